Source: an optimization exercise on an open RTL-to-GDS flow (aim: small area, a short achievable clock period and few clock cycles). Production flows keep margins and buffers that such runs may drop. Function was checked by simulation only, so behaviour that the tests miss may differ from the original. The runs stand in the order in which they began. Some may have run side by side, so a run need not build on the results above it, and the first need not be the original design. Not every run is shown, and edits may drop behaviour that the tests do not exercise.

File: flow/run.sh
#!/bin/bash
# synth_recipe.tcl (not shown) runs the flow's synth.tcl, then flattens the netlist and writes it again
# the make line also repeats each setting of config.mk as NAME=value (left out here)
make -C /OpenROAD-flow-scripts/flow DESIGN_CONFIG=/design/flow/config.mk WORK_HOME=/design/flow/orfs CLKGATE_MAP_FILE= SYNTH_SCRIPT=/design/flow/synth_recipe.tcl finish
File: flow/config.mk
export PLATFORM = sky130hd
export DESIGN_NAME = frigate_cpu
export DESIGN_NICKNAME = frigate_cpu
export VERILOG_FILES = /design/flow/design.v
export SDC_FILE = /design/flow/constraint.sdc
export NUM_CORES = 8
export LEC_CHECK = 0
export CAP_MARGIN = 20
export CORE_MARGIN = 2
export CORE_UTILIZATION = 25
export SLEW_MARGIN = 20
File: flow/constraint.sdc
create_clock -name core_clock -period 20.0 [get_ports {clk}]
set_input_delay 4.0000 -clock core_clock [delete_from_list [all_inputs] [get_ports {clk}]]
set_output_delay 4.0000 -clock core_clock [all_outputs]
set_load 0.01 [all_outputs]
File: flow/design.v
`default_nettype none
module frigate_cpu (
	input  wire        clk,
	input  wire        rst_n,
	output wire [31:0] i_haddr,
	output wire [1:0]  i_htrans,
	output wire [2:0]  i_hsize,
	output wire [3:0]  i_hprot,
	input  wire        i_hready,
	input  wire [31:0] i_hrdata,
	output wire [31:0] d_haddr,
	output wire        d_hwrite,
	output wire [1:0]  d_htrans,
	output wire [2:0]  d_hsize,
	output wire [3:0]  d_hprot,
	output wire        d_hexcl,
	input  wire        d_hready,
	input  wire        d_hexokay,
	output wire [31:0] d_hwdata,
	input  wire [31:0] d_hrdata
);
wire pwrup_req;
wire unblock_out;
wire [2:0]  i_hburst_unused;
wire        i_hmastlock_unused;
wire [7:0]  i_hmaster_unused;
wire        i_hwrite_unused;
wire [31:0] i_hwdata_unused;
wire [2:0]  d_hburst_unused;
wire        d_hmastlock_unused;
wire [7:0]  d_hmaster_unused;
hazard3_cpu_2port #(
	.RESET_VECTOR    (32'h0000_0040),
	.MTVEC_INIT      (32'h0000_0000),
	.CSR_M_MANDATORY (1),
	.CSR_M_TRAP      (1),
	.DEBUG_SUPPORT   (1),
	.NUM_IRQS        (64),
	.RESET_REGFILE   (1)
) cpu (
	.clk                        (clk),
	.clk_always_on              (clk),
	.rst_n                      (rst_n),
	.pwrup_req                  (pwrup_req),
	.pwrup_ack                  (pwrup_req),
	.clk_en                     (),
	.unblock_out                (unblock_out),
	.unblock_in                 (unblock_out),
	.i_haddr                    (i_haddr),
	.i_hwrite                   (i_hwrite_unused),
	.i_htrans                   (i_htrans),
	.i_hsize                    (i_hsize),
	.i_hburst                   (i_hburst_unused),
	.i_hprot                    (i_hprot),
	.i_hmastlock                (i_hmastlock_unused),
	.i_hmaster                  (i_hmaster_unused),
	.i_hready                   (i_hready),
	.i_hresp                    (1'b0),
	.i_hwdata                   (i_hwdata_unused),
	.i_hrdata                   (i_hrdata),
	.d_haddr                    (d_haddr),
	.d_hwrite                   (d_hwrite),
	.d_htrans                   (d_htrans),
	.d_hsize                    (d_hsize),
	.d_hburst                   (d_hburst_unused),
	.d_hprot                    (d_hprot),
	.d_hmastlock                (d_hmastlock_unused),
	.d_hmaster                  (d_hmaster_unused),
	.d_hexcl                    (d_hexcl),
	.d_hready                   (d_hready),
	.d_hresp                    (1'b0),
	.d_hexokay                  (d_hexokay),
	.d_hwdata                   (d_hwdata),
	.d_hrdata                   (d_hrdata),
	.dbg_req_halt               (1'b0),
	.dbg_req_halt_on_reset      (1'b0),
	.dbg_req_resume             (1'b0),
	.dbg_halted                 (),
	.dbg_running                (),
	.dbg_data0_rdata            (32'h0),
	.dbg_data0_wdata            (),
	.dbg_data0_wen              (),
	.dbg_instr_data             (32'h0),
	.dbg_instr_data_vld         (1'b0),
	.dbg_instr_data_rdy         (),
	.dbg_instr_caught_exception (),
	.dbg_instr_caught_ebreak    (),
	.dbg_sbus_addr              (32'h0),
	.dbg_sbus_write             (1'b0),
	.dbg_sbus_size              (2'h0),
	.dbg_sbus_vld               (1'b0),
	.dbg_sbus_rdy               (),
	.dbg_sbus_err               (),
	.dbg_sbus_wdata             (32'h0),
	.dbg_sbus_rdata             (),
	.irq                        (64'h0),
	.soft_irq                   (1'b0),
	.timer_irq                  (1'b0)
);
endmodule
`default_nettype wire
`default_nettype none
module hazard3_alu #(
parameter RESET_VECTOR        = 32'h00000040,
parameter MTVEC_INIT          = 32'h00000000,
parameter EXTENSION_A         = 1,
parameter EXTENSION_C         = 1,
parameter EXTENSION_M         = 1,
parameter EXTENSION_ZBA       = 0,
parameter EXTENSION_ZBB       = 0,
parameter EXTENSION_ZBC       = 0,
parameter EXTENSION_ZBS       = 0,
parameter EXTENSION_ZBKB      = 0,
parameter EXTENSION_ZCB       = 0,
parameter EXTENSION_ZCMP      = 0,
parameter EXTENSION_ZIFENCEI  = 0,
parameter EXTENSION_XH3BEXTM  = 0,
parameter EXTENSION_XH3IRQ    = 1,
parameter EXTENSION_XH3PMPM   = 0,
parameter EXTENSION_XH3POWER  = 1,
parameter CSR_M_MANDATORY     = 1,
parameter CSR_M_TRAP          = 1,
parameter CSR_COUNTER         = 0,
parameter U_MODE              = 0,
parameter PMP_REGIONS         = 0,
parameter PMP_REGIONS_TEMP    = PMP_REGIONS ? PMP_REGIONS:1, 
parameter PMP_GRAIN           = 0,
parameter PMP_HARDWIRED       = PMP_REGIONS > 0 ? {PMP_REGIONS_TEMP{1'b0}} : 1'b0,
parameter PMP_HARDWIRED_ADDR  = PMP_REGIONS > 0 ? {PMP_REGIONS_TEMP{32'h0}} : 1'b0,
parameter PMP_HARDWIRED_CFG   = PMP_REGIONS > 0 ? {PMP_REGIONS_TEMP{8'h00}} : 1'b0,
parameter DEBUG_SUPPORT       = 1,
parameter BREAKPOINT_TRIGGERS = 0,
parameter NUM_IRQS            = 64,
parameter IRQ_PRIORITY_BITS   = 0,
parameter IRQ_INPUT_BYPASS    = {NUM_IRQS{1'b0}},
parameter MVENDORID_VAL       = 32'h0,
parameter MIMPID_VAL          = 32'h0,
parameter MHARTID_VAL         = 32'h0,
parameter MCONFIGPTR_VAL      = 32'h0,
parameter REDUCED_BYPASS      = 0,
parameter MULDIV_UNROLL       = 1,
parameter MUL_FAST            = 0,
parameter MUL_FASTER          = 0,
parameter MULH_FAST           = 0,
parameter FAST_BRANCHCMP      = 1,
parameter RESET_REGFILE       = 1,
parameter BRANCH_PREDICTOR    = 0,
parameter MTVEC_WMASK         = 32'hfffffffd,
parameter W_ADDR              = 32,    
parameter W_DATA              = 32     
,
parameter W_REGADDR = 5,
parameter W_ALUOP   = 6,
parameter W_ALUSRC  = 1,
parameter W_MEMOP   = 5,
parameter W_BCOND   = 2,
parameter W_SHAMT   = 5,
parameter W_EXCEPT  = 4,
parameter W_MULOP   = 3
) (
	input  wire [W_ALUOP-1:0] aluop,
	input  wire [6:0]         funct7_32b,
	input  wire [2:0]         funct3_32b,
	input  wire [W_DATA-1:0]  op_a,
	input  wire [W_DATA-1:0]  op_b,
	output reg  [W_DATA-1:0]  result,
	output wire               cmp
);
localparam ALUOP_ADD     = 6'h00; 
localparam ALUOP_SUB     = 6'h01; 
localparam ALUOP_LT      = 6'h02;
localparam ALUOP_LTU     = 6'h04;
localparam ALUOP_AND     = 6'h06;
localparam ALUOP_OR      = 6'h07;
localparam ALUOP_XOR     = 6'h08;
localparam ALUOP_SRL     = 6'h09;
localparam ALUOP_SRA     = 6'h0a;
localparam ALUOP_SLL     = 6'h0b;
localparam ALUOP_MULDIV  = 6'h0c;
localparam ALUOP_RS2     = 6'h0d;  
localparam ALUOP_SHXADD  = 6'h20;
localparam ALUOP_CLZ     = 6'h23;
localparam ALUOP_CPOP    = 6'h24;
localparam ALUOP_CTZ     = 6'h25;
localparam ALUOP_ANDN    = 6'h26;  
localparam ALUOP_ORN     = 6'h27;  
localparam ALUOP_XNOR    = 6'h28;  
localparam ALUOP_MAX     = 6'h29;
localparam ALUOP_MAXU    = 6'h2a;
localparam ALUOP_MIN     = 6'h2b;
localparam ALUOP_MINU    = 6'h2c;
localparam ALUOP_ORC_B   = 6'h2d;
localparam ALUOP_REV8    = 6'h2e;
localparam ALUOP_ROL     = 6'h2f;
localparam ALUOP_ROR     = 6'h30;
localparam ALUOP_SEXT_B  = 6'h31;
localparam ALUOP_SEXT_H  = 6'h32;
localparam ALUOP_ZEXT_H  = 6'h33;
localparam ALUOP_CLMUL   = 6'h34;
localparam ALUOP_BCLR    = 6'h35;
localparam ALUOP_BEXT    = 6'h36;
localparam ALUOP_BINV    = 6'h37;
localparam ALUOP_BSET    = 6'h38;
localparam ALUOP_PACK    = 6'h39;
localparam ALUOP_PACKH   = 6'h3a;
localparam ALUOP_BREV8   = 6'h3b;
localparam ALUOP_ZIP     = 6'h3c;
localparam ALUOP_UNZIP   = 6'h3d;
localparam ALUOP_BEXTM   = 6'h3e;
localparam ALUSRCA_RS1 = 1'h0;
localparam ALUSRCA_PC  = 1'h1;
localparam ALUSRCB_RS2 = 1'h0;
localparam ALUSRCB_IMM = 1'h1;
localparam MEMOP_LW   = 5'h00;
localparam MEMOP_LH   = 5'h01;
localparam MEMOP_LB   = 5'h02;
localparam MEMOP_LHU  = 5'h03;
localparam MEMOP_LBU  = 5'h04;
localparam MEMOP_SW   = 5'h05;
localparam MEMOP_SH   = 5'h06;
localparam MEMOP_SB   = 5'h07;
localparam MEMOP_LR_W = 5'h08;
localparam MEMOP_SC_W = 5'h09;
localparam MEMOP_AMO  = 5'h0a;
localparam MEMOP_NONE = 5'h10;
localparam BCOND_NEVER  = 2'h0;
localparam BCOND_ALWAYS = 2'h1;
localparam BCOND_ZERO   = 2'h2;
localparam BCOND_NZERO  = 2'h3;
localparam CSR_WTYPE_W    = 2'h0;
localparam CSR_WTYPE_S    = 2'h1;
localparam CSR_WTYPE_C    = 2'h2;
localparam EXCEPT_NONE           = 4'hf;
localparam EXCEPT_INSTR_MISALIGN = 4'h0;
localparam EXCEPT_INSTR_FAULT    = 4'h1;
localparam EXCEPT_INSTR_ILLEGAL  = 4'h2;
localparam EXCEPT_EBREAK         = 4'h3;
localparam EXCEPT_LOAD_ALIGN     = 4'h4;
localparam EXCEPT_LOAD_FAULT     = 4'h5;
localparam EXCEPT_STORE_ALIGN    = 4'h6;
localparam EXCEPT_STORE_FAULT    = 4'h7;
localparam EXCEPT_ECALL_U        = 4'h8;
localparam EXCEPT_MRET           = 4'ha;  
localparam EXCEPT_ECALL_M        = 4'hb;
localparam M_OP_MUL    = 3'h0;
localparam M_OP_MULH   = 3'h1;
localparam M_OP_MULHSU = 3'h2;
localparam M_OP_MULHU  = 3'h3;
localparam M_OP_DIV    = 3'h4;
localparam M_OP_DIVU   = 3'h5;
localparam M_OP_REM    = 3'h6;
localparam M_OP_REMU   = 3'h7;
wire sub = !(aluop == ALUOP_ADD || (|EXTENSION_ZBA && aluop == ALUOP_SHXADD));
wire inv_op_b = sub && !(
	aluop == ALUOP_AND || aluop == ALUOP_OR || aluop == ALUOP_XOR || aluop == ALUOP_RS2
);
wire [W_DATA-1:0] op_a_shifted =
	|EXTENSION_ZBA && aluop == ALUOP_SHXADD ? (
		!funct3_32b[2] ? op_a << 1 :
		!funct3_32b[1] ? op_a << 2 : op_a << 3
	) : op_a;
wire [W_DATA-1:0] op_b_inv = op_b ^ {W_DATA{inv_op_b}};
wire [W_DATA-1:0] sum  = op_a_shifted + op_b_inv + sub;
wire [W_DATA-1:0] op_xor = op_a ^ op_b;
wire cmp_is_unsigned = aluop == ALUOP_LTU ||
	|EXTENSION_ZBB && aluop == ALUOP_MAXU ||
	|EXTENSION_ZBB && aluop == ALUOP_MINU;
wire lt = op_a[W_DATA-1] == op_b[W_DATA-1] ? sum[W_DATA-1]  :
          cmp_is_unsigned                  ? op_b[W_DATA-1] : op_a[W_DATA-1] ;
assign cmp = aluop == ALUOP_SUB ? |op_xor : lt;
wire [W_DATA-1:0] shift_dout;
wire shift_right_nleft = aluop == ALUOP_SRL || aluop == ALUOP_SRA ||
	|EXTENSION_ZBB      && aluop == ALUOP_ROR  ||
	|EXTENSION_ZBS      && aluop == ALUOP_BEXT ||
	|EXTENSION_XH3BEXTM && aluop == ALUOP_BEXTM;
wire shift_arith = aluop == ALUOP_SRA;
wire shift_rotate = |EXTENSION_ZBB & (aluop == ALUOP_ROR || aluop == ALUOP_ROL);
hazard3_shift_barrel #(
.RESET_VECTOR        (RESET_VECTOR),
.MTVEC_INIT          (MTVEC_INIT),
.EXTENSION_A         (EXTENSION_A),
.EXTENSION_C         (EXTENSION_C),
.EXTENSION_M         (EXTENSION_M),
.EXTENSION_ZBA       (EXTENSION_ZBA),
.EXTENSION_ZBB       (EXTENSION_ZBB),
.EXTENSION_ZBC       (EXTENSION_ZBC),
.EXTENSION_ZBS       (EXTENSION_ZBS),
.EXTENSION_ZBKB      (EXTENSION_ZBKB),
.EXTENSION_ZCB       (EXTENSION_ZCB),
.EXTENSION_ZCMP      (EXTENSION_ZCMP),
.EXTENSION_ZIFENCEI  (EXTENSION_ZIFENCEI),
.EXTENSION_XH3BEXTM  (EXTENSION_XH3BEXTM),
.EXTENSION_XH3IRQ    (EXTENSION_XH3IRQ),
.EXTENSION_XH3PMPM   (EXTENSION_XH3PMPM),
.EXTENSION_XH3POWER  (EXTENSION_XH3POWER),
.CSR_M_MANDATORY     (CSR_M_MANDATORY),
.CSR_M_TRAP          (CSR_M_TRAP),
.CSR_COUNTER         (CSR_COUNTER),
.U_MODE              (U_MODE),
.PMP_REGIONS         (PMP_REGIONS),
.PMP_GRAIN           (PMP_GRAIN),
.PMP_HARDWIRED       (PMP_HARDWIRED),
.PMP_HARDWIRED_ADDR  (PMP_HARDWIRED_ADDR),
.PMP_HARDWIRED_CFG   (PMP_HARDWIRED_CFG),
.DEBUG_SUPPORT       (DEBUG_SUPPORT),
.BREAKPOINT_TRIGGERS (BREAKPOINT_TRIGGERS),
.NUM_IRQS            (NUM_IRQS),
.IRQ_PRIORITY_BITS   (IRQ_PRIORITY_BITS),
.IRQ_INPUT_BYPASS    (IRQ_INPUT_BYPASS),
.MVENDORID_VAL       (MVENDORID_VAL),
.MIMPID_VAL          (MIMPID_VAL),
.MHARTID_VAL         (MHARTID_VAL),
.MCONFIGPTR_VAL      (MCONFIGPTR_VAL),
.REDUCED_BYPASS      (REDUCED_BYPASS),
.MULDIV_UNROLL       (MULDIV_UNROLL),
.MUL_FAST            (MUL_FAST),
.MUL_FASTER          (MUL_FASTER),
.MULH_FAST           (MULH_FAST),
.FAST_BRANCHCMP      (FAST_BRANCHCMP),
.BRANCH_PREDICTOR    (BRANCH_PREDICTOR),
.MTVEC_WMASK         (MTVEC_WMASK),
.RESET_REGFILE       (RESET_REGFILE),
.W_ADDR              (W_ADDR),
.W_DATA              (W_DATA)
) shifter (
	.din         (op_a),
	.shamt       (op_b[4:0]),
	.right_nleft (shift_right_nleft),
	.rotate      (shift_rotate),
	.arith       (shift_arith),
	.dout        (shift_dout)
);
reg [W_DATA-1:0] op_a_rev;
always @ (*) begin: rev_op_a
	integer i;
	for (i = 0; i < W_DATA; i = i + 1) begin
		op_a_rev[i] = op_a[W_DATA - 1 - i];
	end
end
wire [W_DATA-1:0] ctz_search_mask = aluop == ALUOP_CLZ ? op_a_rev : op_a;
wire [W_SHAMT:0]  ctz_clz;
hazard3_priority_encode #(
	.W_REQ        (W_DATA),
	.HIGHEST_WINS (0)
) ctz_priority_encode (
	.req (ctz_search_mask),
	.gnt (ctz_clz[W_SHAMT-1:0])
);
assign ctz_clz[W_SHAMT] = ~|op_a;
reg [W_SHAMT:0] cpop;
always @ (*) begin: cpop_count
	integer i;
	cpop = {W_SHAMT+1{1'b0}};
	for (i = 0; i < W_DATA; i = i + 1) begin
		cpop = cpop + {{W_SHAMT{1'b0}}, op_a[i]};
	end
end
reg [2*W_DATA-1:0] clmul64;
always @ (*) begin: clmul_mul
	integer i;
	clmul64 = {2*W_DATA{1'b0}};
	for (i = 0; i < W_DATA; i = i + 1) begin
		clmul64 = clmul64 ^ (({{W_DATA{1'b0}}, op_a} << i) & {2*W_DATA{op_b[i]}});
	end
end
wire [W_DATA-1:0] clmul =
	!funct3_32b[1] ? clmul64[31: 0] :
	!funct3_32b[0] ? clmul64[62:31] : clmul64[63:32];
reg [W_DATA-1:0] zip;
reg [W_DATA-1:0] unzip;
always @ (*) begin: do_zip_unzip
	integer i;
	for (i = 0; i < W_DATA; i = i + 1) begin
		zip[i]   = op_a[{i[0], i[4:1]}];  
		unzip[i] = op_a[{i[3:0], i[4]}];  
	end
end
reg [W_DATA-1:0] bitwise;
always @ (*) begin: bitwise_ops
	case (aluop[1:0])
		ALUOP_AND[1:0]: bitwise = op_a & op_b_inv;
		ALUOP_OR [1:0]: bitwise = op_a | op_b_inv;
		ALUOP_XOR[1:0]: bitwise = op_a ^ op_b_inv;
		ALUOP_RS2[1:0]: bitwise =        op_b_inv;
	endcase
end
wire [W_DATA-1:0] zbs_mask = {{W_DATA-1{1'b0}}, 1'b1} << op_b[W_SHAMT-1:0];
always @ (*) begin
	casez ({|EXTENSION_A, |EXTENSION_ZBA, |EXTENSION_ZBB, |EXTENSION_ZBC,
	        |EXTENSION_ZBS, |EXTENSION_ZBKB, |EXTENSION_XH3BEXTM, aluop})
		{7'bzzzzzzz, ALUOP_ADD    }: result = sum;
		{7'bzzzzzzz, ALUOP_SUB    }: result = sum;
		{7'bzzzzzzz, ALUOP_LT     }: result = {{W_DATA-1{1'b0}}, lt};
		{7'bzzzzzzz, ALUOP_LTU    }: result = {{W_DATA-1{1'b0}}, lt};
		{7'bzzzzzzz, ALUOP_SRL    }: result = shift_dout;
		{7'bzzzzzzz, ALUOP_SRA    }: result = shift_dout;
		{7'bzzzzzzz, ALUOP_SLL    }: result = shift_dout;
		{7'b1zzzzzz, ALUOP_MAX    }: result = lt ? op_b : op_a;
		{7'b1zzzzzz, ALUOP_MAXU   }: result = lt ? op_b : op_a;
		{7'b1zzzzzz, ALUOP_MIN    }: result = lt ? op_a : op_b;
		{7'b1zzzzzz, ALUOP_MINU   }: result = lt ? op_a : op_b;
		{7'bz1zzzzz, ALUOP_SHXADD }: result = sum;
		{7'bzz1zzzz, ALUOP_ANDN   }: result = bitwise;
		{7'bzz1zzzz, ALUOP_ORN    }: result = bitwise;
		{7'bzz1zzzz, ALUOP_XNOR   }: result = bitwise;
		{7'bzz1zzzz, ALUOP_CLZ    }: result = {{W_DATA-W_SHAMT-1{1'b0}}, ctz_clz};
		{7'bzz1zzzz, ALUOP_CTZ    }: result = {{W_DATA-W_SHAMT-1{1'b0}}, ctz_clz};
		{7'bzz1zzzz, ALUOP_CPOP   }: result = {{W_DATA-W_SHAMT-1{1'b0}}, cpop};
		{7'bzz1zzzz, ALUOP_MAX    }: result = lt ? op_b : op_a;
		{7'bzz1zzzz, ALUOP_MAXU   }: result = lt ? op_b : op_a;
		{7'bzz1zzzz, ALUOP_MIN    }: result = lt ? op_a : op_b;
		{7'bzz1zzzz, ALUOP_MINU   }: result = lt ? op_a : op_b;
		{7'bzz1zzzz, ALUOP_SEXT_B }: result = {{W_DATA-8{op_a[7]}}, op_a[7:0]};
		{7'bzz1zzzz, ALUOP_SEXT_H }: result = {{W_DATA-16{op_a[15]}}, op_a[15:0]};
		{7'bzz1zzzz, ALUOP_ZEXT_H }: result = {{W_DATA-16{1'b0}}, op_a[15:0]};
		{7'bzz1zzzz, ALUOP_ORC_B  }: result = {{8{|op_a[31:24]}}, {8{|op_a[23:16]}}, {8{|op_a[15:8]}}, {8{|op_a[7:0]}}};
		{7'bzz1zzzz, ALUOP_REV8   }: result = {op_a[7:0], op_a[15:8], op_a[23:16], op_a[31:24]};
		{7'bzz1zzzz, ALUOP_ROL    }: result = shift_dout;
		{7'bzz1zzzz, ALUOP_ROR    }: result = shift_dout;
		{7'bzzz1zzz, ALUOP_CLMUL  }: result = clmul;
		{7'bzzzz1zz, ALUOP_BCLR   }: result = op_a & ~zbs_mask;
		{7'bzzzz1zz, ALUOP_BSET   }: result = op_a |  zbs_mask;
		{7'bzzzz1zz, ALUOP_BINV   }: result = op_a ^  zbs_mask;
		{7'bzzzz1zz, ALUOP_BEXT   }: result = {{W_DATA-1{1'b0}}, shift_dout[0]};
		{7'bzzzzz1z, ALUOP_PACK   }: result = {op_b[15:0], op_a[15:0]};
		{7'bzzzzz1z, ALUOP_PACKH  }: result = {{W_DATA-16{1'b0}}, op_b[7:0], op_a[7:0]};
		{7'bzzzzz1z, ALUOP_BREV8  }: result = {op_a_rev[7:0], op_a_rev[15:8], op_a_rev[23:16], op_a_rev[31:24]};
		{7'bzzzzz1z, ALUOP_UNZIP  }: result = unzip;
		{7'bzzzzz1z, ALUOP_ZIP    }: result = zip;
		{7'bzzzzzz1, ALUOP_BEXTM  }: result = shift_dout & {24'h0, {~(8'hfe << funct7_32b[3:1])}};
		default:                    result = bitwise;
	endcase
end
endmodule
`default_nettype wire
`default_nettype none
module hazard3_branchcmp #(
parameter RESET_VECTOR        = 32'h00000040,
parameter MTVEC_INIT          = 32'h00000000,
parameter EXTENSION_A         = 1,
parameter EXTENSION_C         = 1,
parameter EXTENSION_M         = 1,
parameter EXTENSION_ZBA       = 0,
parameter EXTENSION_ZBB       = 0,
parameter EXTENSION_ZBC       = 0,
parameter EXTENSION_ZBS       = 0,
parameter EXTENSION_ZBKB      = 0,
parameter EXTENSION_ZCB       = 0,
parameter EXTENSION_ZCMP      = 0,
parameter EXTENSION_ZIFENCEI  = 0,
parameter EXTENSION_XH3BEXTM  = 0,
parameter EXTENSION_XH3IRQ    = 1,
parameter EXTENSION_XH3PMPM   = 0,
parameter EXTENSION_XH3POWER  = 1,
parameter CSR_M_MANDATORY     = 1,
parameter CSR_M_TRAP          = 1,
parameter CSR_COUNTER         = 0,
parameter U_MODE              = 0,
parameter PMP_REGIONS         = 0,
parameter PMP_REGIONS_TEMP    = PMP_REGIONS ? PMP_REGIONS:1, 
parameter PMP_GRAIN           = 0,
parameter PMP_HARDWIRED       = PMP_REGIONS > 0 ? {PMP_REGIONS_TEMP{1'b0}} : 1'b0,
parameter PMP_HARDWIRED_ADDR  = PMP_REGIONS > 0 ? {PMP_REGIONS_TEMP{32'h0}} : 1'b0,
parameter PMP_HARDWIRED_CFG   = PMP_REGIONS > 0 ? {PMP_REGIONS_TEMP{8'h00}} : 1'b0,
parameter DEBUG_SUPPORT       = 1,
parameter BREAKPOINT_TRIGGERS = 0,
parameter NUM_IRQS            = 64,
parameter IRQ_PRIORITY_BITS   = 0,
parameter IRQ_INPUT_BYPASS    = {NUM_IRQS{1'b0}},
parameter MVENDORID_VAL       = 32'h0,
parameter MIMPID_VAL          = 32'h0,
parameter MHARTID_VAL         = 32'h0,
parameter MCONFIGPTR_VAL      = 32'h0,
parameter REDUCED_BYPASS      = 0,
parameter MULDIV_UNROLL       = 1,
parameter MUL_FAST            = 0,
parameter MUL_FASTER          = 0,
parameter MULH_FAST           = 0,
parameter FAST_BRANCHCMP      = 1,
parameter RESET_REGFILE       = 1,
parameter BRANCH_PREDICTOR    = 0,
parameter MTVEC_WMASK         = 32'hfffffffd,
parameter W_ADDR              = 32,    
parameter W_DATA              = 32     
,
parameter W_REGADDR = 5,
parameter W_ALUOP   = 6,
parameter W_ALUSRC  = 1,
parameter W_MEMOP   = 5,
parameter W_BCOND   = 2,
parameter W_SHAMT   = 5,
parameter W_EXCEPT  = 4,
parameter W_MULOP   = 3
) (
	input  wire [W_ALUOP-1:0] aluop,
	input  wire [W_DATA-1:0]  op_a,
	input  wire [W_DATA-1:0]  op_b,
	output wire               cmp
);
localparam ALUOP_ADD     = 6'h00; 
localparam ALUOP_SUB     = 6'h01; 
localparam ALUOP_LT      = 6'h02;
localparam ALUOP_LTU     = 6'h04;
localparam ALUOP_AND     = 6'h06;
localparam ALUOP_OR      = 6'h07;
localparam ALUOP_XOR     = 6'h08;
localparam ALUOP_SRL     = 6'h09;
localparam ALUOP_SRA     = 6'h0a;
localparam ALUOP_SLL     = 6'h0b;
localparam ALUOP_MULDIV  = 6'h0c;
localparam ALUOP_RS2     = 6'h0d;  
localparam ALUOP_SHXADD  = 6'h20;
localparam ALUOP_CLZ     = 6'h23;
localparam ALUOP_CPOP    = 6'h24;
localparam ALUOP_CTZ     = 6'h25;
localparam ALUOP_ANDN    = 6'h26;  
localparam ALUOP_ORN     = 6'h27;  
localparam ALUOP_XNOR    = 6'h28;  
localparam ALUOP_MAX     = 6'h29;
localparam ALUOP_MAXU    = 6'h2a;
localparam ALUOP_MIN     = 6'h2b;
localparam ALUOP_MINU    = 6'h2c;
localparam ALUOP_ORC_B   = 6'h2d;
localparam ALUOP_REV8    = 6'h2e;
localparam ALUOP_ROL     = 6'h2f;
localparam ALUOP_ROR     = 6'h30;
localparam ALUOP_SEXT_B  = 6'h31;
localparam ALUOP_SEXT_H  = 6'h32;
localparam ALUOP_ZEXT_H  = 6'h33;
localparam ALUOP_CLMUL   = 6'h34;
localparam ALUOP_BCLR    = 6'h35;
localparam ALUOP_BEXT    = 6'h36;
localparam ALUOP_BINV    = 6'h37;
localparam ALUOP_BSET    = 6'h38;
localparam ALUOP_PACK    = 6'h39;
localparam ALUOP_PACKH   = 6'h3a;
localparam ALUOP_BREV8   = 6'h3b;
localparam ALUOP_ZIP     = 6'h3c;
localparam ALUOP_UNZIP   = 6'h3d;
localparam ALUOP_BEXTM   = 6'h3e;
localparam ALUSRCA_RS1 = 1'h0;
localparam ALUSRCA_PC  = 1'h1;
localparam ALUSRCB_RS2 = 1'h0;
localparam ALUSRCB_IMM = 1'h1;
localparam MEMOP_LW   = 5'h00;
localparam MEMOP_LH   = 5'h01;
localparam MEMOP_LB   = 5'h02;
localparam MEMOP_LHU  = 5'h03;
localparam MEMOP_LBU  = 5'h04;
localparam MEMOP_SW   = 5'h05;
localparam MEMOP_SH   = 5'h06;
localparam MEMOP_SB   = 5'h07;
localparam MEMOP_LR_W = 5'h08;
localparam MEMOP_SC_W = 5'h09;
localparam MEMOP_AMO  = 5'h0a;
localparam MEMOP_NONE = 5'h10;
localparam BCOND_NEVER  = 2'h0;
localparam BCOND_ALWAYS = 2'h1;
localparam BCOND_ZERO   = 2'h2;
localparam BCOND_NZERO  = 2'h3;
localparam CSR_WTYPE_W    = 2'h0;
localparam CSR_WTYPE_S    = 2'h1;
localparam CSR_WTYPE_C    = 2'h2;
localparam EXCEPT_NONE           = 4'hf;
localparam EXCEPT_INSTR_MISALIGN = 4'h0;
localparam EXCEPT_INSTR_FAULT    = 4'h1;
localparam EXCEPT_INSTR_ILLEGAL  = 4'h2;
localparam EXCEPT_EBREAK         = 4'h3;
localparam EXCEPT_LOAD_ALIGN     = 4'h4;
localparam EXCEPT_LOAD_FAULT     = 4'h5;
localparam EXCEPT_STORE_ALIGN    = 4'h6;
localparam EXCEPT_STORE_FAULT    = 4'h7;
localparam EXCEPT_ECALL_U        = 4'h8;
localparam EXCEPT_MRET           = 4'ha;  
localparam EXCEPT_ECALL_M        = 4'hb;
localparam M_OP_MUL    = 3'h0;
localparam M_OP_MULH   = 3'h1;
localparam M_OP_MULHSU = 3'h2;
localparam M_OP_MULHU  = 3'h3;
localparam M_OP_DIV    = 3'h4;
localparam M_OP_DIVU   = 3'h5;
localparam M_OP_REM    = 3'h6;
localparam M_OP_REMU   = 3'h7;
wire [W_DATA-1:0] diff = op_a - op_b;
wire cmp_is_unsigned = aluop[2];  
wire lt = op_a[W_DATA-1] == op_b[W_DATA-1] ? diff[W_DATA-1] :
          cmp_is_unsigned                  ? op_b[W_DATA-1] :
                                             op_a[W_DATA-1] ;
assign cmp = aluop[0] ? op_a != op_b : lt;
endmodule
`default_nettype wire
`default_nettype none
module hazard3_core #(
parameter RESET_VECTOR        = 32'h00000040,
parameter MTVEC_INIT          = 32'h00000000,
parameter EXTENSION_A         = 1,
parameter EXTENSION_C         = 1,
parameter EXTENSION_M         = 1,
parameter EXTENSION_ZBA       = 0,
parameter EXTENSION_ZBB       = 0,
parameter EXTENSION_ZBC       = 0,
parameter EXTENSION_ZBS       = 0,
parameter EXTENSION_ZBKB      = 0,
parameter EXTENSION_ZCB       = 0,
parameter EXTENSION_ZCMP      = 0,
parameter EXTENSION_ZIFENCEI  = 0,
parameter EXTENSION_XH3BEXTM  = 0,
parameter EXTENSION_XH3IRQ    = 1,
parameter EXTENSION_XH3PMPM   = 0,
parameter EXTENSION_XH3POWER  = 1,
parameter CSR_M_MANDATORY     = 1,
parameter CSR_M_TRAP          = 1,
parameter CSR_COUNTER         = 0,
parameter U_MODE              = 0,
parameter PMP_REGIONS         = 0,
parameter PMP_REGIONS_TEMP    = PMP_REGIONS ? PMP_REGIONS:1, 
parameter PMP_GRAIN           = 0,
parameter PMP_HARDWIRED       = PMP_REGIONS > 0 ? {PMP_REGIONS_TEMP{1'b0}} : 1'b0,
parameter PMP_HARDWIRED_ADDR  = PMP_REGIONS > 0 ? {PMP_REGIONS_TEMP{32'h0}} : 1'b0,
parameter PMP_HARDWIRED_CFG   = PMP_REGIONS > 0 ? {PMP_REGIONS_TEMP{8'h00}} : 1'b0,
parameter DEBUG_SUPPORT       = 1,
parameter BREAKPOINT_TRIGGERS = 0,
parameter NUM_IRQS            = 64,
parameter IRQ_PRIORITY_BITS   = 0,
parameter IRQ_INPUT_BYPASS    = {NUM_IRQS{1'b0}},
parameter MVENDORID_VAL       = 32'h0,
parameter MIMPID_VAL          = 32'h0,
parameter MHARTID_VAL         = 32'h0,
parameter MCONFIGPTR_VAL      = 32'h0,
parameter REDUCED_BYPASS      = 0,
parameter MULDIV_UNROLL       = 1,
parameter MUL_FAST            = 0,
parameter MUL_FASTER          = 0,
parameter MULH_FAST           = 0,
parameter FAST_BRANCHCMP      = 1,
parameter RESET_REGFILE       = 1,
parameter BRANCH_PREDICTOR    = 0,
parameter MTVEC_WMASK         = 32'hfffffffd,
parameter W_ADDR              = 32,    
parameter W_DATA              = 32     
,
parameter W_REGADDR = 5,
parameter W_ALUOP   = 6,
parameter W_ALUSRC  = 1,
parameter W_MEMOP   = 5,
parameter W_BCOND   = 2,
parameter W_SHAMT   = 5,
parameter W_EXCEPT  = 4,
parameter W_MULOP   = 3
) (
	input wire                 clk,
	input wire                 clk_always_on,
	input wire                 rst_n,
	output wire                pwrup_req,
	input  wire                pwrup_ack,
	output wire                clk_en,
	output reg                 unblock_out,
	input  wire                unblock_in,
	output wire                bus_aph_req_i,
	output wire                bus_aph_panic_i,  
	input  wire                bus_aph_ready_i,
	input  wire                bus_dph_ready_i,
	input  wire                bus_dph_err_i,
	output wire [W_ADDR-1:0]   bus_haddr_i,
	output wire [2:0]          bus_hsize_i,
	output wire                bus_priv_i,
	input  wire [W_DATA-1:0]   bus_rdata_i,
	output reg                 bus_aph_req_d,
	output wire                bus_aph_excl_d,
	input  wire                bus_aph_ready_d,
	input  wire                bus_dph_ready_d,
	input  wire                bus_dph_err_d,
	input  wire                bus_dph_exokay_d,
	output reg  [W_ADDR-1:0]   bus_haddr_d,
	output reg  [2:0]          bus_hsize_d,
	output reg                 bus_priv_d,
	output reg                 bus_hwrite_d,
	output reg  [W_DATA-1:0]   bus_wdata_d,
	input  wire [W_DATA-1:0]   bus_rdata_d,
	input  wire                dbg_req_halt,
	input  wire                dbg_req_halt_on_reset,
	input  wire                dbg_req_resume,
	output wire                dbg_halted,
	output wire                dbg_running,
	input  wire [W_DATA-1:0]   dbg_data0_rdata,
	output wire [W_DATA-1:0]   dbg_data0_wdata,
	output wire                dbg_data0_wen,
	input  wire [W_DATA-1:0]   dbg_instr_data,
	input  wire                dbg_instr_data_vld,
	output wire                dbg_instr_data_rdy,
	output wire                dbg_instr_caught_exception,
	output wire                dbg_instr_caught_ebreak,
	input  wire [NUM_IRQS-1:0] irq,        
	input  wire                soft_irq,   
	input  wire                timer_irq   
);
localparam ALUOP_ADD     = 6'h00; 
localparam ALUOP_SUB     = 6'h01; 
localparam ALUOP_LT      = 6'h02;
localparam ALUOP_LTU     = 6'h04;
localparam ALUOP_AND     = 6'h06;
localparam ALUOP_OR      = 6'h07;
localparam ALUOP_XOR     = 6'h08;
localparam ALUOP_SRL     = 6'h09;
localparam ALUOP_SRA     = 6'h0a;
localparam ALUOP_SLL     = 6'h0b;
localparam ALUOP_MULDIV  = 6'h0c;
localparam ALUOP_RS2     = 6'h0d;  
localparam ALUOP_SHXADD  = 6'h20;
localparam ALUOP_CLZ     = 6'h23;
localparam ALUOP_CPOP    = 6'h24;
localparam ALUOP_CTZ     = 6'h25;
localparam ALUOP_ANDN    = 6'h26;  
localparam ALUOP_ORN     = 6'h27;  
localparam ALUOP_XNOR    = 6'h28;  
localparam ALUOP_MAX     = 6'h29;
localparam ALUOP_MAXU    = 6'h2a;
localparam ALUOP_MIN     = 6'h2b;
localparam ALUOP_MINU    = 6'h2c;
localparam ALUOP_ORC_B   = 6'h2d;
localparam ALUOP_REV8    = 6'h2e;
localparam ALUOP_ROL     = 6'h2f;
localparam ALUOP_ROR     = 6'h30;
localparam ALUOP_SEXT_B  = 6'h31;
localparam ALUOP_SEXT_H  = 6'h32;
localparam ALUOP_ZEXT_H  = 6'h33;
localparam ALUOP_CLMUL   = 6'h34;
localparam ALUOP_BCLR    = 6'h35;
localparam ALUOP_BEXT    = 6'h36;
localparam ALUOP_BINV    = 6'h37;
localparam ALUOP_BSET    = 6'h38;
localparam ALUOP_PACK    = 6'h39;
localparam ALUOP_PACKH   = 6'h3a;
localparam ALUOP_BREV8   = 6'h3b;
localparam ALUOP_ZIP     = 6'h3c;
localparam ALUOP_UNZIP   = 6'h3d;
localparam ALUOP_BEXTM   = 6'h3e;
localparam ALUSRCA_RS1 = 1'h0;
localparam ALUSRCA_PC  = 1'h1;
localparam ALUSRCB_RS2 = 1'h0;
localparam ALUSRCB_IMM = 1'h1;
localparam MEMOP_LW   = 5'h00;
localparam MEMOP_LH   = 5'h01;
localparam MEMOP_LB   = 5'h02;
localparam MEMOP_LHU  = 5'h03;
localparam MEMOP_LBU  = 5'h04;
localparam MEMOP_SW   = 5'h05;
localparam MEMOP_SH   = 5'h06;
localparam MEMOP_SB   = 5'h07;
localparam MEMOP_LR_W = 5'h08;
localparam MEMOP_SC_W = 5'h09;
localparam MEMOP_AMO  = 5'h0a;
localparam MEMOP_NONE = 5'h10;
localparam BCOND_NEVER  = 2'h0;
localparam BCOND_ALWAYS = 2'h1;
localparam BCOND_ZERO   = 2'h2;
localparam BCOND_NZERO  = 2'h3;
localparam CSR_WTYPE_W    = 2'h0;
localparam CSR_WTYPE_S    = 2'h1;
localparam CSR_WTYPE_C    = 2'h2;
localparam EXCEPT_NONE           = 4'hf;
localparam EXCEPT_INSTR_MISALIGN = 4'h0;
localparam EXCEPT_INSTR_FAULT    = 4'h1;
localparam EXCEPT_INSTR_ILLEGAL  = 4'h2;
localparam EXCEPT_EBREAK         = 4'h3;
localparam EXCEPT_LOAD_ALIGN     = 4'h4;
localparam EXCEPT_LOAD_FAULT     = 4'h5;
localparam EXCEPT_STORE_ALIGN    = 4'h6;
localparam EXCEPT_STORE_FAULT    = 4'h7;
localparam EXCEPT_ECALL_U        = 4'h8;
localparam EXCEPT_MRET           = 4'ha;  
localparam EXCEPT_ECALL_M        = 4'hb;
localparam M_OP_MUL    = 3'h0;
localparam M_OP_MULH   = 3'h1;
localparam M_OP_MULHSU = 3'h2;
localparam M_OP_MULHU  = 3'h3;
localparam M_OP_DIV    = 3'h4;
localparam M_OP_DIVU   = 3'h5;
localparam M_OP_REM    = 3'h6;
localparam M_OP_REMU   = 3'h7;
wire x_stall;
wire m_stall;
localparam HSIZE_WORD  = 3'd2;
localparam HSIZE_HWORD = 3'd1;
localparam HSIZE_BYTE  = 3'd0;
wire debug_mode;
assign dbg_halted = DEBUG_SUPPORT && debug_mode;
assign dbg_running = DEBUG_SUPPORT && !debug_mode;
wire                 f_jump_req;
wire [W_ADDR-1:0]    f_jump_target;
wire                 f_jump_priv;
wire                 f_jump_rdy;
wire                 f_jump_now = f_jump_req && f_jump_rdy;
wire                 f_frontend_pwrdown_ok;
wire [W_REGADDR-1:0] f_rs1_coarse;
wire [W_REGADDR-1:0] f_rs2_coarse;
wire [W_REGADDR-1:0] f_rs1_fine;
wire [W_REGADDR-1:0] f_rs2_fine;
wire [31:0]          fd_cir;
wire [1:0]           fd_cir_err;
wire [1:0]           fd_cir_predbranch;
wire [1:0]           fd_cir_vld;
wire [1:0]           df_cir_use;
wire                 df_cir_flush_behind;
wire [3:0]           df_uop_step_next;
wire                 x_btb_set;
wire [W_ADDR-1:0]    x_btb_set_src_addr;
wire                 x_btb_set_src_size;
wire [W_ADDR-1:0]    x_btb_set_target_addr;
wire                 x_btb_clear;
wire [W_ADDR-1:0]    d_btb_target_addr;
assign bus_aph_panic_i = 1'b0;
wire f_mem_size;
assign bus_hsize_i = f_mem_size ? HSIZE_WORD : HSIZE_HWORD;
hazard3_frontend #(
.RESET_VECTOR        (RESET_VECTOR),
.MTVEC_INIT          (MTVEC_INIT),
.EXTENSION_A         (EXTENSION_A),
.EXTENSION_C         (EXTENSION_C),
.EXTENSION_M         (EXTENSION_M),
.EXTENSION_ZBA       (EXTENSION_ZBA),
.EXTENSION_ZBB       (EXTENSION_ZBB),
.EXTENSION_ZBC       (EXTENSION_ZBC),
.EXTENSION_ZBS       (EXTENSION_ZBS),
.EXTENSION_ZBKB      (EXTENSION_ZBKB),
.EXTENSION_ZCB       (EXTENSION_ZCB),
.EXTENSION_ZCMP      (EXTENSION_ZCMP),
.EXTENSION_ZIFENCEI  (EXTENSION_ZIFENCEI),
.EXTENSION_XH3BEXTM  (EXTENSION_XH3BEXTM),
.EXTENSION_XH3IRQ    (EXTENSION_XH3IRQ),
.EXTENSION_XH3PMPM   (EXTENSION_XH3PMPM),
.EXTENSION_XH3POWER  (EXTENSION_XH3POWER),
.CSR_M_MANDATORY     (CSR_M_MANDATORY),
.CSR_M_TRAP          (CSR_M_TRAP),
.CSR_COUNTER         (CSR_COUNTER),
.U_MODE              (U_MODE),
.PMP_REGIONS         (PMP_REGIONS),
.PMP_GRAIN           (PMP_GRAIN),
.PMP_HARDWIRED       (PMP_HARDWIRED),
.PMP_HARDWIRED_ADDR  (PMP_HARDWIRED_ADDR),
.PMP_HARDWIRED_CFG   (PMP_HARDWIRED_CFG),
.DEBUG_SUPPORT       (DEBUG_SUPPORT),
.BREAKPOINT_TRIGGERS (BREAKPOINT_TRIGGERS),
.NUM_IRQS            (NUM_IRQS),
.IRQ_PRIORITY_BITS   (IRQ_PRIORITY_BITS),
.IRQ_INPUT_BYPASS    (IRQ_INPUT_BYPASS),
.MVENDORID_VAL       (MVENDORID_VAL),
.MIMPID_VAL          (MIMPID_VAL),
.MHARTID_VAL         (MHARTID_VAL),
.MCONFIGPTR_VAL      (MCONFIGPTR_VAL),
.REDUCED_BYPASS      (REDUCED_BYPASS),
.MULDIV_UNROLL       (MULDIV_UNROLL),
.MUL_FAST            (MUL_FAST),
.MUL_FASTER          (MUL_FASTER),
.MULH_FAST           (MULH_FAST),
.FAST_BRANCHCMP      (FAST_BRANCHCMP),
.BRANCH_PREDICTOR    (BRANCH_PREDICTOR),
.MTVEC_WMASK         (MTVEC_WMASK),
.RESET_REGFILE       (RESET_REGFILE),
.W_ADDR              (W_ADDR),
.W_DATA              (W_DATA)
) frontend (
	.clk                  (clk),
	.rst_n                (rst_n),
	.mem_size             (f_mem_size),
	.mem_addr             (bus_haddr_i),
	.mem_priv             (bus_priv_i),
	.mem_addr_vld         (bus_aph_req_i),
	.mem_addr_rdy         (bus_aph_ready_i),
	.mem_data             (bus_rdata_i),
	.mem_data_err         (bus_dph_err_i),
	.mem_data_vld         (bus_dph_ready_i),
	.jump_target          (f_jump_target),
	.jump_priv            (f_jump_priv),
	.jump_target_vld      (f_jump_req),
	.jump_target_rdy      (f_jump_rdy),
	.btb_set              (x_btb_set),
	.btb_set_src_addr     (x_btb_set_src_addr),
	.btb_set_src_size     (x_btb_set_src_size),
	.btb_set_target_addr  (x_btb_set_target_addr),
	.btb_clear            (x_btb_clear),
	.btb_target_addr_out  (d_btb_target_addr),
	.cir                  (fd_cir),
	.cir_err              (fd_cir_err),
	.cir_predbranch       (fd_cir_predbranch),
	.cir_vld              (fd_cir_vld),
	.cir_use              (df_cir_use),
	.cir_flush_behind     (df_cir_flush_behind),
	.df_uop_step_next     (df_uop_step_next),
	.pwrdown_ok           (f_frontend_pwrdown_ok),
	.delay_first_fetch    (!pwrup_ack),
	.predecode_rs1_coarse (f_rs1_coarse),
	.predecode_rs2_coarse (f_rs2_coarse),
	.predecode_rs1_fine   (f_rs1_fine),
	.predecode_rs2_fine   (f_rs2_fine),
	.debug_mode           (debug_mode),
	.dbg_instr_data       (dbg_instr_data),
	.dbg_instr_data_vld   (dbg_instr_data_vld),
	.dbg_instr_data_rdy   (dbg_instr_data_rdy)
);
wire                 d_starved;
wire [W_DATA-1:0]    d_imm;
wire [W_REGADDR-1:0] d_rs1;
wire [W_REGADDR-1:0] d_rs2;
wire [W_REGADDR-1:0] d_rd;
wire [2:0]           d_funct3_32b;
wire [6:0]           d_funct7_32b;
wire [W_ALUSRC-1:0]  d_alusrc_a;
wire [W_ALUSRC-1:0]  d_alusrc_b;
wire [W_ALUOP-1:0]   d_aluop;
wire [W_MEMOP-1:0]   d_memop;
wire [W_MULOP-1:0]   d_mulop;
wire [W_BCOND-1:0]   d_branchcond;
wire [W_ADDR-1:0]    d_addr_offs;
wire                 d_addr_is_regoffs;
wire [W_ADDR-1:0]    d_pc;
wire [W_EXCEPT-1:0]  d_except;
wire                 d_sleep_wfi;
wire                 d_sleep_block;
wire                 d_sleep_unblock;
wire                 d_no_pc_increment;
wire                 d_uninterruptible;
wire                 d_fence_i;
wire                 d_csr_ren;
wire                 d_csr_wen;
wire [1:0]           d_csr_wtype;
wire                 d_csr_w_imm;
wire                 x_jump_not_except;
wire                 x_mmode_execution;
wire                 x_trap_wfi;
wire [W_ADDR-1:0]    debug_dpc_wdata;
wire                 debug_dpc_wen;
wire [W_ADDR-1:0]    debug_dpc_rdata;
hazard3_decode #(
.RESET_VECTOR        (RESET_VECTOR),
.MTVEC_INIT          (MTVEC_INIT),
.EXTENSION_A         (EXTENSION_A),
.EXTENSION_C         (EXTENSION_C),
.EXTENSION_M         (EXTENSION_M),
.EXTENSION_ZBA       (EXTENSION_ZBA),
.EXTENSION_ZBB       (EXTENSION_ZBB),
.EXTENSION_ZBC       (EXTENSION_ZBC),
.EXTENSION_ZBS       (EXTENSION_ZBS),
.EXTENSION_ZBKB      (EXTENSION_ZBKB),
.EXTENSION_ZCB       (EXTENSION_ZCB),
.EXTENSION_ZCMP      (EXTENSION_ZCMP),
.EXTENSION_ZIFENCEI  (EXTENSION_ZIFENCEI),
.EXTENSION_XH3BEXTM  (EXTENSION_XH3BEXTM),
.EXTENSION_XH3IRQ    (EXTENSION_XH3IRQ),
.EXTENSION_XH3PMPM   (EXTENSION_XH3PMPM),
.EXTENSION_XH3POWER  (EXTENSION_XH3POWER),
.CSR_M_MANDATORY     (CSR_M_MANDATORY),
.CSR_M_TRAP          (CSR_M_TRAP),
.CSR_COUNTER         (CSR_COUNTER),
.U_MODE              (U_MODE),
.PMP_REGIONS         (PMP_REGIONS),
.PMP_GRAIN           (PMP_GRAIN),
.PMP_HARDWIRED       (PMP_HARDWIRED),
.PMP_HARDWIRED_ADDR  (PMP_HARDWIRED_ADDR),
.PMP_HARDWIRED_CFG   (PMP_HARDWIRED_CFG),
.DEBUG_SUPPORT       (DEBUG_SUPPORT),
.BREAKPOINT_TRIGGERS (BREAKPOINT_TRIGGERS),
.NUM_IRQS            (NUM_IRQS),
.IRQ_PRIORITY_BITS   (IRQ_PRIORITY_BITS),
.IRQ_INPUT_BYPASS    (IRQ_INPUT_BYPASS),
.MVENDORID_VAL       (MVENDORID_VAL),
.MIMPID_VAL          (MIMPID_VAL),
.MHARTID_VAL         (MHARTID_VAL),
.MCONFIGPTR_VAL      (MCONFIGPTR_VAL),
.REDUCED_BYPASS      (REDUCED_BYPASS),
.MULDIV_UNROLL       (MULDIV_UNROLL),
.MUL_FAST            (MUL_FAST),
.MUL_FASTER          (MUL_FASTER),
.MULH_FAST           (MULH_FAST),
.FAST_BRANCHCMP      (FAST_BRANCHCMP),
.BRANCH_PREDICTOR    (BRANCH_PREDICTOR),
.MTVEC_WMASK         (MTVEC_WMASK),
.RESET_REGFILE       (RESET_REGFILE),
.W_ADDR              (W_ADDR),
.W_DATA              (W_DATA)
) decode_u (
	.clk                  (clk),
	.rst_n                (rst_n),
	.fd_cir               (fd_cir),
	.fd_cir_err           (fd_cir_err),
	.fd_cir_predbranch    (fd_cir_predbranch),
	.fd_cir_vld           (fd_cir_vld),
	.df_cir_use           (df_cir_use),
	.df_cir_flush_behind  (df_cir_flush_behind),
	.df_uop_step_next     (df_uop_step_next),
	.d_pc                 (d_pc),
	.x_jump_not_except    (x_jump_not_except),
	.debug_mode           (debug_mode),
	.m_mode               (x_mmode_execution),
	.trap_wfi             (x_trap_wfi),
	.debug_dpc_wdata      (debug_dpc_wdata),
	.debug_dpc_wen        (debug_dpc_wen),
	.debug_dpc_rdata      (debug_dpc_rdata),
	.d_starved            (d_starved),
	.x_stall              (x_stall),
	.f_jump_now           (f_jump_now),
	.f_jump_target        (f_jump_target),
	.d_btb_target_addr    (d_btb_target_addr),
	.d_imm                (d_imm),
	.d_rs1                (d_rs1),
	.d_rs2                (d_rs2),
	.d_rd                 (d_rd),
	.d_funct3_32b         (d_funct3_32b),
	.d_funct7_32b         (d_funct7_32b),
	.d_alusrc_a           (d_alusrc_a),
	.d_alusrc_b           (d_alusrc_b),
	.d_aluop              (d_aluop),
	.d_memop              (d_memop),
	.d_mulop              (d_mulop),
	.d_csr_ren            (d_csr_ren),
	.d_csr_wen            (d_csr_wen),
	.d_csr_wtype          (d_csr_wtype),
	.d_csr_w_imm          (d_csr_w_imm),
	.d_branchcond         (d_branchcond),
	.d_addr_offs          (d_addr_offs),
	.d_addr_is_regoffs    (d_addr_is_regoffs),
	.d_except             (d_except),
	.d_sleep_wfi          (d_sleep_wfi),
	.d_sleep_block        (d_sleep_block),
	.d_sleep_unblock      (d_sleep_unblock),
	.d_no_pc_increment    (d_no_pc_increment),
	.d_uninterruptible    (d_uninterruptible),
	.d_fence_i            (d_fence_i)
);
reg  [W_REGADDR-1:0] mw_rd;
reg  [W_DATA-1:0]    mw_result;
wire [W_DATA-1:0]    x_rdata1;
wire [W_DATA-1:0]    x_rdata2;
reg   [W_DATA-1:0]   x_rs1_bypass;
reg   [W_DATA-1:0]   x_rs2_bypass;
reg   [W_DATA-1:0]   x_op_a;
reg   [W_DATA-1:0]   x_op_b;
wire  [W_DATA-1:0]   x_alu_result;
wire                 x_alu_cmp;
wire [W_DATA-1:0]    m_trap_addr;
wire                 m_trap_is_irq;
wire                 m_trap_is_debug_entry;
wire                 m_trap_enter_vld;
wire                 m_trap_enter_soon;
wire                 m_trap_enter_rdy = f_jump_rdy;
wire                 x_mmode_loadstore;
wire                 m_mmode_trap_entry;
reg  [W_REGADDR-1:0] xm_rs1;
reg  [W_REGADDR-1:0] xm_rs2;
reg  [W_REGADDR-1:0] xm_rd;
reg  [W_DATA-1:0]    xm_result;
reg  [1:0]           xm_addr_align;
reg  [W_MEMOP-1:0]   xm_memop;
reg  [W_EXCEPT-1:0]  xm_except;
reg                  xm_except_to_d_mode;
reg                  xm_no_pc_increment;
reg                  xm_sleep_wfi;
reg                  xm_sleep_block;
reg                  xm_delay_irq_entry_on_ls_stagex;
wire x_stall_on_trap = m_trap_enter_vld && !m_trap_enter_rdy ||
	m_trap_enter_soon && !m_trap_enter_vld;
wire d_memop_is_amo = |EXTENSION_A && d_memop == MEMOP_AMO;
wire x_stall_on_exclusive_overlap = |EXTENSION_A && (
	(d_memop_is_amo || d_memop == MEMOP_SC_W || d_memop == MEMOP_LR_W) &&
	(xm_memop == MEMOP_SC_W || xm_memop	== MEMOP_LR_W)
);
reg [2:0] x_amo_phase;
wire x_stall_on_amo = |EXTENSION_A && d_memop_is_amo && !m_trap_enter_soon && (
	x_amo_phase < 3'h3 || (x_amo_phase == 3'h3 && (!bus_dph_ready_d || !bus_dph_exokay_d || bus_dph_err_d))
);
wire m_fast_mul_result_vld;
wire m_generating_result =
	xm_memop < MEMOP_SW ||
	|EXTENSION_A && xm_memop == MEMOP_LR_W ||
	|EXTENSION_A && xm_memop == MEMOP_SC_W ||  
	|EXTENSION_M && m_fast_mul_result_vld;
reg x_stall_on_raw;
always @ (*) begin
	x_stall_on_raw = 1'b0;
	if (REDUCED_BYPASS) begin
		x_stall_on_raw =
			|xm_rd && (xm_rd == d_rs1 || xm_rd == d_rs2) ||
			|mw_rd && (mw_rd == d_rs1 || mw_rd == d_rs2);
	end else if (m_generating_result) begin
		if (|xm_rd && xm_rd == d_rs1) begin
			x_stall_on_raw = 1'b1;
		end else if (|xm_rd && xm_rd == d_rs2) begin
			x_stall_on_raw = !(d_memop == MEMOP_SW || d_memop == MEMOP_SH || d_memop == MEMOP_SB);
		end
	end
end
wire x_stall_muldiv;
wire x_jump_req;
assign x_stall =
	m_stall ||
	x_stall_on_trap ||
	x_stall_on_exclusive_overlap ||
	x_stall_on_amo ||
	x_stall_on_raw ||
	x_stall_muldiv ||
	bus_aph_req_d && !bus_aph_ready_d ||
	x_jump_req && !f_jump_rdy;
wire m_sleep_stall_release;
wire x_loadstore_pmp_fail;
wire x_exec_pmp_fail;
wire x_trig_break;
wire x_trig_break_d_mode;
reg [W_REGADDR-1:0] d_rs1_predecoded;
reg [W_REGADDR-1:0] d_rs2_predecoded;
always @ (posedge clk or negedge rst_n) begin
	if (!rst_n) begin
		d_rs1_predecoded <= {W_REGADDR{1'b0}};
		d_rs2_predecoded <= {W_REGADDR{1'b0}};
	end else if (d_starved || !x_stall) begin
		d_rs1_predecoded <= f_rs1_fine;
		d_rs2_predecoded <= f_rs2_fine;
	end
end
always @ (*) begin
	if (~|d_rs1_predecoded) begin
		x_rs1_bypass = {W_DATA{1'b0}};
	end else if (xm_rd == d_rs1_predecoded) begin
		x_rs1_bypass = xm_result;
	end else if (mw_rd == d_rs1_predecoded && !REDUCED_BYPASS) begin
		x_rs1_bypass = mw_result;
	end else begin
		x_rs1_bypass = x_rdata1;
	end
	if (~|d_rs2_predecoded) begin
		x_rs2_bypass = {W_DATA{1'b0}};
	end else if (xm_rd == d_rs2_predecoded) begin
		x_rs2_bypass = xm_result;
	end else if (mw_rd == d_rs2_predecoded && !REDUCED_BYPASS) begin
		x_rs2_bypass = mw_result;
	end else begin
		x_rs2_bypass = x_rdata2;
	end
	if (|EXTENSION_A && x_amo_phase == 3'h2)
		x_op_a = mw_result;
	else if (d_alusrc_a)
		x_op_a = d_pc;
	else
		x_op_a = x_rs1_bypass;
	if (d_alusrc_b)
		x_op_b = d_imm;
	else
		x_op_b = x_rs2_bypass;
end
hazard3_alu #(
.RESET_VECTOR        (RESET_VECTOR),
.MTVEC_INIT          (MTVEC_INIT),
.EXTENSION_A         (EXTENSION_A),
.EXTENSION_C         (EXTENSION_C),
.EXTENSION_M         (EXTENSION_M),
.EXTENSION_ZBA       (EXTENSION_ZBA),
.EXTENSION_ZBB       (EXTENSION_ZBB),
.EXTENSION_ZBC       (EXTENSION_ZBC),
.EXTENSION_ZBS       (EXTENSION_ZBS),
.EXTENSION_ZBKB      (EXTENSION_ZBKB),
.EXTENSION_ZCB       (EXTENSION_ZCB),
.EXTENSION_ZCMP      (EXTENSION_ZCMP),
.EXTENSION_ZIFENCEI  (EXTENSION_ZIFENCEI),
.EXTENSION_XH3BEXTM  (EXTENSION_XH3BEXTM),
.EXTENSION_XH3IRQ    (EXTENSION_XH3IRQ),
.EXTENSION_XH3PMPM   (EXTENSION_XH3PMPM),
.EXTENSION_XH3POWER  (EXTENSION_XH3POWER),
.CSR_M_MANDATORY     (CSR_M_MANDATORY),
.CSR_M_TRAP          (CSR_M_TRAP),
.CSR_COUNTER         (CSR_COUNTER),
.U_MODE              (U_MODE),
.PMP_REGIONS         (PMP_REGIONS),
.PMP_GRAIN           (PMP_GRAIN),
.PMP_HARDWIRED       (PMP_HARDWIRED),
.PMP_HARDWIRED_ADDR  (PMP_HARDWIRED_ADDR),
.PMP_HARDWIRED_CFG   (PMP_HARDWIRED_CFG),
.DEBUG_SUPPORT       (DEBUG_SUPPORT),
.BREAKPOINT_TRIGGERS (BREAKPOINT_TRIGGERS),
.NUM_IRQS            (NUM_IRQS),
.IRQ_PRIORITY_BITS   (IRQ_PRIORITY_BITS),
.IRQ_INPUT_BYPASS    (IRQ_INPUT_BYPASS),
.MVENDORID_VAL       (MVENDORID_VAL),
.MIMPID_VAL          (MIMPID_VAL),
.MHARTID_VAL         (MHARTID_VAL),
.MCONFIGPTR_VAL      (MCONFIGPTR_VAL),
.REDUCED_BYPASS      (REDUCED_BYPASS),
.MULDIV_UNROLL       (MULDIV_UNROLL),
.MUL_FAST            (MUL_FAST),
.MUL_FASTER          (MUL_FASTER),
.MULH_FAST           (MULH_FAST),
.FAST_BRANCHCMP      (FAST_BRANCHCMP),
.BRANCH_PREDICTOR    (BRANCH_PREDICTOR),
.MTVEC_WMASK         (MTVEC_WMASK),
.RESET_REGFILE       (RESET_REGFILE),
.W_ADDR              (W_ADDR),
.W_DATA              (W_DATA)
) alu (
	.aluop      (d_aluop),
	.funct3_32b (d_funct3_32b),
	.funct7_32b (d_funct7_32b),
	.op_a       (x_op_a),
	.op_b       (x_op_b),
	.result     (x_alu_result),
	.cmp        (x_alu_cmp)
);
wire x_unaligned_addr = d_memop != MEMOP_NONE && (
	bus_hsize_d == HSIZE_WORD && |bus_haddr_d[1:0] ||
	bus_hsize_d == HSIZE_HWORD && bus_haddr_d[0]
);
reg mw_local_exclusive_reserved;
wire x_memop_vld = d_memop != MEMOP_NONE && !(
	|EXTENSION_A && d_memop == MEMOP_SC_W && !mw_local_exclusive_reserved ||
	|EXTENSION_A && d_memop_is_amo && x_amo_phase != 3'h0 && x_amo_phase != 3'h2
);
wire x_memop_write =
	d_memop == MEMOP_SW || d_memop == MEMOP_SH || d_memop == MEMOP_SB ||
	|EXTENSION_A && d_memop == MEMOP_SC_W ||
	|EXTENSION_A && d_memop_is_amo && x_amo_phase == 3'h2;
assign bus_aph_excl_d = |EXTENSION_A && (
	d_memop == MEMOP_LR_W ||
	d_memop == MEMOP_SC_W ||
	d_memop_is_amo
);
always @ (posedge clk or negedge rst_n) begin
	if (!rst_n) begin
		x_amo_phase <= 3'h0;
	end else if (|EXTENSION_A && d_memop_is_amo && (
		bus_aph_ready_d || bus_dph_ready_d ||
		m_trap_enter_vld || x_unaligned_addr ||
		x_amo_phase == 3'h4
	)) begin
		if (m_trap_enter_vld) begin
			x_amo_phase <= 3'h0;
		end else if (x_stall_on_raw || x_stall_on_exclusive_overlap || m_trap_enter_soon) begin
			x_amo_phase <= 3'h0;
		end else if (x_amo_phase == 3'h4) begin
			if (!x_stall)
				x_amo_phase <= 3'h0;
		end else if (x_unaligned_addr) begin
			x_amo_phase <= 3'h4;
		end else if (x_amo_phase == 3'h1 && !bus_dph_exokay_d) begin
			x_amo_phase <= 3'h4;
		end else if ((x_amo_phase == 3'h1 || x_amo_phase == 3'h3) && bus_dph_err_d) begin
			x_amo_phase <= 3'h4;
		end else if (x_amo_phase == 3'h3) begin
			x_amo_phase <= 3'h0;
		end else begin
			x_amo_phase <= x_amo_phase + 3'h1;
		end
	end
end
wire [W_ADDR-1:0] x_addr_sum = (d_addr_is_regoffs ? x_rs1_bypass : d_pc) + d_addr_offs;
always @ (*) begin
	bus_haddr_d = x_addr_sum;
	bus_hwrite_d = x_memop_write;
	bus_priv_d = x_mmode_loadstore;
	case (d_memop)
		MEMOP_LW:  bus_hsize_d = HSIZE_WORD;
		MEMOP_SW:  bus_hsize_d = HSIZE_WORD;
		MEMOP_LH:  bus_hsize_d = HSIZE_HWORD;
		MEMOP_LHU: bus_hsize_d = HSIZE_HWORD;
		MEMOP_SH:  bus_hsize_d = HSIZE_HWORD;
		MEMOP_LB:  bus_hsize_d = HSIZE_BYTE;
		MEMOP_LBU: bus_hsize_d = HSIZE_BYTE;
		MEMOP_SB:  bus_hsize_d = HSIZE_BYTE;
		default:   bus_hsize_d = HSIZE_WORD;
	endcase
	bus_aph_req_d = x_memop_vld && !(
		x_stall_on_raw ||
		x_stall_on_exclusive_overlap ||
		x_loadstore_pmp_fail ||
		x_exec_pmp_fail ||
		x_trig_break ||
		x_unaligned_addr ||
		m_trap_enter_soon ||
		((xm_sleep_wfi || xm_sleep_block) && !m_sleep_stall_release)
	);
end
wire [W_DATA-1:0] x_muldiv_result;
wire [W_DATA-1:0] m_fast_mul_result;
wire x_use_fast_mul = d_aluop == ALUOP_MULDIV && (
	MUL_FAST  && d_mulop == M_OP_MUL   ||
	MULH_FAST && d_mulop == M_OP_MULH  ||
	MULH_FAST && d_mulop == M_OP_MULHU ||
	MULH_FAST && d_mulop == M_OP_MULHSU
);
generate
if (EXTENSION_M) begin: has_muldiv
	wire              x_muldiv_op_vld;
	wire              x_muldiv_op_rdy;
	wire              x_muldiv_result_vld;
	wire [W_DATA-1:0] x_muldiv_result_h;
	wire [W_DATA-1:0] x_muldiv_result_l;
	reg x_muldiv_posted;
	always @ (posedge clk or negedge rst_n)
		if (!rst_n)
			x_muldiv_posted <= 1'b0;
		else
			x_muldiv_posted <= (x_muldiv_posted || (x_muldiv_op_vld && x_muldiv_op_rdy)) && x_stall;
	wire x_muldiv_kill = m_trap_enter_soon;
	assign x_muldiv_op_vld = (d_aluop == ALUOP_MULDIV && !x_use_fast_mul)
		&& !(x_muldiv_posted || x_stall_on_raw || x_muldiv_kill);
	hazard3_muldiv_seq #(
.RESET_VECTOR        (RESET_VECTOR),
.MTVEC_INIT          (MTVEC_INIT),
.EXTENSION_A         (EXTENSION_A),
.EXTENSION_C         (EXTENSION_C),
.EXTENSION_M         (EXTENSION_M),
.EXTENSION_ZBA       (EXTENSION_ZBA),
.EXTENSION_ZBB       (EXTENSION_ZBB),
.EXTENSION_ZBC       (EXTENSION_ZBC),
.EXTENSION_ZBS       (EXTENSION_ZBS),
.EXTENSION_ZBKB      (EXTENSION_ZBKB),
.EXTENSION_ZCB       (EXTENSION_ZCB),
.EXTENSION_ZCMP      (EXTENSION_ZCMP),
.EXTENSION_ZIFENCEI  (EXTENSION_ZIFENCEI),
.EXTENSION_XH3BEXTM  (EXTENSION_XH3BEXTM),
.EXTENSION_XH3IRQ    (EXTENSION_XH3IRQ),
.EXTENSION_XH3PMPM   (EXTENSION_XH3PMPM),
.EXTENSION_XH3POWER  (EXTENSION_XH3POWER),
.CSR_M_MANDATORY     (CSR_M_MANDATORY),
.CSR_M_TRAP          (CSR_M_TRAP),
.CSR_COUNTER         (CSR_COUNTER),
.U_MODE              (U_MODE),
.PMP_REGIONS         (PMP_REGIONS),
.PMP_GRAIN           (PMP_GRAIN),
.PMP_HARDWIRED       (PMP_HARDWIRED),
.PMP_HARDWIRED_ADDR  (PMP_HARDWIRED_ADDR),
.PMP_HARDWIRED_CFG   (PMP_HARDWIRED_CFG),
.DEBUG_SUPPORT       (DEBUG_SUPPORT),
.BREAKPOINT_TRIGGERS (BREAKPOINT_TRIGGERS),
.NUM_IRQS            (NUM_IRQS),
.IRQ_PRIORITY_BITS   (IRQ_PRIORITY_BITS),
.IRQ_INPUT_BYPASS    (IRQ_INPUT_BYPASS),
.MVENDORID_VAL       (MVENDORID_VAL),
.MIMPID_VAL          (MIMPID_VAL),
.MHARTID_VAL         (MHARTID_VAL),
.MCONFIGPTR_VAL      (MCONFIGPTR_VAL),
.REDUCED_BYPASS      (REDUCED_BYPASS),
.MULDIV_UNROLL       (MULDIV_UNROLL),
.MUL_FAST            (MUL_FAST),
.MUL_FASTER          (MUL_FASTER),
.MULH_FAST           (MULH_FAST),
.FAST_BRANCHCMP      (FAST_BRANCHCMP),
.BRANCH_PREDICTOR    (BRANCH_PREDICTOR),
.MTVEC_WMASK         (MTVEC_WMASK),
.RESET_REGFILE       (RESET_REGFILE),
.W_ADDR              (W_ADDR),
.W_DATA              (W_DATA)
	) muldiv (
		.clk        (clk),
		.rst_n      (rst_n),
		.op         (d_mulop),
		.op_vld     (x_muldiv_op_vld),
		.op_rdy     (x_muldiv_op_rdy),
		.op_kill    (x_muldiv_kill),
		.op_a       (x_rs1_bypass),
		.op_b       (x_rs2_bypass),
		.result_h   (x_muldiv_result_h),
		.result_l   (x_muldiv_result_l),
		.result_vld (x_muldiv_result_vld)
	);
	wire x_muldiv_result_is_high =
		d_mulop == M_OP_MULH ||
		d_mulop == M_OP_MULHSU ||
		d_mulop == M_OP_MULHU ||
		d_mulop == M_OP_REM ||
		d_mulop == M_OP_REMU;
	assign x_muldiv_result = x_muldiv_result_is_high ? x_muldiv_result_h : x_muldiv_result_l;
	assign x_stall_muldiv = x_muldiv_op_vld || !x_muldiv_result_vld;
	if (MUL_FAST) begin: has_fast_mul
		wire x_issue_fast_mul = x_use_fast_mul && |d_rd && !x_stall && !MUL_FASTER;
		hazard3_mul_fast #(
.RESET_VECTOR        (RESET_VECTOR),
.MTVEC_INIT          (MTVEC_INIT),
.EXTENSION_A         (EXTENSION_A),
.EXTENSION_C         (EXTENSION_C),
.EXTENSION_M         (EXTENSION_M),
.EXTENSION_ZBA       (EXTENSION_ZBA),
.EXTENSION_ZBB       (EXTENSION_ZBB),
.EXTENSION_ZBC       (EXTENSION_ZBC),
.EXTENSION_ZBS       (EXTENSION_ZBS),
.EXTENSION_ZBKB      (EXTENSION_ZBKB),
.EXTENSION_ZCB       (EXTENSION_ZCB),
.EXTENSION_ZCMP      (EXTENSION_ZCMP),
.EXTENSION_ZIFENCEI  (EXTENSION_ZIFENCEI),
.EXTENSION_XH3BEXTM  (EXTENSION_XH3BEXTM),
.EXTENSION_XH3IRQ    (EXTENSION_XH3IRQ),
.EXTENSION_XH3PMPM   (EXTENSION_XH3PMPM),
.EXTENSION_XH3POWER  (EXTENSION_XH3POWER),
.CSR_M_MANDATORY     (CSR_M_MANDATORY),
.CSR_M_TRAP          (CSR_M_TRAP),
.CSR_COUNTER         (CSR_COUNTER),
.U_MODE              (U_MODE),
.PMP_REGIONS         (PMP_REGIONS),
.PMP_GRAIN           (PMP_GRAIN),
.PMP_HARDWIRED       (PMP_HARDWIRED),
.PMP_HARDWIRED_ADDR  (PMP_HARDWIRED_ADDR),
.PMP_HARDWIRED_CFG   (PMP_HARDWIRED_CFG),
.DEBUG_SUPPORT       (DEBUG_SUPPORT),
.BREAKPOINT_TRIGGERS (BREAKPOINT_TRIGGERS),
.NUM_IRQS            (NUM_IRQS),
.IRQ_PRIORITY_BITS   (IRQ_PRIORITY_BITS),
.IRQ_INPUT_BYPASS    (IRQ_INPUT_BYPASS),
.MVENDORID_VAL       (MVENDORID_VAL),
.MIMPID_VAL          (MIMPID_VAL),
.MHARTID_VAL         (MHARTID_VAL),
.MCONFIGPTR_VAL      (MCONFIGPTR_VAL),
.REDUCED_BYPASS      (REDUCED_BYPASS),
.MULDIV_UNROLL       (MULDIV_UNROLL),
.MUL_FAST            (MUL_FAST),
.MUL_FASTER          (MUL_FASTER),
.MULH_FAST           (MULH_FAST),
.FAST_BRANCHCMP      (FAST_BRANCHCMP),
.BRANCH_PREDICTOR    (BRANCH_PREDICTOR),
.MTVEC_WMASK         (MTVEC_WMASK),
.RESET_REGFILE       (RESET_REGFILE),
.W_ADDR              (W_ADDR),
.W_DATA              (W_DATA)
		) mul_fast (
			.clk        (clk),
			.rst_n      (rst_n),
			.op_vld     (x_issue_fast_mul),
			.op         (d_mulop),
			.op_a       (x_rs1_bypass),
			.op_b       (x_rs2_bypass),
			.result     (m_fast_mul_result),
			.result_vld (m_fast_mul_result_vld)
		);
	end else begin: no_fast_mul
		assign m_fast_mul_result = {W_DATA{1'b0}};
		assign m_fast_mul_result_vld = 1'b0;
	end
end else begin: no_muldiv
	assign x_muldiv_result = {W_DATA{1'b0}};
	assign m_fast_mul_result = {W_DATA{1'b0}};
	assign m_fast_mul_result_vld = 1'b0;
	assign x_stall_muldiv = 1'b0;
end
endgenerate
wire [W_ADDR-1:0] x_jump_target = x_addr_sum & ~32'h1;
wire              x_jump_misaligned = ~|EXTENSION_C && x_addr_sum[1];
wire              x_branch_cmp_noinvert;
wire              x_branch_was_predicted = |BRANCH_PREDICTOR && fd_cir_predbranch[0];
wire              x_branch_cmp = x_branch_cmp_noinvert ^ x_branch_was_predicted;
generate
if (~|FAST_BRANCHCMP) begin: alu_branchcmp
	assign x_branch_cmp_noinvert = x_alu_cmp;
end else begin: fast_branchcmp
	hazard3_branchcmp #(
.RESET_VECTOR        (RESET_VECTOR),
.MTVEC_INIT          (MTVEC_INIT),
.EXTENSION_A         (EXTENSION_A),
.EXTENSION_C         (EXTENSION_C),
.EXTENSION_M         (EXTENSION_M),
.EXTENSION_ZBA       (EXTENSION_ZBA),
.EXTENSION_ZBB       (EXTENSION_ZBB),
.EXTENSION_ZBC       (EXTENSION_ZBC),
.EXTENSION_ZBS       (EXTENSION_ZBS),
.EXTENSION_ZBKB      (EXTENSION_ZBKB),
.EXTENSION_ZCB       (EXTENSION_ZCB),
.EXTENSION_ZCMP      (EXTENSION_ZCMP),
.EXTENSION_ZIFENCEI  (EXTENSION_ZIFENCEI),
.EXTENSION_XH3BEXTM  (EXTENSION_XH3BEXTM),
.EXTENSION_XH3IRQ    (EXTENSION_XH3IRQ),
.EXTENSION_XH3PMPM   (EXTENSION_XH3PMPM),
.EXTENSION_XH3POWER  (EXTENSION_XH3POWER),
.CSR_M_MANDATORY     (CSR_M_MANDATORY),
.CSR_M_TRAP          (CSR_M_TRAP),
.CSR_COUNTER         (CSR_COUNTER),
.U_MODE              (U_MODE),
.PMP_REGIONS         (PMP_REGIONS),
.PMP_GRAIN           (PMP_GRAIN),
.PMP_HARDWIRED       (PMP_HARDWIRED),
.PMP_HARDWIRED_ADDR  (PMP_HARDWIRED_ADDR),
.PMP_HARDWIRED_CFG   (PMP_HARDWIRED_CFG),
.DEBUG_SUPPORT       (DEBUG_SUPPORT),
.BREAKPOINT_TRIGGERS (BREAKPOINT_TRIGGERS),
.NUM_IRQS            (NUM_IRQS),
.IRQ_PRIORITY_BITS   (IRQ_PRIORITY_BITS),
.IRQ_INPUT_BYPASS    (IRQ_INPUT_BYPASS),
.MVENDORID_VAL       (MVENDORID_VAL),
.MIMPID_VAL          (MIMPID_VAL),
.MHARTID_VAL         (MHARTID_VAL),
.MCONFIGPTR_VAL      (MCONFIGPTR_VAL),
.REDUCED_BYPASS      (REDUCED_BYPASS),
.MULDIV_UNROLL       (MULDIV_UNROLL),
.MUL_FAST            (MUL_FAST),
.MUL_FASTER          (MUL_FASTER),
.MULH_FAST           (MULH_FAST),
.FAST_BRANCHCMP      (FAST_BRANCHCMP),
.BRANCH_PREDICTOR    (BRANCH_PREDICTOR),
.MTVEC_WMASK         (MTVEC_WMASK),
.RESET_REGFILE       (RESET_REGFILE),
.W_ADDR              (W_ADDR),
.W_DATA              (W_DATA)
	) branchcmp_u (
		.aluop (d_aluop),
		.op_a  (x_rs1_bypass),
		.op_b  (x_rs2_bypass),
		.cmp   (x_branch_cmp_noinvert)
	);
end
endgenerate
wire x_jump_req_unchecked = !x_stall_on_raw && (
	d_branchcond == BCOND_ALWAYS ||
	d_branchcond == BCOND_ZERO && !x_branch_cmp ||
	d_branchcond == BCOND_NZERO && x_branch_cmp
);
assign x_jump_req = x_jump_req_unchecked && !x_jump_misaligned && !x_exec_pmp_fail && !x_trig_break;
assign x_btb_set = |BRANCH_PREDICTOR && (
	x_jump_req_unchecked && d_addr_offs[W_ADDR - 1] && !x_branch_was_predicted &&
	(d_branchcond == BCOND_NZERO || d_branchcond == BCOND_ZERO)
);
assign x_btb_clear = d_fence_i || (m_trap_enter_vld && m_trap_enter_rdy) || (|BRANCH_PREDICTOR && (
	x_branch_was_predicted && x_jump_req_unchecked
));
assign x_btb_set_src_addr = d_pc;
assign x_btb_set_target_addr = x_jump_target;
assign x_btb_set_src_size = &fd_cir[1:0];
wire [11:0]       x_pmp_cfg_addr;
wire              x_pmp_cfg_wen;
wire [W_DATA-1:0] x_pmp_cfg_wdata;
wire [W_DATA-1:0] x_pmp_cfg_rdata;
generate
if (PMP_REGIONS > 0) begin: have_pmp
	wire x_loadstore_pmp_badperm;
	assign x_loadstore_pmp_fail = x_loadstore_pmp_badperm && x_memop_vld;
	hazard3_pmp #(
.RESET_VECTOR        (RESET_VECTOR),
.MTVEC_INIT          (MTVEC_INIT),
.EXTENSION_A         (EXTENSION_A),
.EXTENSION_C         (EXTENSION_C),
.EXTENSION_M         (EXTENSION_M),
.EXTENSION_ZBA       (EXTENSION_ZBA),
.EXTENSION_ZBB       (EXTENSION_ZBB),
.EXTENSION_ZBC       (EXTENSION_ZBC),
.EXTENSION_ZBS       (EXTENSION_ZBS),
.EXTENSION_ZBKB      (EXTENSION_ZBKB),
.EXTENSION_ZCB       (EXTENSION_ZCB),
.EXTENSION_ZCMP      (EXTENSION_ZCMP),
.EXTENSION_ZIFENCEI  (EXTENSION_ZIFENCEI),
.EXTENSION_XH3BEXTM  (EXTENSION_XH3BEXTM),
.EXTENSION_XH3IRQ    (EXTENSION_XH3IRQ),
.EXTENSION_XH3PMPM   (EXTENSION_XH3PMPM),
.EXTENSION_XH3POWER  (EXTENSION_XH3POWER),
.CSR_M_MANDATORY     (CSR_M_MANDATORY),
.CSR_M_TRAP          (CSR_M_TRAP),
.CSR_COUNTER         (CSR_COUNTER),
.U_MODE              (U_MODE),
.PMP_REGIONS         (PMP_REGIONS),
.PMP_GRAIN           (PMP_GRAIN),
.PMP_HARDWIRED       (PMP_HARDWIRED),
.PMP_HARDWIRED_ADDR  (PMP_HARDWIRED_ADDR),
.PMP_HARDWIRED_CFG   (PMP_HARDWIRED_CFG),
.DEBUG_SUPPORT       (DEBUG_SUPPORT),
.BREAKPOINT_TRIGGERS (BREAKPOINT_TRIGGERS),
.NUM_IRQS            (NUM_IRQS),
.IRQ_PRIORITY_BITS   (IRQ_PRIORITY_BITS),
.IRQ_INPUT_BYPASS    (IRQ_INPUT_BYPASS),
.MVENDORID_VAL       (MVENDORID_VAL),
.MIMPID_VAL          (MIMPID_VAL),
.MHARTID_VAL         (MHARTID_VAL),
.MCONFIGPTR_VAL      (MCONFIGPTR_VAL),
.REDUCED_BYPASS      (REDUCED_BYPASS),
.MULDIV_UNROLL       (MULDIV_UNROLL),
.MUL_FAST            (MUL_FAST),
.MUL_FASTER          (MUL_FASTER),
.MULH_FAST           (MULH_FAST),
.FAST_BRANCHCMP      (FAST_BRANCHCMP),
.BRANCH_PREDICTOR    (BRANCH_PREDICTOR),
.MTVEC_WMASK         (MTVEC_WMASK),
.RESET_REGFILE       (RESET_REGFILE),
.W_ADDR              (W_ADDR),
.W_DATA              (W_DATA)
	) pmp (
		.clk              (clk),
		.rst_n            (rst_n),
		.cfg_addr         (x_pmp_cfg_addr),
		.cfg_wen          (x_pmp_cfg_wen),
		.cfg_wdata        (x_pmp_cfg_wdata),
		.cfg_rdata        (x_pmp_cfg_rdata),
		.i_addr           (d_pc),
		.i_instr_is_32bit (&fd_cir[1:0]),
		.i_m_mode         (x_mmode_execution),
		.i_kill           (x_exec_pmp_fail),
		.d_addr           (bus_haddr_d),
		.d_m_mode         (x_mmode_loadstore),
		.d_write          (bus_hwrite_d),
		.d_kill           (x_loadstore_pmp_badperm)
	);
end else begin: no_pmp
	assign x_pmp_cfg_rdata = 1'b0;
	assign x_loadstore_pmp_fail = 1'b0;
	assign x_exec_pmp_fail = 1'b0;
end
endgenerate
wire [11:0]       x_trig_cfg_addr;
wire              x_trig_cfg_wen;
wire [W_DATA-1:0] x_trig_cfg_wdata;
wire [W_DATA-1:0] x_trig_cfg_rdata;
wire              x_trig_m_en;
generate
if (BREAKPOINT_TRIGGERS > 0) begin: have_triggers
	hazard3_triggers #(
.RESET_VECTOR        (RESET_VECTOR),
.MTVEC_INIT          (MTVEC_INIT),
.EXTENSION_A         (EXTENSION_A),
.EXTENSION_C         (EXTENSION_C),
.EXTENSION_M         (EXTENSION_M),
.EXTENSION_ZBA       (EXTENSION_ZBA),
.EXTENSION_ZBB       (EXTENSION_ZBB),
.EXTENSION_ZBC       (EXTENSION_ZBC),
.EXTENSION_ZBS       (EXTENSION_ZBS),
.EXTENSION_ZBKB      (EXTENSION_ZBKB),
.EXTENSION_ZCB       (EXTENSION_ZCB),
.EXTENSION_ZCMP      (EXTENSION_ZCMP),
.EXTENSION_ZIFENCEI  (EXTENSION_ZIFENCEI),
.EXTENSION_XH3BEXTM  (EXTENSION_XH3BEXTM),
.EXTENSION_XH3IRQ    (EXTENSION_XH3IRQ),
.EXTENSION_XH3PMPM   (EXTENSION_XH3PMPM),
.EXTENSION_XH3POWER  (EXTENSION_XH3POWER),
.CSR_M_MANDATORY     (CSR_M_MANDATORY),
.CSR_M_TRAP          (CSR_M_TRAP),
.CSR_COUNTER         (CSR_COUNTER),
.U_MODE              (U_MODE),
.PMP_REGIONS         (PMP_REGIONS),
.PMP_GRAIN           (PMP_GRAIN),
.PMP_HARDWIRED       (PMP_HARDWIRED),
.PMP_HARDWIRED_ADDR  (PMP_HARDWIRED_ADDR),
.PMP_HARDWIRED_CFG   (PMP_HARDWIRED_CFG),
.DEBUG_SUPPORT       (DEBUG_SUPPORT),
.BREAKPOINT_TRIGGERS (BREAKPOINT_TRIGGERS),
.NUM_IRQS            (NUM_IRQS),
.IRQ_PRIORITY_BITS   (IRQ_PRIORITY_BITS),
.IRQ_INPUT_BYPASS    (IRQ_INPUT_BYPASS),
.MVENDORID_VAL       (MVENDORID_VAL),
.MIMPID_VAL          (MIMPID_VAL),
.MHARTID_VAL         (MHARTID_VAL),
.MCONFIGPTR_VAL      (MCONFIGPTR_VAL),
.REDUCED_BYPASS      (REDUCED_BYPASS),
.MULDIV_UNROLL       (MULDIV_UNROLL),
.MUL_FAST            (MUL_FAST),
.MUL_FASTER          (MUL_FASTER),
.MULH_FAST           (MULH_FAST),
.FAST_BRANCHCMP      (FAST_BRANCHCMP),
.BRANCH_PREDICTOR    (BRANCH_PREDICTOR),
.MTVEC_WMASK         (MTVEC_WMASK),
.RESET_REGFILE       (RESET_REGFILE),
.W_ADDR              (W_ADDR),
.W_DATA              (W_DATA)
	) triggers (
		.clk              (clk),
		.rst_n            (rst_n),
		.cfg_addr         (x_trig_cfg_addr),
		.cfg_wen          (x_trig_cfg_wen),
		.cfg_wdata        (x_trig_cfg_wdata),
		.cfg_rdata        (x_trig_cfg_rdata),
		.trig_m_en        (x_trig_m_en),
		.pc               (d_pc),
		.m_mode           (x_mmode_execution),
		.d_mode           (debug_mode),
		.break_any        (x_trig_break),
		.break_d_mode     (x_trig_break_d_mode)
	);
end else begin: no_triggers
	assign x_trig_cfg_rdata = {W_DATA{1'b0}};
	assign x_trig_break = 1'b0;
	assign x_trig_break_d_mode = 1'b0;
end
endgenerate
wire [W_DATA-1:0] x_csr_wdata = d_csr_w_imm ?
	{{W_DATA-5{1'b0}}, d_rs1} : x_rs1_bypass;
wire [W_DATA-1:0] x_csr_rdata;
wire              x_csr_illegal_access;
reg prev_instr_was_32_bit;
always @ (posedge clk or negedge rst_n) begin
	if (!rst_n) begin
		xm_delay_irq_entry_on_ls_stagex <= 1'b0;
		prev_instr_was_32_bit <= 1'b0;
	end else begin
		xm_delay_irq_entry_on_ls_stagex <= bus_aph_req_d && !bus_aph_ready_d ||
			d_memop_is_amo && !(
				x_amo_phase == 3'h3 && bus_dph_ready_d && !bus_dph_err_d ||
				x_amo_phase == 3'h1 & bus_dph_ready_d && !bus_dph_err_d && bus_dph_exokay_d
			);
		if (!x_stall)
			prev_instr_was_32_bit <= df_cir_use == 2'd2;
	end
end
wire [W_ADDR-1:0] m_exception_return_addr;
wire [W_EXCEPT-1:0] x_except =
	x_trig_break                                             ? EXCEPT_EBREAK         :
	x_exec_pmp_fail                                          ? EXCEPT_INSTR_FAULT    :
	x_jump_req_unchecked && x_jump_misaligned                ? EXCEPT_INSTR_MISALIGN :
	x_csr_illegal_access                                     ? EXCEPT_INSTR_ILLEGAL  :
	|EXTENSION_A && x_unaligned_addr &&  d_memop_is_amo      ? EXCEPT_STORE_ALIGN    :
	|EXTENSION_A && x_amo_phase == 3'h4 && x_unaligned_addr  ? EXCEPT_STORE_ALIGN    :
	|EXTENSION_A && x_amo_phase == 3'h4                      ? EXCEPT_STORE_FAULT    :
	x_unaligned_addr &&  x_memop_write                       ? EXCEPT_STORE_ALIGN    :
	x_unaligned_addr && !x_memop_write                       ? EXCEPT_LOAD_ALIGN     :
	x_loadstore_pmp_fail && (d_memop_is_amo || bus_hwrite_d) ? EXCEPT_STORE_FAULT    :
	x_loadstore_pmp_fail                                     ? EXCEPT_LOAD_FAULT     : d_except;
wire x_except_counts_as_retire =
	x_except == EXCEPT_EBREAK  ||
	x_except == EXCEPT_MRET    ||
	x_except == EXCEPT_ECALL_M ||
	x_except == EXCEPT_ECALL_U;
wire x_instr_ret = |df_cir_use && (x_except == EXCEPT_NONE || x_except_counts_as_retire);
wire m_dphase_in_flight = xm_memop != MEMOP_NONE && xm_memop != MEMOP_AMO;
wire m_delay_irq_entry = xm_delay_irq_entry_on_ls_stagex ||
	((xm_sleep_wfi || xm_sleep_block) && !m_sleep_stall_release);
wire m_pwr_allow_clkgate;
wire m_pwr_allow_power_down;
wire m_pwr_allow_sleep_on_block;
wire m_wfi_wakeup_req;
hazard3_csr #(
	.XLEN            (W_DATA),
.RESET_VECTOR        (RESET_VECTOR),
.MTVEC_INIT          (MTVEC_INIT),
.EXTENSION_A         (EXTENSION_A),
.EXTENSION_C         (EXTENSION_C),
.EXTENSION_M         (EXTENSION_M),
.EXTENSION_ZBA       (EXTENSION_ZBA),
.EXTENSION_ZBB       (EXTENSION_ZBB),
.EXTENSION_ZBC       (EXTENSION_ZBC),
.EXTENSION_ZBS       (EXTENSION_ZBS),
.EXTENSION_ZBKB      (EXTENSION_ZBKB),
.EXTENSION_ZCB       (EXTENSION_ZCB),
.EXTENSION_ZCMP      (EXTENSION_ZCMP),
.EXTENSION_ZIFENCEI  (EXTENSION_ZIFENCEI),
.EXTENSION_XH3BEXTM  (EXTENSION_XH3BEXTM),
.EXTENSION_XH3IRQ    (EXTENSION_XH3IRQ),
.EXTENSION_XH3PMPM   (EXTENSION_XH3PMPM),
.EXTENSION_XH3POWER  (EXTENSION_XH3POWER),
.CSR_M_MANDATORY     (CSR_M_MANDATORY),
.CSR_M_TRAP          (CSR_M_TRAP),
.CSR_COUNTER         (CSR_COUNTER),
.U_MODE              (U_MODE),
.PMP_REGIONS         (PMP_REGIONS),
.PMP_GRAIN           (PMP_GRAIN),
.PMP_HARDWIRED       (PMP_HARDWIRED),
.PMP_HARDWIRED_ADDR  (PMP_HARDWIRED_ADDR),
.PMP_HARDWIRED_CFG   (PMP_HARDWIRED_CFG),
.DEBUG_SUPPORT       (DEBUG_SUPPORT),
.BREAKPOINT_TRIGGERS (BREAKPOINT_TRIGGERS),
.NUM_IRQS            (NUM_IRQS),
.IRQ_PRIORITY_BITS   (IRQ_PRIORITY_BITS),
.IRQ_INPUT_BYPASS    (IRQ_INPUT_BYPASS),
.MVENDORID_VAL       (MVENDORID_VAL),
.MIMPID_VAL          (MIMPID_VAL),
.MHARTID_VAL         (MHARTID_VAL),
.MCONFIGPTR_VAL      (MCONFIGPTR_VAL),
.REDUCED_BYPASS      (REDUCED_BYPASS),
.MULDIV_UNROLL       (MULDIV_UNROLL),
.MUL_FAST            (MUL_FAST),
.MUL_FASTER          (MUL_FASTER),
.MULH_FAST           (MULH_FAST),
.FAST_BRANCHCMP      (FAST_BRANCHCMP),
.BRANCH_PREDICTOR    (BRANCH_PREDICTOR),
.MTVEC_WMASK         (MTVEC_WMASK),
.RESET_REGFILE       (RESET_REGFILE),
.W_ADDR              (W_ADDR),
.W_DATA              (W_DATA)
) csr_u (
	.clk                        (clk),
	.clk_always_on              (clk_always_on),
	.rst_n                      (rst_n),
	.debug_mode                 (debug_mode),
	.dbg_req_halt               (dbg_req_halt),
	.dbg_req_halt_on_reset      (dbg_req_halt_on_reset),
	.dbg_req_resume             (dbg_req_resume),
	.dbg_instr_caught_exception (dbg_instr_caught_exception),
	.dbg_instr_caught_ebreak    (dbg_instr_caught_ebreak),
	.dbg_data0_rdata            (dbg_data0_rdata),
	.dbg_data0_wdata            (dbg_data0_wdata),
	.dbg_data0_wen              (dbg_data0_wen),
	.debug_dpc_wdata            (debug_dpc_wdata),
	.debug_dpc_wen              (debug_dpc_wen),
	.debug_dpc_rdata            (debug_dpc_rdata),
	.addr                       (fd_cir[31:20]),  
	.wdata                      (x_csr_wdata),
	.wen_raw                    (d_csr_wen),
	.wen_soon                   (d_csr_wen && !m_trap_enter_soon),
	.wen                        (d_csr_wen && !m_trap_enter_soon && !x_stall),
	.wtype                      (d_csr_wtype),
	.rdata                      (x_csr_rdata),
	.ren_soon                   (d_csr_ren && !m_trap_enter_soon),
	.ren                        (d_csr_ren && !m_trap_enter_soon && !x_stall),
	.illegal                    (x_csr_illegal_access),
	.trap_addr                  (m_trap_addr),
	.trap_is_irq                (m_trap_is_irq),
	.trap_is_debug_entry        (m_trap_is_debug_entry),
	.trap_enter_soon            (m_trap_enter_soon),
	.trap_enter_vld             (m_trap_enter_vld),
	.trap_enter_rdy             (m_trap_enter_rdy),
	.loadstore_dphase_pending   (m_dphase_in_flight),
	.delay_irq_entry            (m_delay_irq_entry || d_uninterruptible),
	.mepc_in                    (m_exception_return_addr),
	.pwr_allow_clkgate          (m_pwr_allow_clkgate),
	.pwr_allow_power_down       (m_pwr_allow_power_down),
	.pwr_allow_sleep_on_block   (m_pwr_allow_sleep_on_block),
	.pwr_wfi_wakeup_req         (m_wfi_wakeup_req),
	.m_mode_execution           (x_mmode_execution),
	.m_mode_loadstore           (x_mmode_loadstore),
	.m_mode_trap_entry          (m_mmode_trap_entry),
	.irq                        (irq),
	.irq_software               (soft_irq),
	.irq_timer                  (timer_irq),
	.except                     (xm_except),
	.except_to_d_mode           (xm_except_to_d_mode),
	.pmp_cfg_addr               (x_pmp_cfg_addr),
	.pmp_cfg_wen                (x_pmp_cfg_wen),
	.pmp_cfg_wdata              (x_pmp_cfg_wdata),
	.pmp_cfg_rdata              (x_pmp_cfg_rdata),
	.trig_cfg_addr              (x_trig_cfg_addr),
	.trig_cfg_wen               (x_trig_cfg_wen),
	.trig_cfg_wdata             (x_trig_cfg_wdata),
	.trig_cfg_rdata             (x_trig_cfg_rdata),
	.trig_m_en                  (x_trig_m_en),
	.trap_wfi                   (x_trap_wfi),
	.instr_ret                  (x_instr_ret)
);
always @ (posedge clk or negedge rst_n) begin
	if (!rst_n) begin
		xm_memop <= MEMOP_NONE;
		xm_except <= EXCEPT_NONE;
		xm_except_to_d_mode <= 1'b0;
		xm_sleep_wfi <= 1'b0;
		xm_sleep_block <= 1'b0;
		unblock_out <= 1'b0;
		xm_rs1 <= {W_REGADDR{1'b0}};
		xm_rs2 <= {W_REGADDR{1'b0}};
		xm_rd <= {W_REGADDR{1'b0}};
		xm_no_pc_increment <= 1'b0;
	end else begin
		unblock_out <= 1'b0;
		if (!m_stall) begin
			xm_rs1 <= d_rs1;
			xm_rs2 <= d_rs2;
			xm_rd <= d_rd;
			xm_no_pc_increment <= d_no_pc_increment && |EXTENSION_ZCMP;
			xm_memop            <= x_except != EXCEPT_NONE ? MEMOP_NONE : d_memop;
			xm_except           <= x_except;
			xm_except_to_d_mode <= x_trig_break_d_mode;
			xm_sleep_wfi        <= x_except == EXCEPT_NONE && d_sleep_wfi;
			xm_sleep_block      <= x_except == EXCEPT_NONE && d_sleep_block;
			unblock_out         <= x_except == EXCEPT_NONE && d_sleep_unblock;
			if (x_stall || d_starved || m_trap_enter_soon) begin
				xm_rd               <= {W_REGADDR{1'b0}};
				xm_memop            <= MEMOP_NONE;
				xm_except           <= EXCEPT_NONE;
				xm_except_to_d_mode <= 1'b0;
				xm_sleep_wfi        <= 1'b0;
				xm_sleep_block      <= 1'b0;
				unblock_out         <= 1'b0;
			end
		end else if (bus_dph_err_d) begin
			xm_except <=
				|EXTENSION_A && xm_memop == MEMOP_LR_W ? EXCEPT_LOAD_FAULT :
				                xm_memop <= MEMOP_LBU  ? EXCEPT_LOAD_FAULT : EXCEPT_STORE_FAULT;
		end
	end
end
always @ (posedge clk or negedge rst_n) begin
	if (!rst_n) begin
		xm_result <= {W_DATA{1'b0}};
		xm_addr_align <= 2'b00;
	end else if (!m_stall && !(|EXTENSION_A && x_amo_phase == 3'h3 && !bus_dph_ready_d)) begin
		xm_result <=
			d_csr_ren                               ? x_csr_rdata       :
			|EXTENSION_A && x_amo_phase == 3'h3     ? mw_result         :
			|MUL_FASTER  && x_use_fast_mul          ? m_fast_mul_result :
			|EXTENSION_M && d_aluop == ALUOP_MULDIV ? x_muldiv_result   :
			                                          x_alu_result;
		xm_addr_align <= x_addr_sum[1:0];
	end
end
reg [W_DATA-1:0] m_rdata_pick_sext;
reg [W_DATA-1:0] m_wdata;
reg [W_DATA-1:0] m_result;
assign f_jump_req = x_jump_req || m_trap_enter_vld;
assign f_jump_target = m_trap_enter_vld	? m_trap_addr : x_jump_target;
assign f_jump_priv = m_trap_enter_vld ? m_mmode_trap_entry : x_mmode_execution;
assign x_jump_not_except = !m_trap_enter_vld;
wire m_bus_stall = m_dphase_in_flight && !bus_dph_ready_d && xm_except == EXCEPT_NONE && !(
	|EXTENSION_A && xm_memop == MEMOP_SC_W && !mw_local_exclusive_reserved
);
assign m_stall = m_bus_stall ||
	(m_trap_enter_vld && !m_trap_enter_rdy && !m_trap_is_irq) ||
	((xm_sleep_wfi || xm_sleep_block) && !m_sleep_stall_release);
assign m_exception_return_addr = d_pc - (
	m_trap_is_irq         ? 32'h0 :
	xm_no_pc_increment    ? 32'h0 :
	prev_instr_was_32_bit ? 32'h4 : 32'h2
);
hazard3_power_ctrl power_ctrl (
	.clk_always_on          (clk_always_on),
	.rst_n                  (rst_n),
	.pwrup_req              (pwrup_req),
	.pwrup_ack              (pwrup_ack),
	.clk_en                 (clk_en),
	.allow_clkgate          (m_pwr_allow_clkgate),
	.allow_power_down       (m_pwr_allow_power_down),
	.allow_sleep_on_block   (m_pwr_allow_sleep_on_block),
	.frontend_pwrdown_ok    (f_frontend_pwrdown_ok),
	.sleeping_on_wfi        (xm_sleep_wfi),
	.wfi_wakeup_req         (m_wfi_wakeup_req),
	.sleeping_on_block      (xm_sleep_block),
	.block_wakeup_req_pulse (unblock_in),
	.stall_release          (m_sleep_stall_release)
);
always @ (*) begin
	if (|mw_rd && xm_rs2 == mw_rd && !REDUCED_BYPASS) begin
		m_wdata = mw_result;
	end else begin
		m_wdata = xm_result;
	end
	case (xm_memop)
		MEMOP_SH: bus_wdata_d = {2{m_wdata[15:0]}};
		MEMOP_SB: bus_wdata_d = {4{m_wdata[7:0]}};
		default:  bus_wdata_d = m_wdata;
	endcase
	casez ({xm_memop, xm_addr_align[1:0]})
		{MEMOP_LH  , 2'b0z}: m_rdata_pick_sext = {{16{bus_rdata_d[15]}}, bus_rdata_d[15: 0]};
		{MEMOP_LH  , 2'b1z}: m_rdata_pick_sext = {{16{bus_rdata_d[31]}}, bus_rdata_d[31:16]};
		{MEMOP_LHU , 2'b0z}: m_rdata_pick_sext = {{16{1'b0           }}, bus_rdata_d[15: 0]};
		{MEMOP_LHU , 2'b1z}: m_rdata_pick_sext = {{16{1'b0           }}, bus_rdata_d[31:16]};
		{MEMOP_LB  , 2'b00}: m_rdata_pick_sext = {{24{bus_rdata_d[ 7]}}, bus_rdata_d[ 7: 0]};
		{MEMOP_LB  , 2'b01}: m_rdata_pick_sext = {{24{bus_rdata_d[15]}}, bus_rdata_d[15: 8]};
		{MEMOP_LB  , 2'b10}: m_rdata_pick_sext = {{24{bus_rdata_d[23]}}, bus_rdata_d[23:16]};
		{MEMOP_LB  , 2'b11}: m_rdata_pick_sext = {{24{bus_rdata_d[31]}}, bus_rdata_d[31:24]};
		{MEMOP_LBU , 2'b00}: m_rdata_pick_sext = {{24{1'b0           }}, bus_rdata_d[ 7: 0]};
		{MEMOP_LBU , 2'b01}: m_rdata_pick_sext = {{24{1'b0           }}, bus_rdata_d[15: 8]};
		{MEMOP_LBU , 2'b10}: m_rdata_pick_sext = {{24{1'b0           }}, bus_rdata_d[23:16]};
		{MEMOP_LBU , 2'b11}: m_rdata_pick_sext = {{24{1'b0           }}, bus_rdata_d[31:24]};
		{MEMOP_LW  , 2'bzz}: m_rdata_pick_sext = bus_rdata_d;
		{MEMOP_LR_W, 2'bzz}: m_rdata_pick_sext = bus_rdata_d;
		default:             m_rdata_pick_sext = 32'hxxxx_xxxx;
	endcase
	if (|EXTENSION_A && x_amo_phase == 3'h1) begin
		m_result = bus_rdata_d;
	end else if (|EXTENSION_A && xm_memop == MEMOP_SC_W) begin
		m_result = {31'h0, !(mw_local_exclusive_reserved && bus_dph_exokay_d)};
	end else if (xm_memop != MEMOP_NONE && xm_memop != MEMOP_AMO) begin
		m_result = m_rdata_pick_sext;
	end else if (MUL_FAST && m_fast_mul_result_vld) begin
		m_result = m_fast_mul_result;
	end else begin
		m_result = xm_result;
	end
end
always @ (posedge clk or negedge rst_n) begin
	if (!rst_n) begin
		mw_local_exclusive_reserved <= 1'b0;
	end else begin
		if (|EXTENSION_A && (!m_stall || bus_dph_err_d)) begin
			if (d_memop_is_amo) begin
				mw_local_exclusive_reserved <= 1'b0;
			end else if (xm_memop == MEMOP_SC_W && (bus_dph_ready_d || bus_dph_err_d)) begin
				mw_local_exclusive_reserved <= 1'b0;
			end else if (xm_memop == MEMOP_LR_W && bus_dph_ready_d) begin
				mw_local_exclusive_reserved <= bus_dph_exokay_d && !bus_dph_err_d;
			end
		end
		if (m_trap_enter_vld && m_trap_enter_rdy && !(debug_mode || m_trap_is_debug_entry)) begin
			mw_local_exclusive_reserved <= 1'b0;
		end
	end
end
wire m_reg_wen_if_nonzero = !m_bus_stall && xm_except == EXCEPT_NONE;
wire m_reg_wen = |xm_rd && m_reg_wen_if_nonzero;
always @ (posedge clk or negedge rst_n) begin
	if (!rst_n) begin
		mw_result <= {W_DATA{1'b0}};
	end else if (m_reg_wen_if_nonzero && !(|EXTENSION_A && x_amo_phase[1])) begin
		mw_result <= m_result;
	end
end
always @ (posedge clk or negedge rst_n) begin
	if (!rst_n) begin
		mw_rd <= {W_REGADDR{1'b0}};
	end else begin
		if (m_reg_wen_if_nonzero)
			mw_rd <= xm_rd;
	end
end
hazard3_regfile_1w2r #(
	.RESET_REGS (RESET_REGFILE),
	.N_REGS     (32),
	.W_DATA     (W_DATA)
) regs (
	.clk    (clk),
	.rst_n  (rst_n),
	.raddr1 (x_stall && !d_starved ? d_rs1 : f_rs1_coarse),
	.rdata1 (x_rdata1),
	.raddr2 (x_stall && !d_starved ? d_rs2 : f_rs2_coarse),
	.rdata2 (x_rdata2),
	.waddr  (xm_rd),
	.wdata  (m_result),
	.wen    (m_reg_wen)
);
endmodule
`default_nettype wire
`default_nettype none
module hazard3_cpu_2port #(
parameter RESET_VECTOR        = 32'h00000040,
parameter MTVEC_INIT          = 32'h00000000,
parameter EXTENSION_A         = 1,
parameter EXTENSION_C         = 1,
parameter EXTENSION_M         = 1,
parameter EXTENSION_ZBA       = 0,
parameter EXTENSION_ZBB       = 0,
parameter EXTENSION_ZBC       = 0,
parameter EXTENSION_ZBS       = 0,
parameter EXTENSION_ZBKB      = 0,
parameter EXTENSION_ZCB       = 0,
parameter EXTENSION_ZCMP      = 0,
parameter EXTENSION_ZIFENCEI  = 0,
parameter EXTENSION_XH3BEXTM  = 0,
parameter EXTENSION_XH3IRQ    = 1,
parameter EXTENSION_XH3PMPM   = 0,
parameter EXTENSION_XH3POWER  = 1,
parameter CSR_M_MANDATORY     = 1,
parameter CSR_M_TRAP          = 1,
parameter CSR_COUNTER         = 0,
parameter U_MODE              = 0,
parameter PMP_REGIONS         = 0,
parameter PMP_REGIONS_TEMP    = PMP_REGIONS ? PMP_REGIONS:1, 
parameter PMP_GRAIN           = 0,
parameter PMP_HARDWIRED       = PMP_REGIONS > 0 ? {PMP_REGIONS_TEMP{1'b0}} : 1'b0,
parameter PMP_HARDWIRED_ADDR  = PMP_REGIONS > 0 ? {PMP_REGIONS_TEMP{32'h0}} : 1'b0,
parameter PMP_HARDWIRED_CFG   = PMP_REGIONS > 0 ? {PMP_REGIONS_TEMP{8'h00}} : 1'b0,
parameter DEBUG_SUPPORT       = 1,
parameter BREAKPOINT_TRIGGERS = 0,
parameter NUM_IRQS            = 64,
parameter IRQ_PRIORITY_BITS   = 0,
parameter IRQ_INPUT_BYPASS    = {NUM_IRQS{1'b0}},
parameter MVENDORID_VAL       = 32'h0,
parameter MIMPID_VAL          = 32'h0,
parameter MHARTID_VAL         = 32'h0,
parameter MCONFIGPTR_VAL      = 32'h0,
parameter REDUCED_BYPASS      = 0,
parameter MULDIV_UNROLL       = 1,
parameter MUL_FAST            = 0,
parameter MUL_FASTER          = 0,
parameter MULH_FAST           = 0,
parameter FAST_BRANCHCMP      = 1,
parameter RESET_REGFILE       = 1,
parameter BRANCH_PREDICTOR    = 0,
parameter MTVEC_WMASK         = 32'hfffffffd,
parameter W_ADDR              = 32,    
parameter W_DATA              = 32     
) (
	input wire                clk,
	input wire                clk_always_on,
	input wire                rst_n,
	output wire               pwrup_req,
	input  wire               pwrup_ack,
	output wire               clk_en,
	output wire               unblock_out,
	input  wire               unblock_in,
	output wire [W_ADDR-1:0]  i_haddr,
	output wire               i_hwrite,
	output wire [1:0]         i_htrans,
	output wire [2:0]         i_hsize,
	output wire [2:0]         i_hburst,
	output wire [3:0]         i_hprot,
	output wire               i_hmastlock,
	output wire [7:0]         i_hmaster,
	input  wire               i_hready,
	input  wire               i_hresp,
	output wire [W_DATA-1:0]  i_hwdata,
	input  wire [W_DATA-1:0]  i_hrdata,
	output wire [W_ADDR-1:0]  d_haddr,
	output wire               d_hwrite,
	output wire [1:0]         d_htrans,
	output wire [2:0]         d_hsize,
	output wire [2:0]         d_hburst,
	output wire [3:0]         d_hprot,
	output wire               d_hmastlock,
	output wire [7:0]         d_hmaster,
	output wire               d_hexcl,
	input  wire               d_hready,
	input  wire               d_hresp,
	input  wire               d_hexokay,
	output wire [W_DATA-1:0]  d_hwdata,
	input  wire [W_DATA-1:0]  d_hrdata,
	input  wire               dbg_req_halt,
	input  wire               dbg_req_halt_on_reset,
	input  wire               dbg_req_resume,
	output wire               dbg_halted,
	output wire               dbg_running,
	input  wire [W_DATA-1:0]  dbg_data0_rdata,
	output wire [W_DATA-1:0]  dbg_data0_wdata,
	output wire               dbg_data0_wen,
	input  wire [W_DATA-1:0]  dbg_instr_data,
	input  wire               dbg_instr_data_vld,
	output wire               dbg_instr_data_rdy,
	output wire               dbg_instr_caught_exception,
	output wire               dbg_instr_caught_ebreak,
	input  wire [W_ADDR-1:0]  dbg_sbus_addr,
	input  wire               dbg_sbus_write,
	input  wire [1:0]         dbg_sbus_size,
	input  wire               dbg_sbus_vld,
	output wire               dbg_sbus_rdy,
	output wire               dbg_sbus_err,
	input  wire [W_DATA-1:0]  dbg_sbus_wdata,
	output wire [W_DATA-1:0]  dbg_sbus_rdata,
	input wire [NUM_IRQS-1:0] irq,        
	input wire                soft_irq,   
	input wire                timer_irq   
);
wire              core_aph_req_i;
wire              core_aph_ready_i;
wire              core_dph_ready_i;
wire              core_dph_err_i;
wire [W_ADDR-1:0] core_haddr_i;
wire [2:0]        core_hsize_i;
wire              core_priv_i;
wire [W_DATA-1:0] core_rdata_i;
wire              core_aph_req_d;
wire              core_aph_excl_d;
wire              core_aph_ready_d;
wire              core_dph_ready_d;
wire              core_dph_err_d;
wire              core_dph_exokay_d;
wire [W_ADDR-1:0] core_haddr_d;
wire [2:0]        core_hsize_d;
wire              core_priv_d;
wire              core_hwrite_d;
wire [W_DATA-1:0] core_wdata_d;
wire [W_DATA-1:0] core_rdata_d;
hazard3_core #(
.RESET_VECTOR        (RESET_VECTOR),
.MTVEC_INIT          (MTVEC_INIT),
.EXTENSION_A         (EXTENSION_A),
.EXTENSION_C         (EXTENSION_C),
.EXTENSION_M         (EXTENSION_M),
.EXTENSION_ZBA       (EXTENSION_ZBA),
.EXTENSION_ZBB       (EXTENSION_ZBB),
.EXTENSION_ZBC       (EXTENSION_ZBC),
.EXTENSION_ZBS       (EXTENSION_ZBS),
.EXTENSION_ZBKB      (EXTENSION_ZBKB),
.EXTENSION_ZCB       (EXTENSION_ZCB),
.EXTENSION_ZCMP      (EXTENSION_ZCMP),
.EXTENSION_ZIFENCEI  (EXTENSION_ZIFENCEI),
.EXTENSION_XH3BEXTM  (EXTENSION_XH3BEXTM),
.EXTENSION_XH3IRQ    (EXTENSION_XH3IRQ),
.EXTENSION_XH3PMPM   (EXTENSION_XH3PMPM),
.EXTENSION_XH3POWER  (EXTENSION_XH3POWER),
.CSR_M_MANDATORY     (CSR_M_MANDATORY),
.CSR_M_TRAP          (CSR_M_TRAP),
.CSR_COUNTER         (CSR_COUNTER),
.U_MODE              (U_MODE),
.PMP_REGIONS         (PMP_REGIONS),
.PMP_GRAIN           (PMP_GRAIN),
.PMP_HARDWIRED       (PMP_HARDWIRED),
.PMP_HARDWIRED_ADDR  (PMP_HARDWIRED_ADDR),
.PMP_HARDWIRED_CFG   (PMP_HARDWIRED_CFG),
.DEBUG_SUPPORT       (DEBUG_SUPPORT),
.BREAKPOINT_TRIGGERS (BREAKPOINT_TRIGGERS),
.NUM_IRQS            (NUM_IRQS),
.IRQ_PRIORITY_BITS   (IRQ_PRIORITY_BITS),
.IRQ_INPUT_BYPASS    (IRQ_INPUT_BYPASS),
.MVENDORID_VAL       (MVENDORID_VAL),
.MIMPID_VAL          (MIMPID_VAL),
.MHARTID_VAL         (MHARTID_VAL),
.MCONFIGPTR_VAL      (MCONFIGPTR_VAL),
.REDUCED_BYPASS      (REDUCED_BYPASS),
.MULDIV_UNROLL       (MULDIV_UNROLL),
.MUL_FAST            (MUL_FAST),
.MUL_FASTER          (MUL_FASTER),
.MULH_FAST           (MULH_FAST),
.FAST_BRANCHCMP      (FAST_BRANCHCMP),
.BRANCH_PREDICTOR    (BRANCH_PREDICTOR),
.MTVEC_WMASK         (MTVEC_WMASK),
.RESET_REGFILE       (RESET_REGFILE),
.W_ADDR              (W_ADDR),
.W_DATA              (W_DATA)
) core (
	.clk                        (clk),
	.clk_always_on              (clk_always_on),
	.rst_n                      (rst_n),
	.pwrup_req                  (pwrup_req),
	.pwrup_ack                  (pwrup_ack),
	.clk_en                     (clk_en),
	.unblock_out                (unblock_out),
	.unblock_in                 (unblock_in),
	.bus_aph_req_i              (core_aph_req_i),
	.bus_aph_panic_i            ( ),
	.bus_aph_ready_i            (core_aph_ready_i),
	.bus_dph_ready_i            (core_dph_ready_i),
	.bus_dph_err_i              (core_dph_err_i),
	.bus_haddr_i                (core_haddr_i),
	.bus_hsize_i                (core_hsize_i),
	.bus_priv_i                 (core_priv_i),
	.bus_rdata_i                (core_rdata_i),
	.bus_aph_req_d              (core_aph_req_d),
	.bus_aph_excl_d             (core_aph_excl_d),
	.bus_aph_ready_d            (core_aph_ready_d),
	.bus_dph_ready_d            (core_dph_ready_d),
	.bus_dph_err_d              (core_dph_err_d),
	.bus_dph_exokay_d           (core_dph_exokay_d),
	.bus_haddr_d                (core_haddr_d),
	.bus_hsize_d                (core_hsize_d),
	.bus_priv_d                 (core_priv_d),
	.bus_hwrite_d               (core_hwrite_d),
	.bus_wdata_d                (core_wdata_d),
	.bus_rdata_d                (core_rdata_d),
	.dbg_req_halt               (dbg_req_halt),
	.dbg_req_halt_on_reset      (dbg_req_halt_on_reset),
	.dbg_req_resume             (dbg_req_resume),
	.dbg_halted                 (dbg_halted),
	.dbg_running                (dbg_running),
	.dbg_data0_rdata            (dbg_data0_rdata),
	.dbg_data0_wdata            (dbg_data0_wdata),
	.dbg_data0_wen              (dbg_data0_wen),
	.dbg_instr_data             (dbg_instr_data),
	.dbg_instr_data_vld         (dbg_instr_data_vld),
	.dbg_instr_data_rdy         (dbg_instr_data_rdy),
	.dbg_instr_caught_exception (dbg_instr_caught_exception),
	.dbg_instr_caught_ebreak    (dbg_instr_caught_ebreak),
	.irq                        (irq),
	.soft_irq                   (soft_irq),
	.timer_irq                  (timer_irq)
);
localparam HTRANS_IDLE = 2'b00;
localparam HTRANS_NSEQ = 2'b10;
assign i_haddr = core_haddr_i;
assign i_htrans = core_aph_req_i ? HTRANS_NSEQ : HTRANS_IDLE;
assign i_hsize = core_hsize_i;
reg dphase_active_i;
always @ (posedge clk or negedge rst_n)
	if (!rst_n)
		dphase_active_i <= 1'b0;
	else if (i_hready)
		dphase_active_i <= core_aph_req_i;
assign core_aph_ready_i = i_hready && core_aph_req_i;
assign core_dph_ready_i = i_hready && dphase_active_i;
assign core_dph_err_i   = i_hready && dphase_active_i && i_hresp;
assign core_rdata_i = i_hrdata;
assign i_hwrite = 1'b0;
assign i_hburst = 3'h0;
assign i_hmastlock = 1'b0;
assign i_hmaster = 8'h00;
assign i_hwdata = {W_DATA{1'b0}};
assign i_hprot = {
	2'b00,          
	core_priv_i,    
	1'b0            
};
wire      bus_gnt_d;
wire      bus_gnt_s;
reg       bus_hold_aph;
reg [1:0] bus_gnt_ds_prev;
reg       bus_active_dph_d;
reg       bus_active_dph_s;
always @ (posedge clk or negedge rst_n) begin
	if (!rst_n) begin
		bus_hold_aph <= 1'b0;
		bus_gnt_ds_prev <= 2'h0;
	end else begin
		bus_hold_aph <= d_htrans[1] && !d_hready && !d_hresp;
		bus_gnt_ds_prev <= {bus_gnt_d, bus_gnt_s};
	end
end
assign {bus_gnt_d, bus_gnt_s} =
	bus_hold_aph                      ? bus_gnt_ds_prev :
	core_aph_req_d                    ? 2'b10 :
	dbg_sbus_vld && !bus_active_dph_s ? 2'b01 :
	                                    2'b00 ;
always @ (posedge clk or negedge rst_n) begin
	if (!rst_n) begin
		bus_active_dph_d <= 1'b0;
		bus_active_dph_s <= 1'b0;
	end else if (d_hready) begin
		bus_active_dph_d <= bus_gnt_d;
		bus_active_dph_s <= bus_gnt_s;
	end
end
assign d_htrans = bus_gnt_d || bus_gnt_s ? HTRANS_NSEQ : HTRANS_IDLE;
assign d_haddr  = bus_gnt_s ? dbg_sbus_addr         : core_haddr_d;
assign d_hwrite = bus_gnt_s ? dbg_sbus_write        : core_hwrite_d;
assign d_hsize  = bus_gnt_s ? {1'b0, dbg_sbus_size} : core_hsize_d;
assign d_hexcl  = bus_gnt_s ? 1'b0                  : core_aph_excl_d;
assign d_hprot = {
	2'b00,                     
	bus_gnt_s || core_priv_d,  
	1'b1                       
};
assign d_hwdata = bus_active_dph_s ? dbg_sbus_wdata : core_wdata_d;
assign core_aph_ready_d  = d_hready && bus_gnt_d;
assign core_dph_ready_d  = bus_active_dph_d && d_hready;
assign core_dph_err_d    = bus_active_dph_d && d_hresp;
assign core_dph_exokay_d = bus_active_dph_d && d_hexokay;
assign core_rdata_d = d_hrdata;
assign dbg_sbus_err = bus_active_dph_s && d_hresp;
assign dbg_sbus_rdy = bus_active_dph_s && d_hready;
assign dbg_sbus_rdata = d_hrdata;
assign d_hburst = 3'h0;
assign d_hmastlock = 1'b0;
assign d_hmaster = bus_gnt_s ? 8'h01 : 8'h00;
endmodule
`default_nettype wire
`default_nettype none
module hazard3_csr #(
	parameter XLEN            = 32,    
parameter RESET_VECTOR        = 32'h00000040,
parameter MTVEC_INIT          = 32'h00000000,
parameter EXTENSION_A         = 1,
parameter EXTENSION_C         = 1,
parameter EXTENSION_M         = 1,
parameter EXTENSION_ZBA       = 0,
parameter EXTENSION_ZBB       = 0,
parameter EXTENSION_ZBC       = 0,
parameter EXTENSION_ZBS       = 0,
parameter EXTENSION_ZBKB      = 0,
parameter EXTENSION_ZCB       = 0,
parameter EXTENSION_ZCMP      = 0,
parameter EXTENSION_ZIFENCEI  = 0,
parameter EXTENSION_XH3BEXTM  = 0,
parameter EXTENSION_XH3IRQ    = 1,
parameter EXTENSION_XH3PMPM   = 0,
parameter EXTENSION_XH3POWER  = 1,
parameter CSR_M_MANDATORY     = 1,
parameter CSR_M_TRAP          = 1,
parameter CSR_COUNTER         = 0,
parameter U_MODE              = 0,
parameter PMP_REGIONS         = 0,
parameter PMP_REGIONS_TEMP    = PMP_REGIONS ? PMP_REGIONS:1, 
parameter PMP_GRAIN           = 0,
parameter PMP_HARDWIRED       = PMP_REGIONS > 0 ? {PMP_REGIONS_TEMP{1'b0}} : 1'b0,
parameter PMP_HARDWIRED_ADDR  = PMP_REGIONS > 0 ? {PMP_REGIONS_TEMP{32'h0}} : 1'b0,
parameter PMP_HARDWIRED_CFG   = PMP_REGIONS > 0 ? {PMP_REGIONS_TEMP{8'h00}} : 1'b0,
parameter DEBUG_SUPPORT       = 1,
parameter BREAKPOINT_TRIGGERS = 0,
parameter NUM_IRQS            = 64,
parameter IRQ_PRIORITY_BITS   = 0,
parameter IRQ_INPUT_BYPASS    = {NUM_IRQS{1'b0}},
parameter MVENDORID_VAL       = 32'h0,
parameter MIMPID_VAL          = 32'h0,
parameter MHARTID_VAL         = 32'h0,
parameter MCONFIGPTR_VAL      = 32'h0,
parameter REDUCED_BYPASS      = 0,
parameter MULDIV_UNROLL       = 1,
parameter MUL_FAST            = 0,
parameter MUL_FASTER          = 0,
parameter MULH_FAST           = 0,
parameter FAST_BRANCHCMP      = 1,
parameter RESET_REGFILE       = 1,
parameter BRANCH_PREDICTOR    = 0,
parameter MTVEC_WMASK         = 32'hfffffffd,
parameter W_ADDR              = 32,    
parameter W_DATA              = 32     
,
parameter W_REGADDR = 5,
parameter W_ALUOP   = 6,
parameter W_ALUSRC  = 1,
parameter W_MEMOP   = 5,
parameter W_BCOND   = 2,
parameter W_SHAMT   = 5,
parameter W_EXCEPT  = 4,
parameter W_MULOP   = 3
) (
	input  wire               clk,
	input  wire               clk_always_on,
	input  wire               rst_n,
	output reg                debug_mode,
	input  wire               dbg_req_halt,
	input  wire               dbg_req_halt_on_reset,
	input  wire               dbg_req_resume,
	output wire               dbg_instr_caught_exception,
	output wire               dbg_instr_caught_ebreak,
	input  wire [W_DATA-1:0]  dbg_data0_rdata,
	output wire [W_DATA-1:0]  dbg_data0_wdata,
	output wire               dbg_data0_wen,
	output wire [W_ADDR-1:0]  debug_dpc_wdata,
	output wire               debug_dpc_wen,
	input  wire [W_ADDR-1:0]  debug_dpc_rdata,
	input  wire [11:0]        addr,
	input  wire [XLEN-1:0]    wdata,
	input  wire               wen,
	input  wire               wen_soon,  
	input  wire               wen_raw,   
	input  wire [1:0]         wtype,
	output reg  [XLEN-1:0]    rdata,
	input  wire               ren,
	input  wire               ren_soon,  
	output wire               illegal,
	output wire [XLEN-1:0]     trap_addr,
	output wire                trap_is_irq,
	output wire                trap_is_debug_entry,
	output wire                trap_enter_vld,
	input  wire                trap_enter_rdy,
	output wire                trap_enter_soon,
	input  wire                loadstore_dphase_pending,
	input  wire                delay_irq_entry,
	input  wire [XLEN-1:0]     mepc_in,
	output wire                pwr_allow_clkgate,
	output wire                pwr_allow_power_down,
	output wire                pwr_allow_sleep_on_block,
	output wire                pwr_wfi_wakeup_req,
	output wire                m_mode_execution,
	output wire                m_mode_trap_entry,
	output wire                m_mode_loadstore,
	input  wire [W_EXCEPT-1:0] except,
	input  wire                except_to_d_mode,
	input  wire [NUM_IRQS-1:0] irq,
	input  wire                irq_software,
	input  wire                irq_timer,
	output wire [11:0]         pmp_cfg_addr,
	output reg                 pmp_cfg_wen,
	output wire [W_DATA-1:0]   pmp_cfg_wdata,
	input  wire [W_DATA-1:0]   pmp_cfg_rdata,
	output wire [11:0]         trig_cfg_addr,
	output reg                 trig_cfg_wen,
	output wire [W_DATA-1:0]   trig_cfg_wdata,
	input  wire [W_DATA-1:0]   trig_cfg_rdata,
	output wire                trig_m_en,
	output wire                trap_wfi,
	input  wire                instr_ret
);
localparam ALUOP_ADD     = 6'h00; 
localparam ALUOP_SUB     = 6'h01; 
localparam ALUOP_LT      = 6'h02;
localparam ALUOP_LTU     = 6'h04;
localparam ALUOP_AND     = 6'h06;
localparam ALUOP_OR      = 6'h07;
localparam ALUOP_XOR     = 6'h08;
localparam ALUOP_SRL     = 6'h09;
localparam ALUOP_SRA     = 6'h0a;
localparam ALUOP_SLL     = 6'h0b;
localparam ALUOP_MULDIV  = 6'h0c;
localparam ALUOP_RS2     = 6'h0d;  
localparam ALUOP_SHXADD  = 6'h20;
localparam ALUOP_CLZ     = 6'h23;
localparam ALUOP_CPOP    = 6'h24;
localparam ALUOP_CTZ     = 6'h25;
localparam ALUOP_ANDN    = 6'h26;  
localparam ALUOP_ORN     = 6'h27;  
localparam ALUOP_XNOR    = 6'h28;  
localparam ALUOP_MAX     = 6'h29;
localparam ALUOP_MAXU    = 6'h2a;
localparam ALUOP_MIN     = 6'h2b;
localparam ALUOP_MINU    = 6'h2c;
localparam ALUOP_ORC_B   = 6'h2d;
localparam ALUOP_REV8    = 6'h2e;
localparam ALUOP_ROL     = 6'h2f;
localparam ALUOP_ROR     = 6'h30;
localparam ALUOP_SEXT_B  = 6'h31;
localparam ALUOP_SEXT_H  = 6'h32;
localparam ALUOP_ZEXT_H  = 6'h33;
localparam ALUOP_CLMUL   = 6'h34;
localparam ALUOP_BCLR    = 6'h35;
localparam ALUOP_BEXT    = 6'h36;
localparam ALUOP_BINV    = 6'h37;
localparam ALUOP_BSET    = 6'h38;
localparam ALUOP_PACK    = 6'h39;
localparam ALUOP_PACKH   = 6'h3a;
localparam ALUOP_BREV8   = 6'h3b;
localparam ALUOP_ZIP     = 6'h3c;
localparam ALUOP_UNZIP   = 6'h3d;
localparam ALUOP_BEXTM   = 6'h3e;
localparam ALUSRCA_RS1 = 1'h0;
localparam ALUSRCA_PC  = 1'h1;
localparam ALUSRCB_RS2 = 1'h0;
localparam ALUSRCB_IMM = 1'h1;
localparam MEMOP_LW   = 5'h00;
localparam MEMOP_LH   = 5'h01;
localparam MEMOP_LB   = 5'h02;
localparam MEMOP_LHU  = 5'h03;
localparam MEMOP_LBU  = 5'h04;
localparam MEMOP_SW   = 5'h05;
localparam MEMOP_SH   = 5'h06;
localparam MEMOP_SB   = 5'h07;
localparam MEMOP_LR_W = 5'h08;
localparam MEMOP_SC_W = 5'h09;
localparam MEMOP_AMO  = 5'h0a;
localparam MEMOP_NONE = 5'h10;
localparam BCOND_NEVER  = 2'h0;
localparam BCOND_ALWAYS = 2'h1;
localparam BCOND_ZERO   = 2'h2;
localparam BCOND_NZERO  = 2'h3;
localparam CSR_WTYPE_W    = 2'h0;
localparam CSR_WTYPE_S    = 2'h1;
localparam CSR_WTYPE_C    = 2'h2;
localparam EXCEPT_NONE           = 4'hf;
localparam EXCEPT_INSTR_MISALIGN = 4'h0;
localparam EXCEPT_INSTR_FAULT    = 4'h1;
localparam EXCEPT_INSTR_ILLEGAL  = 4'h2;
localparam EXCEPT_EBREAK         = 4'h3;
localparam EXCEPT_LOAD_ALIGN     = 4'h4;
localparam EXCEPT_LOAD_FAULT     = 4'h5;
localparam EXCEPT_STORE_ALIGN    = 4'h6;
localparam EXCEPT_STORE_FAULT    = 4'h7;
localparam EXCEPT_ECALL_U        = 4'h8;
localparam EXCEPT_MRET           = 4'ha;  
localparam EXCEPT_ECALL_M        = 4'hb;
localparam M_OP_MUL    = 3'h0;
localparam M_OP_MULH   = 3'h1;
localparam M_OP_MULHSU = 3'h2;
localparam M_OP_MULHU  = 3'h3;
localparam M_OP_DIV    = 3'h4;
localparam M_OP_DIVU   = 3'h5;
localparam M_OP_REM    = 3'h6;
localparam M_OP_REMU   = 3'h7;
localparam MVENDORID      = 12'hf11;  
localparam MARCHID        = 12'hf12;  
localparam MIMPID         = 12'hf13;  
localparam MHARTID        = 12'hf14;  
localparam MCONFIGPTR     = 12'hf15;  
localparam MSTATUS        = 12'h300;  
localparam MSTATUSH       = 12'h310;  
localparam MISA           = 12'h301;  
localparam MEDELEG        = 12'h302;  
localparam MIDELEG        = 12'h303;  
localparam MIE            = 12'h304;  
localparam MTVEC          = 12'h305;  
localparam MCOUNTEREN     = 12'h306;  
localparam MSCRATCH       = 12'h340;  
localparam MEPC           = 12'h341;  
localparam MCAUSE         = 12'h342;  
localparam MTVAL          = 12'h343;  
localparam MIP            = 12'h344;  
localparam PMPCFG0        = 12'h3a0;  
localparam PMPCFG1        = 12'h3a1;  
localparam PMPCFG2        = 12'h3a2;  
localparam PMPCFG3        = 12'h3a3;  
localparam PMPADDR0       = 12'h3b0;  
localparam PMPADDR1       = 12'h3b1;  
localparam PMPADDR2       = 12'h3b2;
localparam PMPADDR3       = 12'h3b3;
localparam PMPADDR4       = 12'h3b4;
localparam PMPADDR5       = 12'h3b5;
localparam PMPADDR6       = 12'h3b6;
localparam PMPADDR7       = 12'h3b7;
localparam PMPADDR8       = 12'h3b8;
localparam PMPADDR9       = 12'h3b9;
localparam PMPADDR10      = 12'h3ba;
localparam PMPADDR11      = 12'h3bb;
localparam PMPADDR12      = 12'h3bc;
localparam PMPADDR13      = 12'h3bd;
localparam PMPADDR14      = 12'h3be;
localparam PMPADDR15      = 12'h3bf;
localparam MSECCFG        = 12'h747;
localparam MSECCFGH       = 12'h757;
localparam MCYCLE         = 12'hb00;  
localparam MINSTRET       = 12'hb02;  
localparam MHPMCOUNTER3   = 12'hb03;  
localparam MHPMCOUNTER4   = 12'hb04;  
localparam MHPMCOUNTER5   = 12'hb05;  
localparam MHPMCOUNTER6   = 12'hb06;  
localparam MHPMCOUNTER7   = 12'hb07;  
localparam MHPMCOUNTER8   = 12'hb08;  
localparam MHPMCOUNTER9   = 12'hb09;  
localparam MHPMCOUNTER10  = 12'hb0a;  
localparam MHPMCOUNTER11  = 12'hb0b;  
localparam MHPMCOUNTER12  = 12'hb0c;  
localparam MHPMCOUNTER13  = 12'hb0d;  
localparam MHPMCOUNTER14  = 12'hb0e;  
localparam MHPMCOUNTER15  = 12'hb0f;  
localparam MHPMCOUNTER16  = 12'hb10;  
localparam MHPMCOUNTER17  = 12'hb11;  
localparam MHPMCOUNTER18  = 12'hb12;  
localparam MHPMCOUNTER19  = 12'hb13;  
localparam MHPMCOUNTER20  = 12'hb14;  
localparam MHPMCOUNTER21  = 12'hb15;  
localparam MHPMCOUNTER22  = 12'hb16;  
localparam MHPMCOUNTER23  = 12'hb17;  
localparam MHPMCOUNTER24  = 12'hb18;  
localparam MHPMCOUNTER25  = 12'hb19;  
localparam MHPMCOUNTER26  = 12'hb1a;  
localparam MHPMCOUNTER27  = 12'hb1b;  
localparam MHPMCOUNTER28  = 12'hb1c;  
localparam MHPMCOUNTER29  = 12'hb1d;  
localparam MHPMCOUNTER30  = 12'hb1e;  
localparam MHPMCOUNTER31  = 12'hb1f;  
localparam MCYCLEH        = 12'hb80;  
localparam MINSTRETH      = 12'hb82;
localparam MHPMCOUNTER3H  = 12'hb83;
localparam MHPMCOUNTER4H  = 12'hb84;
localparam MHPMCOUNTER5H  = 12'hb85;
localparam MHPMCOUNTER6H  = 12'hb86;
localparam MHPMCOUNTER7H  = 12'hb87;
localparam MHPMCOUNTER8H  = 12'hb88;
localparam MHPMCOUNTER9H  = 12'hb89;
localparam MHPMCOUNTER10H = 12'hb8a;
localparam MHPMCOUNTER11H = 12'hb8b;
localparam MHPMCOUNTER12H = 12'hb8c;
localparam MHPMCOUNTER13H = 12'hb8d;
localparam MHPMCOUNTER14H = 12'hb8e;
localparam MHPMCOUNTER15H = 12'hb8f;
localparam MHPMCOUNTER16H = 12'hb90;
localparam MHPMCOUNTER17H = 12'hb91;
localparam MHPMCOUNTER18H = 12'hb92;
localparam MHPMCOUNTER19H = 12'hb93;
localparam MHPMCOUNTER20H = 12'hb94;
localparam MHPMCOUNTER21H = 12'hb95;
localparam MHPMCOUNTER22H = 12'hb96;
localparam MHPMCOUNTER23H = 12'hb97;
localparam MHPMCOUNTER24H = 12'hb98;
localparam MHPMCOUNTER25H = 12'hb99;
localparam MHPMCOUNTER26H = 12'hb9a;
localparam MHPMCOUNTER27H = 12'hb9b;
localparam MHPMCOUNTER28H = 12'hb9c;
localparam MHPMCOUNTER29H = 12'hb9d;
localparam MHPMCOUNTER30H = 12'hb9e;
localparam MHPMCOUNTER31H = 12'hb9f;
localparam MCOUNTINHIBIT  = 12'h320;  
localparam MHPMEVENT3     = 12'h323;  
localparam MHPMEVENT4     = 12'h324;  
localparam MHPMEVENT5     = 12'h325;  
localparam MHPMEVENT6     = 12'h326;  
localparam MHPMEVENT7     = 12'h327;  
localparam MHPMEVENT8     = 12'h328;  
localparam MHPMEVENT9     = 12'h329;  
localparam MHPMEVENT10    = 12'h32a;  
localparam MHPMEVENT11    = 12'h32b;  
localparam MHPMEVENT12    = 12'h32c;  
localparam MHPMEVENT13    = 12'h32d;  
localparam MHPMEVENT14    = 12'h32e;  
localparam MHPMEVENT15    = 12'h32f;  
localparam MHPMEVENT16    = 12'h330;  
localparam MHPMEVENT17    = 12'h331;  
localparam MHPMEVENT18    = 12'h332;  
localparam MHPMEVENT19    = 12'h333;  
localparam MHPMEVENT20    = 12'h334;  
localparam MHPMEVENT21    = 12'h335;  
localparam MHPMEVENT22    = 12'h336;  
localparam MHPMEVENT23    = 12'h337;  
localparam MHPMEVENT24    = 12'h338;  
localparam MHPMEVENT25    = 12'h339;  
localparam MHPMEVENT26    = 12'h33a;  
localparam MHPMEVENT27    = 12'h33b;  
localparam MHPMEVENT28    = 12'h33c;  
localparam MHPMEVENT29    = 12'h33d;  
localparam MHPMEVENT30    = 12'h33e;  
localparam MHPMEVENT31    = 12'h33f;  
localparam MENVCFG        = 12'h30a;
localparam MENVCFGH       = 12'h31a;
localparam PMPCFGM0       = 12'hbd0;  
localparam MEIEA          = 12'hbe0;  
localparam MEIPA          = 12'hbe1;  
localparam MEIFA          = 12'hbe2;  
localparam MEIPRA         = 12'hbe3;  
localparam MEINEXT        = 12'hbe4;  
localparam MEICONTEXT     = 12'hbe5;  
localparam MSLEEP         = 12'hbf0;  
localparam CYCLE          = 12'hc00;
localparam TIME           = 12'hc01;
localparam INSTRET        = 12'hc02;
localparam CYCLEH         = 12'hc80;
localparam TIMEH          = 12'hc81;
localparam INSTRETH       = 12'hc82;
localparam SLEEP          = 12'h8f0;  
localparam TSELECT       = 12'h7a0;
localparam TDATA1        = 12'h7a1;
localparam TDATA2        = 12'h7a2;
localparam TINFO         = 12'h7a4;
localparam TCONTROL      = 12'h7a5;
localparam MCONTEXT      = 12'h7a8;
localparam DCSR           = 12'h7b0;
localparam DPC            = 12'h7b1;
localparam DMDATA0        = 12'hbff;  
localparam X0 = {XLEN{1'b0}};
wire [XLEN-1:0] wdata_update =
		wtype == CSR_WTYPE_C ? rdata & ~wdata :
		wtype == CSR_WTYPE_S ? rdata |  wdata : wdata;
function [XLEN-1:0] update_nonconst;
	input [XLEN-1:0] prev;
	input [XLEN-1:0] nonconst;
begin
		update_nonconst = (wdata_update & nonconst) | (prev & ~nonconst) ;
end
endfunction
wire enter_debug_mode;
wire exit_debug_mode;
always @ (posedge clk or negedge rst_n) begin
	if (!rst_n) begin
		debug_mode <= 1'b0;
	end else if (DEBUG_SUPPORT) begin
		debug_mode <= (debug_mode && !exit_debug_mode) || enter_debug_mode;
	end
end
reg  m_mode;
wire wen_m_mode = wen && (m_mode || debug_mode);
wire ren_m_mode = ren && (m_mode || debug_mode);
wire debug_suppresses_trap_update = DEBUG_SUPPORT && (debug_mode || enter_debug_mode);
wire trapreg_update = trap_enter_vld && trap_enter_rdy && !debug_suppresses_trap_update;
wire trapreg_update_enter = trapreg_update && except != EXCEPT_MRET;
wire trapreg_update_exit = trapreg_update && except == EXCEPT_MRET;
reg mstatus_mpie;
reg mstatus_mie;
reg mstatus_mpp;  
reg mstatus_mprv;
reg mstatus_tw;
always @ (posedge clk or negedge rst_n) begin
	if (!rst_n) begin
		m_mode <= 1'b1;
		mstatus_mpie <= 1'b0;
		mstatus_mie <= 1'b0;
		mstatus_mpp <= 1'b1;
		mstatus_mprv <= 1'b0;
		mstatus_tw <= 1'b0;
	end else if (CSR_M_TRAP) begin
		if (trapreg_update_exit) begin
			mstatus_mpie <= 1'b1;
			mstatus_mie <= mstatus_mpie;
			if (U_MODE) begin
				m_mode <= mstatus_mpp;
				mstatus_mpp <= 1'b0;
				if (!mstatus_mpp) begin
					mstatus_mprv <= 1'b0;
				end
			end
		end else if (trapreg_update_enter) begin
			mstatus_mpie <= mstatus_mie;
			mstatus_mie <= 1'b0;
			if (U_MODE) begin
				m_mode <= 1'b1;
				mstatus_mpp <= m_mode;
			end
		end else if (wen_m_mode && addr == MSTATUS) begin
			mstatus_mpie <= wdata_update[7];
			mstatus_mie  <= wdata_update[3];
			mstatus_mprv <= wdata_update[17];
			mstatus_mpp  <= wdata_update[12] || !U_MODE;
			mstatus_tw   <= wdata_update[21] && U_MODE;
		end else if (wen_raw && debug_mode && addr == DCSR && U_MODE && DEBUG_SUPPORT) begin
			m_mode <= wdata_update[1];
		end
	end
end
assign trap_wfi = mstatus_tw && !(debug_mode || m_mode);
reg [XLEN-1:0] mscratch;
always @ (posedge clk or negedge rst_n) begin
	if (!rst_n) begin
		mscratch <= X0;
	end else if (CSR_M_TRAP) begin
		if (wen_m_mode && addr == MSCRATCH)
			mscratch <= wdata_update;
	end
end
reg  [XLEN-1:0] mtvec_reg;
wire [XLEN-1:0] mtvec = mtvec_reg & ({XLEN{1'b1}} << 2);
wire            irq_vector_enable = mtvec_reg[0];
always @ (posedge clk or negedge rst_n) begin
	if (!rst_n) begin
		mtvec_reg <= MTVEC_INIT;
	end else if (CSR_M_TRAP) begin
		if (wen_m_mode && addr == MTVEC)
			mtvec_reg <= update_nonconst(mtvec_reg, MTVEC_WMASK);
	end
end
reg [XLEN-1:0] mepc;
localparam MEPC_MASK = {{XLEN-2{1'b1}}, |EXTENSION_C, 1'b0};
always @ (posedge clk or negedge rst_n) begin
	if (!rst_n) begin
		mepc <= X0;
	end else if (CSR_M_TRAP) begin
		if (trapreg_update_enter) begin
			mepc <= mepc_in & MEPC_MASK;
		end else if (wen_m_mode && addr == MEPC) begin
			mepc <= wdata_update & MEPC_MASK;
		end
	end
end
reg [XLEN-1:0] mie;
localparam MIE_WMASK = 32'h00000888;  
wire meicontext_clearts;
always @ (posedge clk or negedge rst_n) begin
	if (!rst_n) begin
		mie <= X0;
	end else if (CSR_M_TRAP) begin
		if (wen_m_mode && addr == MIE) begin
			mie <= update_nonconst(mie, MIE_WMASK);
		end else if (wen_m_mode && addr == MEICONTEXT) begin
			mie[7] <= (mie[7] || wdata_update[3]) && !meicontext_clearts;
			mie[3] <= (mie[3] || wdata_update[2]) && !meicontext_clearts;
		end
	end
end
wire [XLEN-1:0] mip;
reg        mcause_irq;
reg  [3:0] mcause_code;
wire       mcause_irq_next;
wire [3:0] mcause_code_next;
always @ (posedge clk or negedge rst_n) begin
	if (!rst_n) begin
		mcause_irq <= 1'b0;
		mcause_code <= 4'h0;
	end else if (CSR_M_TRAP) begin
		if (trapreg_update_enter) begin
			mcause_irq <= mcause_irq_next;
			mcause_code <= mcause_code_next;
		end else if (wen_m_mode && addr == MCAUSE) begin
			{mcause_irq, mcause_code} <= {wdata_update[31], wdata_update[3:0]};
		end
	end
end
wire [XLEN-1:0] irq_ctrl_rdata;
wire            external_irq_pending;
generate
if (|EXTENSION_XH3IRQ) begin: have_irq_ctrl
	hazard3_irq_ctrl #(
.RESET_VECTOR        (RESET_VECTOR),
.MTVEC_INIT          (MTVEC_INIT),
.EXTENSION_A         (EXTENSION_A),
.EXTENSION_C         (EXTENSION_C),
.EXTENSION_M         (EXTENSION_M),
.EXTENSION_ZBA       (EXTENSION_ZBA),
.EXTENSION_ZBB       (EXTENSION_ZBB),
.EXTENSION_ZBC       (EXTENSION_ZBC),
.EXTENSION_ZBS       (EXTENSION_ZBS),
.EXTENSION_ZBKB      (EXTENSION_ZBKB),
.EXTENSION_ZCB       (EXTENSION_ZCB),
.EXTENSION_ZCMP      (EXTENSION_ZCMP),
.EXTENSION_ZIFENCEI  (EXTENSION_ZIFENCEI),
.EXTENSION_XH3BEXTM  (EXTENSION_XH3BEXTM),
.EXTENSION_XH3IRQ    (EXTENSION_XH3IRQ),
.EXTENSION_XH3PMPM   (EXTENSION_XH3PMPM),
.EXTENSION_XH3POWER  (EXTENSION_XH3POWER),
.CSR_M_MANDATORY     (CSR_M_MANDATORY),
.CSR_M_TRAP          (CSR_M_TRAP),
.CSR_COUNTER         (CSR_COUNTER),
.U_MODE              (U_MODE),
.PMP_REGIONS         (PMP_REGIONS),
.PMP_GRAIN           (PMP_GRAIN),
.PMP_HARDWIRED       (PMP_HARDWIRED),
.PMP_HARDWIRED_ADDR  (PMP_HARDWIRED_ADDR),
.PMP_HARDWIRED_CFG   (PMP_HARDWIRED_CFG),
.DEBUG_SUPPORT       (DEBUG_SUPPORT),
.BREAKPOINT_TRIGGERS (BREAKPOINT_TRIGGERS),
.NUM_IRQS            (NUM_IRQS),
.IRQ_PRIORITY_BITS   (IRQ_PRIORITY_BITS),
.IRQ_INPUT_BYPASS    (IRQ_INPUT_BYPASS),
.MVENDORID_VAL       (MVENDORID_VAL),
.MIMPID_VAL          (MIMPID_VAL),
.MHARTID_VAL         (MHARTID_VAL),
.MCONFIGPTR_VAL      (MCONFIGPTR_VAL),
.REDUCED_BYPASS      (REDUCED_BYPASS),
.MULDIV_UNROLL       (MULDIV_UNROLL),
.MUL_FAST            (MUL_FAST),
.MUL_FASTER          (MUL_FASTER),
.MULH_FAST           (MULH_FAST),
.FAST_BRANCHCMP      (FAST_BRANCHCMP),
.BRANCH_PREDICTOR    (BRANCH_PREDICTOR),
.MTVEC_WMASK         (MTVEC_WMASK),
.RESET_REGFILE       (RESET_REGFILE),
.W_ADDR              (W_ADDR),
.W_DATA              (W_DATA)
	) irq_ctrl (
		.clk                  (clk),
		.clk_always_on        (clk_always_on),
		.rst_n                (rst_n),
		.addr                 (addr),
		.wtype                (wtype),
		.wen_m_mode           (wen_m_mode),
		.ren_m_mode           (ren_m_mode),
		.wdata_raw            (wdata),
		.wdata                (wdata_update),
		.rdata                (irq_ctrl_rdata),
		.trapreg_update_enter (trapreg_update_enter),
		.trapreg_update_exit  (trapreg_update_exit),
		.trap_entry_is_eirq   (mcause_irq_next && mcause_code_next == 4'hb),
		.meicontext_clearts   (meicontext_clearts),
		.mie_mtie             (mie[7]),
		.mie_msie             (mie[3]),
		.irq                  (irq),
		.external_irq_pending (external_irq_pending)
	);
end else begin: no_irq_ctrl
	reg external_irq_pending_r;
	always @ (posedge clk_always_on or negedge rst_n) begin
		if (!rst_n) begin
			external_irq_pending_r <= 1'b0;
		end else begin
			external_irq_pending_r <= |irq;
		end
	end
	assign irq_ctrl_rdata = {W_DATA{1'b0}};
	assign meicontext_clearts = 1'b0;
	assign external_irq_pending = external_irq_pending_r;
end
endgenerate
reg msleep_sleeponblock;
reg msleep_powerdown;
reg msleep_deepsleep;
always @ (posedge clk or negedge rst_n) begin
	if (!rst_n) begin
		msleep_sleeponblock <= 1'b0;
		msleep_powerdown    <= 1'b0;
		msleep_deepsleep    <= 1'b0;
	end else if (wen_m_mode && addr == MSLEEP) begin
		msleep_sleeponblock <= wdata_update[2] && |EXTENSION_XH3POWER;
		msleep_powerdown    <= wdata_update[1] && |EXTENSION_XH3POWER;
		msleep_deepsleep    <= wdata_update[0] && |EXTENSION_XH3POWER;
	end
end
assign pwr_allow_sleep_on_block = msleep_sleeponblock;
assign pwr_allow_power_down = msleep_powerdown;
assign pwr_allow_clkgate = msleep_deepsleep;
reg mcountinhibit_cy;
reg mcountinhibit_ir;
reg [XLEN-1:0] mcycleh;
reg [XLEN-1:0] mcycle;
reg [XLEN-1:0] minstreth;
reg [XLEN-1:0] minstret;
always @ (posedge clk or negedge rst_n) begin
	if (!rst_n) begin
		mcycleh <= X0;
		mcycle <= X0;
		minstreth <= X0;
		minstret <= X0;
		mcountinhibit_cy <= 1'b1;
		mcountinhibit_ir <= 1'b1;
	end else begin
		if (!(mcountinhibit_cy || debug_mode))
			{mcycleh, mcycle} <= ({mcycleh, mcycle} + 1'b1) & {2*XLEN{|CSR_COUNTER}};
		if (!(mcountinhibit_ir || debug_mode) && instr_ret)
			{minstreth, minstret} <= ({minstreth, minstret} + 1'b1) & {2*XLEN{|CSR_COUNTER}};
		if (wen_m_mode) begin
			if (addr == MCYCLEH)
				mcycleh <= wdata_update & {XLEN{|CSR_COUNTER}};
			if (addr == MCYCLE)
				mcycle <= wdata_update & {XLEN{|CSR_COUNTER}};
			if (addr == MINSTRETH)
				minstreth <= wdata_update & {XLEN{|CSR_COUNTER}};
			if (addr == MINSTRET)
				minstret <= wdata_update & {XLEN{|CSR_COUNTER}};
			if (addr == MCOUNTINHIBIT) begin
				{mcountinhibit_ir, mcountinhibit_cy} <= {wdata_update[2], wdata_update[0]} | {2{~|CSR_COUNTER}};
			end
		end
	end
end
reg mcounteren_cy;
reg mcounteren_tm;
reg mcounteren_ir;
always @ (posedge clk or negedge rst_n) begin
	if (!rst_n) begin
		mcounteren_cy <= 1'b0;
		mcounteren_tm <= 1'b0;
		mcounteren_ir <= 1'b0;
	end else if (wen_m_mode && addr == MCOUNTEREN) begin
		mcounteren_cy <= wdata_update[0] && |CSR_COUNTER && |U_MODE;
		mcounteren_tm <= wdata_update[1] && |CSR_COUNTER && |U_MODE;
		mcounteren_ir <= wdata_update[2] && |CSR_COUNTER && |U_MODE;
	end
end
reg dcsr_ebreakm;
reg dcsr_ebreaku;
reg dcsr_step;
reg [2:0] dcsr_cause;
wire [2:0] dcause_next;
localparam DCSR_CAUSE_EBREAK  = 3'h1;
localparam DCSR_CAUSE_TRIGGER = 3'h2;
localparam DCSR_CAUSE_HALTREQ = 3'h3;
localparam DCSR_CAUSE_STEP    = 3'h4;
always @ (posedge clk or negedge rst_n) begin
	if (!rst_n) begin
		dcsr_ebreakm <= 1'b0;
		dcsr_ebreaku <= 1'b0;
		dcsr_step <= 1'b0;
		dcsr_cause <= 3'h0;
	end else begin
		if (debug_mode && wen_raw && addr == DCSR) begin
			{dcsr_ebreakm, dcsr_ebreaku, dcsr_step} <= {
				wdata_update[15],
				wdata_update[12] && U_MODE,
				wdata_update[2]
			} & {3{|DEBUG_SUPPORT}};
		end
		if (enter_debug_mode) begin
			dcsr_cause <= dcause_next & {3{|DEBUG_SUPPORT}};
		end
	end
end
assign debug_dpc_wdata = (debug_mode ? wdata_update           : mepc_in) & (~X0 << 2 - EXTENSION_C);
assign debug_dpc_wen   =  debug_mode ? wen_raw && addr == DPC : enter_debug_mode;
assign dbg_data0_wdata = wdata;
assign dbg_data0_wen = debug_mode && wen_raw && addr == DMDATA0;
reg tcontrol_mte;
reg tcontrol_mpte;
always @ (posedge clk or negedge rst_n) begin
	if (!rst_n) begin
		tcontrol_mpte <= 1'b0;
		tcontrol_mte <= 1'b0;
	end else if (wen_m_mode && addr == TCONTROL) begin
		tcontrol_mpte <= wdata_update[7] && DEBUG_SUPPORT;
		tcontrol_mte <= wdata_update[3] && DEBUG_SUPPORT;
	end else if (DEBUG_SUPPORT && trapreg_update_enter) begin
		tcontrol_mte <= 1'b0;
		tcontrol_mpte <= tcontrol_mte;
	end else if (DEBUG_SUPPORT && trapreg_update_exit) begin
		tcontrol_mte <= tcontrol_mpte;
	end
end
reg decode_match;
wire match_drw = DEBUG_SUPPORT && debug_mode;
wire match_mrw = m_mode || debug_mode;
wire match_mro = (m_mode || debug_mode) && !wen_soon;
wire match_urw = U_MODE && 1'b1;
wire match_uro = U_MODE && !wen_soon;
always @ (*) begin
	decode_match = 1'b0;
	rdata = {XLEN{1'b0}};
	pmp_cfg_wen = 1'b0;
	trig_cfg_wen = 1'b0;
	case (addr)
	MISA: if (CSR_M_MANDATORY) begin
		decode_match = match_mrw;
		rdata = {
			2'h1,               
			{XLEN-28{1'b0}},    
			2'd0,               
			|{                  
				|EXTENSION_XH3BEXTM,
				|EXTENSION_XH3IRQ,
				|EXTENSION_XH3PMPM,
				|EXTENSION_XH3POWER
			},
			2'd0,               
			|U_MODE,
			7'd0,               
			|EXTENSION_M,
			3'd0,               
			1'b1,               
			5'd0,               
			|EXTENSION_C,
			1'b0,
			|EXTENSION_A
		};
	end
	MVENDORID: if (CSR_M_MANDATORY) begin
		decode_match = match_mro;
		rdata = MVENDORID_VAL;
	end
	MARCHID: if (CSR_M_MANDATORY) begin
		decode_match = match_mro;
		rdata = 32'd27;
	end
	MIMPID: if (CSR_M_MANDATORY) begin
		decode_match = match_mro;
		rdata = MIMPID_VAL;
	end
	MHARTID: if (CSR_M_MANDATORY) begin
		decode_match = match_mro;
		rdata = MHARTID_VAL;
	end
	MCONFIGPTR: if (CSR_M_MANDATORY) begin
		decode_match = match_mro;
		rdata = MCONFIGPTR_VAL;
	end
	MSTATUS: if (CSR_M_MANDATORY || CSR_M_TRAP) begin
		decode_match = match_mrw;
		rdata = {
			1'b0,              
			8'd0,              
			1'b0,              
			mstatus_tw,        
			1'b0,              
			1'b0,              
			1'b0,              
			mstatus_mprv,      
			4'd0,              
			{2{mstatus_mpp}},  
			2'd0,              
			1'b0,              
			mstatus_mpie,      
			3'd0,              
			mstatus_mie,       
			3'd0               
		};
	end
	MSTATUSH: if (CSR_M_MANDATORY || CSR_M_TRAP) begin
		decode_match = match_mrw;
	end
	MENVCFGH: if (U_MODE) begin
		decode_match = match_mrw;
	end
	MENVCFG: if (U_MODE) begin
		decode_match = match_mrw;
	end
	MSCRATCH: if (CSR_M_TRAP && CSR_M_MANDATORY) begin
		decode_match = match_mrw;
		rdata = mscratch;
	end
	MEPC: if (CSR_M_TRAP) begin
		decode_match = match_mrw;
		rdata = mepc;
	end
	MCAUSE: if (CSR_M_TRAP) begin
		decode_match = match_mrw;
		rdata = {
			mcause_irq,       
			{27{1'b0}},       
			mcause_code[3:0]  
		};
	end
	MTVAL: if (CSR_M_TRAP) begin
		decode_match = match_mrw;
	end
	MIE: if (CSR_M_TRAP) begin
		decode_match = match_mrw;
		rdata = mie;
	end
	MIP: if (CSR_M_TRAP) begin
		decode_match = match_mrw;
		rdata = mip;
	end
	MTVEC: if (CSR_M_TRAP) begin
		decode_match = match_mrw;
		rdata = {
			mtvec[XLEN-1:2],   
			1'b0,              
			irq_vector_enable  
		};
	end
	MHPMCOUNTER3:   if (CSR_COUNTER) begin decode_match = match_mrw; end
	MHPMCOUNTER4:   if (CSR_COUNTER) begin decode_match = match_mrw; end
	MHPMCOUNTER5:   if (CSR_COUNTER) begin decode_match = match_mrw; end
	MHPMCOUNTER6:   if (CSR_COUNTER) begin decode_match = match_mrw; end
	MHPMCOUNTER7:   if (CSR_COUNTER) begin decode_match = match_mrw; end
	MHPMCOUNTER8:   if (CSR_COUNTER) begin decode_match = match_mrw; end
	MHPMCOUNTER9:   if (CSR_COUNTER) begin decode_match = match_mrw; end
	MHPMCOUNTER10:  if (CSR_COUNTER) begin decode_match = match_mrw; end
	MHPMCOUNTER11:  if (CSR_COUNTER) begin decode_match = match_mrw; end
	MHPMCOUNTER12:  if (CSR_COUNTER) begin decode_match = match_mrw; end
	MHPMCOUNTER13:  if (CSR_COUNTER) begin decode_match = match_mrw; end
	MHPMCOUNTER14:  if (CSR_COUNTER) begin decode_match = match_mrw; end
	MHPMCOUNTER15:  if (CSR_COUNTER) begin decode_match = match_mrw; end
	MHPMCOUNTER16:  if (CSR_COUNTER) begin decode_match = match_mrw; end
	MHPMCOUNTER17:  if (CSR_COUNTER) begin decode_match = match_mrw; end
	MHPMCOUNTER18:  if (CSR_COUNTER) begin decode_match = match_mrw; end
	MHPMCOUNTER19:  if (CSR_COUNTER) begin decode_match = match_mrw; end
	MHPMCOUNTER20:  if (CSR_COUNTER) begin decode_match = match_mrw; end
	MHPMCOUNTER21:  if (CSR_COUNTER) begin decode_match = match_mrw; end
	MHPMCOUNTER22:  if (CSR_COUNTER) begin decode_match = match_mrw; end
	MHPMCOUNTER23:  if (CSR_COUNTER) begin decode_match = match_mrw; end
	MHPMCOUNTER24:  if (CSR_COUNTER) begin decode_match = match_mrw; end
	MHPMCOUNTER25:  if (CSR_COUNTER) begin decode_match = match_mrw; end
	MHPMCOUNTER26:  if (CSR_COUNTER) begin decode_match = match_mrw; end
	MHPMCOUNTER27:  if (CSR_COUNTER) begin decode_match = match_mrw; end
	MHPMCOUNTER28:  if (CSR_COUNTER) begin decode_match = match_mrw; end
	MHPMCOUNTER29:  if (CSR_COUNTER) begin decode_match = match_mrw; end
	MHPMCOUNTER30:  if (CSR_COUNTER) begin decode_match = match_mrw; end
	MHPMCOUNTER31:  if (CSR_COUNTER) begin decode_match = match_mrw; end
	MHPMCOUNTER3H:  if (CSR_COUNTER) begin decode_match = match_mrw; end
	MHPMCOUNTER4H:  if (CSR_COUNTER) begin decode_match = match_mrw; end
	MHPMCOUNTER5H:  if (CSR_COUNTER) begin decode_match = match_mrw; end
	MHPMCOUNTER6H:  if (CSR_COUNTER) begin decode_match = match_mrw; end
	MHPMCOUNTER7H:  if (CSR_COUNTER) begin decode_match = match_mrw; end
	MHPMCOUNTER8H:  if (CSR_COUNTER) begin decode_match = match_mrw; end
	MHPMCOUNTER9H:  if (CSR_COUNTER) begin decode_match = match_mrw; end
	MHPMCOUNTER10H: if (CSR_COUNTER) begin decode_match = match_mrw; end
	MHPMCOUNTER11H: if (CSR_COUNTER) begin decode_match = match_mrw; end
	MHPMCOUNTER12H: if (CSR_COUNTER) begin decode_match = match_mrw; end
	MHPMCOUNTER13H: if (CSR_COUNTER) begin decode_match = match_mrw; end
	MHPMCOUNTER14H: if (CSR_COUNTER) begin decode_match = match_mrw; end
	MHPMCOUNTER15H: if (CSR_COUNTER) begin decode_match = match_mrw; end
	MHPMCOUNTER16H: if (CSR_COUNTER) begin decode_match = match_mrw; end
	MHPMCOUNTER17H: if (CSR_COUNTER) begin decode_match = match_mrw; end
	MHPMCOUNTER18H: if (CSR_COUNTER) begin decode_match = match_mrw; end
	MHPMCOUNTER19H: if (CSR_COUNTER) begin decode_match = match_mrw; end
	MHPMCOUNTER20H: if (CSR_COUNTER) begin decode_match = match_mrw; end
	MHPMCOUNTER21H: if (CSR_COUNTER) begin decode_match = match_mrw; end
	MHPMCOUNTER22H: if (CSR_COUNTER) begin decode_match = match_mrw; end
	MHPMCOUNTER23H: if (CSR_COUNTER) begin decode_match = match_mrw; end
	MHPMCOUNTER24H: if (CSR_COUNTER) begin decode_match = match_mrw; end
	MHPMCOUNTER25H: if (CSR_COUNTER) begin decode_match = match_mrw; end
	MHPMCOUNTER26H: if (CSR_COUNTER) begin decode_match = match_mrw; end
	MHPMCOUNTER27H: if (CSR_COUNTER) begin decode_match = match_mrw; end
	MHPMCOUNTER28H: if (CSR_COUNTER) begin decode_match = match_mrw; end
	MHPMCOUNTER29H: if (CSR_COUNTER) begin decode_match = match_mrw; end
	MHPMCOUNTER30H: if (CSR_COUNTER) begin decode_match = match_mrw; end
	MHPMCOUNTER31H: if (CSR_COUNTER) begin decode_match = match_mrw; end
	MHPMEVENT3:     if (CSR_COUNTER) begin decode_match = match_mrw; end
	MHPMEVENT4:     if (CSR_COUNTER) begin decode_match = match_mrw; end
	MHPMEVENT5:     if (CSR_COUNTER) begin decode_match = match_mrw; end
	MHPMEVENT6:     if (CSR_COUNTER) begin decode_match = match_mrw; end
	MHPMEVENT7:     if (CSR_COUNTER) begin decode_match = match_mrw; end
	MHPMEVENT8:     if (CSR_COUNTER) begin decode_match = match_mrw; end
	MHPMEVENT9:     if (CSR_COUNTER) begin decode_match = match_mrw; end
	MHPMEVENT10:    if (CSR_COUNTER) begin decode_match = match_mrw; end
	MHPMEVENT11:    if (CSR_COUNTER) begin decode_match = match_mrw; end
	MHPMEVENT12:    if (CSR_COUNTER) begin decode_match = match_mrw; end
	MHPMEVENT13:    if (CSR_COUNTER) begin decode_match = match_mrw; end
	MHPMEVENT14:    if (CSR_COUNTER) begin decode_match = match_mrw; end
	MHPMEVENT15:    if (CSR_COUNTER) begin decode_match = match_mrw; end
	MHPMEVENT16:    if (CSR_COUNTER) begin decode_match = match_mrw; end
	MHPMEVENT17:    if (CSR_COUNTER) begin decode_match = match_mrw; end
	MHPMEVENT18:    if (CSR_COUNTER) begin decode_match = match_mrw; end
	MHPMEVENT19:    if (CSR_COUNTER) begin decode_match = match_mrw; end
	MHPMEVENT20:    if (CSR_COUNTER) begin decode_match = match_mrw; end
	MHPMEVENT21:    if (CSR_COUNTER) begin decode_match = match_mrw; end
	MHPMEVENT22:    if (CSR_COUNTER) begin decode_match = match_mrw; end
	MHPMEVENT23:    if (CSR_COUNTER) begin decode_match = match_mrw; end
	MHPMEVENT24:    if (CSR_COUNTER) begin decode_match = match_mrw; end
	MHPMEVENT25:    if (CSR_COUNTER) begin decode_match = match_mrw; end
	MHPMEVENT26:    if (CSR_COUNTER) begin decode_match = match_mrw; end
	MHPMEVENT27:    if (CSR_COUNTER) begin decode_match = match_mrw; end
	MHPMEVENT28:    if (CSR_COUNTER) begin decode_match = match_mrw; end
	MHPMEVENT29:    if (CSR_COUNTER) begin decode_match = match_mrw; end
	MHPMEVENT30:    if (CSR_COUNTER) begin decode_match = match_mrw; end
	MHPMEVENT31:    if (CSR_COUNTER) begin decode_match = match_mrw; end
	MCOUNTINHIBIT:  if (CSR_COUNTER) begin
		decode_match = match_mrw;
		rdata = {
			29'd0,
			mcountinhibit_ir,
			1'b0,
			mcountinhibit_cy
		};
	end
	MCYCLE: if (CSR_COUNTER) begin
		decode_match = match_mrw;
		rdata = mcycle;
	end
	MINSTRET: if (CSR_COUNTER) begin
		decode_match = match_mrw;
		rdata = minstret;
	end
	MCYCLEH: if (CSR_COUNTER) begin
		decode_match = match_mrw;
		rdata = mcycleh;
	end
	MINSTRETH: if (CSR_COUNTER) begin
		decode_match = match_mrw;
		rdata = minstreth;
	end
	MCOUNTEREN: if (CSR_COUNTER && U_MODE) begin
		decode_match = match_mrw;
		rdata = {
			29'd0,
			mcounteren_ir,
			mcounteren_tm,
			mcounteren_cy
		};
	end
	PMPCFG0:   if (PMP_REGIONS > 0) begin
		decode_match = match_mrw;
		pmp_cfg_wen = match_mrw && wen;
		rdata = pmp_cfg_rdata;
	end
	PMPCFG1:   if (PMP_REGIONS > 0) begin
		decode_match = match_mrw;
		pmp_cfg_wen = match_mrw && wen;
		rdata = pmp_cfg_rdata;
	end
	PMPCFG2:   if (PMP_REGIONS > 0) begin
		decode_match = match_mrw;
		pmp_cfg_wen = match_mrw && wen;
		rdata = pmp_cfg_rdata;
	end
	PMPCFG3:   if (PMP_REGIONS > 0) begin
		decode_match = match_mrw;
		pmp_cfg_wen = match_mrw && wen;
		rdata = pmp_cfg_rdata;
	end
	PMPADDR0:  if (PMP_REGIONS > 0) begin
		decode_match = match_mrw;
		pmp_cfg_wen = match_mrw && wen;
		rdata = pmp_cfg_rdata;
	end
	PMPADDR1:  if (PMP_REGIONS > 0) begin
		decode_match = match_mrw;
		pmp_cfg_wen = match_mrw && wen;
		rdata = pmp_cfg_rdata;
	end
	PMPADDR2:  if (PMP_REGIONS > 0) begin
		decode_match = match_mrw;
		pmp_cfg_wen = match_mrw && wen;
		rdata = pmp_cfg_rdata;
	end
	PMPADDR3:  if (PMP_REGIONS > 0) begin
		decode_match = match_mrw;
		pmp_cfg_wen = match_mrw && wen;
		rdata = pmp_cfg_rdata;
	end
	PMPADDR4:  if (PMP_REGIONS > 0) begin
		decode_match = match_mrw;
		pmp_cfg_wen = match_mrw && wen;
		rdata = pmp_cfg_rdata;
	end
	PMPADDR5:  if (PMP_REGIONS > 0) begin
		decode_match = match_mrw;
		pmp_cfg_wen = match_mrw && wen;
		rdata = pmp_cfg_rdata;
	end
	PMPADDR6:  if (PMP_REGIONS > 0) begin
		decode_match = match_mrw;
		pmp_cfg_wen = match_mrw && wen;
		rdata = pmp_cfg_rdata;
	end
	PMPADDR7:  if (PMP_REGIONS > 0) begin
		decode_match = match_mrw;
		pmp_cfg_wen = match_mrw && wen;
		rdata = pmp_cfg_rdata;
	end
	PMPADDR8:  if (PMP_REGIONS > 0) begin
		decode_match = match_mrw;
		pmp_cfg_wen = match_mrw && wen;
		rdata = pmp_cfg_rdata;
	end
	PMPADDR9:  if (PMP_REGIONS > 0) begin
		decode_match = match_mrw;
		pmp_cfg_wen = match_mrw && wen;
		rdata = pmp_cfg_rdata;
	end
	PMPADDR10: if (PMP_REGIONS > 0) begin
		decode_match = match_mrw;
		pmp_cfg_wen = match_mrw && wen;
		rdata = pmp_cfg_rdata;
	end
	PMPADDR11: if (PMP_REGIONS > 0) begin
		decode_match = match_mrw;
		pmp_cfg_wen = match_mrw && wen;
		rdata = pmp_cfg_rdata;
	end
	PMPADDR12: if (PMP_REGIONS > 0) begin
		decode_match = match_mrw;
		pmp_cfg_wen = match_mrw && wen;
		rdata = pmp_cfg_rdata;
	end
	PMPADDR13: if (PMP_REGIONS > 0) begin
		decode_match = match_mrw;
		pmp_cfg_wen = match_mrw && wen;
		rdata = pmp_cfg_rdata;
	end
	PMPADDR14: if (PMP_REGIONS > 0) begin
		decode_match = match_mrw;
		pmp_cfg_wen = match_mrw && wen;
		rdata = pmp_cfg_rdata;
	end
	PMPADDR15: if (PMP_REGIONS > 0) begin
		decode_match = match_mrw;
		pmp_cfg_wen = match_mrw && wen;
		rdata = pmp_cfg_rdata;
	end
	CYCLE: if (CSR_COUNTER) begin
		decode_match = mcounteren_cy ? match_uro : match_mro;
		rdata = mcycle;
	end
	CYCLEH: if (CSR_COUNTER) begin
		decode_match = mcounteren_cy ? match_uro : match_mro;
		rdata = mcycleh;
	end
	INSTRET: if (CSR_COUNTER) begin
		decode_match = mcounteren_ir ? match_uro : match_mro;
		rdata = minstret;
	end
	INSTRETH: if (CSR_COUNTER) begin
		decode_match = mcounteren_ir ? match_uro : match_mro;
		rdata = minstreth;
	end
	TSELECT: if (DEBUG_SUPPORT) begin
		decode_match = match_mrw;
		if (BREAKPOINT_TRIGGERS > 0) begin
			trig_cfg_wen = match_mrw && wen;
			rdata = trig_cfg_rdata;
		end else begin
			rdata = 32'h00000000;
		end
	end
	TDATA1: if (DEBUG_SUPPORT) begin
		decode_match = match_mrw;
		if (BREAKPOINT_TRIGGERS > 0) begin
			trig_cfg_wen = match_mrw && wen;
			rdata = trig_cfg_rdata;
		end else begin
			rdata = 32'h00000000;
		end
	end
	TDATA2: if (DEBUG_SUPPORT) begin
		decode_match = match_mrw;
		if (BREAKPOINT_TRIGGERS > 0) begin
			trig_cfg_wen = match_mrw && wen;
			rdata = trig_cfg_rdata;
		end else begin
			rdata = 32'h00000000;
		end
	end
	TINFO: if (DEBUG_SUPPORT) begin
		decode_match = match_mrw;
		if (BREAKPOINT_TRIGGERS > 0) begin
			trig_cfg_wen = match_mrw && wen;
			rdata = trig_cfg_rdata;
		end else begin
			rdata = 32'h00000001;
		end
	end
	TCONTROL: if (DEBUG_SUPPORT && BREAKPOINT_TRIGGERS > 0) begin
		decode_match = match_mrw;
		rdata = {
			24'h0,
			tcontrol_mpte,
			3'h0,
			tcontrol_mte,
			3'h0
		};
	end
	DCSR: if (DEBUG_SUPPORT) begin
		decode_match = match_drw;
		rdata = {
			4'h4,          
			12'd0,         
			dcsr_ebreakm,
			2'h0,          
			dcsr_ebreaku,
			1'b0,          
			1'b1,          
			1'b1,          
			dcsr_cause,
			1'b0,          
			1'b0,          
			1'b0,          
			dcsr_step,
			{2{m_mode}}    
		};
	end
	DPC: if (DEBUG_SUPPORT) begin
		decode_match = match_drw;
		rdata = debug_dpc_rdata;
	end
	DMDATA0: if (DEBUG_SUPPORT) begin
		decode_match = match_drw;
		rdata = dbg_data0_rdata;
	end
	PMPCFGM0: if (PMP_REGIONS > 0 && EXTENSION_XH3PMPM) begin
		decode_match = match_mrw;
		pmp_cfg_wen = match_mrw && wen;
		rdata = pmp_cfg_rdata;
	end
	MEIEA: if (CSR_M_TRAP && EXTENSION_XH3IRQ) begin
		decode_match = match_mrw;
		rdata = irq_ctrl_rdata;
	end
	MEIPA: if (CSR_M_TRAP && EXTENSION_XH3IRQ) begin
		decode_match = match_mrw;
		rdata = irq_ctrl_rdata;
	end
	MEIFA: if (CSR_M_TRAP && EXTENSION_XH3IRQ) begin
		decode_match = match_mrw;
		rdata = irq_ctrl_rdata;
	end
	MEIPRA: if (CSR_M_TRAP && EXTENSION_XH3IRQ) begin
		decode_match = match_mrw;
		rdata = irq_ctrl_rdata;
	end
	MEINEXT: if (CSR_M_TRAP && EXTENSION_XH3IRQ) begin
		decode_match = match_mrw;
		rdata = irq_ctrl_rdata;
	end
	MEICONTEXT: if (CSR_M_TRAP && EXTENSION_XH3IRQ) begin
		decode_match = match_mrw;
		rdata = irq_ctrl_rdata;
	end
	MSLEEP: if (EXTENSION_XH3POWER) begin
		decode_match = match_mrw;
		rdata = {
			29'h0,
			msleep_sleeponblock,
			msleep_powerdown,
			msleep_deepsleep
		};
	end
	default: begin end
	endcase
end
assign illegal = (wen_soon || ren_soon) && !decode_match;
reg have_just_reset;
reg step_halt_req;
reg dbg_req_resume_prev;
reg dbg_req_halt_prev;
reg dbg_req_halt_on_reset_sticky;
reg pending_dbg_resume_prev;
wire pending_dbg_resume = (pending_dbg_resume_prev || dbg_req_resume_prev) && debug_mode;
always @ (posedge clk_always_on or negedge rst_n) begin
	if (!rst_n) begin
		dbg_req_halt_prev <= 1'b0;
	end else begin
		dbg_req_halt_prev <= dbg_req_halt && DEBUG_SUPPORT != 0;
	end
end
always @ (posedge clk or negedge rst_n) begin
	if (!rst_n) begin
		have_just_reset <= |DEBUG_SUPPORT;
		dbg_req_halt_on_reset_sticky <= 1'b0;
		step_halt_req <= 1'b0;
		dbg_req_resume_prev <= 1'b0;
		pending_dbg_resume_prev <= 1'b0;
	end else if (DEBUG_SUPPORT) begin
		have_just_reset <= 1'b0;
		if (have_just_reset && dbg_req_halt_on_reset) begin
			dbg_req_halt_on_reset_sticky <= 1'b1;
		end else if (enter_debug_mode) begin
			dbg_req_halt_on_reset_sticky <= 1'b0;
		end
		dbg_req_resume_prev <= dbg_req_resume;
		if (debug_mode) begin
			step_halt_req <= 1'b0;
		end else if (dcsr_step && (instr_ret || (trap_enter_vld && trap_enter_rdy))) begin
			step_halt_req <= 1'b1;
		end
		pending_dbg_resume_prev <= pending_dbg_resume;
	end
end
wire exception_req_any;
wire halt_delayed_by_exception = exception_req_any || loadstore_dphase_pending;
wire want_halt_except = DEBUG_SUPPORT && !debug_mode && (
	dcsr_ebreakm &&  m_mode && except == EXCEPT_EBREAK ||
	dcsr_ebreaku && !m_mode && except == EXCEPT_EBREAK ||
	except_to_d_mode        && except == EXCEPT_EBREAK
);
wire want_halt_irq_if_no_exception = DEBUG_SUPPORT && !debug_mode && !want_halt_except && (
	(dbg_req_halt_prev && !delay_irq_entry) ||
	dbg_req_halt_on_reset_sticky ||
	step_halt_req
);
wire want_halt_irq = want_halt_irq_if_no_exception && !halt_delayed_by_exception;
assign dcause_next =
	except == EXCEPT_EBREAK && except_to_d_mode ? 3'h2 :  
	except == EXCEPT_EBREAK                     ? 3'h1 :  
	dbg_req_halt_prev || dbg_req_halt_on_reset  ? 3'h3 :  
	                                              3'h4;   
assign trap_is_debug_entry = |DEBUG_SUPPORT && !debug_mode && (want_halt_irq || want_halt_except);
assign enter_debug_mode = trap_is_debug_entry && trap_enter_rdy;
assign exit_debug_mode = debug_mode && pending_dbg_resume && trap_enter_rdy;
assign dbg_instr_caught_ebreak = debug_mode && except == EXCEPT_EBREAK && trap_enter_rdy;
assign dbg_instr_caught_exception = debug_mode && except != EXCEPT_NONE &&
	except != EXCEPT_EBREAK && trap_enter_rdy;
reg irq_software_r;
reg irq_timer_r;
always @ (posedge clk_always_on or negedge rst_n) begin
	if (!rst_n) begin
		irq_software_r <= 1'b0;
		irq_timer_r <= 1'b0;
	end else begin
		irq_software_r <= irq_software;
		irq_timer_r <= irq_timer;
	end
end
assign mip = {
	20'h0,                 
	external_irq_pending,  
	3'h0,                  
	irq_timer_r,           
	3'h0,                  
	irq_software_r,        
	3'h0                   
};
wire irq_active = |(mip & mie) && mstatus_mie && !dcsr_step;
assign pwr_wfi_wakeup_req = |(mip & mie) || dcsr_step || debug_mode ||
	want_halt_irq_if_no_exception || dbg_req_halt_prev;
wire [3:0] standard_irq_num =
	mip[11] && mie[11] ? 4'd11 :
	mip[3]  && mie[3]  ? 4'd3  :
	mip[7]  && mie[7]  ? 4'd7  : 4'd0;
assign exception_req_any = except != EXCEPT_NONE && !(
	except == EXCEPT_EBREAK && (m_mode ? dcsr_ebreakm : dcsr_ebreaku)
);
wire [3:0] mcause_irq_num =	irq_active ? standard_irq_num : 4'd0;
wire [3:0] vector_sel =	!exception_req_any && irq_vector_enable ? mcause_irq_num : 4'd0;
assign trap_addr =
	except == EXCEPT_MRET ? mepc             :
	pending_dbg_resume    ? debug_dpc_rdata  : mtvec | {26'h0, vector_sel, 2'h0};
assign trap_is_irq = DEBUG_SUPPORT && (want_halt_except || want_halt_irq) ?
	!want_halt_except : !exception_req_any;
assign trap_enter_vld =
	CSR_M_TRAP && (exception_req_any ||
		!delay_irq_entry && !debug_mode && irq_active && !loadstore_dphase_pending) ||
	DEBUG_SUPPORT && (
		(!delay_irq_entry && want_halt_irq) || want_halt_except || pending_dbg_resume);
assign trap_enter_soon = trap_enter_vld || (
	|DEBUG_SUPPORT && want_halt_irq_if_no_exception ||
	!delay_irq_entry && !debug_mode && irq_active && loadstore_dphase_pending
);
assign mcause_irq_next = !exception_req_any;
assign mcause_code_next = exception_req_any ? except : mcause_irq_num;
assign pmp_cfg_addr = addr;
assign pmp_cfg_wdata = wdata_update;
assign trig_cfg_addr = addr;
assign trig_cfg_wdata = wdata_update;
assign trig_m_en = tcontrol_mte;
assign m_mode_execution = !U_MODE || debug_mode || m_mode;
assign m_mode_trap_entry = !U_MODE || (
	except == EXCEPT_MRET ? mstatus_mpp : 1'b1
);
assign m_mode_loadstore = !U_MODE || debug_mode || (
	mstatus_mprv ? mstatus_mpp : m_mode
);
endmodule
`default_nettype wire
`default_nettype none
module hazard3_decode #(
parameter RESET_VECTOR        = 32'h00000040,
parameter MTVEC_INIT          = 32'h00000000,
parameter EXTENSION_A         = 1,
parameter EXTENSION_C         = 1,
parameter EXTENSION_M         = 1,
parameter EXTENSION_ZBA       = 0,
parameter EXTENSION_ZBB       = 0,
parameter EXTENSION_ZBC       = 0,
parameter EXTENSION_ZBS       = 0,
parameter EXTENSION_ZBKB      = 0,
parameter EXTENSION_ZCB       = 0,
parameter EXTENSION_ZCMP      = 0,
parameter EXTENSION_ZIFENCEI  = 0,
parameter EXTENSION_XH3BEXTM  = 0,
parameter EXTENSION_XH3IRQ    = 1,
parameter EXTENSION_XH3PMPM   = 0,
parameter EXTENSION_XH3POWER  = 1,
parameter CSR_M_MANDATORY     = 1,
parameter CSR_M_TRAP          = 1,
parameter CSR_COUNTER         = 0,
parameter U_MODE              = 0,
parameter PMP_REGIONS         = 0,
parameter PMP_REGIONS_TEMP    = PMP_REGIONS ? PMP_REGIONS:1, 
parameter PMP_GRAIN           = 0,
parameter PMP_HARDWIRED       = PMP_REGIONS > 0 ? {PMP_REGIONS_TEMP{1'b0}} : 1'b0,
parameter PMP_HARDWIRED_ADDR  = PMP_REGIONS > 0 ? {PMP_REGIONS_TEMP{32'h0}} : 1'b0,
parameter PMP_HARDWIRED_CFG   = PMP_REGIONS > 0 ? {PMP_REGIONS_TEMP{8'h00}} : 1'b0,
parameter DEBUG_SUPPORT       = 1,
parameter BREAKPOINT_TRIGGERS = 0,
parameter NUM_IRQS            = 64,
parameter IRQ_PRIORITY_BITS   = 0,
parameter IRQ_INPUT_BYPASS    = {NUM_IRQS{1'b0}},
parameter MVENDORID_VAL       = 32'h0,
parameter MIMPID_VAL          = 32'h0,
parameter MHARTID_VAL         = 32'h0,
parameter MCONFIGPTR_VAL      = 32'h0,
parameter REDUCED_BYPASS      = 0,
parameter MULDIV_UNROLL       = 1,
parameter MUL_FAST            = 0,
parameter MUL_FASTER          = 0,
parameter MULH_FAST           = 0,
parameter FAST_BRANCHCMP      = 1,
parameter RESET_REGFILE       = 1,
parameter BRANCH_PREDICTOR    = 0,
parameter MTVEC_WMASK         = 32'hfffffffd,
parameter W_ADDR              = 32,    
parameter W_DATA              = 32     
,
parameter W_REGADDR = 5,
parameter W_ALUOP   = 6,
parameter W_ALUSRC  = 1,
parameter W_MEMOP   = 5,
parameter W_BCOND   = 2,
parameter W_SHAMT   = 5,
parameter W_EXCEPT  = 4,
parameter W_MULOP   = 3
) (
	input  wire                 clk,
	input  wire                 rst_n,
	input  wire [31:0]          fd_cir,
	input  wire [1:0]           fd_cir_err,
	input  wire [1:0]           fd_cir_predbranch,
	input  wire [1:0]           fd_cir_vld,
	output wire [1:0]           df_cir_use,
	output wire                 df_cir_flush_behind,
	output wire [3:0]           df_uop_step_next,
	output wire [W_ADDR-1:0]    d_pc,
	input  wire                 debug_mode,
	input  wire                 m_mode,
	input  wire                 trap_wfi,
	input  wire [W_ADDR-1:0]    debug_dpc_wdata,
	input  wire                 debug_dpc_wen,
	output wire [W_ADDR-1:0]    debug_dpc_rdata,
	output wire                 d_starved,
	input  wire                 x_stall,
	input  wire                 f_jump_now,
	input  wire [W_ADDR-1:0]    f_jump_target,
	input  wire                 x_jump_not_except,
	input  wire [W_ADDR-1:0]    d_btb_target_addr,
	output reg  [W_DATA-1:0]    d_imm,
	output reg  [W_REGADDR-1:0] d_rs1,
	output reg  [W_REGADDR-1:0] d_rs2,
	output reg  [W_REGADDR-1:0] d_rd,
	output reg  [2:0]           d_funct3_32b,
	output reg  [6:0]           d_funct7_32b,
	output reg  [W_ALUSRC-1:0]  d_alusrc_a,
	output reg  [W_ALUSRC-1:0]  d_alusrc_b,
	output reg  [W_ALUOP-1:0]   d_aluop,
	output reg  [W_MEMOP-1:0]   d_memop,
	output reg  [W_MULOP-1:0]   d_mulop,
	output reg                  d_csr_ren,
	output reg                  d_csr_wen,
	output reg  [1:0]           d_csr_wtype,
	output reg                  d_csr_w_imm,
	output reg  [W_BCOND-1:0]   d_branchcond,
	output reg  [W_ADDR-1:0]    d_addr_offs,
	output reg                  d_addr_is_regoffs,
	output reg  [W_EXCEPT-1:0]  d_except,
	output reg                  d_sleep_wfi,
	output reg                  d_sleep_block,
	output reg                  d_sleep_unblock,
	output wire                 d_no_pc_increment,
	output wire                 d_uninterruptible,
	output reg                  d_fence_i
);
localparam RV_RS1_LSB = 15;
localparam RV_RS1_BITS = 5;
localparam RV_RS2_LSB = 20;
localparam RV_RS2_BITS = 5;
localparam RV_RD_LSB = 7;
localparam RV_RD_BITS = 5;
localparam ALUOP_ADD     = 6'h00; 
localparam ALUOP_SUB     = 6'h01; 
localparam ALUOP_LT      = 6'h02;
localparam ALUOP_LTU     = 6'h04;
localparam ALUOP_AND     = 6'h06;
localparam ALUOP_OR      = 6'h07;
localparam ALUOP_XOR     = 6'h08;
localparam ALUOP_SRL     = 6'h09;
localparam ALUOP_SRA     = 6'h0a;
localparam ALUOP_SLL     = 6'h0b;
localparam ALUOP_MULDIV  = 6'h0c;
localparam ALUOP_RS2     = 6'h0d;  
localparam ALUOP_SHXADD  = 6'h20;
localparam ALUOP_CLZ     = 6'h23;
localparam ALUOP_CPOP    = 6'h24;
localparam ALUOP_CTZ     = 6'h25;
localparam ALUOP_ANDN    = 6'h26;  
localparam ALUOP_ORN     = 6'h27;  
localparam ALUOP_XNOR    = 6'h28;  
localparam ALUOP_MAX     = 6'h29;
localparam ALUOP_MAXU    = 6'h2a;
localparam ALUOP_MIN     = 6'h2b;
localparam ALUOP_MINU    = 6'h2c;
localparam ALUOP_ORC_B   = 6'h2d;
localparam ALUOP_REV8    = 6'h2e;
localparam ALUOP_ROL     = 6'h2f;
localparam ALUOP_ROR     = 6'h30;
localparam ALUOP_SEXT_B  = 6'h31;
localparam ALUOP_SEXT_H  = 6'h32;
localparam ALUOP_ZEXT_H  = 6'h33;
localparam ALUOP_CLMUL   = 6'h34;
localparam ALUOP_BCLR    = 6'h35;
localparam ALUOP_BEXT    = 6'h36;
localparam ALUOP_BINV    = 6'h37;
localparam ALUOP_BSET    = 6'h38;
localparam ALUOP_PACK    = 6'h39;
localparam ALUOP_PACKH   = 6'h3a;
localparam ALUOP_BREV8   = 6'h3b;
localparam ALUOP_ZIP     = 6'h3c;
localparam ALUOP_UNZIP   = 6'h3d;
localparam ALUOP_BEXTM   = 6'h3e;
localparam ALUSRCA_RS1 = 1'h0;
localparam ALUSRCA_PC  = 1'h1;
localparam ALUSRCB_RS2 = 1'h0;
localparam ALUSRCB_IMM = 1'h1;
localparam MEMOP_LW   = 5'h00;
localparam MEMOP_LH   = 5'h01;
localparam MEMOP_LB   = 5'h02;
localparam MEMOP_LHU  = 5'h03;
localparam MEMOP_LBU  = 5'h04;
localparam MEMOP_SW   = 5'h05;
localparam MEMOP_SH   = 5'h06;
localparam MEMOP_SB   = 5'h07;
localparam MEMOP_LR_W = 5'h08;
localparam MEMOP_SC_W = 5'h09;
localparam MEMOP_AMO  = 5'h0a;
localparam MEMOP_NONE = 5'h10;
localparam BCOND_NEVER  = 2'h0;
localparam BCOND_ALWAYS = 2'h1;
localparam BCOND_ZERO   = 2'h2;
localparam BCOND_NZERO  = 2'h3;
localparam CSR_WTYPE_W    = 2'h0;
localparam CSR_WTYPE_S    = 2'h1;
localparam CSR_WTYPE_C    = 2'h2;
localparam EXCEPT_NONE           = 4'hf;
localparam EXCEPT_INSTR_MISALIGN = 4'h0;
localparam EXCEPT_INSTR_FAULT    = 4'h1;
localparam EXCEPT_INSTR_ILLEGAL  = 4'h2;
localparam EXCEPT_EBREAK         = 4'h3;
localparam EXCEPT_LOAD_ALIGN     = 4'h4;
localparam EXCEPT_LOAD_FAULT     = 4'h5;
localparam EXCEPT_STORE_ALIGN    = 4'h6;
localparam EXCEPT_STORE_FAULT    = 4'h7;
localparam EXCEPT_ECALL_U        = 4'h8;
localparam EXCEPT_MRET           = 4'ha;  
localparam EXCEPT_ECALL_M        = 4'hb;
localparam M_OP_MUL    = 3'h0;
localparam M_OP_MULH   = 3'h1;
localparam M_OP_MULHSU = 3'h2;
localparam M_OP_MULHU  = 3'h3;
localparam M_OP_DIV    = 3'h4;
localparam M_OP_DIVU   = 3'h5;
localparam M_OP_REM    = 3'h6;
localparam M_OP_REMU   = 3'h7;
localparam HAVE_CSR = CSR_M_MANDATORY || CSR_M_TRAP || CSR_COUNTER;
wire [31:0] d_instr;
wire        d_instr_is_32bit;
wire        d_invalid_16bit;
reg         d_invalid_32bit;
wire        d_invalid = d_invalid_16bit || d_invalid_32bit;
wire        uop_seq_raw;
wire        uop_final;
wire        uop_no_pc_update;
wire        uop_atomic;
wire        uop_stall;
wire        uop_clear;
hazard3_instr_decompress #(
.RESET_VECTOR        (RESET_VECTOR),
.MTVEC_INIT          (MTVEC_INIT),
.EXTENSION_A         (EXTENSION_A),
.EXTENSION_C         (EXTENSION_C),
.EXTENSION_M         (EXTENSION_M),
.EXTENSION_ZBA       (EXTENSION_ZBA),
.EXTENSION_ZBB       (EXTENSION_ZBB),
.EXTENSION_ZBC       (EXTENSION_ZBC),
.EXTENSION_ZBS       (EXTENSION_ZBS),
.EXTENSION_ZBKB      (EXTENSION_ZBKB),
.EXTENSION_ZCB       (EXTENSION_ZCB),
.EXTENSION_ZCMP      (EXTENSION_ZCMP),
.EXTENSION_ZIFENCEI  (EXTENSION_ZIFENCEI),
.EXTENSION_XH3BEXTM  (EXTENSION_XH3BEXTM),
.EXTENSION_XH3IRQ    (EXTENSION_XH3IRQ),
.EXTENSION_XH3PMPM   (EXTENSION_XH3PMPM),
.EXTENSION_XH3POWER  (EXTENSION_XH3POWER),
.CSR_M_MANDATORY     (CSR_M_MANDATORY),
.CSR_M_TRAP          (CSR_M_TRAP),
.CSR_COUNTER         (CSR_COUNTER),
.U_MODE              (U_MODE),
.PMP_REGIONS         (PMP_REGIONS),
.PMP_GRAIN           (PMP_GRAIN),
.PMP_HARDWIRED       (PMP_HARDWIRED),
.PMP_HARDWIRED_ADDR  (PMP_HARDWIRED_ADDR),
.PMP_HARDWIRED_CFG   (PMP_HARDWIRED_CFG),
.DEBUG_SUPPORT       (DEBUG_SUPPORT),
.BREAKPOINT_TRIGGERS (BREAKPOINT_TRIGGERS),
.NUM_IRQS            (NUM_IRQS),
.IRQ_PRIORITY_BITS   (IRQ_PRIORITY_BITS),
.IRQ_INPUT_BYPASS    (IRQ_INPUT_BYPASS),
.MVENDORID_VAL       (MVENDORID_VAL),
.MIMPID_VAL          (MIMPID_VAL),
.MHARTID_VAL         (MHARTID_VAL),
.MCONFIGPTR_VAL      (MCONFIGPTR_VAL),
.REDUCED_BYPASS      (REDUCED_BYPASS),
.MULDIV_UNROLL       (MULDIV_UNROLL),
.MUL_FAST            (MUL_FAST),
.MUL_FASTER          (MUL_FASTER),
.MULH_FAST           (MULH_FAST),
.FAST_BRANCHCMP      (FAST_BRANCHCMP),
.BRANCH_PREDICTOR    (BRANCH_PREDICTOR),
.MTVEC_WMASK         (MTVEC_WMASK),
.RESET_REGFILE       (RESET_REGFILE),
.W_ADDR              (W_ADDR),
.W_DATA              (W_DATA)
) decomp (
	.clk                        (clk),
	.rst_n                      (rst_n),
	.instr_in                   (fd_cir),
	.instr_is_32bit             (d_instr_is_32bit),
	.instr_out                  (d_instr),
	.instr_out_is_uop           (uop_seq_raw),
	.instr_out_is_final_uop     (uop_final),
	.instr_out_uop_no_pc_update (uop_no_pc_update),
	.instr_out_uop_atomic       (uop_atomic),
	.instr_out_uop_stall        (uop_stall),
	.instr_out_uop_clear        (uop_clear),
	.df_uop_step_next           (df_uop_step_next),
	.invalid                    (d_invalid_16bit)
);
wire   uop_seq           = uop_seq_raw && !d_starved;
wire   uop_nonfinal      = uop_seq && !uop_final;
assign uop_stall         = x_stall || d_starved;
assign d_uninterruptible = uop_atomic && !d_invalid;
assign d_no_pc_increment = uop_nonfinal;
assign uop_clear         = f_jump_now && !df_cir_flush_behind;
wire [31:0] d_imm_i = {{21{d_instr[31]}}, d_instr[30:20]};
wire [31:0] d_imm_s = {{21{d_instr[31]}}, d_instr[30:25], d_instr[11:7]};
wire [31:0] d_imm_b = {{20{d_instr[31]}}, d_instr[7], d_instr[30:25], d_instr[11:8], 1'b0};
wire [31:0] d_imm_u = {d_instr[31:12], {12{1'b0}}};
wire [31:0] d_imm_j = {{12{d_instr[31]}}, d_instr[19:12], d_instr[20], d_instr[30:21], 1'b0};
wire d_except_instr_bus_fault = fd_cir_vld > 2'd0 && fd_cir_err[0] ||
	fd_cir_vld > 2'd1 && d_instr_is_32bit && fd_cir_err[1];
assign d_starved = ~|fd_cir_vld || fd_cir_vld[0] && d_instr_is_32bit;
wire d_stall = x_stall || d_starved || uop_nonfinal;
assign df_cir_use =
	d_starved || d_stall ? 2'h0 :
	d_instr_is_32bit ? 2'h2 : 2'h1;
wire jump_caused_by_d = f_jump_now && x_jump_not_except;
wire assert_cir_lock = jump_caused_by_d && d_stall;
wire deassert_cir_lock = !d_stall;
reg cir_lock_prev;
wire cir_lock = (cir_lock_prev && !deassert_cir_lock) || assert_cir_lock;
assign df_cir_flush_behind = assert_cir_lock && !cir_lock_prev;
always @ (posedge clk or negedge rst_n) begin
	if (!rst_n) begin
		cir_lock_prev <= 1'b0;
	end else begin
		cir_lock_prev <= cir_lock;
	end
end
reg  [W_ADDR-1:0] pc;
wire [W_ADDR-1:0] pc_seq_next = pc + (
	|EXTENSION_ZCMP && uop_seq && uop_no_pc_update ? 32'h0 :
	d_instr_is_32bit                               ? 32'h4 : 32'h2
);
assign d_pc = pc;
assign debug_dpc_rdata = pc;
wire partial_predicted_branch = !d_starved &&
	|BRANCH_PREDICTOR && d_instr_is_32bit && ^fd_cir_predbranch;
wire predicted_branch = |BRANCH_PREDICTOR && fd_cir_predbranch[0];
wire hold_pc_on_cir_lock = assert_cir_lock && !(uop_seq && !uop_no_pc_update);
wire update_pc_on_cir_unlock = cir_lock_prev && deassert_cir_lock && !(uop_seq && uop_no_pc_update);
always @ (posedge clk or negedge rst_n) begin
	if (!rst_n) begin
		pc <= RESET_VECTOR;
	end else begin
		if (debug_dpc_wen) begin
			pc <= debug_dpc_wdata;
		end else if (debug_mode) begin
			pc <= pc;
		end else if ((f_jump_now && !hold_pc_on_cir_lock) || update_pc_on_cir_unlock) begin
			pc <= f_jump_target;
		end else if (!d_stall && !cir_lock) begin
			pc <= predicted_branch ? d_btb_target_addr : pc_seq_next;
		end
	end
end
wire [W_ADDR-1:0] branch_offs =
	!d_instr_is_32bit && fd_cir_predbranch[0] && |BRANCH_PREDICTOR ? 32'h2 :
	 d_instr_is_32bit && fd_cir_predbranch[1] && |BRANCH_PREDICTOR ? 32'h4 : d_imm_b;
always @ (*) begin
	casez ({|EXTENSION_A, |EXTENSION_ZIFENCEI, d_instr[6:2]})
	{1'bz, 1'bz, 5'b11011}: d_addr_offs = d_imm_j      ;  
	{1'bz, 1'bz, 5'b11000}: d_addr_offs = branch_offs  ;  
	{1'bz, 1'bz, 5'b01000}: d_addr_offs = d_imm_s      ;  
	{1'bz, 1'bz, 5'b11001}: d_addr_offs = d_imm_i      ;  
	{1'bz, 1'bz, 5'b00000}: d_addr_offs = d_imm_i      ;  
	{1'b1, 1'bz, 5'b01011}: d_addr_offs = 32'h0000_0000;  
	{1'bz, 1'b1, 5'b00011}: d_addr_offs = 32'h0000_0004;  
	default:                d_addr_offs = 32'hxxxx_xxxx;
	endcase
	if (partial_predicted_branch) begin
		d_addr_offs = 32'h0000_0000;
	end
end
localparam X0 = {W_REGADDR{1'b0}};
always @ (*) begin
	d_rs1 = d_instr[19:15];
	d_rs2 = d_instr[24:20];
	d_rd  = d_instr[11: 7];
	d_imm = d_imm_i;
	d_alusrc_a = ALUSRCA_RS1;
	d_alusrc_b = ALUSRCB_RS2;
	d_aluop = ALUOP_ADD;
	d_memop = MEMOP_NONE;
	d_mulop = M_OP_MUL;
	d_csr_ren = 1'b0;
	d_csr_wen = 1'b0;
	d_csr_wtype = CSR_WTYPE_W;
	d_csr_w_imm = 1'b0;
	d_branchcond = BCOND_NEVER;
	d_addr_is_regoffs = 1'b0;
	d_invalid_32bit = 1'b0;
	d_except = EXCEPT_NONE;
	d_sleep_wfi = 1'b0;
	d_sleep_block = 1'b0;
	d_sleep_unblock = 1'b0;
	d_fence_i = 1'b0;
	d_funct3_32b = fd_cir[14:12];
	d_funct7_32b = fd_cir[31:25];
	casez (d_instr)
	32'b?????????????????000?????1100011:       begin d_invalid_32bit = DEBUG_SUPPORT && debug_mode; d_rd = X0; d_aluop = ALUOP_SUB; d_branchcond = BCOND_ZERO;  end
	32'b?????????????????001?????1100011:       begin d_invalid_32bit = DEBUG_SUPPORT && debug_mode; d_rd = X0; d_aluop = ALUOP_SUB; d_branchcond = BCOND_NZERO; end
	32'b?????????????????100?????1100011:       begin d_invalid_32bit = DEBUG_SUPPORT && debug_mode; d_rd = X0; d_aluop = ALUOP_LT;  d_branchcond = BCOND_NZERO; end
	32'b?????????????????101?????1100011:       begin d_invalid_32bit = DEBUG_SUPPORT && debug_mode; d_rd = X0; d_aluop = ALUOP_LT;  d_branchcond = BCOND_ZERO; end
	32'b?????????????????110?????1100011:      begin d_invalid_32bit = DEBUG_SUPPORT && debug_mode; d_rd = X0; d_aluop = ALUOP_LTU; d_branchcond = BCOND_NZERO; end
	32'b?????????????????111?????1100011:      begin d_invalid_32bit = DEBUG_SUPPORT && debug_mode; d_rd = X0; d_aluop = ALUOP_LTU; d_branchcond = BCOND_ZERO; end
	32'b?????????????????000?????1100111:      begin d_invalid_32bit = DEBUG_SUPPORT && debug_mode; d_branchcond = BCOND_ALWAYS; d_addr_is_regoffs = 1'b1; d_rs2 = X0; d_aluop = ALUOP_ADD; d_alusrc_a = ALUSRCA_PC; d_alusrc_b = ALUSRCB_IMM; d_imm = d_instr_is_32bit ? 32'h4 : 32'h2; end
	32'b?????????????????????????1101111:       begin d_invalid_32bit = DEBUG_SUPPORT && debug_mode; d_branchcond = BCOND_ALWAYS; d_rs1 = X0;               d_rs2 = X0; d_aluop = ALUOP_ADD; d_alusrc_a = ALUSRCA_PC; d_alusrc_b = ALUSRCB_IMM; d_imm = d_instr_is_32bit ? 32'h4 : 32'h2; end
	32'b?????????????????????????0110111:       begin d_aluop = ALUOP_RS2; d_imm = d_imm_u; d_alusrc_b = ALUSRCB_IMM; d_rs2 = X0; d_rs1 = X0; end
	32'b?????????????????????????0010111:     begin d_invalid_32bit = DEBUG_SUPPORT && debug_mode; d_aluop = ALUOP_ADD; d_imm = d_imm_u; d_alusrc_b = ALUSRCB_IMM; d_rs2 = X0; d_alusrc_a = ALUSRCA_PC;  d_rs1 = X0; end
	32'b?????????????????000?????0010011:      begin d_aluop = ALUOP_ADD; d_imm = d_imm_i; d_alusrc_b = ALUSRCB_IMM; d_rs2 = X0; end
	32'b0000000??????????001?????0010011:      begin d_aluop = ALUOP_SLL; d_imm = d_imm_i; d_alusrc_b = ALUSRCB_IMM; d_rs2 = X0; end
	32'b?????????????????010?????0010011:      begin d_aluop = ALUOP_LT;  d_imm = d_imm_i; d_alusrc_b = ALUSRCB_IMM; d_rs2 = X0; end
	32'b?????????????????011?????0010011:     begin d_aluop = ALUOP_LTU; d_imm = d_imm_i; d_alusrc_b = ALUSRCB_IMM; d_rs2 = X0; end
	32'b?????????????????100?????0010011:      begin d_aluop = ALUOP_XOR; d_imm = d_imm_i; d_alusrc_b = ALUSRCB_IMM; d_rs2 = X0; end
	32'b0000000??????????101?????0010011:      begin d_aluop = ALUOP_SRL; d_imm = d_imm_i; d_alusrc_b = ALUSRCB_IMM; d_rs2 = X0; end
	32'b0100000??????????101?????0010011:      begin d_aluop = ALUOP_SRA; d_imm = d_imm_i; d_alusrc_b = ALUSRCB_IMM; d_rs2 = X0; end
	32'b?????????????????110?????0010011:       begin d_aluop = ALUOP_OR;  d_imm = d_imm_i; d_alusrc_b = ALUSRCB_IMM; d_rs2 = X0; end
	32'b?????????????????111?????0010011:      begin d_aluop = ALUOP_AND; d_imm = d_imm_i; d_alusrc_b = ALUSRCB_IMM; d_rs2 = X0; end
	32'b0000000??????????000?????0110011:       begin d_aluop = ALUOP_ADD; end
	32'b0100000??????????000?????0110011:       begin d_aluop = ALUOP_SUB; end
	32'b0000000??????????001?????0110011:       begin d_aluop = ALUOP_SLL; end
	32'b0000000??????????011?????0110011:      begin d_aluop = ALUOP_LTU; end
	32'b0000000??????????100?????0110011:       begin d_aluop = ALUOP_XOR; end
	32'b0000000??????????101?????0110011:       begin d_aluop = ALUOP_SRL; end
	32'b0100000??????????101?????0110011:       begin d_aluop = ALUOP_SRA; end
	32'b0000000??????????110?????0110011:        begin d_aluop = ALUOP_OR;  end
	32'b0000000??????????111?????0110011:       begin d_aluop = ALUOP_AND; end
	32'b?????????????????000?????0000011:        begin d_addr_is_regoffs = 1'b1; d_rs2 = X0; d_memop = MEMOP_LB;  end
	32'b?????????????????001?????0000011:        begin d_addr_is_regoffs = 1'b1; d_rs2 = X0; d_memop = MEMOP_LH;  end
	32'b?????????????????010?????0000011:        begin d_addr_is_regoffs = 1'b1; d_rs2 = X0; d_memop = MEMOP_LW;  end
	32'b?????????????????100?????0000011:       begin d_addr_is_regoffs = 1'b1; d_rs2 = X0; d_memop = MEMOP_LBU; end
	32'b?????????????????101?????0000011:       begin d_addr_is_regoffs = 1'b1; d_rs2 = X0; d_memop = MEMOP_LHU; end
	32'b?????????????????000?????0100011:        begin d_addr_is_regoffs = 1'b1; d_aluop = ALUOP_RS2; d_memop = MEMOP_SB;  d_rd = X0; end
	32'b?????????????????001?????0100011:        begin d_addr_is_regoffs = 1'b1; d_aluop = ALUOP_RS2; d_memop = MEMOP_SH;  d_rd = X0; end
	32'b?????????????????010?????0100011:        begin d_addr_is_regoffs = 1'b1; d_aluop = ALUOP_RS2; d_memop = MEMOP_SW;  d_rd = X0; end
	32'b0000000??????????010?????0110011:       begin
		d_aluop = ALUOP_LT;
		if (|EXTENSION_XH3POWER && ~|d_rd && ~|d_rs1) begin
			if (d_rs2 == 5'h00) begin
				d_invalid_32bit = trap_wfi;
				d_sleep_block = !trap_wfi;
			end else if (d_rs2 == 5'h01) begin
				d_invalid_32bit = trap_wfi;
				d_sleep_unblock = !trap_wfi;
			end
		end
	end
	32'b0000001??????????000?????0110011:       if (EXTENSION_M) begin d_aluop = ALUOP_MULDIV; d_mulop = M_OP_MUL;    end else begin d_invalid_32bit = 1'b1; end
	32'b0000001??????????001?????0110011:      if (EXTENSION_M) begin d_aluop = ALUOP_MULDIV; d_mulop = M_OP_MULH;   end else begin d_invalid_32bit = 1'b1; end
	32'b0000001??????????010?????0110011:    if (EXTENSION_M) begin d_aluop = ALUOP_MULDIV; d_mulop = M_OP_MULHSU; end else begin d_invalid_32bit = 1'b1; end
	32'b0000001??????????011?????0110011:     if (EXTENSION_M) begin d_aluop = ALUOP_MULDIV; d_mulop = M_OP_MULHU;  end else begin d_invalid_32bit = 1'b1; end
	32'b0000001??????????100?????0110011:       if (EXTENSION_M) begin d_aluop = ALUOP_MULDIV; d_mulop = M_OP_DIV;    end else begin d_invalid_32bit = 1'b1; end
	32'b0000001??????????101?????0110011:      if (EXTENSION_M) begin d_aluop = ALUOP_MULDIV; d_mulop = M_OP_DIVU;   end else begin d_invalid_32bit = 1'b1; end
	32'b0000001??????????110?????0110011:       if (EXTENSION_M) begin d_aluop = ALUOP_MULDIV; d_mulop = M_OP_REM;    end else begin d_invalid_32bit = 1'b1; end
	32'b0000001??????????111?????0110011:      if (EXTENSION_M) begin d_aluop = ALUOP_MULDIV; d_mulop = M_OP_REMU;   end else begin d_invalid_32bit = 1'b1; end
	32'b00010??00000?????010?????0101111:      if (EXTENSION_A) begin d_addr_is_regoffs = 1'b1; d_memop = MEMOP_LR_W; d_rs2 = X0;           end else begin d_invalid_32bit = 1'b1; end
	32'b00011????????????010?????0101111:      if (EXTENSION_A) begin d_addr_is_regoffs = 1'b1; d_memop = MEMOP_SC_W; d_aluop = ALUOP_RS2;  end else begin d_invalid_32bit = 1'b1; end
	32'b00001????????????010?????0101111: if (EXTENSION_A) begin d_addr_is_regoffs = 1'b1; d_memop = MEMOP_AMO;  d_aluop = ALUOP_RS2;  end else begin d_invalid_32bit = 1'b1; end
	32'b00000????????????010?????0101111:  if (EXTENSION_A) begin d_addr_is_regoffs = 1'b1; d_memop = MEMOP_AMO;  d_aluop = ALUOP_ADD;  end else begin d_invalid_32bit = 1'b1; end
	32'b00100????????????010?????0101111:  if (EXTENSION_A) begin d_addr_is_regoffs = 1'b1; d_memop = MEMOP_AMO;  d_aluop = ALUOP_XOR;  end else begin d_invalid_32bit = 1'b1; end
	32'b01100????????????010?????0101111:  if (EXTENSION_A) begin d_addr_is_regoffs = 1'b1; d_memop = MEMOP_AMO;  d_aluop = ALUOP_AND;  end else begin d_invalid_32bit = 1'b1; end
	32'b01000????????????010?????0101111:   if (EXTENSION_A) begin d_addr_is_regoffs = 1'b1; d_memop = MEMOP_AMO;  d_aluop = ALUOP_OR;   end else begin d_invalid_32bit = 1'b1; end
	32'b10000????????????010?????0101111:  if (EXTENSION_A) begin d_addr_is_regoffs = 1'b1; d_memop = MEMOP_AMO;  d_aluop = ALUOP_MIN;  end else begin d_invalid_32bit = 1'b1; end
	32'b10100????????????010?????0101111:  if (EXTENSION_A) begin d_addr_is_regoffs = 1'b1; d_memop = MEMOP_AMO;  d_aluop = ALUOP_MAX;  end else begin d_invalid_32bit = 1'b1; end
	32'b11000????????????010?????0101111: if (EXTENSION_A) begin d_addr_is_regoffs = 1'b1; d_memop = MEMOP_AMO;  d_aluop = ALUOP_MINU; end else begin d_invalid_32bit = 1'b1; end
	32'b11100????????????010?????0101111: if (EXTENSION_A) begin d_addr_is_regoffs = 1'b1; d_memop = MEMOP_AMO;  d_aluop = ALUOP_MAXU; end else begin d_invalid_32bit = 1'b1; end
	32'b0010000??????????010?????0110011:    if (EXTENSION_ZBA)  begin d_aluop = ALUOP_SHXADD;                                                        end else begin d_invalid_32bit = 1'b1; end
	32'b0010000??????????100?????0110011:    if (EXTENSION_ZBA)  begin d_aluop = ALUOP_SHXADD;                                                        end else begin d_invalid_32bit = 1'b1; end
	32'b0010000??????????110?????0110011:    if (EXTENSION_ZBA)  begin d_aluop = ALUOP_SHXADD;                                                        end else begin d_invalid_32bit = 1'b1; end
	32'b0100000??????????111?????0110011:      if (EXTENSION_ZBB)  begin d_aluop = ALUOP_ANDN;                                                          end else begin d_invalid_32bit = 1'b1; end
	32'b011000000000?????001?????0010011:       if (EXTENSION_ZBB)  begin d_aluop = ALUOP_CLZ;    d_rs2 = X0;                                            end else begin d_invalid_32bit = 1'b1; end
	32'b011000000010?????001?????0010011:      if (EXTENSION_ZBB)  begin d_aluop = ALUOP_CPOP;   d_rs2 = X0;                                            end else begin d_invalid_32bit = 1'b1; end
	32'b011000000001?????001?????0010011:       if (EXTENSION_ZBB)  begin d_aluop = ALUOP_CTZ;    d_rs2 = X0;                                            end else begin d_invalid_32bit = 1'b1; end
	32'b0000101??????????110?????0110011:       if (EXTENSION_ZBB)  begin d_aluop = ALUOP_MAX;                                                           end else begin d_invalid_32bit = 1'b1; end
	32'b0000101??????????111?????0110011:      if (EXTENSION_ZBB)  begin d_aluop = ALUOP_MAXU;                                                          end else begin d_invalid_32bit = 1'b1; end
	32'b0000101??????????100?????0110011:       if (EXTENSION_ZBB)  begin d_aluop = ALUOP_MIN;                                                           end else begin d_invalid_32bit = 1'b1; end
	32'b0000101??????????101?????0110011:      if (EXTENSION_ZBB)  begin d_aluop = ALUOP_MINU;                                                          end else begin d_invalid_32bit = 1'b1; end
	32'b001010000111?????101?????0010011:     if (EXTENSION_ZBB)  begin d_aluop = ALUOP_ORC_B;  d_rs2 = X0;                                            end else begin d_invalid_32bit = 1'b1; end
	32'b0100000??????????110?????0110011:       if (EXTENSION_ZBB)  begin d_aluop = ALUOP_ORN;                                                           end else begin d_invalid_32bit = 1'b1; end
	32'b011010011000?????101?????0010011:      if (EXTENSION_ZBB)  begin d_aluop = ALUOP_REV8;   d_rs2 = X0;                                            end else begin d_invalid_32bit = 1'b1; end
	32'b0110000??????????001?????0110011:       if (EXTENSION_ZBB)  begin d_aluop = ALUOP_ROL;                                                           end else begin d_invalid_32bit = 1'b1; end
	32'b0110000??????????101?????0110011:       if (EXTENSION_ZBB)  begin d_aluop = ALUOP_ROR;                                                           end else begin d_invalid_32bit = 1'b1; end
	32'b0110000??????????101?????0010011:      if (EXTENSION_ZBB)  begin d_aluop = ALUOP_ROR;    d_rs2 = X0; d_imm = d_imm_i; d_alusrc_b = ALUSRCB_IMM; end else begin d_invalid_32bit = 1'b1; end
	32'b011000000100?????001?????0010011:    if (EXTENSION_ZBB)  begin d_aluop = ALUOP_SEXT_B; d_rs2 = X0;                                            end else begin d_invalid_32bit = 1'b1; end
	32'b011000000101?????001?????0010011:    if (EXTENSION_ZBB)  begin d_aluop = ALUOP_SEXT_H; d_rs2 = X0;                                            end else begin d_invalid_32bit = 1'b1; end
	32'b0100000??????????100?????0110011:      if (EXTENSION_ZBB)  begin d_aluop = ALUOP_XNOR;                                                          end else begin d_invalid_32bit = 1'b1; end
	32'b000010000000?????100?????0110011:    if (EXTENSION_ZBB)  begin d_aluop = ALUOP_ZEXT_H; d_rs2 = X0;                                            end else begin d_invalid_32bit = 1'b1; end
	32'b0000101??????????001?????0110011:     if (EXTENSION_ZBC)  begin d_aluop = ALUOP_CLMUL;                                                         end else begin d_invalid_32bit = 1'b1; end
	32'b0000101??????????011?????0110011:    if (EXTENSION_ZBC)  begin d_aluop = ALUOP_CLMUL;                                                         end else begin d_invalid_32bit = 1'b1; end
	32'b0000101??????????010?????0110011:    if (EXTENSION_ZBC)  begin d_aluop = ALUOP_CLMUL;                                                         end else begin d_invalid_32bit = 1'b1; end
	32'b0100100??????????001?????0110011:      if (EXTENSION_ZBS)  begin d_aluop = ALUOP_BCLR;                                                          end else begin d_invalid_32bit = 1'b1; end
	32'b0100100??????????001?????0010011:     if (EXTENSION_ZBS)  begin d_aluop = ALUOP_BCLR;   d_rs2 = X0; d_imm = d_imm_i; d_alusrc_b = ALUSRCB_IMM; end else begin d_invalid_32bit = 1'b1; end
	32'b0100100??????????101?????0110011:      if (EXTENSION_ZBS)  begin d_aluop = ALUOP_BEXT;                                                          end else begin d_invalid_32bit = 1'b1; end
	32'b0100100??????????101?????0010011:     if (EXTENSION_ZBS)  begin d_aluop = ALUOP_BEXT;   d_rs2 = X0; d_imm = d_imm_i; d_alusrc_b = ALUSRCB_IMM; end else begin d_invalid_32bit = 1'b1; end
	32'b0110100??????????001?????0110011:      if (EXTENSION_ZBS)  begin d_aluop = ALUOP_BINV;                                                          end else begin d_invalid_32bit = 1'b1; end
	32'b0110100??????????001?????0010011:     if (EXTENSION_ZBS)  begin d_aluop = ALUOP_BINV;   d_rs2 = X0; d_imm = d_imm_i; d_alusrc_b = ALUSRCB_IMM; end else begin d_invalid_32bit = 1'b1; end
	32'b0010100??????????001?????0110011:      if (EXTENSION_ZBS)  begin d_aluop = ALUOP_BSET;                                                          end else begin d_invalid_32bit = 1'b1; end
	32'b0010100??????????001?????0010011:     if (EXTENSION_ZBS)  begin d_aluop = ALUOP_BSET;   d_rs2 = X0; d_imm = d_imm_i; d_alusrc_b = ALUSRCB_IMM; end else begin d_invalid_32bit = 1'b1; end
	32'b0000100??????????100?????0110011:      if (EXTENSION_ZBKB) begin d_aluop = ALUOP_PACK;                                                          end else begin d_invalid_32bit = 1'b1; end
	32'b0000100??????????111?????0110011:     if (EXTENSION_ZBKB) begin d_aluop = ALUOP_PACKH;                                                         end else begin d_invalid_32bit = 1'b1; end
	32'b011010000111?????101?????0010011:     if (EXTENSION_ZBKB) begin d_aluop = ALUOP_BREV8;  d_rs2 = X0;                                            end else begin d_invalid_32bit = 1'b1; end
	32'b000010001111?????101?????0010011:     if (EXTENSION_ZBKB) begin d_aluop = ALUOP_UNZIP;  d_rs2 = X0;                                            end else begin d_invalid_32bit = 1'b1; end
	32'b000010001111?????001?????0010011:       if (EXTENSION_ZBKB) begin d_aluop = ALUOP_ZIP;    d_rs2 = X0;                                            end else begin d_invalid_32bit = 1'b1; end
	32'b000???0??????????000?????0001011:  if (EXTENSION_XH3BEXTM) begin d_aluop = ALUOP_BEXTM;                                                         end else begin d_invalid_32bit = 1'b1; end
	32'b000???0??????????100?????0001011: if (EXTENSION_XH3BEXTM) begin d_aluop = ALUOP_BEXTM;  d_rs2 = X0; d_imm = d_imm_i; d_alusrc_b = ALUSRCB_IMM; end else begin d_invalid_32bit = 1'b1; end
	32'b????????????00000000000000001111:     begin d_rs2 = X0; end   
	32'b00000000000000000001000000001111:   if (EXTENSION_ZIFENCEI)    begin d_invalid_32bit = DEBUG_SUPPORT && debug_mode; d_branchcond = BCOND_ALWAYS; d_fence_i = 1'b1; end else begin d_invalid_32bit = 1'b1; end  
	32'b?????????????????001?????1110011:     if (HAVE_CSR)              begin d_imm = d_imm_i; d_csr_wen = 1'b1  ; d_csr_ren = |d_rd; d_csr_wtype = CSR_WTYPE_W; end else begin d_invalid_32bit = 1'b1; end
	32'b?????????????????010?????1110011:     if (HAVE_CSR)              begin d_imm = d_imm_i; d_csr_wen = |d_rs1; d_csr_ren = 1'b1 ; d_csr_wtype = CSR_WTYPE_S; end else begin d_invalid_32bit = 1'b1; end
	32'b?????????????????011?????1110011:     if (HAVE_CSR)              begin d_imm = d_imm_i; d_csr_wen = |d_rs1; d_csr_ren = 1'b1 ; d_csr_wtype = CSR_WTYPE_C; end else begin d_invalid_32bit = 1'b1; end
	32'b?????????????????101?????1110011:    if (HAVE_CSR)              begin d_imm = d_imm_i; d_csr_wen = 1'b1  ; d_csr_ren = |d_rd; d_csr_wtype = CSR_WTYPE_W; d_csr_w_imm = 1'b1; end else begin d_invalid_32bit = 1'b1; end
	32'b?????????????????110?????1110011:    if (HAVE_CSR)              begin d_imm = d_imm_i; d_csr_wen = |d_rs1; d_csr_ren = 1'b1 ; d_csr_wtype = CSR_WTYPE_S; d_csr_w_imm = 1'b1; end else begin d_invalid_32bit = 1'b1; end
	32'b?????????????????111?????1110011:    if (HAVE_CSR)              begin d_imm = d_imm_i; d_csr_wen = |d_rs1; d_csr_ren = 1'b1 ; d_csr_wtype = CSR_WTYPE_C; d_csr_w_imm = 1'b1; end else begin d_invalid_32bit = 1'b1; end
	32'b00000000000000000000000001110011:     if (HAVE_CSR)              begin d_except = m_mode || !U_MODE ? EXCEPT_ECALL_M : EXCEPT_ECALL_U;  d_rs2 = X0; d_rs1 = X0; d_rd = X0; end else begin d_invalid_32bit = 1'b1; end
	32'b00000000000100000000000001110011:    if (HAVE_CSR)              begin d_except = EXCEPT_EBREAK; d_rs2 = X0; d_rs1 = X0; d_rd = X0; end else begin d_invalid_32bit = 1'b1; end
	32'b00110000001000000000000001110011:      if (HAVE_CSR && m_mode)    begin d_except = EXCEPT_MRET;   d_rs2 = X0; d_rs1 = X0; d_rd = X0; end else begin d_invalid_32bit = 1'b1; end
	32'b00010000010100000000000001110011:       if (HAVE_CSR && !trap_wfi) begin d_sleep_wfi = 1'b1;       d_rs2 = X0; d_rs1 = X0; d_rd = X0; end else begin d_invalid_32bit = 1'b1; end
	default:      begin d_invalid_32bit = 1'b1; end
	endcase
	if (d_invalid || d_starved || d_except_instr_bus_fault || partial_predicted_branch) begin
		d_rs1             = {W_REGADDR{1'b0}};
		d_rs2             = {W_REGADDR{1'b0}};
		d_rd              = {W_REGADDR{1'b0}};
		d_memop           = MEMOP_NONE;
		d_branchcond      = BCOND_NEVER;
		d_csr_ren         = 1'b0;
		d_csr_wen         = 1'b0;
		d_except          = EXCEPT_NONE;
		d_sleep_wfi       = 1'b0;
		d_sleep_block     = 1'b0;
		d_sleep_unblock   = 1'b0;
		d_addr_is_regoffs = 1'b1;
		if (EXTENSION_M)
			d_aluop = ALUOP_ADD;
		if (d_except_instr_bus_fault)
			d_except = EXCEPT_INSTR_FAULT;
		else if (d_invalid && !d_starved)
			d_except = EXCEPT_INSTR_ILLEGAL;
	end
	if (partial_predicted_branch) begin
		d_addr_is_regoffs = 1'b0;
		d_branchcond = BCOND_ALWAYS;
	end
	if (cir_lock_prev) begin
		d_branchcond = BCOND_NEVER;
	end
end
endmodule
`default_nettype wire
`default_nettype none
module hazard3_frontend #(
parameter RESET_VECTOR        = 32'h00000040,
parameter MTVEC_INIT          = 32'h00000000,
parameter EXTENSION_A         = 1,
parameter EXTENSION_C         = 1,
parameter EXTENSION_M         = 1,
parameter EXTENSION_ZBA       = 0,
parameter EXTENSION_ZBB       = 0,
parameter EXTENSION_ZBC       = 0,
parameter EXTENSION_ZBS       = 0,
parameter EXTENSION_ZBKB      = 0,
parameter EXTENSION_ZCB       = 0,
parameter EXTENSION_ZCMP      = 0,
parameter EXTENSION_ZIFENCEI  = 0,
parameter EXTENSION_XH3BEXTM  = 0,
parameter EXTENSION_XH3IRQ    = 1,
parameter EXTENSION_XH3PMPM   = 0,
parameter EXTENSION_XH3POWER  = 1,
parameter CSR_M_MANDATORY     = 1,
parameter CSR_M_TRAP          = 1,
parameter CSR_COUNTER         = 0,
parameter U_MODE              = 0,
parameter PMP_REGIONS         = 0,
parameter PMP_REGIONS_TEMP    = PMP_REGIONS ? PMP_REGIONS:1, 
parameter PMP_GRAIN           = 0,
parameter PMP_HARDWIRED       = PMP_REGIONS > 0 ? {PMP_REGIONS_TEMP{1'b0}} : 1'b0,
parameter PMP_HARDWIRED_ADDR  = PMP_REGIONS > 0 ? {PMP_REGIONS_TEMP{32'h0}} : 1'b0,
parameter PMP_HARDWIRED_CFG   = PMP_REGIONS > 0 ? {PMP_REGIONS_TEMP{8'h00}} : 1'b0,
parameter DEBUG_SUPPORT       = 1,
parameter BREAKPOINT_TRIGGERS = 0,
parameter NUM_IRQS            = 64,
parameter IRQ_PRIORITY_BITS   = 0,
parameter IRQ_INPUT_BYPASS    = {NUM_IRQS{1'b0}},
parameter MVENDORID_VAL       = 32'h0,
parameter MIMPID_VAL          = 32'h0,
parameter MHARTID_VAL         = 32'h0,
parameter MCONFIGPTR_VAL      = 32'h0,
parameter REDUCED_BYPASS      = 0,
parameter MULDIV_UNROLL       = 1,
parameter MUL_FAST            = 0,
parameter MUL_FASTER          = 0,
parameter MULH_FAST           = 0,
parameter FAST_BRANCHCMP      = 1,
parameter RESET_REGFILE       = 1,
parameter BRANCH_PREDICTOR    = 0,
parameter MTVEC_WMASK         = 32'hfffffffd,
parameter W_ADDR              = 32,    
parameter W_DATA              = 32     
) (
	input  wire              clk,
	input  wire              rst_n,
	output wire              mem_size,  
	output wire [W_ADDR-1:0] mem_addr,
	output wire              mem_priv,
	output wire              mem_addr_vld,
	input  wire              mem_addr_rdy,
	input  wire [W_DATA-1:0] mem_data,
	input  wire              mem_data_err,
	input  wire              mem_data_vld,
	input  wire [W_ADDR-1:0] jump_target,
	input  wire              jump_priv,
	input  wire              jump_target_vld,
	output wire              jump_target_rdy,
	input  wire              btb_set,
	input  wire [W_ADDR-1:0] btb_set_src_addr,
	input  wire              btb_set_src_size,
	input  wire [W_ADDR-1:0] btb_set_target_addr,
	input  wire              btb_clear,
	output wire [W_ADDR-1:0] btb_target_addr_out,
	output reg  [31:0]       cir,
	output reg  [1:0]        cir_vld,         
	input  wire [1:0]        cir_use,         
	output wire [1:0]        cir_err,         
	output wire [1:0]        cir_predbranch,  
	input  wire              cir_flush_behind,
	input  wire [3:0]        df_uop_step_next,
	output wire              pwrdown_ok,
	input  wire              delay_first_fetch,
	output reg  [4:0]        predecode_rs1_coarse,
	output reg  [4:0]        predecode_rs2_coarse,
	output reg  [4:0]        predecode_rs1_fine,
	output reg  [4:0]        predecode_rs2_fine,
	input  wire              debug_mode,
	input  wire [W_DATA-1:0] dbg_instr_data,
	input  wire              dbg_instr_data_vld,
	output wire              dbg_instr_data_rdy
);
localparam RV_RS1_LSB = 15;
localparam RV_RS1_BITS = 5;
localparam RV_RS2_LSB = 20;
localparam RV_RS2_BITS = 5;
localparam RV_RD_LSB = 7;
localparam RV_RD_BITS = 5;
localparam W_BUNDLE = 16;
localparam FIFO_DEPTH = 2;
wire jump_now = jump_target_vld && jump_target_rdy;
reg [1:0] mem_data_hwvld;
reg [1:0] mem_data_predbranch;
reg  [W_DATA-1:0]    fifo_mem        [0:FIFO_DEPTH-1];
reg                  fifo_err        [0:FIFO_DEPTH-1];
reg  [1:0]           fifo_predbranch [0:FIFO_DEPTH-1];
reg  [1:0]           fifo_valid_hw   [0:FIFO_DEPTH-1];
wire [FIFO_DEPTH:0]  fifo_valid;
wire [W_DATA-1:0] fifo_rdata       = fifo_mem[0];
wire              fifo_full        = fifo_valid[FIFO_DEPTH - 1];
wire              fifo_empty       = !fifo_valid[0];
wire              fifo_almost_full = fifo_valid[FIFO_DEPTH - 2];
wire              fifo_push;
wire              fifo_pop;
wire              fifo_dbg_inject = DEBUG_SUPPORT && dbg_instr_data_vld && dbg_instr_data_rdy;
assign fifo_valid[FIFO_DEPTH] = 1'b0;
genvar fifo_g;
generate
for (fifo_g = 0; fifo_g < FIFO_DEPTH; fifo_g = fifo_g + 1) begin: fifo_valid_gen
	assign fifo_valid[fifo_g] = |EXTENSION_C ? |fifo_valid_hw[fifo_g] : fifo_valid_hw[fifo_g][0];
end
endgenerate
always @ (posedge clk or negedge rst_n) begin: fifo_update
	integer i;
	if (!rst_n) begin
		for (i = 0; i < FIFO_DEPTH; i = i + 1) begin
			fifo_valid_hw[i] <= 2'b00;
			fifo_mem[i] <= 32'h0;
			fifo_err[i] <= 1'b0;
			fifo_predbranch[i] <= 2'b00;
		end
	end else begin
		for (i = 0; i < FIFO_DEPTH; i = i + 1) begin
			if (fifo_pop || (fifo_push && !fifo_valid[i])) begin
				fifo_mem[i]        <= fifo_valid[i + 1] ? fifo_mem[(i + 1) % FIFO_DEPTH]        : mem_data;
				fifo_err[i]        <= fifo_valid[i + 1] ? fifo_err[(i + 1) % FIFO_DEPTH]        : mem_data_err;
				fifo_predbranch[i] <= fifo_valid[i + 1] ? fifo_predbranch[(i + 1) % FIFO_DEPTH] : mem_data_predbranch;
			end
			fifo_valid_hw[i] <=
				jump_now                                                 ? 2'h0                            :
				fifo_valid[i + 1] && fifo_pop                            ? fifo_valid_hw[(i + 1) % FIFO_DEPTH]            :
				fifo_valid[i]     && fifo_pop                            ? mem_data_hwvld & {2{fifo_push}} :
				fifo_valid[i]                                            ? fifo_valid_hw[i]                :
				fifo_push && !fifo_pop && (i == 0 || fifo_valid[i - |i]) ? mem_data_hwvld                  : 2'h0;
		end
		if (fifo_dbg_inject) begin
			fifo_mem[0] <= dbg_instr_data;
			fifo_err[0] <= 1'b0;
			fifo_predbranch[0] <= 2'b00;
			fifo_valid_hw[0] <= jump_now ? 2'b00 : 2'b11;
		end
	end
end
assign pwrdown_ok = fifo_full && !jump_target_vld;
reg [W_ADDR-1:0] btb_src_addr;
reg              btb_src_size;
reg [W_ADDR-1:0] btb_target_addr;
reg              btb_valid;
generate
if (BRANCH_PREDICTOR) begin: have_btb
	always @ (posedge clk or negedge rst_n) begin
		if (!rst_n) begin
			btb_src_addr <= {W_ADDR{1'b0}};
			btb_src_size <= 1'b0;
			btb_target_addr <= {W_ADDR{1'b0}};
			btb_valid <= 1'b0;
		end else if (btb_clear) begin
			btb_valid <= 1'b0;
		end else if (btb_set) begin
			btb_src_addr <= btb_set_src_addr;
			btb_src_size <= btb_set_src_size;
			btb_target_addr <= btb_set_target_addr;
			btb_valid <= 1'b1;
		end
	end
end else begin: no_btb
	always_comb begin
		btb_src_addr = {W_ADDR{1'b0}};
		btb_src_size = 1'b0;
		btb_target_addr = {W_ADDR{1'b0}};
		btb_valid = 1'b0;
	end
end
endgenerate
assign btb_target_addr_out = btb_target_addr;
reg [W_ADDR-1:0] fetch_addr;
reg              fetch_priv;
reg              btb_prev_start_of_overhanging;
reg [1:0]        mem_aph_hwvld;
reg              mem_addr_hold;
wire btb_match_word = |BRANCH_PREDICTOR && btb_valid && (
	fetch_addr[W_ADDR-1:2] == btb_src_addr[W_ADDR-1:2]
);
wire btb_src_overhanging    = btb_src_size && btb_src_addr[1];
wire btb_jumped_beyond      = !btb_src_size && !btb_src_addr[1] && !mem_aph_hwvld[0];
wire btb_match_current_addr = btb_match_word && !btb_src_overhanging && !btb_jumped_beyond;
wire btb_match_next_addr    = btb_match_word && btb_src_overhanging;
wire btb_match_now = btb_match_current_addr || btb_prev_start_of_overhanging;
always @ (posedge clk or negedge rst_n) begin
	if (!rst_n) begin
		fetch_addr <= RESET_VECTOR;
		fetch_priv <= 1'b1;
		btb_prev_start_of_overhanging <= 1'b0;
	end else begin
		if (jump_now) begin
			fetch_addr <= {jump_target[W_ADDR-1:2] + (mem_addr_rdy && !mem_addr_hold), 2'b00};
			fetch_priv <= jump_priv || !U_MODE;
			btb_prev_start_of_overhanging <= 1'b0;
		end else if (mem_addr_vld && mem_addr_rdy) begin
			if (btb_match_now && |BRANCH_PREDICTOR) begin
				fetch_addr <= {btb_target_addr[W_ADDR-1:2], 2'b00};
			end else begin
				fetch_addr <= fetch_addr + 32'h4;
			end
			btb_prev_start_of_overhanging <= btb_match_next_addr;
		end
	end
end
reg reset_holdoff;
always @ (posedge clk or negedge rst_n) begin
	if (!rst_n) begin
		reset_holdoff <= 1'b1;
	end else begin
		reset_holdoff <= (|EXTENSION_XH3POWER && delay_first_fetch) ? reset_holdoff : 1'b0;
	end
end
reg [W_ADDR-1:0] mem_addr_r;
reg              mem_priv_r;
reg              mem_addr_vld_r;
assign mem_addr = mem_addr_r;
assign mem_priv = mem_priv_r;
assign mem_addr_vld = mem_addr_vld_r && !reset_holdoff;
assign mem_size = 1'b1;
wire fetch_stall;
always @ (*) begin
	mem_addr_r = fetch_addr;
	mem_priv_r = fetch_priv;
	mem_addr_vld_r = 1'b1;
	case (1'b1)
		mem_addr_hold                    : begin mem_addr_r = fetch_addr; end
		jump_target_vld || reset_holdoff : begin
		                                         mem_addr_r = {jump_target[W_ADDR-1:2], 2'b00};
		                                         mem_priv_r = jump_priv || !U_MODE;
		end
		DEBUG_SUPPORT && debug_mode      : begin mem_addr_vld_r = 1'b0; end
		!fetch_stall                     : begin mem_addr_r = fetch_addr; end
		default                          : begin mem_addr_vld_r = 1'b0; end
	endcase
end
assign jump_target_rdy = !mem_addr_hold;
reg  [1:0] pending_fetches;
reg  [1:0] ctr_flush_pending;
wire [1:0] pending_fetches_next = pending_fetches + (mem_addr_vld && !mem_addr_hold) - mem_data_vld;
assign fetch_stall = fifo_full
	|| fifo_almost_full && |pending_fetches
	|| pending_fetches > 2'h1;
assign dbg_instr_data_rdy = DEBUG_SUPPORT && !fifo_valid[0] && ~|ctr_flush_pending;
wire cir_room_for_fetch;
assign fifo_push = mem_data_vld && ~|ctr_flush_pending && !(cir_room_for_fetch && fifo_empty)
	&& !(DEBUG_SUPPORT && debug_mode);
always @ (posedge clk or negedge rst_n) begin
	if (!rst_n) begin
		mem_addr_hold <= 1'b0;
		pending_fetches <= 2'h0;
		ctr_flush_pending <= 2'h0;
	end else begin
		mem_addr_hold <= mem_addr_vld && !mem_addr_rdy;
		pending_fetches <= pending_fetches_next;
		if (jump_now) begin
			ctr_flush_pending <= pending_fetches - mem_data_vld;
		end else if (|ctr_flush_pending && mem_data_vld) begin
			ctr_flush_pending <= ctr_flush_pending - 1'b1;
		end
	end
end
always @ (posedge clk or negedge rst_n) begin
	if (!rst_n) begin
		mem_data_hwvld <= 2'b11;
		mem_aph_hwvld <= 2'b11;
		mem_data_predbranch <= 2'b00;
	end else begin
		if (jump_now) begin
			if (|EXTENSION_C) begin
				if (mem_addr_rdy) begin
					mem_aph_hwvld <= 2'b11;
					mem_data_hwvld <= {1'b1, !jump_target[1]};
				end else begin
					mem_aph_hwvld <= {1'b1, !jump_target[1]};
				end
			end
			mem_data_predbranch <= 2'b00;
		end else if (mem_addr_vld && mem_addr_rdy) begin
			if (|EXTENSION_C) begin
				mem_data_hwvld <= mem_aph_hwvld & {
					!(|BRANCH_PREDICTOR && btb_match_now && (btb_src_addr[1] == btb_src_size)),
					1'b1
				};
				mem_aph_hwvld <= {
					1'b1,
					!(|BRANCH_PREDICTOR && btb_match_now && btb_target_addr[1])
				};
			end
			mem_data_predbranch <=
				|BRANCH_PREDICTOR && btb_match_word ? (
					btb_src_addr[1] ? 2'b10 :
					btb_src_size    ? 2'b11 : 2'b01
				) :
				|BRANCH_PREDICTOR && btb_prev_start_of_overhanging ? (
					2'b01
				) : 2'b00;
		end
	end
end
reg [1:0] buf_level;
reg [W_BUNDLE-1:0] hwbuf;
wire [W_DATA-1:0] fetch_data = fifo_empty ? mem_data : fifo_rdata;
wire [1:0] fetch_data_hwvld = fifo_empty ? mem_data_hwvld : fifo_valid_hw[0];
wire fetch_data_vld = !fifo_empty || (mem_data_vld && ~|ctr_flush_pending && !debug_mode);
wire [2*W_BUNDLE-1:0] fetch_data_aligned = {
	fetch_data[W_BUNDLE +: W_BUNDLE],
	fetch_data_hwvld[0] || ~|EXTENSION_C ?
		fetch_data[0 +: W_BUNDLE] : fetch_data[W_BUNDLE +: W_BUNDLE]
};
wire [3*W_BUNDLE-1:0] instr_data_shifted =
	cir_use[1]                ? {hwbuf, cir[W_BUNDLE +: W_BUNDLE], hwbuf} :
	cir_use[0] && EXTENSION_C ? {hwbuf, hwbuf, cir[W_BUNDLE +: W_BUNDLE]} :
	                            {hwbuf, cir};
wire [1:0] level_next_no_fetch = buf_level - cir_use;
assign cir_room_for_fetch = level_next_no_fetch <= (|EXTENSION_C && ~&fetch_data_hwvld ? 2'h2 : 2'h1);
assign fifo_pop = cir_room_for_fetch && !fifo_empty;
wire [3*W_BUNDLE-1:0] instr_data_plus_fetch =
	!cir_room_for_fetch                    ? instr_data_shifted :
	level_next_no_fetch[1] && |EXTENSION_C ? {fetch_data_aligned[0 +: W_BUNDLE], instr_data_shifted[0 +: 2 * W_BUNDLE]} :
	level_next_no_fetch[0] && |EXTENSION_C ? {fetch_data_aligned, instr_data_shifted[0 +: W_BUNDLE]} :
	                                         {instr_data_shifted[2 * W_BUNDLE +: W_BUNDLE], fetch_data_aligned};
wire fetch_bus_err = fifo_empty ? mem_data_err : fifo_err[0];
reg  [2:0] cir_bus_err;
wire [2:0] cir_bus_err_shifted =
	cir_use[1]                ? cir_bus_err >> 2 :
	cir_use[0] && EXTENSION_C ? cir_bus_err >> 1 : cir_bus_err;
wire [2:0] cir_bus_err_plus_fetch =
	!cir_room_for_fetch                    ? cir_bus_err_shifted :
	level_next_no_fetch[1] && |EXTENSION_C ? {fetch_bus_err, cir_bus_err_shifted[1:0]} :
	level_next_no_fetch[0] && |EXTENSION_C ? {{2{fetch_bus_err}}, cir_bus_err_shifted[0]} :
	                                         {cir_bus_err_shifted[2], {2{fetch_bus_err}}};
wire [1:0] fetch_predbranch = fifo_empty ? mem_data_predbranch : fifo_predbranch[0];
wire [1:0] fetch_predbranch_aligned = {
	fetch_predbranch[1],
	fetch_data_hwvld[0] || ~|EXTENSION_C ? fetch_predbranch[0] : fetch_predbranch[1]
};
reg  [2:0] cir_predbranch_reg;
wire [2:0] cir_predbranch_shifted =
	cir_use[1]                ? cir_predbranch_reg >> 2 :
	cir_use[0] && EXTENSION_C ? cir_predbranch_reg >> 1 : cir_predbranch_reg;
wire [2:0] cir_predbranch_plus_fetch =
	!cir_room_for_fetch                    ? cir_predbranch_shifted :
	level_next_no_fetch[1] && |EXTENSION_C ? {fetch_predbranch_aligned[0], cir_predbranch_shifted[1:0]} :
	level_next_no_fetch[0] && |EXTENSION_C ? {fetch_predbranch_aligned, cir_predbranch_shifted[0]} :
	                                         {cir_predbranch_shifted[2], fetch_predbranch_aligned};
wire [1:0] fetch_fill_amount = cir_room_for_fetch && fetch_data_vld ? (
	&fetch_data_hwvld ? 2'h2 : 2'h1
) : 2'h0;
wire [1:0] buf_level_next =
	jump_now && cir_flush_behind   ? (cir[1:0] == 2'b11 || ~|EXTENSION_C ? 2'h2 : 2'h1) :
	jump_now                       ? 2'h0 : level_next_no_fetch + fetch_fill_amount;
always @ (posedge clk or negedge rst_n) begin
	if (!rst_n) begin
		buf_level <= 2'h0;
		cir_vld <= 2'h0;
		hwbuf <= 16'h0;
		cir <= 16'h0;
		cir_bus_err <= 3'h0;
		cir_predbranch_reg <= 3'h0;
	end else begin
		buf_level <= buf_level_next;
		cir_vld <= buf_level_next & ~(buf_level_next >> 1'b1);
		cir_bus_err <= cir_bus_err_plus_fetch;
		cir_predbranch_reg <= cir_predbranch_plus_fetch;
		{hwbuf, cir} <= instr_data_plus_fetch;
	end
end
assign cir_err = cir_bus_err[1:0];
assign cir_predbranch = cir_predbranch_reg[1:0];
wire [31:0] next_instr = instr_data_plus_fetch[31:0];
wire next_instr_is_32bit = next_instr[1:0] == 2'b11 || ~|EXTENSION_C;
wire [3:0] uop_ctr = df_uop_step_next & {4{|EXTENSION_ZCMP}};
wire [4:0] zcmp_pushpop_rs2 =
	uop_ctr == 4'h0 ? 5'd01                   :  
	uop_ctr == 4'h1 ? 5'd08                   :  
	uop_ctr == 4'h2 ? 5'd09                   :  
	                  5'd15 + {1'b0, uop_ctr} ;  
wire [4:0] zcmp_pushpop_rs1 =
	uop_ctr <  4'hd ? 5'd02 :                    
	uop_ctr == 4'hd ? 5'd00 :                    
	uop_ctr == 4'he ? 5'd01 :                    
	                  5'd02 ;                    
wire [4:0] zcmp_sa01_r1s  = {|next_instr[9:8], ~|next_instr[9:8], next_instr[9:7]};
wire [4:0] zcmp_sa01_r2s  = {|next_instr[4:3], ~|next_instr[4:3], next_instr[4:2]};
wire [4:0] zcmp_mvsa01_rs1 = {4'h5, uop_ctr[0]};
wire [4:0] zcmp_mva01s_rs1 = uop_ctr[0] ? zcmp_sa01_r2s : zcmp_sa01_r1s;
always @ (*) begin
	casez ({next_instr_is_32bit, |EXTENSION_ZCMP, next_instr[15:0]})
	{1'b1, 1'bz, 16'bzzzzzzzzzzzzzzzz}: predecode_rs1_coarse = next_instr[19:15];  
	{1'b0, 1'bz, 16'b00zzzzzzzzzzzz00}: predecode_rs1_coarse = 5'd2;               
	{1'b0, 1'bz, 16'b0zzzzzzzzzzzzz01}: predecode_rs1_coarse = next_instr[11:7];   
	{1'b0, 1'bz, 16'b100zzzzzzzzzzz10}: predecode_rs1_coarse = next_instr[11:7];   
	{1'b0, 1'bz, 16'bz10zzzzzzzzzzz10}: predecode_rs1_coarse = 5'd2;               
	{1'b0, 1'bz, 16'bz00zzzzzzzzzzz10}: predecode_rs1_coarse = next_instr[11:7];   
	{1'b0, 1'b1, 16'b1z11zzzzzzzzzz10}: predecode_rs1_coarse = zcmp_pushpop_rs1;   
	{1'b0, 1'b1, 16'b1z10zzzzz0zzzz10}: predecode_rs1_coarse = zcmp_mvsa01_rs1;    
	{1'b0, 1'b1, 16'b1z10zzzzz1zzzz10}: predecode_rs1_coarse = zcmp_mva01s_rs1;    
	default:                            predecode_rs1_coarse = {2'b01, next_instr[9:7]};
	endcase
	casez ({next_instr_is_32bit, next_instr[1:0], next_instr[13]})
	{1'b1, 2'bzz, 1'bz}: predecode_rs2_coarse = next_instr[24:20];
	{1'b0, 2'b10, 1'b0}: predecode_rs2_coarse = next_instr[6:2];     
	{1'b0, 2'b10, 1'b1}: predecode_rs2_coarse = zcmp_pushpop_rs2;    
	default:             predecode_rs2_coarse = {2'b01, next_instr[4:2]};
	endcase
	casez ({|EXTENSION_C, next_instr})
	{1'b1, 16'hzzzz, 16'b010???????????01}: predecode_rs1_fine = 5'd0;
	{1'b1, 16'hzzzz, 16'b1000??????????10}: begin
		if (next_instr[6:2] == 5'd0) begin
			predecode_rs1_fine = predecode_rs1_coarse;
		end else begin
			predecode_rs1_fine = 5'd0;
		end
	end
	default: predecode_rs1_fine = predecode_rs1_coarse;
	endcase
	casez ({|EXTENSION_C, next_instr})
	{1'b1, 16'hzzzz, 16'b110???????????01}: predecode_rs2_fine = 5'd0;     
	{1'b1, 16'hzzzz, 16'b111???????????01}: predecode_rs2_fine = 5'd0;     
	default:                         predecode_rs2_fine = predecode_rs2_coarse;
	endcase
end
endmodule
`default_nettype wire
`default_nettype none
module hazard3_instr_decompress #(
parameter RESET_VECTOR        = 32'h00000040,
parameter MTVEC_INIT          = 32'h00000000,
parameter EXTENSION_A         = 1,
parameter EXTENSION_C         = 1,
parameter EXTENSION_M         = 1,
parameter EXTENSION_ZBA       = 0,
parameter EXTENSION_ZBB       = 0,
parameter EXTENSION_ZBC       = 0,
parameter EXTENSION_ZBS       = 0,
parameter EXTENSION_ZBKB      = 0,
parameter EXTENSION_ZCB       = 0,
parameter EXTENSION_ZCMP      = 0,
parameter EXTENSION_ZIFENCEI  = 0,
parameter EXTENSION_XH3BEXTM  = 0,
parameter EXTENSION_XH3IRQ    = 1,
parameter EXTENSION_XH3PMPM   = 0,
parameter EXTENSION_XH3POWER  = 1,
parameter CSR_M_MANDATORY     = 1,
parameter CSR_M_TRAP          = 1,
parameter CSR_COUNTER         = 0,
parameter U_MODE              = 0,
parameter PMP_REGIONS         = 0,
parameter PMP_REGIONS_TEMP    = PMP_REGIONS ? PMP_REGIONS:1, 
parameter PMP_GRAIN           = 0,
parameter PMP_HARDWIRED       = PMP_REGIONS > 0 ? {PMP_REGIONS_TEMP{1'b0}} : 1'b0,
parameter PMP_HARDWIRED_ADDR  = PMP_REGIONS > 0 ? {PMP_REGIONS_TEMP{32'h0}} : 1'b0,
parameter PMP_HARDWIRED_CFG   = PMP_REGIONS > 0 ? {PMP_REGIONS_TEMP{8'h00}} : 1'b0,
parameter DEBUG_SUPPORT       = 1,
parameter BREAKPOINT_TRIGGERS = 0,
parameter NUM_IRQS            = 64,
parameter IRQ_PRIORITY_BITS   = 0,
parameter IRQ_INPUT_BYPASS    = {NUM_IRQS{1'b0}},
parameter MVENDORID_VAL       = 32'h0,
parameter MIMPID_VAL          = 32'h0,
parameter MHARTID_VAL         = 32'h0,
parameter MCONFIGPTR_VAL      = 32'h0,
parameter REDUCED_BYPASS      = 0,
parameter MULDIV_UNROLL       = 1,
parameter MUL_FAST            = 0,
parameter MUL_FASTER          = 0,
parameter MULH_FAST           = 0,
parameter FAST_BRANCHCMP      = 1,
parameter RESET_REGFILE       = 1,
parameter BRANCH_PREDICTOR    = 0,
parameter MTVEC_WMASK         = 32'hfffffffd,
parameter W_ADDR              = 32,    
parameter W_DATA              = 32     
) (
	input  wire        clk,
	input  wire        rst_n,
	input  wire [31:0] instr_in,
	output reg         instr_is_32bit,
	output reg  [31:0] instr_out,
	output wire        instr_out_is_uop,
	output wire        instr_out_is_final_uop,
	output wire        instr_out_uop_no_pc_update,
	output wire        instr_out_uop_atomic,
	input  wire        instr_out_uop_stall,
	input  wire        instr_out_uop_clear,
	output wire [3:0]  df_uop_step_next,
	output reg         invalid
);
localparam RV_RS1_LSB = 15;
localparam RV_RS1_BITS = 5;
localparam RV_RS2_LSB = 20;
localparam RV_RS2_BITS = 5;
localparam RV_RD_LSB = 7;
localparam RV_RD_BITS = 5;
localparam W_REGADDR = 5;
localparam PASSTHROUGH = ~|EXTENSION_C;
wire [W_REGADDR-1:0] rd_l  = instr_in[11:7];
wire [W_REGADDR-1:0] rs1_l = instr_in[11:7];
wire [W_REGADDR-1:0] rs2_l = instr_in[6:2];
wire [W_REGADDR-1:0] rd_s  = {2'b01, instr_in[4:2]};
wire [W_REGADDR-1:0] rs1_s = {2'b01, instr_in[9:7]};
wire [W_REGADDR-1:0] rs2_s = {2'b01, instr_in[4:2]};
wire [31:0] imm_ci = {
	{7{instr_in[12]}},
	instr_in[6:2],
	20'h00000
};
wire [31:0] imm_cj = {
	instr_in[12],
	instr_in[8],
	instr_in[10:9],
	instr_in[6],
	instr_in[7],
	instr_in[2],
	instr_in[11],
	instr_in[5:3],
	{9{instr_in[12]}},
	12'h000
};
wire [31:0] imm_cb ={
	{4{instr_in[12]}},
	instr_in[6:5],
	instr_in[2],
	13'h0000,
	instr_in[11:10],
	instr_in[4:3],
	instr_in[12],
	7'h00
};
wire [31:0] imm_c_lb = {
	10'h0,
	instr_in[5],
	instr_in[6],
	20'h00000
};
wire [31:0] imm_c_lh = {
	10'h000,
	instr_in[5],
	1'b0,
	20'h00000
};
function [31:0] rfmt_rd;  input [4:0] rd;  begin rfmt_rd  = {20'h00000, rd, 7'h00};   end endfunction
function [31:0] rfmt_rs1; input [4:0] rs1; begin rfmt_rs1 = {12'h000, rs1, 15'h0000}; end endfunction
function [31:0] rfmt_rs2; input [4:0] rs2; begin rfmt_rs2 = {7'h00, rs2, 20'h00000};  end endfunction
reg [3:0] uop_ctr;
reg [3:0] uop_ctr_nxt;
reg       in_uop_seq;
reg       uop_seq_end;
reg       uop_atomic;
reg       uop_no_pc_update;
assign instr_out_is_uop = in_uop_seq;
assign instr_out_is_final_uop = uop_seq_end;
assign instr_out_uop_atomic = uop_atomic;
assign instr_out_uop_no_pc_update = uop_no_pc_update;
assign df_uop_step_next = uop_ctr_nxt;
wire [3:0] zcmp_rlist = instr_in[7:4];
wire [3:0] zcmp_n_regs = zcmp_rlist == 4'hf ? 4'hd : zcmp_rlist - 4'h3;
wire [11:0] zcmp_stack_adj_base =
	zcmp_rlist == 4'hf ? 12'h040 :
	zcmp_rlist >= 4'hc ? 12'h030 :
	zcmp_rlist >= 4'h8 ? 12'h020 : 12'h010;
wire [11:0] zcmp_stack_adj = zcmp_stack_adj_base + {6'h00, instr_in[3:2], 4'h0};
wire [11:0] zcmp_stack_lw_offset = -{6'h00, {zcmp_n_regs - uop_ctr}, 2'h0} + zcmp_stack_adj;
wire [11:0] zcmp_stack_sw_offset = -{6'h00, {zcmp_n_regs - uop_ctr}, 2'h0};
wire [4:0] zcmp_ls_reg =
	uop_ctr == 4'h0 ? 5'd01 :  
	uop_ctr == 4'h1 ? 5'd08 :  
	uop_ctr == 4'h2 ? 5'd09 :  
	5'd15 + {1'b0, uop_ctr};   
wire [31:0] zcmp_push_sw_instr = 32'b00000000000000000010000000100011 | rfmt_rs1(5'd2) | rfmt_rs2(zcmp_ls_reg) | {
	zcmp_stack_sw_offset[11:5], 13'h0000, zcmp_stack_sw_offset[4:0], 7'h00
};
wire [31:0] zcmp_pop_lw_instr = 32'b00000000000000000010000000000011 | rfmt_rd(zcmp_ls_reg) | rfmt_rs1(5'd2)| {
	zcmp_stack_lw_offset[11:0], 20'h00000
};
wire [31:0] zcmp_push_stack_adj_instr = 32'b00000000000000000000000000010011 | rfmt_rd(5'd2) | rfmt_rs1(5'd2) | {
	-zcmp_stack_adj,
	20'h00000
};
wire [31:0] zcmp_pop_stack_adj_instr = 32'b00000000000000000000000000010011 | rfmt_rd(5'd2) | rfmt_rs1(5'd2) | {
	zcmp_stack_adj,
	20'h00000
};
wire [4:0] zcmp_sa01_r1s = {|instr_in[9:8], ~|instr_in[9:8], instr_in[9:7]};
wire [4:0] zcmp_sa01_r2s = {|instr_in[4:3], ~|instr_in[4:3], instr_in[4:2]};
generate
if (PASSTHROUGH) begin: instr_passthrough
	always @ (*) begin
		instr_is_32bit = 1'b1;
		instr_out = instr_in;
		invalid = 1'b0;
	end
end else begin: instr_decompress
	always @ (*) begin
		if (instr_in[1:0] == 2'b11) begin
			instr_is_32bit = 1'b1;
			instr_out = instr_in;
			invalid = 1'b0;
			uop_seq_end = 1'b0;
			in_uop_seq = 1'b0;
			uop_atomic = 1'b0;
			uop_no_pc_update = 1'b0;
			uop_ctr_nxt = uop_ctr;
		end else begin
			instr_is_32bit = 1'b0;
			instr_out = 32'h0;
			invalid = 1'b0;
			uop_seq_end = 1'b0;
			in_uop_seq = 1'b0;
			uop_atomic = 1'b0;
			uop_no_pc_update = 1'b0;
			uop_ctr_nxt = uop_ctr;
			casez (instr_in[15:0])
			16'h0:         invalid = 1'b1;
			16'b000???????????00: instr_out = 32'b00000000000000000000000000010011 | rfmt_rd(rd_s) | rfmt_rs1(5'h2)
				| {2'h0, instr_in[10:7], instr_in[12:11], instr_in[5], instr_in[6], 2'b00, 20'h00000};
			16'b010???????????00:       instr_out = 32'b00000000000000000010000000000011 | rfmt_rd(rd_s) | rfmt_rs1(rs1_s)
				| {5'h00, instr_in[5], instr_in[12:10], instr_in[6], 2'b00, 20'h00000};
			16'b110???????????00:       instr_out = 32'b00000000000000000010000000100011 | rfmt_rs2(rs2_s) | rfmt_rs1(rs1_s)
				| {5'h00, instr_in[5], instr_in[12], 13'h000, instr_in[11:10], instr_in[6], 2'b00, 7'h00};
			16'b000???????????01:     instr_out = 32'b00000000000000000000000000010011 | rfmt_rd(rd_l) | rfmt_rs1(rs1_l) | imm_ci;
			16'b001???????????01:      instr_out = 32'b00000000000000000000000001101111  | rfmt_rd(5'h1) | imm_cj;
			16'b101???????????01:        instr_out = 32'b00000000000000000000000001101111  | rfmt_rd(5'h0) | imm_cj;
			16'b010???????????01:       instr_out = 32'b00000000000000000000000000010011 | rfmt_rd(rd_l) | imm_ci;
			16'b011???????????01: begin
				if (rd_l == 5'h2) begin
					instr_out = 32'b00000000000000000000000000010011 | rfmt_rd(5'h2) | rfmt_rs1(5'h2) |
						{{3{instr_in[12]}}, instr_in[4:3], instr_in[5], instr_in[2], instr_in[6], 24'h000000};
				end else begin
					instr_out = 32'b00000000000000000000000000110111 | rfmt_rd(rd_l) | {{15{instr_in[12]}}, instr_in[6:2], 12'h000};
				end
				invalid = ~|{instr_in[12], instr_in[6:2]};  
			end
			16'b0000??????????10:     instr_out = 32'b00000000000000000001000000010011 | rfmt_rd(rs1_l) | rfmt_rs1(rs1_l) | imm_ci;
			16'b100001????????01:     instr_out = 32'b01000000000000000101000000010011 | rfmt_rd(rs1_s) | rfmt_rs1(rs1_s) | imm_ci;
			16'b100000????????01:     instr_out = 32'b00000000000000000101000000010011 | rfmt_rd(rs1_s) | rfmt_rs1(rs1_s) | imm_ci;
			16'b100?10????????01:     instr_out = 32'b00000000000000000111000000010011 | rfmt_rd(rs1_s) | rfmt_rs1(rs1_s) | imm_ci;
			16'b100011???11???01:      instr_out = 32'b00000000000000000111000000110011  | rfmt_rd(rs1_s) | rfmt_rs1(rs1_s) | rfmt_rs2(rs2_s);
			16'b100011???10???01:       instr_out = 32'b00000000000000000110000000110011   | rfmt_rd(rs1_s) | rfmt_rs1(rs1_s) | rfmt_rs2(rs2_s);
			16'b100011???01???01:      instr_out = 32'b00000000000000000100000000110011  | rfmt_rd(rs1_s) | rfmt_rs1(rs1_s) | rfmt_rs2(rs2_s);
			16'b100011???00???01:      instr_out = 32'b01000000000000000000000000110011  | rfmt_rd(rs1_s) | rfmt_rs1(rs1_s) | rfmt_rs2(rs2_s);
			16'b1001??????????10: begin
				if (|rs2_l) begin
					instr_out = 32'b00000000000000000000000000110011 | rfmt_rd(rd_l) | rfmt_rs1(rs1_l) | rfmt_rs2(rs2_l);
				end else if (|rs1_l) begin  
					instr_out = 32'b00000000000000000000000001100111 | rfmt_rd(5'h1) | rfmt_rs1(rs1_l);
				end else begin  
					instr_out = 32'b00000000000100000000000001110011;
				end
			end
			16'b1000??????????10: begin
				if (|rs2_l) begin  
					instr_out = 32'b00000000000000000000000000110011 | rfmt_rd(rd_l) | rfmt_rs2(rs2_l);
				end else begin  
					instr_out = 32'b00000000000000000000000001100111 | rfmt_rs1(rs1_l);
					invalid = ~|rs1_l;  
				end
			end
			16'b010???????????10: begin
				instr_out = 32'b00000000000000000010000000000011 | rfmt_rd(rd_l) | rfmt_rs1(5'h2) |
					{4'h0, instr_in[3:2], instr_in[12], instr_in[6:4], 2'b00, 20'h00000};
				invalid = ~|rd_l;  
			end
			16'b110???????????10:    instr_out = 32'b00000000000000000010000000100011 | rfmt_rs2(rs2_l) | rfmt_rs1(5'h2)
				| {4'h0, instr_in[8:7], instr_in[12], 13'h0000, instr_in[11:9], 2'b00, 7'h00};
			16'b110???????????01:     instr_out = 32'b00000000000000000000000001100011 | rfmt_rs1(rs1_s) | imm_cb;
			16'b111???????????01:     instr_out = 32'b00000000000000000001000001100011 | rfmt_rs1(rs1_s) | imm_cb;
			16'b100000????????00: begin
				instr_out = 32'b00000000000000000100000000000011    | rfmt_rd(rd_s)  | rfmt_rs1(rs1_s) | imm_c_lb;
				invalid = ~|EXTENSION_ZCB;
			end
			16'b100001???0????00: begin
				instr_out = 32'b00000000000000000101000000000011    | rfmt_rd(rd_s)  | rfmt_rs1(rs1_s) | imm_c_lh;
				invalid = ~|EXTENSION_ZCB;
			end
			16'b100001???1????00: begin
				instr_out = 32'b00000000000000000001000000000011     | rfmt_rd(rd_s)  | rfmt_rs1(rs1_s) | imm_c_lh;
				invalid = ~|EXTENSION_ZCB;
			end
			16'b100010????????00: begin
				instr_out = 32'b00000000000000000000000000100011     | rfmt_rs2(rd_s) | rfmt_rs1(rs1_s) | imm_c_lb >> 13;
				invalid = ~|EXTENSION_ZCB;
			end
			16'b100011???0????00: begin
				instr_out = 32'b00000000000000000001000000100011     | rfmt_rs2(rd_s) | rfmt_rs1(rs1_s) | imm_c_lh >> 13;
				invalid = ~|EXTENSION_ZCB;
			end
			16'b100111???1100001: begin
				instr_out = 32'b00000000000000000111000000010011   | rfmt_rd(rs1_s) | rfmt_rs1(rs1_s) | 32'h0ff00000;
				invalid = ~|EXTENSION_ZCB;
			end
			16'b100111???1100101: begin
				instr_out = 32'b01100000010000000001000000010011 | rfmt_rd(rs1_s) | rfmt_rs1(rs1_s);
				invalid = ~|EXTENSION_ZCB || ~|EXTENSION_ZBB;
			end
			16'b100111???1101001: begin
				instr_out = 32'b00001000000000000100000000110011 | rfmt_rd(rs1_s) | rfmt_rs1(rs1_s);
				invalid = ~|EXTENSION_ZCB || ~|EXTENSION_ZBB;
			end
			16'b100111???1101101: begin
				instr_out = 32'b01100000010100000001000000010011 | rfmt_rd(rs1_s) | rfmt_rs1(rs1_s);
				invalid = ~|EXTENSION_ZCB || ~|EXTENSION_ZBB;
			end
			16'b100111???1110101: begin
				instr_out = 32'b00000000000000000100000000010011   | rfmt_rd(rs1_s) | rfmt_rs1(rs1_s) | 32'hfff00000;
				invalid = ~|EXTENSION_ZCB;
			end
			16'b100111???10???01: begin
				instr_out = 32'b00000010000000000000000000110011    | rfmt_rd(rs1_s) | rfmt_rs1(rs1_s) | rfmt_rs2(rs2_s);
				invalid = ~|EXTENSION_ZCB || ~|EXTENSION_M;
			end
			16'b10111000??????10: if (~|EXTENSION_ZCMP || zcmp_rlist < 4'h4) begin
				invalid = 1'b1;
			end else if (uop_ctr == 4'hf) begin
				in_uop_seq = 1'b1;
				uop_seq_end = 1'b1;
				uop_ctr_nxt = 4'h0;
				instr_out = zcmp_push_stack_adj_instr;
			end else begin
				in_uop_seq = 1'b1;
				uop_ctr_nxt = uop_ctr + 4'h1;
				instr_out = zcmp_push_sw_instr;
				uop_no_pc_update = 1'b1;
				if (uop_ctr_nxt == zcmp_n_regs) begin
					uop_ctr_nxt = 4'hf;
				end
			end
			16'b10111010??????10: if (~|EXTENSION_ZCMP || zcmp_rlist < 4'h4) begin
				invalid = 1'b1;
			end else if (uop_ctr == 4'hf) begin
				in_uop_seq = 1'b1;
				uop_seq_end = 1'b1;
				uop_ctr_nxt = 4'h0;
				uop_atomic = 1'b1;
				instr_out = zcmp_pop_stack_adj_instr;
			end else begin
				in_uop_seq = 1'b1;
				uop_ctr_nxt = uop_ctr + 4'h1;
				uop_no_pc_update = 1'b1;
				instr_out = zcmp_pop_lw_instr;
				if (uop_ctr_nxt == zcmp_n_regs) begin
					uop_ctr_nxt = 4'hf;
				end
			end
			16'b10111110??????10: if (~|EXTENSION_ZCMP || zcmp_rlist < 4'h4) begin
				invalid = 1'b1;
			end else if (uop_ctr == 4'he) begin
				in_uop_seq = 1'b1;
				uop_ctr_nxt = uop_ctr + 4'h1;
				instr_out = 32'b00000000000000000000000001100111 | rfmt_rs1(5'h1);
			end else if (uop_ctr == 4'hf) begin
				in_uop_seq = 1'b1;
				uop_seq_end = 1'b1;
				uop_atomic = 1'b1;
				uop_ctr_nxt = 4'h0;
				uop_no_pc_update = 1'b1;
				instr_out = zcmp_pop_stack_adj_instr;
			end else begin
				in_uop_seq = 1'b1;
				uop_ctr_nxt = uop_ctr + 4'h1;
				instr_out = zcmp_pop_lw_instr;
				uop_no_pc_update = 1'b1;
				if (uop_ctr_nxt == zcmp_n_regs) begin
					uop_ctr_nxt = 4'he;
				end
			end
			16'b10111100??????10: if (~|EXTENSION_ZCMP || zcmp_rlist < 4'h4) begin
				invalid = 1'b1;
			end else if (uop_ctr == 4'hd) begin
				in_uop_seq = 1'b1;
				uop_ctr_nxt = uop_ctr + 4'h1;
				uop_no_pc_update = 1'b1;
				instr_out = 32'b00000000000000000000000000010011 | rfmt_rd(5'd10);  
			end else if (uop_ctr == 4'he) begin
				in_uop_seq = 1'b1;
				uop_atomic = 1'b1;
				uop_ctr_nxt = uop_ctr + 4'h1;
				instr_out = 32'b00000000000000000000000001100111 | rfmt_rs1(5'h1);
			end else if (uop_ctr == 4'hf) begin
				in_uop_seq = 1'b1;
				uop_seq_end = 1'b1;
				uop_atomic = 1'b1;
				uop_ctr_nxt = 4'h0;
				uop_no_pc_update = 1'b1;
				instr_out = zcmp_pop_stack_adj_instr;
			end else begin
				in_uop_seq = 1'b1;
				uop_ctr_nxt = uop_ctr + 4'h1;
				uop_no_pc_update = 1'b1;
				instr_out = zcmp_pop_lw_instr;
				if (uop_ctr_nxt == zcmp_n_regs) begin
					uop_ctr_nxt = 4'hd;
				end
			end
			16'b101011???01???10: if (~|EXTENSION_ZCMP) begin
				invalid = 1'b1;
			end else if (uop_ctr == 4'h0) begin
				in_uop_seq = 1'b1;
				uop_ctr_nxt = uop_ctr + 4'h1;
				uop_no_pc_update = 1'b1;
				instr_out = 32'b00000000000000000000000000010011 | rfmt_rd(zcmp_sa01_r1s) | rfmt_rs1(5'd10);
			end else begin
				in_uop_seq = 1'b1;
				uop_seq_end = 1'b1;
				uop_atomic = 1'b1;
				uop_ctr_nxt = 4'h0;
				instr_out = 32'b00000000000000000000000000010011 | rfmt_rd(zcmp_sa01_r2s) | rfmt_rs1(5'd11);
			end
			16'b101011???11???10: if (~|EXTENSION_ZCMP) begin
				invalid = 1'b1;
			end else if (uop_ctr == 4'h0) begin
				in_uop_seq = 1'b1;
				uop_ctr_nxt = uop_ctr + 4'h1;
				uop_no_pc_update = 1'b1;
				instr_out = 32'b00000000000000000000000000010011 | rfmt_rd(5'd10) | rfmt_rs1(zcmp_sa01_r1s);
			end else begin
				in_uop_seq = 1'b1;
				uop_seq_end = 1'b1;
				uop_atomic = 1'b1;
				uop_ctr_nxt = 4'h0;
				instr_out = 32'b00000000000000000000000000010011 | rfmt_rd(5'd11) | rfmt_rs1(zcmp_sa01_r2s);
			end
			default: invalid = 1'b1;
			endcase
			if (instr_out_uop_clear) begin
				uop_ctr_nxt = 4'h0;
			end else if (instr_out_uop_stall) begin
				uop_ctr_nxt = uop_ctr;
			end
		end
	end
end
endgenerate
generate
if (EXTENSION_ZCMP) begin: have_uop_ctr;
	always @ (posedge clk or negedge rst_n) begin
		if (!rst_n) begin
			uop_ctr <= 4'h0;
		end else begin
			uop_ctr <= uop_ctr_nxt;
		end
	end
end else begin: no_uop_ctr
	always_comb uop_ctr = 4'h0;
end
endgenerate
endmodule
`default_nettype wire
`default_nettype none
module hazard3_irq_ctrl #(
parameter RESET_VECTOR        = 32'h00000040,
parameter MTVEC_INIT          = 32'h00000000,
parameter EXTENSION_A         = 1,
parameter EXTENSION_C         = 1,
parameter EXTENSION_M         = 1,
parameter EXTENSION_ZBA       = 0,
parameter EXTENSION_ZBB       = 0,
parameter EXTENSION_ZBC       = 0,
parameter EXTENSION_ZBS       = 0,
parameter EXTENSION_ZBKB      = 0,
parameter EXTENSION_ZCB       = 0,
parameter EXTENSION_ZCMP      = 0,
parameter EXTENSION_ZIFENCEI  = 0,
parameter EXTENSION_XH3BEXTM  = 0,
parameter EXTENSION_XH3IRQ    = 1,
parameter EXTENSION_XH3PMPM   = 0,
parameter EXTENSION_XH3POWER  = 1,
parameter CSR_M_MANDATORY     = 1,
parameter CSR_M_TRAP          = 1,
parameter CSR_COUNTER         = 0,
parameter U_MODE              = 0,
parameter PMP_REGIONS         = 0,
parameter PMP_REGIONS_TEMP    = PMP_REGIONS ? PMP_REGIONS:1, 
parameter PMP_GRAIN           = 0,
parameter PMP_HARDWIRED       = PMP_REGIONS > 0 ? {PMP_REGIONS_TEMP{1'b0}} : 1'b0,
parameter PMP_HARDWIRED_ADDR  = PMP_REGIONS > 0 ? {PMP_REGIONS_TEMP{32'h0}} : 1'b0,
parameter PMP_HARDWIRED_CFG   = PMP_REGIONS > 0 ? {PMP_REGIONS_TEMP{8'h00}} : 1'b0,
parameter DEBUG_SUPPORT       = 1,
parameter BREAKPOINT_TRIGGERS = 0,
parameter NUM_IRQS            = 64,
parameter IRQ_PRIORITY_BITS   = 0,
parameter IRQ_INPUT_BYPASS    = {NUM_IRQS{1'b0}},
parameter MVENDORID_VAL       = 32'h0,
parameter MIMPID_VAL          = 32'h0,
parameter MHARTID_VAL         = 32'h0,
parameter MCONFIGPTR_VAL      = 32'h0,
parameter REDUCED_BYPASS      = 0,
parameter MULDIV_UNROLL       = 1,
parameter MUL_FAST            = 0,
parameter MUL_FASTER          = 0,
parameter MULH_FAST           = 0,
parameter FAST_BRANCHCMP      = 1,
parameter RESET_REGFILE       = 1,
parameter BRANCH_PREDICTOR    = 0,
parameter MTVEC_WMASK         = 32'hfffffffd,
parameter W_ADDR              = 32,    
parameter W_DATA              = 32     
) (
	input  wire                clk,
	input  wire                clk_always_on,
	input  wire                rst_n,
	input  wire [11:0]         addr,
	input  wire [1:0]          wtype,
	input  wire                wen_m_mode,
	input  wire                ren_m_mode,
	input  wire [W_DATA-1:0]   wdata_raw,
	input  wire [W_DATA-1:0]   wdata,
	output reg  [W_DATA-1:0]   rdata,
	input  wire                trapreg_update_enter,
	input  wire                trapreg_update_exit,
	input  wire                trap_entry_is_eirq,
	output wire                meicontext_clearts,
	input  wire                mie_mtie,
	input  wire                mie_msie,
	input  wire [NUM_IRQS-1:0] irq,
	output wire                external_irq_pending
);
localparam ALUOP_ADD     = 6'h00; 
localparam ALUOP_SUB     = 6'h01; 
localparam ALUOP_LT      = 6'h02;
localparam ALUOP_LTU     = 6'h04;
localparam ALUOP_AND     = 6'h06;
localparam ALUOP_OR      = 6'h07;
localparam ALUOP_XOR     = 6'h08;
localparam ALUOP_SRL     = 6'h09;
localparam ALUOP_SRA     = 6'h0a;
localparam ALUOP_SLL     = 6'h0b;
localparam ALUOP_MULDIV  = 6'h0c;
localparam ALUOP_RS2     = 6'h0d;  
localparam ALUOP_SHXADD  = 6'h20;
localparam ALUOP_CLZ     = 6'h23;
localparam ALUOP_CPOP    = 6'h24;
localparam ALUOP_CTZ     = 6'h25;
localparam ALUOP_ANDN    = 6'h26;  
localparam ALUOP_ORN     = 6'h27;  
localparam ALUOP_XNOR    = 6'h28;  
localparam ALUOP_MAX     = 6'h29;
localparam ALUOP_MAXU    = 6'h2a;
localparam ALUOP_MIN     = 6'h2b;
localparam ALUOP_MINU    = 6'h2c;
localparam ALUOP_ORC_B   = 6'h2d;
localparam ALUOP_REV8    = 6'h2e;
localparam ALUOP_ROL     = 6'h2f;
localparam ALUOP_ROR     = 6'h30;
localparam ALUOP_SEXT_B  = 6'h31;
localparam ALUOP_SEXT_H  = 6'h32;
localparam ALUOP_ZEXT_H  = 6'h33;
localparam ALUOP_CLMUL   = 6'h34;
localparam ALUOP_BCLR    = 6'h35;
localparam ALUOP_BEXT    = 6'h36;
localparam ALUOP_BINV    = 6'h37;
localparam ALUOP_BSET    = 6'h38;
localparam ALUOP_PACK    = 6'h39;
localparam ALUOP_PACKH   = 6'h3a;
localparam ALUOP_BREV8   = 6'h3b;
localparam ALUOP_ZIP     = 6'h3c;
localparam ALUOP_UNZIP   = 6'h3d;
localparam ALUOP_BEXTM   = 6'h3e;
localparam ALUSRCA_RS1 = 1'h0;
localparam ALUSRCA_PC  = 1'h1;
localparam ALUSRCB_RS2 = 1'h0;
localparam ALUSRCB_IMM = 1'h1;
localparam MEMOP_LW   = 5'h00;
localparam MEMOP_LH   = 5'h01;
localparam MEMOP_LB   = 5'h02;
localparam MEMOP_LHU  = 5'h03;
localparam MEMOP_LBU  = 5'h04;
localparam MEMOP_SW   = 5'h05;
localparam MEMOP_SH   = 5'h06;
localparam MEMOP_SB   = 5'h07;
localparam MEMOP_LR_W = 5'h08;
localparam MEMOP_SC_W = 5'h09;
localparam MEMOP_AMO  = 5'h0a;
localparam MEMOP_NONE = 5'h10;
localparam BCOND_NEVER  = 2'h0;
localparam BCOND_ALWAYS = 2'h1;
localparam BCOND_ZERO   = 2'h2;
localparam BCOND_NZERO  = 2'h3;
localparam CSR_WTYPE_W    = 2'h0;
localparam CSR_WTYPE_S    = 2'h1;
localparam CSR_WTYPE_C    = 2'h2;
localparam EXCEPT_NONE           = 4'hf;
localparam EXCEPT_INSTR_MISALIGN = 4'h0;
localparam EXCEPT_INSTR_FAULT    = 4'h1;
localparam EXCEPT_INSTR_ILLEGAL  = 4'h2;
localparam EXCEPT_EBREAK         = 4'h3;
localparam EXCEPT_LOAD_ALIGN     = 4'h4;
localparam EXCEPT_LOAD_FAULT     = 4'h5;
localparam EXCEPT_STORE_ALIGN    = 4'h6;
localparam EXCEPT_STORE_FAULT    = 4'h7;
localparam EXCEPT_ECALL_U        = 4'h8;
localparam EXCEPT_MRET           = 4'ha;  
localparam EXCEPT_ECALL_M        = 4'hb;
localparam M_OP_MUL    = 3'h0;
localparam M_OP_MULH   = 3'h1;
localparam M_OP_MULHSU = 3'h2;
localparam M_OP_MULHU  = 3'h3;
localparam M_OP_DIV    = 3'h4;
localparam M_OP_DIVU   = 3'h5;
localparam M_OP_REM    = 3'h6;
localparam M_OP_REMU   = 3'h7;
localparam MVENDORID      = 12'hf11;  
localparam MARCHID        = 12'hf12;  
localparam MIMPID         = 12'hf13;  
localparam MHARTID        = 12'hf14;  
localparam MCONFIGPTR     = 12'hf15;  
localparam MSTATUS        = 12'h300;  
localparam MSTATUSH       = 12'h310;  
localparam MISA           = 12'h301;  
localparam MEDELEG        = 12'h302;  
localparam MIDELEG        = 12'h303;  
localparam MIE            = 12'h304;  
localparam MTVEC          = 12'h305;  
localparam MCOUNTEREN     = 12'h306;  
localparam MSCRATCH       = 12'h340;  
localparam MEPC           = 12'h341;  
localparam MCAUSE         = 12'h342;  
localparam MTVAL          = 12'h343;  
localparam MIP            = 12'h344;  
localparam PMPCFG0        = 12'h3a0;  
localparam PMPCFG1        = 12'h3a1;  
localparam PMPCFG2        = 12'h3a2;  
localparam PMPCFG3        = 12'h3a3;  
localparam PMPADDR0       = 12'h3b0;  
localparam PMPADDR1       = 12'h3b1;  
localparam PMPADDR2       = 12'h3b2;
localparam PMPADDR3       = 12'h3b3;
localparam PMPADDR4       = 12'h3b4;
localparam PMPADDR5       = 12'h3b5;
localparam PMPADDR6       = 12'h3b6;
localparam PMPADDR7       = 12'h3b7;
localparam PMPADDR8       = 12'h3b8;
localparam PMPADDR9       = 12'h3b9;
localparam PMPADDR10      = 12'h3ba;
localparam PMPADDR11      = 12'h3bb;
localparam PMPADDR12      = 12'h3bc;
localparam PMPADDR13      = 12'h3bd;
localparam PMPADDR14      = 12'h3be;
localparam PMPADDR15      = 12'h3bf;
localparam MSECCFG        = 12'h747;
localparam MSECCFGH       = 12'h757;
localparam MCYCLE         = 12'hb00;  
localparam MINSTRET       = 12'hb02;  
localparam MHPMCOUNTER3   = 12'hb03;  
localparam MHPMCOUNTER4   = 12'hb04;  
localparam MHPMCOUNTER5   = 12'hb05;  
localparam MHPMCOUNTER6   = 12'hb06;  
localparam MHPMCOUNTER7   = 12'hb07;  
localparam MHPMCOUNTER8   = 12'hb08;  
localparam MHPMCOUNTER9   = 12'hb09;  
localparam MHPMCOUNTER10  = 12'hb0a;  
localparam MHPMCOUNTER11  = 12'hb0b;  
localparam MHPMCOUNTER12  = 12'hb0c;  
localparam MHPMCOUNTER13  = 12'hb0d;  
localparam MHPMCOUNTER14  = 12'hb0e;  
localparam MHPMCOUNTER15  = 12'hb0f;  
localparam MHPMCOUNTER16  = 12'hb10;  
localparam MHPMCOUNTER17  = 12'hb11;  
localparam MHPMCOUNTER18  = 12'hb12;  
localparam MHPMCOUNTER19  = 12'hb13;  
localparam MHPMCOUNTER20  = 12'hb14;  
localparam MHPMCOUNTER21  = 12'hb15;  
localparam MHPMCOUNTER22  = 12'hb16;  
localparam MHPMCOUNTER23  = 12'hb17;  
localparam MHPMCOUNTER24  = 12'hb18;  
localparam MHPMCOUNTER25  = 12'hb19;  
localparam MHPMCOUNTER26  = 12'hb1a;  
localparam MHPMCOUNTER27  = 12'hb1b;  
localparam MHPMCOUNTER28  = 12'hb1c;  
localparam MHPMCOUNTER29  = 12'hb1d;  
localparam MHPMCOUNTER30  = 12'hb1e;  
localparam MHPMCOUNTER31  = 12'hb1f;  
localparam MCYCLEH        = 12'hb80;  
localparam MINSTRETH      = 12'hb82;
localparam MHPMCOUNTER3H  = 12'hb83;
localparam MHPMCOUNTER4H  = 12'hb84;
localparam MHPMCOUNTER5H  = 12'hb85;
localparam MHPMCOUNTER6H  = 12'hb86;
localparam MHPMCOUNTER7H  = 12'hb87;
localparam MHPMCOUNTER8H  = 12'hb88;
localparam MHPMCOUNTER9H  = 12'hb89;
localparam MHPMCOUNTER10H = 12'hb8a;
localparam MHPMCOUNTER11H = 12'hb8b;
localparam MHPMCOUNTER12H = 12'hb8c;
localparam MHPMCOUNTER13H = 12'hb8d;
localparam MHPMCOUNTER14H = 12'hb8e;
localparam MHPMCOUNTER15H = 12'hb8f;
localparam MHPMCOUNTER16H = 12'hb90;
localparam MHPMCOUNTER17H = 12'hb91;
localparam MHPMCOUNTER18H = 12'hb92;
localparam MHPMCOUNTER19H = 12'hb93;
localparam MHPMCOUNTER20H = 12'hb94;
localparam MHPMCOUNTER21H = 12'hb95;
localparam MHPMCOUNTER22H = 12'hb96;
localparam MHPMCOUNTER23H = 12'hb97;
localparam MHPMCOUNTER24H = 12'hb98;
localparam MHPMCOUNTER25H = 12'hb99;
localparam MHPMCOUNTER26H = 12'hb9a;
localparam MHPMCOUNTER27H = 12'hb9b;
localparam MHPMCOUNTER28H = 12'hb9c;
localparam MHPMCOUNTER29H = 12'hb9d;
localparam MHPMCOUNTER30H = 12'hb9e;
localparam MHPMCOUNTER31H = 12'hb9f;
localparam MCOUNTINHIBIT  = 12'h320;  
localparam MHPMEVENT3     = 12'h323;  
localparam MHPMEVENT4     = 12'h324;  
localparam MHPMEVENT5     = 12'h325;  
localparam MHPMEVENT6     = 12'h326;  
localparam MHPMEVENT7     = 12'h327;  
localparam MHPMEVENT8     = 12'h328;  
localparam MHPMEVENT9     = 12'h329;  
localparam MHPMEVENT10    = 12'h32a;  
localparam MHPMEVENT11    = 12'h32b;  
localparam MHPMEVENT12    = 12'h32c;  
localparam MHPMEVENT13    = 12'h32d;  
localparam MHPMEVENT14    = 12'h32e;  
localparam MHPMEVENT15    = 12'h32f;  
localparam MHPMEVENT16    = 12'h330;  
localparam MHPMEVENT17    = 12'h331;  
localparam MHPMEVENT18    = 12'h332;  
localparam MHPMEVENT19    = 12'h333;  
localparam MHPMEVENT20    = 12'h334;  
localparam MHPMEVENT21    = 12'h335;  
localparam MHPMEVENT22    = 12'h336;  
localparam MHPMEVENT23    = 12'h337;  
localparam MHPMEVENT24    = 12'h338;  
localparam MHPMEVENT25    = 12'h339;  
localparam MHPMEVENT26    = 12'h33a;  
localparam MHPMEVENT27    = 12'h33b;  
localparam MHPMEVENT28    = 12'h33c;  
localparam MHPMEVENT29    = 12'h33d;  
localparam MHPMEVENT30    = 12'h33e;  
localparam MHPMEVENT31    = 12'h33f;  
localparam MENVCFG        = 12'h30a;
localparam MENVCFGH       = 12'h31a;
localparam PMPCFGM0       = 12'hbd0;  
localparam MEIEA          = 12'hbe0;  
localparam MEIPA          = 12'hbe1;  
localparam MEIFA          = 12'hbe2;  
localparam MEIPRA         = 12'hbe3;  
localparam MEINEXT        = 12'hbe4;  
localparam MEICONTEXT     = 12'hbe5;  
localparam MSLEEP         = 12'hbf0;  
localparam CYCLE          = 12'hc00;
localparam TIME           = 12'hc01;
localparam INSTRET        = 12'hc02;
localparam CYCLEH         = 12'hc80;
localparam TIMEH          = 12'hc81;
localparam INSTRETH       = 12'hc82;
localparam SLEEP          = 12'h8f0;  
localparam TSELECT       = 12'h7a0;
localparam TDATA1        = 12'h7a1;
localparam TDATA2        = 12'h7a2;
localparam TINFO         = 12'h7a4;
localparam TCONTROL      = 12'h7a5;
localparam MCONTEXT      = 12'h7a8;
localparam DCSR           = 12'h7b0;
localparam DPC            = 12'h7b1;
localparam DMDATA0        = 12'hbff;  
localparam MAX_IRQS = 512;
localparam [3:0] IRQ_PRIORITY_MASK = ~(4'hf >> IRQ_PRIORITY_BITS);
wire [NUM_IRQS-1:0] irq_r;
genvar g;
generate
for (g = 0; g < NUM_IRQS; g = g + 1) begin: irq_reg_loop
	if (IRQ_INPUT_BYPASS[g]) begin: no_reg
		assign irq_r[g] = irq[g];
	end else begin: have_reg
		reg q;
		always @ (posedge clk_always_on or negedge rst_n) begin
			if (!rst_n) begin
				q <= 1'b0;
			end else begin
				q <= irq[g];
			end
		end
		assign irq_r[g] = q;
	end
end
endgenerate
wire [8:0]            meinext_irq;
wire                  meinext_noirq;
reg  [3:0]            eirq_highest_priority;
reg  [NUM_IRQS-1:0]   meiea;
reg  [NUM_IRQS-1:0]   meifa;
reg  [4*NUM_IRQS-1:0] meipra;
wire [MAX_IRQS-1:0]   meiea_rdata  = {{MAX_IRQS-NUM_IRQS{1'b0}}, meiea};
wire [MAX_IRQS-1:0]   meifa_rdata  = {{MAX_IRQS-NUM_IRQS{1'b0}}, meifa};
wire [4*MAX_IRQS-1:0] meipra_rdata = {{4*(MAX_IRQS-NUM_IRQS){1'b0}}, meipra};
always @ (posedge clk or negedge rst_n) begin: update_irq_reg_arrays
	integer i;
	if (!rst_n) begin
		meiea <= {NUM_IRQS{1'b0}};
		meifa <= {NUM_IRQS{1'b0}};
		meipra <= {4*NUM_IRQS{1'b0}};
	end else begin
		for (i = 0; i < NUM_IRQS; i = i + 1) begin
			if (wen_m_mode && addr == MEIEA && wdata_raw[4:0] == i / 16) begin
				meiea[i]  <= wdata[16 + (i % 16)];
			end
			if (wen_m_mode && addr == MEIFA && wdata_raw[4:0] == i / 16) begin
				meifa[i]  <= wdata[16 + (i % 16)];
			end
			if (wen_m_mode && addr == MEIPRA && wdata_raw[6:0] == i / 4) begin
				meipra[4 * i +: 4] <= wdata[16 + 4 * (i % 4) +: 4] & IRQ_PRIORITY_MASK;
			end
			if (meinext_irq == i && ren_m_mode && addr == MEINEXT && !meinext_noirq) begin
				meifa[meinext_irq] <= 1'b0;
			end
		end
	end
end
reg [3:0] meicontext_pppreempt;
reg [3:0] meicontext_ppreempt;
reg [4:0] meicontext_preempt;
reg       meicontext_noirq;
reg [8:0] meicontext_irq;
reg       meicontext_mreteirq;
wire [4:0] preempt_level_next = meinext_noirq ? 5'h10 : (
	(5'd1 << (4 - IRQ_PRIORITY_BITS)) + {1'b0, eirq_highest_priority}
);
always @ (posedge clk or negedge rst_n) begin
	if (!rst_n) begin
		meicontext_pppreempt <= 4'h0;
		meicontext_ppreempt <= 4'h0;
		meicontext_preempt <= 5'h0;
		meicontext_noirq <= 1'b1;
		meicontext_irq <= 9'h0;
		meicontext_mreteirq <= 1'b0;
	end else if (trapreg_update_enter) begin
		if (trap_entry_is_eirq) begin
			meicontext_pppreempt <= meicontext_ppreempt & IRQ_PRIORITY_MASK;
			meicontext_ppreempt <= meicontext_preempt[3:0] & IRQ_PRIORITY_MASK;
			meicontext_preempt <= preempt_level_next & {1'b1, IRQ_PRIORITY_MASK};
			meicontext_mreteirq <= 1'b1;
		end else begin
			meicontext_mreteirq <= 1'b0;
		end
	end else if (trapreg_update_exit) begin
		meicontext_mreteirq <= 1'b0;
		if (meicontext_mreteirq) begin
			meicontext_pppreempt <= 4'h0;
			meicontext_ppreempt <= meicontext_pppreempt & IRQ_PRIORITY_MASK;
			meicontext_preempt <= {1'b0, meicontext_ppreempt & IRQ_PRIORITY_MASK};
		end
	end else if (wen_m_mode && addr == MEICONTEXT) begin
		meicontext_pppreempt <= wdata[31:28] & IRQ_PRIORITY_MASK;
		meicontext_ppreempt <= wdata[27:24] & IRQ_PRIORITY_MASK;
		meicontext_preempt <= wdata[20:16] & {1'b1, IRQ_PRIORITY_MASK};
		meicontext_noirq <= wdata[15];
		meicontext_irq <= wdata[12:4];
		meicontext_mreteirq <= wdata[0];
	end else if (wen_m_mode && addr == MEINEXT && wdata[0]) begin
		meicontext_preempt <= preempt_level_next & {1'b1, IRQ_PRIORITY_MASK};
		meicontext_noirq <= meinext_noirq;
		meicontext_irq <= meinext_irq;
	end
end
assign meicontext_clearts = wen_m_mode && wtype != CSR_WTYPE_C && addr == MEICONTEXT && wdata_raw[1];
wire [NUM_IRQS-1:0] meipa = irq_r | meifa;
wire [MAX_IRQS-1:0] meipa_rdata = {{MAX_IRQS-NUM_IRQS{1'b0}}, meipa};
reg [NUM_IRQS-1:0] eirq_active_above_preempt;
reg [NUM_IRQS-1:0] eirq_active_above_ppreempt;
always @ (*) begin: eirq_compare
	integer i;
	for (i = 0; i < NUM_IRQS; i = i + 1) begin
		eirq_active_above_preempt[i]  = meipa[i] && meiea[i] && {1'b0, meipra[i * 4 +: 4]} >= meicontext_preempt;
		eirq_active_above_ppreempt[i] = meipa[i] && meiea[i] &&        meipra[i * 4 +: 4]  >= meicontext_ppreempt;
	end
end
assign external_irq_pending =  |eirq_active_above_preempt;
assign meinext_noirq        = ~|eirq_active_above_ppreempt;
wire [NUM_IRQS-1:0] highest_eirq_onehot;
wire [8:0]          meinext_irq_unmasked;
hazard3_onehot_priority_dynamic #(
	.W_REQ                 (NUM_IRQS),
	.N_PRIORITIES          (16),
	.PRIORITY_HIGHEST_WINS (1),
	.TIEBREAK_HIGHEST_WINS (0)
) eirq_priority_u (
	.pri (meipra[4*NUM_IRQS-1:0] & {NUM_IRQS{IRQ_PRIORITY_MASK}}),
	.req (eirq_active_above_ppreempt),
	.gnt (highest_eirq_onehot)
);
always @ (*) begin: get_highest_eirq_priority
	integer i;
	eirq_highest_priority = 4'h0;
	for (i = 0; i < NUM_IRQS; i = i + 1) begin
		eirq_highest_priority = eirq_highest_priority | (
			meipra[4 * i +: 4] & {4{highest_eirq_onehot[i]}}
		);
	end
end
hazard3_onehot_encode #(
	.W_REQ (NUM_IRQS),
	.W_GNT (9)
) eirq_encode_u (
	.req (highest_eirq_onehot),
	.gnt (meinext_irq_unmasked)
);
assign meinext_irq = meinext_irq_unmasked & {9{!meinext_noirq}};
always @ (*) begin
	rdata = {W_DATA{1'b0}};
	case (addr)
	MEIEA: rdata = {
		meiea_rdata[wdata_raw[4:0] * 16 +: 16],
		16'h0
	};
	MEIPA: rdata = {
		meipa[wdata_raw[4:0] * 16 +: 16],
		16'h0
	};
	MEIFA: rdata = {
		meifa_rdata[wdata_raw[4:0] * 16 +: 16],
		16'h0
	};
	MEIPRA: rdata = {
		meipra_rdata[wdata_raw[6:0] * 16 +: 16],
		16'h0
	};
	MEINEXT: rdata = {
		meinext_noirq,
		20'h0,
		meinext_irq,
		2'h0
	};
	MEICONTEXT: rdata = {
		meicontext_pppreempt,
		meicontext_ppreempt,
		3'h0,
		meicontext_preempt,
		meicontext_noirq,
		2'h0,
		meicontext_irq,
		mie_mtie && meicontext_clearts,
		mie_msie && meicontext_clearts,
		1'b0,
		meicontext_mreteirq
	};
	default: rdata = {W_DATA{1'b0}};
	endcase
end
endmodule
`default_nettype wire
`default_nettype none
module hazard3_mul_fast #(
parameter RESET_VECTOR        = 32'h00000040,
parameter MTVEC_INIT          = 32'h00000000,
parameter EXTENSION_A         = 1,
parameter EXTENSION_C         = 1,
parameter EXTENSION_M         = 1,
parameter EXTENSION_ZBA       = 0,
parameter EXTENSION_ZBB       = 0,
parameter EXTENSION_ZBC       = 0,
parameter EXTENSION_ZBS       = 0,
parameter EXTENSION_ZBKB      = 0,
parameter EXTENSION_ZCB       = 0,
parameter EXTENSION_ZCMP      = 0,
parameter EXTENSION_ZIFENCEI  = 0,
parameter EXTENSION_XH3BEXTM  = 0,
parameter EXTENSION_XH3IRQ    = 1,
parameter EXTENSION_XH3PMPM   = 0,
parameter EXTENSION_XH3POWER  = 1,
parameter CSR_M_MANDATORY     = 1,
parameter CSR_M_TRAP          = 1,
parameter CSR_COUNTER         = 0,
parameter U_MODE              = 0,
parameter PMP_REGIONS         = 0,
parameter PMP_REGIONS_TEMP    = PMP_REGIONS ? PMP_REGIONS:1, 
parameter PMP_GRAIN           = 0,
parameter PMP_HARDWIRED       = PMP_REGIONS > 0 ? {PMP_REGIONS_TEMP{1'b0}} : 1'b0,
parameter PMP_HARDWIRED_ADDR  = PMP_REGIONS > 0 ? {PMP_REGIONS_TEMP{32'h0}} : 1'b0,
parameter PMP_HARDWIRED_CFG   = PMP_REGIONS > 0 ? {PMP_REGIONS_TEMP{8'h00}} : 1'b0,
parameter DEBUG_SUPPORT       = 1,
parameter BREAKPOINT_TRIGGERS = 0,
parameter NUM_IRQS            = 64,
parameter IRQ_PRIORITY_BITS   = 0,
parameter IRQ_INPUT_BYPASS    = {NUM_IRQS{1'b0}},
parameter MVENDORID_VAL       = 32'h0,
parameter MIMPID_VAL          = 32'h0,
parameter MHARTID_VAL         = 32'h0,
parameter MCONFIGPTR_VAL      = 32'h0,
parameter REDUCED_BYPASS      = 0,
parameter MULDIV_UNROLL       = 1,
parameter MUL_FAST            = 0,
parameter MUL_FASTER          = 0,
parameter MULH_FAST           = 0,
parameter FAST_BRANCHCMP      = 1,
parameter RESET_REGFILE       = 1,
parameter BRANCH_PREDICTOR    = 0,
parameter MTVEC_WMASK         = 32'hfffffffd,
parameter W_ADDR              = 32,    
parameter W_DATA              = 32     
,
parameter W_REGADDR = 5,
parameter W_ALUOP   = 6,
parameter W_ALUSRC  = 1,
parameter W_MEMOP   = 5,
parameter W_BCOND   = 2,
parameter W_SHAMT   = 5,
parameter W_EXCEPT  = 4,
parameter W_MULOP   = 3
) (
	input  wire               clk,
	input  wire               rst_n,
	input  wire [W_MULOP-1:0] op,
	input  wire               op_vld,
	input  wire [W_DATA-1:0]  op_a,
	input  wire [W_DATA-1:0]  op_b,
	output wire [W_DATA-1:0] result,
	output reg               result_vld
);
localparam ALUOP_ADD     = 6'h00; 
localparam ALUOP_SUB     = 6'h01; 
localparam ALUOP_LT      = 6'h02;
localparam ALUOP_LTU     = 6'h04;
localparam ALUOP_AND     = 6'h06;
localparam ALUOP_OR      = 6'h07;
localparam ALUOP_XOR     = 6'h08;
localparam ALUOP_SRL     = 6'h09;
localparam ALUOP_SRA     = 6'h0a;
localparam ALUOP_SLL     = 6'h0b;
localparam ALUOP_MULDIV  = 6'h0c;
localparam ALUOP_RS2     = 6'h0d;  
localparam ALUOP_SHXADD  = 6'h20;
localparam ALUOP_CLZ     = 6'h23;
localparam ALUOP_CPOP    = 6'h24;
localparam ALUOP_CTZ     = 6'h25;
localparam ALUOP_ANDN    = 6'h26;  
localparam ALUOP_ORN     = 6'h27;  
localparam ALUOP_XNOR    = 6'h28;  
localparam ALUOP_MAX     = 6'h29;
localparam ALUOP_MAXU    = 6'h2a;
localparam ALUOP_MIN     = 6'h2b;
localparam ALUOP_MINU    = 6'h2c;
localparam ALUOP_ORC_B   = 6'h2d;
localparam ALUOP_REV8    = 6'h2e;
localparam ALUOP_ROL     = 6'h2f;
localparam ALUOP_ROR     = 6'h30;
localparam ALUOP_SEXT_B  = 6'h31;
localparam ALUOP_SEXT_H  = 6'h32;
localparam ALUOP_ZEXT_H  = 6'h33;
localparam ALUOP_CLMUL   = 6'h34;
localparam ALUOP_BCLR    = 6'h35;
localparam ALUOP_BEXT    = 6'h36;
localparam ALUOP_BINV    = 6'h37;
localparam ALUOP_BSET    = 6'h38;
localparam ALUOP_PACK    = 6'h39;
localparam ALUOP_PACKH   = 6'h3a;
localparam ALUOP_BREV8   = 6'h3b;
localparam ALUOP_ZIP     = 6'h3c;
localparam ALUOP_UNZIP   = 6'h3d;
localparam ALUOP_BEXTM   = 6'h3e;
localparam ALUSRCA_RS1 = 1'h0;
localparam ALUSRCA_PC  = 1'h1;
localparam ALUSRCB_RS2 = 1'h0;
localparam ALUSRCB_IMM = 1'h1;
localparam MEMOP_LW   = 5'h00;
localparam MEMOP_LH   = 5'h01;
localparam MEMOP_LB   = 5'h02;
localparam MEMOP_LHU  = 5'h03;
localparam MEMOP_LBU  = 5'h04;
localparam MEMOP_SW   = 5'h05;
localparam MEMOP_SH   = 5'h06;
localparam MEMOP_SB   = 5'h07;
localparam MEMOP_LR_W = 5'h08;
localparam MEMOP_SC_W = 5'h09;
localparam MEMOP_AMO  = 5'h0a;
localparam MEMOP_NONE = 5'h10;
localparam BCOND_NEVER  = 2'h0;
localparam BCOND_ALWAYS = 2'h1;
localparam BCOND_ZERO   = 2'h2;
localparam BCOND_NZERO  = 2'h3;
localparam CSR_WTYPE_W    = 2'h0;
localparam CSR_WTYPE_S    = 2'h1;
localparam CSR_WTYPE_C    = 2'h2;
localparam EXCEPT_NONE           = 4'hf;
localparam EXCEPT_INSTR_MISALIGN = 4'h0;
localparam EXCEPT_INSTR_FAULT    = 4'h1;
localparam EXCEPT_INSTR_ILLEGAL  = 4'h2;
localparam EXCEPT_EBREAK         = 4'h3;
localparam EXCEPT_LOAD_ALIGN     = 4'h4;
localparam EXCEPT_LOAD_FAULT     = 4'h5;
localparam EXCEPT_STORE_ALIGN    = 4'h6;
localparam EXCEPT_STORE_FAULT    = 4'h7;
localparam EXCEPT_ECALL_U        = 4'h8;
localparam EXCEPT_MRET           = 4'ha;  
localparam EXCEPT_ECALL_M        = 4'hb;
localparam M_OP_MUL    = 3'h0;
localparam M_OP_MULH   = 3'h1;
localparam M_OP_MULHSU = 3'h2;
localparam M_OP_MULHU  = 3'h3;
localparam M_OP_DIV    = 3'h4;
localparam M_OP_DIVU   = 3'h5;
localparam M_OP_REM    = 3'h6;
localparam M_OP_REMU   = 3'h7;
localparam XLEN = W_DATA;
generate if (MULH_FAST && !MUL_FAST)
	initial $fatal("%m: MULH_FAST requires that MUL_FAST is also set.");
endgenerate
generate if (MUL_FASTER && !MUL_FAST)
	initial $fatal("%m: MUL_FASTER requires that MUL_FAST is also set.");
endgenerate
always @ (posedge clk or negedge rst_n) begin
	if (!rst_n) begin
		result_vld <= 1'b0;
	end else begin
		result_vld <= op_vld;
	end
end
generate
if (!MULH_FAST) begin: mul_only
reg [XLEN-1:0] op_a_r;
reg [XLEN-1:0] op_b_r;
if (MUL_FASTER) begin: op_passthrough
	always @ (*) begin
		op_a_r = op_a;
		op_b_r = op_b;
	end
end else begin: op_register
	always @ (posedge clk) begin
		if (op_vld) begin
			op_a_r <= op_a;
			op_b_r <= op_b;
		end
	end
end
assign result = op_a_r * op_b_r;
end else begin: mul_and_mulh
reg [XLEN-1:0]    op_a_r;
reg [XLEN-1:0]    op_b_r;
reg [W_MULOP-1:0] op_r;
if (MUL_FASTER) begin: op_passthrough
	always @ (*) begin
		op_a_r = op_a;
		op_b_r = op_b;
		op_r = op;
	end
end else begin: op_register
	always @ (posedge clk) begin
		if (op_vld) begin
			op_a_r <= op_a;
			op_b_r <= op_b;
			op_r <= op;
		end
	end
end
wire op_a_signed = op_r == M_OP_MULH || op_r == M_OP_MULHSU;
wire op_b_signed = op_r == M_OP_MULH;
wire [2*XLEN-1:0] op_a_sext = {
	{XLEN{op_a_r[XLEN - 1] && op_a_signed}},
	op_a_r
};
wire [2*XLEN-1:0] op_b_sext = {
	{XLEN{op_b_r[XLEN - 1] && op_b_signed}},
	op_b_r
};
wire [2*XLEN-1:0] result_full = op_a_sext * op_b_sext;
assign result = op_r == M_OP_MUL ? result_full[0 +: XLEN] : result_full[XLEN +: XLEN];
end
endgenerate
endmodule
`default_nettype wire
`default_nettype none
module hazard3_muldiv_seq #(
parameter RESET_VECTOR        = 32'h00000040,
parameter MTVEC_INIT          = 32'h00000000,
parameter EXTENSION_A         = 1,
parameter EXTENSION_C         = 1,
parameter EXTENSION_M         = 1,
parameter EXTENSION_ZBA       = 0,
parameter EXTENSION_ZBB       = 0,
parameter EXTENSION_ZBC       = 0,
parameter EXTENSION_ZBS       = 0,
parameter EXTENSION_ZBKB      = 0,
parameter EXTENSION_ZCB       = 0,
parameter EXTENSION_ZCMP      = 0,
parameter EXTENSION_ZIFENCEI  = 0,
parameter EXTENSION_XH3BEXTM  = 0,
parameter EXTENSION_XH3IRQ    = 1,
parameter EXTENSION_XH3PMPM   = 0,
parameter EXTENSION_XH3POWER  = 1,
parameter CSR_M_MANDATORY     = 1,
parameter CSR_M_TRAP          = 1,
parameter CSR_COUNTER         = 0,
parameter U_MODE              = 0,
parameter PMP_REGIONS         = 0,
parameter PMP_REGIONS_TEMP    = PMP_REGIONS ? PMP_REGIONS:1, 
parameter PMP_GRAIN           = 0,
parameter PMP_HARDWIRED       = PMP_REGIONS > 0 ? {PMP_REGIONS_TEMP{1'b0}} : 1'b0,
parameter PMP_HARDWIRED_ADDR  = PMP_REGIONS > 0 ? {PMP_REGIONS_TEMP{32'h0}} : 1'b0,
parameter PMP_HARDWIRED_CFG   = PMP_REGIONS > 0 ? {PMP_REGIONS_TEMP{8'h00}} : 1'b0,
parameter DEBUG_SUPPORT       = 1,
parameter BREAKPOINT_TRIGGERS = 0,
parameter NUM_IRQS            = 64,
parameter IRQ_PRIORITY_BITS   = 0,
parameter IRQ_INPUT_BYPASS    = {NUM_IRQS{1'b0}},
parameter MVENDORID_VAL       = 32'h0,
parameter MIMPID_VAL          = 32'h0,
parameter MHARTID_VAL         = 32'h0,
parameter MCONFIGPTR_VAL      = 32'h0,
parameter REDUCED_BYPASS      = 0,
parameter MULDIV_UNROLL       = 1,
parameter MUL_FAST            = 0,
parameter MUL_FASTER          = 0,
parameter MULH_FAST           = 0,
parameter FAST_BRANCHCMP      = 1,
parameter RESET_REGFILE       = 1,
parameter BRANCH_PREDICTOR    = 0,
parameter MTVEC_WMASK         = 32'hfffffffd,
parameter W_ADDR              = 32,    
parameter W_DATA              = 32     
,
parameter W_REGADDR = 5,
parameter W_ALUOP   = 6,
parameter W_ALUSRC  = 1,
parameter W_MEMOP   = 5,
parameter W_BCOND   = 2,
parameter W_SHAMT   = 5,
parameter W_EXCEPT  = 4,
parameter W_MULOP   = 3
) (
	input  wire               clk,
	input  wire               rst_n,
	input  wire [W_MULOP-1:0] op,
	input  wire               op_vld,
	output wire               op_rdy,
	input  wire               op_kill,
	input  wire [W_DATA-1:0]  op_a,
	input  wire [W_DATA-1:0]  op_b,
	output wire [W_DATA-1:0]  result_h,  
	output wire [W_DATA-1:0]  result_l,  
	output wire               result_vld
);
localparam ALUOP_ADD     = 6'h00; 
localparam ALUOP_SUB     = 6'h01; 
localparam ALUOP_LT      = 6'h02;
localparam ALUOP_LTU     = 6'h04;
localparam ALUOP_AND     = 6'h06;
localparam ALUOP_OR      = 6'h07;
localparam ALUOP_XOR     = 6'h08;
localparam ALUOP_SRL     = 6'h09;
localparam ALUOP_SRA     = 6'h0a;
localparam ALUOP_SLL     = 6'h0b;
localparam ALUOP_MULDIV  = 6'h0c;
localparam ALUOP_RS2     = 6'h0d;  
localparam ALUOP_SHXADD  = 6'h20;
localparam ALUOP_CLZ     = 6'h23;
localparam ALUOP_CPOP    = 6'h24;
localparam ALUOP_CTZ     = 6'h25;
localparam ALUOP_ANDN    = 6'h26;  
localparam ALUOP_ORN     = 6'h27;  
localparam ALUOP_XNOR    = 6'h28;  
localparam ALUOP_MAX     = 6'h29;
localparam ALUOP_MAXU    = 6'h2a;
localparam ALUOP_MIN     = 6'h2b;
localparam ALUOP_MINU    = 6'h2c;
localparam ALUOP_ORC_B   = 6'h2d;
localparam ALUOP_REV8    = 6'h2e;
localparam ALUOP_ROL     = 6'h2f;
localparam ALUOP_ROR     = 6'h30;
localparam ALUOP_SEXT_B  = 6'h31;
localparam ALUOP_SEXT_H  = 6'h32;
localparam ALUOP_ZEXT_H  = 6'h33;
localparam ALUOP_CLMUL   = 6'h34;
localparam ALUOP_BCLR    = 6'h35;
localparam ALUOP_BEXT    = 6'h36;
localparam ALUOP_BINV    = 6'h37;
localparam ALUOP_BSET    = 6'h38;
localparam ALUOP_PACK    = 6'h39;
localparam ALUOP_PACKH   = 6'h3a;
localparam ALUOP_BREV8   = 6'h3b;
localparam ALUOP_ZIP     = 6'h3c;
localparam ALUOP_UNZIP   = 6'h3d;
localparam ALUOP_BEXTM   = 6'h3e;
localparam ALUSRCA_RS1 = 1'h0;
localparam ALUSRCA_PC  = 1'h1;
localparam ALUSRCB_RS2 = 1'h0;
localparam ALUSRCB_IMM = 1'h1;
localparam MEMOP_LW   = 5'h00;
localparam MEMOP_LH   = 5'h01;
localparam MEMOP_LB   = 5'h02;
localparam MEMOP_LHU  = 5'h03;
localparam MEMOP_LBU  = 5'h04;
localparam MEMOP_SW   = 5'h05;
localparam MEMOP_SH   = 5'h06;
localparam MEMOP_SB   = 5'h07;
localparam MEMOP_LR_W = 5'h08;
localparam MEMOP_SC_W = 5'h09;
localparam MEMOP_AMO  = 5'h0a;
localparam MEMOP_NONE = 5'h10;
localparam BCOND_NEVER  = 2'h0;
localparam BCOND_ALWAYS = 2'h1;
localparam BCOND_ZERO   = 2'h2;
localparam BCOND_NZERO  = 2'h3;
localparam CSR_WTYPE_W    = 2'h0;
localparam CSR_WTYPE_S    = 2'h1;
localparam CSR_WTYPE_C    = 2'h2;
localparam EXCEPT_NONE           = 4'hf;
localparam EXCEPT_INSTR_MISALIGN = 4'h0;
localparam EXCEPT_INSTR_FAULT    = 4'h1;
localparam EXCEPT_INSTR_ILLEGAL  = 4'h2;
localparam EXCEPT_EBREAK         = 4'h3;
localparam EXCEPT_LOAD_ALIGN     = 4'h4;
localparam EXCEPT_LOAD_FAULT     = 4'h5;
localparam EXCEPT_STORE_ALIGN    = 4'h6;
localparam EXCEPT_STORE_FAULT    = 4'h7;
localparam EXCEPT_ECALL_U        = 4'h8;
localparam EXCEPT_MRET           = 4'ha;  
localparam EXCEPT_ECALL_M        = 4'hb;
localparam M_OP_MUL    = 3'h0;
localparam M_OP_MULH   = 3'h1;
localparam M_OP_MULHSU = 3'h2;
localparam M_OP_MULHU  = 3'h3;
localparam M_OP_DIV    = 3'h4;
localparam M_OP_DIVU   = 3'h5;
localparam M_OP_REM    = 3'h6;
localparam M_OP_REMU   = 3'h7;
generate if (MULDIV_UNROLL & (MULDIV_UNROLL - 1) || ~|MULDIV_UNROLL)
	initial $fatal("%m: MULDIV_UNROLL must be a positive power of 2");
endgenerate
localparam XLEN = W_DATA;
parameter W_CTR = $clog2(XLEN + 1);
reg [W_MULOP-1:0] op_r;
reg [2*XLEN-1:0]  accum;
reg               op_a_neg_r;
reg               op_b_neg_r;
reg               prenegate_op_b;
wire op_a_signed =
	op_r == M_OP_MULH ||
	op_r == M_OP_MULHSU ||
	op_r == M_OP_DIV ||
	op_r == M_OP_REM;
wire op_b_signed =
	op_r == M_OP_MULH ||
	op_r == M_OP_DIV ||
	op_r == M_OP_REM;
wire op_a_neg = op_a_signed && accum[XLEN-1];
wire op_b_neg = op_b_signed && op_b[XLEN-1];
wire is_div = op_r[2] || (MUL_FAST && MULH_FAST);
wire [XLEN-1:0] op_b_sign_adj = prenegate_op_b ? -op_b : op_b;
wire accum_neg_l;
wire accum_inv_h;
wire accum_incr_h;
reg [2*XLEN-1:0] accum_next;
reg [2*XLEN-1:0] addend;
reg [2*XLEN-1:0] shift_tmp;
reg [2*XLEN-1:0] addsub_tmp;
reg              neg_l_borrow;
always @ (*) begin: alu
	integer i;
	accum_next = accum;
	addend = {2*XLEN{1'b0}};
	addsub_tmp = {2*XLEN{1'b0}};
	neg_l_borrow = 1'b0;
	for (i = 0; i < MULDIV_UNROLL; i = i + 1) begin
		addend = {is_div && |op_b_sign_adj, op_b_sign_adj, {XLEN-1{1'b0}}};
		shift_tmp = is_div ? accum_next : accum_next >> 1;
		addsub_tmp = shift_tmp + addend;
		accum_next = (is_div ? !addsub_tmp[2 * XLEN - 1] : accum_next[0]) ?
			addsub_tmp : shift_tmp;
		if (is_div)
			accum_next = {accum_next[2*XLEN-2:0], !addsub_tmp[2 * XLEN - 1]};
	end
	if (accum_neg_l)
		{neg_l_borrow, accum_next[XLEN-1:0]} = {~accum[XLEN-1:0]} + 1'b1;
	if (accum_incr_h || accum_inv_h)
		accum_next[XLEN +: XLEN] = (accum[XLEN +: XLEN] ^ {XLEN{accum_inv_h}})
			+ accum_incr_h;
end
reg sign_preadj_done;
reg [W_CTR-1:0] ctr;
reg sign_postadj_done;
reg sign_postadj_carry;
localparam CTR_TOP = XLEN[W_CTR-1:0];
always @ (posedge clk or negedge rst_n) begin
	if (!rst_n) begin
		ctr <= {W_CTR{1'b0}};
		sign_preadj_done <= 1'b1;
		sign_postadj_done <= 1'b1;
		sign_postadj_carry <= 1'b0;
		op_r <= {W_MULOP{1'b0}};
		op_a_neg_r <= 1'b0;
		op_b_neg_r <= 1'b0;
		prenegate_op_b <= 1'b0;
		accum <= {XLEN*2{1'b0}};
	end else if (op_kill || (op_vld && op_rdy)) begin
		ctr <= op_vld ? CTR_TOP : {W_CTR{1'b0}};
		sign_preadj_done <= !op_vld;
		sign_postadj_done <= !op_vld;
		sign_postadj_carry <= 1'b0;
		prenegate_op_b <= 1'b0;
		op_r <= op;
		accum <= {{XLEN{1'b0}}, op_a};
	end else if (!sign_preadj_done) begin
		op_a_neg_r <= op_a_neg;
		op_b_neg_r <= op_b_neg;
		sign_preadj_done <= 1'b1;
		if (accum_neg_l || (op_b_neg ^ is_div)) begin
			if (accum_neg_l)
				accum[0 +: XLEN] <= accum_next[0 +: XLEN];
			if (op_b_neg ^ is_div) begin
				prenegate_op_b <= 1'b1;
			end
		end else begin
			ctr <= ctr - MULDIV_UNROLL[W_CTR-1:0];
			accum <= accum_next;
		end
	end else if (|ctr) begin
		ctr <= ctr - MULDIV_UNROLL[W_CTR-1:0];
		accum <= accum_next;
	end else if (!sign_postadj_done || sign_postadj_carry) begin
		sign_postadj_done <= 1'b1;
		if (accum_inv_h || accum_incr_h)
			accum[XLEN +: XLEN] <= accum_next[XLEN +: XLEN];
		if (accum_neg_l) begin
			accum[0 +: XLEN] <= accum_next[0 +: XLEN];
			if (!is_div) begin
				sign_postadj_carry <= neg_l_borrow;
				sign_postadj_done <= !neg_l_borrow;
			end
		end
	end
end
wire do_postadj = ~|{ctr, sign_postadj_done};
wire op_signs_differ = op_a_neg_r ^ op_b_neg_r;
assign accum_neg_l =
	!sign_preadj_done && op_a_neg ||
	do_postadj && !sign_postadj_carry && op_signs_differ && !(is_div && ~|op_b_sign_adj);
assign {accum_incr_h, accum_inv_h} =
	do_postadj &&  is_div && op_a_neg_r                             ? 2'b11 :
	do_postadj && !is_div && op_signs_differ && !sign_postadj_carry ? 2'b01 :
	do_postadj && !is_div && op_signs_differ &&  sign_postadj_carry ? 2'b10 :
	                                                                  2'b00 ;
assign op_rdy = ~|{ctr, accum_neg_l, accum_incr_h, accum_inv_h};
assign result_vld = op_rdy;
assign {result_h, result_l} = accum;
endmodule
`default_nettype wire
`default_nettype none
module hazard3_onehot_encode #(
	parameter W_REQ = 16,
	parameter W_GNT = $clog2(W_REQ)  
) (
	input  wire [W_REQ-1:0] req,
	output reg  [W_GNT-1:0] gnt
);
always @ (*) begin: encode
	reg [W_GNT:0] i;
	gnt = {W_GNT{1'b0}};
	for (i = 0; i < W_REQ; i = i + 1) begin
		gnt = gnt | ({W_GNT{req[i]}} & i[W_GNT-1:0]);
	end
end
endmodule
`default_nettype wire
`default_nettype none
module hazard3_onehot_priority #(
	parameter W_REQ        = 16,
	parameter HIGHEST_WINS = 0
) (
	input  wire [W_REQ-1:0] req,
	output reg  [W_REQ-1:0] gnt
);
always @ (*) begin: select
	integer i;
	for (i = 0; i < W_REQ; i = i + 1) begin
		gnt[i] = req[i] && ~|(req & (
			HIGHEST_WINS ? ~({W_REQ{1'b1}} >> (W_REQ - 1 - i)) : ~({W_REQ{1'b1}} << i)
		));
	end
end
endmodule
`default_nettype wire
`default_nettype none
module hazard3_onehot_priority_dynamic #(
	parameter W_REQ                 = 8,
	parameter N_PRIORITIES          = 2,
	parameter PRIORITY_HIGHEST_WINS = 1,  
	parameter TIEBREAK_HIGHEST_WINS = 0,  
	parameter W_PRIORITY            = $clog2(N_PRIORITIES)
) (
	input  wire [W_REQ*W_PRIORITY-1:0] pri,
	input  wire [W_REQ-1:0]            req,
	output wire [W_REQ-1:0]            gnt
);
reg [W_REQ-1:0]        req_stratified [0:N_PRIORITIES-1];
reg [N_PRIORITIES-1:0] level_has_req;
always @ (*) begin: stratify
	integer i, j;
	for (i = 0; i < N_PRIORITIES; i = i + 1) begin
		for (j = 0; j < W_REQ; j = j + 1) begin
			req_stratified[i][j] = req[j] && pri[W_PRIORITY * j +: W_PRIORITY] == i;
		end
		level_has_req[i] = |req_stratified[i];
	end
end
wire [N_PRIORITIES-1:0] active_layer_sel;
hazard3_onehot_priority #(
	.W_REQ        (N_PRIORITIES),
	.HIGHEST_WINS (PRIORITY_HIGHEST_WINS)
) prisel_layer (
	.req (level_has_req),
	.gnt (active_layer_sel)
);
reg [W_REQ-1:0] reqs_from_highest_layer;
always @ (*) begin: mux_reqs_by_layer
	integer i;
	reqs_from_highest_layer = {W_REQ{1'b0}};
	for (i = 0; i < N_PRIORITIES; i = i + 1)
		reqs_from_highest_layer = reqs_from_highest_layer |
			(req_stratified[i] & {W_REQ{active_layer_sel[i]}});
end
hazard3_onehot_priority #(
	.W_REQ        (W_REQ),
	.HIGHEST_WINS (TIEBREAK_HIGHEST_WINS)
) prisel_tiebreak (
	.req (reqs_from_highest_layer),
	.gnt (gnt)
);
endmodule
`default_nettype wire
`default_nettype none
module hazard3_pmp #(
parameter RESET_VECTOR        = 32'h00000040,
parameter MTVEC_INIT          = 32'h00000000,
parameter EXTENSION_A         = 1,
parameter EXTENSION_C         = 1,
parameter EXTENSION_M         = 1,
parameter EXTENSION_ZBA       = 0,
parameter EXTENSION_ZBB       = 0,
parameter EXTENSION_ZBC       = 0,
parameter EXTENSION_ZBS       = 0,
parameter EXTENSION_ZBKB      = 0,
parameter EXTENSION_ZCB       = 0,
parameter EXTENSION_ZCMP      = 0,
parameter EXTENSION_ZIFENCEI  = 0,
parameter EXTENSION_XH3BEXTM  = 0,
parameter EXTENSION_XH3IRQ    = 1,
parameter EXTENSION_XH3PMPM   = 0,
parameter EXTENSION_XH3POWER  = 1,
parameter CSR_M_MANDATORY     = 1,
parameter CSR_M_TRAP          = 1,
parameter CSR_COUNTER         = 0,
parameter U_MODE              = 0,
parameter PMP_REGIONS         = 0,
parameter PMP_REGIONS_TEMP    = PMP_REGIONS ? PMP_REGIONS:1, 
parameter PMP_GRAIN           = 0,
parameter PMP_HARDWIRED       = PMP_REGIONS > 0 ? {PMP_REGIONS_TEMP{1'b0}} : 1'b0,
parameter PMP_HARDWIRED_ADDR  = PMP_REGIONS > 0 ? {PMP_REGIONS_TEMP{32'h0}} : 1'b0,
parameter PMP_HARDWIRED_CFG   = PMP_REGIONS > 0 ? {PMP_REGIONS_TEMP{8'h00}} : 1'b0,
parameter DEBUG_SUPPORT       = 1,
parameter BREAKPOINT_TRIGGERS = 0,
parameter NUM_IRQS            = 64,
parameter IRQ_PRIORITY_BITS   = 0,
parameter IRQ_INPUT_BYPASS    = {NUM_IRQS{1'b0}},
parameter MVENDORID_VAL       = 32'h0,
parameter MIMPID_VAL          = 32'h0,
parameter MHARTID_VAL         = 32'h0,
parameter MCONFIGPTR_VAL      = 32'h0,
parameter REDUCED_BYPASS      = 0,
parameter MULDIV_UNROLL       = 1,
parameter MUL_FAST            = 0,
parameter MUL_FASTER          = 0,
parameter MULH_FAST           = 0,
parameter FAST_BRANCHCMP      = 1,
parameter RESET_REGFILE       = 1,
parameter BRANCH_PREDICTOR    = 0,
parameter MTVEC_WMASK         = 32'hfffffffd,
parameter W_ADDR              = 32,    
parameter W_DATA              = 32     
) (
	input  wire              clk,
	input  wire              rst_n,
	input  wire [11:0]       cfg_addr,
	input  wire              cfg_wen,
	input  wire [W_DATA-1:0] cfg_wdata,
	output reg  [W_DATA-1:0] cfg_rdata,
	input  wire [W_ADDR-1:0] i_addr,
	input  wire              i_instr_is_32bit,
	input  wire              i_m_mode,
	output wire              i_kill,
	input  wire [W_ADDR-1:0] d_addr,
	input  wire              d_m_mode,
	input  wire              d_write,
	output wire              d_kill
);
localparam PMP_A_OFF   = 2'b00;
localparam PMP_A_TOR   = 2'b01;  
localparam PMP_A_NA4   = 2'b10;
localparam PMP_A_NAPOT = 2'b11;
localparam MVENDORID      = 12'hf11;  
localparam MARCHID        = 12'hf12;  
localparam MIMPID         = 12'hf13;  
localparam MHARTID        = 12'hf14;  
localparam MCONFIGPTR     = 12'hf15;  
localparam MSTATUS        = 12'h300;  
localparam MSTATUSH       = 12'h310;  
localparam MISA           = 12'h301;  
localparam MEDELEG        = 12'h302;  
localparam MIDELEG        = 12'h303;  
localparam MIE            = 12'h304;  
localparam MTVEC          = 12'h305;  
localparam MCOUNTEREN     = 12'h306;  
localparam MSCRATCH       = 12'h340;  
localparam MEPC           = 12'h341;  
localparam MCAUSE         = 12'h342;  
localparam MTVAL          = 12'h343;  
localparam MIP            = 12'h344;  
localparam PMPCFG0        = 12'h3a0;  
localparam PMPCFG1        = 12'h3a1;  
localparam PMPCFG2        = 12'h3a2;  
localparam PMPCFG3        = 12'h3a3;  
localparam PMPADDR0       = 12'h3b0;  
localparam PMPADDR1       = 12'h3b1;  
localparam PMPADDR2       = 12'h3b2;
localparam PMPADDR3       = 12'h3b3;
localparam PMPADDR4       = 12'h3b4;
localparam PMPADDR5       = 12'h3b5;
localparam PMPADDR6       = 12'h3b6;
localparam PMPADDR7       = 12'h3b7;
localparam PMPADDR8       = 12'h3b8;
localparam PMPADDR9       = 12'h3b9;
localparam PMPADDR10      = 12'h3ba;
localparam PMPADDR11      = 12'h3bb;
localparam PMPADDR12      = 12'h3bc;
localparam PMPADDR13      = 12'h3bd;
localparam PMPADDR14      = 12'h3be;
localparam PMPADDR15      = 12'h3bf;
localparam MSECCFG        = 12'h747;
localparam MSECCFGH       = 12'h757;
localparam MCYCLE         = 12'hb00;  
localparam MINSTRET       = 12'hb02;  
localparam MHPMCOUNTER3   = 12'hb03;  
localparam MHPMCOUNTER4   = 12'hb04;  
localparam MHPMCOUNTER5   = 12'hb05;  
localparam MHPMCOUNTER6   = 12'hb06;  
localparam MHPMCOUNTER7   = 12'hb07;  
localparam MHPMCOUNTER8   = 12'hb08;  
localparam MHPMCOUNTER9   = 12'hb09;  
localparam MHPMCOUNTER10  = 12'hb0a;  
localparam MHPMCOUNTER11  = 12'hb0b;  
localparam MHPMCOUNTER12  = 12'hb0c;  
localparam MHPMCOUNTER13  = 12'hb0d;  
localparam MHPMCOUNTER14  = 12'hb0e;  
localparam MHPMCOUNTER15  = 12'hb0f;  
localparam MHPMCOUNTER16  = 12'hb10;  
localparam MHPMCOUNTER17  = 12'hb11;  
localparam MHPMCOUNTER18  = 12'hb12;  
localparam MHPMCOUNTER19  = 12'hb13;  
localparam MHPMCOUNTER20  = 12'hb14;  
localparam MHPMCOUNTER21  = 12'hb15;  
localparam MHPMCOUNTER22  = 12'hb16;  
localparam MHPMCOUNTER23  = 12'hb17;  
localparam MHPMCOUNTER24  = 12'hb18;  
localparam MHPMCOUNTER25  = 12'hb19;  
localparam MHPMCOUNTER26  = 12'hb1a;  
localparam MHPMCOUNTER27  = 12'hb1b;  
localparam MHPMCOUNTER28  = 12'hb1c;  
localparam MHPMCOUNTER29  = 12'hb1d;  
localparam MHPMCOUNTER30  = 12'hb1e;  
localparam MHPMCOUNTER31  = 12'hb1f;  
localparam MCYCLEH        = 12'hb80;  
localparam MINSTRETH      = 12'hb82;
localparam MHPMCOUNTER3H  = 12'hb83;
localparam MHPMCOUNTER4H  = 12'hb84;
localparam MHPMCOUNTER5H  = 12'hb85;
localparam MHPMCOUNTER6H  = 12'hb86;
localparam MHPMCOUNTER7H  = 12'hb87;
localparam MHPMCOUNTER8H  = 12'hb88;
localparam MHPMCOUNTER9H  = 12'hb89;
localparam MHPMCOUNTER10H = 12'hb8a;
localparam MHPMCOUNTER11H = 12'hb8b;
localparam MHPMCOUNTER12H = 12'hb8c;
localparam MHPMCOUNTER13H = 12'hb8d;
localparam MHPMCOUNTER14H = 12'hb8e;
localparam MHPMCOUNTER15H = 12'hb8f;
localparam MHPMCOUNTER16H = 12'hb90;
localparam MHPMCOUNTER17H = 12'hb91;
localparam MHPMCOUNTER18H = 12'hb92;
localparam MHPMCOUNTER19H = 12'hb93;
localparam MHPMCOUNTER20H = 12'hb94;
localparam MHPMCOUNTER21H = 12'hb95;
localparam MHPMCOUNTER22H = 12'hb96;
localparam MHPMCOUNTER23H = 12'hb97;
localparam MHPMCOUNTER24H = 12'hb98;
localparam MHPMCOUNTER25H = 12'hb99;
localparam MHPMCOUNTER26H = 12'hb9a;
localparam MHPMCOUNTER27H = 12'hb9b;
localparam MHPMCOUNTER28H = 12'hb9c;
localparam MHPMCOUNTER29H = 12'hb9d;
localparam MHPMCOUNTER30H = 12'hb9e;
localparam MHPMCOUNTER31H = 12'hb9f;
localparam MCOUNTINHIBIT  = 12'h320;  
localparam MHPMEVENT3     = 12'h323;  
localparam MHPMEVENT4     = 12'h324;  
localparam MHPMEVENT5     = 12'h325;  
localparam MHPMEVENT6     = 12'h326;  
localparam MHPMEVENT7     = 12'h327;  
localparam MHPMEVENT8     = 12'h328;  
localparam MHPMEVENT9     = 12'h329;  
localparam MHPMEVENT10    = 12'h32a;  
localparam MHPMEVENT11    = 12'h32b;  
localparam MHPMEVENT12    = 12'h32c;  
localparam MHPMEVENT13    = 12'h32d;  
localparam MHPMEVENT14    = 12'h32e;  
localparam MHPMEVENT15    = 12'h32f;  
localparam MHPMEVENT16    = 12'h330;  
localparam MHPMEVENT17    = 12'h331;  
localparam MHPMEVENT18    = 12'h332;  
localparam MHPMEVENT19    = 12'h333;  
localparam MHPMEVENT20    = 12'h334;  
localparam MHPMEVENT21    = 12'h335;  
localparam MHPMEVENT22    = 12'h336;  
localparam MHPMEVENT23    = 12'h337;  
localparam MHPMEVENT24    = 12'h338;  
localparam MHPMEVENT25    = 12'h339;  
localparam MHPMEVENT26    = 12'h33a;  
localparam MHPMEVENT27    = 12'h33b;  
localparam MHPMEVENT28    = 12'h33c;  
localparam MHPMEVENT29    = 12'h33d;  
localparam MHPMEVENT30    = 12'h33e;  
localparam MHPMEVENT31    = 12'h33f;  
localparam MENVCFG        = 12'h30a;
localparam MENVCFGH       = 12'h31a;
localparam PMPCFGM0       = 12'hbd0;  
localparam MEIEA          = 12'hbe0;  
localparam MEIPA          = 12'hbe1;  
localparam MEIFA          = 12'hbe2;  
localparam MEIPRA         = 12'hbe3;  
localparam MEINEXT        = 12'hbe4;  
localparam MEICONTEXT     = 12'hbe5;  
localparam MSLEEP         = 12'hbf0;  
localparam CYCLE          = 12'hc00;
localparam TIME           = 12'hc01;
localparam INSTRET        = 12'hc02;
localparam CYCLEH         = 12'hc80;
localparam TIMEH          = 12'hc81;
localparam INSTRETH       = 12'hc82;
localparam SLEEP          = 12'h8f0;  
localparam TSELECT       = 12'h7a0;
localparam TDATA1        = 12'h7a1;
localparam TDATA2        = 12'h7a2;
localparam TINFO         = 12'h7a4;
localparam TCONTROL      = 12'h7a5;
localparam MCONTEXT      = 12'h7a8;
localparam DCSR           = 12'h7b0;
localparam DPC            = 12'h7b1;
localparam DMDATA0        = 12'hbff;  
generate
if (PMP_REGIONS == 0) begin: no_pmp
always @ (*) cfg_rdata = {W_DATA{1'b0}};
assign i_kill = 1'b0;
assign d_kill = 1'b0;
end else begin: have_pmp
reg              pmpcfg_l [0:PMP_REGIONS-1];
reg [1:0]        pmpcfg_a [0:PMP_REGIONS-1];
reg              pmpcfg_r [0:PMP_REGIONS-1];
reg              pmpcfg_w [0:PMP_REGIONS-1];
reg              pmpcfg_x [0:PMP_REGIONS-1];
reg [W_ADDR-3:0] pmpaddr  [0:PMP_REGIONS-1];
reg [PMP_REGIONS-1:0] pmpcfg_m;
always @ (posedge clk or negedge rst_n) begin: cfg_update
	integer i;
	if (!rst_n) begin
		for (i = 0; i < PMP_REGIONS; i = i + 1) begin
			pmpcfg_l[i] <= PMP_HARDWIRED[i] ? PMP_HARDWIRED_CFG[8 * i + 7]      : 1'b0;
			pmpcfg_a[i] <= PMP_HARDWIRED[i] ? PMP_HARDWIRED_CFG[8 * i + 3 +: 2] : 2'h0;
			pmpcfg_r[i] <= PMP_HARDWIRED[i] ? PMP_HARDWIRED_CFG[8 * i + 2]      : 1'b0;
			pmpcfg_w[i] <= PMP_HARDWIRED[i] ? PMP_HARDWIRED_CFG[8 * i + 1]      : 1'b0;
			pmpcfg_x[i] <= PMP_HARDWIRED[i] ? PMP_HARDWIRED_CFG[8 * i + 0]      : 1'b0;
			pmpaddr[i]  <= PMP_HARDWIRED[i] ? PMP_HARDWIRED_ADDR[32 * i +: 30]  :
			               PMP_GRAIN > 1    ? ~(~30'h0 << (PMP_GRAIN - 1))      : 30'h0;
		end
		pmpcfg_m <= {PMP_REGIONS{1'b0}};
	end else if (cfg_wen) begin
		for (i = 0; i < PMP_REGIONS; i = i + 1) begin
			if (cfg_addr == PMPCFG0 + i / 4 && !pmpcfg_l[i]) begin
				if (PMP_HARDWIRED[i]) begin
					pmpcfg_l[i] <= PMP_HARDWIRED_CFG[8 * i + 7];
					pmpcfg_a[i] <= PMP_HARDWIRED_CFG[8 * i + 3 +: 2];
					pmpcfg_r[i] <= PMP_HARDWIRED_CFG[8 * i + 2];
					pmpcfg_w[i] <= PMP_HARDWIRED_CFG[8 * i + 1];
					pmpcfg_x[i] <= PMP_HARDWIRED_CFG[8 * i + 0];
					pmpaddr[i]  <= PMP_HARDWIRED_ADDR[32 * i +: 30];
				end else begin
					pmpcfg_l[i] <= cfg_wdata[i % 4 * 8 + 7];
					pmpcfg_r[i] <= cfg_wdata[i % 4 * 8 + 2];
					pmpcfg_w[i] <= cfg_wdata[i % 4 * 8 + 1];
					pmpcfg_x[i] <= cfg_wdata[i % 4 * 8 + 0];
					pmpcfg_a[i] <=
						cfg_wdata[i % 4 * 8 + 3 +: 2] == PMP_A_TOR ? PMP_A_OFF :
						cfg_wdata[i % 4 * 8 + 3 +: 2] == PMP_A_NA4 && PMP_GRAIN > 0 ? PMP_A_OFF :
						cfg_wdata[i % 4 * 8 + 3 +: 2];
				end
			end
			if (cfg_addr == PMPADDR0 + i && !pmpcfg_l[i]) begin
				if (PMP_GRAIN > 1) begin
					pmpaddr[i] <= cfg_wdata[W_ADDR-3:0] | ~(~30'h0 << (PMP_GRAIN - 1));
				end else begin
					pmpaddr[i] <= cfg_wdata[W_ADDR-3:0];
				end
			end
		end
		if (cfg_addr == PMPCFGM0) begin
			pmpcfg_m <= cfg_wdata[PMP_REGIONS-1:0] & ~PMP_HARDWIRED & {PMP_REGIONS{|EXTENSION_XH3PMPM}};
		end
	end
end
always @ (*) begin: cfg_read
	integer i;
	cfg_rdata = {W_DATA{1'b0}};
	for (i = 0; i < PMP_REGIONS; i = i + 1) begin
		if (cfg_addr == PMPCFG0 + i / 4) begin
			cfg_rdata[i % 4 * 8 +: 8] = {
				pmpcfg_l[i],
				2'b00,
				pmpcfg_a[i],
				pmpcfg_r[i],
				pmpcfg_w[i],
				pmpcfg_x[i]
			};
		end else if (cfg_addr == PMPADDR0 + i) begin
			if (PMP_GRAIN > 1 && !PMP_HARDWIRED[i]) begin
				cfg_rdata[W_ADDR-3:0] = pmpaddr[i] & ~(
					{30{pmpcfg_a[i] != PMP_A_OFF}} & ~(~30'h0 << (PMP_GRAIN - 1))
				);
			end else begin
				cfg_rdata[W_ADDR-3:0] = pmpaddr[i];
			end
		end
	end
	if (cfg_addr == PMPCFGM0) begin
		cfg_rdata = {{32-PMP_REGIONS{1'b0}}, pmpcfg_m} & {32{|EXTENSION_XH3PMPM}};
	end
end
reg [W_ADDR-1:0] match_mask [0:PMP_REGIONS-1];
reg [W_ADDR-1:0] match_addr [0:PMP_REGIONS-1];
always @ (*) begin: decode_match_mask_addr
	integer i, j;
	for (i = 0; i < PMP_REGIONS; i = i + 1) begin
		if (pmpcfg_a[i] == PMP_A_NA4) begin
			match_mask[i] = {{W_ADDR-2{1'b1}}, 2'b00};
		end else begin
			match_mask[i] = {W_ADDR{1'b0}};
			for (j = 3; j < W_ADDR; j = j + 1) begin
				match_mask[i][j] = match_mask[i][j - 1] || !pmpaddr[i][j - 3];
			end
		end
		match_addr[i] = {pmpaddr[i], 2'b00} & match_mask[i];
	end
end
reg d_m;  
reg d_l;
reg d_r;
reg d_w;
always @ (*) begin: check_d_match
	integer i;
	d_m = 1'b0;
	d_l = 1'b0;
	d_r = 1'b0;
	d_w = 1'b0;
	for (i = PMP_REGIONS - 1; i >= 0; i = i - 1) begin
		if (|pmpcfg_a[i] && (d_addr & match_mask[i]) == match_addr[i]) begin
			d_m = pmpcfg_m[i];
			d_l = pmpcfg_l[i];
			d_r = pmpcfg_r[i];
			d_w = pmpcfg_w[i];
		end
	end
end
reg i_partial_match;
reg i_m;  
reg i_l;
reg i_x;
wire [W_ADDR-1:0] i_addr_hw1 = i_addr + 2'h2;
always @ (*) begin: check_i_match
	integer i;
	reg match_hw0, match_hw1;
	i_partial_match = 1'b0;
	i_m = 1'b0;
	i_l = 1'b0;
	i_x = 1'b0;
	for (i = PMP_REGIONS - 1; i >= 0; i = i - 1) begin
		match_hw0 = |pmpcfg_a[i] && (i_addr     & match_mask[i]) == match_addr[i];
		match_hw1 = |pmpcfg_a[i] && (i_addr_hw1 & match_mask[i]) == match_addr[i];
		if (match_hw0 || match_hw1) begin
			i_partial_match = (match_hw0 ^ match_hw1) && i_instr_is_32bit;
			i_m = pmpcfg_m[i];
			i_l = pmpcfg_l[i];
			i_x = pmpcfg_x[i];
		end
	end
end
assign d_kill = (!d_m_mode || d_l || d_m) && (
	(!d_write && !d_r) ||
	( d_write && !d_w)
);
assign i_kill = i_partial_match || (
	(!i_m_mode || i_l || i_m) && !i_x
);
end
endgenerate
endmodule
`default_nettype wire
`default_nettype none
module hazard3_power_ctrl #(
parameter RESET_VECTOR        = 32'h00000040,
parameter MTVEC_INIT          = 32'h00000000,
parameter EXTENSION_A         = 1,
parameter EXTENSION_C         = 1,
parameter EXTENSION_M         = 1,
parameter EXTENSION_ZBA       = 0,
parameter EXTENSION_ZBB       = 0,
parameter EXTENSION_ZBC       = 0,
parameter EXTENSION_ZBS       = 0,
parameter EXTENSION_ZBKB      = 0,
parameter EXTENSION_ZCB       = 0,
parameter EXTENSION_ZCMP      = 0,
parameter EXTENSION_ZIFENCEI  = 0,
parameter EXTENSION_XH3BEXTM  = 0,
parameter EXTENSION_XH3IRQ    = 1,
parameter EXTENSION_XH3PMPM   = 0,
parameter EXTENSION_XH3POWER  = 1,
parameter CSR_M_MANDATORY     = 1,
parameter CSR_M_TRAP          = 1,
parameter CSR_COUNTER         = 0,
parameter U_MODE              = 0,
parameter PMP_REGIONS         = 0,
parameter PMP_REGIONS_TEMP    = PMP_REGIONS ? PMP_REGIONS:1, 
parameter PMP_GRAIN           = 0,
parameter PMP_HARDWIRED       = PMP_REGIONS > 0 ? {PMP_REGIONS_TEMP{1'b0}} : 1'b0,
parameter PMP_HARDWIRED_ADDR  = PMP_REGIONS > 0 ? {PMP_REGIONS_TEMP{32'h0}} : 1'b0,
parameter PMP_HARDWIRED_CFG   = PMP_REGIONS > 0 ? {PMP_REGIONS_TEMP{8'h00}} : 1'b0,
parameter DEBUG_SUPPORT       = 1,
parameter BREAKPOINT_TRIGGERS = 0,
parameter NUM_IRQS            = 64,
parameter IRQ_PRIORITY_BITS   = 0,
parameter IRQ_INPUT_BYPASS    = {NUM_IRQS{1'b0}},
parameter MVENDORID_VAL       = 32'h0,
parameter MIMPID_VAL          = 32'h0,
parameter MHARTID_VAL         = 32'h0,
parameter MCONFIGPTR_VAL      = 32'h0,
parameter REDUCED_BYPASS      = 0,
parameter MULDIV_UNROLL       = 1,
parameter MUL_FAST            = 0,
parameter MUL_FASTER          = 0,
parameter MULH_FAST           = 0,
parameter FAST_BRANCHCMP      = 1,
parameter RESET_REGFILE       = 1,
parameter BRANCH_PREDICTOR    = 0,
parameter MTVEC_WMASK         = 32'hfffffffd,
parameter W_ADDR              = 32,    
parameter W_DATA              = 32     
) (
	input  wire              clk_always_on,
	input  wire              rst_n,
	output reg               pwrup_req,
	input  wire              pwrup_ack,
	output reg               clk_en,
	input  wire              allow_clkgate,
	input  wire              allow_power_down,
	input  wire              allow_sleep_on_block,
	input  wire              frontend_pwrdown_ok,
	input  wire              sleeping_on_wfi,
	input  wire              wfi_wakeup_req,
	input  wire              sleeping_on_block,
	input  wire              block_wakeup_req_pulse,
	output reg               stall_release
);
localparam W_STATE              = 2;
localparam S_AWAKE              = 2'h0;
localparam S_ENTER_ASLEEP       = 2'h1;
localparam S_ASLEEP             = 2'h2;
localparam S_ENTER_AWAKE        = 2'h3;
reg [W_STATE-1:0] state;
reg               block_wakeup_req;
wire active_wake_req =
	(sleeping_on_block && (block_wakeup_req || wfi_wakeup_req)) ||
	(sleeping_on_wfi && wfi_wakeup_req);
always @ (posedge clk_always_on or negedge rst_n) begin
	if (!rst_n) begin
		state <= S_AWAKE;
		pwrup_req <= 1'b1;
		clk_en <= 1'b1;
		stall_release <= 1'b0;
	end else begin
		stall_release <= 1'b0;
		case (state)
		S_AWAKE: if (sleeping_on_wfi || sleeping_on_block) begin
			if (stall_release) begin
				state <= S_AWAKE;
			end else if (active_wake_req) begin
				stall_release <= 1'b1;
			end else if ((allow_power_down || allow_clkgate) && (sleeping_on_wfi || allow_sleep_on_block)) begin
				if (frontend_pwrdown_ok) begin
					pwrup_req <= !allow_power_down;
					clk_en <= !allow_clkgate;
					state <= allow_power_down ? S_ENTER_ASLEEP : S_ASLEEP;
				end else begin
					state <= S_AWAKE;
				end					
			end else begin
				state <= S_AWAKE;
			end
		end
		S_ENTER_ASLEEP: if (!pwrup_ack) begin
			state <= S_ASLEEP;
		end
		S_ASLEEP: if (active_wake_req) begin
			pwrup_req <= 1'b1;
			clk_en <= 1'b1;
			state <= S_ENTER_AWAKE;
		end
		S_ENTER_AWAKE: if (pwrup_ack || !allow_power_down) begin
			state <= S_AWAKE;
			stall_release <= 1'b1;
		end
		default: begin
			state <= S_AWAKE;
		end
		endcase
	end
end
always @ (posedge clk_always_on or negedge rst_n) begin
	if (!rst_n) begin
		block_wakeup_req <= 1'b0;
	end else begin
		block_wakeup_req <= (block_wakeup_req && !(
			sleeping_on_block && stall_release
		)) || block_wakeup_req_pulse;
	end
end
endmodule
`default_nettype wire
`default_nettype none
module hazard3_priority_encode #(
	parameter W_REQ        = 16,
	parameter HIGHEST_WINS = 0,
	parameter W_GNT        = $clog2(W_REQ)  
) (
	input  wire [W_REQ-1:0] req,
	output wire [W_GNT-1:0] gnt
);
wire [W_REQ-1:0] gnt_onehot;
hazard3_onehot_priority #(
	.W_REQ        (W_REQ),
	.HIGHEST_WINS (HIGHEST_WINS)
) priority_u (
	.req (req),
	.gnt (gnt_onehot)
);
hazard3_onehot_encode #(
	.W_REQ (W_REQ)
) encode_u (
	.req (gnt_onehot),
	.gnt (gnt)
);
endmodule
`default_nettype wire
`default_nettype none
module hazard3_regfile_1w2r #(
	parameter RESET_REGS = 0,	 
	parameter N_REGS = 16,
	parameter W_DATA = 32,
	parameter W_ADDR = $clog2(W_DATA)	 
) (
	input wire clk,
	input wire rst_n,
	input wire [W_ADDR-1:0] raddr1,
	output reg [W_DATA-1:0] rdata1,
	input wire [W_ADDR-1:0] raddr2,
	output reg [W_DATA-1:0] rdata2,
	input wire [W_ADDR-1:0] waddr,
	input wire [W_DATA-1:0] wdata,
	input wire              wen
);
generate
if (RESET_REGS) begin: real_dualport_reset
	reg [W_DATA-1:0] mem [0:N_REGS-1];
	integer i;
	always @ (posedge clk or negedge rst_n) begin
		if (!rst_n) begin
			for (i = 0; i < N_REGS; i = i + 1) begin
				mem[i] <= {W_DATA{1'b0}};
			end
			rdata1 <= {W_DATA{1'b0}};
			rdata2 <= {W_DATA{1'b0}};
		end else begin
			if (wen) begin
				mem[waddr] <= wdata;
			end
			rdata1 <= mem[raddr1];
			rdata2 <= mem[raddr2];
		end
	end
end else begin: real_dualport_noreset
	reg [W_DATA-1:0] mem [0:N_REGS-1];
	always @ (posedge clk) begin
		if (wen) begin
			mem[waddr] <= wdata;
		end
		rdata1 <= mem[raddr1];
		rdata2 <= mem[raddr2];
	end
end
endgenerate
endmodule
`default_nettype wire
`default_nettype none
module hazard3_shift_barrel #(
parameter RESET_VECTOR        = 32'h00000040,
parameter MTVEC_INIT          = 32'h00000000,
parameter EXTENSION_A         = 1,
parameter EXTENSION_C         = 1,
parameter EXTENSION_M         = 1,
parameter EXTENSION_ZBA       = 0,
parameter EXTENSION_ZBB       = 0,
parameter EXTENSION_ZBC       = 0,
parameter EXTENSION_ZBS       = 0,
parameter EXTENSION_ZBKB      = 0,
parameter EXTENSION_ZCB       = 0,
parameter EXTENSION_ZCMP      = 0,
parameter EXTENSION_ZIFENCEI  = 0,
parameter EXTENSION_XH3BEXTM  = 0,
parameter EXTENSION_XH3IRQ    = 1,
parameter EXTENSION_XH3PMPM   = 0,
parameter EXTENSION_XH3POWER  = 1,
parameter CSR_M_MANDATORY     = 1,
parameter CSR_M_TRAP          = 1,
parameter CSR_COUNTER         = 0,
parameter U_MODE              = 0,
parameter PMP_REGIONS         = 0,
parameter PMP_REGIONS_TEMP    = PMP_REGIONS ? PMP_REGIONS:1, 
parameter PMP_GRAIN           = 0,
parameter PMP_HARDWIRED       = PMP_REGIONS > 0 ? {PMP_REGIONS_TEMP{1'b0}} : 1'b0,
parameter PMP_HARDWIRED_ADDR  = PMP_REGIONS > 0 ? {PMP_REGIONS_TEMP{32'h0}} : 1'b0,
parameter PMP_HARDWIRED_CFG   = PMP_REGIONS > 0 ? {PMP_REGIONS_TEMP{8'h00}} : 1'b0,
parameter DEBUG_SUPPORT       = 1,
parameter BREAKPOINT_TRIGGERS = 0,
parameter NUM_IRQS            = 64,
parameter IRQ_PRIORITY_BITS   = 0,
parameter IRQ_INPUT_BYPASS    = {NUM_IRQS{1'b0}},
parameter MVENDORID_VAL       = 32'h0,
parameter MIMPID_VAL          = 32'h0,
parameter MHARTID_VAL         = 32'h0,
parameter MCONFIGPTR_VAL      = 32'h0,
parameter REDUCED_BYPASS      = 0,
parameter MULDIV_UNROLL       = 1,
parameter MUL_FAST            = 0,
parameter MUL_FASTER          = 0,
parameter MULH_FAST           = 0,
parameter FAST_BRANCHCMP      = 1,
parameter RESET_REGFILE       = 1,
parameter BRANCH_PREDICTOR    = 0,
parameter MTVEC_WMASK         = 32'hfffffffd,
parameter W_ADDR              = 32,    
parameter W_DATA              = 32     
,
parameter W_REGADDR = 5,
parameter W_ALUOP   = 6,
parameter W_ALUSRC  = 1,
parameter W_MEMOP   = 5,
parameter W_BCOND   = 2,
parameter W_SHAMT   = 5,
parameter W_EXCEPT  = 4,
parameter W_MULOP   = 3
) (
	input wire [W_DATA-1:0]  din,
	input wire [W_SHAMT-1:0] shamt,
	input wire               right_nleft,
	input wire               rotate,
	input wire               arith,
	output reg [W_DATA-1:0]  dout
);
reg [W_DATA-1:0] din_rev;
reg [W_DATA-1:0] shift_accum;
reg sext;  
always @ (*) begin: shift
	integer i;
	for (i = 0; i < W_DATA; i = i + 1)
		din_rev[i] = right_nleft ? din[W_DATA - 1 - i] : din[i];
	sext = arith && din_rev[0];
	shift_accum = din_rev;
	for (i = 0; i < W_SHAMT; i = i + 1) begin
		if (shamt[i]) begin
			shift_accum = (shift_accum << (1 << i)) |
				({W_DATA{sext}} & ~({W_DATA{1'b1}} << (1 << i))) |
				({W_DATA{rotate && |EXTENSION_ZBB}} & (shift_accum >> (W_DATA - (1 << i))));
		end
	end
	for (i = 0; i < W_DATA; i = i + 1)
		dout[i] = right_nleft ? shift_accum[W_DATA - 1 - i] : shift_accum[i];
end
endmodule
`default_nettype wire
`default_nettype none
module hazard3_triggers #(
parameter RESET_VECTOR        = 32'h00000040,
parameter MTVEC_INIT          = 32'h00000000,
parameter EXTENSION_A         = 1,
parameter EXTENSION_C         = 1,
parameter EXTENSION_M         = 1,
parameter EXTENSION_ZBA       = 0,
parameter EXTENSION_ZBB       = 0,
parameter EXTENSION_ZBC       = 0,
parameter EXTENSION_ZBS       = 0,
parameter EXTENSION_ZBKB      = 0,
parameter EXTENSION_ZCB       = 0,
parameter EXTENSION_ZCMP      = 0,
parameter EXTENSION_ZIFENCEI  = 0,
parameter EXTENSION_XH3BEXTM  = 0,
parameter EXTENSION_XH3IRQ    = 1,
parameter EXTENSION_XH3PMPM   = 0,
parameter EXTENSION_XH3POWER  = 1,
parameter CSR_M_MANDATORY     = 1,
parameter CSR_M_TRAP          = 1,
parameter CSR_COUNTER         = 0,
parameter U_MODE              = 0,
parameter PMP_REGIONS         = 0,
parameter PMP_REGIONS_TEMP    = PMP_REGIONS ? PMP_REGIONS:1, 
parameter PMP_GRAIN           = 0,
parameter PMP_HARDWIRED       = PMP_REGIONS > 0 ? {PMP_REGIONS_TEMP{1'b0}} : 1'b0,
parameter PMP_HARDWIRED_ADDR  = PMP_REGIONS > 0 ? {PMP_REGIONS_TEMP{32'h0}} : 1'b0,
parameter PMP_HARDWIRED_CFG   = PMP_REGIONS > 0 ? {PMP_REGIONS_TEMP{8'h00}} : 1'b0,
parameter DEBUG_SUPPORT       = 1,
parameter BREAKPOINT_TRIGGERS = 0,
parameter NUM_IRQS            = 64,
parameter IRQ_PRIORITY_BITS   = 0,
parameter IRQ_INPUT_BYPASS    = {NUM_IRQS{1'b0}},
parameter MVENDORID_VAL       = 32'h0,
parameter MIMPID_VAL          = 32'h0,
parameter MHARTID_VAL         = 32'h0,
parameter MCONFIGPTR_VAL      = 32'h0,
parameter REDUCED_BYPASS      = 0,
parameter MULDIV_UNROLL       = 1,
parameter MUL_FAST            = 0,
parameter MUL_FASTER          = 0,
parameter MULH_FAST           = 0,
parameter FAST_BRANCHCMP      = 1,
parameter RESET_REGFILE       = 1,
parameter BRANCH_PREDICTOR    = 0,
parameter MTVEC_WMASK         = 32'hfffffffd,
parameter W_ADDR              = 32,    
parameter W_DATA              = 32     
) (
	input  wire              clk,
	input  wire              rst_n,
	input  wire [11:0]       cfg_addr,
	input  wire              cfg_wen,
	input  wire [W_DATA-1:0] cfg_wdata,
	output reg  [W_DATA-1:0] cfg_rdata,
	input  wire              trig_m_en,
	input  wire [W_ADDR-1:0] pc,
	input  wire              m_mode,
	input  wire              d_mode,
	output wire              break_any,
	output wire              break_d_mode
);
localparam MVENDORID      = 12'hf11;  
localparam MARCHID        = 12'hf12;  
localparam MIMPID         = 12'hf13;  
localparam MHARTID        = 12'hf14;  
localparam MCONFIGPTR     = 12'hf15;  
localparam MSTATUS        = 12'h300;  
localparam MSTATUSH       = 12'h310;  
localparam MISA           = 12'h301;  
localparam MEDELEG        = 12'h302;  
localparam MIDELEG        = 12'h303;  
localparam MIE            = 12'h304;  
localparam MTVEC          = 12'h305;  
localparam MCOUNTEREN     = 12'h306;  
localparam MSCRATCH       = 12'h340;  
localparam MEPC           = 12'h341;  
localparam MCAUSE         = 12'h342;  
localparam MTVAL          = 12'h343;  
localparam MIP            = 12'h344;  
localparam PMPCFG0        = 12'h3a0;  
localparam PMPCFG1        = 12'h3a1;  
localparam PMPCFG2        = 12'h3a2;  
localparam PMPCFG3        = 12'h3a3;  
localparam PMPADDR0       = 12'h3b0;  
localparam PMPADDR1       = 12'h3b1;  
localparam PMPADDR2       = 12'h3b2;
localparam PMPADDR3       = 12'h3b3;
localparam PMPADDR4       = 12'h3b4;
localparam PMPADDR5       = 12'h3b5;
localparam PMPADDR6       = 12'h3b6;
localparam PMPADDR7       = 12'h3b7;
localparam PMPADDR8       = 12'h3b8;
localparam PMPADDR9       = 12'h3b9;
localparam PMPADDR10      = 12'h3ba;
localparam PMPADDR11      = 12'h3bb;
localparam PMPADDR12      = 12'h3bc;
localparam PMPADDR13      = 12'h3bd;
localparam PMPADDR14      = 12'h3be;
localparam PMPADDR15      = 12'h3bf;
localparam MSECCFG        = 12'h747;
localparam MSECCFGH       = 12'h757;
localparam MCYCLE         = 12'hb00;  
localparam MINSTRET       = 12'hb02;  
localparam MHPMCOUNTER3   = 12'hb03;  
localparam MHPMCOUNTER4   = 12'hb04;  
localparam MHPMCOUNTER5   = 12'hb05;  
localparam MHPMCOUNTER6   = 12'hb06;  
localparam MHPMCOUNTER7   = 12'hb07;  
localparam MHPMCOUNTER8   = 12'hb08;  
localparam MHPMCOUNTER9   = 12'hb09;  
localparam MHPMCOUNTER10  = 12'hb0a;  
localparam MHPMCOUNTER11  = 12'hb0b;  
localparam MHPMCOUNTER12  = 12'hb0c;  
localparam MHPMCOUNTER13  = 12'hb0d;  
localparam MHPMCOUNTER14  = 12'hb0e;  
localparam MHPMCOUNTER15  = 12'hb0f;  
localparam MHPMCOUNTER16  = 12'hb10;  
localparam MHPMCOUNTER17  = 12'hb11;  
localparam MHPMCOUNTER18  = 12'hb12;  
localparam MHPMCOUNTER19  = 12'hb13;  
localparam MHPMCOUNTER20  = 12'hb14;  
localparam MHPMCOUNTER21  = 12'hb15;  
localparam MHPMCOUNTER22  = 12'hb16;  
localparam MHPMCOUNTER23  = 12'hb17;  
localparam MHPMCOUNTER24  = 12'hb18;  
localparam MHPMCOUNTER25  = 12'hb19;  
localparam MHPMCOUNTER26  = 12'hb1a;  
localparam MHPMCOUNTER27  = 12'hb1b;  
localparam MHPMCOUNTER28  = 12'hb1c;  
localparam MHPMCOUNTER29  = 12'hb1d;  
localparam MHPMCOUNTER30  = 12'hb1e;  
localparam MHPMCOUNTER31  = 12'hb1f;  
localparam MCYCLEH        = 12'hb80;  
localparam MINSTRETH      = 12'hb82;
localparam MHPMCOUNTER3H  = 12'hb83;
localparam MHPMCOUNTER4H  = 12'hb84;
localparam MHPMCOUNTER5H  = 12'hb85;
localparam MHPMCOUNTER6H  = 12'hb86;
localparam MHPMCOUNTER7H  = 12'hb87;
localparam MHPMCOUNTER8H  = 12'hb88;
localparam MHPMCOUNTER9H  = 12'hb89;
localparam MHPMCOUNTER10H = 12'hb8a;
localparam MHPMCOUNTER11H = 12'hb8b;
localparam MHPMCOUNTER12H = 12'hb8c;
localparam MHPMCOUNTER13H = 12'hb8d;
localparam MHPMCOUNTER14H = 12'hb8e;
localparam MHPMCOUNTER15H = 12'hb8f;
localparam MHPMCOUNTER16H = 12'hb90;
localparam MHPMCOUNTER17H = 12'hb91;
localparam MHPMCOUNTER18H = 12'hb92;
localparam MHPMCOUNTER19H = 12'hb93;
localparam MHPMCOUNTER20H = 12'hb94;
localparam MHPMCOUNTER21H = 12'hb95;
localparam MHPMCOUNTER22H = 12'hb96;
localparam MHPMCOUNTER23H = 12'hb97;
localparam MHPMCOUNTER24H = 12'hb98;
localparam MHPMCOUNTER25H = 12'hb99;
localparam MHPMCOUNTER26H = 12'hb9a;
localparam MHPMCOUNTER27H = 12'hb9b;
localparam MHPMCOUNTER28H = 12'hb9c;
localparam MHPMCOUNTER29H = 12'hb9d;
localparam MHPMCOUNTER30H = 12'hb9e;
localparam MHPMCOUNTER31H = 12'hb9f;
localparam MCOUNTINHIBIT  = 12'h320;  
localparam MHPMEVENT3     = 12'h323;  
localparam MHPMEVENT4     = 12'h324;  
localparam MHPMEVENT5     = 12'h325;  
localparam MHPMEVENT6     = 12'h326;  
localparam MHPMEVENT7     = 12'h327;  
localparam MHPMEVENT8     = 12'h328;  
localparam MHPMEVENT9     = 12'h329;  
localparam MHPMEVENT10    = 12'h32a;  
localparam MHPMEVENT11    = 12'h32b;  
localparam MHPMEVENT12    = 12'h32c;  
localparam MHPMEVENT13    = 12'h32d;  
localparam MHPMEVENT14    = 12'h32e;  
localparam MHPMEVENT15    = 12'h32f;  
localparam MHPMEVENT16    = 12'h330;  
localparam MHPMEVENT17    = 12'h331;  
localparam MHPMEVENT18    = 12'h332;  
localparam MHPMEVENT19    = 12'h333;  
localparam MHPMEVENT20    = 12'h334;  
localparam MHPMEVENT21    = 12'h335;  
localparam MHPMEVENT22    = 12'h336;  
localparam MHPMEVENT23    = 12'h337;  
localparam MHPMEVENT24    = 12'h338;  
localparam MHPMEVENT25    = 12'h339;  
localparam MHPMEVENT26    = 12'h33a;  
localparam MHPMEVENT27    = 12'h33b;  
localparam MHPMEVENT28    = 12'h33c;  
localparam MHPMEVENT29    = 12'h33d;  
localparam MHPMEVENT30    = 12'h33e;  
localparam MHPMEVENT31    = 12'h33f;  
localparam MENVCFG        = 12'h30a;
localparam MENVCFGH       = 12'h31a;
localparam PMPCFGM0       = 12'hbd0;  
localparam MEIEA          = 12'hbe0;  
localparam MEIPA          = 12'hbe1;  
localparam MEIFA          = 12'hbe2;  
localparam MEIPRA         = 12'hbe3;  
localparam MEINEXT        = 12'hbe4;  
localparam MEICONTEXT     = 12'hbe5;  
localparam MSLEEP         = 12'hbf0;  
localparam CYCLE          = 12'hc00;
localparam TIME           = 12'hc01;
localparam INSTRET        = 12'hc02;
localparam CYCLEH         = 12'hc80;
localparam TIMEH          = 12'hc81;
localparam INSTRETH       = 12'hc82;
localparam SLEEP          = 12'h8f0;  
localparam TSELECT       = 12'h7a0;
localparam TDATA1        = 12'h7a1;
localparam TDATA2        = 12'h7a2;
localparam TINFO         = 12'h7a4;
localparam TCONTROL      = 12'h7a5;
localparam MCONTEXT      = 12'h7a8;
localparam DCSR           = 12'h7b0;
localparam DPC            = 12'h7b1;
localparam DMDATA0        = 12'hbff;  
parameter W_TSELECT = $clog2(BREAKPOINT_TRIGGERS);
generate
if (BREAKPOINT_TRIGGERS == 0) begin: no_triggers
always @ (*) cfg_rdata = {W_DATA{1'b0}};
assign break_any = 1'b0;
assign break_d_mode = 1'b0;
end else begin: have_triggers
reg [W_TSELECT-1:0] tselect;
reg              tdata1_dmode     [0:BREAKPOINT_TRIGGERS-1];
reg              mcontrol_action  [0:BREAKPOINT_TRIGGERS-1];
reg              mcontrol_m       [0:BREAKPOINT_TRIGGERS-1];
reg              mcontrol_u       [0:BREAKPOINT_TRIGGERS-1];
reg              mcontrol_execute [0:BREAKPOINT_TRIGGERS-1];
reg [W_DATA-1:0] tdata2           [0:BREAKPOINT_TRIGGERS-1];
always @ (posedge clk or negedge rst_n) begin: cfg_update
	integer i;
	if (!rst_n) begin
		tselect <= {W_TSELECT{1'b0}};
		for (i = 0; i < BREAKPOINT_TRIGGERS; i = i + 1) begin
			tdata1_dmode[i] <= 1'b0;
			mcontrol_action[i] <= 1'b0;
			mcontrol_m[i] <= 1'b0;
			mcontrol_u[i] <= 1'b0;
			mcontrol_execute[i] <= 1'b0;
			tdata2[i] <= {W_DATA{1'b0}};
		end
	end else if (cfg_wen && cfg_addr == TSELECT) begin
		tselect <= cfg_wdata[W_TSELECT-1:0];
	end else if (cfg_wen && tselect < BREAKPOINT_TRIGGERS && !(tdata1_dmode[tselect] && !d_mode)) begin
		if (cfg_addr == TDATA1) begin
			if (d_mode) begin
				tdata1_dmode[tselect] <= cfg_wdata[27];
			end
			mcontrol_action[tselect] <= cfg_wdata[12];
			mcontrol_m[tselect] <= cfg_wdata[6];
			mcontrol_u[tselect] <= cfg_wdata[3];
			mcontrol_execute[tselect] <= cfg_wdata[2];
		end else if (cfg_addr == TDATA2) begin
			tdata2[tselect] <= cfg_wdata;
		end
	end
end
always @ (*) begin
	cfg_rdata = {W_DATA{1'b0}};
	if (cfg_addr == TSELECT) begin
		cfg_rdata = {{W_DATA-W_TSELECT{1'b0}}, tselect};
	end else if (cfg_addr == TDATA1) begin
		if (tselect >= BREAKPOINT_TRIGGERS) begin
			cfg_rdata = {W_DATA{1'b0}};
		end else begin
			cfg_rdata = {
				4'h2,                               
				tdata1_dmode[tselect],
				6'h00,                              
				1'b0,                               
				1'b0,                               
				1'b0,                               
				2'h0,                               
				{3'h0, mcontrol_action[tselect]},   
				1'b0,                               
				4'h0,                               
				mcontrol_m[tselect],
				1'b0,
				1'b0,                               
				mcontrol_u[tselect],
				mcontrol_execute[tselect],
				1'b0,                               
				1'b0                                
			};
		end
	end else if (cfg_addr == TDATA2) begin
		if (tselect >= BREAKPOINT_TRIGGERS) begin
			cfg_rdata = {W_DATA{1'b0}};
		end else begin
			cfg_rdata = tdata2[tselect];
		end
	end else if (cfg_addr == TINFO) begin
		if (tselect >= BREAKPOINT_TRIGGERS) begin
			cfg_rdata = 32'h00000001;  
		end else begin
			cfg_rdata = 32'h00000004;  
		end
	end
end
reg [BREAKPOINT_TRIGGERS-1:0] want_d_mode_break;
reg [BREAKPOINT_TRIGGERS-1:0] want_m_mode_break;
always @ (*) begin: match_pc
	integer i;
	want_m_mode_break = {BREAKPOINT_TRIGGERS{1'b0}};
	want_d_mode_break = {BREAKPOINT_TRIGGERS{1'b0}};
	for (i = 0; i < BREAKPOINT_TRIGGERS; i = i + 1) begin
		if (mcontrol_execute[i] && tdata2[i] == pc && !d_mode && (m_mode ? mcontrol_m[i] : mcontrol_u[i])) begin
			want_d_mode_break[i] = mcontrol_action[i] && tdata1_dmode[i];
			want_m_mode_break[i] = !mcontrol_action[i] && trig_m_en;
		end
	end
end
assign break_any    = |want_m_mode_break || |want_d_mode_break;
assign break_d_mode = |want_d_mode_break;
end
endgenerate
endmodule
`default_nettype wire
==> out/metrics.cfg, run 1 <==
[timing]
clock.fmax_mhz = 61.3
final_hold_violation_count = 0
slew_headroom_pct = 5.74
worst_pin_slew_ps = 1410
setup_tns_ps = 0
grt_setup_unrepaired = no
final_setup_violating_endpoints = 0
timing.clock.skew_ps = 181
timing_max_transition_violations_final = 0
post-route-period-util_pct = 81.6
finalCriticalPeriod_ps = 16320

[grt]
grt_antenna_before_repair = 68
gr-max-usage-layer = met2
grt_first_pass_wirelength_um = 898000
global_route.overflow_total = 0
gr-usage-met3_pct = 8.77
grt_start_max_net_pins = 173
grt_util_met1_pct = 32.1
first_global_vias = 113796
groute.layer.met2.usage_pct = 38.1
grtUsageTotal_pct = 26.3

[clock_tree]
cts.path.max_buffers = 4
clkSinkCount = 1735
cts_resized = 0
cts_made_buffers = 194
clkLatencyLatePin_ps = 1020
post_cts_setup_inserts = 0
cts_root_buffer = clkbuf_16
htree_num_levels = 4
holdBufCountCts = 0
clk_pin_slew_ps = 60
tritoncts = yes

[flow_run]
cap_violations = 0

[setup_path]
worst-path-max-fanout = 50
criticalPathCategory = flop to output pin
startpoint_of_the_worst_slack_reg_to_reg_timing_path = cpu.core.frontend.cir[1]
worstSetupEndpointType = output pin
timing.rr.end = cpu.core.regs.rdata2[5]
rrSetupSlack_ps = 3830
worstPathArrival_ps = 12320
critical_path_required_ps = 16000
worst_path_largest_cell_delay_ps = 650
startpoint_type_of_the_worst_setup_path = flop
timing.critical_path.mode_cell = a21oi_1
critPathSlowestCell = nor4bb_1
ff2ff_path_depth = 44

[cells_and_area]
fin_nets = 14086
largest_reg_flops = 1024
largest-register = cpu.core.regs.real_dualport_reset.mem
layout_overhead_on_the_synthesized_area_pct = 13.9
post_route_cells_drive_above_1_share_pct = 10.0
instances_no_fill = 20190
final_design_area_no_fill_sq_um = 132000
final_util_pct = 28.6

[yosys]
synth.yosys.seq_area_share_pct = 37.4
synth_cell_type_count = 128
syn_inst = 14245
synth.ff_latch_count = 1735
postSynth.asyncResetShare_pct = 100
yosysWarningCount = 24
synth_edf_count = 0
synth_area_sq_um = 116000
synth_flop_cell = dfrtp_1
syn_area_per_cell_sq_um = 8.15

[placement]
io_buffer_count = 168
placed_cells = 19794
place_area_sq_um = 125000
gp_congestion = 1.07
dp_hpwl_um = 444000

[routing]
dr.pass1.iters = 15
routed_via_density = 6.13
final_wl_um = 647000
first_iter_violations = 20886
final_antenna_net_count = 0
vias = 123751
wl_per_cell_um = 32.1
final_routed_drc_violation_total = 0

[die]
initial_core_util_pct = 25.1
core_area_sq_um = 463000
dieArea_sq_um = 470000
io_pins = 185
chipHeight_um = 685
chipWidth_um = 685
std_cell_rows = 250

[min_path]
min_path_cells = 0
hold_end = cpu.core.regs.real_dualport_reset.mem[0][28]
worstHoldStart = cpu.core.regs.real_dualport_reset.mem[0][28]
min-delay-path-class = flop to flop

[outcome]
run_status = complete, no violations

-- layout by cell type (no fill, tap or decap), types with 121 or more instances in the layout --
cell type / synthesis / final
ha_1: 189 / 189
a32o_1: 121 / 121
a221oi_1: 208 / 207
and2_1: 147 / 132
nand4_1: 246 / 246
o21ai_0: 1616 / 1604
a22oi_1: 341 / 318
and3_1: 223 / 221
clkbuf_16: 0 / 196
clkdlybuf4s50_1: 0 / 167
buf_4: 30 / 478
nand2_1: 2324 / 2288
inv_1: 246 / 245
nor3_1: 217 / 201
nand3_1: 576 / 573
xnor2_1: 216 / 214
a31oi_1: 184 / 182
a21oi_1: 786 / 767
mux2i_1: 484 / 481
mux2_2: 238 / 238
dfrtp_1: 1721 / 1720
nor2_1: 887 / 865
a211oi_1: 168 / 164
-- stage by stage --
stage          hold WS (ps)  setup WS, ps
2_1_floorplan           404          7200
3_3_place_gp            392          4710
3_5_place_dp            385          4550
4_1_cts                 398          3950
5_1_grt                 409          3140
6_report                401          3680
-- critical path, delay by kind of cell (launching register included) --
| kind | cells | cell delay (ps) |
|---|---|---|
| xor+xnor | 1 | 180 |
| compound gates | 25 | 5420 |
| fa+ha+maj | 1 | 310 |
| mux | 1 | 190 |
| flops | 1 | 320 |
| simple gates | 8 | 3290 |
| buf+inv | 4 | 1660 |
-- cells by family after synthesis --
group / count (synthesis) / synth area share [%]
AO/OA/AOI/OAI: 4476 / 25.0
multiplexers: 730 / 6.62
buffers and inverters: 1547 / 5.31
adder cells (fa/ha/maj): 197 / 2.16
other: 2 / 0.00647
flip-flops: 1735 / 37.4
AND/OR/NAND/NOR: 5238 / 21.0
XOR/XNOR: 320 / 2.42
-- layer usage --
layer / wire length (um) / vias to the layer above
met2: 263000 / 9773
met3: 82300 / 2833
li1: - / 51301
met4: 64700 / 38
met1: 236000 / 59806
met5: 469 / -
-- worst max-delay path by stage --
stage                                    startpoint                       to  slack, ps  depth (start not counted)
after CTS                  cpu.core.frontend.cir[1]              i_haddr[31]       3950                         40
after detailed placement   cpu.core.frontend.cir[1]  cpu.core.regs.rdata2[5]       4550                         44
after global routing       cpu.core.frontend.cir[1]              i_haddr[31]       3140                         40
after global placement    cpu.core.frontend.cir[13]  cpu.core.regs.rdata2[5]       4710                         44
after floorplan           cpu.core.frontend.cir[13]              i_haddr[31]       7200                         41
final                      cpu.core.frontend.cir[1]              i_haddr[31]       3680                         40
-- synthesized netlist by cell type, drive strengths merged (72+ instances only) --
| cell | instances | share of area, % |
|---|---|---|
| a2111oi | 77 | 0.61 |
| a211oi | 173 | 1.1 |
| a21oi | 787 | 3.4 |
| a221o | 75 | 0.65 |
| a221oi | 209 | 1.6 |
| a22o | 109 | 0.82 |
| a22oi | 341 | 2.2 |
| a31oi | 184 | 0.99 |
| a32o | 121 | 1.0 |
| and2 | 155 | 0.84 |
| and3 | 224 | 1.2 |
| buf | 275 | 1.2 |
| clkbuf | 1017 | 3.3 |
| dfrtp | 1721 | 37 |
| ha | 189 | 2.0 |
| inv | 249 | 0.81 |
| mux2 | 240 | 2.3 |
| mux2i | 485 | 4.2 |
| nand2 | 2325 | 7.5 |
| nand2b | 73 | 0.39 |
| nand3 | 579 | 2.5 |
| nand4 | 246 | 1.3 |
| nor2 | 889 | 2.9 |
| nor2b | 81 | 0.44 |
| nor3 | 225 | 1.0 |
| nor4 | 121 | 0.73 |
| o211ai | 99 | 0.64 |
| o21ai | 1639 | 7.1 |
| o22ai | 72 | 0.39 |
| or3 | 91 | 0.49 |
| xnor2 | 216 | 1.6 |
| xor2 | 104 | 0.78 |
-- final cells by class --
type | instances | area (sq um)
Timing Repair Buffer | 660 | 5560
Multi-Input combinational cell | 10977 | 67700
Antenna cell | 44 | 110
Inverter | 254 | 953
Tap cell | 6174 | 7720
Clock inverter | 86 | 1200
Clock buffer | 260 | 5470
Fill cell | 49730 | 331000
Sequential cell | 1735 | 43400
Testbench counts, summed over its fixed seeds: cycles 1,066,456.
Power of run 1 is not shown: the default activity estimate is doubtful for this run.
==> run 2: too many edits to list; what changed since run 1 <==
flow/design.v: 7047 -> 8521 lines; modules unchanged: 18
  frigate_cpu: edited, 99 -> 102 lines
  hazard3_csr: edited, 1288 -> 1288 lines, not shown
  hazard3_mul_fast: edited, 217 -> 221 lines
  hazard3_mul_lo_dadda: new, 1467 lines, shown in part
==> module frigate_cpu, changes in run 2 <==
@@ -33,9 +33,12 @@
 	.MTVEC_INIT      (32'h0000_0000),
 	.CSR_M_MANDATORY (1),
 	.CSR_M_TRAP      (1),
-	.DEBUG_SUPPORT   (1),
+	.DEBUG_SUPPORT   (0),
 	.NUM_IRQS        (64),
-	.RESET_REGFILE   (1)
+	.RESET_REGFILE   (1),
+	.MUL_FAST        (1),
+	.BRANCH_PREDICTOR (1),
+	.MULDIV_UNROLL   (2)
 ) cpu (
 	.clk                        (clk),
 	.clk_always_on              (clk),
==> module hazard3_mul_fast, changes in run 2 <==
@@ -180,7 +180,11 @@
 		end
 	end
 end
-assign result = op_a_r * op_b_r;
+hazard3_mul_lo_dadda mul_lo_u (
+	.a (op_a_r),
+	.b (op_b_r),
+	.p (result)
+);
 end else begin: mul_and_mulh
 reg [XLEN-1:0]    op_a_r;
 reg [XLEN-1:0]    op_b_r;
==> module hazard3_mul_lo_dadda as of run 2, first 64 of 1467 lines <==
module hazard3_mul_lo_dadda (
	input  wire [31:0] a,
	input  wire [31:0] b,
	output wire [31:0] p
);
wire pp_0_0 = a[0] & b[0];
wire pp_0_1 = a[0] & b[1];
wire pp_0_2 = a[0] & b[2];
wire pp_0_3 = a[0] & b[3];
wire pp_0_4 = a[0] & b[4];
wire pp_0_5 = a[0] & b[5];
wire pp_0_6 = a[0] & b[6];
wire pp_0_7 = a[0] & b[7];
wire pp_0_8 = a[0] & b[8];
wire pp_0_9 = a[0] & b[9];
wire pp_0_10 = a[0] & b[10];
wire pp_0_11 = a[0] & b[11];
wire pp_0_12 = a[0] & b[12];
wire pp_0_13 = a[0] & b[13];
wire pp_0_14 = a[0] & b[14];
wire pp_0_15 = a[0] & b[15];
wire pp_0_16 = a[0] & b[16];
wire pp_0_17 = a[0] & b[17];
wire pp_0_18 = a[0] & b[18];
wire pp_0_19 = a[0] & b[19];
wire pp_0_20 = a[0] & b[20];
wire pp_0_21 = a[0] & b[21];
wire pp_0_22 = a[0] & b[22];
wire pp_0_23 = a[0] & b[23];
wire pp_0_24 = a[0] & b[24];
wire pp_0_25 = a[0] & b[25];
wire pp_0_26 = a[0] & b[26];
wire pp_0_27 = a[0] & b[27];
wire pp_0_28 = a[0] & b[28];
wire pp_0_29 = a[0] & b[29];
wire pp_0_30 = a[0] & b[30];
wire pp_0_31 = a[0] & b[31];
wire pp_1_0 = a[1] & b[0];
wire pp_1_1 = a[1] & b[1];
wire pp_1_2 = a[1] & b[2];
wire pp_1_3 = a[1] & b[3];
wire pp_1_4 = a[1] & b[4];
wire pp_1_5 = a[1] & b[5];
wire pp_1_6 = a[1] & b[6];
wire pp_1_7 = a[1] & b[7];
wire pp_1_8 = a[1] & b[8];
wire pp_1_9 = a[1] & b[9];
wire pp_1_10 = a[1] & b[10];
wire pp_1_11 = a[1] & b[11];
wire pp_1_12 = a[1] & b[12];
wire pp_1_13 = a[1] & b[13];
wire pp_1_14 = a[1] & b[14];
wire pp_1_15 = a[1] & b[15];
wire pp_1_16 = a[1] & b[16];
wire pp_1_17 = a[1] & b[17];
wire pp_1_18 = a[1] & b[18];
wire pp_1_19 = a[1] & b[19];
wire pp_1_20 = a[1] & b[20];
wire pp_1_21 = a[1] & b[21];
wire pp_1_22 = a[1] & b[22];
wire pp_1_23 = a[1] & b[23];
wire pp_1_24 = a[1] & b[24];
wire pp_1_25 = a[1] & b[25];
wire pp_1_26 = a[1] & b[26];
==> run 2 against run 1 <==
Net effect:
- still clean on timing, DRC and antenna
- area after synthesis increased by 20%
- die area is 20% higher
- flip-flop and latch count is 132 higher
- final area grew 19%
- via count is 16% higher
- non-clock buffer count rose by 82
- register-to-register slack better by 280 ps
- critical path depth decreased by 5
- core utilization down 0.18 points
- wire length up 16%
- clock skew shrank 6.6 ps
- worst hold slack gained 6.5 ps
==> out/metrics.cfg, run 2 <==
[setup_path]
critPathSlowestCell = nor4_1
criticalPathCategory = flop to output pin
critical-path-top-delay-family = compound AO/OA/AOI/OAI gates
worstPathBufferInverterCount = 2
worst-path-max-fanout = 26
worstPathArrival_ps = 13110
worst_path_largest_cell_delay_ps = 920
timing.critical_path.mode_cell = o21ai_0
critical_path_required_ps = 16000
startpoint_type_of_the_worst_setup_path = flop
worstSetupEndpointType = output pin

[yosys]
syn_area_per_cell_sq_um = 8.21
postSynth.asyncResetShare_pct = 96.6
synth_area_sq_um = 139000
synth_flop_cell = dfrtp_1
synth_edf_count = 64
synth.most_common_cell = nor2_1
syn_inst = 16984
yosysWarningCount = 25
synthTopCellsByCount = nor2_1 (1904), a21oi_1 (1819), dfrtp_1 (1788), nand2_1 (1676), clkbuf_1 (1153)
synth.yosys.seq_area_share_pct = 33.8
synth_cell_type_count = 131
ys_top_cells_by_area = dfrtp_1 (32%), a21oi_1 (6.5%), fa_1 (5.9%)
synth_largest_area_cell = dfrtp_1
synth.ff_latch_count = 1867
synth_largest_type_area_fraction_pct = 32.1

[clock_tree]
holdBufCountCts = 0
clkSinkCount = 1867
cts_resized = 0
clk_pin_slew_ps = 70
htree_num_levels = 4
clkLatencyLatePin_ps = 1040
cts_root_buffer = clkbuf_16
cts_made_buffers = 203
post_cts_setup_inserts = 0
tritoncts = yes
cts.path.max_buffers = 4

[timing]
post-route-period-util_pct = 85.6
setup_tns_ps = 0
timing.clock.skew_ps = 174
final_hold_violation_count = 0
clock.fmax_mhz = 58.4
finalCriticalPeriod_ps = 17110
final_setup_violating_endpoints = 0
worst_pin_slew_ps = 1260
grt_setup_unrepaired = no
timing_max_transition_violations_final = 0
slew_headroom_pct = 15.7

[cells_and_area]
layout_overhead_on_the_synthesized_area_pct = 13.2
fin_nets = 17237
largest_reg_flops = 1024
fillers = 59595
largest-register = cpu.core.regs.real_dualport_reset.mem
commonest_non_fill_non_tap_cells_in_the_layout = nor2_1 (1858), a21oi_1 (1789), dfrtp_1 (1786)
post_route_cells_drive_above_1_share_pct = 9.04
most_common_cell_after_layout_fill_and_taps_aside = nor2_1
final_design_area_no_fill_sq_um = 158000

[flow_run]
cap_violations = 0

[die]
chipWidth_um = 751
std_cell_rows = 274
core_area_sq_um = 556000
initial_core_util_pct = 25.1
io_pins = 185
chipHeight_um = 751
dieArea_sq_um = 563000

[routing]
final_wl_um = 750000
final_antenna_net_count = 0
first_iter_violations = 22289
routed_via_density = 5.97
vias = 143988
wl_per_cell_um = 31.1
final_routed_drc_violation_total = 0
dr.pass1.iters = 13

[placement]
io_buffer_count = 168
gp_congestion = 1.03
place_area_sq_um = 150000
dp_hpwl_um = 520000

[outcome]
run_status = complete, no violations

[grt]
grt_antenna_before_repair = 84
grtUsageTotal_pct = 25.5
first_global_vias = 134021
grt_first_pass_wirelength_um = 1050000
grt_start_max_net_pins = 164
global_route.overflow_total = 0

[min_path]
min-delay-path-class = flop to flop

run 2: layout make-up:
cell class	instances	area, sq um	area share [%]
clock buffers	279	5790	3.67
diodes	41	103	0.0650
flip-flops and latches	1867	47100	29.8
clock inverters	91	1500	0.948
multi-input cells	12977	85300	54.1
inverters	679	2550	1.62
well taps	7452	9320	5.91
repair buffers	742	6180	3.92
run 2: worst reg2reg max path: cells and delay by family (launching register included):
family / cells / cell delay (ps)
compound gates: 10 / 3250
xor+xnor: 1 / 170
fa+ha+maj: 3 / 1150
buf+inv: 8 / 2580
flops: 1 / 900
mux: 3 / 1070
simple gates: 15 / 6730
run 2: kinds of logic (layout without fill, tap and decap cells):
kind of cell | count (synthesis) | after routing | synth area share [%]
and+or+nand+nor | 6297 | 6297 | 21.6
AOI/OAI and AO/OA | 4818 | 4818 | 22.0
buffers and inverters | 2154 | 1791 | 6.07
DFF | 1867 | 1867 | 33.8
adders and majority gates | 699 | 699 | 8.50
muxes | 693 | 693 | 5.22
xor gates and xnor gates | 454 | 454 | 2.85
other | 2 | 57 | 0.00539
run 2: final timing paths:
check | from | end | slack, ps | depth (start not counted)
min in group asynchronous | rst_n | cpu.core.regs.real_dualport_reset.mem[22][19] | 2880 | 1
setup reg to reg | cpu.core.frontend.cir[1] | cpu.core.regs.rdata1[20] | 4110 | 40
setup / recovery | cpu.core.frontend.cir[1] | i_haddr[30] | 2890 | 35
hold reg to reg | cpu.core.regs.real_dualport_reset.mem[0][25] | cpu.core.regs.real_dualport_reset.mem[0][25] | 410 | 0
max in group asynchronous | rst_n | cpu.core.csr_u.mtvec_reg[11] | 12800 | 5
hold / removal | cpu.core.regs.real_dualport_reset.mem[0][25] | cpu.core.regs.real_dualport_reset.mem[0][25] | 410 | 0
run 2: stage by stage:
step / util, % / hold slack (ps) / setup slack [ps] / std cells
final: 28.4 / 407 / 2890 / 24128
after global routing: 28.4 / 417 / 2290 / 24096
after CTS: 28.3 / 408 / 3260 / 24083
after detailed placement: 27.0 / 393 / 4320 / 23713
after global placement: 27.0 / 391 / 4290 / 23709
after floorplan: - / 404 / 7680 / 16998
run 2: layer usage:
metal | part of all wire [%] | track usage (%) | vias up | routed length (um)
li1 | - | - | 59860 | -
met1 | 38 | 32.0 | 70759 | 284000
met3 | 14 | 10.1 | 2909 | 103000
met5 | 0.12 | 0.960 | - | 899
met2 | 41 | 36.5 | 10396 | 304000
met4 | 7.7 | 15.2 | 64 | 57700
Testbench counts for the RTL of run 2, summed over its fixed seeds: cycles 652,322.
Power of run 2 is not shown: the default activity estimate is doubtful for this run.
==> run 3, diff against run 2 <==
--- a/flow/design.v
+++ b/flow/design.v
@@ -800,6 +800,7 @@
 wire [W_REGADDR-1:0] f_rs1_fine;
 wire [W_REGADDR-1:0] f_rs2_fine;
 wire [31:0]          fd_cir;
+wire [31:0]          fd_cir_next;
 wire [1:0]           fd_cir_err;
 wire [1:0]           fd_cir_predbranch;
 wire [1:0]           fd_cir_vld;
@@ -886,6 +887,7 @@
 	.cir                  (fd_cir),
 	.cir_err              (fd_cir_err),
 	.cir_predbranch       (fd_cir_predbranch),
+	.cir_next             (fd_cir_next),
 	.cir_vld              (fd_cir_vld),
 	.cir_use              (df_cir_use),
 	.cir_flush_behind     (df_cir_flush_behind),
@@ -985,6 +987,7 @@
 	.clk                  (clk),
 	.rst_n                (rst_n),
 	.fd_cir               (fd_cir),
+	.fd_cir_next          (fd_cir_next),
 	.fd_cir_err           (fd_cir_err),
 	.fd_cir_predbranch    (fd_cir_predbranch),
 	.fd_cir_vld           (fd_cir_vld),
@@ -1119,21 +1122,69 @@
 		d_rs2_predecoded <= f_rs2_fine;
 	end
 end
+wire m_reg_wen_if_nonzero;
+wire                 bp_rs_upd     = d_starved || !x_stall;
+wire                 bp_xm_bubble  = x_stall || d_starved || m_trap_enter_soon;
+wire [W_REGADDR-1:0] bp_f_rs1 = f_rs1_fine;
+wire [W_REGADDR-1:0] bp_f_rs2 = f_rs2_fine;
+reg bp1_zero, bp1_xm, bp1_mw;
+reg bp2_zero, bp2_xm, bp2_mw;
+wire bp1_xm_next = bp_rs_upd ? (
+	m_stall      ? bp_f_rs1 == xm_rd :
+	bp_xm_bubble ? ~|bp_f_rs1        : bp_f_rs1 == d_rd
+) : (
+	m_stall      ? d_rs1_predecoded == xm_rd :
+	bp_xm_bubble ? ~|d_rs1_predecoded        : d_rs1_predecoded == d_rd
+);
+wire bp2_xm_next = bp_rs_upd ? (
+	m_stall      ? bp_f_rs2 == xm_rd :
+	bp_xm_bubble ? ~|bp_f_rs2        : bp_f_rs2 == d_rd
+) : (
+	m_stall      ? d_rs2_predecoded == xm_rd :
+	bp_xm_bubble ? ~|d_rs2_predecoded        : d_rs2_predecoded == d_rd
+);
+wire bp1_mw_next = bp_rs_upd ? (
+	m_reg_wen_if_nonzero ? bp_f_rs1 == xm_rd : bp_f_rs1 == mw_rd
+) : (
+	m_reg_wen_if_nonzero ? d_rs1_predecoded == xm_rd : d_rs1_predecoded == mw_rd
+);
+wire bp2_mw_next = bp_rs_upd ? (
+	m_reg_wen_if_nonzero ? bp_f_rs2 == xm_rd : bp_f_rs2 == mw_rd
+) : (
+	m_reg_wen_if_nonzero ? d_rs2_predecoded == xm_rd : d_rs2_predecoded == mw_rd
+);
+always @ (posedge clk or negedge rst_n) begin
+	if (!rst_n) begin
+		bp1_zero <= 1'b1;
+		bp1_xm   <= 1'b1;
+		bp1_mw   <= 1'b1;
+		bp2_zero <= 1'b1;
+		bp2_xm   <= 1'b1;
+		bp2_mw   <= 1'b1;
+	end else begin
+		bp1_zero <= bp_rs_upd ? ~|bp_f_rs1 : ~|d_rs1_predecoded;
+		bp2_zero <= bp_rs_upd ? ~|bp_f_rs2 : ~|d_rs2_predecoded;
+		bp1_xm   <= bp1_xm_next;
+		bp2_xm   <= bp2_xm_next;
+		bp1_mw   <= bp1_mw_next;
+		bp2_mw   <= bp2_mw_next;
+	end
+end
 always @ (*) begin
-	if (~|d_rs1_predecoded) begin
+	if (bp1_zero) begin
 		x_rs1_bypass = {W_DATA{1'b0}};
-	end else if (xm_rd == d_rs1_predecoded) begin
+	end else if (bp1_xm) begin
 		x_rs1_bypass = xm_result;
-	end else if (mw_rd == d_rs1_predecoded && !REDUCED_BYPASS) begin
+	end else if (bp1_mw && !REDUCED_BYPASS) begin
 		x_rs1_bypass = mw_result;
 	end else begin
 		x_rs1_bypass = x_rdata1;
 	end
-	if (~|d_rs2_predecoded) begin
+	if (bp2_zero) begin
 		x_rs2_bypass = {W_DATA{1'b0}};
-	end else if (xm_rd == d_rs2_predecoded) begin
+	end else if (bp2_xm) begin
 		x_rs2_bypass = xm_result;
-	end else if (mw_rd == d_rs2_predecoded && !REDUCED_BYPASS) begin
+	end else if (bp2_mw && !REDUCED_BYPASS) begin
 		x_rs2_bypass = mw_result;
 	end else begin
 		x_rs2_bypass = x_rdata2;
@@ -1970,7 +2021,7 @@
 		end
 	end
 end
-wire m_reg_wen_if_nonzero = !m_bus_stall && xm_except == EXCEPT_NONE;
+assign m_reg_wen_if_nonzero = !m_bus_stall && xm_except == EXCEPT_NONE;
 wire m_reg_wen = |xm_rd && m_reg_wen_if_nonzero;
 always @ (posedge clk or negedge rst_n) begin
 	if (!rst_n) begin
@@ -3657,6 +3708,7 @@
 	input  wire                 clk,
 	input  wire                 rst_n,
 	input  wire [31:0]          fd_cir,
+	input  wire [31:0]          fd_cir_next,
 	input  wire [1:0]           fd_cir_err,
 	input  wire [1:0]           fd_cir_predbranch,
 	input  wire [1:0]           fd_cir_vld,
@@ -3793,11 +3845,14 @@
 localparam M_OP_REM    = 3'h6;
 localparam M_OP_REMU   = 3'h7;
 localparam HAVE_CSR = CSR_M_MANDATORY || CSR_M_TRAP || CSR_COUNTER;
-wire [31:0] d_instr;
-wire        d_instr_is_32bit;
-wire        d_invalid_16bit;
-reg         d_invalid_32bit;
-wire        d_invalid = d_invalid_16bit || d_invalid_32bit;
+wire [31:0] p_instr;
+wire        p_instr_is_32bit;
+wire        p_invalid_16bit;
+reg         p_invalid_32bit;
+wire        p_invalid = p_invalid_16bit || p_invalid_32bit;
+wire        d_instr_is_32bit = &fd_cir[1:0] || ~|EXTENSION_C;
+reg         r_invalid;
+wire        d_invalid = r_invalid;
 wire        uop_seq_raw;
 wire        uop_final;
 wire        uop_no_pc_update;
@@ -3854,9 +3909,9 @@
 ) decomp (
 	.clk                        (clk),
 	.rst_n                      (rst_n),
-	.instr_in                   (fd_cir),
-	.instr_is_32bit             (d_instr_is_32bit),
-	.instr_out                  (d_instr),
+	.instr_in                   (fd_cir_next),
+	.instr_is_32bit             (p_instr_is_32bit),
+	.instr_out                  (p_instr),
 	.instr_out_is_uop           (uop_seq_raw),
 	.instr_out_is_final_uop     (uop_final),
 	.instr_out_uop_no_pc_update (uop_no_pc_update),
@@ -3864,7 +3919,7 @@
 	.instr_out_uop_stall        (uop_stall),
 	.instr_out_uop_clear        (uop_clear),
 	.df_uop_step_next           (df_uop_step_next),
-	.invalid                    (d_invalid_16bit)
+	.invalid                    (p_invalid_16bit)
 );
 wire   uop_seq           = uop_seq_raw && !d_starved;
 wire   uop_nonfinal      = uop_seq && !uop_final;
@@ -3872,11 +3927,11 @@
 assign d_uninterruptible = uop_atomic && !d_invalid;
 assign d_no_pc_increment = uop_nonfinal;
 assign uop_clear         = f_jump_now && !df_cir_flush_behind;
-wire [31:0] d_imm_i = {{21{d_instr[31]}}, d_instr[30:20]};
-wire [31:0] d_imm_s = {{21{d_instr[31]}}, d_instr[30:25], d_instr[11:7]};
-wire [31:0] d_imm_b = {{20{d_instr[31]}}, d_instr[7], d_instr[30:25], d_instr[11:8], 1'b0};
-wire [31:0] d_imm_u = {d_instr[31:12], {12{1'b0}}};
-wire [31:0] d_imm_j = {{12{d_instr[31]}}, d_instr[19:12], d_instr[20], d_instr[30:21], 1'b0};
+wire [31:0] p_imm_i = {{21{p_instr[31]}}, p_instr[30:20]};
+wire [31:0] p_imm_s = {{21{p_instr[31]}}, p_instr[30:25], p_instr[11:7]};
+wire [31:0] p_imm_b = {{20{p_instr[31]}}, p_instr[7], p_instr[30:25], p_instr[11:8], 1'b0};
+wire [31:0] p_imm_u = {p_instr[31:12], {12{1'b0}}};
+wire [31:0] p_imm_j = {{12{p_instr[31]}}, p_instr[19:12], p_instr[20], p_instr[30:21], 1'b0};
 wire d_except_instr_bus_fault = fd_cir_vld > 2'd0 && fd_cir_err[0] ||
 	fd_cir_vld > 2'd1 && d_instr_is_32bit && fd_cir_err[1];
 assign d_starved = ~|fd_cir_vld || fd_cir_vld[0] && d_instr_is_32bit;
@@ -3924,170 +3979,294 @@
 		end
 	end
 end
-wire [W_ADDR-1:0] branch_offs =
-	!d_instr_is_32bit && fd_cir_predbranch[0] && |BRANCH_PREDICTOR ? 32'h2 :
-	 d_instr_is_32bit && fd_cir_predbranch[1] && |BRANCH_PREDICTOR ? 32'h4 : d_imm_b;
+reg [W_ADDR-1:0] p_addr_offs;
+reg [W_ADDR-1:0] r_addr_offs;
+wire             p_opc_branch = p_instr[6:2] == 5'b11000;
+reg              r_opc_branch;
 always @ (*) begin
-	casez ({|EXTENSION_A, |EXTENSION_ZIFENCEI, d_instr[6:2]})
-	{1'bz, 1'bz, 5'b11011}: d_addr_offs = d_imm_j      ;  
-	{1'bz, 1'bz, 5'b11000}: d_addr_offs = branch_offs  ;  
-	{1'bz, 1'bz, 5'b01000}: d_addr_offs = d_imm_s      ;  
-	{1'bz, 1'bz, 5'b11001}: d_addr_offs = d_imm_i      ;  
-	{1'bz, 1'bz, 5'b00000}: d_addr_offs = d_imm_i      ;  
-	{1'b1, 1'bz, 5'b01011}: d_addr_offs = 32'h0000_0000;  
-	{1'bz, 1'b1, 5'b00011}: d_addr_offs = 32'h0000_0004;  
-	default:                d_addr_offs = 32'hxxxx_xxxx;
+	casez ({|EXTENSION_A, |EXTENSION_ZIFENCEI, p_instr[6:2]})
+	{1'bz, 1'bz, 5'b11011}: p_addr_offs = p_imm_j      ;  
+	{1'bz, 1'bz, 5'b11000}: p_addr_offs = p_imm_b      ;  
+	{1'bz, 1'bz, 5'b01000}: p_addr_offs = p_imm_s      ;  
+	{1'bz, 1'bz, 5'b11001}: p_addr_offs = p_imm_i      ;  
+	{1'bz, 1'bz, 5'b00000}: p_addr_offs = p_imm_i      ;  
+	{1'b1, 1'bz, 5'b01011}: p_addr_offs = 32'h0000_0000;  
+	{1'bz, 1'b1, 5'b00011}: p_addr_offs = 32'h0000_0004;  
+	default:                p_addr_offs = 32'hxxxx_xxxx;
 	endcase
+end
+always @ (*) begin
+	d_addr_offs = r_addr_offs;
+	if (r_opc_branch && |BRANCH_PREDICTOR) begin
+		if (!d_instr_is_32bit && fd_cir_predbranch[0])
+			d_addr_offs = 32'h2;
+		else if (d_instr_is_32bit && fd_cir_predbranch[1])
+			d_addr_offs = 32'h4;
+	end
 	if (partial_predicted_branch) begin
 		d_addr_offs = 32'h0000_0000;
 	end
 end
 localparam X0 = {W_REGADDR{1'b0}};
+reg [W_REGADDR-1:0]  p_rs1;
+reg [W_REGADDR-1:0]  r_rs1;
+reg [W_REGADDR-1:0]  p_rs2;
+reg [W_REGADDR-1:0]  r_rs2;
+reg [W_REGADDR-1:0]  p_rd;
+reg [W_REGADDR-1:0]  r_rd;
+reg [W_DATA-1:0]     p_imm;
+reg [W_DATA-1:0]     r_imm;
+reg [W_ALUSRC-1:0]   p_alusrc_a;
+reg [W_ALUSRC-1:0]   r_alusrc_a;
+reg [W_ALUSRC-1:0]   p_alusrc_b;
+reg [W_ALUSRC-1:0]   r_alusrc_b;
+reg [W_ALUOP-1:0]    p_aluop;
+reg [W_ALUOP-1:0]    r_aluop;
+reg [W_MEMOP-1:0]    p_memop;
+reg [W_MEMOP-1:0]    r_memop;
+reg [W_MULOP-1:0]    p_mulop;
+reg [W_MULOP-1:0]    r_mulop;
+reg                  p_csr_ren;
+reg                  r_csr_ren;
+reg                  p_csr_wen;
+reg                  r_csr_wen;
+reg [1:0]            p_csr_wtype;
+reg [1:0]            r_csr_wtype;
+reg                  p_csr_w_imm;
+reg                  r_csr_w_imm;
+reg [W_BCOND-1:0]    p_branchcond;
+reg [W_BCOND-1:0]    r_branchcond;
+reg                  p_addr_is_regoffs;
+reg                  r_addr_is_regoffs;
+reg [W_EXCEPT-1:0]   p_except;
+reg [W_EXCEPT-1:0]   r_except;
+reg                  p_sleep_wfi;
+reg                  r_sleep_wfi;
+reg                  p_sleep_block;
+reg                  r_sleep_block;
+reg                  p_sleep_unblock;
+reg                  r_sleep_unblock;
+reg                  p_fence_i;
+reg                  r_fence_i;
 always @ (*) begin
-	d_rs1 = d_instr[19:15];
-	d_rs2 = d_instr[24:20];
-	d_rd  = d_instr[11: 7];
-	d_imm = d_imm_i;
-	d_alusrc_a = ALUSRCA_RS1;
-	d_alusrc_b = ALUSRCB_RS2;
-	d_aluop = ALUOP_ADD;
-	d_memop = MEMOP_NONE;
-	d_mulop = M_OP_MUL;
-	d_csr_ren = 1'b0;
-	d_csr_wen = 1'b0;
-	d_csr_wtype = CSR_WTYPE_W;
-	d_csr_w_imm = 1'b0;
-	d_branchcond = BCOND_NEVER;
-	d_addr_is_regoffs = 1'b0;
-	d_invalid_32bit = 1'b0;
-	d_except = EXCEPT_NONE;
-	d_sleep_wfi = 1'b0;
-	d_sleep_block = 1'b0;
-	d_sleep_unblock = 1'b0;
-	d_fence_i = 1'b0;
-	d_funct3_32b = fd_cir[14:12];
-	d_funct7_32b = fd_cir[31:25];
-	casez (d_instr)
-	32'b?????????????????000?????1100011:       begin d_invalid_32bit = DEBUG_SUPPORT && debug_mode; d_rd = X0; d_aluop = ALUOP_SUB; d_branchcond = BCOND_ZERO;  end
-	32'b?????????????????001?????1100011:       begin d_invalid_32bit = DEBUG_SUPPORT && debug_mode; d_rd = X0; d_aluop = ALUOP_SUB; d_branchcond = BCOND_NZERO; end
-	32'b?????????????????100?????1100011:       begin d_invalid_32bit = DEBUG_SUPPORT && debug_mode; d_rd = X0; d_aluop = ALUOP_LT;  d_branchcond = BCOND_NZERO; end
-	32'b?????????????????101?????1100011:       begin d_invalid_32bit = DEBUG_SUPPORT && debug_mode; d_rd = X0; d_aluop = ALUOP_LT;  d_branchcond = BCOND_ZERO; end
-	32'b?????????????????110?????1100011:      begin d_invalid_32bit = DEBUG_SUPPORT && debug_mode; d_rd = X0; d_aluop = ALUOP_LTU; d_branchcond = BCOND_NZERO; end
-	32'b?????????????????111?????1100011:      begin d_invalid_32bit = DEBUG_SUPPORT && debug_mode; d_rd = X0; d_aluop = ALUOP_LTU; d_branchcond = BCOND_ZERO; end
-	32'b?????????????????000?????1100111:      begin d_invalid_32bit = DEBUG_SUPPORT && debug_mode; d_branchcond = BCOND_ALWAYS; d_addr_is_regoffs = 1'b1; d_rs2 = X0; d_aluop = ALUOP_ADD; d_alusrc_a = ALUSRCA_PC; d_alusrc_b = ALUSRCB_IMM; d_imm = d_instr_is_32bit ? 32'h4 : 32'h2; end
-	32'b?????????????????????????1101111:       begin d_invalid_32bit = DEBUG_SUPPORT && debug_mode; d_branchcond = BCOND_ALWAYS; d_rs1 = X0;               d_rs2 = X0; d_aluop = ALUOP_ADD; d_alusrc_a = ALUSRCA_PC; d_alusrc_b = ALUSRCB_IMM; d_imm = d_instr_is_32bit ? 32'h4 : 32'h2; end
-	32'b?????????????????????????0110111:       begin d_aluop = ALUOP_RS2; d_imm = d_imm_u; d_alusrc_b = ALUSRCB_IMM; d_rs2 = X0; d_rs1 = X0; end
-	32'b?????????????????????????0010111:     begin d_invalid_32bit = DEBUG_SUPPORT && debug_mode; d_aluop = ALUOP_ADD; d_imm = d_imm_u; d_alusrc_b = ALUSRCB_IMM; d_rs2 = X0; d_alusrc_a = ALUSRCA_PC;  d_rs1 = X0; end
-	32'b?????????????????000?????0010011:      begin d_aluop = ALUOP_ADD; d_imm = d_imm_i; d_alusrc_b = ALUSRCB_IMM; d_rs2 = X0; end
-	32'b0000000??????????001?????0010011:      begin d_aluop = ALUOP_SLL; d_imm = d_imm_i; d_alusrc_b = ALUSRCB_IMM; d_rs2 = X0; end
-	32'b?????????????????010?????0010011:      begin d_aluop = ALUOP_LT;  d_imm = d_imm_i; d_alusrc_b = ALUSRCB_IMM; d_rs2 = X0; end
-	32'b?????????????????011?????0010011:     begin d_aluop = ALUOP_LTU; d_imm = d_imm_i; d_alusrc_b = ALUSRCB_IMM; d_rs2 = X0; end
-	32'b?????????????????100?????0010011:      begin d_aluop = ALUOP_XOR; d_imm = d_imm_i; d_alusrc_b = ALUSRCB_IMM; d_rs2 = X0; end
-	32'b0000000??????????101?????0010011:      begin d_aluop = ALUOP_SRL; d_imm = d_imm_i; d_alusrc_b = ALUSRCB_IMM; d_rs2 = X0; end
-	32'b0100000??????????101?????0010011:      begin d_aluop = ALUOP_SRA; d_imm = d_imm_i; d_alusrc_b = ALUSRCB_IMM; d_rs2 = X0; end
-	32'b?????????????????110?????0010011:       begin d_aluop = ALUOP_OR;  d_imm = d_imm_i; d_alusrc_b = ALUSRCB_IMM; d_rs2 = X0; end
-	32'b?????????????????111?????0010011:      begin d_aluop = ALUOP_AND; d_imm = d_imm_i; d_alusrc_b = ALUSRCB_IMM; d_rs2 = X0; end
-	32'b0000000??????????000?????0110011:       begin d_aluop = ALUOP_ADD; end
-	32'b0100000??????????000?????0110011:       begin d_aluop = ALUOP_SUB; end
-	32'b0000000??????????001?????0110011:       begin d_aluop = ALUOP_SLL; end
-	32'b0000000??????????011?????0110011:      begin d_aluop = ALUOP_LTU; end
-	32'b0000000??????????100?????0110011:       begin d_aluop = ALUOP_XOR; end
-	32'b0000000??????????101?????0110011:       begin d_aluop = ALUOP_SRL; end
-	32'b0100000??????????101?????0110011:       begin d_aluop = ALUOP_SRA; end
-	32'b0000000??????????110?????0110011:        begin d_aluop = ALUOP_OR;  end
-	32'b0000000??????????111?????0110011:       begin d_aluop = ALUOP_AND; end
-	32'b?????????????????000?????0000011:        begin d_addr_is_regoffs = 1'b1; d_rs2 = X0; d_memop = MEMOP_LB;  end
-	32'b?????????????????001?????0000011:        begin d_addr_is_regoffs = 1'b1; d_rs2 = X0; d_memop = MEMOP_LH;  end
-	32'b?????????????????010?????0000011:        begin d_addr_is_regoffs = 1'b1; d_rs2 = X0; d_memop = MEMOP_LW;  end
-	32'b?????????????????100?????0000011:       begin d_addr_is_regoffs = 1'b1; d_rs2 = X0; d_memop = MEMOP_LBU; end
-	32'b?????????????????101?????0000011:       begin d_addr_is_regoffs = 1'b1; d_rs2 = X0; d_memop = MEMOP_LHU; end
-	32'b?????????????????000?????0100011:        begin d_addr_is_regoffs = 1'b1; d_aluop = ALUOP_RS2; d_memop = MEMOP_SB;  d_rd = X0; end
-	32'b?????????????????001?????0100011:        begin d_addr_is_regoffs = 1'b1; d_aluop = ALUOP_RS2; d_memop = MEMOP_SH;  d_rd = X0; end
-	32'b?????????????????010?????0100011:        begin d_addr_is_regoffs = 1'b1; d_aluop = ALUOP_RS2; d_memop = MEMOP_SW;  d_rd = X0; end
+	p_rs1 = p_instr[19:15];
+	p_rs2 = p_instr[24:20];
+	p_rd  = p_instr[11: 7];
+	p_imm = p_imm_i;
+	p_alusrc_a = ALUSRCA_RS1;
+	p_alusrc_b = ALUSRCB_RS2;
+	p_aluop = ALUOP_ADD;
+	p_memop = MEMOP_NONE;
+	p_mulop = M_OP_MUL;
+	p_csr_ren = 1'b0;
+	p_csr_wen = 1'b0;
+	p_csr_wtype = CSR_WTYPE_W;
+	p_csr_w_imm = 1'b0;
+	p_branchcond = BCOND_NEVER;
+	p_addr_is_regoffs = 1'b0;
+	p_invalid_32bit = 1'b0;
+	p_except = EXCEPT_NONE;
+	p_sleep_wfi = 1'b0;
+	p_sleep_block = 1'b0;
+	p_sleep_unblock = 1'b0;
+	p_fence_i = 1'b0;
+	casez (p_instr)
+	32'b?????????????????000?????1100011:       begin p_invalid_32bit = DEBUG_SUPPORT && debug_mode; p_rd = X0; p_aluop = ALUOP_SUB; p_branchcond = BCOND_ZERO;  end
+	32'b?????????????????001?????1100011:       begin p_invalid_32bit = DEBUG_SUPPORT && debug_mode; p_rd = X0; p_aluop = ALUOP_SUB; p_branchcond = BCOND_NZERO; end
+	32'b?????????????????100?????1100011:       begin p_invalid_32bit = DEBUG_SUPPORT && debug_mode; p_rd = X0; p_aluop = ALUOP_LT;  p_branchcond = BCOND_NZERO; end
+	32'b?????????????????101?????1100011:       begin p_invalid_32bit = DEBUG_SUPPORT && debug_mode; p_rd = X0; p_aluop = ALUOP_LT;  p_branchcond = BCOND_ZERO; end
+	32'b?????????????????110?????1100011:      begin p_invalid_32bit = DEBUG_SUPPORT && debug_mode; p_rd = X0; p_aluop = ALUOP_LTU; p_branchcond = BCOND_NZERO; end
+	32'b?????????????????111?????1100011:      begin p_invalid_32bit = DEBUG_SUPPORT && debug_mode; p_rd = X0; p_aluop = ALUOP_LTU; p_branchcond = BCOND_ZERO; end
+	32'b?????????????????000?????1100111:      begin p_invalid_32bit = DEBUG_SUPPORT && debug_mode; p_branchcond = BCOND_ALWAYS; p_addr_is_regoffs = 1'b1; p_rs2 = X0; p_aluop = ALUOP_ADD; p_alusrc_a = ALUSRCA_PC; p_alusrc_b = ALUSRCB_IMM; p_imm = p_instr_is_32bit ? 32'h4 : 32'h2; end
+	32'b?????????????????????????1101111:       begin p_invalid_32bit = DEBUG_SUPPORT && debug_mode; p_branchcond = BCOND_ALWAYS; p_rs1 = X0;               p_rs2 = X0; p_aluop = ALUOP_ADD; p_alusrc_a = ALUSRCA_PC; p_alusrc_b = ALUSRCB_IMM; p_imm = p_instr_is_32bit ? 32'h4 : 32'h2; end
+	32'b?????????????????????????0110111:       begin p_aluop = ALUOP_RS2; p_imm = p_imm_u; p_alusrc_b = ALUSRCB_IMM; p_rs2 = X0; p_rs1 = X0; end
+	32'b?????????????????????????0010111:     begin p_invalid_32bit = DEBUG_SUPPORT && debug_mode; p_aluop = ALUOP_ADD; p_imm = p_imm_u; p_alusrc_b = ALUSRCB_IMM; p_rs2 = X0; p_alusrc_a = ALUSRCA_PC;  p_rs1 = X0; end
+	32'b?????????????????000?????0010011:      begin p_aluop = ALUOP_ADD; p_imm = p_imm_i; p_alusrc_b = ALUSRCB_IMM; p_rs2 = X0; end
+	32'b0000000??????????001?????0010011:      begin p_aluop = ALUOP_SLL; p_imm = p_imm_i; p_alusrc_b = ALUSRCB_IMM; p_rs2 = X0; end
+	32'b?????????????????010?????0010011:      begin p_aluop = ALUOP_LT;  p_imm = p_imm_i; p_alusrc_b = ALUSRCB_IMM; p_rs2 = X0; end
+	32'b?????????????????011?????0010011:     begin p_aluop = ALUOP_LTU; p_imm = p_imm_i; p_alusrc_b = ALUSRCB_IMM; p_rs2 = X0; end
+	32'b?????????????????100?????0010011:      begin p_aluop = ALUOP_XOR; p_imm = p_imm_i; p_alusrc_b = ALUSRCB_IMM; p_rs2 = X0; end
+	32'b0000000??????????101?????0010011:      begin p_aluop = ALUOP_SRL; p_imm = p_imm_i; p_alusrc_b = ALUSRCB_IMM; p_rs2 = X0; end
+	32'b0100000??????????101?????0010011:      begin p_aluop = ALUOP_SRA; p_imm = p_imm_i; p_alusrc_b = ALUSRCB_IMM; p_rs2 = X0; end
+	32'b?????????????????110?????0010011:       begin p_aluop = ALUOP_OR;  p_imm = p_imm_i; p_alusrc_b = ALUSRCB_IMM; p_rs2 = X0; end
+	32'b?????????????????111?????0010011:      begin p_aluop = ALUOP_AND; p_imm = p_imm_i; p_alusrc_b = ALUSRCB_IMM; p_rs2 = X0; end
+	32'b0000000??????????000?????0110011:       begin p_aluop = ALUOP_ADD; end
+	32'b0100000??????????000?????0110011:       begin p_aluop = ALUOP_SUB; end
+	32'b0000000??????????001?????0110011:       begin p_aluop = ALUOP_SLL; end
+	32'b0000000??????????011?????0110011:      begin p_aluop = ALUOP_LTU; end
+	32'b0000000??????????100?????0110011:       begin p_aluop = ALUOP_XOR; end
+	32'b0000000??????????101?????0110011:       begin p_aluop = ALUOP_SRL; end
+	32'b0100000??????????101?????0110011:       begin p_aluop = ALUOP_SRA; end
+	32'b0000000??????????110?????0110011:        begin p_aluop = ALUOP_OR;  end
+	32'b0000000??????????111?????0110011:       begin p_aluop = ALUOP_AND; end
+	32'b?????????????????000?????0000011:        begin p_addr_is_regoffs = 1'b1; p_rs2 = X0; p_memop = MEMOP_LB;  end
+	32'b?????????????????001?????0000011:        begin p_addr_is_regoffs = 1'b1; p_rs2 = X0; p_memop = MEMOP_LH;  end
+	32'b?????????????????010?????0000011:        begin p_addr_is_regoffs = 1'b1; p_rs2 = X0; p_memop = MEMOP_LW;  end
+	32'b?????????????????100?????0000011:       begin p_addr_is_regoffs = 1'b1; p_rs2 = X0; p_memop = MEMOP_LBU; end
+	32'b?????????????????101?????0000011:       begin p_addr_is_regoffs = 1'b1; p_rs2 = X0; p_memop = MEMOP_LHU; end
+	32'b?????????????????000?????0100011:        begin p_addr_is_regoffs = 1'b1; p_aluop = ALUOP_RS2; p_memop = MEMOP_SB;  p_rd = X0; end
+	32'b?????????????????001?????0100011:        begin p_addr_is_regoffs = 1'b1; p_aluop = ALUOP_RS2; p_memop = MEMOP_SH;  p_rd = X0; end
+	32'b?????????????????010?????0100011:        begin p_addr_is_regoffs = 1'b1; p_aluop = ALUOP_RS2; p_memop = MEMOP_SW;  p_rd = X0; end
 	32'b0000000??????????010?????0110011:       begin
-		d_aluop = ALUOP_LT;
-		if (|EXTENSION_XH3POWER && ~|d_rd && ~|d_rs1) begin
-			if (d_rs2 == 5'h00) begin
-				d_invalid_32bit = trap_wfi;
-				d_sleep_block = !trap_wfi;
-			end else if (d_rs2 == 5'h01) begin
-				d_invalid_32bit = trap_wfi;
-				d_sleep_unblock = !trap_wfi;
-			end
-		end
-	end
-	32'b0000001??????????000?????0110011:       if (EXTENSION_M) begin d_aluop = ALUOP_MULDIV; d_mulop = M_OP_MUL;    end else begin d_invalid_32bit = 1'b1; end
-	32'b0000001??????????001?????0110011:      if (EXTENSION_M) begin d_aluop = ALUOP_MULDIV; d_mulop = M_OP_MULH;   end else begin d_invalid_32bit = 1'b1; end
-	32'b0000001??????????010?????0110011:    if (EXTENSION_M) begin d_aluop = ALUOP_MULDIV; d_mulop = M_OP_MULHSU; end else begin d_invalid_32bit = 1'b1; end
-	32'b0000001??????????011?????0110011:     if (EXTENSION_M) begin d_aluop = ALUOP_MULDIV; d_mulop = M_OP_MULHU;  end else begin d_invalid_32bit = 1'b1; end
-	32'b0000001??????????100?????0110011:       if (EXTENSION_M) begin d_aluop = ALUOP_MULDIV; d_mulop = M_OP_DIV;    end else begin d_invalid_32bit = 1'b1; end
-	32'b0000001??????????101?????0110011:      if (EXTENSION_M) begin d_aluop = ALUOP_MULDIV; d_mulop = M_OP_DIVU;   end else begin d_invalid_32bit = 1'b1; end
-	32'b0000001??????????110?????0110011:       if (EXTENSION_M) begin d_aluop = ALUOP_MULDIV; d_mulop = M_OP_REM;    end else begin d_invalid_32bit = 1'b1; end
-	32'b0000001??????????111?????0110011:      if (EXTENSION_M) begin d_aluop = ALUOP_MULDIV; d_mulop = M_OP_REMU;   end else begin d_invalid_32bit = 1'b1; end
-	32'b00010??00000?????010?????0101111:      if (EXTENSION_A) begin d_addr_is_regoffs = 1'b1; d_memop = MEMOP_LR_W; d_rs2 = X0;           end else begin d_invalid_32bit = 1'b1; end
-	32'b00011????????????010?????0101111:      if (EXTENSION_A) begin d_addr_is_regoffs = 1'b1; d_memop = MEMOP_SC_W; d_aluop = ALUOP_RS2;  end else begin d_invalid_32bit = 1'b1; end
-	32'b00001????????????010?????0101111: if (EXTENSION_A) begin d_addr_is_regoffs = 1'b1; d_memop = MEMOP_AMO;  d_aluop = ALUOP_RS2;  end else begin d_invalid_32bit = 1'b1; end
-	32'b00000????????????010?????0101111:  if (EXTENSION_A) begin d_addr_is_regoffs = 1'b1; d_memop = MEMOP_AMO;  d_aluop = ALUOP_ADD;  end else begin d_invalid_32bit = 1'b1; end
-	32'b00100????????????010?????0101111:  if (EXTENSION_A) begin d_addr_is_regoffs = 1'b1; d_memop = MEMOP_AMO;  d_aluop = ALUOP_XOR;  end else begin d_invalid_32bit = 1'b1; end
-	32'b01100????????????010?????0101111:  if (EXTENSION_A) begin d_addr_is_regoffs = 1'b1; d_memop = MEMOP_AMO;  d_aluop = ALUOP_AND;  end else begin d_invalid_32bit = 1'b1; end
-	32'b01000????????????010?????0101111:   if (EXTENSION_A) begin d_addr_is_regoffs = 1'b1; d_memop = MEMOP_AMO;  d_aluop = ALUOP_OR;   end else begin d_invalid_32bit = 1'b1; end
-	32'b10000????????????010?????0101111:  if (EXTENSION_A) begin d_addr_is_regoffs = 1'b1; d_memop = MEMOP_AMO;  d_aluop = ALUOP_MIN;  end else begin d_invalid_32bit = 1'b1; end
-	32'b10100????????????010?????0101111:  if (EXTENSION_A) begin d_addr_is_regoffs = 1'b1; d_memop = MEMOP_AMO;  d_aluop = ALUOP_MAX;  end else begin d_invalid_32bit = 1'b1; end
-	32'b11000????????????010?????0101111: if (EXTENSION_A) begin d_addr_is_regoffs = 1'b1; d_memop = MEMOP_AMO;  d_aluop = ALUOP_MINU; end else begin d_invalid_32bit = 1'b1; end
-	32'b11100????????????010?????0101111: if (EXTENSION_A) begin d_addr_is_regoffs = 1'b1; d_memop = MEMOP_AMO;  d_aluop = ALUOP_MAXU; end else begin d_invalid_32bit = 1'b1; end
-	32'b0010000??????????010?????0110011:    if (EXTENSION_ZBA)  begin d_aluop = ALUOP_SHXADD;                                                        end else begin d_invalid_32bit = 1'b1; end
-	32'b0010000??????????100?????0110011:    if (EXTENSION_ZBA)  begin d_aluop = ALUOP_SHXADD;                                                        end else begin d_invalid_32bit = 1'b1; end
-	32'b0010000??????????110?????0110011:    if (EXTENSION_ZBA)  begin d_aluop = ALUOP_SHXADD;                                                        end else begin d_invalid_32bit = 1'b1; end
-	32'b0100000??????????111?????0110011:      if (EXTENSION_ZBB)  begin d_aluop = ALUOP_ANDN;                                                          end else begin d_invalid_32bit = 1'b1; end
-	32'b011000000000?????001?????0010011:       if (EXTENSION_ZBB)  begin d_aluop = ALUOP_CLZ;    d_rs2 = X0;                                            end else begin d_invalid_32bit = 1'b1; end
-	32'b011000000010?????001?????0010011:      if (EXTENSION_ZBB)  begin d_aluop = ALUOP_CPOP;   d_rs2 = X0;                                            end else begin d_invalid_32bit = 1'b1; end
-	32'b011000000001?????001?????0010011:       if (EXTENSION_ZBB)  begin d_aluop = ALUOP_CTZ;    d_rs2 = X0;                                            end else begin d_invalid_32bit = 1'b1; end
-	32'b0000101??????????110?????0110011:       if (EXTENSION_ZBB)  begin d_aluop = ALUOP_MAX;                                                           end else begin d_invalid_32bit = 1'b1; end
-	32'b0000101??????????111?????0110011:      if (EXTENSION_ZBB)  begin d_aluop = ALUOP_MAXU;                                                          end else begin d_invalid_32bit = 1'b1; end
-	32'b0000101??????????100?????0110011:       if (EXTENSION_ZBB)  begin d_aluop = ALUOP_MIN;                                                           end else begin d_invalid_32bit = 1'b1; end
-	32'b0000101??????????101?????0110011:      if (EXTENSION_ZBB)  begin d_aluop = ALUOP_MINU;                                                          end else begin d_invalid_32bit = 1'b1; end
-	32'b001010000111?????101?????0010011:     if (EXTENSION_ZBB)  begin d_aluop = ALUOP_ORC_B;  d_rs2 = X0;                                            end else begin d_invalid_32bit = 1'b1; end
-	32'b0100000??????????110?????0110011:       if (EXTENSION_ZBB)  begin d_aluop = ALUOP_ORN;                                                           end else begin d_invalid_32bit = 1'b1; end
-	32'b011010011000?????101?????0010011:      if (EXTENSION_ZBB)  begin d_aluop = ALUOP_REV8;   d_rs2 = X0;                                            end else begin d_invalid_32bit = 1'b1; end
-	32'b0110000??????????001?????0110011:       if (EXTENSION_ZBB)  begin d_aluop = ALUOP_ROL;                                                           end else begin d_invalid_32bit = 1'b1; end
-	32'b0110000??????????101?????0110011:       if (EXTENSION_ZBB)  begin d_aluop = ALUOP_ROR;                                                           end else begin d_invalid_32bit = 1'b1; end
-	32'b0110000??????????101?????0010011:      if (EXTENSION_ZBB)  begin d_aluop = ALUOP_ROR;    d_rs2 = X0; d_imm = d_imm_i; d_alusrc_b = ALUSRCB_IMM; end else begin d_invalid_32bit = 1'b1; end
-	32'b011000000100?????001?????0010011:    if (EXTENSION_ZBB)  begin d_aluop = ALUOP_SEXT_B; d_rs2 = X0;                                            end else begin d_invalid_32bit = 1'b1; end
-	32'b011000000101?????001?????0010011:    if (EXTENSION_ZBB)  begin d_aluop = ALUOP_SEXT_H; d_rs2 = X0;                                            end else begin d_invalid_32bit = 1'b1; end
-	32'b0100000??????????100?????0110011:      if (EXTENSION_ZBB)  begin d_aluop = ALUOP_XNOR;                                                          end else begin d_invalid_32bit = 1'b1; end
-	32'b000010000000?????100?????0110011:    if (EXTENSION_ZBB)  begin d_aluop = ALUOP_ZEXT_H; d_rs2 = X0;                                            end else begin d_invalid_32bit = 1'b1; end
-	32'b0000101??????????001?????0110011:     if (EXTENSION_ZBC)  begin d_aluop = ALUOP_CLMUL;                                                         end else begin d_invalid_32bit = 1'b1; end
-	32'b0000101??????????011?????0110011:    if (EXTENSION_ZBC)  begin d_aluop = ALUOP_CLMUL;                                                         end else begin d_invalid_32bit = 1'b1; end
-	32'b0000101??????????010?????0110011:    if (EXTENSION_ZBC)  begin d_aluop = ALUOP_CLMUL;                                                         end else begin d_invalid_32bit = 1'b1; end
-	32'b0100100??????????001?????0110011:      if (EXTENSION_ZBS)  begin d_aluop = ALUOP_BCLR;                                                          end else begin d_invalid_32bit = 1'b1; end
-	32'b0100100??????????001?????0010011:     if (EXTENSION_ZBS)  begin d_aluop = ALUOP_BCLR;   d_rs2 = X0; d_imm = d_imm_i; d_alusrc_b = ALUSRCB_IMM; end else begin d_invalid_32bit = 1'b1; end
-	32'b0100100??????????101?????0110011:      if (EXTENSION_ZBS)  begin d_aluop = ALUOP_BEXT;                                                          end else begin d_invalid_32bit = 1'b1; end
-	32'b0100100??????????101?????0010011:     if (EXTENSION_ZBS)  begin d_aluop = ALUOP_BEXT;   d_rs2 = X0; d_imm = d_imm_i; d_alusrc_b = ALUSRCB_IMM; end else begin d_invalid_32bit = 1'b1; end
-	32'b0110100??????????001?????0110011:      if (EXTENSION_ZBS)  begin d_aluop = ALUOP_BINV;                                                          end else begin d_invalid_32bit = 1'b1; end
-	32'b0110100??????????001?????0010011:     if (EXTENSION_ZBS)  begin d_aluop = ALUOP_BINV;   d_rs2 = X0; d_imm = d_imm_i; d_alusrc_b = ALUSRCB_IMM; end else begin d_invalid_32bit = 1'b1; end
-	32'b0010100??????????001?????0110011:      if (EXTENSION_ZBS)  begin d_aluop = ALUOP_BSET;                                                          end else begin d_invalid_32bit = 1'b1; end
-	32'b0010100??????????001?????0010011:     if (EXTENSION_ZBS)  begin d_aluop = ALUOP_BSET;   d_rs2 = X0; d_imm = d_imm_i; d_alusrc_b = ALUSRCB_IMM; end else begin d_invalid_32bit = 1'b1; end
-	32'b0000100??????????100?????0110011:      if (EXTENSION_ZBKB) begin d_aluop = ALUOP_PACK;                                                          end else begin d_invalid_32bit = 1'b1; end
-	32'b0000100??????????111?????0110011:     if (EXTENSION_ZBKB) begin d_aluop = ALUOP_PACKH;                                                         end else begin d_invalid_32bit = 1'b1; end
-	32'b011010000111?????101?????0010011:     if (EXTENSION_ZBKB) begin d_aluop = ALUOP_BREV8;  d_rs2 = X0;                                            end else begin d_invalid_32bit = 1'b1; end
-	32'b000010001111?????101?????0010011:     if (EXTENSION_ZBKB) begin d_aluop = ALUOP_UNZIP;  d_rs2 = X0;                                            end else begin d_invalid_32bit = 1'b1; end
-	32'b000010001111?????001?????0010011:       if (EXTENSION_ZBKB) begin d_aluop = ALUOP_ZIP;    d_rs2 = X0;                                            end else begin d_invalid_32bit = 1'b1; end
-	32'b000???0??????????000?????0001011:  if (EXTENSION_XH3BEXTM) begin d_aluop = ALUOP_BEXTM;                                                         end else begin d_invalid_32bit = 1'b1; end
-	32'b000???0??????????100?????0001011: if (EXTENSION_XH3BEXTM) begin d_aluop = ALUOP_BEXTM;  d_rs2 = X0; d_imm = d_imm_i; d_alusrc_b = ALUSRCB_IMM; end else begin d_invalid_32bit = 1'b1; end
-	32'b????????????00000000000000001111:     begin d_rs2 = X0; end   
-	32'b00000000000000000001000000001111:   if (EXTENSION_ZIFENCEI)    begin d_invalid_32bit = DEBUG_SUPPORT && debug_mode; d_branchcond = BCOND_ALWAYS; d_fence_i = 1'b1; end else begin d_invalid_32bit = 1'b1; end  
-	32'b?????????????????001?????1110011:     if (HAVE_CSR)              begin d_imm = d_imm_i; d_csr_wen = 1'b1  ; d_csr_ren = |d_rd; d_csr_wtype = CSR_WTYPE_W; end else begin d_invalid_32bit = 1'b1; end
-	32'b?????????????????010?????1110011:     if (HAVE_CSR)              begin d_imm = d_imm_i; d_csr_wen = |d_rs1; d_csr_ren = 1'b1 ; d_csr_wtype = CSR_WTYPE_S; end else begin d_invalid_32bit = 1'b1; end
-	32'b?????????????????011?????1110011:     if (HAVE_CSR)              begin d_imm = d_imm_i; d_csr_wen = |d_rs1; d_csr_ren = 1'b1 ; d_csr_wtype = CSR_WTYPE_C; end else begin d_invalid_32bit = 1'b1; end
-	32'b?????????????????101?????1110011:    if (HAVE_CSR)              begin d_imm = d_imm_i; d_csr_wen = 1'b1  ; d_csr_ren = |d_rd; d_csr_wtype = CSR_WTYPE_W; d_csr_w_imm = 1'b1; end else begin d_invalid_32bit = 1'b1; end
-	32'b?????????????????110?????1110011:    if (HAVE_CSR)              begin d_imm = d_imm_i; d_csr_wen = |d_rs1; d_csr_ren = 1'b1 ; d_csr_wtype = CSR_WTYPE_S; d_csr_w_imm = 1'b1; end else begin d_invalid_32bit = 1'b1; end
-	32'b?????????????????111?????1110011:    if (HAVE_CSR)              begin d_imm = d_imm_i; d_csr_wen = |d_rs1; d_csr_ren = 1'b1 ; d_csr_wtype = CSR_WTYPE_C; d_csr_w_imm = 1'b1; end else begin d_invalid_32bit = 1'b1; end
-	32'b00000000000000000000000001110011:     if (HAVE_CSR)              begin d_except = m_mode || !U_MODE ? EXCEPT_ECALL_M : EXCEPT_ECALL_U;  d_rs2 = X0; d_rs1 = X0; d_rd = X0; end else begin d_invalid_32bit = 1'b1; end
-	32'b00000000000100000000000001110011:    if (HAVE_CSR)              begin d_except = EXCEPT_EBREAK; d_rs2 = X0; d_rs1 = X0; d_rd = X0; end else begin d_invalid_32bit = 1'b1; end
-	32'b00110000001000000000000001110011:      if (HAVE_CSR && m_mode)    begin d_except = EXCEPT_MRET;   d_rs2 = X0; d_rs1 = X0; d_rd = X0; end else begin d_invalid_32bit = 1'b1; end
-	32'b00010000010100000000000001110011:       if (HAVE_CSR && !trap_wfi) begin d_sleep_wfi = 1'b1;       d_rs2 = X0; d_rs1 = X0; d_rd = X0; end else begin d_invalid_32bit = 1'b1; end
-	default:      begin d_invalid_32bit = 1'b1; end
+		p_aluop = ALUOP_LT;
+		if (|EXTENSION_XH3POWER && ~|p_rd && ~|p_rs1) begin
+			if (p_rs2 == 5'h00) begin
+				p_invalid_32bit = trap_wfi;
+				p_sleep_block = !trap_wfi;
+			end else if (p_rs2 == 5'h01) begin
+				p_invalid_32bit = trap_wfi;
+				p_sleep_unblock = !trap_wfi;
+			end
+		end
+	end
+	32'b0000001??????????000?????0110011:       if (EXTENSION_M) begin p_aluop = ALUOP_MULDIV; p_mulop = M_OP_MUL;    end else begin p_invalid_32bit = 1'b1; end
+	32'b0000001??????????001?????0110011:      if (EXTENSION_M) begin p_aluop = ALUOP_MULDIV; p_mulop = M_OP_MULH;   end else begin p_invalid_32bit = 1'b1; end
+	32'b0000001??????????010?????0110011:    if (EXTENSION_M) begin p_aluop = ALUOP_MULDIV; p_mulop = M_OP_MULHSU; end else begin p_invalid_32bit = 1'b1; end
+	32'b0000001??????????011?????0110011:     if (EXTENSION_M) begin p_aluop = ALUOP_MULDIV; p_mulop = M_OP_MULHU;  end else begin p_invalid_32bit = 1'b1; end
+	32'b0000001??????????100?????0110011:       if (EXTENSION_M) begin p_aluop = ALUOP_MULDIV; p_mulop = M_OP_DIV;    end else begin p_invalid_32bit = 1'b1; end
+	32'b0000001??????????101?????0110011:      if (EXTENSION_M) begin p_aluop = ALUOP_MULDIV; p_mulop = M_OP_DIVU;   end else begin p_invalid_32bit = 1'b1; end
+	32'b0000001??????????110?????0110011:       if (EXTENSION_M) begin p_aluop = ALUOP_MULDIV; p_mulop = M_OP_REM;    end else begin p_invalid_32bit = 1'b1; end
+	32'b0000001??????????111?????0110011:      if (EXTENSION_M) begin p_aluop = ALUOP_MULDIV; p_mulop = M_OP_REMU;   end else begin p_invalid_32bit = 1'b1; end
+	32'b00010??00000?????010?????0101111:      if (EXTENSION_A) begin p_addr_is_regoffs = 1'b1; p_memop = MEMOP_LR_W; p_rs2 = X0;           end else begin p_invalid_32bit = 1'b1; end
+	32'b00011????????????010?????0101111:      if (EXTENSION_A) begin p_addr_is_regoffs = 1'b1; p_memop = MEMOP_SC_W; p_aluop = ALUOP_RS2;  end else begin p_invalid_32bit = 1'b1; end
+	32'b00001????????????010?????0101111: if (EXTENSION_A) begin p_addr_is_regoffs = 1'b1; p_memop = MEMOP_AMO;  p_aluop = ALUOP_RS2;  end else begin p_invalid_32bit = 1'b1; end
+	32'b00000????????????010?????0101111:  if (EXTENSION_A) begin p_addr_is_regoffs = 1'b1; p_memop = MEMOP_AMO;  p_aluop = ALUOP_ADD;  end else begin p_invalid_32bit = 1'b1; end
+	32'b00100????????????010?????0101111:  if (EXTENSION_A) begin p_addr_is_regoffs = 1'b1; p_memop = MEMOP_AMO;  p_aluop = ALUOP_XOR;  end else begin p_invalid_32bit = 1'b1; end
+	32'b01100????????????010?????0101111:  if (EXTENSION_A) begin p_addr_is_regoffs = 1'b1; p_memop = MEMOP_AMO;  p_aluop = ALUOP_AND;  end else begin p_invalid_32bit = 1'b1; end
+	32'b01000????????????010?????0101111:   if (EXTENSION_A) begin p_addr_is_regoffs = 1'b1; p_memop = MEMOP_AMO;  p_aluop = ALUOP_OR;   end else begin p_invalid_32bit = 1'b1; end
+	32'b10000????????????010?????0101111:  if (EXTENSION_A) begin p_addr_is_regoffs = 1'b1; p_memop = MEMOP_AMO;  p_aluop = ALUOP_MIN;  end else begin p_invalid_32bit = 1'b1; end
+	32'b10100????????????010?????0101111:  if (EXTENSION_A) begin p_addr_is_regoffs = 1'b1; p_memop = MEMOP_AMO;  p_aluop = ALUOP_MAX;  end else begin p_invalid_32bit = 1'b1; end
+	32'b11000????????????010?????0101111: if (EXTENSION_A) begin p_addr_is_regoffs = 1'b1; p_memop = MEMOP_AMO;  p_aluop = ALUOP_MINU; end else begin p_invalid_32bit = 1'b1; end
+	32'b11100????????????010?????0101111: if (EXTENSION_A) begin p_addr_is_regoffs = 1'b1; p_memop = MEMOP_AMO;  p_aluop = ALUOP_MAXU; end else begin p_invalid_32bit = 1'b1; end
+	32'b0010000??????????010?????0110011:    if (EXTENSION_ZBA)  begin p_aluop = ALUOP_SHXADD;                                                        end else begin p_invalid_32bit = 1'b1; end
+	32'b0010000??????????100?????0110011:    if (EXTENSION_ZBA)  begin p_aluop = ALUOP_SHXADD;                                                        end else begin p_invalid_32bit = 1'b1; end
+	32'b0010000??????????110?????0110011:    if (EXTENSION_ZBA)  begin p_aluop = ALUOP_SHXADD;                                                        end else begin p_invalid_32bit = 1'b1; end
+	32'b0100000??????????111?????0110011:      if (EXTENSION_ZBB)  begin p_aluop = ALUOP_ANDN;                                                          end else begin p_invalid_32bit = 1'b1; end
+	32'b011000000000?????001?????0010011:       if (EXTENSION_ZBB)  begin p_aluop = ALUOP_CLZ;    p_rs2 = X0;                                            end else begin p_invalid_32bit = 1'b1; end
+	32'b011000000010?????001?????0010011:      if (EXTENSION_ZBB)  begin p_aluop = ALUOP_CPOP;   p_rs2 = X0;                                            end else begin p_invalid_32bit = 1'b1; end
+	32'b011000000001?????001?????0010011:       if (EXTENSION_ZBB)  begin p_aluop = ALUOP_CTZ;    p_rs2 = X0;                                            end else begin p_invalid_32bit = 1'b1; end
+	32'b0000101??????????110?????0110011:       if (EXTENSION_ZBB)  begin p_aluop = ALUOP_MAX;                                                           end else begin p_invalid_32bit = 1'b1; end
+	32'b0000101??????????111?????0110011:      if (EXTENSION_ZBB)  begin p_aluop = ALUOP_MAXU;                                                          end else begin p_invalid_32bit = 1'b1; end
+	32'b0000101??????????100?????0110011:       if (EXTENSION_ZBB)  begin p_aluop = ALUOP_MIN;                                                           end else begin p_invalid_32bit = 1'b1; end
+	32'b0000101??????????101?????0110011:      if (EXTENSION_ZBB)  begin p_aluop = ALUOP_MINU;                                                          end else begin p_invalid_32bit = 1'b1; end
+	32'b001010000111?????101?????0010011:     if (EXTENSION_ZBB)  begin p_aluop = ALUOP_ORC_B;  p_rs2 = X0;                                            end else begin p_invalid_32bit = 1'b1; end
+	32'b0100000??????????110?????0110011:       if (EXTENSION_ZBB)  begin p_aluop = ALUOP_ORN;                                                           end else begin p_invalid_32bit = 1'b1; end
+	32'b011010011000?????101?????0010011:      if (EXTENSION_ZBB)  begin p_aluop = ALUOP_REV8;   p_rs2 = X0;                                            end else begin p_invalid_32bit = 1'b1; end
+	32'b0110000??????????001?????0110011:       if (EXTENSION_ZBB)  begin p_aluop = ALUOP_ROL;                                                           end else begin p_invalid_32bit = 1'b1; end
+	32'b0110000??????????101?????0110011:       if (EXTENSION_ZBB)  begin p_aluop = ALUOP_ROR;                                                           end else begin p_invalid_32bit = 1'b1; end
+	32'b0110000??????????101?????0010011:      if (EXTENSION_ZBB)  begin p_aluop = ALUOP_ROR;    p_rs2 = X0; p_imm = p_imm_i; p_alusrc_b = ALUSRCB_IMM; end else begin p_invalid_32bit = 1'b1; end
+	32'b011000000100?????001?????0010011:    if (EXTENSION_ZBB)  begin p_aluop = ALUOP_SEXT_B; p_rs2 = X0;                                            end else begin p_invalid_32bit = 1'b1; end
+	32'b011000000101?????001?????0010011:    if (EXTENSION_ZBB)  begin p_aluop = ALUOP_SEXT_H; p_rs2 = X0;                                            end else begin p_invalid_32bit = 1'b1; end
+	32'b0100000??????????100?????0110011:      if (EXTENSION_ZBB)  begin p_aluop = ALUOP_XNOR;                                                          end else begin p_invalid_32bit = 1'b1; end
+	32'b000010000000?????100?????0110011:    if (EXTENSION_ZBB)  begin p_aluop = ALUOP_ZEXT_H; p_rs2 = X0;                                            end else begin p_invalid_32bit = 1'b1; end
+	32'b0000101??????????001?????0110011:     if (EXTENSION_ZBC)  begin p_aluop = ALUOP_CLMUL;                                                         end else begin p_invalid_32bit = 1'b1; end
+	32'b0000101??????????011?????0110011:    if (EXTENSION_ZBC)  begin p_aluop = ALUOP_CLMUL;                                                         end else begin p_invalid_32bit = 1'b1; end
+	32'b0000101??????????010?????0110011:    if (EXTENSION_ZBC)  begin p_aluop = ALUOP_CLMUL;                                                         end else begin p_invalid_32bit = 1'b1; end
+	32'b0100100??????????001?????0110011:      if (EXTENSION_ZBS)  begin p_aluop = ALUOP_BCLR;                                                          end else begin p_invalid_32bit = 1'b1; end
+	32'b0100100??????????001?????0010011:     if (EXTENSION_ZBS)  begin p_aluop = ALUOP_BCLR;   p_rs2 = X0; p_imm = p_imm_i; p_alusrc_b = ALUSRCB_IMM; end else begin p_invalid_32bit = 1'b1; end
+	32'b0100100??????????101?????0110011:      if (EXTENSION_ZBS)  begin p_aluop = ALUOP_BEXT;                                                          end else begin p_invalid_32bit = 1'b1; end
+	32'b0100100??????????101?????0010011:     if (EXTENSION_ZBS)  begin p_aluop = ALUOP_BEXT;   p_rs2 = X0; p_imm = p_imm_i; p_alusrc_b = ALUSRCB_IMM; end else begin p_invalid_32bit = 1'b1; end
+	32'b0110100??????????001?????0110011:      if (EXTENSION_ZBS)  begin p_aluop = ALUOP_BINV;                                                          end else begin p_invalid_32bit = 1'b1; end
+	32'b0110100??????????001?????0010011:     if (EXTENSION_ZBS)  begin p_aluop = ALUOP_BINV;   p_rs2 = X0; p_imm = p_imm_i; p_alusrc_b = ALUSRCB_IMM; end else begin p_invalid_32bit = 1'b1; end
+	32'b0010100??????????001?????0110011:      if (EXTENSION_ZBS)  begin p_aluop = ALUOP_BSET;                                                          end else begin p_invalid_32bit = 1'b1; end
+	32'b0010100??????????001?????0010011:     if (EXTENSION_ZBS)  begin p_aluop = ALUOP_BSET;   p_rs2 = X0; p_imm = p_imm_i; p_alusrc_b = ALUSRCB_IMM; end else begin p_invalid_32bit = 1'b1; end
+	32'b0000100??????????100?????0110011:      if (EXTENSION_ZBKB) begin p_aluop = ALUOP_PACK;                                                          end else begin p_invalid_32bit = 1'b1; end
+	32'b0000100??????????111?????0110011:     if (EXTENSION_ZBKB) begin p_aluop = ALUOP_PACKH;                                                         end else begin p_invalid_32bit = 1'b1; end
+	32'b011010000111?????101?????0010011:     if (EXTENSION_ZBKB) begin p_aluop = ALUOP_BREV8;  p_rs2 = X0;                                            end else begin p_invalid_32bit = 1'b1; end
+	32'b000010001111?????101?????0010011:     if (EXTENSION_ZBKB) begin p_aluop = ALUOP_UNZIP;  p_rs2 = X0;                                            end else begin p_invalid_32bit = 1'b1; end
+	32'b000010001111?????001?????0010011:       if (EXTENSION_ZBKB) begin p_aluop = ALUOP_ZIP;    p_rs2 = X0;                                            end else begin p_invalid_32bit = 1'b1; end
+	32'b000???0??????????000?????0001011:  if (EXTENSION_XH3BEXTM) begin p_aluop = ALUOP_BEXTM;                                                         end else begin p_invalid_32bit = 1'b1; end
+	32'b000???0??????????100?????0001011: if (EXTENSION_XH3BEXTM) begin p_aluop = ALUOP_BEXTM;  p_rs2 = X0; p_imm = p_imm_i; p_alusrc_b = ALUSRCB_IMM; end else begin p_invalid_32bit = 1'b1; end
+	32'b????????????00000000000000001111:     begin p_rs2 = X0; end   
+	32'b00000000000000000001000000001111:   if (EXTENSION_ZIFENCEI)    begin p_invalid_32bit = DEBUG_SUPPORT && debug_mode; p_branchcond = BCOND_ALWAYS; p_fence_i = 1'b1; end else begin p_invalid_32bit = 1'b1; end  
+	32'b?????????????????001?????1110011:     if (HAVE_CSR)              begin p_imm = p_imm_i; p_csr_wen = 1'b1  ; p_csr_ren = |p_rd; p_csr_wtype = CSR_WTYPE_W; end else begin p_invalid_32bit = 1'b1; end
+	32'b?????????????????010?????1110011:     if (HAVE_CSR)              begin p_imm = p_imm_i; p_csr_wen = |p_rs1; p_csr_ren = 1'b1 ; p_csr_wtype = CSR_WTYPE_S; end else begin p_invalid_32bit = 1'b1; end
+	32'b?????????????????011?????1110011:     if (HAVE_CSR)              begin p_imm = p_imm_i; p_csr_wen = |p_rs1; p_csr_ren = 1'b1 ; p_csr_wtype = CSR_WTYPE_C; end else begin p_invalid_32bit = 1'b1; end
+	32'b?????????????????101?????1110011:    if (HAVE_CSR)              begin p_imm = p_imm_i; p_csr_wen = 1'b1  ; p_csr_ren = |p_rd; p_csr_wtype = CSR_WTYPE_W; p_csr_w_imm = 1'b1; end else begin p_invalid_32bit = 1'b1; end
+	32'b?????????????????110?????1110011:    if (HAVE_CSR)              begin p_imm = p_imm_i; p_csr_wen = |p_rs1; p_csr_ren = 1'b1 ; p_csr_wtype = CSR_WTYPE_S; p_csr_w_imm = 1'b1; end else begin p_invalid_32bit = 1'b1; end
+	32'b?????????????????111?????1110011:    if (HAVE_CSR)              begin p_imm = p_imm_i; p_csr_wen = |p_rs1; p_csr_ren = 1'b1 ; p_csr_wtype = CSR_WTYPE_C; p_csr_w_imm = 1'b1; end else begin p_invalid_32bit = 1'b1; end
+	32'b00000000000000000000000001110011:     if (HAVE_CSR)              begin p_except = m_mode || !U_MODE ? EXCEPT_ECALL_M : EXCEPT_ECALL_U;  p_rs2 = X0; p_rs1 = X0; p_rd = X0; end else begin p_invalid_32bit = 1'b1; end
+	32'b00000000000100000000000001110011:    if (HAVE_CSR)              begin p_except = EXCEPT_EBREAK; p_rs2 = X0; p_rs1 = X0; p_rd = X0; end else begin p_invalid_32bit = 1'b1; end
+	32'b00110000001000000000000001110011:      if (HAVE_CSR && m_mode)    begin p_except = EXCEPT_MRET;   p_rs2 = X0; p_rs1 = X0; p_rd = X0; end else begin p_invalid_32bit = 1'b1; end
+	32'b00010000010100000000000001110011:       if (HAVE_CSR && !trap_wfi) begin p_sleep_wfi = 1'b1;       p_rs2 = X0; p_rs1 = X0; p_rd = X0; end else begin p_invalid_32bit = 1'b1; end
+	default:      begin p_invalid_32bit = 1'b1; end
 	endcase
+end
+wire d_decode_hold = x_stall && !d_starved;
+always @ (posedge clk or negedge rst_n) begin
+	if (!rst_n) begin
+		r_rs1 <= 0;
+		r_rs2 <= 0;
+		r_rd <= 0;
+		r_imm <= 0;
+		r_alusrc_a <= ALUSRCA_RS1;
+		r_alusrc_b <= ALUSRCB_RS2;
+		r_aluop <= ALUOP_ADD;
+		r_memop <= MEMOP_NONE;
+		r_mulop <= M_OP_MUL;
+		r_csr_ren <= 0;
+		r_csr_wen <= 0;
+		r_csr_wtype <= CSR_WTYPE_W;
+		r_csr_w_imm <= 0;
+		r_branchcond <= BCOND_NEVER;
+		r_addr_is_regoffs <= 0;
+		r_except <= EXCEPT_NONE;
+		r_sleep_wfi <= 0;
+		r_sleep_block <= 0;
+		r_sleep_unblock <= 0;
+		r_fence_i <= 0;
+		r_invalid <= 1'b1;
+		r_addr_offs <= {W_ADDR{1'b0}};
+		r_opc_branch <= 1'b0;
+	end else if (!d_decode_hold) begin
+		r_rs1 <= p_rs1;
+		r_rs2 <= p_rs2;
+		r_rd <= p_rd;
+		r_imm <= p_imm;
+		r_alusrc_a <= p_alusrc_a;
+		r_alusrc_b <= p_alusrc_b;
+		r_aluop <= p_aluop;
+		r_memop <= p_memop;
+		r_mulop <= p_mulop;
+		r_csr_ren <= p_csr_ren;
+		r_csr_wen <= p_csr_wen;
+		r_csr_wtype <= p_csr_wtype;
+		r_csr_w_imm <= p_csr_w_imm;
+		r_branchcond <= p_branchcond;
+		r_addr_is_regoffs <= p_addr_is_regoffs;
+		r_except <= p_except;
+		r_sleep_wfi <= p_sleep_wfi;
+		r_sleep_block <= p_sleep_block;
+		r_sleep_unblock <= p_sleep_unblock;
+		r_fence_i <= p_fence_i;
+		r_invalid <= p_invalid;
+		r_addr_offs <= p_addr_offs;
+		r_opc_branch <= p_opc_branch;
+	end
+end
+always @ (*) begin
+	d_rs1 = r_rs1;
+	d_rs2 = r_rs2;
+	d_rd = r_rd;
+	d_imm = r_imm;
+	d_alusrc_a = r_alusrc_a;
+	d_alusrc_b = r_alusrc_b;
+	d_aluop = r_aluop;
+	d_memop = r_memop;
+	d_mulop = r_mulop;
+	d_csr_ren = r_csr_ren;
+	d_csr_wen = r_csr_wen;
+	d_csr_wtype = r_csr_wtype;
+	d_csr_w_imm = r_csr_w_imm;
+	d_branchcond = r_branchcond;
+	d_addr_is_regoffs = r_addr_is_regoffs;
+	d_except = r_except;
+	d_sleep_wfi = r_sleep_wfi;
+	d_sleep_block = r_sleep_block;
+	d_sleep_unblock = r_sleep_unblock;
+	d_fence_i = r_fence_i;
+	d_funct3_32b = fd_cir[14:12];
+	d_funct7_32b = fd_cir[31:25];
 	if (d_invalid || d_starved || d_except_instr_bus_fault || partial_predicted_branch) begin
 		d_rs1             = {W_REGADDR{1'b0}};
 		d_rs2             = {W_REGADDR{1'b0}};
@@ -4193,6 +4372,7 @@
 	input  wire [1:0]        cir_use,         
 	output wire [1:0]        cir_err,         
 	output wire [1:0]        cir_predbranch,  
+	output wire [31:0]       cir_next,
 	input  wire              cir_flush_behind,
 	input  wire [3:0]        df_uop_step_next,
 	output wire              pwrdown_ok,
@@ -4497,7 +4677,22 @@
 end
 assign cir_err = cir_bus_err[1:0];
 assign cir_predbranch = cir_predbranch_reg[1:0];
-wire [31:0] next_instr = instr_data_plus_fetch[31:0];
+wire       cir_is_32bit_ns = &cir[1:0] || ~|EXTENSION_C;
+wire       cir_starved_ns  = ~|cir_vld || cir_vld[0] && cir_is_32bit_ns;
+wire [1:0] cir_use_ns      = cir_starved_ns ? 2'h0 : cir_is_32bit_ns ? 2'h2 : 2'h1;
+wire [3*W_BUNDLE-1:0] instr_data_shifted_ns =
+	cir_use_ns[1]                ? {hwbuf, cir[W_BUNDLE +: W_BUNDLE], hwbuf} :
+	cir_use_ns[0] && EXTENSION_C ? {hwbuf, hwbuf, cir[W_BUNDLE +: W_BUNDLE]} :
+	                               {hwbuf, cir};
+wire [1:0] level_next_no_fetch_ns = buf_level - cir_use_ns;
+wire cir_room_for_fetch_ns = level_next_no_fetch_ns <= (|EXTENSION_C && ~&fetch_data_hwvld ? 2'h2 : 2'h1);
+wire [3*W_BUNDLE-1:0] instr_data_plus_fetch_ns =
+	!cir_room_for_fetch_ns                    ? instr_data_shifted_ns :
+	level_next_no_fetch_ns[1] && |EXTENSION_C ? {fetch_data_aligned[0 +: W_BUNDLE], instr_data_shifted_ns[0 +: 2 * W_BUNDLE]} :
+	level_next_no_fetch_ns[0] && |EXTENSION_C ? {fetch_data_aligned, instr_data_shifted_ns[0 +: W_BUNDLE]} :
+	                                            {instr_data_shifted_ns[2 * W_BUNDLE +: W_BUNDLE], fetch_data_aligned};
+assign cir_next = instr_data_plus_fetch_ns[31:0];
+wire [31:0] next_instr = cir_next;
 wire next_instr_is_32bit = next_instr[1:0] == 2'b11 || ~|EXTENSION_C;
 wire [3:0] uop_ctr = df_uop_step_next & {4{|EXTENSION_ZCMP}};
 wire [4:0] zcmp_pushpop_rs2 =
@@ -7327,6 +7522,7 @@
 reg               op_a_neg_r;
 reg               op_b_neg_r;
 reg               prenegate_op_b;
+reg  [XLEN-1:0]   op_b_adj_r;
 wire op_a_signed =
 	op_r == M_OP_MULH ||
 	op_r == M_OP_MULHSU ||
@@ -7337,9 +7533,9 @@
 	op_r == M_OP_DIV ||
 	op_r == M_OP_REM;
 wire op_a_neg = op_a_signed && accum[XLEN-1];
-wire op_b_neg = op_b_signed && op_b[XLEN-1];
+wire op_b_neg = op_b_signed && op_b_adj_r[XLEN-1];
 wire is_div = op_r[2] || (MUL_FAST && MULH_FAST);
-wire [XLEN-1:0] op_b_sign_adj = prenegate_op_b ? -op_b : op_b;
+wire [XLEN-1:0] op_b_sign_adj = op_b_adj_r;
 wire accum_neg_l;
 wire accum_inv_h;
 wire accum_incr_h;
@@ -7384,6 +7580,7 @@
 		op_a_neg_r <= 1'b0;
 		op_b_neg_r <= 1'b0;
 		prenegate_op_b <= 1'b0;
+		op_b_adj_r <= {XLEN{1'b0}};
 		accum <= {XLEN*2{1'b0}};
 	end else if (op_kill || (op_vld && op_rdy)) begin
 		ctr <= op_vld ? CTR_TOP : {W_CTR{1'b0}};
@@ -7391,6 +7588,7 @@
 		sign_postadj_done <= !op_vld;
 		sign_postadj_carry <= 1'b0;
 		prenegate_op_b <= 1'b0;
+		op_b_adj_r <= op_b;
 		op_r <= op;
 		accum <= {{XLEN{1'b0}}, op_a};
 	end else if (!sign_preadj_done) begin
@@ -7402,6 +7600,7 @@
 				accum[0 +: XLEN] <= accum_next[0 +: XLEN];
 			if (op_b_neg ^ is_div) begin
 				prenegate_op_b <= 1'b1;
+				op_b_adj_r <= -op_b_adj_r;
 			end
 		end else begin
 			ctr <= ctr - MULDIV_UNROLL[W_CTR-1:0];
@@ -8078,21 +8277,23 @@
 );
 generate
 if (RESET_REGS) begin: real_dualport_reset
-	reg [W_DATA-1:0] mem [0:N_REGS-1];
+	reg [W_DATA-1:0] mem [1:N_REGS-1];
 	integer i;
 	always @ (posedge clk or negedge rst_n) begin
 		if (!rst_n) begin
-			for (i = 0; i < N_REGS; i = i + 1) begin
+			for (i = 1; i < N_REGS; i = i + 1) begin
 				mem[i] <= {W_DATA{1'b0}};
 			end
 			rdata1 <= {W_DATA{1'b0}};
 			rdata2 <= {W_DATA{1'b0}};
 		end else begin
-			if (wen) begin
-				mem[waddr] <= wdata;
+			for (i = 1; i < N_REGS; i = i + 1) begin
+				if (wen && waddr == i) begin
+					mem[i] <= wdata;
+				end
 			end
-			rdata1 <= mem[raddr1];
-			rdata2 <= mem[raddr2];
+			rdata1 <= ~|raddr1 ? {W_DATA{1'b0}} : mem[raddr1];
+			rdata2 <= ~|raddr2 ? {W_DATA{1'b0}} : mem[raddr2];
 		end
 	end
 end else begin: real_dualport_noreset
==> flow/flow/run.sh (new file) <==
#!/bin/bash
set -euo pipefail
bash standard.sh synth > synth.log 2>&1
bash standard.sh SETUP_SLACK_MARGIN=12 finish > layout.log 2>&1
==> flow/standard.sh (new file) <==
#!/bin/bash
# synth_recipe.tcl (not shown) runs the flow's synth.tcl, then flattens the netlist and writes it again
# the make line also repeats each setting of config.mk as NAME=value (left out here)
make -C /OpenROAD-flow-scripts/flow DESIGN_CONFIG=/design/flow/config.mk WORK_HOME=/design/flow/orfs CLKGATE_MAP_FILE= SYNTH_SCRIPT=/design/flow/synth_recipe.tcl "${@:-finish}"
removed: flow/run.sh
==> run 3 against run 2 <==
Net effect:
- register-to-register slack better by 7700 ps
- die area up 3.5%
- non-clock buffer count up 440
- largest cell class unchanged
- highest routed layer unchanged
==> out/metrics.cfg, run 3 <==
[die]
chipHeight_um = 764
initial_core_util_pct = 25.0
dieArea_sq_um = 583000
core_area_sq_um = 576000
std_cell_rows = 279
io_pins = 185
chipWidth_um = 764

[clock_tree]
tritoncts = yes
htree_num_levels = 4
clk_pin_slew_ps = 70
cts.path.max_buffers = 4
clkSinkCount = 1971
cts_made_buffers = 231
cts_root_buffer = clkbuf_16
clkLatencyLatePin_ps = 1080

[setup_path]
criticalPathCategory = flop to output pin
worstSetupEndpointType = output pin
crit_chain = clkinvlp_4, buf_12, buf_4, and2_4, nor3_4, ha_1, nand4_1, nor4_2, nand2_1, o311ai_4, o211a_1, nor4_2, or4_1, a21o_4, nand2_8, o21ai_4, buf_12, buf_12, mux2_4, buf_6
startpoint_type_of_the_worst_setup_path = flop
startpoint_of_the_worst_slack_reg_to_reg_timing_path = cpu.core.has_muldiv.muldiv.op_r[2]
critPathSlowestCell = dfstp_4
timing.critical_path.mode_cell = buf_12
rrSetupSlack_ps = 11780
ff2ff_path_depth = 38
timing.rr.end = cpu.core.has_muldiv.muldiv.accum[47]
critical_path_required_ps = 16000
worst_path_largest_cell_delay_ps = 690
worstPathArrival_ps = 5990
worst-path-max-fanout = 13

[yosys]
synth_largest_area_cell = dfrtp_1
syn_area_per_cell_sq_um = 8.46
synth_flop_cell = dfrtp_1
synth_largest_type_area_fraction_pct = 32.6
synthTopCellsByCount = nand2_1 (2309), dfrtp_1 (1881), o21ai_0 (1566), nor2_1 (1193), clkbuf_1 (1098)
synth_edf_count = 64
syn_inst = 17043
ys_top_cells_by_area = dfrtp_1 (33%), nand2_1 (6.0%), fa_1 (5.7%)
synth_area_sq_um = 144000
synth.ff_latch_count = 1971
synth.most_common_cell = nand2_1
yosysWarningCount = 57
postSynth.asyncResetShare_pct = 96.8
synth_cell_type_count = 116
synth.yosys.seq_area_share_pct = 34.4

[routing]
wl_per_cell_um = 31.4
final_routed_drc_violation_total = 0
wl_met2_um = 328000
final_antenna_net_count = 0
vias = 150035
wl_met3_um = 92900
routed_via_density = 6.02
metal1_wirelength_um = 285000
dr.pass1.iters = 15
final_wl_um = 783000
first_iter_violations = 22705
top_layer = met5

[timing]
timing_max_transition_violations_final = 0
final_setup_violating_endpoints = 0
grt_setup_unrepaired = yes
timing.clock.skew_ps = 200
setup_tns_ps = 0
slew_headroom_pct = 13.5
worst_pin_slew_ps = 1290
finalCriticalPeriod_ps = 9990
final_hold_violation_count = 0
clock.fmax_mhz = 100
post-route-period-util_pct = 50.0

[min_path]
min_path_cells = 1
min-delay-path-class = flop to flop
hold_end = cpu.core.power_ctrl.block_wakeup_req
worstHoldStart = cpu.core.unblock_out

[cells_and_area]
fin_nets = 17872
largest-register = cpu.core.regs.real_dualport_reset.mem
post_route_cells_drive_above_1_share_pct = 16.0
fillers = 60493
most_common_cell_after_layout_fill_and_taps_aside = nand2_1
largest_reg_flops = 992
commonest_non_fill_non_tap_cells_in_the_layout = nand2_1 (2232), dfrtp_1 (1859), o21ai_0 (1489)
layout_overhead_on_the_synthesized_area_pct = 20.3
final_util_pct = 30.1

[grt]
grt_start_max_net_pins = 166
grt_antenna_before_repair = 86
first_global_vias = 139640
grt_first_pass_wirelength_um = 1090000
global_route.overflow_total = 0
grtUsageTotal_pct = 25.6

[placement]
gp_congestion = 1.04
io_buffer_count = 168
dp_hpwl_um = 531000

[flow_run]
cap_violations = 0

[outcome]
run_status = complete, no violations

run 3: changes by cell type after synthesis, sizes merged, moves of 71 or more:
cell    before   now
a21oi     1822  1063
a221oi     175   363
a22o       173   325
and3       192   120
dfrtp     1788  1881
mux2       228   332
nand2     1676  2310
nand3      516   308
nand4      592   231
nor2      1907  1195
o21ai      889  1600
o221a        2    73
run 3: timing repair:
action | CTS | global route
cloned | 25 | 4
endpoints found under the setup margin | 770 | 629
buffers inserted | 265 | 142
hold buffers | 0 | 0
gates resized for setup | 1067 | 440
pin swaps | 173 | 158
run 3: through the flow:
| step | instance area [sq um] | std cells | hold slack, ps | setup slack [ps] |
|---|---|---|---|---|
| CTS | 171000 | 24729 | 428 | 9870 |
| floorplan | 145000 | 17057 | 404 | 11290 |
| global route | 173000 | 24883 | 437 | 9950 |
| finish | 174000 | 24927 | 427 | 10010 |
| detailed placement | 156000 | 24020 | 414 | 9020 |
| global placement | 156000 | 24018 | 425 | 9060 |
run 3: worst max-delay path by stage:
stage	startpoint	end	slack (ps)	cells past startpoint
2_1_floorplan	cpu.core.frontend.cir_vld[0]	i_haddr[31]	11290	22
3_3_place_gp	cpu.core.bp1_xm	i_haddr[19]	9060	18
3_5_place_dp	cpu.core.bp1_xm	i_haddr[2]	9020	18
4_1_cts	cpu.core.bp1_mw	i_haddr[10]	9870	19
5_1_grt	cpu.core.bp1_mw	i_haddr[30]	9950	26
6_report	cpu.core.bp1_xm	i_haddr[10]	10010	20
run 3: worst max-delay path, delay by kind of cell (launching register included):
kind	cells	cell delay, ps
AOI/OAI and AO/OA	4	1000
adders and majority gates	1	200
buffers and inverters	6	920
DFF	1	690
muxes	1	300
and+or+nand+nor	8	1850
run 3: per-layer routing:
metal / vias to the layer above / global-route usage, %
met2: 11137 / 38.0
met4: 34 / 19.1
met5: - / 0.238
met3: 3479 / 7.67
met1: 73492 / 31.2
li1: 61893 / -
run 3: cells by family after synthesis:
logic type               Yosys count  synth area share, %
buffers and inverters           2089                 5.65
adder cells (fa/ha/maj)          701                 8.23
other                              2              0.00521
AO/OA/AOI/OAI                   5400                 24.9
multiplexers                     761                 5.61
XOR/XNOR                         479                 2.91
flip-flops                      1971                 34.4
AND/OR/NAND/NOR                 5640                 18.3
run 3: final cells by class:
type | count | area, sq um | share of cell area, %
multi-input cells | 12999 | 92100 | 53.0
flip-flops and latches | 1971 | 49700 | 28.6
repair buffers | 1182 | 11400 | 6.59
well taps | 7587 | 9490 | 5.47
clock buffers | 329 | 6690 | 3.86
inverters | 717 | 2730 | 1.57
clock inverters | 90 | 1330 | 0.768
diodes | 52 | 130 | 0.0750
Testbench counts for the RTL of run 3, summed over its fixed seeds: cycles 652,322.
Power of run 3 is not shown: the default activity estimate is doubtful for this run.
## Run 4: large edit since run 3, in outline
flow/design.v: 8722 -> 8226 lines; modules unchanged: 14
  frigate_cpu: edited, 102 -> 103 lines
  hazard3_branchcmp: edited, 154 -> 173 lines, not shown
  hazard3_core: edited, 1461 -> 1488 lines, not shown
  hazard3_add_fast: new, 28 lines
  hazard3_decode: edited, 649 -> 663 lines, not shown
  hazard3_frontend: edited, 448 -> 503 lines, not shown
  hazard3_mul_fast: edited, 221 -> 221 lines
  hazard3_mul_lo_booth: new, 809 lines, not shown
  hazard3_regfile_1w2r: edited, 49 -> 67 lines, not shown
  removed: hazard3_mul_lo_dadda
==> module frigate_cpu, changes in run 4 <==
@@ -37,6 +37,7 @@
 	.NUM_IRQS        (64),
 	.RESET_REGFILE   (1),
 	.MUL_FAST        (1),
+	.MUL_FASTER      (1),
 	.BRANCH_PREDICTOR (1),
 	.MULDIV_UNROLL   (2)
 ) cpu (
==> module hazard3_add_fast as of run 4 <==
module hazard3_add_fast #(
	parameter W = 32
) (
	input  wire [W-1:0] a,
	input  wire [W-1:0] b,
	output wire [W-1:0] sum
);
localparam L = $clog2(W);
wire [(L+1)*W-1:0] g;
wire [(L+1)*W-1:0] p;
assign g[0 +: W] = a & b;
assign p[0 +: W] = a ^ b;
genvar lv, i;
generate
for (lv = 0; lv < L; lv = lv + 1) begin: level
	for (i = 0; i < W; i = i + 1) begin: bit_
		if (i >= (1 << lv)) begin: merge
			assign g[(lv + 1) * W + i] = g[lv * W + i] | (p[lv * W + i] & g[lv * W + i - (1 << lv)]);
			assign p[(lv + 1) * W + i] = p[lv * W + i] & p[lv * W + i - (1 << lv)];
		end else begin: pass
			assign g[(lv + 1) * W + i] = g[lv * W + i];
			assign p[(lv + 1) * W + i] = p[lv * W + i];
		end
	end
end
endgenerate
assign sum = p[0 +: W] ^ {g[L * W +: W-1], 1'b0};
endmodule
==> module hazard3_mul_fast, changes in run 4 <==
@@ -180,7 +180,7 @@
 		end
 	end
 end
-hazard3_mul_lo_dadda mul_lo_u (
+hazard3_mul_lo_booth mul_lo_u (
 	.a (op_a_r),
 	.b (op_b_r),
 	.p (result)
==> flow/flow/run.sh (replaced) <==
#!/bin/bash
set -euo pipefail
bash standard.sh synth > synth.log 2>&1
bash standard.sh SETUP_SLACK_MARGIN=11 finish > layout.log 2>&1
--- a/flow/config.mk
+++ b/flow/config.mk
@@ -7,5 +7,5 @@
 export LEC_CHECK = 0
 export CAP_MARGIN = 20
 export CORE_MARGIN = 2
-export CORE_UTILIZATION = 25
+export CORE_UTILIZATION = 50
 export SLEW_MARGIN = 20
==> run 4 against run 3 <==
Net effect:
- wire length shrank 0.28%
- worst hold slack gained 48 ps
- non-clock buffer count shrank 148
- clock-buffer cell count shrank 32
- sequential share of layout area grew 5.6 points
- largest cell class unchanged
- via count is essentially flat
- critical path depth grew 3
- flip-flop and latch count grew 43
- fmax shrank 3.0%
- area after synthesis shrank 2.3%
- first-iteration DRC count grew 30%
- setup slack lost 310 ps
==> out/metrics.cfg, run 4 <==
[clock_tree]
tritoncts = yes
cts_root_buffer = clkbuf_16
clk_pin_slew_ps = 70
htree_num_levels = 4
clkSinkCount = 2014
clkLatencyLatePin_ps = 1010
cts_made_buffers = 222
cts.path.max_buffers = 4

[routing]
wl_per_cell_um = 40.3
first_iter_violations = 29428
final_antenna_net_count = 0
dr.pass1.iters = 22
final_wl_um = 780000
routed_via_density = 7.75
vias = 149977
final_routed_drc_violation_total = 0

[setup_path]
critical_path_required_ps = 16000
crit_chain = bufbuf_16, a222oi_1, bufbuf_16, xor2_2, ha_1, nand4_1, nor2_2, and3_4, nand4_1, xor2_1, nor2_1, a211o_1, buf_6, a21oi_4, buf_6, a21o_4, buf_12, buf_8, buf_16, buf_12, nand2_2, o21ai_1, buf_2
worstSetupEndpointType = output pin
critPathSlowestCell = nand4_1
criticalPathCategory = flop to output pin
worst_path_largest_cell_delay_ps = 730
worst-path-max-fanout = 16
startpoint_type_of_the_worst_setup_path = flop
worstPathArrival_ps = 6300

[cells_and_area]
fin_nets = 15933
layout_overhead_on_the_synthesized_area_pct = 14.9
commonest_non_fill_non_tap_cells_in_the_layout = nand2_1 (1279), a21oi_1 (1137), nor2_1 (1045)
post_route_cells_drive_above_1_share_pct = 15.5
largest-register = cpu.core.regs.real_dualport_reset.mem
most_common_cell_after_layout_fill_and_taps_aside = nand2_1
largest_reg_flops = 992
fillers = 24128

[yosys]
synth_edf_count = 992
syn_inst = 15417
synth.ff_latch_count = 2014
synth_cell_type_count = 113
synth_largest_type_area_fraction_pct = 21.1
synth_area_sq_um = 141000
syn_area_per_cell_sq_um = 9.15
synth.most_common_cell = nand2_1
ys_top_cells_by_area = edfxtp_1 (21%), dfrtp_1 (18%), a21oi_1 (4.2%)
yosysWarningCount = 29
postSynth.asyncResetShare_pct = 50.7
synth_largest_area_cell = edfxtp_1
synth_flop_cell = dfrtp_1
synthTopCellsByCount = nand2_1 (1337), a21oi_1 (1185), nor2_1 (1117), o21ai_0 (1056), dfrtp_1 (1002)
synth.yosys.seq_area_share_pct = 39.3

[timing]
clock.fmax_mhz = 97.1
worst_pin_slew_ps = 1370
finalCriticalPeriod_ps = 10300
final_setup_violating_endpoints = 0
grt_setup_unrepaired = yes
post-route-period-util_pct = 51.5
final_hold_violation_count = 0
timing_max_transition_violations_final = 0
setup_tns_ps = 0
slew_headroom_pct = 7.56
timing.clock.skew_ps = 153

[placement]
io_buffer_count = 168
dp_hpwl_um = 510000
gp_congestion = 1.09

[grt]
grtUsageTotal_pct = 52.2
grt_antenna_before_repair = 74
global_route.overflow_total = 0
grt_start_max_net_pins = 175
first_global_vias = 138339
grt_first_pass_wirelength_um = 1070000

[die]
io_pins = 185
std_cell_rows = 194
initial_core_util_pct = 50.4
chipWidth_um = 535
dieArea_sq_um = 286000
core_area_sq_um = 280000
chipHeight_um = 535

[flow_run]
cap_violations = 0

[outcome]
run_status = complete, no violations

[min_path]
min-delay-path-class = flop to flop

## run 4: cell count changes in the layout (fill, tap and decap cells not counted), sizes merged, moves of 253 or more
cell    before   now
inv        718   465
o21ai     1600  1088
edfxtp      64   992
nand2     2310  1339
dfrtp     1881  1002
and2       536   115
a22oi      415   694
## run 4: kinds of logic after synthesis
| logic type | Yosys count | share of synthesized area, % |
|---|---|---|
| mux | 903 | 7.04 |
| buf+inv | 1793 | 4.99 |
| fa+ha+maj | 480 | 5.29 |
| simple gates | 4319 | 14.5 |
| flops | 2014 | 39.3 |
| compound gates | 5330 | 25.3 |
| xor+xnor | 576 | 3.58 |
| other cells | 2 | 0.00533 |
## run 4: area by class of cell
cell class / instances / area (sq um) / area share (%)
timing repair buffer: 1034 / 10000 / 6.18
antenna: 58 / 145 / 0.0896
clock buffer: 297 / 6130 / 3.78
inverter: 480 / 1960 / 1.21
clock inverter: 116 / 1450 / 0.892
tap: 3724 / 4660 / 2.88
multi-input combinational: 11628 / 82100 / 50.7
sequential: 2014 / 55400 / 34.2
timing repair inverter: 4 / 20.0 / 0.0124
## run 4: metrics by stage
stage / hold WS (ps) / cells / area (sq um) / setup slack, ps / utilization [%]
after CTS: 478 / 19181 / 159000 / 10250 / 57.0
final: 475 / 19355 / 162000 / 9700 / 57.9
after global routing: 488 / 19308 / 162000 / 9720 / 57.8
after floorplan: 404 / 15431 / 141000 / 11010 / -
after detailed placement: 465 / 18598 / 148000 / 9120 / 53.0
after global placement: 439 / 18595 / 148000 / 9330 / 53.0
## run 4: what timing repair did
| item | in CTS | in global routing |
|---|---|---|
| buffers inserted | 139 | 93 |
| hold buffers | 0 | 0 |
| gates resized for setup | 628 | 289 |
| cloned | 31 | 15 |
| pin swaps | 109 | 96 |
| endpoints found under the setup margin | 300 | 302 |
| endpoints found under the hold margin | 0 | 0 |
## run 4: worst paths after layout
check                                                   startpoint  slack [ps]                                   end  cells past startpoint
worst max register to register  cpu.core.has_muldiv.muldiv.op_r[2]       11090  cpu.core.has_muldiv.muldiv.accum[31]                     37
worst min register to register                cpu.core.unblock_out         480  cpu.core.power_ctrl.block_wakeup_req                      1
min in group asynchronous                                    rst_n        3080      cpu.core.frontend.fetch_addr[21]                      1
worst min-delay path                          cpu.core.unblock_out         480  cpu.core.power_ctrl.block_wakeup_req                      1
max in group asynchronous                                    rst_n       13680  cpu.core.frontend.cir_pred_id_reg[0]                      5
worst max-delay path                             cpu.core.bp1_s_xm        9700                            i_haddr[7]                     23
## run 4: critical path, delay by kind of cell, from the launching register on
kind | cells | cell delay, ps
AO/OA/AOI/OAI | 5 | 1070
XOR/XNOR | 2 | 430
adder cells (fa/ha/maj) | 1 | 310
buffers and inverters | 9 | 1610
flip-flops | 1 | 450
AND/OR/NAND/NOR | 6 | 1400
## run 4: layer usage
| metal | up-vias | part of all wire (%) | global-route usage [%] |
|---|---|---|---|
| li1 | 58481 | - | - |
| met1 | 71546 | 33 | 63.2 |
| met2 | 15169 | 39 | 71.6 |
| met3 | 4737 | 17 | 23.2 |
| met4 | 44 | 11 | 41.7 |
| met5 | - | 0.076 | 0.566 |
Testbench counts for the RTL of run 4, summed over its fixed seeds: cycles 621,876.
Power of run 4 is not shown: the default activity estimate is doubtful for this run.
==> run 5, diff against run 4 <==
--- a/flow/design.v
+++ b/flow/design.v
@@ -1467,6 +1467,8 @@
 	assign x_stall_muldiv = x_muldiv_op_vld || !x_muldiv_result_vld;
 	if (MUL_FAST) begin: has_fast_mul
 		wire x_issue_fast_mul = x_use_fast_mul && |d_rd && !x_stall && !MUL_FASTER;
+		wire [W_DATA-1:0] x_mul_op_a = x_rs1_bypass & {W_DATA{x_use_fast_mul || !MUL_FASTER}};
+		wire [W_DATA-1:0] x_mul_op_b = x_rs2_bypass & {W_DATA{x_use_fast_mul || !MUL_FASTER}};
 		hazard3_mul_fast #(
 .RESET_VECTOR        (RESET_VECTOR),
 .MTVEC_INIT          (MTVEC_INIT),
@@ -1519,8 +1521,8 @@
 			.rst_n      (rst_n),
 			.op_vld     (x_issue_fast_mul),
 			.op         (d_mulop),
-			.op_a       (x_rs1_bypass),
-			.op_b       (x_rs2_bypass),
+			.op_a       (x_mul_op_a),
+			.op_b       (x_mul_op_b),
 			.result     (m_fast_mul_result),
 			.result_vld (m_fast_mul_result_vld)
 		);
@@ -1962,11 +1964,8 @@
 		end
 	end
 end
-always @ (posedge clk or negedge rst_n) begin
-	if (!rst_n) begin
-		xm_result <= {W_DATA{1'b0}};
-		xm_addr_align <= 2'b00;
-	end else if (!m_stall && !(|EXTENSION_A && x_amo_phase == 3'h3 && !bus_dph_ready_d)) begin
+always @ (posedge clk) begin
+	if (!m_stall && !(|EXTENSION_A && x_amo_phase == 3'h3 && !bus_dph_ready_d)) begin
 		xm_result <=
 			d_csr_ren                               ? x_csr_rdata       :
 			|EXTENSION_A && x_amo_phase == 3'h3     ? mw_result         :
@@ -2070,10 +2069,8 @@
 end
 assign m_reg_wen_if_nonzero = !m_bus_stall && xm_except == EXCEPT_NONE;
 wire m_reg_wen = |xm_rd && m_reg_wen_if_nonzero;
-always @ (posedge clk or negedge rst_n) begin
-	if (!rst_n) begin
-		mw_result <= {W_DATA{1'b0}};
-	end else if (m_reg_wen_if_nonzero && !(|EXTENSION_A && x_amo_phase[1])) begin
+always @ (posedge clk) begin
+	if (m_reg_wen_if_nonzero && !(|EXTENSION_A && x_amo_phase[1])) begin
 		mw_result <= m_result;
 	end
 end
@@ -4284,30 +4281,13 @@
 wire d_decode_hold = x_stall && !d_starved;
 always @ (posedge clk or negedge rst_n) begin
 	if (!rst_n) begin
-		r_rs1 <= 0;
-		r_rs2 <= 0;
-		r_rd <= 0;
-		r_imm <= 0;
-		r_alusrc_a <= ALUSRCA_RS1;
-		r_alusrc_b <= ALUSRCB_RS2;
-		r_aluop <= ALUOP_ADD;
-		r_memop <= MEMOP_NONE;
-		r_mulop <= M_OP_MUL;
-		r_csr_ren <= 0;
-		r_csr_wen <= 0;
-		r_csr_wtype <= CSR_WTYPE_W;
-		r_csr_w_imm <= 0;
-		r_branchcond <= BCOND_NEVER;
-		r_addr_is_regoffs <= 0;
-		r_except <= EXCEPT_NONE;
-		r_sleep_wfi <= 0;
-		r_sleep_block <= 0;
-		r_sleep_unblock <= 0;
-		r_fence_i <= 0;
 		r_invalid <= 1'b1;
-		r_addr_offs <= {W_ADDR{1'b0}};
-		r_opc_branch <= 1'b0;
 	end else if (!d_decode_hold) begin
+		r_invalid <= p_invalid;
+	end
+end
+always @ (posedge clk) begin
+	if (!d_decode_hold) begin
 		r_rs1 <= p_rs1;
 		r_rs2 <= p_rs2;
 		r_rd <= p_rd;
@@ -4328,7 +4308,6 @@
 		r_sleep_block <= p_sleep_block;
 		r_sleep_unblock <= p_sleep_unblock;
 		r_fence_i <= p_fence_i;
-		r_invalid <= p_invalid;
 		r_addr_offs <= p_addr_offs;
 		r_opc_branch <= p_opc_branch;
 	end
@@ -4512,19 +4491,9 @@
 	if (!rst_n) begin
 		for (i = 0; i < FIFO_DEPTH; i = i + 1) begin
 			fifo_valid_hw[i] <= 2'b00;
-			fifo_mem[i] <= 32'h0;
-			fifo_err[i] <= 1'b0;
-			fifo_predbranch[i] <= 2'b00;
-			fifo_pred_id[i] <= 1'b0;
 		end
 	end else begin
 		for (i = 0; i < FIFO_DEPTH; i = i + 1) begin
-			if (fifo_pop || (fifo_push && !fifo_valid[i])) begin
-				fifo_mem[i]        <= fifo_valid[i + 1] ? fifo_mem[(i + 1) % FIFO_DEPTH]        : mem_data;
-				fifo_err[i]        <= fifo_valid[i + 1] ? fifo_err[(i + 1) % FIFO_DEPTH]        : mem_data_err;
-				fifo_predbranch[i] <= fifo_valid[i + 1] ? fifo_predbranch[(i + 1) % FIFO_DEPTH] : mem_data_predbranch;
-				fifo_pred_id[i]    <= fifo_valid[i + 1] ? fifo_pred_id[(i + 1) % FIFO_DEPTH]    : mem_data_pred_id;
-			end
 			fifo_valid_hw[i] <=
 				jump_now                                                 ? 2'h0                            :
 				fifo_valid[i + 1] && fifo_pop                            ? fifo_valid_hw[(i + 1) % FIFO_DEPTH]            :
@@ -4533,13 +4502,26 @@
 				fifo_push && !fifo_pop && (i == 0 || fifo_valid[i - |i]) ? mem_data_hwvld                  : 2'h0;
 		end
 		if (fifo_dbg_inject) begin
-			fifo_mem[0] <= dbg_instr_data;
-			fifo_err[0] <= 1'b0;
-			fifo_predbranch[0] <= 2'b00;
 			fifo_valid_hw[0] <= jump_now ? 2'b00 : 2'b11;
 		end
 	end
 end
+always @ (posedge clk) begin: fifo_data_update
+	integer i;
+	for (i = 0; i < FIFO_DEPTH; i = i + 1) begin
+		if (fifo_pop || (fifo_push && !fifo_valid[i])) begin
+			fifo_mem[i]        <= fifo_valid[i + 1] ? fifo_mem[(i + 1) % FIFO_DEPTH]        : mem_data;
+			fifo_err[i]        <= fifo_valid[i + 1] ? fifo_err[(i + 1) % FIFO_DEPTH]        : mem_data_err;
+			fifo_predbranch[i] <= fifo_valid[i + 1] ? fifo_predbranch[(i + 1) % FIFO_DEPTH] : mem_data_predbranch;
+			fifo_pred_id[i]    <= fifo_valid[i + 1] ? fifo_pred_id[(i + 1) % FIFO_DEPTH]    : mem_data_pred_id;
+		end
+	end
+	if (fifo_dbg_inject) begin
+		fifo_mem[0] <= dbg_instr_data;
+		fifo_err[0] <= 1'b0;
+		fifo_predbranch[0] <= 2'b00;
+	end
+end
 assign pwrdown_ok = fifo_full && !jump_target_vld;
 reg [W_ADDR-1:0] btb_src_addr    [0:1];
 reg              btb_src_size    [0:1];
@@ -4556,25 +4538,24 @@
 	always @ (posedge clk or negedge rst_n) begin: btb_update
 		integer e;
 		if (!rst_n) begin
-			for (e = 0; e < 2; e = e + 1) begin
-				btb_src_addr[e] <= {W_ADDR{1'b0}};
-				btb_src_size[e] <= 1'b0;
-				btb_target_addr[e] <= {W_ADDR{1'b0}};
-			end
 			btb_valid <= 2'b00;
 			btb_lru <= 1'b0;
 		end else if (btb_clear) begin
 			btb_valid <= 2'b00;
 		end else if (btb_set) begin
-			btb_src_addr[btb_set_idx] <= btb_set_src_addr;
-			btb_src_size[btb_set_idx] <= btb_set_src_size;
-			btb_target_addr[btb_set_idx] <= btb_set_target_addr;
 			btb_valid[btb_set_idx] <= 1'b1;
 			btb_lru <= !btb_set_idx;
 		end else if (btb_use_vld) begin
 			btb_lru <= !btb_use_idx;
 		end
 	end
+	always @ (posedge clk) begin
+		if (btb_set && !btb_clear) begin
+			btb_src_addr[btb_set_idx] <= btb_set_src_addr;
+			btb_src_size[btb_set_idx] <= btb_set_src_size;
+			btb_target_addr[btb_set_idx] <= btb_set_target_addr;
+		end
+	end
 end else begin: no_btb
 	always_comb begin: btb_none
 		integer e;
@@ -4798,6 +4779,9 @@
 wire [1:0] fetch_fill_amount = cir_room_for_fetch && fetch_data_vld ? (
 	&fetch_data_hwvld ? 2'h2 : 2'h1
 ) : 2'h0;
+always @ (posedge clk) begin
+	{hwbuf, cir} <= instr_data_plus_fetch;
+end
 wire [1:0] buf_level_next =
 	jump_now && cir_flush_behind   ? (cir[1:0] == 2'b11 || ~|EXTENSION_C ? 2'h2 : 2'h1) :
 	jump_now                       ? 2'h0 : level_next_no_fetch + fetch_fill_amount;
@@ -4805,8 +4789,6 @@
 	if (!rst_n) begin
 		buf_level <= 2'h0;
 		cir_vld <= 2'h0;
-		hwbuf <= 16'h0;
-		cir <= 16'h0;
 		cir_bus_err <= 3'h0;
 		cir_predbranch_reg <= 3'h0;
 		cir_pred_id_reg <= 3'h0;
@@ -4816,7 +4798,6 @@
 		cir_bus_err <= cir_bus_err_plus_fetch;
 		cir_predbranch_reg <= cir_predbranch_plus_fetch;
 		cir_pred_id_reg <= cir_pred_id_plus_fetch;
-		{hwbuf, cir} <= instr_data_plus_fetch;
 	end
 end
 assign cir_err = cir_bus_err[1:0];
@@ -7056,6 +7037,9 @@
 reg sign_postadj_done;
 reg sign_postadj_carry;
 localparam CTR_TOP = XLEN[W_CTR-1:0];
+wire [XLEN+1:0] div_skip_trial = {1'b0, accum[2*XLEN-8:XLEN-8]} + {2'b11, op_b_sign_adj};
+wire            div_skip8 = is_div && |op_b_sign_adj && ~|accum[2*XLEN-1:2*XLEN-7] &&
+	div_skip_trial[XLEN+1] && ctr >= 6'd8;
 always @ (posedge clk or negedge rst_n) begin
 	if (!rst_n) begin
 		ctr <= {W_CTR{1'b0}};
@@ -7066,41 +7050,29 @@
 		op_a_neg_r <= 1'b0;
 		op_b_neg_r <= 1'b0;
 		prenegate_op_b <= 1'b0;
-		op_b_adj_r <= {XLEN{1'b0}};
-		accum <= {XLEN*2{1'b0}};
 	end else if (op_kill || (op_vld && op_rdy)) begin
 		ctr <= op_vld ? CTR_TOP : {W_CTR{1'b0}};
 		sign_preadj_done <= !op_vld;
 		sign_postadj_done <= !op_vld;
 		sign_postadj_carry <= 1'b0;
 		prenegate_op_b <= 1'b0;
-		op_b_adj_r <= op_b;
 		op_r <= op;
-		accum <= {{XLEN{1'b0}}, op_a};
 	end else if (!sign_preadj_done) begin
 		op_a_neg_r <= op_a_neg;
 		op_b_neg_r <= op_b_neg;
 		sign_preadj_done <= 1'b1;
 		if (accum_neg_l || (op_b_neg ^ is_div)) begin
-			if (accum_neg_l)
-				accum[0 +: XLEN] <= accum_next[0 +: XLEN];
 			if (op_b_neg ^ is_div) begin
 				prenegate_op_b <= 1'b1;
-				op_b_adj_r <= -op_b_adj_r;
 			end
 		end else begin
 			ctr <= ctr - MULDIV_UNROLL[W_CTR-1:0];
-			accum <= accum_next;
 		end
 	end else if (|ctr) begin
-		ctr <= ctr - MULDIV_UNROLL[W_CTR-1:0];
-		accum <= accum_next;
+		ctr <= ctr - (div_skip8 ? 6'd8 : MULDIV_UNROLL[W_CTR-1:0]);
 	end else if (!sign_postadj_done || sign_postadj_carry) begin
 		sign_postadj_done <= 1'b1;
-		if (accum_inv_h || accum_incr_h)
-			accum[XLEN +: XLEN] <= accum_next[XLEN +: XLEN];
 		if (accum_neg_l) begin
-			accum[0 +: XLEN] <= accum_next[0 +: XLEN];
 			if (!is_div) begin
 				sign_postadj_carry <= neg_l_borrow;
 				sign_postadj_done <= !neg_l_borrow;
@@ -7108,6 +7080,28 @@
 		end
 	end
 end
+always @ (posedge clk) begin
+	if (op_kill || (op_vld && op_rdy)) begin
+		op_b_adj_r <= op_b;
+		accum <= {{XLEN{1'b0}}, op_a};
+	end else if (!sign_preadj_done) begin
+		if (accum_neg_l || (op_b_neg ^ is_div)) begin
+			if (accum_neg_l)
+				accum[0 +: XLEN] <= accum_next[0 +: XLEN];
+			if (op_b_neg ^ is_div)
+				op_b_adj_r <= -op_b_adj_r;
+		end else begin
+			accum <= accum_next;
+		end
+	end else if (|ctr) begin
+		accum <= div_skip8 ? {accum[2*XLEN-9:0], 8'h00} : accum_next;
+	end else if (!sign_postadj_done || sign_postadj_carry) begin
+		if (accum_inv_h || accum_incr_h)
+			accum[XLEN +: XLEN] <= accum_next[XLEN +: XLEN];
+		if (accum_neg_l)
+			accum[0 +: XLEN] <= accum_next[0 +: XLEN];
+	end
+end
 wire do_postadj = ~|{ctr, sign_postadj_done};
 wire op_signs_differ = op_a_neg_r ^ op_b_neg_r;
 assign accum_neg_l =
@@ -7788,18 +7782,18 @@
 	always @ (posedge clk or negedge rst_n) begin
 		if (!rst_n) begin
 			mem_written <= {N_REGS-1{1'b0}};
-			rdata1 <= {W_DATA{1'b0}};
-			rdata2 <= {W_DATA{1'b0}};
 		end else begin
 			for (k = 1; k < N_REGS; k = k + 1) begin
 				if (wen && waddr == k) begin
 					mem_written[k] <= 1'b1;
 				end
 			end
-			rdata1 <= rd1;
-			rdata2 <= rd2;
 		end
 	end
+	always @ (posedge clk) begin
+		rdata1 <= rd1;
+		rdata2 <= rd2;
+	end
 end else begin: real_dualport_noreset
 	reg [W_DATA-1:0] mem [0:N_REGS-1];
 	always @ (posedge clk) begin
==> run 5 against run 4 <==
Net effect:
- the layout now fails its checks (capacitance limit, slew limit)
- flip-flop and latch count unchanged
- die area increased by 0.53%
- fmax increased by 5.0%
- non-clock buffer count increased by 109
- critical path type unchanged
- area after synthesis increased by 0.53%
- register-to-register slack got worse by 260 ps
- setup slack improved by 490 ps
- final cell count increased by 1.0%
- critical path depth increased by 1
==> out/metrics.cfg, run 5 <==
[outcome]
run_status = failed layout checks
failed_layout_checks = capacitance limit, slew limit

[grt]
grt_start_max_net_pins = 84
global_route.overflow_total = 0
grt_antenna_before_repair = 110
first_global_vias = 137931
grt_first_pass_wirelength_um = 1100000
grtUsageTotal_pct = 54.4

[clock_tree]
htree_num_levels = 4
cts.path.max_buffers = 4
holdBufCountCts = 0
clkSinkCount = 2014
tritoncts = yes
clk_pin_slew_ps = 60
clkLatencyLatePin_ps = 1030
cts_root_buffer = clkbuf_16
cts_made_buffers = 223

[setup_path]
startpoint_type_of_the_worst_setup_path = flop
worstPathArrival_ps = 5810
criticalPathCategory = flop to output pin
timing.critical_path.mode_cell = buf_6
worst_path_largest_cell_delay_ps = 510
ff2ff_path_depth = 25
worst-path-max-fanout = 8
worstSetupEndpointType = output pin
critical_path_required_ps = 16000
critPathSlowestCell = or4b_1
crit_chain = buf_6, buf_4, buf_6, buf_16, a222oi_1, bufbuf_16, ha_1, nand4_1, nor2_2, buf_4, nand3_2, nor3_1, buf_4, or4b_1, a31o_1, buf_8, nand2_8, buf_12, o21bai_4, buf_6, buf_6, buf_6, o21ai_2, buf_2

[yosys]
synth.yosys.seq_area_share_pct = 40.2
synth.ff_latch_count = 2014
yosysWarningCount = 26
synthTopCellsByCount = nand2_1 (1569), edfxtp_1 (1436), a21oi_1 (1203), nor2_1 (1200), clkbuf_1 (1076)
synth_largest_area_cell = edfxtp_1
synth_flop_cell = edfxtp_1
synth_largest_type_area_fraction_pct = 30.4
synth_area_sq_um = 142000
syn_area_per_cell_sq_um = 9.18
postSynth.asyncResetShare_pct = 22.3
synth_edf_count = 1436
syn_inst = 15440
synth.most_common_cell = nand2_1
ys_top_cells_by_area = edfxtp_1 (30%), dfrtp_1 (7.7%), a21oi_1 (4.2%)
synth_cell_type_count = 122

[die]
initial_core_util_pct = 50.3
io_pins = 185
chipWidth_um = 536
std_cell_rows = 195
chipHeight_um = 536
core_area_sq_um = 282000
dieArea_sq_um = 288000

[routing]
final_antenna_net_count = 0
final_routed_drc_violation_total = 0
vias = 151917
routed_via_density = 7.77
wl_per_cell_um = 41.6
dr.pass1.iters = 13
first_iter_violations = 30285
final_wl_um = 813000

[timing]
timing_max_transition_violations_final = 2
setup_tns_ps = 0
clock.fmax_mhz = 102
timing.clock.skew_ps = 172
grt_setup_unrepaired = yes
finalCriticalPeriod_ps = 9810
post-route-period-util_pct = 49.1
final_hold_violation_count = 0
worst_pin_slew_ps = 1950
post-route-worst-setup-slack_ps = 10190
slew_headroom_pct = -34.1
final_setup_violating_endpoints = 0

[cells_and_area]
most_common_cell_after_layout_fill_and_taps_aside = nand2_1
fillers = 24037
layout_overhead_on_the_synthesized_area_pct = 15.8
fin_nets = 16102
commonest_non_fill_non_tap_cells_in_the_layout = nand2_1 (1525), edfxtp_1 (1436), a21oi_1 (1174)
final_design_area_no_fill_sq_um = 164000
largest-register = cpu.core.regs.real_dualport_reset.mem
largest_reg_flops = 992
post_route_cells_drive_above_1_share_pct = 15.2

[placement]
place_worst_setup_slack_ps = 8630
dp_hpwl_um = 526000
gp_congestion = 1.18
io_buffer_count = 168
place_area_sq_um = 149000

[flow_run]
cap_violations = 1

[min_path]
min_path_cells = 1
min-delay-path-class = flop to flop

run 5: what timing repair did:
action                                  4_1_cts  5_1_grt
hold endpoints to repair                      0        0
pin swaps                                   111      129
cloned                                       41        9
resized for setup                           666      325
buffers inserted                            218       97
endpoints found under the setup margin      346      331
run 5: metal layers:
| layer | share of wire (%) | wire (um) | GRT usage (%) |
|---|---|---|---|
| met3 | 17 | 136000 | 26.0 |
| met2 | 39 | 316000 | 74.0 |
| met1 | 32 | 264000 | 63.3 |
| met4 | 12 | 96600 | 48.0 |
| met5 | 0.067 | 542 | 1.35 |
run 5: kinds of logic (layout without fill, tap and decap cells):
family	Yosys count	in the layout	synth area share [%]
other	2	111	0.00530
AO/OA/AOI/OAI	5104	5110	24.0
buffers and inverters	1771	2026	4.92
XOR/XNOR	618	618	3.82
AND/OR/NAND/NOR	4580	4580	15.0
adder cells (fa/ha/maj)	514	514	5.55
multiplexers	837	837	6.51
flip-flops	2014	2014	40.2
run 5: critical path, delay by kind of cell, from the launching register on:
family / cells / cell delay, ps
buffers and inverters: 13 / 2160
and+or+nand+nor: 6 / 1020
AOI/OAI and AO/OA: 4 / 810
DFF: 1 / 490
adders and majority gates: 1 / 270
run 5: layout make-up:
class                   instances  area, sq um  area share [%]
diodes                         95          238           0.145
clock buffers                 281         6020            3.67
clock inverters               137         1610           0.981
inverters                     463         1910            1.16
multi-input cells           11675        81400            49.6
flip-flops and latches       2014        57000            34.7
well taps                    3743         4680            2.85
repair buffers               1143        11300            6.87
repair inverters                2         17.5          0.0107
run 5: through the flow:
step                instances  util (%)  hold slack (ps)
floorplan               15454         -              404
global placement        18672      52.8              428
detailed placement      18672      52.9              427
CTS                     19349      57.3              439
global route            19474      58.1              458
finish                  19553      58.2              441
run 5: worst paths after layout:
kind / start / end / slack (ps)
min in group asynchronous: rst_n / cpu.core.frontend.btb_valid[0] / 3020
max reg2reg: cpu.core.bp2_s_xm / cpu.core.xm_result[10] / 10830
max in group asynchronous: rst_n / cpu.core.x_amo_phase[0] / 12690
max: cpu.core.bp1_s_xm / i_haddr[30] / 10190
min reg2reg: cpu.core.unblock_out / cpu.core.power_ctrl.block_wakeup_req / 440
min: cpu.core.unblock_out / cpu.core.power_ctrl.block_wakeup_req / 440
Testbench counts for the RTL of run 5, summed over its fixed seeds: cycles 609,054.
Power of run 5 is not shown: the default activity estimate is doubtful for this run.
==> run 6, diff against run 5 <==
--- a/flow/design.v
+++ b/flow/design.v
@@ -590,25 +590,26 @@
 wire [W_DATA-1:0] ca = {op_a[W_DATA-1] ^ !cmp_is_unsigned, op_a[W_DATA-2:0]};
 wire [W_DATA-1:0] cb = {op_b[W_DATA-1] ^ !cmp_is_unsigned, op_b[W_DATA-2:0]};
 wire [(L+1)*W_DATA-1:0] t_lt;
-wire [(L+1)*W_DATA-1:0] t_eq;
+wire [(L+1)*W_DATA-1:0] t_gt;
 assign t_lt[0 +: W_DATA] = ~ca & cb;
-assign t_eq[0 +: W_DATA] = ~(ca ^ cb);
+assign t_gt[0 +: W_DATA] = ca & ~cb;
 genvar lv, i;
 generate
 for (lv = 0; lv < L; lv = lv + 1) begin: level
 	for (i = 0; i < (W_DATA >> (lv + 1)); i = i + 1) begin: node
 		assign t_lt[(lv + 1) * W_DATA + i] = t_lt[lv * W_DATA + 2 * i + 1] |
-			(t_eq[lv * W_DATA + 2 * i + 1] & t_lt[lv * W_DATA + 2 * i]);
-		assign t_eq[(lv + 1) * W_DATA + i] = t_eq[lv * W_DATA + 2 * i + 1] & t_eq[lv * W_DATA + 2 * i];
+			(!t_gt[lv * W_DATA + 2 * i + 1] & t_lt[lv * W_DATA + 2 * i]);
+		assign t_gt[(lv + 1) * W_DATA + i] = t_gt[lv * W_DATA + 2 * i + 1] |
+			(!t_lt[lv * W_DATA + 2 * i + 1] & t_gt[lv * W_DATA + 2 * i]);
 	end
 	for (i = (W_DATA >> (lv + 1)); i < W_DATA; i = i + 1) begin: unused
 		assign t_lt[(lv + 1) * W_DATA + i] = 1'b0;
-		assign t_eq[(lv + 1) * W_DATA + i] = 1'b0;
+		assign t_gt[(lv + 1) * W_DATA + i] = 1'b0;
 	end
 end
 endgenerate
 wire lt = t_lt[L * W_DATA];
-wire ne = !t_eq[L * W_DATA];
+wire ne = t_lt[L * W_DATA] | t_gt[L * W_DATA];
 assign cmp = aluop[0] ? ne : lt;
 endmodule
 `default_nettype wire
@@ -1602,10 +1603,14 @@
 end
 endgenerate
 wire x_is_jal = d_branchcond == BCOND_ALWAYS && !d_addr_is_regoffs && !d_partial_predicted_branch;
+wire x_take_if_cmp  = d_branchcond == BCOND_ZERO && x_branch_was_predicted ||
+                      d_branchcond == BCOND_NZERO && !x_branch_was_predicted;
+wire x_take_if_ncmp = d_branchcond == BCOND_ZERO && !x_branch_was_predicted ||
+                      d_branchcond == BCOND_NZERO && x_branch_was_predicted;
 wire x_jump_req_unchecked = !x_stall_on_raw && (
 	d_branchcond == BCOND_ALWAYS && !(x_branch_was_predicted && x_is_jal) ||
-	d_branchcond == BCOND_ZERO && !x_branch_cmp ||
-	d_branchcond == BCOND_NZERO && x_branch_cmp
+	x_take_if_cmp && x_branch_cmp_noinvert ||
+	x_take_if_ncmp && !x_branch_cmp_noinvert
 );
 assign x_jump_req = x_jump_req_unchecked && !x_jump_misaligned && !x_exec_pmp_fail && !x_trig_break;
 assign x_btb_set = |BRANCH_PREDICTOR && (
==> flow/flow/run.sh (replaced) <==
#!/bin/bash
set -euo pipefail
MARGIN=12
bash standard.sh synth > synth.log 2>&1
bash standard.sh SETUP_SLACK_MARGIN=$MARGIN finish > layout.log 2>&1

drv_ok() {
	python3 - "$1" <<'PY'
import json, sys
r = json.load(open(sys.argv[1]))
bad = r.get("finish__timing__drv__max_slew", 0) or r.get("finish__timing__drv__max_cap", 0)
sys.exit(1 if bad else 0)
PY
}

REPORT=orfs/logs/sky130hd/frigate_cpu/base/6_report.json
n=1
for density in 0.64 0.56; do
	if drv_ok $REPORT; then
		break
	fi
	n=$((n + 1))
	bash standard.sh clean_floorplan clean_place clean_cts clean_route clean_finish > clean$n.log 2>&1
	bash standard.sh SETUP_SLACK_MARGIN=$MARGIN PLACE_DENSITY=$density finish > layout$n.log 2>&1
done
--- a/flow/config.mk
+++ b/flow/config.mk
@@ -7,5 +7,5 @@
 export LEC_CHECK = 0
 export CAP_MARGIN = 20
 export CORE_MARGIN = 2
-export CORE_UTILIZATION = 50
+export CORE_UTILIZATION = 40
 export SLEW_MARGIN = 20
==> run 6 against run 5 <==
Net effect:
- the run now finishes clean
- area after synthesis is 4.7% higher
- worst hold slack got worse by 40 ps
- flip-flop and latch count unchanged
- final area grew 8.6%
- critical endpoint is now i_haddr[12]
- synthesized cell count up 10%
- sequential share of layout area shrank 2.7 points
- die area grew 31%
- wire length up 11%
- global-route usage is 8.2 points lower
- via count up 8.9%
- critical path depth grew 4
- clock skew grew 8.7 ps
==> out/metrics.cfg, run 6 <==
[yosys]
synth_cell_type_count = 116
synth_largest_type_area_fraction_pct = 29.1
synth.ff_latch_count = 2014
syn_inst = 17041
synth_area_sq_um = 148000
ys_top_cells_by_area = edfxtp_1 (29%), dfrtp_1 (7.3%), nand3_1 (6.6%)
synth-adder-area-share_pct = 5.67
synth_flop_cell = edfxtp_1
synth_edf_count = 1436
synthTopCellsByCount = nand3_1 (1948), nand2_1 (1642), edfxtp_1 (1436), nor2_1 (1301), clkbuf_1 (1270)
post_synth_xor_area_fraction_pct = 3.73
synthSimpleGateAreaFrac_pct = 21.0
synth.yosys.seq_area_share_pct = 38.4
synth.most_common_cell = nand3_1
synth_mux_area_share_pct = 5.87
postSynth.asyncResetShare_pct = 22.3
yosysWarningCount = 26
synth_largest_area_cell = edfxtp_1
combinational_family_with_the_most_area_after_synthesis = simple AND/OR/NAND/NOR gates
syn_area_per_cell_sq_um = 8.71
synth-compound-area-share_pct = 20.3

[timing]
final_hold_violation_count = 0
finalCriticalPeriod_ps = 10130
post-route-period-util_pct = 50.6
slew_headroom_pct = 12.8
timing.clock.skew_ps = 181
setup_tns_ps = 0
timing_max_transition_violations_final = 0
clock.fmax_mhz = 98.8
worst_pin_slew_ps = 1300
grt_setup_unrepaired = yes
final_setup_violating_endpoints = 0

[cells_and_area]
most_common_cell_after_layout_fill_and_taps_aside = nand3_1
post_route_cells_drive_above_1_share_pct = 18.4
fillers = 35035
largest_reg_flops = 992
commonest_non_fill_non_tap_cells_in_the_layout = nand3_1 (1928), nand2_1 (1574), edfxtp_1 (1436)
largest-register = cpu.core.regs.real_dualport_reset.mem
fin_nets = 17811
layout_overhead_on_the_synthesized_area_pct = 20.2

[routing]
final_antenna_net_count = 0
vias = 165432
routed_via_density = 7.35
final_routed_drc_violation_total = 0
wl_per_cell_um = 40.2
final_wl_um = 906000
first_iter_violations = 33105
dr.pass1.iters = 23

[die]
initial_core_util_pct = 40.2
core_area_sq_um = 369000
dieArea_sq_um = 376000
std_cell_rows = 223
chipHeight_um = 613
chipWidth_um = 613
io_pins = 185

[placement]
io_buffer_count = 168
dp_hpwl_um = 578000
gp_congestion = 1.03

[clock_tree]
clkSinkCount = 2014
clk_pin_slew_ps = 70
clkLatencyLatePin_ps = 1070
htree_num_levels = 4
cts_made_buffers = 232
cts.path.max_buffers = 4
holdBufCountCts = 0
cts_root_buffer = clkbuf_16
tritoncts = yes

[grt]
global_route.overflow_total = 0
grt_start_max_net_pins = 138
first_global_vias = 148691
grt_antenna_before_repair = 119
grtUsageTotal_pct = 46.2
grt_first_pass_wirelength_um = 1220000

[setup_path]
critical_path_required_ps = 16000
timing.critical_path.mode_cell = buf_6
ff2ff_path_depth = 26
worstPathArrival_ps = 6130
worstSetupEndpointType = output pin
worst_path_largest_cell_delay_ps = 630
criticalPathCategory = flop to output pin
worst-path-max-fanout = 14
critPathSlowestCell = a222oi_1
startpoint_type_of_the_worst_setup_path = flop

[outcome]
run_status = complete, no violations

[min_path]
min-delay-path-class = flop to flop
min_path_cells = 2

[flow_run]
cap_violations = 0

run 6: area by class of cell:
cell class                      count  area, sq um  share of cell area (%)
Inverter                          394         1530                   0.855
Clock buffer                      315         6590                    3.69
Clock inverter                    123         1470                   0.825
Timing Repair Buffer             1495        14700                    8.26
Antenna cell                      104          260                   0.146
Multi-Input combinational cell  13126        90500                    50.7
Sequential cell                  2014        57100                    32.0
Tap cell                         4950         6190                    3.47
run 6: timing repair:
| action | in CTS | in global routing |
|---|---|---|
| gates resized for setup | 1035 | 608 |
| pin swaps | 222 | 274 |
| endpoints found under the setup margin | 628 | 365 |
| buffers inserted | 419 | 162 |
| cloned | 68 | 9 |
run 6: worst paths after layout:
| check | startpoint | slack, ps | end |
|---|---|---|---|
| max in group asynchronous | rst_n | 13940 | cpu.core.frontend.cir_vld[1] |
| min in group asynchronous | rst_n | 2960 | cpu.core.frontend.btb_valid[0] |
| min | cpu.core.regs.real_dualport_reset.mem[4][29] | 400 | cpu.core.regs.rdata2[29] |
| max reg2reg | cpu.core.bp1_s_xm | 11410 | cpu.core.xm_result[31] |
| max | cpu.core.bp1_s_xm | 9870 | i_haddr[12] |
| min reg2reg | cpu.core.regs.real_dualport_reset.mem[4][29] | 400 | cpu.core.regs.rdata2[29] |
run 6: cell families after synthesis:
logic type / after synthesis
compound gates: 4553
xor+xnor: 631
fa+ha+maj: 576
buf+inv: 1930
flops: 2014
mux: 790
other cells: 2
simple gates: 6545
run 6: per-layer routing:
metal / global-route usage, % / routed length, um / up-vias
li1: - / - / 64893
met1: 55.5 / 311000 / 79258
met2: 62.1 / 348000 / 16029
met3: 21.3 / 146000 / 5177
met4: 38.1 / 98400 / 75
met5: 3.55 / 1780 / -
run 6: stage by stage:
step | area, sq um | utilization (%) | hold WS [ps] | cells | setup slack (ps)
global route | 178000 | 48.2 | 442 | 22443 | 9910
finish | 178000 | 48.3 | 401 | 22521 | 9870
global placement | 157000 | 42.6 | 414 | 21317 | 9490
CTS | 174000 | 47.2 | 406 | 22244 | 10230
detailed placement | 157000 | 42.6 | 417 | 21319 | 9380
floorplan | 149000 | - | 404 | 17055 | 11370
run 6: critical path: cells and delay by family, from the launching register on:
family / cells / cell delay (ps)
compound gates: 4 / 1160
buf+inv: 15 / 2470
simple gates: 9 / 1070
flops: 1 / 490
Testbench counts for the RTL of run 6, summed over its fixed seeds: cycles 609,054.
Power of run 6 is not shown: the default activity estimate is doubtful for this run.
==> run 7, diff against run 6 <==
--- a/flow/design.v
+++ b/flow/design.v
@@ -590,26 +590,25 @@
 wire [W_DATA-1:0] ca = {op_a[W_DATA-1] ^ !cmp_is_unsigned, op_a[W_DATA-2:0]};
 wire [W_DATA-1:0] cb = {op_b[W_DATA-1] ^ !cmp_is_unsigned, op_b[W_DATA-2:0]};
 wire [(L+1)*W_DATA-1:0] t_lt;
-wire [(L+1)*W_DATA-1:0] t_gt;
+wire [(L+1)*W_DATA-1:0] t_eq;
 assign t_lt[0 +: W_DATA] = ~ca & cb;
-assign t_gt[0 +: W_DATA] = ca & ~cb;
+assign t_eq[0 +: W_DATA] = ~(ca ^ cb);
 genvar lv, i;
 generate
 for (lv = 0; lv < L; lv = lv + 1) begin: level
 	for (i = 0; i < (W_DATA >> (lv + 1)); i = i + 1) begin: node
 		assign t_lt[(lv + 1) * W_DATA + i] = t_lt[lv * W_DATA + 2 * i + 1] |
-			(!t_gt[lv * W_DATA + 2 * i + 1] & t_lt[lv * W_DATA + 2 * i]);
-		assign t_gt[(lv + 1) * W_DATA + i] = t_gt[lv * W_DATA + 2 * i + 1] |
-			(!t_lt[lv * W_DATA + 2 * i + 1] & t_gt[lv * W_DATA + 2 * i]);
+			(t_eq[lv * W_DATA + 2 * i + 1] & t_lt[lv * W_DATA + 2 * i]);
+		assign t_eq[(lv + 1) * W_DATA + i] = t_eq[lv * W_DATA + 2 * i + 1] & t_eq[lv * W_DATA + 2 * i];
 	end
 	for (i = (W_DATA >> (lv + 1)); i < W_DATA; i = i + 1) begin: unused
 		assign t_lt[(lv + 1) * W_DATA + i] = 1'b0;
-		assign t_gt[(lv + 1) * W_DATA + i] = 1'b0;
+		assign t_eq[(lv + 1) * W_DATA + i] = 1'b0;
 	end
 end
 endgenerate
 wire lt = t_lt[L * W_DATA];
-wire ne = t_lt[L * W_DATA] | t_gt[L * W_DATA];
+wire ne = !t_eq[L * W_DATA];
 assign cmp = aluop[0] ? ne : lt;
 endmodule
 `default_nettype wire
@@ -1603,14 +1602,10 @@
 end
 endgenerate
 wire x_is_jal = d_branchcond == BCOND_ALWAYS && !d_addr_is_regoffs && !d_partial_predicted_branch;
-wire x_take_if_cmp  = d_branchcond == BCOND_ZERO && x_branch_was_predicted ||
-                      d_branchcond == BCOND_NZERO && !x_branch_was_predicted;
-wire x_take_if_ncmp = d_branchcond == BCOND_ZERO && !x_branch_was_predicted ||
-                      d_branchcond == BCOND_NZERO && x_branch_was_predicted;
 wire x_jump_req_unchecked = !x_stall_on_raw && (
 	d_branchcond == BCOND_ALWAYS && !(x_branch_was_predicted && x_is_jal) ||
-	x_take_if_cmp && x_branch_cmp_noinvert ||
-	x_take_if_ncmp && !x_branch_cmp_noinvert
+	d_branchcond == BCOND_ZERO && !x_branch_cmp ||
+	d_branchcond == BCOND_NZERO && x_branch_cmp
 );
 assign x_jump_req = x_jump_req_unchecked && !x_jump_misaligned && !x_exec_pmp_fail && !x_trig_break;
 assign x_btb_set = |BRANCH_PREDICTOR && (
--- a/flow/flow/run.sh
+++ b/flow/flow/run.sh
@@ -1,6 +1,6 @@
 #!/bin/bash
 set -euo pipefail
-MARGIN=12
+MARGIN=11
 bash standard.sh synth > synth.log 2>&1
 bash standard.sh SETUP_SLACK_MARGIN=$MARGIN finish > layout.log 2>&1
 
==> run 7 against run 6 <==
Net effect:
- sequential share of layout area up 3.3 points
- flip-flop and latch count unchanged
- setup slack better by 270 ps
- critical endpoint is now i_haddr[30]
- fmax up 2.8%
- non-clock buffer count down 596
- synthesized cell count down 9.4%
- global-route usage down 6.8 points
- die area down 4.4%
- clock-buffer cell count down 12
- worst hold slack better by 56 ps
- area after synthesis down 4.5%
==> out/metrics.cfg, run 7 <==
[outcome]
run_status = complete, no violations

[timing]
slew_headroom_pct = 9.23
timing_max_transition_violations_final = 0
final_hold_violation_count = 0
post-route-worst-setup-slack_ps = 10150
timing.clock.skew_ps = 204
worst_pin_slew_ps = 1360
grt_setup_unrepaired = yes
finalCriticalPeriod_ps = 9850
clock.fmax_mhz = 101
post-route-period-util_pct = 49.3
setup_tns_ps = 0
hold_slack_ps = 457
final_setup_violating_endpoints = 0

[setup_path]
worst_path_largest_cell_delay_ps = 560
criticalPathCategory = flop to output pin
timing.critical_path.mode_cell = a21oi_1
critical_path_required_ps = 16000
critical-path-top-delay-family = compound AO/OA/AOI/OAI gates
critPathSlowestCell = a222oi_1
worstPathBufferInverterCount = 4
worstPathArrival_ps = 5850
startpoint_type_of_the_worst_setup_path = flop
worstSetupEndpointType = output pin
worst-path-max-fanout = 7
crit_chain = buf_6, buf_16, a222oi_1, bufbuf_16, a21oi_1, ha_1, o21ai_0, nand2b_1, and3_4, nand2_2, nor2_4, nand2_1, a211oi_4, o31ai_2, o21ai_1, a21oi_1, xor2_1, a21oi_2, o211ai_1, o21ai_4, buf_2

[cells_and_area]
largest-register = cpu.core.regs.real_dualport_reset.mem
multiInputGateArea_sq_um = 80600
layout_overhead_on_the_synthesized_area_pct = 13.9
fin_nets = 15855
largest_reg_flops = 992
commonest_non_fill_non_tap_cells_in_the_layout = nand2_1 (1523), edfxtp_1 (1436), a21oi_1 (1179)
most_common_cell_after_layout_fill_and_taps_aside = nand2_1
fillers = 33497
post_route_cells_drive_above_1_share_pct = 13.2
final_design_area_no_fill_sq_um = 161000
layout.area.seq_sq_um = 57000

[clock_tree]
htree_num_levels = 4
tritoncts = yes
clkSinkCount = 2014
holdBufCountCts = 0
clk_pin_slew_ps = 60
cts_made_buffers = 223
cts_root_buffer = clkbuf_16
cts.path.max_buffers = 4
clkLatencyLatePin_ps = 1030

[die]
initial_core_util_pct = 40.2
dieArea_sq_um = 359000
io_pins = 185
std_cell_rows = 218
chipWidth_um = 599
chipHeight_um = 599
core_area_sq_um = 353000

[routing]
final_routed_drc_violation_total = 0
wl_per_cell_um = 36.6
first_iter_violations = 25717
vias = 142607
dr.pass1.iters = 12
routed_via_density = 7.05
final_antenna_net_count = 0
final_wl_um = 740000

[placement]
place_worst_setup_slack_ps = 9060
gp_congestion = 1.09
dp_hpwl_um = 485000
place_area_sq_um = 150000
io_buffer_count = 168

[yosys]
synth_largest_area_cell = edfxtp_1
synth.most_common_cell = nand2_1
synth.yosys.seq_area_share_pct = 40.2
synth_area_sq_um = 142000
syn_inst = 15440
postSynth.asyncResetShare_pct = 22.3
ys_top_cells_by_area = edfxtp_1 (30%), dfrtp_1 (7.7%), a21oi_1 (4.2%)
synth_flop_cell = edfxtp_1
synth_edf_count = 1436
synth_cell_type_count = 122
yosysWarningCount = 26
synth.ff_latch_count = 2014
syn_area_per_cell_sq_um = 9.18
synthTopCellsByCount = nand2_1 (1569), edfxtp_1 (1436), a21oi_1 (1203), nor2_1 (1200), clkbuf_1 (1076)
synth_largest_type_area_fraction_pct = 30.4

[grt]
first_global_vias = 129320
grtUsageTotal_pct = 39.4
grt_start_max_net_pins = 165
grt_antenna_before_repair = 61
grt_first_pass_wirelength_um = 1010000
global_route.overflow_total = 0

[flow_run]
cap_violations = 0

[min_path]
min-delay-path-class = flop to flop

==> run 7: cell count changes in the layout (fill, tap and decap cells not counted), moves of 93 or more <==
cell       change
a22o_1       +157
a221oi_1     +135
buf_6        -112
buf_4        -389
nand3_1     -1483
o2111ai_1    -114
nor3_1        -97
maj3_1        -93
a22oi_1      +367
a21oi_1      +314
nand4_1      -150
==> run 7: repair_timing <==
item | 4_1_cts | 5_1_grt
cloned | 22 | 9
endpoints found under the setup margin | 286 | 276
resized for setup | 481 | 190
buffers inserted | 105 | 62
pin swaps | 69 | 74
==> run 7: routing by layer <==
| metal | vias to the layer above | track usage (%) | share of wire, % |
|---|---|---|---|
| met5 | - | 0.548 | 0.067 |
| met4 | 38 | 27.6 | 8.8 |
| met3 | 3209 | 15.0 | 15 |
| met2 | 12362 | 54.9 | 40 |
| met1 | 68827 | 50.0 | 36 |
| li1 | 58171 | - | - |
==> run 7: cell families after synthesis <==
| group | Yosys count | share of synthesized area, % |
|---|---|---|
| and+or+nand+nor | 4580 | 15.0 |
| AOI/OAI and AO/OA | 5104 | 24.0 |
| muxes | 837 | 6.51 |
| xor gates and xnor gates | 618 | 3.82 |
| adders and majority gates | 514 | 5.55 |
| DFF | 2014 | 40.2 |
| other | 2 | 0.00530 |
| buffers and inverters | 1771 | 4.92 |
==> run 7: worst reg2reg max path, stage by stage (launching register included) <==
cell and delay, ps:
dfrtp_4 570, nand4b_4 230, buf_4 230, o2111ai_4 310, buf_4 350, buf_4 540
a21oi_4 90, buf_4 350, xnor2_1 500, inv_1 90, ha_1 310, nor2b_1 140
o21a_1 180, o21ai_0 490, a211o_1 280, a31oi_1 250, a21o_1 310, o311ai_2 570
a32oi_1 390, xnor2_1 530, a21oi_1 150, mux2_2 300, buf_4 280, o21ai_0 260
a21oi_1 110, a211oi_1 920
==> run 7: path summary, 6_finish.rpt <==
kind | start | end | slack [ps] | depth (start not counted)
min in group asynchronous | rst_n | cpu.core.frontend.fetch_addr[29] | 3050 | 1
max in group asynchronous | rst_n | cpu.core.has_muldiv.muldiv.op_r[2] | 14570 | 4
min reg2reg | cpu.core.decode_u.r_sleep_unblock | cpu.core.unblock_out | 460 | 1
min | cpu.core.decode_u.r_sleep_unblock | cpu.core.unblock_out | 460 | 1
max | cpu.core.bp1_s_mw | i_haddr[30] | 10150 | 21
max reg2reg | cpu.core.frontend.cir_vld[0] | cpu.core.xm_result[10] | 10890 | 25
==> run 7: final cells by class <==
type / instances / area share (%)
Inverter: 463 / 1.12
Clock inverter: 108 / 0.810
Antenna cell: 46 / 0.0713
Timing Repair Buffer: 899 / 5.24
Sequential cell: 2014 / 35.3
Clock buffer: 303 / 3.85
Multi-Input combinational cell: 11674 / 49.9
Tap cell: 4730 / 3.67
==> run 7: through the flow <==
| stage | utilization [%] | cells |
|---|---|---|
| final | 45.8 | 20237 |
| after global routing | 45.7 | 20199 |
| after CTS | 45.3 | 20116 |
| after detailed placement | 42.4 | 19578 |
| after global placement | 42.4 | 19574 |
| after floorplan | - | 15454 |
Testbench counts for the RTL of run 7, summed over its fixed seeds: cycles 609,054.
Power of run 7 is not shown: the default activity estimate is doubtful for this run.
==> run 8, diff against run 7 <==
--- a/flow/config.mk
+++ b/flow/config.mk
@@ -7,5 +7,5 @@
 export LEC_CHECK = 0
 export CAP_MARGIN = 20
 export CORE_MARGIN = 2
-export CORE_UTILIZATION = 40
+export CORE_UTILIZATION = 50
 export SLEW_MARGIN = 20
==> run 8 against run 7 <==
Net effect:
- worst hold slack worse by 55 ps
- clock-buffer cell count is 19 lower
- global-route usage is 10 points higher
- sequential share of layout area hardly changed
- wire length is 0.31% higher
- synthesized cell count stayed put
- critical path type unchanged
- largest cell class unchanged
==> out/metrics.cfg, run 8 <==
[min_path]
hold_end = cpu.core.power_ctrl.block_wakeup_req
min_path_cells = 1
worstHoldStart = cpu.core.unblock_out
min-delay-path-class = flop to flop

[die]
dieArea_sq_um = 288000
chipHeight_um = 536
std_cell_rows = 195
core_area_sq_um = 282000
initial_core_util_pct = 50.3
chipWidth_um = 536
io_pins = 185

[cells_and_area]
instances_no_fill = 19335
largest-register = cpu.core.regs.real_dualport_reset.mem
post_route_cells_drive_above_1_share_pct = 13.9
fillers = 24901
fin_nets = 15929
largest_reg_flops = 992
final_design_area_no_fill_sq_um = 162000
most_common_cell_after_layout_fill_and_taps_aside = nand2_1
commonest_non_fill_non_tap_cells_in_the_layout = nand2_1 (1536), edfxtp_1 (1436), a21oi_1 (1173)
layout_overhead_on_the_synthesized_area_pct = 14.0
final_util_pct = 57.3

[routing]
wl_per_cell_um = 38.4
first_iter_violations = 29128
dr.pass1.iters = 22
final_wl_um = 742000
final_routed_drc_violation_total = 0
final_antenna_net_count = 0
vias = 144987
routed_via_density = 7.50

[yosys]
syn_inst = 15440
synth_cell_type_count = 122
synth_largest_type_area_fraction_pct = 30.4
synth_edf_count = 1436
synth_flop_cell = edfxtp_1
synth_area_sq_um = 142000
synth.ff_latch_count = 2014
synth.yosys.seq_area_share_pct = 40.2
postSynth.asyncResetShare_pct = 22.3
syn_area_per_cell_sq_um = 9.18
ys_top_cells_by_area = edfxtp_1 (30%), dfrtp_1 (7.7%), a21oi_1 (4.2%)
synth.most_common_cell = nand2_1
synthTopCellsByCount = nand2_1 (1569), edfxtp_1 (1436), a21oi_1 (1203), nor2_1 (1200), clkbuf_1 (1076)
yosysWarningCount = 26
synth_largest_area_cell = edfxtp_1

[placement]
placed_cells = 18604
place_area_sq_um = 149000
io_buffer_count = 168
gp_congestion = 1.09
dp_hpwl_um = 481000

[timing]
finalCriticalPeriod_ps = 9610
setup_tns_ps = 0
final_setup_violating_endpoints = 0
timing.clock.skew_ps = 136
post-route-period-util_pct = 48.0
slew_headroom_pct = 8.80
grt_setup_unrepaired = yes
final_hold_violation_count = 0
worst_pin_slew_ps = 1350
timing_max_transition_violations_final = 0
clock.fmax_mhz = 104

[setup_path]
criticalPathCategory = flop to output pin
worst-path-max-fanout = 7
rrSetupSlack_ps = 10770
timing.rr.end = cpu.core.xm_result[14]
critical_path_required_ps = 16000
ff2ff_path_depth = 26
startpoint_of_the_worst_slack_reg_to_reg_timing_path = cpu.core.frontend.cir_vld[0]
startpoint_type_of_the_worst_setup_path = flop
worstSetupEndpointType = output pin
worstPathArrival_ps = 5610

[grt]
first_global_vias = 130694
grt_start_max_net_pins = 85
grtUsageTotal_pct = 49.4
grt_first_pass_wirelength_um = 1020000
global_route.overflow_total = 0
grt_antenna_before_repair = 50

[outcome]
run_status = complete, no violations

[flow_run]
cap_violations = 0

[clock_tree]
clk_pin_slew_ps = 70
clkLatencyLatePin_ps = 1020
cts_made_buffers = 223
htree_num_levels = 4
tritoncts = yes
clkSinkCount = 2014
cts.path.max_buffers = 4
cts_root_buffer = clkbuf_16

-- run 8: worst max-delay path by stage --
stage,cells after the start,from,endpoint
after global routing,20,cpu.core.bp1_s_xm,i_haddr[31]
after detailed placement,21,d_hready,cpu.core.frontend.fifo_mem[1][14]
final,20,cpu.core.bp1_s_xm,i_haddr[31]
after global placement,21,d_hready,cpu.core.frontend.fifo_mem[1][14]
after CTS,20,cpu.core.bp1_s_xm,i_haddr[31]
after floorplan,21,d_hready,cpu.core.frontend.fifo_mem[0][0]
-- run 8: area by class of cell --
type	count	area (sq um)	share of cell area, %
Multi-Input combinational cell	11677	80900	50.1
Sequential cell	2014	57000	35.3
Timing Repair Buffer	969	9280	5.74
Clock buffer	284	6110	3.78
Tap cell	3743	4680	2.90
Inverter	463	1940	1.20
Clock inverter	133	1530	0.945
Antenna cell	51	128	0.0790
Timing Repair inverter	1	5.00	0.00310
-- run 8: cells by family after synthesis --
family,after synthesis,share of synthesized area (%)
AOI/OAI and AO/OA,5104,24.0
xor gates and xnor gates,618,3.82
adders and majority gates,514,5.55
buffers and inverters,1771,4.92
DFF,2014,40.2
muxes,837,6.51
other,2,0.00530
and+or+nand+nor,4580,15.0
-- run 8: timing repair --
item | 4_1_cts | 5_1_grt
buffers inserted | 127 | 91
gates resized for setup | 519 | 273
gates cloned | 29 | 11
hold endpoints to repair | 0 | 0
hold buffers | 0 | 0
setup endpoints to repair | 290 | 270
pin swaps | 72 | 113
-- run 8: worst max-delay path, stage by stage, from the launching register on --
cell and delay, ps:
dfrtp_2 490, clkbuf_16 200, a222oi_1 310, buf_4 240
buf_12 150, a21oi_2 50, ha_1 350, a21o_4 240
a21o_4 220, or3_4 410, a31oi_4 180, a21boi_4 210
o211ai_1 140, a2111o_1 430, o211ai_1 150, a21oi_2 110
nor2_1 140, a31oi_1 60, buf_4 200, mux2_4 280
buf_6 120
-- run 8: through the flow --
step                hold slack, ps  worst slack (ps)
global placement               411              9050
global route                   438             10380
finish                         402             10390
detailed placement             413              8910
floorplan                      404             10070
CTS                            408             10430
-- run 8: layer usage --
metal  global-route usage (%)  part of all wire [%]  vias to the layer above  routed length, um
li1                         -                     -                    58350                  -
met1                     62.2                    34                    69103             256000
met2                     67.2                    39                    13771             287000
met3                     20.2                    17                     3725             123000
met4                     37.4                    10                       38              75100
met5                    0.954                 0.088                        -                652
Power of run 8 is not shown: the default activity estimate is doubtful for this run.
==> run 9, diff against run 8 <==
--- a/flow/flow/run.sh
+++ b/flow/flow/run.sh
@@ -1,6 +1,6 @@
 #!/bin/bash
 set -euo pipefail
-MARGIN=11
+MARGIN=10.5
 bash standard.sh synth > synth.log 2>&1
 bash standard.sh SETUP_SLACK_MARGIN=$MARGIN finish > layout.log 2>&1
 
--- a/flow/config.mk
+++ b/flow/config.mk
@@ -7,5 +7,5 @@
 export LEC_CHECK = 0
 export CAP_MARGIN = 20
 export CORE_MARGIN = 2
-export CORE_UTILIZATION = 50
+export CORE_UTILIZATION = 40
 export SLEW_MARGIN = 20
==> run 9 against run 8 <==
Net effect:
- core utilization decreased by 12 points
- die area increased by 25%
- final cell count increased by 4.6%
- critical endpoint is now cpu.core.regs.rdata1[0]
==> out/metrics.cfg, run 9 <==
[outcome]
run_status = complete, no violations

[timing]
final_hold_violation_count = 0
hold_slack_ps = 448
post-route-period-util_pct = 47.8
finalCriticalPeriod_ps = 9550
setup_tns_ps = 0
clock.fmax_mhz = 105
timing.clock.skew_ps = 171
timing_max_transition_violations_final = 0
worst_pin_slew_ps = 1270
slew_headroom_pct = 12.9
grt_setup_unrepaired = yes
final_setup_violating_endpoints = 0

[setup_path]
critical_path_required_ps = 20700
critical-path-top-delay-family = buffers and inverters
criticalPathCategory = input pin to flop
startpoint_type_of_the_worst_setup_path = input pin
worstPathArrival_ps = 10250
worstPathBufferInverterCount = 4
critPathSlowestCell = mux2i_1
timing.critical_path.mode_cell = buf_4
worst_setup_path_startpoint = d_hready
worstSetupEndpointType = flop
rrSetupSlack_ps = 10550
ff2ff_path_depth = 30
timing.rr.end = cpu.core.xm_result[28]
crit_chain = clkdlybuf4s50_1, nand2_1, o21ai_0, o31ai_4, o21bai_1, nand4b_1, nor3b_4, a21o_1, a31oi_4, buf_4, buf_8, mux2i_1, and3_2, buf_4, a22o_1, a221oi_1, nand3_1, or4_1
worst-path-max-fanout = 62
worst_path_largest_cell_delay_ps = 670
startpoint_of_the_worst_slack_reg_to_reg_timing_path = cpu.core.bp2_s_xm

[grt]
grtUsageTotal_pct = 38.9
global_route.overflow_total = 0
grt_antenna_before_repair = 67
grt_first_pass_wirelength_um = 1000000
grt_start_max_net_pins = 164
first_global_vias = 129351

[routing]
wl_per_cell_um = 36.0
dr.pass1.iters = 12
routed_via_density = 7.06
final_routed_drc_violation_total = 0
final_antenna_net_count = 0
first_iter_violations = 27488
vias = 142924
final_wl_um = 729000

[cells_and_area]
largest-register = cpu.core.regs.real_dualport_reset.mem
layout_overhead_on_the_synthesized_area_pct = 13.2
largest_reg_flops = 992
post_route_cells_drive_above_1_share_pct = 12.6
fin_nets = 15845
fillers = 33576
most_common_cell_after_layout_fill_and_taps_aside = nand2_1
commonest_non_fill_non_tap_cells_in_the_layout = nand2_1 (1547), edfxtp_1 (1436), a21oi_1 (1184)

[die]
io_pins = 185
chipHeight_um = 599
core_area_sq_um = 353000
initial_core_util_pct = 40.2
std_cell_rows = 218
chipWidth_um = 599
dieArea_sq_um = 359000

[yosys]
synth_edf_count = 1436
yosysWarningCount = 26
synth_largest_type_area_fraction_pct = 30.4
synth_cell_type_count = 122
ys_top_cells_by_area = edfxtp_1 (30%), dfrtp_1 (7.7%), a21oi_1 (4.2%)
synth_area_sq_um = 142000
synth.ff_latch_count = 2014
synth_largest_area_cell = edfxtp_1
synth.yosys.seq_area_share_pct = 40.2
synth_flop_cell = edfxtp_1
synthTopCellsByCount = nand2_1 (1569), edfxtp_1 (1436), a21oi_1 (1203), nor2_1 (1200), clkbuf_1 (1076)
postSynth.asyncResetShare_pct = 22.3
syn_area_per_cell_sq_um = 9.18
synth.most_common_cell = nand2_1
syn_inst = 15440

[clock_tree]
htree_num_levels = 4
clkLatencyLatePin_ps = 1020
cts_root_buffer = clkbuf_16
holdBufCountCts = 0
cts_made_buffers = 221
cts.path.max_buffers = 4
clk_pin_slew_ps = 60
clkSinkCount = 2014
tritoncts = yes

[min_path]
min_path_cells = 1
worstHoldStart = cpu.core.unblock_out
min-delay-path-class = flop to flop
hold_end = cpu.core.power_ctrl.block_wakeup_req

[placement]
gp_congestion = 1.08
io_buffer_count = 168
dp_hpwl_um = 483000

[flow_run]
cap_violations = 0

## run 9: cell counts after synthesis
Identical to the previous run, type by type.
## run 9: cells by family after synthesis
family	share of synthesized area [%]
AO/OA/AOI/OAI	24.0
buffers and inverters	4.92
XOR/XNOR	3.82
other	0.00530
multiplexers	6.51
flip-flops	40.2
adder cells (fa/ha/maj)	5.55
AND/OR/NAND/NOR	15.0
## run 9: final cells by class
type | count | area (sq um) | area share [%]
multi-input cells | 11669 | 79900 | 49.8
flip-flops and latches | 2014 | 57000 | 35.5
repair buffers | 895 | 8250 | 5.14
clock buffers | 279 | 6080 | 3.79
well taps | 4730 | 5920 | 3.69
inverters | 463 | 1840 | 1.15
clock inverters | 125 | 1330 | 0.826
diodes | 58 | 145 | 0.0904
repair inverters | 1 | 5.00 | 0.00312
## run 9: what timing repair did
action | 4_1_cts | 5_1_grt
setup endpoints to repair | 196 | 229
cloned | 14 | 16
buffers inserted | 85 | 79
gates resized for setup | 229 | 204
pin swaps | 42 | 55
## run 9: metal layers
layer | wire (um) | GRT usage (%) | up-vias
li1 | - | - | 58135
met1 | 263000 | 50.0 | 68654
met2 | 289000 | 53.8 | 12645
met3 | 110000 | 13.6 | 3440
met4 | 67000 | 27.9 | 50
met5 | 504 | 0.642 | -
## run 9: per-stage QoR
step | setup slack [ps] | util, % | cells | instance area [sq um]
floorplan | 10070 | - | 15454 | 142000
CTS | 10350 | 45.0 | 20076 | 159000
global placement | 9010 | 42.4 | 19571 | 150000
global route | 10350 | 45.5 | 20187 | 160000
finish | 10450 | 45.5 | 20234 | 160000
detailed placement | 8920 | 42.4 | 19573 | 150000
## run 9: how the worst max path moves through the flow
stage	to	slack [ps]	depth (start not counted)
after floorplan	cpu.core.frontend.fifo_mem[0][0]	10070	21
after global placement	cpu.core.has_muldiv.muldiv.accum[0]	9010	32
after detailed placement	cpu.core.has_muldiv.muldiv.accum[0]	8920	32
after CTS	i_haddr[30]	10350	21
after global routing	i_haddr[31]	10350	19
final	cpu.core.regs.rdata1[0]	10450	18
## run 9: worst register-to-register path: cells and delay by family (launching register included)
kind	cells	cell delay [ps]
fa+ha+maj	6	3000
xor+xnor	2	810
simple gates	4	800
buf+inv	8	1410
flops	1	480
compound gates	10	2610
Power of run 9 is not shown: the default activity estimate is doubtful for this run.
==> run 10, diff against run 9 <==
--- a/flow/flow/run.sh
+++ b/flow/flow/run.sh
@@ -1,6 +1,6 @@
 #!/bin/bash
 set -euo pipefail
-MARGIN=10.5
+MARGIN=11.5
 bash standard.sh synth > synth.log 2>&1
 bash standard.sh SETUP_SLACK_MARGIN=$MARGIN finish > layout.log 2>&1
 
==> run 10 against run 9 <==
Net effect:
- still clean
- worst hold slack better by 22 ps
- critical path depth is 9 higher
- non-clock buffer count is 157 higher
- clock-buffer cell count is 10 higher
==> out/metrics.cfg, run 10 <==
[outcome]
run_status = complete, no violations

[timing]
final_hold_violation_count = 0
final_setup_violating_endpoints = 0
worst_pin_slew_ps = 1370
grt_setup_unrepaired = yes
slew_headroom_pct = 6.33
timing_max_transition_violations_final = 0
post-route-period-util_pct = 48.2
finalCriticalPeriod_ps = 9640
setup_tns_ps = 0
clock.fmax_mhz = 104
timing.clock.skew_ps = 130

[yosys]
synthTopCellsByCount = nand2_1 (1569), edfxtp_1 (1436), a21oi_1 (1203), nor2_1 (1200), clkbuf_1 (1076)
synth_largest_area_cell = edfxtp_1
synth_flop_cell = edfxtp_1
syn_area_per_cell_sq_um = 9.18
synth_edf_count = 1436
synth.most_common_cell = nand2_1
ys_top_cells_by_area = edfxtp_1 (30%), dfrtp_1 (7.7%), a21oi_1 (4.2%)
syn_inst = 15440
synth_cell_type_count = 122
synth_area_sq_um = 142000
postSynth.asyncResetShare_pct = 22.3
yosysWarningCount = 26
synth.yosys.seq_area_share_pct = 40.2
synth.ff_latch_count = 2014
synth_largest_type_area_fraction_pct = 30.4

[grt]
grt_antenna_before_repair = 89
global_route.overflow_total = 0
first_global_vias = 131512
grt_first_pass_wirelength_um = 1040000
grt_start_max_net_pins = 139
grtUsageTotal_pct = 40.5

[cells_and_area]
fillers = 33197
post_route_cells_drive_above_1_share_pct = 15.7
multiInputGateArea_sq_um = 82500
commonest_non_fill_non_tap_cells_in_the_layout = nand2_1 (1532), edfxtp_1 (1436), a21oi_1 (1151)
most_common_cell_after_layout_fill_and_taps_aside = nand2_1
layout.area.seq_sq_um = 57000
largest-register = cpu.core.regs.real_dualport_reset.mem
fin_nets = 16018
layout_overhead_on_the_synthesized_area_pct = 16.5
largest_reg_flops = 992

[min_path]
worstHoldStart = cpu.core.decode_u.r_sleep_block
min-delay-path-class = flop to flop

[clock_tree]
cts_made_buffers = 227
cts.path.max_buffers = 4
clk_pin_slew_ps = 60
holdBufCountCts = 0
cts_root_buffer = clkbuf_16
tritoncts = yes
clkLatencyLatePin_ps = 990
htree_num_levels = 4
clkSinkCount = 2014

[flow_run]
cap_violations = 0

[routing]
vias = 145135
first_iter_violations = 27357
wl_per_cell_um = 37.1
dr.pass1.iters = 14
final_wl_um = 757000
routed_via_density = 7.11
final_antenna_net_count = 0
final_routed_drc_violation_total = 0

[setup_path]
worst_setup_path_startpoint = cpu.core.bp1_s_xm
worstSetupEndpointType = output pin
worst-path-max-fanout = 8
criticalPathCategory = flop to output pin
worstPathArrival_ps = 5640
rrSetupSlack_ps = 10650
startpoint_type_of_the_worst_setup_path = flop
critical_path_required_ps = 16000
startpoint_of_the_worst_slack_reg_to_reg_timing_path = cpu.core.bp1_s_xm

[die]
std_cell_rows = 218
core_area_sq_um = 353000
io_pins = 185
dieArea_sq_um = 359000
chipWidth_um = 599
chipHeight_um = 599
initial_core_util_pct = 40.2

[placement]
gp_congestion = 1.11
io_buffer_count = 168
dp_hpwl_um = 495000

-- run 10: routing by layer --
| layer | part of all wire [%] | wire, um | GRT usage, % |
|---|---|---|---|
| met3 | 16 | 118000 | 15.9 |
| met5 | 0.10 | 757 | 0.241 |
| met1 | 35 | 265000 | 50.4 |
| met2 | 39 | 298000 | 56.1 |
| met4 | 9.9 | 74700 | 30.3 |
-- run 10: worst paths after layout --
| path | cells after the start | to |
|---|---|---|
| max in group asynchronous | 3 | cpu.core.mw_rd[4] |
| max | 27 | i_haddr[30] |
| max reg2reg | 49 | cpu.core.xm_result[31] |
| min | 1 | cpu.core.xm_sleep_block |
| min reg2reg | 1 | cpu.core.xm_sleep_block |
| min in group asynchronous | 1 | cpu.core.frontend.ctr_flush_pending[0] |
-- run 10: repair_timing --
action / CTS / global route
buffers inserted: 207 / 98
resized for setup: 835 / 319
pin swaps: 173 / 163
cloned: 33 / 7
endpoints found under the hold margin: 0 / 0
endpoints found under the setup margin: 405 / 396
-- run 10: per-stage QoR --
step           util [%]  cells  hold WS, ps  instance area (sq um)  setup WS [ps]
2_1_floorplan         -  15454          404                 142000          11500
3_3_place_gp       42.4  19585          448                 150000           9070
3_5_place_dp       42.5  19588          456                 150000           9120
4_1_cts            46.1  20254          473                 162000          10590
5_1_grt            46.8  20378          500                 165000          10330
6_report           46.8  20411          470                 165000          10360
-- run 10: cell families (layout without fill, tap and decap cells) --
| kind of cell | after synthesis | in the layout | share of synthesized area, % |
|---|---|---|---|
| buf+inv | 1771 | 1942 | 4.92 |
| flops | 2014 | 2014 | 40.2 |
| simple gates | 4580 | 4582 | 15.0 |
| xor+xnor | 618 | 619 | 3.82 |
| fa+ha+maj | 514 | 514 | 5.55 |
| compound gates | 5104 | 5110 | 24.0 |
| other cells | 2 | 62 | 0.00530 |
| mux | 837 | 838 | 6.51 |
-- run 10: worst max-delay path, cell delays in order, from the launching register on --
cell and delay (ps):
dfrtp_2 430, buf_6 120, buf_12 140, a22oi_2 100, nand2_4 90, buf_12 140, clkinv_8 50, buf_12 140
a21oi_4 140, ha_4 160, inv_2 40, fa_2 360, nor2b_2 160, o21ai_2 80, a21oi_2 230, o21bai_4 100
a21boi_4 210, o21ai_4 110, a211oi_4 280, o31ai_2 120, o21ai_1 140, a21oi_1 90, xor2_1 150, buf_4 160
a21oi_4 50, o211ai_1 540, o21ai_1 210, buf_2 180
-- run 10: layout make-up --
cell class                 count  area share, %
antenna                       46         0.0697
clock buffer                 289           3.78
clock inverter               137          0.968
inverter                     463           1.13
multi-input combinational  11679           50.0
sequential                  2014           34.5
tap                         4730           3.58
timing repair buffer        1052           5.99
timing repair inverter         1        0.00303
Power of run 10 is not shown: the default activity estimate is doubtful for this run.
==> run 11, diff against run 10 <==
--- a/flow/flow/run.sh
+++ b/flow/flow/run.sh
@@ -1,6 +1,6 @@
 #!/bin/bash
 set -euo pipefail
-MARGIN=11.5
+MARGIN=10
 bash standard.sh synth > synth.log 2>&1
 bash standard.sh SETUP_SLACK_MARGIN=$MARGIN finish > layout.log 2>&1
 
==> run 11 against run 10 <==
Net effect:
- still clean
- clock skew rose by 53 ps
- via count fell by 2.6%
- core utilization fell by 1.7 points
- flip-flop and latch count did not move
- fmax fell by 4.0%
- synthesized cell count did not move
- final area fell by 3.7%
- setup slack got worse by 400 ps
- global-route usage fell by 1.8 points
- register-to-register slack got worse by 450 ps
==> out/metrics.cfg, run 11 <==
[yosys]
yosysWarningCount = 26
synth_cell_type_count = 122
ys_top_cells_by_area = edfxtp_1 (30%), dfrtp_1 (7.7%), a21oi_1 (4.2%)
synth.most_common_cell = nand2_1
synth.yosys.seq_area_share_pct = 40.2
syn_area_per_cell_sq_um = 9.18
synth_largest_type_area_fraction_pct = 30.4
postSynth.asyncResetShare_pct = 22.3
synthTopCellsByCount = nand2_1 (1569), edfxtp_1 (1436), a21oi_1 (1203), nor2_1 (1200), clkbuf_1 (1076)
synth_area_sq_um = 142000
syn_inst = 15440
synth_largest_area_cell = edfxtp_1
synth_edf_count = 1436
synth_flop_cell = edfxtp_1
synth.ff_latch_count = 2014

[routing]
final_wl_um = 726000
dr.pass1.iters = 10
first_iter_violations = 25341
final_antenna_net_count = 0
routed_via_density = 7.02
wl_per_cell_um = 36.1
final_routed_drc_violation_total = 0
vias = 141333

[die]
chipWidth_um = 599
initial_core_util_pct = 40.2
std_cell_rows = 218
chipHeight_um = 599
dieArea_sq_um = 359000
io_pins = 185
core_area_sq_um = 353000

[clock_tree]
tritoncts = yes
cts_root_buffer = clkbuf_16
clkLatencyLatePin_ps = 1040
htree_num_levels = 4
clkSinkCount = 2014
cts_made_buffers = 221
clk_pin_slew_ps = 70
holdBufCountCts = 0
cts.path.max_buffers = 4

[setup_path]
criticalPathCategory = flop to output pin
startpoint_type_of_the_worst_setup_path = flop
worst_setup_path_startpoint = cpu.core.bp1_s_xm
worstSetupEndpointType = output pin
timing.critical_path.mode_cell = buf_12
startpoint_of_the_worst_slack_reg_to_reg_timing_path = cpu.core.frontend.cir_vld[0]
crit_chain = buf_12, a22oi_1, nand2_1, buf_4, clkinv_2, ha_1, nand4_1, nor2_2, a21oi_1, o211ai_1, a31oi_1, o21a_2, or4b_1, a31o_4, nand2_2, o21bai_4, buf_12, clkbuf_16, o21ai_4, clkdlybuf4s50_1
worstPathArrival_ps = 6040
worst_path_largest_cell_delay_ps = 590
critical_path_required_ps = 16000
worst-path-max-fanout = 21
critPathSlowestCell = clkdlybuf4s50_1

[cells_and_area]
most_common_cell_after_layout_fill_and_taps_aside = nand2_1
commonest_non_fill_non_tap_cells_in_the_layout = nand2_1 (1554), edfxtp_1 (1436), a21oi_1 (1187)
layout_overhead_on_the_synthesized_area_pct = 12.2
post_route_cells_drive_above_1_share_pct = 11.5
largest_reg_flops = 992
largest-register = cpu.core.regs.real_dualport_reset.mem
fin_nets = 15768

[timing]
slew_headroom_pct = 7.60
worst_pin_slew_ps = 1370
timing_max_transition_violations_final = 0
final_setup_violating_endpoints = 0
setup_tns_ps = 0
timing.clock.skew_ps = 182
post-route-period-util_pct = 50.2
grt_setup_unrepaired = yes
final_hold_violation_count = 0
clock.fmax_mhz = 99.6
finalCriticalPeriod_ps = 10040

[min_path]
min-delay-path-class = flop to flop
worstHoldStart = cpu.core.decode_u.r_sleep_unblock

[grt]
grt_antenna_before_repair = 73
grt_first_pass_wirelength_um = 996000
grt_start_max_net_pins = 124
grtUsageTotal_pct = 38.7
global_route.overflow_total = 0
first_global_vias = 128308

[placement]
gp_congestion = 1.08
io_buffer_count = 168
dp_hpwl_um = 488000

[outcome]
run_status = complete, no violations

[flow_run]
cap_violations = 0

## run 11: path summary, 6_finish.rpt
kind,end,slack (ps),cells past startpoint
setup / recovery,i_haddr[25],9960,20
hold / removal,cpu.core.unblock_out,440,1
max in group asynchronous,cpu.core.has_muldiv.muldiv.op_r[2],14290,4
hold reg to reg,cpu.core.unblock_out,440,1
min in group asynchronous,cpu.core.frontend.fetch_addr[28],2980,1
setup reg to reg,cpu.core.xm_result[31],10200,30
## run 11: layer usage
layer | vias up | global-route usage (%) | part of all wire (%)
met3 | 3012 | 13.5 | 15
met4 | 52 | 26.7 | 8.8
met2 | 11948 | 54.2 | 40
met1 | 68391 | 49.6 | 36
met5 | - | 0 | 0.060
li1 | 57930 | - | -
## run 11: what timing repair did
item	4_1_cts	5_1_grt
gates cloned	3	10
setup endpoints to repair	97	94
resized for setup	119	129
buffers inserted	28	55
pin swaps	10	27
## run 11: layout make-up
type,instances,area [sq um]
clock inverter,113,1290
antenna,25,62.6
tap,4730,5920
timing repair buffer,819,7280
inverter,463,1820
clock buffer,292,6080
sequential,2014,57000
multi-input combinational,11669,79600
fill,33833,194000
## run 11: cells by family (layout without fill, tap and decap cells)
group           Yosys count  after routing  share of synthesized area (%)
flops                  2014           2014                           40.2
fa+ha+maj               514            514                           5.55
xor+xnor                618            618                           3.82
simple gates           4580           4580                           15.0
buf+inv                1771           1687                           4.92
mux                     837            837                           6.51
other cells               2             41                        0.00530
compound gates         5104           5104                           24.0
## run 11: stage by stage
step                      std cells  area (sq um)  hold WS, ps  setup slack, ps  utilization, %
final                         20125        159000          440             9960            45.1
after CTS                     20032        158000          446            10000            44.7
after global routing          20106        159000          462             9860            45.1
after floorplan               15454        142000          404             9130               -
after detailed placement      19596        150000          439             8660            42.4
after global placement        19593        150000          437             8820            42.4
## run 11: critical path: cells and delay by family (launching register included)
family | cells | cell delay (ps)
AOI/OAI and AO/OA | 8 | 1310
and+or+nand+nor | 5 | 1120
buffers and inverters | 6 | 1840
adders and majority gates | 1 | 380
DFF | 1 | 470
Power of run 11 is not shown: the default activity estimate is doubtful for this run.

## afterwards: timing with drivers on the ports
In the flow no input, the clock included, has a driving cell. The finished layouts below were timed again as built, in two steps.
Step 1: set_driving_cell puts a clkbuf_16 on clk and a buf_2 on each other input, an assumption about the parent block.
Step 2 times the ports against the registers' clock, not the clock port: input delays grow and output delays shrink by t, the midpoint of the rising clock arrivals with the driver on.
a / b / c = ideal ports / drivers / drivers and shift; a / b = the first two.
| run | shift t [ns] | setup WS [ns] | worst hold slack (ns) | worst register clock-pin slew, ns |
|---|---|---|---|---|
| run 1 | 1.052 | 3.682 / 3.562 / 3.832 | 0.401 / 0.401 / 0.401 | 0.08 / 0.08 |
| run 2 | 1.106 | 2.888 / 2.739 / 3.845 | 0.407 / 0.407 / 0.407 | 0.08 / 0.08 |
| run 3 | 1.111 | 10.006 / 9.877 / 10.877 | 0.427 / 0.427 / 0.427 | 0.07 / 0.07 |
| run 4 | 1.050 | 9.699 / 9.583 / 9.809 | 0.475 / 0.475 / 0.475 | 0.07 / 0.07 |
| run 5 | 1.041 | 10.187 / 10.093 / 10.046 | 0.441 / 0.441 / 0.441 | 0.07 / 0.07 |
| run 6 | 1.107 | 9.874 / 9.747 / 10.714 | 0.401 / 0.401 / 0.401 | 0.08 / 0.08 |
| run 7 | 1.046 | 10.147 / 10.028 / 9.916 | 0.457 / 0.457 / 0.457 | 0.07 / 0.07 |
| run 8 | 1.057 | 10.391 / 10.282 / 9.977 | 0.402 / 0.402 / 0.402 | 0.08 / 0.08 |
| run 9 | 1.048 | 10.447 / 10.343 / 9.486 | 0.448 / 0.448 / 0.448 | 0.09 / 0.09 |
| run 10 | 1.023 | 10.361 / 10.261 / 10.336 | 0.470 / 0.470 / 0.470 | 0.10 / 0.10 |
| run 11 | 1.059 | 9.963 / 9.849 / 9.223 | 0.440 / 0.440 / 0.440 | 0.09 / 0.09 |
The setup slack of run 9, which loses most, moves by -0.104 ns with the drivers and by -0.961 ns with both steps.
